From an optimization exercise on the open Yosys and OpenROAD flow, aimed at small area and a short achievable clock period; shortcuts taken in it are not production practice.
At most, simulation tests tie the RTL to the original design; equivalence was not proved.
The runs stand in the order in which they began. Some may have run side by side, so a run need not build on the results above it, and the first need not be the original design.
Some runs may be left out. An edit can pass the tests and still lose a function that they never use.
The RTL of runs 2, 3, 5 to 8, 14, 20, 22, 28 and 29 was laid out without a check of its function.
No activity file was given, so power comes from the tool's default toggle rates.

`flow/design.v`:
```
module testSpeed
(
	input clk_50Mhz,
	input rst,
	input speedInfrac,
	output reg [13:0] outSpeed
);
reg [26:0] cnt;
reg [6:0] circleCnt;
reg last; 
always@(posedge clk_50Mhz) begin
	if(rst) begin
		last=1;
		outSpeed<=9999;
		cnt=0;
		circleCnt=0;
	end
	else begin
	if(speedInfrac!=last && speedInfrac) begin 
		circleCnt=circleCnt+1;
	end
	else if(circleCnt>30) begin
		circleCnt=0;
		if(cnt==0)
			outSpeed<=14'h3fff;
		else
			outSpeed<=172787/cnt; 
		cnt=0;
	end
	else if(cnt < 50000) begin 
		cnt=cnt+1;
	end
	else begin
		cnt=0;
		outSpeed<=0;
	end
	last=speedInfrac;
	end
end
endmodule
module Digital(clk_16k, rst, A, OL, DIG);
	input clk_16k;
	input rst;
	input [13:0] A;
	output reg [6:0] OL;
	output reg [3:0] DIG;
	reg [1:0] col;
	reg [3:0] out;
	always@ (posedge clk_16k) begin
		if(rst) begin
			col=0;
			OL<=0;
			DIG<=0;
		end
		else begin
		col=col+1;
		case(col)
			0: begin out=A/1000;DIG<=4'b1000; end
			1: begin out=(A/100)%10; DIG<=4'b0100; end
			2: begin out=(A/10)%10; DIG<=4'b0010; end
			3: begin out=A%10; DIG<=4'b0001; end
		endcase
		case(out)
			0: OL<=7'b1111110;
			1: OL<=7'b0110000;
			2: OL<=7'b1101101;
			3: OL<=7'b1111001;
			4: OL<=7'b0110011;
			5: OL<=7'b1011011;
			6: OL<=7'b1011111;
			7: OL<=7'b1110000;
			8: OL<=7'b1111111;
			9: OL<=7'b1111011;
			default: OL<=7'b0000000;
		endcase
		end
	end
endmodule
module speedometer
(
	input clk,
	input rst,
	input speedInfrac,
	output [13:0] outSpeed,
	output [6:0] OL,
	output [3:0] DIG
);
testSpeed u_speed
(
	.clk_50Mhz(clk),
	.rst(rst),
	.speedInfrac(speedInfrac),
	.outSpeed(outSpeed)
);
Digital u_disp
(
	.clk_16k(clk),
	.rst(rst),
	.A(outSpeed),
	.OL(OL),
	.DIG(DIG)
);
endmodule
```
`flow/config.mk`:
```
export PLATFORM = sky130hd
export DESIGN_NAME = speedometer
export DESIGN_NICKNAME = speedometer
export VERILOG_FILES = /design/flow/design.v
export SDC_FILE = /design/flow/constraint.sdc
export NUM_CORES = 4
export LEC_CHECK = 0
export ABC_AREA = 1
export CAP_MARGIN = 20
export CORE_MARGIN = 2
export CORE_UTILIZATION = 40
export SLEW_MARGIN = 20
```
`flow/constraint.sdc`:
```
create_clock -name core_clock -period 150.0 [get_ports {clk}]
set_input_delay 30.0000 -clock core_clock [delete_from_list [all_inputs] [get_ports {clk}]]
set_output_delay 30.0000 -clock core_clock [all_outputs]
set_load 0.01 [all_outputs]
```
`flow/run.sh`:
```
#!/bin/bash
# synth_recipe.tcl (not shown) runs the flow's synth.tcl, then flattens the netlist and writes it again
# the make line also repeats each setting of config.mk as NAME=value (left out here)
make -C /OpenROAD-flow-scripts/flow DESIGN_CONFIG=/design/flow/config.mk WORK_HOME=/design/flow/orfs CLKGATE_MAP_FILE= SYNTH_SCRIPT=/design/flow/synth_recipe.tcl finish
```
==> out/qor.csv, run 1 <==
stage,metric,value,unit
outcome,outcome,finished clean,
sta,rsz0062_at_grt,false,
critical_path,crit_path_end_kind,flop,
drt,firstDrtPassIters,6,
place,dpl_cell_area,35600,sq um
global_route,antenna_found_initial,0,
worst_hold_path,min-delay-start,u_disp.col[0],
cells_and_area,layout-drive-gt1-share,4.81,%
sta,fmax,0.0109,GHz
critical_path,r2r_setup_slack,58.64,ns
critical_path,crit_arrival,91.61,ns
critical_path,crit_type,reg2reg,
synth,ys_types,69,
cts,cts_tree,done,
cells_and_area,nets,6398,
sta,max_slew_margin,32.4,%
cells_and_area,fin_cells,6984,
cts,htreeDepth,3,
synth,synthSimpleGateAreaFrac,32.4,%
critical_path,r2r_cells,608,
drt,drt_iter0_markers,1950,
die,dieArea,87500,sq um
synth,synth_fa_ha_area_share,20.6,%
global_route,grt_pass1_vias,33290,
critical_path,crit_path_start,u_speed.cnt[19],
synth,ys_top_cells_by_area,"ha_1 21%, nand2_1 15%, inv_1 8.7%, a21oi_1 8.5%, xor2_1 7.4%",
synth,synth_seq_area_share,3.64,%
drt,wl_per_cell,14.8,um
synth,yosysTopAreaCell,ha_1,
die,fp.dieW,296,um
run,cap_violations,0,
global_route,grt_pass1_wl,168000,um
worst_hold_path,hold_depth,1,
die,fp-row-count,107,
sta,hold_viol,0,
critical_path,cp-start-kind,flop,
synth,synth_mux_area_share,0.0588,%
synth,yosys.cell_count.top_type,nand2_1,
global_route,grt.total_usage,23.3,%
cts,post-cts-setup-buffer-count,0,
drt,num_vias,36273,
die,core,84700,sq um
synth,synth_fp_nets,6427,
synth,synth_edf_count,0,
cts,cts-root-buf,clkbuf_16,
critical_path,endpoint,u_speed.outSpeed[0],
cts,insertion_delay,0.36,ns
sta,final.setup_skew,0.0130,ns
cts,cts.clk_slew.worst_paths,0.06,ns
cts,ctsResizeCount,0,
synth,yosysWarnings,2,
synth,async_reset_ff_share,0,%
synth,syn_area,34100,sq um
sta,tns,0,ns
global_route,grt_max_degree,49,
critical_path,r2r_start,u_speed.cnt[19],
synth,syn_area_per_cell,5.81,sq um
drt,drc,0,
critical_path,cpMostUsedCell,nand2_1,
synth,syn_inst,5864,
critical_path,required,150.25,ns
place,dp_cells,6968,
cells_and_area,diodes,0,
synth,synth_compound_area_share,21.0,%
place,io_buffers,27,
cts,cts_buffers,9,
cts,ctsHoldBuffers,0,
worst_hold_path,whs_endpoint,u_disp.col[0],
cells_and_area,finalInstanceArea,35900,sq um
global_route,overflow,0,
sta,worstMarginPinSlew,1.01,ns
critical_path,slowest_delay,0.77,ns
drt,avgViaCountPerCell,5.19,
synth,synthFlopType,dfxtp_1,
drt,routed_wl,104000,um
critical_path,cp_max_fo,48,
cells_and_area,area_growth,5.53,%
sta,layout_min_cycle_time,91.36,ns
drt,antenna_left,0,
synth,synth.ff_latch_count,62,
critical_path,r2r-end,u_speed.outSpeed[0],
cts,cts.sinks,62,
synth,synthTopCellsByCount,"1365 x nand2_1, 793 x inv_1, 577 x a21oi_1, 560 x ha_1, 472 x nor2_1",
place,globalplace.congestion,0.904,
sta,setup_viol,0,
critical_path,slowest_stage,nor2_2,
critical_path,critical_path_depth,608,
critical_path,crit_family,compound AO/OA/AOI/OAI gates,
worst_hold_path,worstHoldPathType,reg2reg,
die,ios,28,
critical_path,crit_buf_inv,70,
synth,synth_top_family_by_area,simple AND/OR/NAND/NOR gates,
cts,cts_buffer_depth,2,
sta,drv_slew,0,
die,die_h,296,um
synth,synth_xor_area_share,11.7,%
die,start_util,40.2,%
sta,fin_crit_sh,60.9,%
place,place_hpwl,82700,um
synth,synth_top_area_share,20.6,%
[through the flow]
step / hold WS [ns] / setup slack (ns) / util [%]
2_1_floorplan: 0.433 / 70.73 / -
3_3_place_gp: 0.453 / 61.57 / 42.1
3_5_place_dp: 0.463 / 59.50 / 42.1
4_1_cts: 0.475 / 59.13 / 42.4
5_1_grt: 0.521 / 46.21 / 42.4
6_report: 0.474 / 58.64 / 42.4
[layer usage]
layer	part of all wire (%)	up-vias	track usage [%]
met5	0	-	0
met4	2.5	0	5.86
met3	3.4	148	1.24
met2	48	612	42.5
met1	46	16163	29.8
li1	-	19350	-
[cell families after synthesis]
family	Yosys count
simple gates	2541
compound gates	1303
xor+xnor	455
flops	62
mux	2
fa+ha+maj	560
buf+inv	940
other cells	1
[area by class of cell]
type,count,area (sq um)
clock buffers,11,243
clock inverters,5,57.6
fillers,9273,48800
inverters,830,3120
multi-input cells,4862,29200
flip-flops and latches,62,1240
well taps,1144,1430
repair buffers,70,593
[registers in the layout, indices dropped and copies added (netlist names)]
signal / count
u_speed.circleCnt: 7
u_disp.OL: 7
u_speed.cnt: 27
u_disp.DIG: 4
u_speed.last: 1
u_speed.outSpeed: 14
u_disp.col: 2
[cells in the final DEF (no fill, tap or decap), types with 10 or more instances in the layout]
cell	instances
dfxtp_1	61
nand2_4	11
o21bai_1	113
o211ai_1	15
a21oi_1	575
a31oi_1	11
and2_1	11
nand2_2	58
buf_4	43
inv_2	24
nand2_1	1365
inv_1	791
nand3b_1	10
ha_1	559
nor2_4	14
xnor2_1	166
o21ai_1	43
xor2_1	287
nor3_1	60
clkinv_1	12
nand3_2	17
clkdlybuf4s50_1	27
nor2_1	468
o21ai_0	453
a21o_1	23
nand4_1	72
or2_2	46
o31ai_1	12
nor2_2	22
nand3_1	360
Power of run 1 is not shown: the default activity estimate is doubtful for this run.
==> run 2: changes to the inputs <==
==> flow/design.v (replaced) <==
module testSpeed
(
	input clk_50Mhz,
	input rst,
	input speedInfrac,
	output reg [13:0] outSpeed
);
reg [15:0] cnt;	 
reg [4:0] circleCnt;	 
reg last;
wire [15:0] ncnt = ~cnt;
wire [0:0] t17 = 1'd1;
wire [0:0] n17 = ncnt[0:0];
wire [1:0] c17;
wire [1:0] d17;
assign c17[0] = 1'b1;
genvar g17;
generate for (g17 = 0; g17 < 1; g17 = g17 + 1) begin : row17
	assign d17[g17] = t17[g17] ^ n17[g17] ^ c17[g17];
	assign c17[g17+1] = (t17[g17] & n17[g17]) | (t17[g17] & c17[g17]) | (n17[g17] & c17[g17]);
end endgenerate
assign d17[1] = ~c17[1];
wire q17 = ~|cnt[15:1] & ~d17[1];
wire [0:0] r17 = q17 ? d17[0:0] : t17[0:0];
wire [1:0] t16 = {r17, 1'b0};
wire [1:0] n16 = ncnt[1:0];
wire [2:0] c16;
wire [2:0] d16;
assign c16[0] = 1'b1;
genvar g16;
generate for (g16 = 0; g16 < 2; g16 = g16 + 1) begin : row16
	assign d16[g16] = t16[g16] ^ n16[g16] ^ c16[g16];
	assign c16[g16+1] = (t16[g16] & n16[g16]) | (t16[g16] & c16[g16]) | (n16[g16] & c16[g16]);
end endgenerate
assign d16[2] = ~c16[2];
wire q16 = ~|cnt[15:2] & ~d16[2];
wire [1:0] r16 = q16 ? d16[1:0] : t16[1:0];
wire [2:0] t15 = {r16, 1'b1};
wire [2:0] n15 = ncnt[2:0];
wire [3:0] c15;
wire [3:0] d15;
assign c15[0] = 1'b1;
genvar g15;
generate for (g15 = 0; g15 < 3; g15 = g15 + 1) begin : row15
	assign d15[g15] = t15[g15] ^ n15[g15] ^ c15[g15];
	assign c15[g15+1] = (t15[g15] & n15[g15]) | (t15[g15] & c15[g15]) | (n15[g15] & c15[g15]);
end endgenerate
assign d15[3] = ~c15[3];
wire q15 = ~|cnt[15:3] & ~d15[3];
wire [2:0] r15 = q15 ? d15[2:0] : t15[2:0];
wire [3:0] t14 = {r15, 1'b0};
wire [3:0] n14 = ncnt[3:0];
wire [4:0] c14;
wire [4:0] d14;
assign c14[0] = 1'b1;
genvar g14;
generate for (g14 = 0; g14 < 4; g14 = g14 + 1) begin : row14
	assign d14[g14] = t14[g14] ^ n14[g14] ^ c14[g14];
	assign c14[g14+1] = (t14[g14] & n14[g14]) | (t14[g14] & c14[g14]) | (n14[g14] & c14[g14]);
end endgenerate
assign d14[4] = ~c14[4];
wire q14 = ~|cnt[15:4] & ~d14[4];
wire [3:0] r14 = q14 ? d14[3:0] : t14[3:0];
wire [4:0] t13 = {r14, 1'b1};
wire [4:0] n13 = ncnt[4:0];
wire [5:0] c13;
wire [5:0] d13;
assign c13[0] = 1'b1;
genvar g13;
generate for (g13 = 0; g13 < 5; g13 = g13 + 1) begin : row13
	assign d13[g13] = t13[g13] ^ n13[g13] ^ c13[g13];
	assign c13[g13+1] = (t13[g13] & n13[g13]) | (t13[g13] & c13[g13]) | (n13[g13] & c13[g13]);
end endgenerate
assign d13[5] = ~c13[5];
wire q13 = ~|cnt[15:5] & ~d13[5];
wire [4:0] r13 = q13 ? d13[4:0] : t13[4:0];
wire [5:0] t12 = {r13, 1'b0};
wire [5:0] n12 = ncnt[5:0];
wire [6:0] c12;
wire [6:0] d12;
assign c12[0] = 1'b1;
genvar g12;
generate for (g12 = 0; g12 < 6; g12 = g12 + 1) begin : row12
	assign d12[g12] = t12[g12] ^ n12[g12] ^ c12[g12];
	assign c12[g12+1] = (t12[g12] & n12[g12]) | (t12[g12] & c12[g12]) | (n12[g12] & c12[g12]);
end endgenerate
assign d12[6] = ~c12[6];
wire q12 = ~|cnt[15:6] & ~d12[6];
wire [5:0] r12 = q12 ? d12[5:0] : t12[5:0];
wire [6:0] t11 = {r12, 1'b0};
wire [6:0] n11 = ncnt[6:0];
wire [7:0] c11;
wire [7:0] d11;
assign c11[0] = 1'b1;
genvar g11;
generate for (g11 = 0; g11 < 7; g11 = g11 + 1) begin : row11
	assign d11[g11] = t11[g11] ^ n11[g11] ^ c11[g11];
	assign c11[g11+1] = (t11[g11] & n11[g11]) | (t11[g11] & c11[g11]) | (n11[g11] & c11[g11]);
end endgenerate
assign d11[7] = ~c11[7];
wire q11 = ~|cnt[15:7] & ~d11[7];
wire [6:0] r11 = q11 ? d11[6:0] : t11[6:0];
wire [7:0] t10 = {r11, 1'b0};
wire [7:0] n10 = ncnt[7:0];
wire [8:0] c10;
wire [8:0] d10;
assign c10[0] = 1'b1;
genvar g10;
generate for (g10 = 0; g10 < 8; g10 = g10 + 1) begin : row10
	assign d10[g10] = t10[g10] ^ n10[g10] ^ c10[g10];
	assign c10[g10+1] = (t10[g10] & n10[g10]) | (t10[g10] & c10[g10]) | (n10[g10] & c10[g10]);
end endgenerate
assign d10[8] = ~c10[8];
wire q10 = ~|cnt[15:8] & ~d10[8];
wire [7:0] r10 = q10 ? d10[7:0] : t10[7:0];
wire [8:0] t9 = {r10, 1'b1};
wire [8:0] n9 = ncnt[8:0];
wire [9:0] c9;
wire [9:0] d9;
assign c9[0] = 1'b1;
genvar g9;
generate for (g9 = 0; g9 < 9; g9 = g9 + 1) begin : row9
	assign d9[g9] = t9[g9] ^ n9[g9] ^ c9[g9];
	assign c9[g9+1] = (t9[g9] & n9[g9]) | (t9[g9] & c9[g9]) | (n9[g9] & c9[g9]);
end endgenerate
assign d9[9] = ~c9[9];
wire q9 = ~|cnt[15:9] & ~d9[9];
wire [8:0] r9 = q9 ? d9[8:0] : t9[8:0];
wire [9:0] t8 = {r9, 1'b0};
wire [9:0] n8 = ncnt[9:0];
wire [10:0] c8;
wire [10:0] d8;
assign c8[0] = 1'b1;
genvar g8;
generate for (g8 = 0; g8 < 10; g8 = g8 + 1) begin : row8
	assign d8[g8] = t8[g8] ^ n8[g8] ^ c8[g8];
	assign c8[g8+1] = (t8[g8] & n8[g8]) | (t8[g8] & c8[g8]) | (n8[g8] & c8[g8]);
end endgenerate
assign d8[10] = ~c8[10];
wire q8 = ~|cnt[15:10] & ~d8[10];
wire [9:0] r8 = q8 ? d8[9:0] : t8[9:0];
wire [10:0] t7 = {r8, 1'b1};
wire [10:0] n7 = ncnt[10:0];
wire [11:0] c7;
wire [11:0] d7;
assign c7[0] = 1'b1;
genvar g7;
generate for (g7 = 0; g7 < 11; g7 = g7 + 1) begin : row7
	assign d7[g7] = t7[g7] ^ n7[g7] ^ c7[g7];
	assign c7[g7+1] = (t7[g7] & n7[g7]) | (t7[g7] & c7[g7]) | (n7[g7] & c7[g7]);
end endgenerate
assign d7[11] = ~c7[11];
wire q7 = ~|cnt[15:11] & ~d7[11];
wire [10:0] r7 = q7 ? d7[10:0] : t7[10:0];
wire [11:0] t6 = {r7, 1'b1};
wire [11:0] n6 = ncnt[11:0];
wire [12:0] c6;
wire [12:0] d6;
assign c6[0] = 1'b1;
genvar g6;
generate for (g6 = 0; g6 < 12; g6 = g6 + 1) begin : row6
	assign d6[g6] = t6[g6] ^ n6[g6] ^ c6[g6];
	assign c6[g6+1] = (t6[g6] & n6[g6]) | (t6[g6] & c6[g6]) | (n6[g6] & c6[g6]);
end endgenerate
assign d6[12] = ~c6[12];
wire q6 = ~|cnt[15:12] & ~d6[12];
wire [11:0] r6 = q6 ? d6[11:0] : t6[11:0];
wire [12:0] t5 = {r6, 1'b1};
wire [12:0] n5 = ncnt[12:0];
wire [13:0] c5;
wire [13:0] d5;
assign c5[0] = 1'b1;
genvar g5;
generate for (g5 = 0; g5 < 13; g5 = g5 + 1) begin : row5
	assign d5[g5] = t5[g5] ^ n5[g5] ^ c5[g5];
	assign c5[g5+1] = (t5[g5] & n5[g5]) | (t5[g5] & c5[g5]) | (n5[g5] & c5[g5]);
end endgenerate
assign d5[13] = ~c5[13];
wire q5 = ~|cnt[15:13] & ~d5[13];
wire [12:0] r5 = q5 ? d5[12:0] : t5[12:0];
wire [13:0] t4 = {r5, 1'b1};
wire [13:0] n4 = ncnt[13:0];
wire [14:0] c4;
wire [14:0] d4;
assign c4[0] = 1'b1;
genvar g4;
generate for (g4 = 0; g4 < 14; g4 = g4 + 1) begin : row4
	assign d4[g4] = t4[g4] ^ n4[g4] ^ c4[g4];
	assign c4[g4+1] = (t4[g4] & n4[g4]) | (t4[g4] & c4[g4]) | (n4[g4] & c4[g4]);
end endgenerate
assign d4[14] = ~c4[14];
wire q4 = ~|cnt[15:14] & ~d4[14];
wire [13:0] r4 = q4 ? d4[13:0] : t4[13:0];
wire [14:0] t3 = {r4, 1'b0};
wire [14:0] n3 = ncnt[14:0];
wire [15:0] c3;
wire [15:0] d3;
assign c3[0] = 1'b1;
genvar g3;
generate for (g3 = 0; g3 < 15; g3 = g3 + 1) begin : row3
	assign d3[g3] = t3[g3] ^ n3[g3] ^ c3[g3];
	assign c3[g3+1] = (t3[g3] & n3[g3]) | (t3[g3] & c3[g3]) | (n3[g3] & c3[g3]);
end endgenerate
assign d3[15] = ~c3[15];
wire q3 = ~|cnt[15:15] & ~d3[15];
wire [14:0] r3 = q3 ? d3[14:0] : t3[14:0];
wire [15:0] t2 = {r3, 1'b0};
wire [15:0] n2 = ncnt[15:0];
wire [16:0] c2;
wire [16:0] d2;
assign c2[0] = 1'b1;
genvar g2;
generate for (g2 = 0; g2 < 16; g2 = g2 + 1) begin : row2
	assign d2[g2] = t2[g2] ^ n2[g2] ^ c2[g2];
	assign c2[g2+1] = (t2[g2] & n2[g2]) | (t2[g2] & c2[g2]) | (n2[g2] & c2[g2]);
end endgenerate
assign d2[16] = ~c2[16];
wire q2 = 1'b1 & ~d2[16];
wire [15:0] r2 = q2 ? d2[15:0] : t2[15:0];
wire [16:0] t1 = {r2, 1'b1};
wire [16:0] n1 = {{1{1'b1}}, ncnt[15:0]};
wire [17:0] c1;
wire [17:0] d1;
assign c1[0] = 1'b1;
genvar g1;
generate for (g1 = 0; g1 < 17; g1 = g1 + 1) begin : row1
	assign d1[g1] = t1[g1] ^ n1[g1] ^ c1[g1];
	assign c1[g1+1] = (t1[g1] & n1[g1]) | (t1[g1] & c1[g1]) | (n1[g1] & c1[g1]);
end endgenerate
assign d1[17] = ~c1[17];
wire q1 = 1'b1 & ~d1[17];
wire [15:0] r1 = q1 ? d1[15:0] : t1[15:0];
wire [16:0] t0 = {r1, 1'b1};
wire [16:0] n0 = {{1{1'b1}}, ncnt[15:0]};
wire [17:0] c0;
wire [17:0] d0;
assign c0[0] = 1'b1;
genvar g0;
generate for (g0 = 0; g0 < 17; g0 = g0 + 1) begin : row0
	assign d0[g0] = t0[g0] ^ n0[g0] ^ c0[g0];
	assign c0[g0+1] = (t0[g0] & n0[g0]) | (t0[g0] & c0[g0]) | (n0[g0] & c0[g0]);
end endgenerate
assign d0[17] = ~c0[17];
wire q0 = 1'b1 & ~d0[17];
wire [13:0] quo = {q13, q12, q11, q10, q9, q8, q7, q6, q5, q4, q3, q2, q1, q0};
wire edge_ = speedInfrac & ~last;
wire meas = &circleCnt;
wire tmo = cnt[15] & cnt[14] & cnt[9] & cnt[8] & cnt[6] & cnt[4];
always @(posedge clk_50Mhz) begin
	if (rst) begin
		last <= 1'b1;
		outSpeed <= 14'd9999;
		cnt <= 16'd0;
		circleCnt <= 5'd0;
	end
	else begin
		if (edge_)
			circleCnt <= circleCnt + 5'd1;
		else if (meas) begin
			circleCnt <= 5'd0;
			outSpeed <= quo;	 
			cnt <= 16'd0;
		end
		else if (!tmo)
			cnt <= cnt + 16'd1;
		else begin
			cnt <= 16'd0;
			outSpeed <= 14'd0;
		end
		last <= speedInfrac;
	end
end
endmodule
module Digital(clk_16k, rst, A, OL, DIG);
	input clk_16k;
	input rst;
	input [13:0] A;
	output reg [6:0] OL;
	output reg [3:0] DIG;
	reg [3:0] dig;
	reg [19:0] bcd;
	integer i;
	always @* begin
		bcd = 20'd0;
		for (i = 13; i >= 0; i = i - 1) begin
			if (bcd[3:0] > 4) bcd[3:0] = bcd[3:0] + 4'd3;
			if (bcd[7:4] > 4) bcd[7:4] = bcd[7:4] + 4'd3;
			if (bcd[11:8] > 4) bcd[11:8] = bcd[11:8] + 4'd3;
			if (bcd[15:12] > 4) bcd[15:12] = bcd[15:12] + 4'd3;
			bcd = {bcd[18:0], A[i]};
		end
	end
	wire [3:0] thou = bcd[15:12] + (bcd[16] ? 4'd10 : 4'd0);
	always @(posedge clk_16k) begin
		if (rst) begin
			dig <= 4'hf;
			DIG <= 4'b0000;
		end
		else begin
			DIG <= {DIG[0], DIG[3] | ~|DIG, DIG[2], DIG[1]};
			if (DIG[0]) dig <= thou;
			else if (DIG[1]) dig <= bcd[3:0];
			else if (DIG[2]) dig <= bcd[7:4];
			else dig <= bcd[11:8];
		end
	end
	always @* begin
		case(dig)
			0: OL = 7'b1111110;
			1: OL = 7'b0110000;
			2: OL = 7'b1101101;
			3: OL = 7'b1111001;
			4: OL = 7'b0110011;
			5: OL = 7'b1011011;
			6: OL = 7'b1011111;
			7: OL = 7'b1110000;
			8: OL = 7'b1111111;
			9: OL = 7'b1111011;
			default: OL = 7'b0000000;
		endcase
	end
endmodule
module speedometer
(
	input clk,
	input rst,
	input speedInfrac,
	output [13:0] outSpeed,
	output [6:0] OL,
	output [3:0] DIG
);
testSpeed u_speed
(
	.clk_50Mhz(clk),
	.rst(rst),
	.speedInfrac(speedInfrac),
	.outSpeed(outSpeed)
);
Digital u_disp
(
	.clk_16k(clk),
	.rst(rst),
	.A(outSpeed),
	.OL(OL),
	.DIG(DIG)
);
endmodule
==> run 2 against run 1 <==
Still clean. Register-to-register slack improved by 22 ns. Synthesized cell count fell by 75%. Clock-buffer cell count fell by 5. Die area fell by 70%. Global-route usage fell by 4.3 points. Final cell count fell by 74%. Final area fell by 69%. Flip-flop and latch count fell by 15.
==> out/qor.csv, run 2 <==
stage,metric,value,unit
cts,ctsHoldBuffers,0,
worst_hold_path,whs_endpoint,u_speed.circleCnt[4],
critical_path,r2r_cells,211,
sta,final.setup_skew,0.0100,ns
drt,drt_iter0_markers,369,
sta,whs,0.471,ns
cts,cts_tree,done,
synth,yosysTopAreaCell,fa_1,
sta,hold_viol,0,
drt,firstDrtPassIters,5,
drt,antenna_left,0,
synth,synth_fp_nets,1686,
global_route,grt_pass1_wl,41600,um
worst_hold_path,hold_depth,2,
synth,yosysWarnings,2,
critical_path,slowest_delay,0.63,ns
synth,ys_top_cells_by_area,"fa_1 25%, nand2_1 19%, dfxtp_1 9.3%, ha_1 9.2%, inv_1 6.5%",
die,die_h,163,um
synth,synthFlopType,dfxtp_1,
cts,cts-root-buf,clkbuf_16,
cells_and_area,layout_common_cells,"504 x nand2_1, 176 x inv_1, 126 x nor2_1, 126 x fa_1, 102 x nand3_1",
synth,synth_edf_count,0,
sta,drv_slew,0,
power_and_ir_drop,p_leak,0.00574,uW
synth,syn_area,10100,sq um
critical_path,slowest_stage,clkinv_1,
drt,routed_wl,23300,um
cells_and_area,largest_reg_flops,16,
critical_path,required,150.20,ns
critical_path,crit_path_end_kind,flop,
cells_and_area,area_growth,8.63,%
cts,cts_buffer_depth,2,
global_route,grt_pass1_vias,8993,
die,ios,28,
worst_hold_path,worstHoldPathType,reg2reg,
sta,max_slew_margin,34.1,%
global_route,grt_max_degree,31,
die,core,25000,sq um
critical_path,crit_type,reg2reg,
drt,num_vias,9172,
sta,fmax,0.0145,GHz
die,start_util,40.4,%
die,fp-row-count,58,
global_route,grt.total_usage,19.0,%
cells_and_area,diodes,0,
cts,cts.sinks,47,
critical_path,r2r-end,u_speed.outSpeed[0],
synth,synth.ff_latch_count,47,
place,globalplace.congestion,0.837,
synth,synth_seq_area_share,9.32,%
synth,yosys.cell_count.top_type,nand2_1,
cells_and_area,fin_cells,1838,
sta,tns,0,ns
cts,htreeDepth,2,
worst_hold_path,min-delay-start,u_speed.circleCnt[4],
run,cap_violations,0,
global_route,antenna_found_initial,0,
cells_and_area,layout-drive-gt1-share,8.02,%
cts,insertion_delay,0.31,ns
die,fp.dieW,163,um
drt,wl_per_cell,12.7,um
power_and_ir_drop,power_density,10.1,nW/um^2
synth,syn_area_per_cell,6.80,sq um
place,io_buffers,27,
sta,fin_crit_sh,46.0,%
outcome,outcome,finished clean,
cts,cts_buffers,5,
synth,syn_inst,1483,
power_and_ir_drop,ir_drop,0.0000107,V
critical_path,cpMostUsedCell,fa_1,
cts,ctsResizeCount,0,
cells_and_area,layout_commonest_cell,nand2_1,
place,place_hpwl,19400,um
critical_path,r2r_start,u_speed.cnt[4],
synth,ys_types,49,
drt,drc,0,
synth,synthTopCellsByCount,"504 x nand2_1, 176 x inv_1, 126 x fa_1, 126 x nor2_1, 102 x nand3_1",
sta,setup_viol,0,
cts,cts.clk_slew.worst_paths,0.08,ns
die,dieArea,26500,sq um
critical_path,cp-start-kind,flop,
cells_and_area,nets,1710,
critical_path,cp_max_fo,22,
global_route,overflow,0,
drt,avgViaCountPerCell,4.99,
critical_path,r2r_setup_slack,80.93,ns
cts,post-cts-setup-buffer-count,0,
synth,async_reset_ff_share,0,%
place,dp_cells,1830,
critical_path,crit_arrival,69.28,ns
synth,synth_top_area_share,25.0,%
sta,rsz0062_at_grt,false,
sta,worstMarginPinSlew,0.988,ns
sta,layout_min_cycle_time,69.07,ns
run 2: worst max path at each step:
stage	from	end	slack, ns	depth (start not counted)
2_1_floorplan	u_speed.cnt[2]	u_speed.outSpeed[0]	87.12	209
3_3_place_gp	u_speed.cnt[4]	u_speed.outSpeed[0]	82.05	211
3_5_place_dp	u_speed.cnt[5]	u_speed.outSpeed[0]	80.70	211
4_1_cts	u_speed.cnt[4]	u_speed.outSpeed[0]	80.63	211
5_1_grt	u_speed.cnt[5]	u_speed.outSpeed[0]	75.93	211
6_report	u_speed.cnt[4]	u_speed.outSpeed[0]	80.93	211
run 2: cells by family after synthesis:
| group | share of synthesized area, % |
|---|---|
| adders and majority gates | 34.2 |
| AOI/OAI and AO/OA | 9.23 |
| muxes | 0.0992 |
| buffers and inverters | 8.41 |
| and+or+nand+nor | 36.4 |
| DFF | 9.32 |
| xor gates and xnor gates | 2.34 |
run 2: cell type report:
class	count	area [sq um]
Inverter	202	761
Sequential cell	47	941
Fill cell	2629	14000
Clock buffer	6	139
Timing Repair Buffer	40	368
Tap cell	330	413
Multi-Input combinational cell	1211	8300
Clock inverter	2	38.8
run 2: report_power, final:
| group | switching (uW) | internal, uW |
|---|---|---|
| registers | 0.216 | 12.9 |
| logic | 51.1 | 31.6 |
| clock network | 6.03 | 8.42 |
| total | 57.3 | 52.9 |
run 2: through the flow:
stage / setup WS, ns / area (sq um) / total power [uW] / util [%]
6_report: 80.93 / 11000 / 110 / 43.9
5_1_grt: 75.93 / 11000 / 129 / 43.9
3_3_place_gp: 82.05 / 10800 / 95.5 / 43.2
3_5_place_dp: 80.70 / 10800 / 96.8 / 43.2
2_1_floorplan: 87.12 / 10100 / 81.2 / -
4_1_cts: 80.63 / 11000 / 112 / 43.9
run 2: critical path, delay by kind of cell, from the launching register on:
family / cells / cell delay, ns
AO/OA/AOI/OAI: 9 / 1.15
adder cells (fa/ha/maj): 125 / 52.51
buffers and inverters: 19 / 5.33
flip-flops: 1 / 0.32
AND/OR/NAND/NOR: 58 / 9.57
run 2: routing by layer:
metal / vias to the layer above / track usage (%) / share of wire [%]
met1: 4296 / 24.0 / 45
li1: 4729 / - / -
met3: 25 / 1.91 / 2.7
met2: 122 / 35.0 / 50
met5: - / 0 / 0
met4: 0 / 3.78 / 1.5
==> run 3: changes to the inputs <==
==> flow/design.v (replaced) <==
module testSpeed
(
	input clk_50Mhz,
	input rst,
	input speedInfrac,
	output reg [13:0] outSpeed
);
reg [15:0] cnt;		 
reg [4:0] circleCnt;	 
reg last;
wire edge_ = speedInfrac & ~last;
wire meas = &circleCnt;
wire tmo = cnt[15] & cnt[14] & cnt[9] & cnt[8] & cnt[6] & cnt[4];
wire [15:0] ncnt = ~cnt;
wire [0:0] t17 = 1'd1;
wire [0:0] n17 = ncnt[0:0];
wire [1:0] c17;
wire [0:0] d17;
assign c17[0] = 1'b1;
genvar g17;
generate for (g17 = 0; g17 < 1; g17 = g17 + 1) begin : row17
	assign d17[g17] = t17[g17] ^ n17[g17] ^ c17[g17];
	assign c17[g17+1] = (t17[g17] & n17[g17]) | (t17[g17] & c17[g17]) | (n17[g17] & c17[g17]);
end endgenerate
wire q17 = ~|cnt[15:1] & c17[1];
wire [0:0] r17 = q17 ? d17[0:0] : t17[0:0];
wire [1:0] t16 = {r17, 1'b0};
wire [1:0] n16 = ncnt[1:0];
wire [2:0] c16;
wire [1:0] d16;
assign c16[0] = 1'b1;
genvar g16;
generate for (g16 = 0; g16 < 2; g16 = g16 + 1) begin : row16
	assign d16[g16] = t16[g16] ^ n16[g16] ^ c16[g16];
	assign c16[g16+1] = (t16[g16] & n16[g16]) | (t16[g16] & c16[g16]) | (n16[g16] & c16[g16]);
end endgenerate
wire q16 = ~|cnt[15:2] & c16[2];
wire [1:0] r16 = q16 ? d16[1:0] : t16[1:0];
wire [2:0] t15 = {r16, 1'b1};
wire [2:0] n15 = ncnt[2:0];
wire [3:0] c15;
wire [2:0] d15;
assign c15[0] = 1'b1;
genvar g15;
generate for (g15 = 0; g15 < 3; g15 = g15 + 1) begin : row15
	assign d15[g15] = t15[g15] ^ n15[g15] ^ c15[g15];
	assign c15[g15+1] = (t15[g15] & n15[g15]) | (t15[g15] & c15[g15]) | (n15[g15] & c15[g15]);
end endgenerate
wire q15 = ~|cnt[15:3] & c15[3];
wire [2:0] r15 = q15 ? d15[2:0] : t15[2:0];
wire [3:0] t14 = {r15, 1'b0};
wire [3:0] n14 = ncnt[3:0];
wire [4:0] c14;
wire [3:0] d14;
assign c14[0] = 1'b1;
genvar g14;
generate for (g14 = 0; g14 < 4; g14 = g14 + 1) begin : row14
	assign d14[g14] = t14[g14] ^ n14[g14] ^ c14[g14];
	assign c14[g14+1] = (t14[g14] & n14[g14]) | (t14[g14] & c14[g14]) | (n14[g14] & c14[g14]);
end endgenerate
wire q14 = ~|cnt[15:4] & c14[4];
wire [3:0] r14 = q14 ? d14[3:0] : t14[3:0];
wire [4:0] t13 = {r14, 1'b1};
wire [4:0] n13 = ncnt[4:0];
wire [5:0] c13;
wire [4:0] d13;
assign c13[0] = 1'b1;
genvar g13;
generate for (g13 = 0; g13 < 5; g13 = g13 + 1) begin : row13
	assign d13[g13] = t13[g13] ^ n13[g13] ^ c13[g13];
	assign c13[g13+1] = (t13[g13] & n13[g13]) | (t13[g13] & c13[g13]) | (n13[g13] & c13[g13]);
end endgenerate
wire q13 = ~|cnt[15:5] & c13[5];
wire [4:0] r13 = q13 ? d13[4:0] : t13[4:0];
wire [5:0] t12 = {r13, 1'b0};
wire [5:0] n12 = ncnt[5:0];
wire [6:0] c12;
wire [5:0] d12;
assign c12[0] = 1'b1;
genvar g12;
generate for (g12 = 0; g12 < 6; g12 = g12 + 1) begin : row12
	assign d12[g12] = t12[g12] ^ n12[g12] ^ c12[g12];
	assign c12[g12+1] = (t12[g12] & n12[g12]) | (t12[g12] & c12[g12]) | (n12[g12] & c12[g12]);
end endgenerate
wire q12 = ~|cnt[15:6] & c12[6];
wire [5:0] r12 = q12 ? d12[5:0] : t12[5:0];
wire [6:0] t11 = {r12, 1'b0};
wire [6:0] n11 = ncnt[6:0];
wire [7:0] c11;
wire [6:0] d11;
assign c11[0] = 1'b1;
genvar g11;
generate for (g11 = 0; g11 < 7; g11 = g11 + 1) begin : row11
	assign d11[g11] = t11[g11] ^ n11[g11] ^ c11[g11];
	assign c11[g11+1] = (t11[g11] & n11[g11]) | (t11[g11] & c11[g11]) | (n11[g11] & c11[g11]);
end endgenerate
wire q11 = ~|cnt[15:7] & c11[7];
wire [6:0] r11 = q11 ? d11[6:0] : t11[6:0];
wire [7:0] t10 = {r11, 1'b0};
wire [7:0] n10 = ncnt[7:0];
wire [8:0] c10;
wire [7:0] d10;
assign c10[0] = 1'b1;
genvar g10;
generate for (g10 = 0; g10 < 8; g10 = g10 + 1) begin : row10
	assign d10[g10] = t10[g10] ^ n10[g10] ^ c10[g10];
	assign c10[g10+1] = (t10[g10] & n10[g10]) | (t10[g10] & c10[g10]) | (n10[g10] & c10[g10]);
end endgenerate
wire q10 = ~|cnt[15:8] & c10[8];
wire [7:0] r10 = q10 ? d10[7:0] : t10[7:0];
wire [8:0] t9 = {r10, 1'b1};
wire [8:0] n9 = ncnt[8:0];
wire [9:0] c9;
wire [8:0] d9;
assign c9[0] = 1'b1;
genvar g9;
generate for (g9 = 0; g9 < 9; g9 = g9 + 1) begin : row9
	assign d9[g9] = t9[g9] ^ n9[g9] ^ c9[g9];
	assign c9[g9+1] = (t9[g9] & n9[g9]) | (t9[g9] & c9[g9]) | (n9[g9] & c9[g9]);
end endgenerate
wire q9 = ~|cnt[15:9] & c9[9];
wire [8:0] r9 = q9 ? d9[8:0] : t9[8:0];
wire [9:0] t8 = {r9, 1'b0};
wire [9:0] n8 = ncnt[9:0];
wire [10:0] c8;
wire [9:0] d8;
assign c8[0] = 1'b1;
genvar g8;
generate for (g8 = 0; g8 < 10; g8 = g8 + 1) begin : row8
	assign d8[g8] = t8[g8] ^ n8[g8] ^ c8[g8];
	assign c8[g8+1] = (t8[g8] & n8[g8]) | (t8[g8] & c8[g8]) | (n8[g8] & c8[g8]);
end endgenerate
wire q8 = ~|cnt[15:10] & c8[10];
wire [9:0] r8 = q8 ? d8[9:0] : t8[9:0];
wire [10:0] t7 = {r8, 1'b1};
wire [10:0] n7 = ncnt[10:0];
wire [11:0] c7;
wire [10:0] d7;
assign c7[0] = 1'b1;
genvar g7;
generate for (g7 = 0; g7 < 11; g7 = g7 + 1) begin : row7
	assign d7[g7] = t7[g7] ^ n7[g7] ^ c7[g7];
	assign c7[g7+1] = (t7[g7] & n7[g7]) | (t7[g7] & c7[g7]) | (n7[g7] & c7[g7]);
end endgenerate
wire q7 = ~|cnt[15:11] & c7[11];
wire [10:0] r7 = q7 ? d7[10:0] : t7[10:0];
wire [11:0] t6 = {r7, 1'b1};
wire [11:0] n6 = ncnt[11:0];
wire [12:0] c6;
wire [11:0] d6;
assign c6[0] = 1'b1;
genvar g6;
generate for (g6 = 0; g6 < 12; g6 = g6 + 1) begin : row6
	assign d6[g6] = t6[g6] ^ n6[g6] ^ c6[g6];
	assign c6[g6+1] = (t6[g6] & n6[g6]) | (t6[g6] & c6[g6]) | (n6[g6] & c6[g6]);
end endgenerate
wire q6 = ~|cnt[15:12] & c6[12];
wire [11:0] r6 = q6 ? d6[11:0] : t6[11:0];
reg [11:0] p6;
always @(posedge clk_50Mhz) p6 <= r6;
reg pq13_0;
always @(posedge clk_50Mhz) pq13_0 <= q13;
reg pq12_0;
always @(posedge clk_50Mhz) pq12_0 <= q12;
reg pq11_0;
always @(posedge clk_50Mhz) pq11_0 <= q11;
reg pq10_0;
always @(posedge clk_50Mhz) pq10_0 <= q10;
reg pq9_0;
always @(posedge clk_50Mhz) pq9_0 <= q9;
reg pq8_0;
always @(posedge clk_50Mhz) pq8_0 <= q8;
reg pq7_0;
always @(posedge clk_50Mhz) pq7_0 <= q7;
reg pq6_0;
always @(posedge clk_50Mhz) pq6_0 <= q6;
wire [12:0] t5 = {p6, 1'b1};
wire [12:0] n5 = ncnt[12:0];
wire [13:0] c5;
wire [12:0] d5;
assign c5[0] = 1'b1;
genvar g5;
generate for (g5 = 0; g5 < 13; g5 = g5 + 1) begin : row5
	assign d5[g5] = t5[g5] ^ n5[g5] ^ c5[g5];
	assign c5[g5+1] = (t5[g5] & n5[g5]) | (t5[g5] & c5[g5]) | (n5[g5] & c5[g5]);
end endgenerate
wire q5 = ~|cnt[15:13] & c5[13];
wire [12:0] r5 = q5 ? d5[12:0] : t5[12:0];
wire [13:0] t4 = {r5, 1'b1};
wire [13:0] n4 = ncnt[13:0];
wire [14:0] c4;
wire [13:0] d4;
assign c4[0] = 1'b1;
genvar g4;
generate for (g4 = 0; g4 < 14; g4 = g4 + 1) begin : row4
	assign d4[g4] = t4[g4] ^ n4[g4] ^ c4[g4];
	assign c4[g4+1] = (t4[g4] & n4[g4]) | (t4[g4] & c4[g4]) | (n4[g4] & c4[g4]);
end endgenerate
wire q4 = ~|cnt[15:14] & c4[14];
wire [13:0] r4 = q4 ? d4[13:0] : t4[13:0];
wire [14:0] t3 = {r4, 1'b0};
wire [14:0] n3 = ncnt[14:0];
wire [15:0] c3;
wire [14:0] d3;
assign c3[0] = 1'b1;
genvar g3;
generate for (g3 = 0; g3 < 15; g3 = g3 + 1) begin : row3
	assign d3[g3] = t3[g3] ^ n3[g3] ^ c3[g3];
	assign c3[g3+1] = (t3[g3] & n3[g3]) | (t3[g3] & c3[g3]) | (n3[g3] & c3[g3]);
end endgenerate
wire q3 = ~|cnt[15:15] & c3[15];
wire [14:0] r3 = q3 ? d3[14:0] : t3[14:0];
wire [15:0] t2 = {r3, 1'b0};
wire [15:0] n2 = ncnt[15:0];
wire [16:0] c2;
wire [15:0] d2;
assign c2[0] = 1'b1;
genvar g2;
generate for (g2 = 0; g2 < 16; g2 = g2 + 1) begin : row2
	assign d2[g2] = t2[g2] ^ n2[g2] ^ c2[g2];
	assign c2[g2+1] = (t2[g2] & n2[g2]) | (t2[g2] & c2[g2]) | (n2[g2] & c2[g2]);
end endgenerate
wire q2 = 1'b1 & c2[16];
wire [15:0] r2 = q2 ? d2[15:0] : t2[15:0];
wire [16:0] t1 = {r2, 1'b1};
wire [16:0] n1 = {{1{1'b1}}, ncnt[15:0]};
wire [17:0] c1;
wire [16:0] d1;
assign c1[0] = 1'b1;
genvar g1;
generate for (g1 = 0; g1 < 17; g1 = g1 + 1) begin : row1
	assign d1[g1] = t1[g1] ^ n1[g1] ^ c1[g1];
	assign c1[g1+1] = (t1[g1] & n1[g1]) | (t1[g1] & c1[g1]) | (n1[g1] & c1[g1]);
end endgenerate
wire q1 = 1'b1 & c1[17];
wire [15:0] r1 = q1 ? d1[15:0] : t1[15:0];
wire [16:0] t0 = {r1, 1'b1};
wire [16:0] n0 = {{1{1'b1}}, ncnt[15:0]};
wire [17:0] c0;
wire [16:0] d0;
assign c0[0] = 1'b1;
genvar g0;
generate for (g0 = 0; g0 < 17; g0 = g0 + 1) begin : row0
	assign d0[g0] = t0[g0] ^ n0[g0] ^ c0[g0];
	assign c0[g0+1] = (t0[g0] & n0[g0]) | (t0[g0] & c0[g0]) | (n0[g0] & c0[g0]);
end endgenerate
wire q0 = 1'b1 & c0[17];
wire [13:0] quo = {pq13_0, pq12_0, pq11_0, pq10_0, pq9_0, pq8_0, pq7_0, pq6_0, q5, q4, q3, q2, q1, q0};
always @(posedge clk_50Mhz) begin
	if (rst) begin
		last <= 1'b1;
		outSpeed <= 14'd9999;
		cnt <= 16'd0;
		circleCnt <= 5'd0;
	end
	else begin
		if (edge_)
			circleCnt <= circleCnt + 5'd1;
		else if (meas) begin
			circleCnt <= 5'd0;
			outSpeed <= quo;	 
			cnt <= 16'd0;
		end
		else if (!tmo)
			cnt <= cnt + 16'd1;
		else begin
			cnt <= 16'd0;
			outSpeed <= 14'd0;
		end
		last <= speedInfrac;
	end
end
endmodule
module Digital(clk_16k, rst, A, OL, DIG);
	input clk_16k;
	input rst;
	input [13:0] A;
	output reg [6:0] OL;
	output reg [3:0] DIG;
	reg [3:0] dig;
	reg [19:0] bcd;
	integer i;
	always @* begin
		bcd = 20'd0;
		for (i = 13; i >= 0; i = i - 1) begin
			if (bcd[3:0] > 4) bcd[3:0] = bcd[3:0] + 4'd3;
			if (bcd[7:4] > 4) bcd[7:4] = bcd[7:4] + 4'd3;
			if (bcd[11:8] > 4) bcd[11:8] = bcd[11:8] + 4'd3;
			if (bcd[15:12] > 4) bcd[15:12] = bcd[15:12] + 4'd3;
			bcd = {bcd[18:0], A[i]};
		end
	end
	wire [3:0] thou = bcd[15:12] + (bcd[16] ? 4'd10 : 4'd0);
	always @(posedge clk_16k) begin
		if (rst) begin
			dig <= 4'hf;
			DIG <= 4'b0000;
		end
		else begin
			DIG <= {DIG[0], DIG[3] | ~|DIG, DIG[2], DIG[1]};
			if (DIG[0]) dig <= thou;
			else if (DIG[1]) dig <= bcd[3:0];
			else if (DIG[2]) dig <= bcd[7:4];
			else dig <= bcd[11:8];
		end
	end
	always @* begin
		case(dig)
			0: OL = 7'b1111110;
			1: OL = 7'b0110000;
			2: OL = 7'b1101101;
			3: OL = 7'b1111001;
			4: OL = 7'b0110011;
			5: OL = 7'b1011011;
			6: OL = 7'b1011111;
			7: OL = 7'b1110000;
			8: OL = 7'b1111111;
			9: OL = 7'b1111011;
			default: OL = 7'b0000000;
		endcase
	end
endmodule
module speedometer
(
	input clk,
	input rst,
	input speedInfrac,
	output [13:0] outSpeed,
	output [6:0] OL,
	output [3:0] DIG
);
testSpeed u_speed
(
	.clk_50Mhz(clk),
	.rst(rst),
	.speedInfrac(speedInfrac),
	.outSpeed(outSpeed)
);
Digital u_disp
(
	.clk_16k(clk),
	.rst(rst),
	.A(outSpeed),
	.OL(OL),
	.DIG(DIG)
);
endmodule
==> run 3 against run 2 <==
Still clean. Worst hold slack worse by 0.010 ns. Clock power increased by 51%. Non-clock buffer count grew 3. Critical path depth shrank 106. Flip-flop and latch count increased by 20. Register-to-register slack better by 33 ns. Sequential share of layout area grew 2.6 points. Power is 2.8% higher. Maximum frequency is 92% higher. Largest power group unchanged.
==> out/qor.csv, run 3 <==
stage,metric,value,unit
place,io_buffers,27,
global_route,antenna_found_initial,0,
die,start_util,40.7,%
die,ios,28,
die,core,26900,sq um
worst_hold_path,whs_endpoint,u_speed.outSpeed[13],
power_and_ir_drop,p_leak,0.00601,uW
synth,yosysWarnings,2,
synth,synth_fp_nets,1739,
place,dp_cells,1897,
critical_path,required,150.29,ns
cts,cts.clk_slew.worst_paths,0.06,ns
cells_and_area,largest_reg_flops,16,
sta,fin_crit_sh,24.0,%
critical_path,cp_max_fo,29,
sta,drv_slew,0,
synth,syn_area_per_cell,7.11,sq um
drt,num_vias,9639,
power_and_ir_drop,ir_drop,0.00000659,V
sta,layout_setup_ws,114.05,ns
cells_and_area,fin_cells,1913,
critical_path,r2r_cells,105,
run,cap_violations,0,
synth,yosys.cell_count.top_type,nand2_1,
cells_and_area,area_growth,9.39,%
sta,tns,0,ns
cts,insertion_delay,0.35,ns
synth,synth_top_area_share,23.1,%
drt,routed_wl,25400,um
cells_and_area,fillers,2770,
global_route,grt_pass1_wl,45200,um
sta,fmax,0.0278,GHz
synth,synthTopCellsByCount,"482 x nand2_1, 190 x inv_1, 126 x fa_1, 123 x nand3_1, 115 x nor2_1",
place,dp_slack,113.93,ns
sta,hold_viol,0,
cts,cts_buffers,9,
power_and_ir_drop,power_density,9.48,nW/um^2
sta,whs,0.461,ns
sta,worstMarginPinSlew,0.929,ns
synth,async_reset_ff_share,0,%
die,fp-row-count,60,
cts,cts-root-buf,clkbuf_16,
cts,ctsResizeCount,0,
critical_path,r2r_start,u_speed.cnt[1],
outcome,outcome,finished clean,
synth,yosysTopAreaCell,fa_1,
die,dieArea,28700,sq um
die,die_h,169,um
sta,layout_min_cycle_time,35.95,ns
critical_path,r2r_setup_slack,114.05,ns
sta,max_slew_margin,37.9,%
cts,ctsHoldBuffers,0,
global_route,grt_pass1_vias,9553,
drt,avgViaCountPerCell,5.04,
worst_hold_path,worstHoldPathType,reg2reg,
sta,final.setup_skew,0.0140,ns
critical_path,cpMostUsedCell,fa_1,
sta,setup_viol,0,
drt,drc,0,
cells_and_area,diodes,0,
cells_and_area,layout_commonest_cell,nand2_1,
cts,cts_buffer_depth,2,
synth,synth_seq_area_share,12.3,%
drt,drt_iter0_markers,477,
critical_path,cp-start-kind,flop,
synth,synthFlopType,dfxtp_1,
cells_and_area,nets,1770,
place,place_hpwl,20800,um
synth,ys_top_cells_by_area,"fa_1 23%, nand2_1 17%, dfxtp_1 12%, ha_1 8.5%, inv_1 6.5%",
critical_path,r2r-end,u_speed.outSpeed[0],
critical_path,slowest_stage,clkinv_1,
critical_path,crit_arrival,36.24,ns
critical_path,slowest_delay,0.70,ns
cts,htreeDepth,3,
die,fp.dieW,169,um
synth,syn_inst,1536,
sta,rsz0062_at_grt,false,
synth,ys_types,51,
critical_path,crit_path_end_kind,flop,
cells_and_area,layout-drive-gt1-share,10.2,%
synth,synth_edf_count,0,
drt,wl_per_cell,13.3,um
critical_path,crit_type,reg2reg,
synth,syn_area,10900,sq um
cts,cts_tree,done,
worst_hold_path,min-delay-start,u_speed.pq13_0,
drt,firstDrtPassIters,7,
cells_and_area,layout_common_cells,"482 x nand2_1, 190 x inv_1, 126 x fa_1, 123 x nand3_1, 115 x nor2_1",
global_route,grt_max_degree,30,
synth,synth.ff_latch_count,67,
place,globalplace.congestion,0.814,
drt,antenna_left,0,
cts,cts.sinks,67,
cts,post-cts-setup-buffer-count,0,
global_route,grt.total_usage,19.1,%
global_route,overflow,0,
worst_hold_path,hold_depth,2,
==> run 3: worst max path at each step <==
stage	startpoint	slack (ns)	endpoint	cells past startpoint
floorplan	u_speed.cnt[12]	117.86	u_speed.p6[1]	118
global placement	u_speed.cnt[1]	114.19	u_speed.outSpeed[0]	105
detailed placement	u_speed.cnt[1]	113.93	u_speed.outSpeed[0]	105
CTS	u_speed.cnt[1]	113.84	u_speed.outSpeed[0]	104
global route	u_speed.cnt[1]	111.97	u_speed.outSpeed[0]	105
finish	u_speed.cnt[1]	114.05	u_speed.outSpeed[0]	105
==> run 3: per-layer routing <==
metal / routed length, um / track usage [%] / vias up
met5: 0 / 0 / -
met4: 380 / 4.53 / 0
met3: 541 / 1.94 / 21
met2: 12800 / 34.4 / 111
met1: 11700 / 24.5 / 4560
li1: - / - / 4947
==> run 3: layout make-up <==
class	instances	area (sq um)	share of cell area (%)
clock buffers	10	229	1.92
multi-input cells	1242	8730	73.1
repair buffers	43	390	3.27
clock inverters	6	66.3	0.555
inverters	204	766	6.41
well taps	341	427	3.57
flip-flops and latches	67	1340	11.2
==> run 3: critical path: cells and delay by family (launching register included) <==
kind                     cells  cell delay, ns
AND/OR/NAND/NOR             19            3.44
flip-flops                   1            0.34
adder cells (fa/ha/maj)     68           28.55
buffers and inverters        9            2.27
AO/OA/AOI/OAI                9            1.27
==> run 3: kinds of logic after synthesis <==
kind of cell / share of synthesized area [%]
AOI/OAI and AO/OA: 7.37
xor gates and xnor gates: 1.01
and+or+nand+nor: 38.3
buffers and inverters: 7.80
adders and majority gates: 31.7
muxes: 1.57
DFF: 12.3
==> run 3: through the flow <==
step / utilization (%) / total power, uW / cell area [sq um]
3_5_place_dp: 43.4 / 92.3 / 11700
6_report: 44.5 / 113 / 12000
2_1_floorplan: - / 76.9 / 10900
5_1_grt: 44.5 / 129 / 12000
4_1_cts: 44.5 / 115 / 12000
3_3_place_gp: 43.4 / 92.0 / 11700
==> run 3: power by group <==
part / switching, uW / internal [uW] / total, uW
combinational: 43.5 / 26.3 / 69.8
sequential: 1.48 / 20.1 / 21.6
clock: 9.01 / 12.9 / 21.9
total: 54.0 / 59.3 / 113
==> run 4: changes to the inputs <==
--- a/flow/design.v
+++ b/flow/design.v
@@ -16,7 +16,7 @@
 wire [0:0] n17 = ncnt[0:0];
 wire [1:0] c17;
 wire [0:0] d17;
-assign c17[0] = 1'b1;
+assign c17[0] = 1'b0;
 genvar g17;
 generate for (g17 = 0; g17 < 1; g17 = g17 + 1) begin : row17
 	assign d17[g17] = t17[g17] ^ n17[g17] ^ c17[g17];
@@ -28,7 +28,7 @@
 wire [1:0] n16 = ncnt[1:0];
 wire [2:0] c16;
 wire [1:0] d16;
-assign c16[0] = 1'b1;
+assign c16[0] = 1'b0;
 genvar g16;
 generate for (g16 = 0; g16 < 2; g16 = g16 + 1) begin : row16
 	assign d16[g16] = t16[g16] ^ n16[g16] ^ c16[g16];
@@ -40,7 +40,7 @@
 wire [2:0] n15 = ncnt[2:0];
 wire [3:0] c15;
 wire [2:0] d15;
-assign c15[0] = 1'b1;
+assign c15[0] = 1'b0;
 genvar g15;
 generate for (g15 = 0; g15 < 3; g15 = g15 + 1) begin : row15
 	assign d15[g15] = t15[g15] ^ n15[g15] ^ c15[g15];
@@ -52,7 +52,7 @@
 wire [3:0] n14 = ncnt[3:0];
 wire [4:0] c14;
 wire [3:0] d14;
-assign c14[0] = 1'b1;
+assign c14[0] = 1'b0;
 genvar g14;
 generate for (g14 = 0; g14 < 4; g14 = g14 + 1) begin : row14
 	assign d14[g14] = t14[g14] ^ n14[g14] ^ c14[g14];
@@ -64,7 +64,7 @@
 wire [4:0] n13 = ncnt[4:0];
 wire [5:0] c13;
 wire [4:0] d13;
-assign c13[0] = 1'b1;
+assign c13[0] = 1'b0;
 genvar g13;
 generate for (g13 = 0; g13 < 5; g13 = g13 + 1) begin : row13
 	assign d13[g13] = t13[g13] ^ n13[g13] ^ c13[g13];
@@ -76,7 +76,7 @@
 wire [5:0] n12 = ncnt[5:0];
 wire [6:0] c12;
 wire [5:0] d12;
-assign c12[0] = 1'b1;
+assign c12[0] = 1'b0;
 genvar g12;
 generate for (g12 = 0; g12 < 6; g12 = g12 + 1) begin : row12
 	assign d12[g12] = t12[g12] ^ n12[g12] ^ c12[g12];
@@ -88,7 +88,7 @@
 wire [6:0] n11 = ncnt[6:0];
 wire [7:0] c11;
 wire [6:0] d11;
-assign c11[0] = 1'b1;
+assign c11[0] = 1'b0;
 genvar g11;
 generate for (g11 = 0; g11 < 7; g11 = g11 + 1) begin : row11
 	assign d11[g11] = t11[g11] ^ n11[g11] ^ c11[g11];
@@ -100,7 +100,7 @@
 wire [7:0] n10 = ncnt[7:0];
 wire [8:0] c10;
 wire [7:0] d10;
-assign c10[0] = 1'b1;
+assign c10[0] = 1'b0;
 genvar g10;
 generate for (g10 = 0; g10 < 8; g10 = g10 + 1) begin : row10
 	assign d10[g10] = t10[g10] ^ n10[g10] ^ c10[g10];
@@ -112,7 +112,7 @@
 wire [8:0] n9 = ncnt[8:0];
 wire [9:0] c9;
 wire [8:0] d9;
-assign c9[0] = 1'b1;
+assign c9[0] = 1'b0;
 genvar g9;
 generate for (g9 = 0; g9 < 9; g9 = g9 + 1) begin : row9
 	assign d9[g9] = t9[g9] ^ n9[g9] ^ c9[g9];
@@ -120,7 +120,19 @@
 end endgenerate
 wire q9 = ~|cnt[15:9] & c9[9];
 wire [8:0] r9 = q9 ? d9[8:0] : t9[8:0];
-wire [9:0] t8 = {r9, 1'b0};
+reg [8:0] p9;
+always @(posedge clk_50Mhz) p9 <= r9;
+reg pq13_0;
+always @(posedge clk_50Mhz) pq13_0 <= q13 | tmo;
+reg pq12_0;
+always @(posedge clk_50Mhz) pq12_0 <= q12 | tmo;
+reg pq11_0;
+always @(posedge clk_50Mhz) pq11_0 <= q11 | tmo;
+reg pq10_0;
+always @(posedge clk_50Mhz) pq10_0 <= q10 | tmo;
+reg pq9_0;
+always @(posedge clk_50Mhz) pq9_0 <= q9 | tmo;
+wire [9:0] t8 = {p9, 1'b0};
 wire [9:0] n8 = ncnt[9:0];
 wire [10:0] c8;
 wire [9:0] d8;
@@ -156,25 +168,7 @@
 end endgenerate
 wire q6 = ~|cnt[15:12] & c6[12];
 wire [11:0] r6 = q6 ? d6[11:0] : t6[11:0];
-reg [11:0] p6;
-always @(posedge clk_50Mhz) p6 <= r6;
-reg pq13_0;
-always @(posedge clk_50Mhz) pq13_0 <= q13;
-reg pq12_0;
-always @(posedge clk_50Mhz) pq12_0 <= q12;
-reg pq11_0;
-always @(posedge clk_50Mhz) pq11_0 <= q11;
-reg pq10_0;
-always @(posedge clk_50Mhz) pq10_0 <= q10;
-reg pq9_0;
-always @(posedge clk_50Mhz) pq9_0 <= q9;
-reg pq8_0;
-always @(posedge clk_50Mhz) pq8_0 <= q8;
-reg pq7_0;
-always @(posedge clk_50Mhz) pq7_0 <= q7;
-reg pq6_0;
-always @(posedge clk_50Mhz) pq6_0 <= q6;
-wire [12:0] t5 = {p6, 1'b1};
+wire [12:0] t5 = {r6, 1'b1};
 wire [12:0] n5 = ncnt[12:0];
 wire [13:0] c5;
 wire [12:0] d5;
@@ -198,7 +192,29 @@
 end endgenerate
 wire q4 = ~|cnt[15:14] & c4[14];
 wire [13:0] r4 = q4 ? d4[13:0] : t4[13:0];
-wire [14:0] t3 = {r4, 1'b0};
+reg [13:0] p4;
+always @(posedge clk_50Mhz) p4 <= r4;
+reg pq13_1;
+always @(posedge clk_50Mhz) pq13_1 <= pq13_0;
+reg pq12_1;
+always @(posedge clk_50Mhz) pq12_1 <= pq12_0;
+reg pq11_1;
+always @(posedge clk_50Mhz) pq11_1 <= pq11_0;
+reg pq10_1;
+always @(posedge clk_50Mhz) pq10_1 <= pq10_0;
+reg pq9_1;
+always @(posedge clk_50Mhz) pq9_1 <= pq9_0;
+reg pq8_1;
+always @(posedge clk_50Mhz) pq8_1 <= q8;
+reg pq7_1;
+always @(posedge clk_50Mhz) pq7_1 <= q7;
+reg pq6_1;
+always @(posedge clk_50Mhz) pq6_1 <= q6;
+reg pq5_1;
+always @(posedge clk_50Mhz) pq5_1 <= q5;
+reg pq4_1;
+always @(posedge clk_50Mhz) pq4_1 <= q4;
+wire [14:0] t3 = {p4, 1'b0};
 wire [14:0] n3 = ncnt[14:0];
 wire [15:0] c3;
 wire [14:0] d3;
@@ -245,7 +261,7 @@
 	assign c0[g0+1] = (t0[g0] & n0[g0]) | (t0[g0] & c0[g0]) | (n0[g0] & c0[g0]);
 end endgenerate
 wire q0 = 1'b1 & c0[17];
-wire [13:0] quo = {pq13_0, pq12_0, pq11_0, pq10_0, pq9_0, pq8_0, pq7_0, pq6_0, q5, q4, q3, q2, q1, q0};
+wire [13:0] quo = {pq13_1, pq12_1, pq11_1, pq10_1, pq9_1, pq8_1, pq7_1, pq6_1, pq5_1, pq4_1, q3, q2, q1, q0};
 always @(posedge clk_50Mhz) begin
 	if (rst) begin
 		last <= 1'b1;
==> run 4 against run 3 <==
Still clean. Via count down 0.36%. Critical path depth fell by 97. Worst setup slack improved by 3.6 ns. Die area increased by 1.2%. Sequential power up 36%. First-iteration DRC count is 16% lower. Final cell count shrank 0.31%. Clock skew hardly changed. Core utilization grew 0.29 points. Maximum frequency rose by 11%. Synthesized cell count down 0.33%. Register-to-register slack gained 8.4 ns.
==> out/qor.csv, run 4 <==
stage,metric,value,unit
cells_and_area,layout-drive-gt1-share,7.02,%
synth,async_reset_ff_share,0,%
synth,ys_top_cells_by_area,"fa_1 22%, nand2_1 16%, dfxtp_1 15%, ha_1 8.9%, nand3_1 7.1%",
cells_and_area,largest_reg_flops,16,
critical_path,r2r_start,u_speed.cnt[0],
sta,fmax,0.0309,GHz
sta,drv_slew,0,
power_and_ir_drop,p_leak,0.00591,uW
synth,ys_types,39,
critical_path,crit_arrival,32.62,ns
drt,drt_iter0_markers,401,
cells_and_area,layout_commonest_cell,nand2_1,
power_and_ir_drop,sw_frac_of_total,45.7,%
sta,final.setup_skew,0.0138,ns
die,fp-row-count,60,
drt,routed_wl,25800,um
sta,hold_viol,0,
critical_path,r2r-end,u_speed.p4[13],
drt,drc,0,
global_route,use_met1,24.1,%
cts,cts-root-buf,clkbuf_16,
power_and_ir_drop,seq_power_share,25.4,%
run,cap_violations,0,
worst_hold_path,min-delay-start,u_speed.pq12_0,
critical_path,r2r_setup_slack,122.41,ns
synth,synth_seq_area_share,15.4,%
cells_and_area,area_growth,9.34,%
synth,yosysWarnings,2,
synth,synth_fp_nets,1734,
critical_path,cp_max_fo,14,
critical_path,crit_type,in2reg,
cts,post-cts-setup-buffer-count,0,
cells_and_area,diodes,0,
die,die_h,170,um
power_and_ir_drop,power_density,9.58,nW/um^2
power_and_ir_drop,internal_power,62.9,uW
global_route,grt_pass1_wl,44900,um
drt,wl_per_cell,13.5,um
global_route,antenna_found_initial,0,
drt,firstDrtPassIters,5,
worst_hold_path,worstHoldPathType,reg2reg,
critical_path,r2r_cells,72,
synth,synth.ff_latch_count,85,
cts,cts.sinks,85,
drt,avgViaCountPerCell,5.04,
synth,syn_area,11100,sq um
cts,cts_buffers,9,
worst_hold_path,whs_endpoint,u_speed.pq12_1,
sta,worstMarginPinSlew,0.822,ns
cts,ctsHoldBuffers,0,
global_route,met3_usage,2.05,%
cts,htreeDepth,3,
place,io_buffers,27,
cts,cts_buffer_depth,2,
global_route,grt.total_usage,19.0,%
global_route,grt_pass1_vias,9595,
synth,synthTopCellsByCount,"484 x nand2_1, 187 x inv_1, 157 x nand3_1, 121 x fa_1",
place,dp_slack,117.29,ns
synth,yosys.cell_count.top_type,nand2_1,
cts,ctsResizeCount,0,
critical_path,required,150.30,ns
cts,cts.clk_slew.worst_paths,0.07,ns
synth,synth_top_area_share,21.9,%
cts,cts_tree,done,
power_and_ir_drop,p_clk_share,19.4,%
global_route,grt_max_degree,24,
drt,antenna_left,0,
synth,synth_edf_count,0,
die,ios,28,
sta,tns,0,ns
die,fp.dieW,170,um
power_and_ir_drop,p_comb_share,55.2,%
synth,synthFlopType,dfxtp_1,
power_and_ir_drop,ir_drop,0.0000108,V
die,dieArea,29000,sq um
global_route,busiest_layer,met2,
synth,yosysTopAreaCell,fa_1,
sta,setup_viol,0,
synth,syn_area_per_cell,7.23,sq um
worst_hold_path,hold_depth,0,
critical_path,cp-start-kind,primary input,
global_route,overflow,0,
sta,rsz0062_at_grt,false,
die,core,27000,sq um
cells_and_area,fillers,2761,
power_and_ir_drop,power.switching,53.0,uW
place,globalplace.congestion,0.799,
sta,layout_setup_ws,117.68,ns
critical_path,crit_path_end_kind,flop,
synth,syn_inst,1531,
cells_and_area,layout_common_cells,"484 x nand2_1, 187 x inv_1, 157 x nand3_1, 121 x fa_1",
place,place_hpwl,20900,um
drt,num_vias,9604,
die,start_util,40.9,%
sta,fin_crit_sh,21.5,%
global_route,grt_use_met2,34.7,%
sta,max_slew_margin,45.0,%
cts,insertion_delay,0.36,ns
outcome,outcome,finished clean,
sta,layout_min_cycle_time,32.32,ns
cells_and_area,nets,1764,
## run 4: through the flow
step | util [%] | cells | area [sq um] | hold WS, ns | power, uW
global route | 44.8 | 1907 | 12100 | 0.335 | 131
detailed placement | 43.7 | 1891 | 11800 | 0.312 | 95.2
floorplan | - | 1531 | 11100 | 0.310 | 81.3
global placement | 43.7 | 1891 | 11800 | 0.312 | 92.8
finish | 44.8 | 1907 | 12100 | 0.328 | 116
CTS | 44.8 | 1907 | 12100 | 0.330 | 118
## run 4: cells by family (layout without fill, tap and decap cells)
family                     Yosys count  after routing  share of synthesized area, %
xor gates and xnor gates             5              5                         0.396
muxes                               39             39                          3.54
buffers and inverters              219            254                          7.43
AOI/OAI and AO/OA                  130            130                          6.67
adders and majority gates          200            200                          30.8
DFF                                 85             85                          15.4
and+or+nand+nor                    853            853                          35.7
## run 4: cell type report
type	instances	area [sq um]	area share, %
clock buffers	9	225	1.86
multi-input cells	1227	8540	70.6
repair buffers	44	398	3.29
clock inverters	7	73.8	0.610
flip-flops and latches	85	1700	14.1
inverters	194	728	6.02
well taps	341	427	3.53
## run 4: worst max-delay path by stage
stage / startpoint / to / slack [ns]
2_1_floorplan: speedInfrac / u_speed.outSpeed[4] / 118.74
5_1_grt: speedInfrac / u_speed.cnt[10] / 117.39
4_1_cts: speedInfrac / u_speed.cnt[10] / 117.66
3_5_place_dp: speedInfrac / u_speed.cnt[10] / 117.29
6_report: speedInfrac / u_speed.cnt[10] / 117.68
3_3_place_gp: speedInfrac / u_speed.cnt[10] / 117.36
## run 4: per-layer routing
layer / vias to the layer above / wire length [um]
li1: 4969 / -
met4: 0 / 286
met1: 4512 / 11700
met2: 101 / 13100
met3: 22 / 615
met5: - / 0
## run 4: power by group through the flow
stage               combinational, uW  sequential [uW]  clock (uW)
CTS                              65.3             29.5        23.1
detailed placement               65.2             30.0           0
global route                     77.3             30.0        23.8
global placement                 62.9             29.9           0
floorplan                        51.5             29.7           0
finish                           64.0             29.4        22.5
## run 4: worst max-delay path, stage by stage
cell,delay [ns]
clkdlybuf4s50_1,0.45
inv_1,0.06
nor2_1,0.63
a21oi_1,0.37
nor2_1,0.43
inv_1,0.34
a21oi_1,0.20
o21a_1,0.13
==> run 5: changes to the inputs <==
--- a/flow/design.v
+++ b/flow/design.v
@@ -294,15 +294,26 @@
 	output reg [6:0] OL;
 	output reg [3:0] DIG;
 	reg [3:0] dig;
+	function [3:0] add3;
+		input [3:0] x;
+		reg ge5;
+		begin
+			ge5 = x[3] | (x[2] & (x[1] | x[0]));
+			add3[3] = ge5;
+			add3[2] = (x[2] & ~x[1] & ~x[0]) | (x[3] & x[0]);
+			add3[1] = (x[1] & (~x[2] | x[0])) | (x[3] & ~x[0]);
+			add3[0] = x[0] ^ ge5;
+		end
+	endfunction
 	reg [19:0] bcd;
 	integer i;
 	always @* begin
 		bcd = 20'd0;
 		for (i = 13; i >= 0; i = i - 1) begin
-			if (bcd[3:0] > 4) bcd[3:0] = bcd[3:0] + 4'd3;
-			if (bcd[7:4] > 4) bcd[7:4] = bcd[7:4] + 4'd3;
-			if (bcd[11:8] > 4) bcd[11:8] = bcd[11:8] + 4'd3;
-			if (bcd[15:12] > 4) bcd[15:12] = bcd[15:12] + 4'd3;
+			bcd[3:0] = add3(bcd[3:0]);
+			bcd[7:4] = add3(bcd[7:4]);
+			bcd[11:8] = add3(bcd[11:8]);
+			bcd[15:12] = add3(bcd[15:12]);
 			bcd = {bcd[18:0], A[i]};
 		end
 	end
==> run 5 against run 4 <==
Still clean. Critical path depth down 1. Maximum frequency down 0.42%. Global-route usage up 0.15 points. Combinational power down 0.6%. Clock skew down 0.0033 ns. Sequential power about the same. Non-clock buffer count down 4. Core utilization up 0.33 points. Final cell count down 22%. Clock-buffer cell count unchanged.
==> out/qor.csv, run 5 <==
stage,metric,value,unit
synth,syn_area_per_cell,7.66,sq um
sta,tns,0,ns
synth,synthTopCellsByCount,"346 x nand2_1, 121 x fa_1, 116 x inv_1, 85 x dfxtp_1, 83 x nor2_1",
critical_path,worstPathCellList,clkdlybuf4s50_1 -> inv_1 -> nor2_1 -> a21oi_1 -> nor2_1 -> inv_1 -> a2111oi_0,
critical_path,crit_path_end_kind,flop,
critical_path,cp_max_fo,15,
synth,synth_top_area_share,27.1,%
cts,ctsResizeCount,0,
cells_and_area,diodes,0,
die,die_h,153,um
sta,layout_min_cycle_time,32.46,ns
sta,setup_viol,0,
cts,cts_buffers,9,
power_and_ir_drop,p_leak,0.00453,uW
place,globalplace.congestion,0.782,
critical_path,crit_arrival,32.69,ns
cells_and_area,layout_common_cells,"346 x nand2_1, 121 x fa_1, 116 x inv_1, 85 x dfxtp_1, 83 x nor2_1",
cts,ctsHoldBuffers,0,
sta,final.setup_skew,0.0105,ns
cts,insertion_delay,0.35,ns
synth,synth_fa_ha_area_share,30.5,%
synth,synth_compound_area_share,13.3,%
drt,drt_iter0_markers,391,
synth,synth_top_family_by_area,adder cells,
outcome,outcome,finished clean,
synth,synth.ff_latch_count,85,
global_route,grt_pass1_wl,36900,um
global_route,overflow,0,
critical_path,required,150.24,ns
cts,cts.clk_slew.worst_paths,0.07,ns
synth,syn_area,8930,sq um
sta,rsz0062_at_grt,false,
global_route,grt_max_degree,25,
global_route,antenna_found_initial,0,
drt,antenna_left,0,
sta,worstMarginPinSlew,0.976,ns
die,ios,28,
power_and_ir_drop,power_density,11.8,nW/um^2
sta,hold_viol,0,
drt,routed_wl,21100,um
power_and_ir_drop,ir_drop,0.00000807,V
synth,async_reset_ff_share,0,%
synth,syn_inst,1166,
sta,drv_slew,0,
cells_and_area,fillers,2201,
critical_path,cp-start-kind,primary input,
cts,htreeDepth,3,
cells_and_area,fin_util,45.1,%
critical_path,slowest_stage,nor2_1,
synth,yosysTopAreaCell,fa_1,
synth,synth_xor_area_share,0.588,%
place,dp_slack,117.16,ns
drt,avgViaCountPerCell,5.08,
die,start_util,40.8,%
cells_and_area,largest_reg_flops,16,
drt,wl_per_cell,14.3,um
cts,post-cts-setup-buffer-count,0,
sta,layout_setup_ws,117.54,ns
die,dieArea,23500,sq um
sta,max_slew_margin,34.7,%
sta,fin_crit_sh,21.6,%
global_route,grt_pass1_vias,7522,
synth,ys_top_cells_by_area,"fa_1 27%, dfxtp_1 19%, nand2_1 15%, inv_1 4.9%, mux2i_1 4.4%",
cts,cts_buffer_depth,2,
die,fp-row-count,54,
worst_hold_path,worstHoldPathType,reg2reg,
run,cap_violations,0,
cells_and_area,nets,1341,
cells_and_area,layout-drive-gt1-share,8.01,%
critical_path,crit_type,in2reg,
synth,synth_seq_area_share,19.0,%
synth,yosysWarnings,2,
synth,ys_types,46,
drt,num_vias,7503,
cells_and_area,area_growth,10.5,%
die,core,21900,sq um
place,io_buffers,27,
synth,synthSimpleGateAreaFrac,25.0,%
synth,yosys.cell_count.top_type,nand2_1,
critical_path,slowest_delay,0.73,ns
synth,synth_fp_nets,1314,
die,fp.dieW,153,um
drt,drc,0,
cts,cts_tree,done,
sta,whs,0.321,ns
cts,cts.sinks,85,
place,place_hpwl,16900,um
global_route,grt.total_usage,19.2,%
synth,synthFlopType,dfxtp_1,
drt,firstDrtPassIters,4,
sta,fmax,0.0308,GHz
synth,synth_edf_count,0,
synth,synth_mux_area_share,4.50,%
cells_and_area,layout_commonest_cell,nand2_1,
cts,cts-root-buf,clkbuf_16,
==> run 5: changes by cell type after synthesis, sizes merged, moves of 9 or more <==
cell    delta
nand3b    -14
nand3    -118
nand2    -174
nand4      -9
inv       -50
a31oi      +9
o21ai     +28
ha        -55
o22ai     +12
==> run 5: path summary, 6_finish.rpt <==
| kind | start | end | slack, ns | depth (start not counted) |
|---|---|---|---|---|
| max reg2reg | u_speed.cnt[1] | u_speed.p4[11] | 122.53 | 70 |
| max | speedInfrac | u_speed.cnt[4] | 117.54 | 7 |
| min | u_speed.pq13_0 | u_speed.pq13_1 | 0.32 | 0 |
| min reg2reg | u_speed.pq13_0 | u_speed.pq13_1 | 0.32 | 0 |
==> run 5: kinds of logic after synthesis <==
kind of cell               Yosys count
AOI/OAI and AO/OA                  189
xor gates and xnor gates             6
adders and majority gates          145
buffers and inverters              169
DFF                                 85
muxes                               40
and+or+nand+nor                    532
==> run 5: per-stage QoR <==
stage / area [sq um] / cells / power (uW)
2_1_floorplan: 8930 / 1166 / 81.1
3_3_place_gp: 9560 / 1462 / 92.4
3_5_place_dp: 9560 / 1462 / 94.0
4_1_cts: 9870 / 1478 / 118
5_1_grt: 9870 / 1478 / 132
6_report: 9870 / 1478 / 116
==> run 5: cell type report <==
| type | instances | area [sq um] | area share (%) |
|---|---|---|---|
| clock inverter | 7 | 81.3 | 0.824 |
| timing repair buffer | 40 | 368 | 3.73 |
| multi-input combinational | 912 | 6600 | 66.9 |
| tap | 280 | 350 | 3.55 |
| sequential | 85 | 1700 | 17.2 |
| inverter | 145 | 544 | 5.51 |
| clock buffer | 9 | 225 | 2.28 |
==> run 5: critical path: cells and delay by family <==
kind,cells,cell delay (ns)
AOI/OAI and AO/OA,2,0.72
buffers and inverters,3,0.86
and+or+nand+nor,2,1.12
==> run 5: power by group <==
part	leakage [uW]	switching, uW	internal (uW)
registers	0.000698	2.67	26.7
clock network	0.000146	10.2	13.2
logic	0.00369	39.1	24.4
total	0.00453	52.0	64.3
==> run 5: layer usage <==
metal / routed length, um / track usage [%]
met2: 10200 / 33.0
met3: 697 / 2.27
met4: 310 / 4.98
met5: 0 / 0
met1: 9920 / 25.7
==> run 6: changes to the inputs <==
--- a/flow/config.mk
+++ b/flow/config.mk
@@ -9,4 +9,5 @@
 export CAP_MARGIN = 20
 export CORE_MARGIN = 2
 export CORE_UTILIZATION = 40
+export CTS_BUF_LIST = sky130_fd_sc_hd__clkbuf_8
 export SLEW_MARGIN = 20
==> run 6 against run 5 <==
Still clean on timing, DRC and antenna. Maximum frequency rose by 0.18%. Non-clock buffer count did not move. Worst setup slack improved by 0.057 ns. Critical path type unchanged. Highest routed layer unchanged.
==> out/qor.csv, run 6 <==
stage,metric,value,unit
cts,insertion_delay,0.39,ns
global_route,antenna_found_initial,0,
drt,num_vias,7508,
synth,synth_top_family_by_area,adder cells,
synth,syn_area,8930,sq um
drt,wl_per_cell,14.3,um
place,globalplace.congestion,0.782,
cells_and_area,fin_cells,1478,
cts,cts.clk_slew.worst_paths,0.09,ns
die,fp.dieW,153,um
cells_and_area,layout_commonest_cell,nand2_1,
synth,synth_edf_count,0,
critical_path,crit_type,in2reg,
synth,synthSimpleGateAreaFrac,25.0,%
worst_hold_path,hold_depth,0,
synth,synth.ff_latch_count,85,
cells_and_area,fin_util,44.6,%
power_and_ir_drop,finalPower,110,uW
synth,yosysWarnings,2,
critical_path,r2r_setup_slack,122.55,ns
global_route,grt_pass1_wl,36800,um
drt,avgViaCountPerCell,5.08,
cts,cts_buffers,9,
place,dp_cells,1462,
drt,routed_wl,21100,um
sta,tns,0,ns
global_route,grt_max_degree,25,
cts,cts.sinks,85,
critical_path,crit_arrival,32.68,ns
cts,post-cts-setup-buffer-count,0,
critical_path,cp_max_fo,15,
cts,ctsHoldBuffers,0,
drt,drt_iter0_markers,312,
critical_path,r2r_cells,70,
synth,yosysTopAreaCell,fa_1,
sta,setup_viol,0,
synth,ys_top_cells_by_area,"fa_1 27%, dfxtp_1 19%, nand2_1 15%, inv_1 4.9%, mux2i_1 4.4%",
worst_hold_path,worstHoldPathType,reg2reg,
drt,antenna_left,0,
cells_and_area,area_growth,9.33,%
sta,hold_viol,0,
synth,synth_seq_area_share,19.0,%
synth,synthFlopType,dfxtp_1,
synth,syn_area_per_cell,7.66,sq um
cells_and_area,layout-drive-gt1-share,8.01,%
cts,htreeDepth,3,
power_and_ir_drop,p_leak,0.00448,uW
cts,cts_tree,done,
die,core,21900,sq um
cts,cts_buffer_depth,2,
synth,synth_fp_nets,1314,
synth,ys_types,46,
power_and_ir_drop,power_density,11.3,nW/um^2
worst_hold_path,min-delay-start,u_speed.pq13_0,
critical_path,r2r-end,u_speed.p4[4],
synth,synth_fa_ha_area_share,30.5,%
critical_path,r2r_start,u_speed.cnt[1],
cells_and_area,fillers,2225,
drt,drc,0,
cts,ctsResizeCount,0,
power_and_ir_drop,ir_drop,0.00000690,V
critical_path,crit_path_end_kind,flop,
synth,synth_compound_area_share,13.3,%
global_route,overflow,0,
cells_and_area,largest_reg_flops,16,
sta,fmax,0.0309,GHz
global_route,grt.total_usage,19.2,%
critical_path,required,150.27,ns
synth,synth_xor_area_share,0.588,%
cells_and_area,layout_common_cells,"346 x nand2_1, 121 x fa_1, 116 x inv_1, 85 x dfxtp_1, 83 x nor2_1",
die,die_h,153,um
place,io_buffers,27,
synth,yosys.cell_count.top_type,nand2_1,
cells_and_area,nets,1341,
cts,cts-root-buf,clkbuf_8,
sta,fin_crit_sh,21.6,%
cells_and_area,diodes,0,
sta,rsz0062_at_grt,false,
outcome,outcome,finished clean,
synth,synth_mux_area_share,4.50,%
synth,async_reset_ff_share,0,%
die,ios,28,
run,cap_violations,0,
die,fp-row-count,54,
sta,drv_slew,0,
worst_hold_path,whs_endpoint,u_speed.pq13_1,
synth,syn_inst,1166,
synth,synth_top_area_share,27.1,%
sta,worstMarginPinSlew,0.963,ns
sta,layout_min_cycle_time,32.40,ns
sta,final.setup_skew,0.0162,ns
sta,max_slew_margin,35.6,%
place,place_hpwl,16900,um
drt,firstDrtPassIters,5,
die,start_util,40.8,%
global_route,grt_pass1_vias,7512,
synth,synthTopCellsByCount,"346 x nand2_1, 121 x fa_1, 116 x inv_1, 85 x dfxtp_1, 83 x nor2_1",
critical_path,cp-start-kind,primary input,
die,dieArea,23500,sq um
run 6: layout make-up:
class,instances,area (sq um),area share [%]
clock buffer,9,124,1.27
clock inverter,7,81.3,0.833
inverter,145,544,5.57
multi-input combinational,912,6600,67.6
sequential,85,1700,17.4
tap,280,350,3.59
timing repair buffer,40,368,3.77
run 6: critical path, stage by stage:
cell	delay, ns
clkdlybuf4s50_1	0.49
inv_1	0.06
nor2_1	0.72
a21oi_1	0.39
nor2_1	0.39
inv_1	0.31
a2111oi_0	0.32
run 6: logic make-up after synthesis:
group	Yosys count
simple gates	532
compound gates	189
buf+inv	169
fa+ha+maj	145
flops	85
mux	40
xor+xnor	6
run 6: worst max path at each step:
stage | start | endpoint | slack (ns) | depth (start not counted)
after floorplan | speedInfrac | u_speed.cnt[14] | 118.31 | 15
after global placement | speedInfrac | u_speed.cnt[4] | 117.27 | 7
after detailed placement | speedInfrac | u_speed.cnt[4] | 117.16 | 7
after CTS | speedInfrac | u_speed.cnt[4] | 117.55 | 7
after global routing | speedInfrac | u_speed.cnt[4] | 117.31 | 7
final | speedInfrac | u_speed.cnt[4] | 117.60 | 7
run 6: metal layers:
metal | track usage, % | part of all wire, % | vias to the layer above
met5 | 0 | 0 | -
met4 | 4.76 | 1.5 | 0
met3 | 2.69 | 3.2 | 22
met2 | 32.8 | 48 | 105
met1 | 25.7 | 47 | 3538
li1 | - | - | 3843
run 6: power by group:
group | switching, uW | total, uW | internal (uW)
clock | 9.50 | 17.4 | 7.95
combinational | 39.1 | 63.5 | 24.4
sequential | 2.65 | 29.3 | 26.6
total | 51.3 | 110 | 59.0
run 6: metrics by stage:
stage                     hold WS [ns]  cell area, sq um  setup WS, ns
after detailed placement         0.314              9560        117.16
final                            0.326              9770        117.60
after global placement           0.311              9560        117.27
after CTS                        0.332              9770        117.55
after global routing             0.339              9770        117.31
after floorplan                  0.310              8930        118.31
==> run 7: changes to the inputs <==
==> flow/flow/run.sh (new file) <==
#!/bin/bash
set -euo pipefail
rm -rf scripts_area
cp -r "$FLOW_HOME/scripts" scripts_area
printf 'strash\ndch\nmap -a\n' > scripts_area/abc_area.script
bash standard.sh SCRIPTS_DIR="$PWD/scripts_area" \
  BUFFER_PORTS_ARGS="-buffer_cell sky130_fd_sc_hd__buf_1" finish > standard_flow.log 2>&1
==> flow/standard.sh (new file) <==
#!/bin/bash
# synth_recipe.tcl (not shown) runs the flow's synth.tcl, then flattens the netlist and writes it again
# the make line also repeats each setting of config.mk as NAME=value (left out here)
make -C /OpenROAD-flow-scripts/flow DESIGN_CONFIG=/design/flow/config.mk WORK_HOME=/design/flow/orfs CLKGATE_MAP_FILE= SYNTH_SCRIPT=/design/flow/synth_recipe.tcl "${@:-finish}"
removed: flow/run.sh
==> run 7 against run 6 <==
Still clean on timing, DRC and antenna. Global-route usage rose by 0.28 points. Flip-flop and latch count did not move. Clock skew rose by 0.0014 ns. Worst hold slack improved by 0.0016 ns. Clock power fell by 5%. Via count fell by 5.6%. Sequential power barely moved. Critical endpoint is now OL[3]. Largest cell class unchanged. Highest routed layer unchanged.
==> out/qor.csv, run 7 <==
stage,metric,value,unit
outcome,outcome,finished clean,
synth,syn_area,8390,sq um
synth,syn_area_per_cell,7.95,sq um
sta,hold_viol,0,
drt,antenna_left,0,
drt,routed_wl,19700,um
cts,insertion_delay,0.38,ns
cells_and_area,layout_commonest_cell,nand2_1,
sta,tns,0,ns
global_route,grt_pass1_vias,6933,
power_and_ir_drop,ir_drop,0.00000542,V
worst_hold_path,worstHoldPathType,reg2reg,
sta,fin_crit_sh,21.1,%
cells_and_area,layout-drive-gt1-share,3.15,%
cells_and_area,multiInputGateArea,6160,sq um
critical_path,required,150.32,ns
die,die_h,149,um
sta,rsz0062_at_grt,false,
global_route,use_met1,26.6,%
synth,synth_top_area_share,28.9,%
sta,worstMarginPinSlew,0.905,ns
synth,async_reset_ff_share,0,%
synth,ys_types,28,
critical_path,crit_path_start,rst,
cts,cts_buffers,9,
sta,drv_slew,0,
critical_path,r2r-end,u_speed.p4[13],
die,start_util,41.1,%
drt,firstDrtPassIters,7,
sta,final.setup_skew,0.0177,ns
sta,layout_min_cycle_time,31.69,ns
global_route,grt.total_usage,19.5,%
cts,cts_buffer_depth,2,
cells_and_area,layout_common_cells,"232 x nand2_1, 140 x clkinv_1, 132 x nor2_1, 121 x fa_1, 85 x dfxtp_1",
synth,syn_inst,1055,
global_route,grt_max_degree,23,
cells_and_area,nets,1255,
power_and_ir_drop,internal_power,58.4,uW
die,fp-row-count,52,
cts,cts_tree,done,
synth,yosysTopAreaCell,fa_1,
power_and_ir_drop,power_density,12.2,nW/um^2
drt,drc,0,
power_and_ir_drop,power.switching,52.8,uW
synth,synth.ff_latch_count,85,
critical_path,endpoint,OL[3],
drt,wl_per_cell,14.3,um
synth,yosys.cell_count.top_type,nand2_1,
synth,yosysWarnings,2,
global_route,met3_usage,3.00,%
place,io_buffers,27,
sta,max_slew_margin,39.0,%
global_route,antenna_found_initial,0,
critical_path,crit_path_end_kind,flop,
cts,cts-root-buf,clkbuf_8,
synth,ys_top_cells_by_area,"fa_1 29%, dfxtp_1 20%, nand2_1 10%, clkinv_1 6.3%, nor2_1 5.9%",
critical_path,r2r_setup_slack,121.40,ns
global_route,grt_use_met2,33.0,%
critical_path,r2r_cells,73,
cts,ctsResizeCount,0,
die,dieArea,22200,sq um
critical_path,cp_max_fo,18,
synth,synth_fp_nets,1203,
run,cap_violations,0,
die,core,20400,sq um
place,place_hpwl,16000,um
synth,synth_seq_area_share,20.3,%
critical_path,r2r_start,u_speed.cnt[0],
power_and_ir_drop,p_leak,0.00374,uW
drt,drt_iter0_markers,339,
cts,ctsHoldBuffers,0,
cells_and_area,layout.area.seq,1700,sq um
die,fp.dieW,149,um
drt,num_vias,7090,
cells_and_area,largest_reg_flops,16,
cells_and_area,fillers,2091,
global_route,overflow,0,
power_and_ir_drop,seq_power_share,26.3,%
cells_and_area,fin_util,44.7,%
sta,fmax,0.0316,GHz
drt,avgViaCountPerCell,5.13,
sta,setup_viol,0,
synth,synthTopCellsByCount,"232 x nand2_1, 140 x clkinv_1, 132 x nor2_1, 121 x fa_1, 85 x dfxtp_1",
cts,cts.clk_slew.worst_paths,0.11,ns
critical_path,crit_type,in2reg,
cts,htreeDepth,3,
power_and_ir_drop,p_comb_share,58.8,%
die,ios,28,
power_and_ir_drop,sw_frac_of_total,47.5,%
global_route,grt_pass1_wl,34500,um
place,globalplace.congestion,0.813,
cells_and_area,diodes,0,
cts,cts.sinks,85,
global_route,busiest_layer,met2,
synth,synthFlopType,dfxtp_1,
critical_path,cp-start-kind,primary input,
critical_path,crit_arrival,32.01,ns
cells_and_area,area_growth,8.90,%
cts,post-cts-setup-buffer-count,0,
power_and_ir_drop,p_clk_share,15.0,%
synth,synth_edf_count,0,
## run 7: cell types whose count changed in the layout (fill, tap and decap cells not counted), moves of 22 or more
cell             before  now
nand2_1             346  232
inv_2                25    0
buf_1                 0   27
nand3_1              50   20
clkdlybuf4s50_1      27    0
a21oi_1              30   58
nor2_1               83  132
clkinv_1              4  140
inv_1               116    0
o21ai_1              22    0
## run 7: worst max-delay path, stage by stage
cell	delay, ns
buf_1	0.07
buf_4	0.20
nor2_1	0.20
clkinv_1	0.10
o21ai_0	0.71
clkinv_1	0.33
nor2_1	0.20
a21oi_1	0.05
o21ai_0	0.13
## run 7: worst min path at each step
stage / from / endpoint / slack, ns / cells past startpoint
floorplan: u_speed.pq10_0 / u_speed.pq10_1 / 0.31 / 0
global placement: u_speed.pq13_0 / u_speed.pq13_1 / 0.31 / 0
detailed placement: u_speed.pq13_0 / u_speed.pq13_1 / 0.31 / 0
CTS: u_speed.pq13_0 / u_speed.pq13_1 / 0.33 / 0
global route: u_speed.pq13_0 / u_speed.pq13_1 / 0.33 / 0
finish: u_speed.pq13_0 / u_speed.pq13_1 / 0.33 / 0
## run 7: cell type report
| type | count | share of cell area [%] |
|---|---|---|
| clock buffer | 9 | 1.36 |
| clock inverter | 7 | 0.863 |
| inverter | 140 | 5.75 |
| multi-input combinational | 830 | 67.5 |
| sequential | 85 | 18.6 |
| tap | 270 | 3.70 |
| timing repair buffer | 41 | 2.26 |
## run 7: power by group through the flow
stage / clock [uW] / combinational, uW / sequential [uW]
finish: 16.6 / 65.3 / 29.2
global route: 18.0 / 79.3 / 29.9
CTS: 17.1 / 66.6 / 29.3
detailed placement: 0 / 66.3 / 29.8
global placement: 0 / 64.4 / 29.7
floorplan: 0 / 53.0 / 29.6
## run 7: per-layer routing
metal	vias up	wire, um
li1	3606	-
met1	3356	9350
met2	115	9280
met3	13	852
met4	0	265
met5	-	0
## run 7: cells by family (layout without fill, tap and decap cells)
family	after synthesis	count (layout)	share of synthesized area, %
AO/OA/AOI/OAI	213	213	14.9
XOR/XNOR	20	20	2.09
multiplexers	37	37	4.41
AND/OR/NAND/NOR	413	413	19.4
flip-flops	85	85	20.3
buffers and inverters	140	197	6.26
adder cells (fa/ha/maj)	147	147	32.7
## run 7: per-stage QoR
stage                     std cells  hold slack (ns)  power [uW]  cell area [sq um]  setup slack (ns)
final                          1382            0.328         111               9140            118.31
after global routing           1382            0.330         127               9140            118.01
after CTS                      1382            0.331         113               9140            118.34
after detailed placement       1366            0.314        96.2               8930            117.93
after global placement         1366            0.310        94.2               8930            117.99
after floorplan                1055            0.310        82.7               8390            118.34
==> run 8: changes to the inputs <==
--- a/flow/design.v
+++ b/flow/design.v
@@ -12,54 +12,29 @@
 wire meas = &circleCnt;
 wire tmo = cnt[15] & cnt[14] & cnt[9] & cnt[8] & cnt[6] & cnt[4];
 wire [15:0] ncnt = ~cnt;
-wire [0:0] t17 = 1'd1;
-wire [0:0] n17 = ncnt[0:0];
-wire [1:0] c17;
-wire [0:0] d17;
-assign c17[0] = 1'b0;
-genvar g17;
-generate for (g17 = 0; g17 < 1; g17 = g17 + 1) begin : row17
-	assign d17[g17] = t17[g17] ^ n17[g17] ^ c17[g17];
-	assign c17[g17+1] = (t17[g17] & n17[g17]) | (t17[g17] & c17[g17]) | (n17[g17] & c17[g17]);
-end endgenerate
-wire q17 = ~|cnt[15:1] & c17[1];
-wire [0:0] r17 = q17 ? d17[0:0] : t17[0:0];
-wire [1:0] t16 = {r17, 1'b0};
-wire [1:0] n16 = ncnt[1:0];
-wire [2:0] c16;
-wire [1:0] d16;
-assign c16[0] = 1'b0;
-genvar g16;
-generate for (g16 = 0; g16 < 2; g16 = g16 + 1) begin : row16
-	assign d16[g16] = t16[g16] ^ n16[g16] ^ c16[g16];
-	assign c16[g16+1] = (t16[g16] & n16[g16]) | (t16[g16] & c16[g16]) | (n16[g16] & c16[g16]);
-end endgenerate
-wire q16 = ~|cnt[15:2] & c16[2];
-wire [1:0] r16 = q16 ? d16[1:0] : t16[1:0];
-wire [2:0] t15 = {r16, 1'b1};
-wire [2:0] n15 = ncnt[2:0];
-wire [3:0] c15;
-wire [2:0] d15;
-assign c15[0] = 1'b0;
-genvar g15;
-generate for (g15 = 0; g15 < 3; g15 = g15 + 1) begin : row15
-	assign d15[g15] = t15[g15] ^ n15[g15] ^ c15[g15];
-	assign c15[g15+1] = (t15[g15] & n15[g15]) | (t15[g15] & c15[g15]) | (n15[g15] & c15[g15]);
-end endgenerate
-wire q15 = ~|cnt[15:3] & c15[3];
-wire [2:0] r15 = q15 ? d15[2:0] : t15[2:0];
-wire [3:0] t14 = {r15, 1'b0};
-wire [3:0] n14 = ncnt[3:0];
-wire [4:0] c14;
-wire [3:0] d14;
-assign c14[0] = 1'b0;
-genvar g14;
-generate for (g14 = 0; g14 < 4; g14 = g14 + 1) begin : row14
-	assign d14[g14] = t14[g14] ^ n14[g14] ^ c14[g14];
-	assign c14[g14+1] = (t14[g14] & n14[g14]) | (t14[g14] & c14[g14]) | (n14[g14] & c14[g14]);
-end endgenerate
-wire q14 = ~|cnt[15:4] & c14[4];
-wire [3:0] r14 = q14 ? d14[3:0] : t14[3:0];
+reg [3:0] tab14;
+always @* begin
+	case (cnt[3:0])
+		4'd0: tab14 = 4'd0;
+		4'd1: tab14 = 4'd0;
+		4'd2: tab14 = 4'd1;
+		4'd3: tab14 = 4'd2;
+		4'd4: tab14 = 4'd0;
+		4'd5: tab14 = 4'd4;
+		4'd6: tab14 = 4'd3;
+		4'd7: tab14 = 4'd2;
+		4'd8: tab14 = 4'd1;
+		4'd9: tab14 = 4'd0;
+		4'd10: tab14 = 4'd10;
+		4'd11: tab14 = 4'd10;
+		4'd12: tab14 = 4'd10;
+		4'd13: tab14 = 4'd10;
+		4'd14: tab14 = 4'd10;
+		4'd15: tab14 = 4'd10;
+	endcase
+end
+wire big14 = |cnt[15:4];	 
+wire [3:0] r14 = big14 ? 4'd10 : tab14[3:0];
 wire [4:0] t13 = {r14, 1'b1};
 wire [4:0] n13 = ncnt[4:0];
 wire [5:0] c13;
@@ -331,20 +306,19 @@
 			else dig <= bcd[11:8];
 		end
 	end
+	wire [15:0] dd;
+	genvar k;
+	generate for (k = 0; k < 16; k = k + 1) begin : dec
+		assign dd[k] = dig == k;
+	end endgenerate
 	always @* begin
-		case(dig)
-			0: OL = 7'b1111110;
-			1: OL = 7'b0110000;
-			2: OL = 7'b1101101;
-			3: OL = 7'b1111001;
-			4: OL = 7'b0110011;
-			5: OL = 7'b1011011;
-			6: OL = 7'b1011111;
-			7: OL = 7'b1110000;
-			8: OL = 7'b1111111;
-			9: OL = 7'b1111011;
-			default: OL = 7'b0000000;
-		endcase
+		OL[6] = dd[0] | dd[2] | dd[3] | dd[5] | dd[6] | dd[7] | dd[8] | dd[9];
+		OL[5] = dd[0] | dd[1] | dd[2] | dd[3] | dd[4] | dd[7] | dd[8] | dd[9];
+		OL[4] = dd[0] | dd[1] | dd[3] | dd[4] | dd[5] | dd[6] | dd[7] | dd[8] | dd[9];
+		OL[3] = dd[0] | dd[2] | dd[3] | dd[5] | dd[6] | dd[8] | dd[9];
+		OL[2] = dd[0] | dd[2] | dd[6] | dd[8];
+		OL[1] = dd[0] | dd[4] | dd[5] | dd[6] | dd[8] | dd[9];
+		OL[0] = dd[2] | dd[3] | dd[4] | dd[5] | dd[6] | dd[8] | dd[9];
 	end
 endmodule
 module speedometer
==> run 8 against run 7 <==
Combinational power down 21%. Clock skew is essentially flat. Maximum frequency down 0.58%. Clock power is essentially flat. Synthesized area is 1.8% lower. Flip-flop and latch count increased by 1. Clock-buffer cell count did not move. Final cell count fell by 0.58%. Critical path type unchanged.
==> out/qor.csv, run 8 <==
stage,metric,value,unit
global_route,grt.total_usage,21.0,%
worst_hold_path,worstHoldPathType,reg2reg,
drt,drc,0,
sta,final.setup_skew,0.0172,ns
drt,top_layer,met4,
drt,num_vias,7156,
drt,dr_wl_met3,717,um
critical_path,crit_buf_inv,5,
global_route,grt_max_degree,21,
cts,post-cts-setup-buffer-count,0,
place,globalplace.congestion,0.821,
die,ios,28,
power_and_ir_drop,power_density,10.9,nW/um^2
critical_path,cp_max_fo,17,
cells_and_area,largest_reg_flops,16,
synth,syn_area,8240,sq um
cts,cts.clk_slew.worst_paths,0.11,ns
place,io_buffers,27,
cells_and_area,area_growth,9.13,%
power_and_ir_drop,ir_drop,0.00000903,V
drt,wl_per_cell,15.6,um
power_and_ir_drop,p_leak,0.00362,uW
synth,synth_edf_count,0,
critical_path,crit_arrival,32.21,ns
place,place_hpwl,16800,um
die,fp-row-count,52,
cts,cts.sinks,86,
global_route,overflow,0,
cells_and_area,layout_common_cells,"235 x nand2_1, 152 x clkinv_1, 120 x nor2_1, 119 x fa_1, 86 x dfxtp_1",
cells_and_area,diodes,0,
drt,routed_wl,21400,um
cells_and_area,layout.area.seq,1720,sq um
synth,synth_top_area_share,28.9,%
place,dp_slack,117.73,ns
worst_hold_path,whs_endpoint,u_speed.pq11_1,
cells_and_area,nets,1236,
drt,firstDrtPassIters,5,
cts,insertion_delay,0.40,ns
die,core,20200,sq um
global_route,grt_pass1_wl,36000,um
cells_and_area,multiInputGateArea,5950,sq um
drt,antenna_left,0,
sta,layout_setup_ws,118.12,ns
cells_and_area,layout-drive-gt1-share,3.26,%
cts,ctsHoldBuffers,0,
critical_path,r2r_cells,70,
cells_and_area,fin_util,44.4,%
synth,synthFlopType,dfxtp_1,
worst_hold_path,min-delay-start,u_speed.pq11_0,
critical_path,r2r_setup_slack,122.09,ns
cts,cts_buffer_depth,2,
critical_path,slowest_stage,clkinv_1,
cts,cts-root-buf,clkbuf_8,
synth,ys_types,31,
worst_hold_path,hold_depth,0,
sta,drv_slew,0,
synth,yosysTopAreaCell,fa_1,
synth,syn_area_per_cell,7.88,sq um
critical_path,crit_family,buffers and inverters,
synth,ys_top_cells_by_area,"fa_1 29%, dfxtp_1 21%, nand2_1 11%, clkinv_1 6.9%, nor2_1 5.5%",
sta,rsz0062_at_grt,false,
drt,avgViaCountPerCell,5.21,
die,start_util,40.7,%
global_route,grt_pass1_vias,7007,
critical_path,crit_path_end_kind,flop,
critical_path,r2r_start,u_speed.cnt[0],
synth,synth_seq_area_share,20.9,%
sta,max_slew_margin,48.5,%
sta,fmax,0.0314,GHz
synth,synth.ff_latch_count,86,
synth,synth_fp_nets,1183,
sta,worstMarginPinSlew,0.770,ns
synth,syn_inst,1046,
cts,cts_buffers,9,
critical_path,crit_type,in2reg,
synth,yosysWarnings,2,
drt,drt_iter0_markers,334,
cts,htreeDepth,3,
critical_path,cp-start-kind,primary input,
cells_and_area,layout_commonest_cell,nand2_1,
outcome,outcome,finished clean,
global_route,antenna_found_initial,0,
critical_path,worstPathCellList,buf_1 -> clkinv_1 -> nor2_1 -> buf_4 -> a21oi_1 -> nor2_1 -> clkinv_1 -> nor3_1 -> clkinv_1 -> a21oi_1 -> or2_2,
sta,layout_min_cycle_time,31.88,ns
sta,setup_viol,0,
critical_path,slowest_delay,0.45,ns
cts,ctsResizeCount,0,
die,dieArea,21800,sq um
synth,async_reset_ff_share,0,%
sta,hold_viol,0,
drt,wl_met1,9890,um
critical_path,cpMostUsedCell,clkinv_1,
cts,cts_tree,done,
synth,yosys.cell_count.top_type,nand2_1,
sta,fin_crit_sh,21.3,%
die,die_h,148,um
critical_path,r2r-end,u_speed.p4[3],
die,fp.dieW,148,um
drt,wl_met2,10200,um
critical_path,required,150.33,ns
synth,synthTopCellsByCount,"235 x nand2_1, 152 x clkinv_1, 120 x nor2_1, 119 x fa_1, 86 x dfxtp_1",
cells_and_area,fillers,2054,
run,cap_violations,0,
sta,tns,0,ns
==> run 8: cell count changes after synthesis, sizes merged, moves of 3 or more <==
cell    before  now
clkinv     140  152
nor2       132  120
a31oi       27   18
ha          24   15
a21oi       58   66
o21ai       66   60
o22ai       19   25
nand4        3    7
a211oi       1    4
a22oi       16   13
mux2i       37   34
nand2      232  235
==> run 8: worst max path at each step <==
stage | from | to | slack [ns] | depth (start not counted)
2_1_floorplan | speedInfrac | u_speed.tab14[1] | 117.96 | 9
3_3_place_gp | speedInfrac | u_speed.tab14[1] | 117.75 | 11
3_5_place_dp | speedInfrac | u_speed.tab14[1] | 117.73 | 11
4_1_cts | speedInfrac | u_speed.tab14[1] | 118.15 | 11
5_1_grt | speedInfrac | u_speed.tab14[1] | 117.82 | 11
6_report | speedInfrac | u_speed.tab14[1] | 118.12 | 11
==> run 8: cell families after synthesis <==
kind of cell	count (synthesis)	share of synthesized area, %
muxes	34	4.13
DFF	86	20.9
and+or+nand+nor	408	19.7
xor gates and xnor gates	19	2.02
buffers and inverters	152	6.93
AOI/OAI and AO/OA	213	15.2
adders and majority gates	134	31.2
==> run 8: cell type report <==
cell class	count	share of cell area, %
flip-flops and latches	86	19.2
multi-input cells	808	66.1
repair buffers	42	2.38
clock buffers	9	1.38
well taps	270	3.76
clock inverters	7	0.849
inverters	152	6.35
==> run 8: where the power goes <==
part	internal, uW	switching (uW)	leakage [uW]
Sequential	26.7	3.02	0.000706
Clock	6.59	10.3	0.000102
Combinational	20.1	31.6	0.00281
==> run 8: layer usage <==
metal	track usage, %	vias up
li1	-	3572
met1	28.5	3445
met2	35.2	113
met3	2.10	26
met4	7.50	0
met5	0	-
==> run 8: metrics by stage <==
stage	hold WS (ns)	cell area (sq um)	std cells	power (uW)
after floorplan	0.310	8240	1046	71.9
final	0.317	8990	1374	98.3
after global placement	0.311	8790	1358	81.2
after CTS	0.315	8990	1374	99.7
after detailed placement	0.313	8790	1358	83.0
after global routing	0.323	8990	1374	111
==> run 9: changes to the inputs <==
--- a/flow/design.v
+++ b/flow/design.v
@@ -12,27 +12,16 @@
 wire meas = &circleCnt;
 wire tmo = cnt[15] & cnt[14] & cnt[9] & cnt[8] & cnt[6] & cnt[4];
 wire [15:0] ncnt = ~cnt;
-reg [3:0] tab14;
-always @* begin
-	case (cnt[3:0])
-		4'd0: tab14 = 4'd0;
-		4'd1: tab14 = 4'd0;
-		4'd2: tab14 = 4'd1;
-		4'd3: tab14 = 4'd2;
-		4'd4: tab14 = 4'd0;
-		4'd5: tab14 = 4'd4;
-		4'd6: tab14 = 4'd3;
-		4'd7: tab14 = 4'd2;
-		4'd8: tab14 = 4'd1;
-		4'd9: tab14 = 4'd0;
-		4'd10: tab14 = 4'd10;
-		4'd11: tab14 = 4'd10;
-		4'd12: tab14 = 4'd10;
-		4'd13: tab14 = 4'd10;
-		4'd14: tab14 = 4'd10;
-		4'd15: tab14 = 4'd10;
-	endcase
-end
+wire [15:0] dv14;
+genvar gv14;
+generate for (gv14 = 0; gv14 < 16; gv14 = gv14 + 1) begin : dec14
+	assign dv14[gv14] = cnt[3:0] == gv14;
+end endgenerate
+wire [3:0] tab14;
+assign tab14[0] = dv14[2] | dv14[6] | dv14[8];
+assign tab14[1] = dv14[3] | dv14[6] | dv14[7] | dv14[10] | dv14[11] | dv14[12] | dv14[13] | dv14[14] | dv14[15];
+assign tab14[2] = dv14[5];
+assign tab14[3] = dv14[10] | dv14[11] | dv14[12] | dv14[13] | dv14[14] | dv14[15];
 wire big14 = |cnt[15:4];	 
 wire [3:0] r14 = big14 ? 4'd10 : tab14[3:0];
 wire [4:0] t13 = {r14, 1'b1};
==> flow/flow/run.sh (replaced) <==
#!/bin/bash
set -euo pipefail
rm -rf scripts_area
cp -r "$FLOW_HOME/scripts" scripts_area
printf 'strash\ndch\nmap -a\n' > scripts_area/abc_area.script
bash standard.sh SCRIPTS_DIR="$PWD/scripts_area" \
  BUFFER_PORTS_ARGS="-buffer_cell sky130_fd_sc_hd__buf_1" SETUP_SLACK_MARGIN=119 finish > standard_flow.log 2>&1
--- a/flow/config.mk
+++ b/flow/config.mk
@@ -8,6 +8,6 @@
 export ABC_AREA = 1
 export CAP_MARGIN = 20
 export CORE_MARGIN = 2
-export CORE_UTILIZATION = 40
+export CORE_UTILIZATION = 60
 export CTS_BUF_LIST = sky130_fd_sc_hd__clkbuf_8
 export SLEW_MARGIN = 20
==> run 9 against run 8 <==
Sequential share of layout area decreased by 0.42 points. Worst hold slack improved by 0.019 ns. Clock skew down 0.0078 ns. Via count down 1.5%. Critical path depth decreased by 7. Core utilization grew 23 points. Worst setup slack gained 0.54 ns. Routed wire length down 10%. Flip-flop and latch count down 4. Non-clock buffer count rose by 2. Sequential power decreased by 3%. Critical endpoint is now OL[5]. Largest cell class unchanged. Highest routed layer unchanged.
==> out/qor.csv, run 9 <==
stage,metric,value,unit
cells_and_area,fin_util,67.3,%
synth,synth.ff_latch_count,82,
cells_and_area,layout-drive-gt1-share,7.89,%
sta,layout_min_cycle_time,31.34,ns
drt,drc,0,
place,globalplace.congestion,0.885,
die,die_h,120,um
die,dieArea,14500,sq um
drt,drt_iter0_markers,423,
critical_path,required,120.00,ns
drt,avgViaCountPerCell,5.62,
sta,whs,0.336,ns
die,fp-row-count,42,
critical_path,crit_arrival,1.34,ns
synth,ys_top_cells_by_area,"fa_1 29%, dfxtp_1 20%, nand2_1 10%, clkinv_1 6.2%, nor2_1 5.7%",
global_route,overflow,0,
global_route,antenna_found_initial,0,
synth,synth_top_area_share,29.3,%
critical_path,crit_type,reg2out,
die,core,13200,sq um
sta,layout_setup_ws,118.66,ns
synth,syn_inst,1017,
critical_path,crit_path_end_kind,primary output,
cts,cts_buffers,9,
drt,wl_per_cell,15.3,um
synth,synthTopCellsByCount,"226 x nand2_1, 134 x clkinv_1, 123 x nor2_1, 119 x fa_1, 82 x dfxtp_1",
cts,cts.sinks,82,
synth,async_reset_ff_share,0,%
synth,synthFlopType,dfxtp_1,
die,ios,28,
outcome,outcome,finished clean,
die,fp.dieW,120,um
cells_and_area,fillers,1178,
synth,syn_area,8120,sq um
synth,syn_area_per_cell,7.99,sq um
die,start_util,61.3,%
synth,synth_fp_nets,1156,
sta,fmax,0.0319,GHz
sta,setup_viol,0,
global_route,grt.total_usage,28.8,%
cts,cts.clk_slew.worst_paths,0.10,ns
sta,max_slew_margin,54.3,%
drt,num_vias,7046,
cts,cts_buffer_depth,2,
cts,htreeDepth,3,
run,cap_violations,0,
cells_and_area,largest_reg_flops,16,
drt,antenna_left,0,
synth,synth_seq_area_share,20.2,%
cts,insertion_delay,0.38,ns
synth,yosysTopAreaCell,fa_1,
synth,yosys.cell_count.top_type,nand2_1,
drt,routed_wl,19100,um
place,dp_slack,118.23,ns
cells_and_area,area_growth,9.80,%
global_route,grt_pass1_vias,6756,
global_route,grt_pass1_wl,32700,um
critical_path,cp-start-kind,flop,
cts,cts-root-buf,clkbuf_8,
global_route,grt_max_degree,23,
cells_and_area,layout_common_cells,"225 x nand2_1, 129 x clkinv_1, 119 x fa_1, 116 x nor2_1, 71 x dfxtp_1",
cells_and_area,diodes,0,
place,io_buffers,27,
power_and_ir_drop,ir_drop,0.00000960,V
cells_and_area,nets,1211,
synth,synth_edf_count,0,
sta,drv_slew,0,
power_and_ir_drop,p_leak,0.00368,uW
place,place_hpwl,15000,um
cells_and_area,layout_commonest_cell,nand2_1,
cts,cts_tree,done,
sta,worstMarginPinSlew,0.683,ns
critical_path,cp_max_fo,6,
sta,tns,0,ns
synth,yosysWarnings,2,
sta,fin_crit_sh,20.9,%
cts,ctsHoldBuffers,0,
power_and_ir_drop,power_density,10.9,nW/um^2
drt,firstDrtPassIters,5,
sta,hold_viol,0,
sta,rsz0062_at_grt,true,
synth,ys_types,35,
worst_hold_path,worstHoldPathType,reg2reg,
sta,final.setup_skew,0.00942,ns
[run 9: kinds of logic after synthesis]
kind of cell | after synthesis | share of synthesized area [%]
adder cells (fa/ha/maj) | 137 | 32.1
buffers and inverters | 134 | 6.19
flip-flops | 82 | 20.2
multiplexers | 35 | 4.31
XOR/XNOR | 24 | 2.59
AO/OA/AOI/OAI | 208 | 15.3
AND/OR/NAND/NOR | 397 | 19.3
[run 9: through the flow]
stage                     power, uW  cell area, sq um  std cells
after global placement         79.6              8570       1233
after global routing            110              8920       1253
final                          97.3              8920       1253
after floorplan                71.2              8150       1017
after CTS                      98.3              8840       1251
after detailed placement       81.8              8570       1233
[run 9: report_power, final]
group	internal (uW)	leakage [uW]	total (uW)	switching, uW
Sequential	25.6	0.000674	28.7	3.11
Combinational	20.9	0.00290	52.2	31.3
Clock	6.69	0.000104	16.3	9.63
[run 9: path summary, 6_finish.rpt]
| path | slack, ns | end | from | cells past startpoint |
|---|---|---|---|---|
| setup / recovery | 118.66 | OL[5] | u_disp.dig[3] | 4 |
| hold / removal | 0.34 | u_speed.pq9_1 | u_speed.pq9_0 | 0 |
| setup reg to reg | 121.26 | u_speed.p4[7] | u_speed.cnt[0] | 71 |
| hold reg to reg | 0.34 | u_speed.pq9_1 | u_speed.pq9_0 | 0 |
[run 9: cell type report]
class,count,area (sq um),area share (%)
clock buffer,9,124,1.39
clock inverter,7,78.8,0.884
inverter,134,514,5.77
multi-input combinational,801,6060,68.0
sequential,82,1670,18.7
tap,176,220,2.47
timing repair buffer,44,248,2.78
[run 9: timing repair]
action | 4_1_cts | 5_1_grt
setup endpoints to repair | 26 | 29
pin swaps | 5 | 7
buffers inserted | 2 | 2
endpoints found under the hold margin | 0 | 0
resized for setup | 28 | 23
[run 9: layer usage]
layer	up-vias	part of all wire (%)	routed length (um)	GRT usage (%)
met5	-	0	0	0
li1	3497	-	-	-
met2	167	49	9310	49.1
met4	0	2.1	405	8.36
met1	3355	45	8530	38.4
met3	27	4.7	900	4.39
[run 9: critical path: stages (launching register included)]
cell and delay [ns]:
dfxtp_4 0.42, nor2_2 0.08, o21ai_2 0.19, o2111ai_2 0.12, buf_2 0.16
==> run 10: changes to the inputs <==
==> flow/flow/run.sh (replaced) <==
#!/bin/bash
set -euo pipefail
rm -rf scripts_area
cp -r "$FLOW_HOME/scripts" scripts_area
printf 'strash\ndch\nmap -a\n' > scripts_area/abc_area.script
bash standard.sh SCRIPTS_DIR="$PWD/scripts_area" \
  BUFFER_PORTS_ARGS="-buffer_cell sky130_fd_sc_hd__buf_1" finish > standard_flow.log 2>&1
==> run 10 against run 9 <==
Critical path type is now in2reg. Synthesized cell count did not move. Flip-flop and latch count unchanged. Synthesized area stayed put.
==> out/qor.csv, run 10 <==
stage,metric,value,unit
drt,avgViaCountPerCell,5.61,
synth,synth_seq_area_share,20.2,%
power_and_ir_drop,p_leak,0.00358,uW
critical_path,crit_family,simple AND/OR/NAND/NOR gates,
cells_and_area,layout_common_cells,"226 x nand2_1, 134 x clkinv_1, 123 x nor2_1, 119 x fa_1, 82 x dfxtp_1",
drt,top_layer,met4,
drt,wl_met1,8660,um
synth,async_reset_ff_share,0,%
drt,drc,0,
drt,drt_iter0_markers,372,
global_route,overflow,0,
global_route,grt_pass1_wl,33400,um
synth,syn_area,8120,sq um
sta,fmax,0.0314,GHz
worst_hold_path,whs_endpoint,u_speed.pq9_1,
run,cap_violations,0,
critical_path,slowest_delay,0.55,ns
cts,insertion_delay,0.39,ns
die,fp-row-count,42,
drt,wl_per_cell,15.5,um
global_route,grt_pass1_vias,6799,
sta,hold_viol,0,
cts,cts.clk_slew.worst_paths,0.10,ns
cts,post-cts-setup-buffer-count,0,
critical_path,required,150.30,ns
cells_and_area,layout_commonest_cell,nand2_1,
die,dieArea,14500,sq um
power_and_ir_drop,power_density,11.1,nW/um^2
cts,cts_buffer_depth,2,
critical_path,crit_buf_inv,3,
drt,num_vias,7001,
worst_hold_path,hold_depth,0,
sta,layout_min_cycle_time,31.84,ns
drt,wl_met2,9450,um
cells_and_area,fin_util,65.9,%
global_route,grt_max_degree,23,
sta,tns,0,ns
synth,syn_area_per_cell,7.99,sq um
place,globalplace.congestion,0.856,
place,place_hpwl,15200,um
critical_path,crit_path_end_kind,flop,
cts,ctsResizeCount,0,
outcome,outcome,finished clean,
die,core,13200,sq um
synth,yosysWarnings,2,
cts,cts-root-buf,clkbuf_8,
cts,ctsHoldBuffers,0,
synth,ys_top_cells_by_area,"fa_1 29%, dfxtp_1 20%, nand2_1 10%, clkinv_1 6.2%, nor2_1 5.7%",
synth,yosysTopAreaCell,fa_1,
sta,final.setup_skew,0.0131,ns
drt,antenna_left,0,
worst_hold_path,worstHoldPathType,reg2reg,
sta,drv_slew,0,
drt,routed_wl,19300,um
synth,syn_inst,1017,
critical_path,r2r_start,u_speed.cnt[0],
place,io_buffers,27,
die,die_h,120,um
place,dp_slack,117.73,ns
synth,synth.ff_latch_count,82,
power_and_ir_drop,ir_drop,0.0000101,V
sta,setup_viol,0,
cells_and_area,layout-drive-gt1-share,3.45,%
cells_and_area,finalInstanceArea,8730,sq um
synth,synth_fp_nets,1156,
synth,yosys.cell_count.top_type,nand2_1,
cts,cts_tree,done,
global_route,grt.total_usage,29.3,%
sta,worstMarginPinSlew,0.911,ns
synth,synth_top_area_share,29.3,%
cts,htreeDepth,3,
sta,max_slew_margin,39.2,%
place,dpl_cell_area,8530,sq um
critical_path,crit_arrival,32.14,ns
die,fp.dieW,120,um
cells_and_area,largest_reg_flops,16,
cells_and_area,area_growth,7.53,%
synth,synthTopCellsByCount,"226 x nand2_1, 134 x clkinv_1, 123 x nor2_1, 119 x fa_1, 82 x dfxtp_1",
critical_path,cp_max_fo,17,
synth,synthFlopType,dfxtp_1,
critical_path,r2r-end,u_speed.p4[3],
worst_hold_path,min-delay-start,u_speed.pq9_0,
critical_path,slowest_stage,nor2_1,
sta,layout_setup_ws,118.16,ns
sta,whs,0.336,ns
drt,firstDrtPassIters,6,
cts,cts_buffers,9,
cells_and_area,nets,1205,
synth,synth_edf_count,0,
sta,fin_crit_sh,21.2,%
critical_path,cp-start-kind,primary input,
critical_path,r2r_cells,71,
sta,rsz0062_at_grt,false,
die,ios,28,
critical_path,crit_type,in2reg,
global_route,antenna_found_initial,2,
die,start_util,61.3,%
critical_path,worstPathCellList,buf_1 -> clkinv_1 -> nor2_1 -> a21oi_1 -> nor2_1 -> clkinv_1 -> a211oi_1,
drt,dr_wl_met3,809,um
critical_path,r2r_setup_slack,120.37,ns
synth,ys_types,35,
cts,cts.sinks,82,
run 10: final cells by class:
type                            count  area (sq um)
Multi-Input combinational cell    801          5980
Fill cell                        1194          4510
Sequential cell                    82          1640
Inverter                          134           503
Tap cell                          176           220
Timing Repair Buffer               38           184
Clock buffer                        9           124
Clock inverter                      7          78.8
Antenna cell                        2          5.00
run 10: logic make-up after synthesis:
family,share of synthesized area [%]
simple gates,19.3
compound gates,15.3
fa+ha+maj,32.1
buf+inv,6.19
flops,20.2
mux,4.31
xor+xnor,2.59
run 10: report_power, final:
group          switching, uW  leakage [uW]  internal [uW]
clock network           9.85      0.000104           6.70
registers               3.13      0.000674           25.6
logic                   31.3       0.00280           20.7
total                   44.2       0.00358           53.0
run 10: worst max-delay path by stage:
stage | startpoint | end | slack (ns) | cells past startpoint
2_1_floorplan | speedInfrac | u_speed.cnt[11] | 118.56 | 6
3_3_place_gp | speedInfrac | u_speed.cnt[14] | 117.83 | 7
3_5_place_dp | speedInfrac | u_speed.cnt[11] | 117.73 | 7
4_1_cts | speedInfrac | u_speed.cnt[11] | 118.15 | 7
5_1_grt | speedInfrac | u_speed.cnt[11] | 117.93 | 7
6_report | speedInfrac | u_speed.cnt[11] | 118.16 | 7
run 10: per-layer routing:
layer | GRT usage (%) | vias to the layer above
met4 | 8.07 | 0
met2 | 49.9 | 143
met3 | 5.71 | 29
met5 | 0 | -
li1 | - | 3471
met1 | 38.6 | 3358
run 10: metrics by stage:
stage	power, uW	std cells
after CTS	98.3	1247
after detailed placement	81.7	1231
after global routing	110	1248
after global placement	79.5	1231
final	97.3	1249
after floorplan	71.2	1017
==> run 11: changes to the inputs <==
--- a/flow/config.mk
+++ b/flow/config.mk
@@ -10,4 +10,4 @@
 export CORE_MARGIN = 2
 export CORE_UTILIZATION = 60
 export CTS_BUF_LIST = sky130_fd_sc_hd__clkbuf_8
-export SLEW_MARGIN = 20
+export SLEW_MARGIN = 80
==> run 11 against run 10 <==
Clock-buffer cell count is the same. Synthesized cell count unchanged. Final area is 9.2% higher. Critical endpoint is now OL[5]. Highest routed layer unchanged.
==> out/qor.csv, run 11 <==
stage,metric,value,unit
outcome,outcome,finished clean,
die,dieArea,14500,sq um
drt,antenna_left,0,
cts,cts_buffers,9,
synth,async_reset_ff_share,0,%
cells_and_area,layout_commonest_cell,nand2_1,
cells_and_area,layout_common_cells,"220 x nand2_1, 118 x fa_1, 113 x clkinv_1, 104 x nor2_1, 74 x dfxtp_1",
drt,avgViaCountPerCell,5.72,
drt,routed_wl,20300,um
sta,rsz0062_at_grt,false,
global_route,overflow,0,
power_and_ir_drop,power_density,11.4,nW/um^2
cts,htreeDepth,3,
critical_path,crit_path_end_kind,primary output,
sta,hold_viol,0,
global_route,grt_use_met2,51.2,%
cts,cts-root-buf,clkbuf_8,
cts,cts.sinks,82,
sta,max_slew_margin,80.4,%
drt,firstDrtPassIters,5,
global_route,met3_usage,4.95,%
synth,ys_top_cells_by_area,"fa_1 29%, dfxtp_1 20%, nand2_1 10%, clkinv_1 6.2%, nor2_1 5.7%",
cells_and_area,largest_reg_flops,16,
critical_path,crit_family,flip-flops,
critical_path,worstPathCellList,nor2_1 -> o21ai_0 -> o2111ai_1 -> buf_1,
die,fp.dieW,120,um
sta,worstMarginPinSlew,0.288,ns
cts,insertion_delay,0.37,ns
drt,drc,0,
die,die_h,120,um
synth,synth_top_family_by_area,adder cells,
sta,whs,0.336,ns
synth,synth_compound_area_share,15.3,%
sta,layout_min_cycle_time,31.45,ns
synth,synth_fp_nets,1156,
sta,tns,0,ns
critical_path,cp_max_fo,6,
sta,setup_viol,0,
die,ios,28,
sta,fin_crit_sh,21.0,%
cells_and_area,fin_cells,1261,
global_route,antenna_found_initial,1,
cts,ctsHoldBuffers,0,
synth,synth_top_area_share,29.3,%
global_route,grt.total_usage,29.7,%
synth,synthFlopType,dfxtp_1,
synth,synthTopCellsByCount,"226 x nand2_1, 134 x clkinv_1, 123 x nor2_1, 119 x fa_1, 82 x dfxtp_1",
cells_and_area,fillers,1056,
critical_path,required,120.00,ns
synth,synth_edf_count,0,
global_route,use_met1,38.7,%
global_route,grt_max_degree,23,
synth,syn_inst,1017,
synth,synth.ff_latch_count,82,
synth,yosys.cell_count.top_type,nand2_1,
cells_and_area,layout.area.seq,1660,sq um
sta,layout_setup_ws,118.55,ns
die,fp-row-count,42,
die,start_util,61.3,%
global_route,grt_pass1_vias,6963,
cells_and_area,fin_util,72.0,%
die,core,13200,sq um
critical_path,crit_arrival,1.45,ns
drt,num_vias,7219,
run,cap_violations,0,
synth,synth_seq_area_share,20.2,%
synth,syn_area_per_cell,7.99,sq um
critical_path,cp-start-kind,flop,
power_and_ir_drop,p_leak,0.00369,uW
synth,ys_types,35,
synth,syn_area,8120,sq um
cts,cts_tree,done,
cts,ctsResizeCount,0,
synth,yosysWarnings,2,
critical_path,crit_type,reg2out,
global_route,grt_pass1_wl,33700,um
drt,drt_iter0_markers,423,
cells_and_area,layout-drive-gt1-share,16.7,%
synth,yosysTopAreaCell,fa_1,
critical_path,slowest_delay,0.46,ns
cells_and_area,multiInputGateArea,6610,sq um
cells_and_area,area_growth,17.4,%
worst_hold_path,worstHoldPathType,reg2reg,
synth,synth_xor_area_share,2.59,%
power_and_ir_drop,ir_drop,0.0000126,V
synth,synth_mux_area_share,4.31,%
cts,cts.clk_slew.worst_paths,0.09,ns
cells_and_area,nets,1218,
place,io_buffers,27,
critical_path,crit_buf_inv,1,
sta,fmax,0.0318,GHz
critical_path,slowest_stage,dfxtp_1,
place,dp_cells,1239,
global_route,busiest_layer,met2,
place,place_hpwl,15500,um
place,dp_slack,118.41,ns
synth,synth_fa_ha_area_share,32.1,%
drt,wl_per_cell,16.1,um
synth,synthSimpleGateAreaFrac,19.3,%
cts,post-cts-setup-buffer-count,0,
sta,final.setup_skew,0.0103,ns
sta,drv_slew,0,
place,globalplace.congestion,0.856,
cts,cts_buffer_depth,2,
-- run 11: cell types whose count changed in the layout (fill, tap and decap cells not counted), moves of 9 or more --
| cell | before | now |
|---|---|---|
| mux2i_1 | 35 | 1 |
| mux2i_2 | 0 | 26 |
| o21ai_0 | 62 | 37 |
| clkinv_1 | 134 | 113 |
| nor2_1 | 123 | 104 |
| clkinv_2 | 0 | 15 |
| o21ai_1 | 0 | 14 |
| a31oi_1 | 21 | 8 |
| nor2_2 | 0 | 12 |
| o21ai_2 | 0 | 11 |
| a21oi_1 | 60 | 51 |
-- run 11: path summary, 6_finish.rpt --
| path | from | endpoint | slack, ns | depth (start not counted) |
|---|---|---|---|---|
| setup reg to reg | u_speed.cnt[0] | u_speed.p4[3] | 123.75 | 71 |
| hold / removal | u_speed.pq11_0 | u_speed.pq11_1 | 0.34 | 0 |
| setup / recovery | u_disp.dig[3] | OL[5] | 118.55 | 4 |
| hold reg to reg | u_speed.pq11_0 | u_speed.pq11_1 | 0.34 | 0 |
-- run 11: metal layers --
layer	vias up	wire length (um)
met5	-	0
met1	3480	8650
met3	32	1040
met2	198	10100
li1	3509	-
met4	0	429
-- run 11: cells by family (layout without fill, tap and decap cells) --
group	after synthesis	after routing
AOI/OAI and AO/OA	208	208
buffers and inverters	134	201
xor gates and xnor gates	24	24
adders and majority gates	137	137
DFF	82	82
other	0	1
and+or+nand+nor	397	397
muxes	35	35
-- run 11: where the power goes --
group	internal, uW	switching (uW)	leakage [uW]
registers	25.6	3.88	0.000678
logic	27.2	36.5	0.00292
clock network	6.48	9.31	0.0000965
total	59.3	49.7	0.00369
-- run 11: final cells by class --
cell class	count	area share (%)
inverter	134	5.79
clock buffer	9	1.30
clock inverter	7	0.682
tap	176	2.31
timing repair buffer	51	3.16
sequential	82	17.4
multi-input combinational	801	69.3
antenna	1	0.0262
-- run 11: through the flow --
step	power [uW]	area, sq um
after floorplan	71.2	8120
after global routing	121	9530
final	109	9530
after detailed placement	87.3	8980
after CTS	103	9170
after global placement	79.5	8530
-- run 11: worst register-to-register path, delay by kind of cell, from the launching register on --
family / cells / cell delay (ns)
fa+ha+maj: 52 / 22.38
flops: 1 / 0.51
buf+inv: 7 / 1.27
mux: 1 / 0.15
simple gates: 10 / 1.65
compound gates: 1 / 0.24
==> run 12: changes to the inputs <==
--- a/flow/config.mk
+++ b/flow/config.mk
@@ -8,6 +8,6 @@
 export ABC_AREA = 1
 export CAP_MARGIN = 20
 export CORE_MARGIN = 2
-export CORE_UTILIZATION = 60
+export CORE_UTILIZATION = 75
 export CTS_BUF_LIST = sky130_fd_sc_hd__clkbuf_8
-export SLEW_MARGIN = 80
+export SLEW_MARGIN = 20
==> run 12 against run 11 <==
Routed wire length down 5.3%. Critical path depth rose by 3. Largest cell class unchanged. Synthesized area is the same. Critical path type is now in2reg. Highest routed layer unchanged. Synthesized cell count is the same.
==> out/qor.csv, run 12 <==
stage,metric,value,unit
power_and_ir_drop,p_leak,0.00357,uW
place,dpl_cell_area,8470,sq um
sta,setup_viol,0,
critical_path,crit_type,in2reg,
critical_path,r2r_setup_slack,121.31,ns
synth,async_reset_ff_share,0,%
sta,max_slew_margin,40.5,%
global_route,overflow,0,
cells_and_area,area_growth,6.73,%
synth,yosys.cell_count.top_type,nand2_1,
sta,hold_viol,0,
die,dieArea,11700,sq um
sta,tns,0,ns
global_route,antenna_found_initial,0,
global_route,grt_pass1_vias,7135,
critical_path,cp_max_fo,17,
critical_path,cp-start-kind,primary input,
cts,htreeDepth,3,
cts,cts_buffers,9,
sta,fmax,0.0314,GHz
sta,layout_min_cycle_time,31.87,ns
cells_and_area,fin_util,83.2,%
global_route,grt_pass1_wl,32500,um
synth,synth_top_area_share,29.3,%
synth,syn_area_per_cell,7.99,sq um
place,io_buffers,27,
synth,synthTopCellsByCount,"226 x nand2_1, 134 x clkinv_1, 123 x nor2_1, 119 x fa_1, 82 x dfxtp_1",
cts,cts.sinks,82,
synth,synth.ff_latch_count,82,
critical_path,crit_path_end_kind,flop,
power_and_ir_drop,ir_drop,0.0000147,V
global_route,grt_max_degree,23,
critical_path,required,150.28,ns
drt,wl_per_cell,15.9,um
drt,routed_wl,19200,um
cts,cts_tree,done,
synth,synthFlopType,dfxtp_1,
die,fp-row-count,37,
outcome,outcome,finished clean,
die,fp.dieW,108,um
global_route,grt.total_usage,36.0,%
cts,ctsResizeCount,0,
sta,rsz0062_at_grt,false,
cts,insertion_delay,0.38,ns
cts,ctsHoldBuffers,0,
cts,cts_buffer_depth,2,
drt,avgViaCountPerCell,5.97,
cells_and_area,diodes,0,
synth,yosysTopAreaCell,fa_1,
drt,num_vias,7194,
cells_and_area,largest_reg_flops,16,
drt,drt_iter0_markers,629,
synth,synth_edf_count,0,
place,place_hpwl,14900,um
sta,worstMarginPinSlew,0.870,ns
sta,drv_slew,0,
drt,firstDrtPassIters,7,
synth,ys_types,35,
cells_and_area,layout_commonest_cell,nand2_1,
cts,cts-root-buf,clkbuf_8,
die,core,10400,sq um
cts,cts.clk_slew.worst_paths,0.10,ns
die,start_util,78.0,%
sta,final.setup_skew,0.0125,ns
worst_hold_path,worstHoldPathType,reg2reg,
synth,syn_inst,1017,
synth,syn_area,8120,sq um
cts,post-cts-setup-buffer-count,0,
place,globalplace.congestion,0.925,
power_and_ir_drop,power_density,11.3,nW/um^2
sta,layout_setup_ws,118.13,ns
critical_path,slowest_stage,nor2_1,
drt,drc,0,
critical_path,slowest_delay,0.56,ns
cells_and_area,finalInstanceArea,8670,sq um
cells_and_area,layout_common_cells,"226 x nand2_1, 134 x clkinv_1, 123 x nor2_1, 119 x fa_1, 82 x dfxtp_1",
synth,ys_top_cells_by_area,"fa_1 29%, dfxtp_1 20%, nand2_1 10%, clkinv_1 6.2%, nor2_1 5.7%",
cells_and_area,layout-drive-gt1-share,3.36,%
place,dp_slack,117.81,ns
run,cap_violations,0,
drt,antenna_left,0,
synth,yosysWarnings,2,
cells_and_area,nets,1204,
cells_and_area,fin_cells,1206,
cells_and_area,fillers,667,
sta,fin_crit_sh,21.2,%
critical_path,worstPathCellList,buf_1 -> clkinv_1 -> nor2_1 -> a21oi_1 -> nor2_1 -> clkinv_1 -> a211oi_1,
critical_path,crit_arrival,32.15,ns
synth,synth_seq_area_share,20.2,%
die,ios,28,
die,die_h,108,um
place,dp_cells,1190,
synth,synth_fp_nets,1156,
## run 12: area by class of cell
cell class	instances	area, sq um	share of cell area, %
repair buffers	37	176	2.04
flip-flops and latches	82	1640	18.9
clock inverters	7	76.3	0.880
clock buffers	9	124	1.43
inverters	134	503	5.80
multi-input cells	801	5980	69.0
well taps	136	170	1.96
## run 12: worst max-delay path, delay by kind of cell
kind | cells | cell delay [ns]
buf+inv | 3 | 0.63
simple gates | 2 | 0.87
compound gates | 2 | 0.64
## run 12: path summary, 6_finish.rpt
kind                  start              end  cells after the start
max reg2reg  u_speed.cnt[0]    u_speed.p4[2]                     70
min          u_speed.pq13_0   u_speed.pq13_1                      0
max             speedInfrac  u_speed.cnt[14]                      7
min reg2reg  u_speed.pq13_0   u_speed.pq13_1                      0
## run 12: per-stage QoR
step	total power [uW]	hold slack, ns
after floorplan	71.2	0.310
after global placement	78.7	0.312
after CTS	98.5	0.335
after detailed placement	82.4	0.312
after global routing	109	0.352
final	98.3	0.336
## run 12: where the power goes
group	switching [uW]	internal (uW)
combinational	32.3	20.9
sequential	3.09	25.6
clock	9.68	6.67
## run 12: cells by family after synthesis
group / after synthesis / synth area share (%)
and+or+nand+nor: 397 / 19.3
AOI/OAI and AO/OA: 208 / 15.3
adders and majority gates: 137 / 32.1
buffers and inverters: 134 / 6.19
DFF: 82 / 20.2
muxes: 35 / 4.31
xor gates and xnor gates: 24 / 2.59
## run 12: per-layer routing
| layer | vias to the layer above | part of all wire, % | GRT usage (%) |
|---|---|---|---|
| met4 | 0 | 4.6 | 16.8 |
| met3 | 70 | 6.7 | 7.84 |
| met2 | 255 | 49 | 60.7 |
| met1 | 3394 | 40 | 44.3 |
| met5 | - | 0 | 0 |
| li1 | 3475 | - | - |
==> run 13: changes to the inputs <==
--- a/flow/config.mk
+++ b/flow/config.mk
@@ -8,6 +8,7 @@
 export ABC_AREA = 1
 export CAP_MARGIN = 20
 export CORE_MARGIN = 2
-export CORE_UTILIZATION = 75
+export CORE_UTILIZATION = 60
 export CTS_BUF_LIST = sky130_fd_sc_hd__clkbuf_8
+export GPL_TIMING_DRIVEN = 0
 export SLEW_MARGIN = 20
==> run 13 against run 12 <==
Still clean on timing, DRC and antenna. Register-to-register slack got worse by 1.6 ns. Worst hold slack worse by 0.00099 ns. Critical path depth is the same. Die area rose by 24%. Flip-flop and latch count stayed put. Core utilization down 18 points. Critical path type unchanged. Largest power group unchanged. Highest routed layer unchanged.
==> out/qor.csv, run 13 <==
stage,metric,value,unit
outcome,outcome,finished clean,
die,fp.dieW,120,um
synth,async_reset_ff_share,0,%
sta,max_slew_margin,35.5,%
global_route,grt_pass1_vias,6714,
sta,final.setup_skew,0.0138,ns
cts,cts_buffers,9,
critical_path,r2r_start,u_speed.cnt[0],
place,globalplace.congestion,0.840,
synth,synth_top_area_share,29.3,%
synth,synthFlopType,dfxtp_1,
critical_path,r2r-end,u_speed.p4[4],
synth,ys_top_cells_by_area,"fa_1 29%, dfxtp_1 20%, nand2_1 10%, clkinv_1 6.2%, nor2_1 5.7%",
synth,syn_area,8120,sq um
cts,htreeDepth,3,
synth,synthTopCellsByCount,"226 x nand2_1, 134 x clkinv_1, 123 x nor2_1, 119 x fa_1, 82 x dfxtp_1",
sta,fmax,0.0312,GHz
synth,synth_edf_count,0,
synth,syn_area_per_cell,7.99,sq um
cells_and_area,layout_commonest_cell,nand2_1,
critical_path,crit_type,in2reg,
worst_hold_path,min-delay-start,u_speed.pq11_0,
global_route,busiest_layer,met2,
die,fp-row-count,42,
critical_path,required,150.28,ns
die,core,13200,sq um
synth,yosysWarnings,2,
sta,tns,0,ns
place,io_buffers,27,
global_route,use_met1,37.0,%
power_and_ir_drop,p_leak,0.00352,uW
synth,yosys.cell_count.top_type,nand2_1,
critical_path,crit_path_end_kind,flop,
die,ios,28,
place,place_hpwl,14400,um
critical_path,r2r_cells,71,
die,die_h,120,um
place,dp_slack,117.52,ns
global_route,antenna_found_initial,0,
cells_and_area,multiInputGateArea,5990,sq um
critical_path,cp_max_fo,17,
synth,yosysTopAreaCell,fa_1,
sta,setup_viol,0,
cts,post-cts-setup-buffer-count,0,
critical_path,crit_arrival,32.33,ns
drt,drt_iter0_markers,401,
cells_and_area,largest_reg_flops,16,
synth,syn_inst,1017,
power_and_ir_drop,power_density,11.2,nW/um^2
sta,fin_crit_sh,21.4,%
cts,insertion_delay,0.38,ns
worst_hold_path,whs_endpoint,u_speed.pq11_1,
sta,layout_min_cycle_time,32.05,ns
global_route,met3_usage,3.30,%
global_route,grt.total_usage,27.2,%
cts,cts_buffer_depth,2,
sta,worstMarginPinSlew,0.967,ns
drt,drc,0,
cts,cts.sinks,82,
cells_and_area,layout_common_cells,"226 x nand2_1, 134 x clkinv_1, 122 x nor2_1, 119 x fa_1, 82 x dfxtp_1",
cells_and_area,fillers,1232,
worst_hold_path,hold_depth,0,
drt,routed_wl,17700,um
cells_and_area,layout-drive-gt1-share,2.64,%
sta,drv_slew,0,
global_route,overflow,0,
cts,cts.clk_slew.worst_paths,0.09,ns
worst_hold_path,worstHoldPathType,reg2reg,
synth,synth_seq_area_share,20.2,%
critical_path,cp-start-kind,primary input,
drt,antenna_left,0,
synth,ys_types,35,
drt,num_vias,6884,
global_route,grt_pass1_wl,31700,um
cells_and_area,layout.area.seq,1640,sq um
sta,whs,0.335,ns
cts,cts-root-buf,clkbuf_8,
critical_path,r2r_setup_slack,119.68,ns
run,cap_violations,0,
global_route,grt_max_degree,23,
sta,hold_viol,0,
drt,avgViaCountPerCell,5.57,
synth,synth_fp_nets,1156,
synth,synth.ff_latch_count,82,
die,start_util,61.3,%
cells_and_area,diodes,0,
global_route,grt_use_met2,46.8,%
drt,wl_per_cell,14.3,um
sta,layout_setup_ws,117.95,ns
die,dieArea,14500,sq um
cells_and_area,area_growth,6.61,%
cts,ctsResizeCount,0,
power_and_ir_drop,ir_drop,0.0000100,V
cts,ctsHoldBuffers,0,
cells_and_area,nets,1194,
sta,rsz0062_at_grt,false,
drt,firstDrtPassIters,5,
cts,cts_tree,done,
==> run 13: cell types whose count changed in the layout (fill, tap and decap cells not counted), sizes merged <==
cell and delta:
clkinv +1, bufinv +1, inv -2, buf -10
==> run 13: cell type report <==
cell class                      count  share of cell area, %
Multi-Input combinational cell    801                   69.1
Clock inverter                      7                  0.954
Sequential cell                    82                   19.0
Tap cell                          176                   2.54
Inverter                          134                   5.81
Clock buffer                        9                   1.43
Timing Repair Buffer               27                   1.17
==> run 13: cells by family (layout without fill, tap and decap cells) <==
logic type / count (synthesis) / in the layout / synth area share [%]
and+or+nand+nor: 397 / 397 / 19.3
xor gates and xnor gates: 24 / 24 / 2.59
adders and majority gates: 137 / 137 / 32.1
DFF: 82 / 82 / 20.2
AOI/OAI and AO/OA: 208 / 208 / 15.3
buffers and inverters: 134 / 177 / 6.19
muxes: 35 / 35 / 4.31
==> run 13: how the worst max path moves through the flow <==
stage          slack [ns]  cells past startpoint   startpoint                   end
6_report           117.95                      7  speedInfrac   u_speed.outSpeed[7]
5_1_grt            117.65                      7  speedInfrac  u_speed.outSpeed[12]
4_1_cts            117.93                      7  speedInfrac       u_speed.cnt[14]
3_5_place_dp       117.52                      7  speedInfrac       u_speed.cnt[14]
3_3_place_gp       117.55                      7  speedInfrac       u_speed.cnt[14]
2_1_floorplan      118.56                      6  speedInfrac       u_speed.cnt[11]
==> run 13: through the flow <==
| step | power (uW) | cell area [sq um] | std cells | utilization (%) |
|---|---|---|---|---|
| floorplan | 71.2 | 8120 | 1017 | - |
| global placement | 78.7 | 8440 | 1220 | 63.8 |
| detailed placement | 81.0 | 8450 | 1220 | 63.8 |
| CTS | 98.1 | 8650 | 1236 | 65.3 |
| global route | 110 | 8660 | 1236 | 65.4 |
| finish | 96.9 | 8660 | 1236 | 65.4 |
==> run 13: report_power, final <==
| group | internal, uW | total [uW] | switching, uW |
|---|---|---|---|
| sequential | 25.6 | 28.6 | 3.03 |
| clock | 7.99 | 17.2 | 9.24 |
| combinational | 20.5 | 51.0 | 30.6 |
==> run 13: per-layer routing <==
metal,wire length (um),vias up,share of wire [%]
met1,8080,3324,46
met3,644,11,3.6
met5,0,-,0
li1,-,3455,-
met2,8790,94,50
met4,204,0,1.2
==> run 13: critical path: stages <==
cell	delay (ns)
buf_1	0.07
clkinv_1	0.07
nor2_1	0.60
a21oi_1	0.37
nor2_1	0.34
clkinv_1	0.55
o21ai_0	0.33
==> run 14: changes to the inputs <==
--- a/flow/design.v
+++ b/flow/design.v
@@ -3,10 +3,10 @@
 	input clk_50Mhz,
 	input rst,
 	input speedInfrac,
-	output reg [13:0] outSpeed
+	output [13:0] outSpeed
 );
-reg [15:0] cnt;		 
-reg [4:0] circleCnt;	 
+wire [15:0] cnt;	 
+wire [4:0] circleCnt;	 
 reg last;
 wire edge_ = speedInfrac & ~last;
 wire meas = &circleCnt;
@@ -226,28 +226,70 @@
 end endgenerate
 wire q0 = 1'b1 & c0[17];
 wire [13:0] quo = {pq13_1, pq12_1, pq11_1, pq10_1, pq9_1, pq8_1, pq7_1, pq6_1, pq5_1, pq4_1, q3, q2, q1, q0};
+wire [15:0] cnt_n = (meas | tmo) ? 16'd0 : cnt + 16'd1;
+ccReg u_cc (.clk(clk_50Mhz), .rst(rst), .s(speedInfrac), .last(last), .meas(meas), .q(circleCnt));
+cntReg u_cnt (.clk(clk_50Mhz), .rst(rst), .s(speedInfrac), .last(last), .n(cnt_n), .q(cnt));
+osReg u_os (.clk(clk_50Mhz), .rst(rst), .s(speedInfrac), .last(last), .meas(meas), .tmo(tmo), .quo(quo), .q(outSpeed));
 always @(posedge clk_50Mhz) begin
-	if (rst) begin
+	if (rst)
 		last <= 1'b1;
-		outSpeed <= 14'd9999;
-		cnt <= 16'd0;
-		circleCnt <= 5'd0;
-	end
-	else begin
-		if (edge_)
-			circleCnt <= circleCnt + 5'd1;
-		else if (meas) begin
-			circleCnt <= 5'd0;
-			outSpeed <= quo;	 
-			cnt <= 16'd0;
-		end
-		else if (!tmo)
-			cnt <= cnt + 16'd1;
-		else begin
-			cnt <= 16'd0;
-			outSpeed <= 14'd0;
-		end
+	else
 		last <= speedInfrac;
+end
+endmodule
+module ccReg
+(
+	input clk,
+	input rst,
+	input s,
+	input last,
+	input meas,
+	output reg [4:0] q
+);
+always @(posedge clk) begin
+	if (rst)
+		q <= 5'd0;
+	else if (s & ~last)
+		q <= q + 5'd1;
+	else if (meas)
+		q <= 5'd0;
+end
+endmodule
+module cntReg
+(
+	input clk,
+	input rst,
+	input s,
+	input last,
+	input [15:0] n,
+	output reg [15:0] q
+);
+always @(posedge clk) begin
+	if (rst)
+		q <= 16'd0;
+	else if (!(s & ~last))
+		q <= n;
+end
+endmodule
+module osReg
+(
+	input clk,
+	input rst,
+	input s,
+	input last,
+	input meas,
+	input tmo,
+	input [13:0] quo,
+	output reg [13:0] q
+);
+always @(posedge clk) begin
+	if (rst)
+		q <= 14'd9999;
+	else if (!(s & ~last)) begin
+		if (meas)
+			q <= quo;	 
+		else if (tmo)
+			q <= 14'd0;
 	end
 end
 endmodule
@@ -256,8 +298,8 @@
 	input rst;
 	input [13:0] A;
 	output reg [6:0] OL;
-	output reg [3:0] DIG;
-	reg [3:0] dig;
+	output [3:0] DIG;
+	wire [3:0] dig;
 	function [3:0] add3;
 		input [3:0] x;
 		reg ge5;
@@ -282,19 +324,9 @@
 		end
 	end
 	wire [3:0] thou = bcd[15:12] + (bcd[16] ? 4'd10 : 4'd0);
-	always @(posedge clk_16k) begin
-		if (rst) begin
-			dig <= 4'hf;
-			DIG <= 4'b0000;
-		end
-		else begin
-			DIG <= {DIG[0], DIG[3] | ~|DIG, DIG[2], DIG[1]};
-			if (DIG[0]) dig <= thou;
-			else if (DIG[1]) dig <= bcd[3:0];
-			else if (DIG[2]) dig <= bcd[7:4];
-			else dig <= bcd[11:8];
-		end
-	end
+	wire [3:0] DIG_n = {DIG[0], DIG[3] | ~|DIG, DIG[2], DIG[1]};
+	wire [3:0] dig_n = DIG[0] ? thou : DIG[1] ? bcd[3:0] : DIG[2] ? bcd[7:4] : bcd[11:8];
+	digReg u_reg (.clk(clk_16k), .rst(rst), .n({DIG_n, dig_n}), .q({DIG, dig}));
 	wire [15:0] dd;
 	genvar k;
 	generate for (k = 0; k < 16; k = k + 1) begin : dec
@@ -310,6 +342,20 @@
 		OL[0] = dd[2] | dd[3] | dd[4] | dd[5] | dd[6] | dd[8] | dd[9];
 	end
 endmodule
+module digReg
+(
+	input clk,
+	input rst,
+	input [7:0] n,
+	output reg [7:0] q
+);
+always @(posedge clk) begin
+	if (rst)
+		q <= 8'h0f;
+	else
+		q <= n;
+end
+endmodule
 module speedometer
 (
 	input clk,
==> flow/flow/run.sh (replaced) <==
#!/bin/bash
set -euo pipefail
rm -rf scripts_area
cp -r "$FLOW_HOME/scripts" scripts_area
printf 'strash\ndch\nmap -a\n' > scripts_area/abc_area.script
bash standard.sh SCRIPTS_DIR="$PWD/scripts_area" \
  SYNTH_KEEP_MODULES="ccReg cntReg osReg digReg" \
  BUFFER_PORTS_ARGS="-buffer_cell sky130_fd_sc_hd__buf_1" finish > standard_flow.log 2>&1
--- a/flow/config.mk
+++ b/flow/config.mk
@@ -10,5 +10,4 @@
 export CORE_MARGIN = 2
 export CORE_UTILIZATION = 60
 export CTS_BUF_LIST = sky130_fd_sc_hd__clkbuf_8
-export GPL_TIMING_DRIVEN = 0
 export SLEW_MARGIN = 20
==> run 14 against run 13 <==
Still clean. Non-clock buffer count increased by 17. Via count up 5.6%. Core utilization up 0.25 points. Maximum frequency is 1.6% higher. Sequential share of layout area is 0.73 points lower. Synthesized area up 3.0%.
==> out/qor.csv, run 14 <==
stage,metric,value,unit
power_and_ir_drop,p_comb_share,53.8,%
cts,insertion_delay,0.38,ns
critical_path,crit_arrival,1.54,ns
global_route,grt_pass1_wl,33000,um
die,fp.dieW,122,um
die,fp-row-count,43,
sta,tns,0,ns
synth,synth_fp_nets,1212,
drt,routed_wl,18900,um
drt,antenna_left,0,
cells_and_area,layout-drive-gt1-share,4.67,%
critical_path,cp-start-kind,flop,
cts,cts-root-buf,clkbuf_8,
power_and_ir_drop,seq_power_share,30.0,%
cells_and_area,nets,1267,
cells_and_area,largest_reg_flops,16,
cells_and_area,layout_commonest_cell,nand2_1,
cts,cts.sinks,82,
drt,avgViaCountPerCell,5.53,
power_and_ir_drop,power_density,10.4,nW/um^2
sta,final.setup_skew,0.0144,ns
synth,ys_top_cells_by_area,"fa_1 28%, dfxtp_1 20%, nand2_1 12%, clkinv_1 6.1%, nor2_1 5.6%",
cts,cts_buffer_depth,2,
synth,synth_compound_area_share,14.6,%
sta,fmax,0.0317,GHz
drt,drt_iter0_markers,402,
sta,drv_slew,0,
die,start_util,60.9,%
sta,worstMarginPinSlew,0.745,ns
cts,cts_buffers,9,
synth,synthFlopType,dfxtp_1,
synth,synth_fa_ha_area_share,31.6,%
sta,hold_viol,0,
synth,syn_area_per_cell,7.79,sq um
cts,cts.clk_slew.worst_paths,0.09,ns
synth,synthSimpleGateAreaFrac,21.4,%
cells_and_area,finalInstanceArea,9000,sq um
synth,synth_seq_area_share,19.6,%
run,cap_violations,0,
die,ios,28,
drt,firstDrtPassIters,5,
cts,cts_tree,done,
die,die_h,122,um
place,globalplace.congestion,0.821,
cts,htreeDepth,3,
synth,synth.ff_latch_count,82,
synth,yosysTopAreaCell,fa_1,
cells_and_area,fillers,1282,
global_route,grt_pass1_vias,7019,
sta,whs,0.333,ns
synth,synth_mux_area_share,4.46,%
cells_and_area,fin_cells,1314,
synth,yosysWarnings,6,
synth,synth_top_area_share,28.5,%
drt,num_vias,7269,
die,core,13700,sq um
sta,rsz0062_at_grt,false,
cts,ctsResizeCount,0,
synth,synth_xor_area_share,2.30,%
global_route,overflow,0,
synth,async_reset_ff_share,0,%
worst_hold_path,hold_depth,0,
global_route,antenna_found_initial,0,
synth,synth_top_family_by_area,adder cells,
cts,post-cts-setup-buffer-count,0,
place,dp_cells,1298,
power_and_ir_drop,internal_power,51.5,uW
global_route,grt_max_degree,38,
cells_and_area,area_growth,7.68,%
synth,synth_edf_count,0,
global_route,grt.total_usage,28.2,%
power_and_ir_drop,p_clk_share,16.2,%
die,dieArea,14900,sq um
worst_hold_path,worstHoldPathType,reg2reg,
power_and_ir_drop,power.switching,42.5,uW
synth,syn_area,8360,sq um
outcome,outcome,finished clean,
sta,setup_viol,0,
cells_and_area,layout_common_cells,"270 x nand2_1, 135 x clkinv_1, 122 x nor2_1, 119 x fa_1, 82 x dfxtp_1",
synth,synthTopCellsByCount,"270 x nand2_1, 135 x clkinv_1, 124 x nor2_1, 119 x fa_1, 82 x dfxtp_1",
synth,ys_types,33,
drt,wl_per_cell,14.4,um
critical_path,cp_max_fo,5,
place,io_buffers,27,
sta,fin_crit_sh,21.0,%
cts,ctsHoldBuffers,0,
place,place_hpwl,15300,um
synth,yosys.cell_count.top_type,nand2_1,
cells_and_area,diodes,0,
critical_path,crit_path_end_kind,primary output,
power_and_ir_drop,sw_frac_of_total,45.2,%
critical_path,crit_type,reg2out,
place,dpl_cell_area,8820,sq um
power_and_ir_drop,p_leak,0.00374,uW
synth,syn_inst,1074,
critical_path,required,120.00,ns
drt,drc,0,
sta,layout_min_cycle_time,31.54,ns
critical_path,r2r_cells,72,
sta,max_slew_margin,50.4,%
power_and_ir_drop,ir_drop,0.00000940,V
## run 14: cell count changes after synthesis, moves of 3 or more
cell      change
a21oi_1      +13
a22oi_1      +12
a31oi_1       -3
maj3_1        +5
nand2_1      +44
nand3_1       -6
nor3_1       +10
o21ai_0      -13
o221ai_1      -6
or2_2         +5
## run 14: area by class of cell
class	instances	area (sq um)	share of cell area, %
clock inverter	7	53.8	0.598
inverter	135	507	5.63
sequential	82	1640	18.2
clock buffer	9	124	1.38
multi-input combinational	857	6220	69.1
timing repair buffer	44	230	2.56
tap	180	225	2.50
## run 14: power groups by stage
stage / clock, uW / sequential, uW / combinational, uW
floorplan: 0 / 28.4 / 40.7
global placement: 0 / 28.6 / 48.8
detailed placement: 0 / 28.8 / 50.9
CTS: 15.6 / 28.2 / 51.2
global route: 16.4 / 28.7 / 61.7
finish: 15.2 / 28.2 / 50.6
## run 14: modules after synthesis, one instance, submodules excluded
module,cells,flops+latches,cell area [sq um],copies in the design
digReg,20,8,215,1
speedometer,909,39,6920,1
osReg,49,14,465,1
ccReg,29,5,228,1
cntReg,67,16,532,1
## run 14: per-layer routing
metal	global-route usage [%]	vias up	wire length, um
li1	-	3648	-
met4	8.41	0	367
met1	36.0	3489	8430
met2	49.4	106	9370
met3	4.68	26	713
met5	0	-	0
## run 14: per-stage QoR
stage          power (uW)  util, %  setup WS (ns)
2_1_floorplan        69.1        -         118.61
3_3_place_gp         77.4     64.3         117.83
3_5_place_dp         79.6     64.3         117.81
4_1_cts              95.0     65.6         118.23
5_1_grt               107     65.6         118.29
6_report             94.0     65.6         118.46
## run 14: cells by family (layout without fill, tap and decap cells)
logic type	after synthesis	after routing
buffers and inverters	135	195
AOI/OAI and AO/OA	206	206
and+or+nand+nor	451	451
muxes	37	37
DFF	82	82
adders and majority gates	141	141
xor gates and xnor gates	22	22
## run 14: path summary, 6_finish.rpt
kind / startpoint / end / slack, ns
worst max-delay path: u_disp.u_reg.q[2] / OL[5] / 118.46
worst min-delay path: u_speed.pq10_0 / u_speed.pq10_1 / 0.33
worst max register to register: u_speed.u_cnt.q[1] / u_speed.p4[4] / 121.92
worst min register to register: u_speed.pq10_0 / u_speed.pq10_1 / 0.33
## run 14: critical path, cell delays in order (launching register included)
cell and delay (ns):
dfxtp_1 0.40, clkinv_1 0.08, nor2_1 0.24, nand3_1 0.14, o2111ai_1 0.13, buf_1 0.17
==> run 15: changes to the inputs <==
==> flow/design.v: back to that of run 9 <==
==> flow/flow/run.sh (replaced) <==
#!/bin/bash
set -euo pipefail
rm -rf scripts_area
cp -r "$FLOW_HOME/scripts" scripts_area
printf 'strash\ndc2\ndch\namap\n' > scripts_area/abc_area.script
bash standard.sh SCRIPTS_DIR="$PWD/scripts_area" \
  BUFFER_PORTS_ARGS="-buffer_cell sky130_fd_sc_hd__buf_1" finish > standard_flow.log 2>&1
==> run 15 against run 14 <==
Critical endpoint is now u_speed.cnt[14]. Via count decreased by 9.7%. Die area decreased by 8.8%. Worst setup slack worse by 0.98 ns. Still clean. Clock skew shrank 0.0021 ns. Final cell count decreased by 20%. First-iteration DRC count decreased by 5.7%. Combinational power increased by 11%. Core utilization fell by 0.063 points. Flip-flop and latch count is the same. Worst hold slack improved by 0.00055 ns. Highest routed layer unchanged. Clock power is 5% higher. Maximum frequency fell by 3.0%.
==> out/qor.csv, run 15 <==
stage,metric,value,unit
sta,fmax,0.0307,GHz
cts,insertion_delay,0.37,ns
cells_and_area,layout_common_cells,"119 x fa_1, 107 x nor2_1, 99 x clkinv_1, 85 x o22ai_1, 82 x dfxtp_1",
synth,synth_top_area_share,31.3,%
drt,drt_iter0_markers,379,
cts,cts-root-buf,clkbuf_8,
worst_hold_path,worstHoldPathType,reg2reg,
cells_and_area,fin_util,65.6,%
cts,htreeDepth,3,
drt,drc,0,
synth,yosysWarnings,2,
die,dieArea,13600,sq um
drt,antenna_left,0,
global_route,antenna_found_initial,0,
synth,yosysTopAreaCell,fa_1,
synth,syn_area,7600,sq um
outcome,outcome,finished clean,
global_route,grt_max_degree,19,
sta,rsz0062_at_grt,false,
synth,syn_inst,825,
critical_path,required,150.28,ns
sta,worstMarginPinSlew,0.756,ns
sta,drv_slew,0,
synth,synth_seq_area_share,21.6,%
cts,ctsHoldBuffers,0,
die,die_h,117,um
critical_path,cp_max_fo,17,
synth,synthTopCellsByCount,"119 x fa_1, 107 x nor2_1, 99 x clkinv_1, 85 x o22ai_1, 82 x dfxtp_1",
drt,firstDrtPassIters,5,
cells_and_area,diodes,0,
power_and_ir_drop,p_leak,0.00298,uW
sta,fin_crit_sh,21.7,%
die,ios,28,
sta,final.setup_skew,0.0124,ns
die,core,12500,sq um
critical_path,crit_type,in2reg,
critical_path,crit_path_end_kind,flop,
cts,cts.clk_slew.worst_paths,0.10,ns
cts,cts_buffer_depth,2,
cells_and_area,nets,1014,
die,fp-row-count,41,
global_route,grt_pass1_vias,6482,
cells_and_area,fillers,1097,
cells_and_area,largest_reg_flops,16,
sta,layout_min_cycle_time,32.52,ns
cells_and_area,layout-drive-gt1-share,3.30,%
die,start_util,60.7,%
place,place_hpwl,14700,um
drt,routed_wl,18200,um
power_and_ir_drop,ir_drop,0.0000148,V
synth,syn_area_per_cell,9.21,sq um
synth,synth_fp_nets,964,
synth,ys_types,39,
critical_path,crit_arrival,32.81,ns
sta,tns,0,ns
run,cap_violations,0,
place,globalplace.congestion,0.882,
sta,hold_viol,0,
global_route,overflow,0,
global_route,grt.total_usage,29.4,%
cts,ctsResizeCount,0,
place,io_buffers,27,
synth,synthFlopType,dfxtp_1,
sta,setup_viol,0,
drt,wl_per_cell,17.3,um
synth,synth_edf_count,0,
drt,avgViaCountPerCell,6.24,
die,fp.dieW,117,um
cells_and_area,area_growth,7.97,%
cts,post-cts-setup-buffer-count,0,
cells_and_area,layout_commonest_cell,fa_1,
cts,cts_buffers,9,
critical_path,cp-start-kind,primary input,
synth,async_reset_ff_share,0,%
cts,cts_tree,done,
sta,max_slew_margin,49.4,%
power_and_ir_drop,power_density,12.3,nW/um^2
synth,synth.ff_latch_count,82,
synth,ys_top_cells_by_area,"fa_1 31%, dfxtp_1 22%, o22a_1 7.4%, o22ai_1 7.0%, nor2_1 5.3%",
global_route,grt_pass1_wl,31200,um
synth,yosys.cell_count.top_type,fa_1,
drt,num_vias,6563,
cts,cts.sinks,82,
-- run 15: worst paths after layout --
kind             startpoint         endpoint  slack (ns)  cells past startpoint
max reg2reg  u_speed.cnt[0]    u_speed.p4[5]      121.16                     71
max             speedInfrac  u_speed.cnt[14]      117.48                      8
min reg2reg  u_speed.pq10_0   u_speed.pq10_1        0.33                      0
min          u_speed.pq10_0   u_speed.pq10_1        0.33                      0
-- run 15: worst max-delay path, stage by stage --
cell and delay, ns:
buf_1 0.10, nor2b_1 0.49, clkinv_1 0.32, nand2_1 0.36
nand2_1 0.29, nor2_1 0.35, clkinv_1 0.50, a311oi_1 0.39
-- run 15: cell type report --
type                            instances  area, sq um  area share, %
Multi-Input combinational cell        644         5590           68.2
Sequential cell                        82         1640           20.0
Inverter                               99          372           4.53
Tap cell                              172          215           2.62
Timing Repair Buffer                   39          191           2.33
Clock buffer                            9          124           1.51
Clock inverter                          7         68.8          0.839
-- run 15: through the flow --
| step | hold WS [ns] | power [uW] | instances | instance area, sq um | setup WS, ns |
|---|---|---|---|---|---|
| 5_1_grt | 0.342 | 114 | 1052 | 8210 | 117.22 |
| 3_3_place_gp | 0.312 | 83.5 | 1036 | 8010 | 117.36 |
| 4_1_cts | 0.337 | 102 | 1052 | 8200 | 117.54 |
| 2_1_floorplan | 0.310 | 74.7 | 825 | 7600 | 118.02 |
| 3_5_place_dp | 0.314 | 86.1 | 1036 | 8010 | 117.17 |
| 6_report | 0.334 | 101 | 1052 | 8210 | 117.48 |
-- run 15: metal layers --
metal | wire length (um) | vias up | GRT usage, %
met3 | 751 | 30 | 4.36
met5 | 0 | - | 0
met2 | 9110 | 156 | 51.4
li1 | - | 3144 | -
met1 | 7960 | 3233 | 38.4
met4 | 380 | 0 | 8.55
-- run 15: report_power, final --
part           leakage (uW)  switching (uW)  total [uW]  internal [uW]
combinational       0.00221            31.3        56.4           25.1
sequential         0.000674            3.11        29.0           25.9
clock             0.0000915            9.43        15.9           6.44
-- run 15: logic make-up (layout without fill, tap and decap cells) --
kind of cell             after synthesis  after routing  synth area share, %
AO/OA/AOI/OAI                        307            307                 28.0
AND/OR/NAND/NOR                      201            201                 11.4
adder cells (fa/ha/maj)              136            136                 34.1
buffers and inverters                 99            154                 4.89
flip-flops                            82             82                 21.6
==> run 16: changes to the inputs <==
--- a/flow/design.v
+++ b/flow/design.v
@@ -144,20 +144,8 @@
 end endgenerate
 wire q5 = ~|cnt[15:13] & c5[13];
 wire [12:0] r5 = q5 ? d5[12:0] : t5[12:0];
-wire [13:0] t4 = {r5, 1'b1};
-wire [13:0] n4 = ncnt[13:0];
-wire [14:0] c4;
-wire [13:0] d4;
-assign c4[0] = 1'b1;
-genvar g4;
-generate for (g4 = 0; g4 < 14; g4 = g4 + 1) begin : row4
-	assign d4[g4] = t4[g4] ^ n4[g4] ^ c4[g4];
-	assign c4[g4+1] = (t4[g4] & n4[g4]) | (t4[g4] & c4[g4]) | (n4[g4] & c4[g4]);
-end endgenerate
-wire q4 = ~|cnt[15:14] & c4[14];
-wire [13:0] r4 = q4 ? d4[13:0] : t4[13:0];
-reg [13:0] p4;
-always @(posedge clk_50Mhz) p4 <= r4;
+reg [12:0] p5;
+always @(posedge clk_50Mhz) p5 <= r5;
 reg pq13_1;
 always @(posedge clk_50Mhz) pq13_1 <= pq13_0;
 reg pq12_1;
@@ -176,9 +164,19 @@
 always @(posedge clk_50Mhz) pq6_1 <= q6;
 reg pq5_1;
 always @(posedge clk_50Mhz) pq5_1 <= q5;
-reg pq4_1;
-always @(posedge clk_50Mhz) pq4_1 <= q4;
-wire [14:0] t3 = {p4, 1'b0};
+wire [13:0] t4 = {p5, 1'b1};
+wire [13:0] n4 = ncnt[13:0];
+wire [14:0] c4;
+wire [13:0] d4;
+assign c4[0] = 1'b1;
+genvar g4;
+generate for (g4 = 0; g4 < 14; g4 = g4 + 1) begin : row4
+	assign d4[g4] = t4[g4] ^ n4[g4] ^ c4[g4];
+	assign c4[g4+1] = (t4[g4] & n4[g4]) | (t4[g4] & c4[g4]) | (n4[g4] & c4[g4]);
+end endgenerate
+wire q4 = ~|cnt[15:14] & c4[14];
+wire [13:0] r4 = q4 ? d4[13:0] : t4[13:0];
+wire [14:0] t3 = {r4, 1'b0};
 wire [14:0] n3 = ncnt[14:0];
 wire [15:0] c3;
 wire [14:0] d3;
@@ -225,7 +223,7 @@
 	assign c0[g0+1] = (t0[g0] & n0[g0]) | (t0[g0] & c0[g0]) | (n0[g0] & c0[g0]);
 end endgenerate
 wire q0 = 1'b1 & c0[17];
-wire [13:0] quo = {pq13_1, pq12_1, pq11_1, pq10_1, pq9_1, pq8_1, pq7_1, pq6_1, pq5_1, pq4_1, q3, q2, q1, q0};
+wire [13:0] quo = {pq13_1, pq12_1, pq11_1, pq10_1, pq9_1, pq8_1, pq7_1, pq6_1, pq5_1, q4, q3, q2, q1, q0};
 always @(posedge clk_50Mhz) begin
 	if (rst) begin
 		last <= 1'b1;
==> run 16 against run 15 <==
Largest cell class unchanged. Flip-flop and latch count down 2. Die area down 0.39%. Maximum frequency up 0.21%. Sequential power down 3%. Core utilization up 0.23 points. Clock power up 8%. Largest power group unchanged. Sequential share of layout area down 0.48 points. Via count up 1.4%. Worst setup slack better by 0.069 ns. Synthesized area down 0.40%. Critical path depth unchanged.
==> out/qor.csv, run 16 <==
stage,metric,value,unit
outcome,outcome,finished clean,
drt,avgViaCountPerCell,6.29,
critical_path,crit_family,simple AND/OR/NAND/NOR gates,
synth,synth_top_family_by_area,adder cells,
sta,setup_viol,0,
sta,fin_crit_sh,21.6,%
sta,layout_min_cycle_time,32.45,ns
sta,final.setup_skew,0.00768,ns
critical_path,crit_path_end_kind,flop,
cells_and_area,nets,1020,
cts,cts-root-buf,clkbuf_8,
drt,drc,0,
die,ios,28,
critical_path,crit_arrival,32.73,ns
sta,rsz0062_at_grt,false,
drt,routed_wl,18400,um
synth,syn_area_per_cell,9.12,sq um
cts,cts.clk_slew.worst_paths,0.09,ns
synth,ys_types,37,
synth,synth_seq_area_share,21.2,%
synth,synth_edf_count,0,
cts,ctsResizeCount,0,
synth,synth_compound_area_share,27.6,%
cts,ctsHoldBuffers,0,
synth,yosysTopAreaCell,fa_1,
cts,cts_buffer_depth,2,
synth,synthTopCellsByCount,"119 x fa_1, 113 x nor2_1, 100 x clkinv_1, 83 x o22ai_1, 80 x dfxtp_1",
synth,synth_fa_ha_area_share,34.3,%
cells_and_area,area_growth,8.33,%
global_route,grt_max_degree,20,
synth,ys_top_cells_by_area,"fa_1 31%, dfxtp_1 21%, o22ai_1 6.9%, o22a_1 6.6%, nor2_1 5.6%",
power_and_ir_drop,p_leak,0.00299,uW
die,core,12500,sq um
critical_path,cp-start-kind,primary input,
die,start_util,60.7,%
cts,htreeDepth,3,
drt,top_layer,met4,
synth,synth_xor_area_share,0,%
drt,wl_met1,7870,um
critical_path,crit_buf_inv,3,
cells_and_area,fillers,1046,
sta,worstMarginPinSlew,0.958,ns
synth,synth_mux_area_share,0,%
cells_and_area,layout_common_cells,"119 x fa_1, 113 x nor2_1, 100 x clkinv_1, 83 x o22ai_1, 80 x dfxtp_1",
critical_path,slowest_stage,nor2b_1,
global_route,grt.total_usage,29.5,%
sta,hold_viol,0,
place,io_buffers,27,
place,place_hpwl,14600,um
die,fp-row-count,41,
power_and_ir_drop,power_density,12.1,nW/um^2
critical_path,slowest_delay,0.52,ns
run,cap_violations,0,
critical_path,cp_max_fo,19,
synth,yosys.cell_count.top_type,fa_1,
synth,synth_fp_nets,969,
cells_and_area,largest_reg_flops,16,
cells_and_area,fin_util,65.8,%
cells_and_area,diodes,0,
synth,syn_inst,830,
critical_path,required,150.28,ns
power_and_ir_drop,ir_drop,0.00000925,V
die,dieArea,13500,sq um
drt,wl_per_cell,17.4,um
sta,fmax,0.0308,GHz
global_route,antenna_found_initial,0,
cts,insertion_delay,0.38,ns
cells_and_area,layout-drive-gt1-share,3.39,%
cts,cts.sinks,80,
critical_path,r2r_setup_slack,121.38,ns
synth,syn_area,7570,sq um
synth,synthFlopType,dfxtp_1,
cells_and_area,layout_commonest_cell,fa_1,
synth,async_reset_ff_share,0,%
drt,wl_met2,9320,um
place,dp_cells,1041,
drt,antenna_left,0,
place,globalplace.congestion,0.915,
synth,yosysWarnings,2,
synth,synth.ff_latch_count,80,
cts,post-cts-setup-buffer-count,0,
die,fp.dieW,116,um
worst_hold_path,worstHoldPathType,reg2reg,
die,die_h,116,um
critical_path,crit_type,in2reg,
global_route,grt_pass1_wl,31000,um
sta,max_slew_margin,35.6,%
global_route,grt_pass1_vias,6564,
synth,synth_top_area_share,31.5,%
drt,firstDrtPassIters,5,
drt,drt_iter0_markers,405,
synth,synthSimpleGateAreaFrac,12.0,%
sta,tns,0,ns
cts,cts_tree,done,
cts,cts_buffers,9,
global_route,overflow,0,
drt,dr_wl_met3,781,um
sta,drv_slew,0,
cells_and_area,fin_cells,1058,
critical_path,worstPathCellList,buf_1 -> nor2b_1 -> clkinv_1 -> nand2_1 -> nand2_1 -> nor2_1 -> clkinv_1 -> a211oi_1,
drt,num_vias,6652,
-- run 16: cell types whose count changed after synthesis, sizes merged, moves of 3 or more --
cell	change
a221oi	+3
a22o	+7
o21ai	+4
a211oi	-5
a22oi	+3
a21oi	-4
nor2	+6
o221ai	+3
nor2b	+5
o32a	-3
nor4	-3
o22a	-7
-- run 16: kinds of logic after synthesis --
group           count (synthesis)
simple gates                  211
compound gates                303
fa+ha+maj                     136
buf+inv                       100
flops                          80
-- run 16: through the flow --
| stage | instance area [sq um] | power, uW | setup WS (ns) | hold slack, ns |
|---|---|---|---|---|
| floorplan | 7570 | 72.2 | 118.00 | 0.310 |
| global placement | 7980 | 80.8 | 117.41 | 0.315 |
| detailed placement | 7980 | 83.1 | 117.17 | 0.327 |
| global route | 8200 | 110 | 117.16 | 0.356 |
| CTS | 8190 | 101 | 117.56 | 0.348 |
| finish | 8200 | 99.4 | 117.55 | 0.347 |
-- run 16: power breakdown --
group	switching, uW	internal, uW	leakage [uW]
clock	8.72	8.40	0.000110
combinational	29.8	24.3	0.00222
sequential	2.97	25.2	0.000657
-- run 16: layout make-up --
type | count | area (sq um) | area share (%)
Multi-Input combinational cell | 650 | 5600 | 68.3
Tap cell | 172 | 215 | 2.62
Clock buffer | 10 | 138 | 1.68
Clock inverter | 6 | 72.6 | 0.885
Timing Repair Buffer | 40 | 199 | 2.43
Sequential cell | 80 | 1600 | 19.5
Inverter | 100 | 375 | 4.58
-- run 16: worst paths after layout --
path	end	from	cells past startpoint
worst min register to register	u_speed.pq12_1	u_speed.pq12_0	0
worst max register to register	u_speed.outSpeed[0]	u_speed.cnt[2]	95
worst max-delay path	u_speed.cnt[10]	speedInfrac	8
worst min-delay path	u_speed.pq12_1	u_speed.pq12_0	0
-- run 16: per-layer routing --
layer | vias up | GRT usage [%]
met5 | - | 0
met4 | 0 | 10.8
met3 | 36 | 3.84
met2 | 182 | 51.5
met1 | 3286 | 37.7
li1 | 3148 | -
==> run 17: changes to the inputs <==
==> flow/flow/run.sh (replaced) <==
#!/bin/bash
set -euo pipefail
rm -rf scripts_area
cp -r "$FLOW_HOME/scripts" scripts_area
printf 'strash\ndc2\ndch\namap\n' > scripts_area/abc_area.script
bash standard.sh SCRIPTS_DIR="$PWD/scripts_area" \
  CTS_ARGS="-sink_clustering_enable -repair_clock_nets -buf_list sky130_fd_sc_hd__clkbuf_8 -sink_clustering_size 30 -sink_clustering_max_diameter 100 -dont_use_dummy_load" \
  BUFFER_PORTS_ARGS="-buffer_cell sky130_fd_sc_hd__buf_1" finish > standard_flow.log 2>&1
--- a/flow/config.mk
+++ b/flow/config.mk
@@ -10,4 +10,5 @@
 export CORE_MARGIN = 2
 export CORE_UTILIZATION = 60
 export CTS_BUF_LIST = sky130_fd_sc_hd__clkbuf_8
+export GPL_TIMING_DRIVEN = 0
 export SLEW_MARGIN = 20
==> run 17 against run 16 <==
Still clean on timing, DRC and antenna. Clock power fell by 28%. Power fell by 3.9%. Combinational power rose by 1%. Synthesized cell count did not move. Via count fell by 1.7%.
==> out/qor.csv, run 17 <==
stage,metric,value,unit
sta,layout_min_cycle_time,32.89,ns
critical_path,slowest_stage,nor2b_1,
cells_and_area,diodes,0,
cells_and_area,fin_cells,1039,
global_route,antenna_found_initial,0,
synth,ys_top_cells_by_area,"fa_1 31%, dfxtp_1 21%, o22ai_1 6.9%, o22a_1 6.6%, nor2_1 5.6%",
place,globalplace.congestion,0.828,
cts,ctsHoldBuffers,0,
synth,yosysTopAreaCell,fa_1,
sta,final.setup_skew,0.0411,ns
cts,cts_buffer_depth,2,
power_and_ir_drop,power_density,11.9,nW/um^2
die,ios,28,
die,fp.dieW,116,um
synth,syn_inst,830,
cts,htreeDepth,3,
cells_and_area,largest_reg_flops,16,
synth,synth_seq_area_share,21.2,%
cts,insertion_delay,0.39,ns
cells_and_area,fillers,1073,
drt,num_vias,6540,
synth,synthTopCellsByCount,"119 x fa_1, 113 x nor2_1, 100 x clkinv_1, 83 x o22ai_1, 80 x dfxtp_1",
cts,cts.sinks,80,
sta,whs,0.329,ns
global_route,grt_pass1_wl,30900,um
cells_and_area,nets,1008,
drt,wl_per_cell,17.2,um
die,die_h,116,um
global_route,overflow,0,
cells_and_area,finalInstanceArea,8040,sq um
drt,routed_wl,17800,um
cells_and_area,layout_common_cells,"119 x fa_1, 112 x nor2_1, 100 x clkinv_1, 83 x o22ai_1, 80 x dfxtp_1",
critical_path,worstPathCellList,buf_1 -> nor2b_1 -> clkinv_1 -> nand2_1 -> nand2_1 -> nor2_1 -> clkinv_1 -> a311oi_1,
place,place_hpwl,14300,um
critical_path,crit_path_end_kind,flop,
sta,max_slew_margin,38.2,%
drt,drt_iter0_markers,395,
sta,fin_crit_sh,21.9,%
die,core,12500,sq um
cells_and_area,area_growth,6.25,%
drt,antenna_left,0,
synth,synth_edf_count,0,
die,dieArea,13500,sq um
sta,rsz0062_at_grt,false,
synth,syn_area_per_cell,9.12,sq um
drt,drc,0,
synth,synth_fp_nets,969,
synth,synthFlopType,dfxtp_1,
global_route,grt_max_degree,20,
critical_path,required,150.24,ns
cts,cts-root-buf,clkbuf_8,
drt,avgViaCountPerCell,6.29,
cts,cts_tree,done,
die,start_util,60.7,%
outcome,outcome,finished clean,
global_route,grt.total_usage,28.8,%
sta,setup_viol,0,
synth,synth_top_area_share,31.5,%
cells_and_area,layout_commonest_cell,fa_1,
power_and_ir_drop,p_leak,0.00289,uW
place,dp_cells,1030,
drt,firstDrtPassIters,5,
critical_path,crit_type,in2reg,
critical_path,cp_max_fo,19,
global_route,grt_pass1_vias,6453,
sta,hold_viol,0,
sta,drv_slew,0,
place,dpl_cell_area,7910,sq um
synth,yosysWarnings,2,
synth,async_reset_ff_share,0,%
cells_and_area,layout-drive-gt1-share,1.61,%
synth,ys_types,37,
worst_hold_path,worstHoldPathType,reg2reg,
critical_path,crit_arrival,33.13,ns
die,fp-row-count,41,
sta,fmax,0.0304,GHz
synth,syn_area,7570,sq um
critical_path,cp-start-kind,primary input,
cts,cts_buffers,9,
cells_and_area,fin_util,64.5,%
cts,cts.clk_slew.worst_paths,0.07,ns
sta,tns,0,ns
synth,yosys.cell_count.top_type,fa_1,
cts,post-cts-setup-buffer-count,0,
place,io_buffers,27,
power_and_ir_drop,ir_drop,0.0000128,V
critical_path,slowest_delay,0.59,ns
cts,ctsResizeCount,0,
run,cap_violations,0,
sta,worstMarginPinSlew,0.923,ns
synth,synth.ff_latch_count,80,
run 17: cell counts after synthesis:
Identical to the previous run, type by type.
run 17: cells by family after synthesis:
group | after synthesis | share of synthesized area (%)
flops | 80 | 21.2
compound gates | 303 | 27.6
simple gates | 211 | 12.0
fa+ha+maj | 136 | 34.3
buf+inv | 100 | 4.96
run 17: layout make-up:
cell class,instances,area [sq um],share of cell area (%)
Timing Repair Buffer,28,113,1.40
Sequential cell,80,1600,19.9
Clock buffer,9,124,1.54
Multi-Input combinational cell,650,5620,69.8
Tap cell,172,215,2.68
Inverter,100,375,4.67
run 17: worst paths after layout:
check	endpoint	cells past startpoint	slack, ns	startpoint
min reg2reg	u_speed.pq10_1	0	0.33	u_speed.pq10_0
max	u_speed.cnt[14]	8	117.11	speedInfrac
max reg2reg	u_speed.outSpeed[0]	93	120.26	u_speed.cnt[2]
min	u_speed.pq10_1	0	0.33	u_speed.pq10_0
run 17: power breakdown:
group          internal [uW]  total [uW]  leakage, uW  switching, uW
Clock                   5.35        12.3    0.0000647           6.99
Combinational           24.6        54.9      0.00217           30.3
Sequential              25.2        28.2     0.000657           3.01
Total                   55.2        95.5      0.00289           40.3
run 17: critical path: cells and delay by family:
| family | cells | cell delay (ns) |
|---|---|---|
| AND/OR/NAND/NOR | 4 | 1.71 |
| buffers and inverters | 3 | 1.00 |
| AO/OA/AOI/OAI | 1 | 0.41 |
run 17: per-stage QoR:
stage                     power, uW  setup slack (ns)
after floorplan                72.2            118.00
after global placement         80.4            116.89
after detailed placement       83.8            116.78
after CTS                      96.1            117.11
after global routing            106            116.80
final                          95.5            117.11
run 17: metal layers:
layer	global-route usage (%)	vias up	routed length (um)
met2	49.7	141	8980
met5	0	-	0
li1	-	3124	-
met4	8.49	0	375
met1	38.2	3245	7930
met3	4.00	30	546
==> run 18: changes to the inputs <==
--- a/flow/config.mk
+++ b/flow/config.mk
@@ -10,5 +10,4 @@
 export CORE_MARGIN = 2
 export CORE_UTILIZATION = 60
 export CTS_BUF_LIST = sky130_fd_sc_hd__clkbuf_8
-export GPL_TIMING_DRIVEN = 0
 export SLEW_MARGIN = 20
==> run 18 against run 17 <==
Largest power group unchanged. Routed wire length increased by 3.8%. Still clean. Final cell count increased by 1.2%. Worst setup slack improved by 0.40 ns. Clock power about the same. Sequential power about the same. Critical endpoint is now u_speed.cnt[10]. Flip-flop and latch count unchanged. Final area increased by 0.89%. Power decreased by 0.80%. Global-route usage increased by 0.60 points. Maximum frequency increased by 1.2%.
==> out/qor.csv, run 18 <==
stage,metric,value,unit
place,place_hpwl,14600,um
die,start_util,60.7,%
synth,synth_fp_nets,969,
synth,syn_area,7570,sq um
critical_path,crit_buf_inv,3,
critical_path,r2r_setup_slack,121.30,ns
run,cap_violations,0,
global_route,antenna_found_initial,0,
drt,avgViaCountPerCell,6.34,
critical_path,worstPathCellList,buf_1 -> nor2b_1 -> clkinv_1 -> nand2_1 -> nand2_1 -> nor2_1 -> clkinv_1 -> a211oi_1,
sta,rsz0062_at_grt,false,
worst_hold_path,worstHoldPathType,reg2reg,
synth,synth_top_family_by_area,adder cells,
critical_path,r2r_cells,95,
sta,worstMarginPinSlew,0.969,ns
global_route,overflow,0,
sta,setup_viol,0,
worst_hold_path,min-delay-start,u_speed.pq12_0,
cts,cts.clk_slew.worst_paths,0.09,ns
critical_path,crit_path_end_kind,flop,
synth,syn_area_per_cell,9.12,sq um
cts,cts_buffers,9,
drt,firstDrtPassIters,5,
sta,fin_crit_sh,21.7,%
sta,tns,0,ns
sta,max_slew_margin,34.8,%
outcome,outcome,finished clean,
critical_path,critical_path_depth,8,
critical_path,r2r-end,u_speed.outSpeed[0],
synth,syn_inst,830,
global_route,grt.total_usage,29.4,%
cells_and_area,multiInputGateArea,5600,sq um
critical_path,cp-start-kind,primary input,
power_and_ir_drop,ir_drop,0.00000975,V
critical_path,slowest_delay,0.51,ns
cts,insertion_delay,0.38,ns
critical_path,r2r_start,u_speed.cnt[2],
cells_and_area,largest_reg_flops,16,
place,io_buffers,27,
cells_and_area,fillers,1055,
critical_path,required,150.26,ns
power_and_ir_drop,power_density,11.7,nW/um^2
synth,yosysWarnings,2,
sta,final.setup_skew,0.0285,ns
critical_path,slowest_stage,nor2b_1,
cts,cts_buffer_depth,2,
critical_path,crit_family,simple AND/OR/NAND/NOR gates,
place,dpl_cell_area,7980,sq um
drt,drc,0,
die,dieArea,13500,sq um
cts,post-cts-setup-buffer-count,0,
place,globalplace.congestion,0.915,
cells_and_area,diodes,0,
synth,synth.ff_latch_count,80,
drt,num_vias,6661,
synth,yosysTopAreaCell,fa_1,
critical_path,crit_path_start,speedInfrac,
synth,synth_edf_count,0,
drt,routed_wl,18500,um
critical_path,crit_arrival,32.75,ns
sta,fmax,0.0308,GHz
cells_and_area,area_growth,7.19,%
synth,ys_types,37,
synth,synth_xor_area_share,0,%
cells_and_area,nets,1020,
cells_and_area,finalInstanceArea,8120,sq um
cells_and_area,layout-drive-gt1-share,2.62,%
synth,synthSimpleGateAreaFrac,12.0,%
critical_path,cp_max_fo,19,
cells_and_area,layout.area.seq,1600,sq um
synth,synth_top_area_share,31.5,%
synth,synth_mux_area_share,0,%
cells_and_area,layout_common_cells,"119 x fa_1, 113 x nor2_1, 100 x clkinv_1, 83 x o22ai_1, 80 x dfxtp_1",
die,die_h,116,um
die,ios,28,
drt,wl_per_cell,17.6,um
synth,synth_fa_ha_area_share,34.3,%
cts,cts-root-buf,clkbuf_8,
cts,ctsHoldBuffers,0,
global_route,grt_pass1_wl,31000,um
sta,layout_min_cycle_time,32.49,ns
cells_and_area,layout_commonest_cell,fa_1,
global_route,grt_max_degree,20,
power_and_ir_drop,p_leak,0.00295,uW
die,fp.dieW,116,um
synth,synthTopCellsByCount,"119 x fa_1, 113 x nor2_1, 100 x clkinv_1, 83 x o22ai_1, 80 x dfxtp_1",
synth,async_reset_ff_share,0,%
synth,yosys.cell_count.top_type,fa_1,
critical_path,crit_type,in2reg,
global_route,grt_pass1_vias,6533,
cts,htreeDepth,3,
drt,antenna_left,0,
sta,hold_viol,0,
die,fp-row-count,41,
sta,drv_slew,0,
critical_path,endpoint,u_speed.cnt[10],
cts,cts_tree,done,
cts,cts.sinks,80,
synth,synth_compound_area_share,27.6,%
die,core,12500,sq um
cts,ctsResizeCount,0,
synth,ys_top_cells_by_area,"fa_1 31%, dfxtp_1 21%, o22ai_1 6.9%, o22a_1 6.6%, nor2_1 5.6%",
drt,drt_iter0_markers,435,
synth,synth_seq_area_share,21.2,%
synth,synthFlopType,dfxtp_1,
-- run 18: worst min-delay path by stage --
stage | depth (start not counted) | to
final | 0 | u_speed.pq12_1
after global routing | 0 | u_speed.pq11_1
after CTS | 0 | u_speed.pq12_1
after detailed placement | 0 | u_speed.pq12_1
after global placement | 0 | u_speed.pq12_1
after floorplan | 0 | u_speed.pq10_1
-- run 18: metal layers --
layer  global-route usage (%)  vias up  share of wire, %  routed length [um]
li1                         -     3138                 -                   -
met2                     51.4      180                51                9380
met3                     3.84       39               4.3                 802
met1                     37.7     3304                42                7860
met4                     10.8        0               2.5                 470
met5                        0        -                 0                   0
-- run 18: final cells by class --
cell class	count	share of cell area (%)
Multi-Input combinational cell	650	69.0
Sequential cell	80	19.7
Inverter	100	4.63
Tap cell	172	2.65
Timing Repair Buffer	40	2.45
Clock buffer	9	1.53
-- run 18: cell families (layout without fill, tap and decap cells) --
group | Yosys count | in the layout
flip-flops | 80 | 80
AO/OA/AOI/OAI | 303 | 303
AND/OR/NAND/NOR | 211 | 211
adder cells (fa/ha/maj) | 136 | 136
buffers and inverters | 100 | 149
-- run 18: where the power goes --
part | leakage (uW) | internal [uW] | switching (uW)
Combinational | 0.00222 | 24.3 | 29.9
Clock | 0.0000647 | 5.36 | 7.04
Sequential | 0.000657 | 25.2 | 2.98
Total | 0.00295 | 54.9 | 39.9
-- run 18: stage by stage --
stage	setup slack (ns)	std cells	hold slack, ns	util [%]	power [uW]
2_1_floorplan	118.00	830	0.310	-	72.2
3_3_place_gp	117.41	1041	0.315	64.0	80.8
3_5_place_dp	117.17	1041	0.327	64.0	83.1
4_1_cts	117.53	1050	0.348	65.0	95.8
5_1_grt	117.14	1051	0.355	65.1	105
6_report	117.51	1051	0.347	65.1	94.8
==> run 19: changes to the inputs <==
--- a/flow/design.v
+++ b/flow/design.v
@@ -72,11 +72,21 @@
 end endgenerate
 wire q10 = ~|cnt[15:8] & c10[8];
 wire [7:0] r10 = q10 ? d10[7:0] : t10[7:0];
-wire [8:0] t9 = {r10, 1'b1};
+reg [7:0] p10;
+always @(posedge clk_50Mhz) p10 <= r10;
+reg pq13_0;
+always @(posedge clk_50Mhz) pq13_0 <= q13 | tmo;
+reg pq12_0;
+always @(posedge clk_50Mhz) pq12_0 <= q12 | tmo;
+reg pq11_0;
+always @(posedge clk_50Mhz) pq11_0 <= q11 | tmo;
+reg pq10_0;
+always @(posedge clk_50Mhz) pq10_0 <= q10 | tmo;
+wire [8:0] t9 = {p10, 1'b1};
 wire [8:0] n9 = ncnt[8:0];
 wire [9:0] c9;
 wire [8:0] d9;
-assign c9[0] = 1'b0;
+assign c9[0] = 1'b1;
 genvar g9;
 generate for (g9 = 0; g9 < 9; g9 = g9 + 1) begin : row9
 	assign d9[g9] = t9[g9] ^ n9[g9] ^ c9[g9];
@@ -84,19 +94,7 @@
 end endgenerate
 wire q9 = ~|cnt[15:9] & c9[9];
 wire [8:0] r9 = q9 ? d9[8:0] : t9[8:0];
-reg [8:0] p9;
-always @(posedge clk_50Mhz) p9 <= r9;
-reg pq13_0;
-always @(posedge clk_50Mhz) pq13_0 <= q13 | tmo;
-reg pq12_0;
-always @(posedge clk_50Mhz) pq12_0 <= q12 | tmo;
-reg pq11_0;
-always @(posedge clk_50Mhz) pq11_0 <= q11 | tmo;
-reg pq10_0;
-always @(posedge clk_50Mhz) pq10_0 <= q10 | tmo;
-reg pq9_0;
-always @(posedge clk_50Mhz) pq9_0 <= q9 | tmo;
-wire [9:0] t8 = {p9, 1'b0};
+wire [9:0] t8 = {r9, 1'b0};
 wire [9:0] n8 = ncnt[9:0];
 wire [10:0] c8;
 wire [9:0] d8;
@@ -155,7 +153,7 @@
 reg pq10_1;
 always @(posedge clk_50Mhz) pq10_1 <= pq10_0;
 reg pq9_1;
-always @(posedge clk_50Mhz) pq9_1 <= pq9_0;
+always @(posedge clk_50Mhz) pq9_1 <= q9;
 reg pq8_1;
 always @(posedge clk_50Mhz) pq8_1 <= q8;
 reg pq7_1;
==> flow/flow/run.sh (replaced) <==
#!/bin/bash
set -euo pipefail
rm -rf scripts_area
cp -r "$FLOW_HOME/scripts" scripts_area
printf 'strash\ndc2\ndch\namap\n' > scripts_area/abc_area.script
bash standard.sh SCRIPTS_DIR="$PWD/scripts_area" \
  CTS_ARGS="-sink_clustering_enable -repair_clock_nets -buf_list sky130_fd_sc_hd__clkbuf_8 -sink_clustering_size 30 -sink_clustering_max_diameter 100 -dont_use_dummy_load" \
  BUFFER_PORTS_ARGS="-buffer_cell sky130_fd_sc_hd__buf_1" \
  POST_GLOBAL_PLACE_TCL="$PWD/flow/inbuf.tcl" finish > standard_flow.log 2>&1
==> flow/flow/inbuf.tcl (new file) <==
# After port buffering: the input ports' buffers (not the clock's) become
# buf_4, so that rst and speedInfrac reach their many loads sooner.
set block [ord::get_db_block]
foreach bterm [$block getBTerms] {
  if {[$bterm getIoType] != "INPUT" || [$bterm getName] == "clk"} { continue }
  set net [$bterm getNet]
  if {$net == "NULL"} { continue }
  foreach iterm [$net getITerms] {
    set inst [$iterm getInst]
    set master [[$inst getMaster] getName]
    if {[string match "sky130_fd_sc_hd__buf_1" $master]} {
      puts "inbuf: [$inst getName] ($master) on [$bterm getName] -> sky130_fd_sc_hd__buf_4"
      replace_cell [$inst getName] sky130_fd_sc_hd__buf_4
    }
  }
}
==> run 19 against run 18 <==
Still clean on timing, DRC and antenna. Die area down 0.16%. First-iteration DRC count down 3.9%. Synthesized area down 0.17%. Critical path depth up 6. Via count down 0.48%. Largest cell class unchanged. Highest routed layer unchanged.
==> out/qor.csv, run 19 <==
stage,metric,value,unit
power_and_ir_drop,power.switching,38.5,uW
global_route,grt_max_degree,19,
power_and_ir_drop,p_clk_share,13.9,%
cts,ctsResizeCount,0,
worst_hold_path,worstHoldPathType,reg2reg,
synth,syn_inst,834,
cells_and_area,fillers,1068,
drt,avgViaCountPerCell,6.25,
synth,synthFlopType,dfxtp_1,
cts,htreeDepth,3,
critical_path,r2r_setup_slack,121.49,ns
cells_and_area,multiInputGateArea,5580,sq um
critical_path,r2r_start,u_speed.cnt[2],
cts,ctsHoldBuffers,0,
power_and_ir_drop,internal_power,52.9,uW
critical_path,crit_path_end_kind,flop,
drt,antenna_left,0,
cts,cts.sinks,78,
die,start_util,60.6,%
synth,yosysTopAreaCell,fa_1,
global_route,grt_pass1_wl,32000,um
critical_path,crit_arrival,32.15,ns
cells_and_area,diodes,0,
place,dp_cells,1051,
power_and_ir_drop,sw_frac_of_total,42.1,%
cts,cts_buffer_depth,2,
synth,syn_area_per_cell,9.06,sq um
global_route,overflow,0,
synth,ys_types,38,
cells_and_area,nets,1029,
sta,layout_min_cycle_time,31.86,ns
run,cap_violations,0,
place,io_buffers,27,
power_and_ir_drop,power_density,11.2,nW/um^2
sta,fmax,0.0314,GHz
synth,synth_fp_nets,973,
drt,wl_per_cell,17.9,um
global_route,grt_pass1_vias,6643,
cts,cts-root-buf,clkbuf_8,
synth,yosys.cell_count.top_type,fa_1,
synth,synth_seq_area_share,20.7,%
critical_path,cp-start-kind,primary input,
drt,drc,0,
critical_path,crit_type,in2reg,
die,dieArea,13500,sq um
worst_hold_path,min-delay-start,u_speed.pq13_0,
synth,syn_area,7560,sq um
sta,drv_slew,0,
sta,setup_viol,0,
sta,tns,0,ns
drt,firstDrtPassIters,5,
critical_path,required,150.28,ns
sta,rsz0062_at_grt,false,
die,ios,28,
die,fp-row-count,41,
synth,synth_edf_count,0,
synth,synth_top_area_share,31.5,%
sta,max_slew_margin,37.2,%
critical_path,crit_path_start,speedInfrac,
synth,synthTopCellsByCount,"119 x fa_1, 113 x clkinv_1, 109 x nor2_1, 85 x o22ai_1, 78 x dfxtp_1",
cts,cts_buffers,9,
power_and_ir_drop,p_leak,0.00300,uW
cts,insertion_delay,0.39,ns
synth,async_reset_ff_share,0,%
sta,worstMarginPinSlew,0.918,ns
die,fp.dieW,116,um
cells_and_area,layout_commonest_cell,fa_1,
critical_path,r2r_cells,95,
die,core,12500,sq um
sta,final.setup_skew,0.0355,ns
cts,post-cts-setup-buffer-count,0,
outcome,outcome,finished clean,
cells_and_area,area_growth,7.80,%
sta,fin_crit_sh,21.2,%
place,place_hpwl,15200,um
synth,yosysWarnings,2,
synth,ys_top_cells_by_area,"fa_1 32%, dfxtp_1 21%, o22a_1 7.9%, o22ai_1 7.0%, clkinv_1 5.6%",
global_route,grt.total_usage,30.6,%
critical_path,cp_max_fo,9,
cells_and_area,layout_common_cells,"119 x fa_1, 113 x clkinv_1, 109 x nor2_1, 85 x o22ai_1, 78 x dfxtp_1",
critical_path,r2r-end,u_speed.outSpeed[0],
power_and_ir_drop,ir_drop,0.00000805,V
cells_and_area,fin_cells,1060,
cts,cts_tree,done,
drt,num_vias,6629,
die,die_h,116,um
synth,synth.ff_latch_count,78,
cells_and_area,largest_reg_flops,16,
sta,hold_viol,0,
power_and_ir_drop,seq_power_share,30.0,%
critical_path,endpoint,u_speed.cnt[14],
global_route,antenna_found_initial,0,
drt,drt_iter0_markers,418,
power_and_ir_drop,p_comb_share,56.1,%
drt,routed_wl,19000,um
cts,cts.clk_slew.worst_paths,0.10,ns
cells_and_area,layout-drive-gt1-share,3.38,%
cells_and_area,layout.area.seq,1560,sq um
==> run 19: cell types whose count changed after synthesis, moves of 3 or more <==
cell / before / now
nor2_1: 113 / 109
o21ai_0: 43 / 40
clkinv_1: 100 / 113
a31oi_1: 3 / 6
nand2_1: 41 / 35
a22oi_1: 17 / 12
o22a_1: 57 / 68
a211oi_1: 4 / 7
nor2b_1: 12 / 9
a21oi_1: 39 / 43
a22o_1: 12 / 7
==> run 19: cells by family (layout without fill, tap and decap cells) <==
kind of cell / after synthesis / after routing / synth area share (%)
compound gates: 304 / 304 / 27.6
fa+ha+maj: 136 / 136 / 34.3
buf+inv: 113 / 167 / 5.61
flops: 78 / 78 / 20.7
simple gates: 203 / 203 / 11.8
==> run 19: area by class of cell <==
type                       instances  share of cell area [%]
clock buffer                       9                    1.52
inverter                         113                    5.21
multi-input combinational        643                    68.5
sequential                        78                    19.2
tap                              172                    2.64
timing repair buffer              45                    2.99
==> run 19: power by group through the flow <==
| stage | logic (uW) | clock network, uW | registers [uW] |
|---|---|---|---|
| 4_1_cts | 51.9 | 12.8 | 27.4 |
| 6_report | 51.2 | 12.7 | 27.4 |
| 3_5_place_dp | 51.5 | 0 | 27.8 |
| 3_3_place_gp | 48.9 | 0 | 27.6 |
| 2_1_floorplan | 40.7 | 0 | 27.3 |
| 5_1_grt | 59.5 | 13.6 | 27.9 |
==> run 19: critical path, stage by stage <==
cell and delay [ns]:
buf_4 0.11, nor2b_1 0.21, nor2_1 0.17, clkinv_1 0.10, nor3_1 0.23, nand2_1 0.10, nor2_1 0.12, nand2_1 0.09
nor2_1 0.15, clkinv_1 0.12, nor4_1 0.36, nand2_1 0.12, o21ai_0 0.19, a21oi_1 0.06
==> run 19: per-stage QoR <==
step | instance area, sq um | utilization [%] | total power (uW) | hold WS [ns] | setup WS (ns)
3_3_place_gp | 8020 | 64.3 | 76.6 | 0.312 | 117.87
3_5_place_dp | 8020 | 64.4 | 79.3 | 0.316 | 117.73
4_1_cts | 8150 | 65.4 | 92.0 | 0.333 | 118.12
6_report | 8150 | 65.4 | 91.3 | 0.329 | 118.14
2_1_floorplan | 7560 | - | 68.0 | 0.310 | 118.13
5_1_grt | 8150 | 65.4 | 101 | 0.339 | 117.87
==> run 19: worst min-delay path by stage <==
stage	to	slack (ns)	cells past startpoint
CTS	u_speed.pq11_1	0.33	0
finish	u_speed.pq13_1	0.33	0
floorplan	u_speed.pq10_1	0.31	0
global placement	u_speed.pq13_1	0.31	0
global route	u_speed.pq13_1	0.34	0
detailed placement	u_speed.pq11_1	0.32	0
==> run 19: routing by layer <==
layer  vias up  part of all wire, %  track usage [%]
met5         -                    0                0
met4         0                  2.4             9.92
met3        33                  4.2             5.14
met2       161                   52             54.8
met1      3282                   42             37.8
li1       3153                    -                -
==> run 20: changes to the inputs <==
--- a/flow/design.v
+++ b/flow/design.v
@@ -5,142 +5,148 @@
 	input speedInfrac,
 	output reg [13:0] outSpeed
 );
-reg [15:0] cnt;		 
+reg [15:0] x;		 
 reg [4:0] circleCnt;	 
+reg pend;		 
+reg hold;		 
 reg last;
 wire edge_ = speedInfrac & ~last;
-wire meas = &circleCnt;
-wire tmo = cnt[15] & cnt[14] & cnt[9] & cnt[8] & cnt[6] & cnt[4];
-wire [15:0] ncnt = ~cnt;
-wire [15:0] dv14;
+wire [15:0] m = x + 16'd1;	 
+wire full = hold | (m[15] & m[14] & m[9] & m[8] & m[6] & m[4] & ~(m[0] ^ pend));
+wire meas = pend ? (circleCnt == 5'd30) : (circleCnt == 5'd31);
+wire xones = &x;		 
+wire [15:0] nm = ~m;
+wire [15:0] nx = ~x;
+wire [4:0] ti14 = {m[3:0], pend};
+wire [31:0] dv14;
 genvar gv14;
-generate for (gv14 = 0; gv14 < 16; gv14 = gv14 + 1) begin : dec14
-	assign dv14[gv14] = cnt[3:0] == gv14;
+generate for (gv14 = 0; gv14 < 32; gv14 = gv14 + 1) begin : dec14
+	assign dv14[gv14] = ti14 == gv14;
 end endgenerate
 wire [3:0] tab14;
-assign tab14[0] = dv14[2] | dv14[6] | dv14[8];
-assign tab14[1] = dv14[3] | dv14[6] | dv14[7] | dv14[10] | dv14[11] | dv14[12] | dv14[13] | dv14[14] | dv14[15];
-assign tab14[2] = dv14[5];
-assign tab14[3] = dv14[10] | dv14[11] | dv14[12] | dv14[13] | dv14[14] | dv14[15];
-wire big14 = |cnt[15:4];	 
+assign tab14[0] = dv14[4] | dv14[7] | dv14[12] | dv14[15] | dv14[16] | dv14[19];
+assign tab14[1] = dv14[1] | dv14[6] | dv14[9] | dv14[12] | dv14[14] | dv14[15] | dv14[17] | dv14[20] | dv14[22] | dv14[23] | dv14[24] | dv14[25] | dv14[26] | dv14[27] | dv14[28] | dv14[29] | dv14[30] | dv14[31];
+assign tab14[2] = dv14[10] | dv14[13];
+assign tab14[3] = dv14[1] | dv14[20] | dv14[22] | dv14[23] | dv14[24] | dv14[25] | dv14[26] | dv14[27] | dv14[28] | dv14[29] | dv14[30] | dv14[31];
+wire big14 = |m[15:4];	 
 wire [3:0] r14 = big14 ? 4'd10 : tab14[3:0];
 wire [4:0] t13 = {r14, 1'b1};
-wire [4:0] n13 = ncnt[4:0];
+wire [4:0] n13 = nm[4:0];
 wire [5:0] c13;
 wire [4:0] d13;
-assign c13[0] = 1'b0;
+assign c13[0] = pend;
 genvar g13;
 generate for (g13 = 0; g13 < 5; g13 = g13 + 1) begin : row13
 	assign d13[g13] = t13[g13] ^ n13[g13] ^ c13[g13];
 	assign c13[g13+1] = (t13[g13] & n13[g13]) | (t13[g13] & c13[g13]) | (n13[g13] & c13[g13]);
 end endgenerate
-wire q13 = ~|cnt[15:5] & c13[5];
+wire q13 = ~|m[15:5] & c13[5];
 wire [4:0] r13 = q13 ? d13[4:0] : t13[4:0];
 wire [5:0] t12 = {r13, 1'b0};
-wire [5:0] n12 = ncnt[5:0];
+wire [5:0] n12 = nm[5:0];
 wire [6:0] c12;
 wire [5:0] d12;
-assign c12[0] = 1'b0;
+assign c12[0] = pend;
 genvar g12;
 generate for (g12 = 0; g12 < 6; g12 = g12 + 1) begin : row12
 	assign d12[g12] = t12[g12] ^ n12[g12] ^ c12[g12];
 	assign c12[g12+1] = (t12[g12] & n12[g12]) | (t12[g12] & c12[g12]) | (n12[g12] & c12[g12]);
 end endgenerate
-wire q12 = ~|cnt[15:6] & c12[6];
+wire q12 = ~|m[15:6] & c12[6];
 wire [5:0] r12 = q12 ? d12[5:0] : t12[5:0];
 wire [6:0] t11 = {r12, 1'b0};
-wire [6:0] n11 = ncnt[6:0];
+wire [6:0] n11 = nm[6:0];
 wire [7:0] c11;
 wire [6:0] d11;
-assign c11[0] = 1'b0;
+assign c11[0] = pend;
 genvar g11;
 generate for (g11 = 0; g11 < 7; g11 = g11 + 1) begin : row11
 	assign d11[g11] = t11[g11] ^ n11[g11] ^ c11[g11];
 	assign c11[g11+1] = (t11[g11] & n11[g11]) | (t11[g11] & c11[g11]) | (n11[g11] & c11[g11]);
 end endgenerate
-wire q11 = ~|cnt[15:7] & c11[7];
+wire q11 = ~|m[15:7] & c11[7];
 wire [6:0] r11 = q11 ? d11[6:0] : t11[6:0];
 wire [7:0] t10 = {r11, 1'b0};
-wire [7:0] n10 = ncnt[7:0];
+wire [7:0] n10 = nm[7:0];
 wire [8:0] c10;
 wire [7:0] d10;
-assign c10[0] = 1'b0;
+assign c10[0] = pend;
 genvar g10;
 generate for (g10 = 0; g10 < 8; g10 = g10 + 1) begin : row10
 	assign d10[g10] = t10[g10] ^ n10[g10] ^ c10[g10];
 	assign c10[g10+1] = (t10[g10] & n10[g10]) | (t10[g10] & c10[g10]) | (n10[g10] & c10[g10]);
 end endgenerate
-wire q10 = ~|cnt[15:8] & c10[8];
+wire q10 = ~|m[15:8] & c10[8];
 wire [7:0] r10 = q10 ? d10[7:0] : t10[7:0];
 reg [7:0] p10;
 always @(posedge clk_50Mhz) p10 <= r10;
 reg pq13_0;
-always @(posedge clk_50Mhz) pq13_0 <= q13 | tmo;
+always @(posedge clk_50Mhz) pq13_0 <= q13 | full;
 reg pq12_0;
-always @(posedge clk_50Mhz) pq12_0 <= q12 | tmo;
+always @(posedge clk_50Mhz) pq12_0 <= q12 | full;
 reg pq11_0;
-always @(posedge clk_50Mhz) pq11_0 <= q11 | tmo;
+always @(posedge clk_50Mhz) pq11_0 <= q11 | full;
 reg pq10_0;
-always @(posedge clk_50Mhz) pq10_0 <= q10 | tmo;
+always @(posedge clk_50Mhz) pq10_0 <= q10 | full;
 wire [8:0] t9 = {p10, 1'b1};
-wire [8:0] n9 = ncnt[8:0];
+wire [8:0] n9 = nx[8:0];
 wire [9:0] c9;
 wire [8:0] d9;
-assign c9[0] = 1'b1;
+assign c9[0] = 1'b0;
 genvar g9;
 generate for (g9 = 0; g9 < 9; g9 = g9 + 1) begin : row9
 	assign d9[g9] = t9[g9] ^ n9[g9] ^ c9[g9];
 	assign c9[g9+1] = (t9[g9] & n9[g9]) | (t9[g9] & c9[g9]) | (n9[g9] & c9[g9]);
 end endgenerate
-wire q9 = ~|cnt[15:9] & c9[9];
+wire q9 = ~|x[15:9] & c9[9];
 wire [8:0] r9 = q9 ? d9[8:0] : t9[8:0];
 wire [9:0] t8 = {r9, 1'b0};
-wire [9:0] n8 = ncnt[9:0];
+wire [9:0] n8 = nx[9:0];
 wire [10:0] c8;
 wire [9:0] d8;
-assign c8[0] = 1'b1;
+assign c8[0] = 1'b0;
 genvar g8;
 generate for (g8 = 0; g8 < 10; g8 = g8 + 1) begin : row8
 	assign d8[g8] = t8[g8] ^ n8[g8] ^ c8[g8];
 	assign c8[g8+1] = (t8[g8] & n8[g8]) | (t8[g8] & c8[g8]) | (n8[g8] & c8[g8]);
 end endgenerate
-wire q8 = ~|cnt[15:10] & c8[10];
+wire q8 = ~|x[15:10] & c8[10];
 wire [9:0] r8 = q8 ? d8[9:0] : t8[9:0];
 wire [10:0] t7 = {r8, 1'b1};
-wire [10:0] n7 = ncnt[10:0];
+wire [10:0] n7 = nx[10:0];
 wire [11:0] c7;
 wire [10:0] d7;
-assign c7[0] = 1'b1;
+assign c7[0] = 1'b0;
 genvar g7;
 generate for (g7 = 0; g7 < 11; g7 = g7 + 1) begin : row7
 	assign d7[g7] = t7[g7] ^ n7[g7] ^ c7[g7];
 	assign c7[g7+1] = (t7[g7] & n7[g7]) | (t7[g7] & c7[g7]) | (n7[g7] & c7[g7]);
 end endgenerate
-wire q7 = ~|cnt[15:11] & c7[11];
+wire q7 = ~|x[15:11] & c7[11];
 wire [10:0] r7 = q7 ? d7[10:0] : t7[10:0];
 wire [11:0] t6 = {r7, 1'b1};
-wire [11:0] n6 = ncnt[11:0];
+wire [11:0] n6 = nx[11:0];
 wire [12:0] c6;
 wire [11:0] d6;
-assign c6[0] = 1'b1;
+assign c6[0] = 1'b0;
 genvar g6;
 generate for (g6 = 0; g6 < 12; g6 = g6 + 1) begin : row6
 	assign d6[g6] = t6[g6] ^ n6[g6] ^ c6[g6];
 	assign c6[g6+1] = (t6[g6] & n6[g6]) | (t6[g6] & c6[g6]) | (n6[g6] & c6[g6]);
 end endgenerate
-wire q6 = ~|cnt[15:12] & c6[12];
+wire q6 = ~|x[15:12] & c6[12];
 wire [11:0] r6 = q6 ? d6[11:0] : t6[11:0];
 wire [12:0] t5 = {r6, 1'b1};
-wire [12:0] n5 = ncnt[12:0];
+wire [12:0] n5 = nx[12:0];
 wire [13:0] c5;
 wire [12:0] d5;
-assign c5[0] = 1'b1;
+assign c5[0] = 1'b0;
 genvar g5;
 generate for (g5 = 0; g5 < 13; g5 = g5 + 1) begin : row5
 	assign d5[g5] = t5[g5] ^ n5[g5] ^ c5[g5];
 	assign c5[g5+1] = (t5[g5] & n5[g5]) | (t5[g5] & c5[g5]) | (n5[g5] & c5[g5]);
 end endgenerate
-wire q5 = ~|cnt[15:13] & c5[13];
+wire q5 = ~|x[15:13] & c5[13];
 wire [12:0] r5 = q5 ? d5[12:0] : t5[12:0];
 reg [12:0] p5;
 always @(posedge clk_50Mhz) p5 <= r5;
@@ -153,17 +159,17 @@
 reg pq10_1;
 always @(posedge clk_50Mhz) pq10_1 <= pq10_0;
 reg pq9_1;
-always @(posedge clk_50Mhz) pq9_1 <= q9;
+always @(posedge clk_50Mhz) pq9_1 <= q9 | xones;
 reg pq8_1;
-always @(posedge clk_50Mhz) pq8_1 <= q8;
+always @(posedge clk_50Mhz) pq8_1 <= q8 | xones;
 reg pq7_1;
-always @(posedge clk_50Mhz) pq7_1 <= q7;
+always @(posedge clk_50Mhz) pq7_1 <= q7 | xones;
 reg pq6_1;
-always @(posedge clk_50Mhz) pq6_1 <= q6;
+always @(posedge clk_50Mhz) pq6_1 <= q6 | xones;
 reg pq5_1;
-always @(posedge clk_50Mhz) pq5_1 <= q5;
+always @(posedge clk_50Mhz) pq5_1 <= q5 | xones;
 wire [13:0] t4 = {p5, 1'b1};
-wire [13:0] n4 = ncnt[13:0];
+wire [13:0] n4 = nx[13:0];
 wire [14:0] c4;
 wire [13:0] d4;
 assign c4[0] = 1'b1;
@@ -172,10 +178,10 @@
 	assign d4[g4] = t4[g4] ^ n4[g4] ^ c4[g4];
 	assign c4[g4+1] = (t4[g4] & n4[g4]) | (t4[g4] & c4[g4]) | (n4[g4] & c4[g4]);
 end endgenerate
-wire q4 = ~|cnt[15:14] & c4[14];
+wire q4 = ~|x[15:14] & c4[14];
 wire [13:0] r4 = q4 ? d4[13:0] : t4[13:0];
 wire [14:0] t3 = {r4, 1'b0};
-wire [14:0] n3 = ncnt[14:0];
+wire [14:0] n3 = nx[14:0];
 wire [15:0] c3;
 wire [14:0] d3;
 assign c3[0] = 1'b1;
@@ -184,10 +190,10 @@
 	assign d3[g3] = t3[g3] ^ n3[g3] ^ c3[g3];
 	assign c3[g3+1] = (t3[g3] & n3[g3]) | (t3[g3] & c3[g3]) | (n3[g3] & c3[g3]);
 end endgenerate
-wire q3 = ~|cnt[15:15] & c3[15];
+wire q3 = ~|x[15:15] & c3[15];
 wire [14:0] r3 = q3 ? d3[14:0] : t3[14:0];
 wire [15:0] t2 = {r3, 1'b0};
-wire [15:0] n2 = ncnt[15:0];
+wire [15:0] n2 = nx[15:0];
 wire [16:0] c2;
 wire [15:0] d2;
 assign c2[0] = 1'b1;
@@ -199,7 +205,7 @@
 wire q2 = 1'b1 & c2[16];
 wire [15:0] r2 = q2 ? d2[15:0] : t2[15:0];
 wire [16:0] t1 = {r2, 1'b1};
-wire [16:0] n1 = {{1{1'b1}}, ncnt[15:0]};
+wire [16:0] n1 = {{1{1'b1}}, nx[15:0]};
 wire [17:0] c1;
 wire [16:0] d1;
 assign c1[0] = 1'b1;
@@ -211,7 +217,7 @@
 wire q1 = 1'b1 & c1[17];
 wire [15:0] r1 = q1 ? d1[15:0] : t1[15:0];
 wire [16:0] t0 = {r1, 1'b1};
-wire [16:0] n0 = {{1{1'b1}}, ncnt[15:0]};
+wire [16:0] n0 = {{1{1'b1}}, nx[15:0]};
 wire [17:0] c0;
 wire [16:0] d0;
 assign c0[0] = 1'b1;
@@ -225,25 +231,30 @@
 always @(posedge clk_50Mhz) begin
 	if (rst) begin
 		last <= 1'b1;
+		pend <= 1'b0;
+		hold <= 1'b0;
 		outSpeed <= 14'd9999;
-		cnt <= 16'd0;
+		x <= 16'hffff;
 		circleCnt <= 5'd0;
 	end
 	else begin
-		if (edge_)
-			circleCnt <= circleCnt + 5'd1;
-		else if (meas) begin
+		last <= speedInfrac;
+		pend <= edge_;
+		hold <= full & edge_;
+		if (meas | full)
+			x <= 16'hffff;
+		else if (!pend)
+			x <= m;
+		if (meas)
 			circleCnt <= 5'd0;
-			outSpeed <= quo;	 
-			cnt <= 16'd0;
-		end
-		else if (!tmo)
-			cnt <= cnt + 16'd1;
-		else begin
-			cnt <= 16'd0;
-			outSpeed <= 14'd0;
+		else
+			circleCnt <= circleCnt + {4'd0, pend};
+		if (!edge_) begin
+			if (meas)
+				outSpeed <= hold ? 14'd3 : quo;	 
+			else if (full)
+				outSpeed <= 14'd0;
 		end
-		last <= speedInfrac;
 	end
 end
 endmodule
==> flow/flow/run.sh (replaced) <==
#!/bin/bash
set -euo pipefail
rm -rf scripts_area
cp -r "$FLOW_HOME/scripts" scripts_area
printf 'strash\ndc2\ndch\namap\n' > scripts_area/abc_area.script
bash standard.sh SCRIPTS_DIR="$PWD/scripts_area" \
  CTS_ARGS="-sink_clustering_enable -repair_clock_nets -buf_list sky130_fd_sc_hd__clkbuf_8 -sink_clustering_size 30 -sink_clustering_max_diameter 100 -dont_use_dummy_load" \
  BUFFER_PORTS_ARGS="-buffer_cell sky130_fd_sc_hd__buf_1" finish > standard_flow.log 2>&1
removed: flow/flow/inbuf.tcl
==> run 20 against run 19 <==
Clock-buffer cell count stayed put. Final cell count is 2.3% higher. Non-clock buffer count is 9 lower. Via count is 5.4% higher. Synthesized cell count is 4.0% higher. Global-route usage is 2.0 points lower. Flip-flop and latch count is 2 higher. Still clean. Maximum frequency is 0.87% higher. Critical endpoint is now u_speed.x[13]. Clock skew is 0.010 ns lower. Routed wire length is 0.84% lower.
==> out/qor.csv, run 20 <==
stage,metric,value,unit
synth,yosysWarnings,2,
global_route,grt.total_usage,28.6,%
critical_path,crit_arrival,31.75,ns
cts,cts_tree,done,
cells_and_area,area_growth,6.48,%
cells_and_area,layout-drive-gt1-share,1.97,%
sta,final.setup_skew,0.0250,ns
cts,cts.clk_slew.worst_paths,0.09,ns
drt,routed_wl,18800,um
place,io_buffers,27,
drt,antenna_left,0,
worst_hold_path,hold_depth,0,
synth,ys_top_cells_by_area,"fa_1 31%, dfxtp_1 20%, o22a_1 6.8%, o22ai_1 6.5%, nor2_1 5.4%",
sta,worstMarginPinSlew,1.02,ns
critical_path,cp_max_fo,20,
drt,num_vias,6988,
sta,setup_viol,0,
cts,htreeDepth,3,
global_route,grt_pass1_wl,33000,um
global_route,grt_pass1_vias,6717,
die,start_util,61.9,%
critical_path,r2r_setup_slack,120.97,ns
critical_path,crit_buf_inv,2,
die,fp-row-count,41,
synth,synth_edf_count,0,
sta,fmax,0.0317,GHz
outcome,outcome,finished clean,
critical_path,worstPathCellList,buf_1 -> buf_4 -> or2_0 -> nor2b_1 -> o221ai_1,
synth,synthFlopType,dfxtp_1,
global_route,antenna_found_initial,0,
drt,drc,0,
drt,firstDrtPassIters,9,
sta,drv_slew,0,
synth,synth_top_area_share,31.1,%
worst_hold_path,worstHoldPathType,reg2reg,
cells_and_area,fillers,1107,
synth,yosys.cell_count.top_type,fa_1,
cells_and_area,layout_commonest_cell,fa_1,
critical_path,cp-start-kind,primary input,
cts,ctsResizeCount,0,
global_route,grt_max_degree,21,
cells_and_area,layout_common_cells,"122 x fa_1, 113 x nor2_1, 112 x clkinv_1, 81 x o22ai_1, 80 x dfxtp_1",
worst_hold_path,min-delay-start,u_speed.pq13_0,
drt,wl_per_cell,17.3,um
synth,yosysTopAreaCell,fa_1,
global_route,overflow,0,
synth,syn_area,7840,sq um
critical_path,slowest_stage,nor2b_1,
drt,drt_iter0_markers,504,
die,core,12700,sq um
worst_hold_path,whs_endpoint,u_speed.pq13_1,
sta,layout_min_cycle_time,31.59,ns
cts,post-cts-setup-buffer-count,0,
synth,synth_seq_area_share,20.4,%
synth,async_reset_ff_share,0,%
cts,ctsHoldBuffers,0,
sta,max_slew_margin,31.2,%
synth,syn_inst,867,
cells_and_area,largest_reg_flops,16,
critical_path,crit_family,simple AND/OR/NAND/NOR gates,
critical_path,crit_path_start,rst,
die,dieArea,14000,sq um
cts,cts_buffer_depth,2,
sta,rsz0062_at_grt,false,
critical_path,crit_path_end_kind,flop,
critical_path,crit_type,in2reg,
synth,synth.ff_latch_count,80,
die,ios,28,
place,place_hpwl,15600,um
cts,insertion_delay,0.36,ns
place,globalplace.congestion,0.887,
critical_path,slowest_delay,0.82,ns
die,fp.dieW,118,um
cells_and_area,nets,1054,
synth,ys_types,38,
cts,cts-root-buf,clkbuf_8,
cells_and_area,diodes,0,
drt,avgViaCountPerCell,6.45,
sta,fin_crit_sh,21.1,%
critical_path,required,150.16,ns
sta,hold_viol,0,
critical_path,r2r_cells,95,
synth,synth_fp_nets,1007,
sta,tns,0,ns
cts,cts_buffers,9,
die,die_h,118,um
run,cap_violations,0,
synth,synthTopCellsByCount,"122 x fa_1, 113 x nor2_1, 112 x clkinv_1, 81 x o22ai_1, 80 x dfxtp_1",
synth,syn_area_per_cell,9.05,sq um
critical_path,r2r-end,u_speed.outSpeed[0],
critical_path,r2r_start,u_speed.x[2],
cts,cts.sinks,80,
critical_path,critical_path_depth,5,
==> run 20: cell types whose count changed after synthesis, sizes merged, moves of 5 or more <==
cell / delta
o21ai: +6
a21oi: -6
o32ai: +5
o221ai: +12
nor3: +8
o22a: -7
nor2b: +5
a22oi: +15
==> run 20: final cells by class <==
| type | instances | area [sq um] | share of cell area, % |
|---|---|---|---|
| Inverter | 112 | 420 | 5.03 |
| Clock buffer | 9 | 124 | 1.48 |
| Tap cell | 172 | 215 | 2.58 |
| Sequential cell | 80 | 1600 | 19.2 |
| Timing Repair Buffer | 36 | 169 | 2.02 |
| Multi-Input combinational cell | 675 | 5820 | 69.7 |
==> run 20: through the flow <==
stage,setup slack (ns),hold WS [ns],utilization [%],std cells,cell area (sq um)
final,118.41,0.327,65.9,1084,8350
after global routing,118.24,0.334,65.9,1084,8350
after CTS,118.40,0.327,65.9,1084,8350
after detailed placement,118.04,0.315,64.9,1075,8230
after global placement,118.16,0.313,64.9,1075,8230
after floorplan,118.73,0.310,-,867,7840
==> run 20: cells by family after synthesis <==
family	share of synthesized area, %
buffers and inverters	5.36
AND/OR/NAND/NOR	11.7
adder cells (fa/ha/maj)	33.5
flip-flops	20.4
AO/OA/AOI/OAI	29.0
==> run 20: worst max-delay path by stage <==
stage,to,slack [ns]
floorplan,u_speed.outSpeed[4],118.73
global placement,u_speed.x[15],118.16
detailed placement,u_speed.x[13],118.04
CTS,u_speed.x[13],118.40
global route,u_speed.outSpeed[12],118.24
finish,u_speed.x[13],118.41
==> run 20: layer usage <==
| metal | global-route usage (%) | routed length, um | vias up |
|---|---|---|---|
| met1 | 43.1 | 8930 | 3449 |
| met4 | 7.53 | 281 | 0 |
| met3 | 2.51 | 1090 | 25 |
| met5 | 0 | 0 | - |
| li1 | - | - | 3276 |
| met2 | 44.6 | 8500 | 238 |
Power of run 20 is not shown: the default activity estimate is doubtful for this run.
==> run 21: changes to the inputs <==
==> flow/design.v: back to that of run 19 <==
==> run 21 against run 20 <==
Sequential share of layout area hardly changed. Final area is 2.5% lower. Critical endpoint is now u_speed.cnt[8]. Register-to-register slack better by 0.40 ns.
==> out/qor.csv, run 21 <==
stage,metric,value,unit
outcome,outcome,finished clean,
critical_path,slowest_stage,nor2b_1,
sta,final.setup_skew,0.0344,ns
die,fp.dieW,116,um
critical_path,cpMostUsedCell,nor2_1,
place,io_buffers,27,
synth,ys_types,38,
global_route,grt_max_degree,19,
cells_and_area,layout_commonest_cell,fa_1,
drt,firstDrtPassIters,5,
sta,fmax,0.0314,GHz
global_route,grt_pass1_wl,32100,um
cts,cts-root-buf,clkbuf_8,
die,dieArea,13500,sq um
cts,insertion_delay,0.39,ns
cts,cts_buffers,9,
die,ios,28,
sta,layout_setup_ws,118.15,ns
power_and_ir_drop,ir_drop,0.00000738,V
drt,drt_iter0_markers,429,
synth,ys_top_cells_by_area,"fa_1 32%, dfxtp_1 21%, o22a_1 7.9%, o22ai_1 7.0%, clkinv_1 5.6%",
critical_path,r2r_start,u_speed.cnt[2],
cts,ctsHoldBuffers,0,
synth,synth_mux_area_share,0,%
critical_path,slowest_delay,0.49,ns
synth,synth.ff_latch_count,78,
drt,routed_wl,19000,um
cells_and_area,fillers,1080,
synth,async_reset_ff_share,0,%
place,globalplace.congestion,0.862,
critical_path,crit_buf_inv,2,
sta,setup_viol,0,
sta,drv_slew,0,
drt,drc,0,
synth,synth_edf_count,0,
cells_and_area,layout_common_cells,"119 x fa_1, 113 x clkinv_1, 109 x nor2_1, 85 x o22ai_1, 78 x dfxtp_1",
cells_and_area,nets,1029,
sta,max_slew_margin,47.4,%
cts,cts_tree,done,
critical_path,cp-start-kind,primary input,
synth,synthTopCellsByCount,"119 x fa_1, 113 x clkinv_1, 109 x nor2_1, 85 x o22ai_1, 78 x dfxtp_1",
synth,yosys.cell_count.top_type,fa_1,
drt,num_vias,6621,
critical_path,required,150.27,ns
global_route,grt_pass1_vias,6624,
worst_hold_path,worstHoldPathType,reg2reg,
synth,syn_area_per_cell,9.06,sq um
synth,yosysWarnings,2,
critical_path,cp_max_fo,17,
power_and_ir_drop,finalPower,91.4,uW
place,dpl_cell_area,8020,sq um
drt,wl_per_cell,17.9,um
cts,post-cts-setup-buffer-count,0,
sta,layout_min_cycle_time,31.85,ns
critical_path,crit_family,simple AND/OR/NAND/NOR gates,
run,cap_violations,0,
cells_and_area,finalInstanceArea,8140,sq um
cts,cts.clk_slew.worst_paths,0.07,ns
cells_and_area,largest_reg_flops,16,
cells_and_area,layout-drive-gt1-share,3.15,%
critical_path,crit_type,in2reg,
die,start_util,60.6,%
cts,ctsResizeCount,0,
power_and_ir_drop,power_density,11.2,nW/um^2
place,place_hpwl,15100,um
drt,antenna_left,0,
synth,synthFlopType,dfxtp_1,
cells_and_area,diodes,0,
cts,cts.sinks,78,
critical_path,crit_arrival,32.12,ns
die,die_h,116,um
synth,synth_fa_ha_area_share,34.3,%
cells_and_area,area_growth,7.71,%
critical_path,crit_path_start,speedInfrac,
synth,synth_xor_area_share,0,%
critical_path,r2r_setup_slack,121.37,ns
sta,hold_viol,0,
global_route,antenna_found_initial,0,
sta,rsz0062_at_grt,false,
critical_path,worstPathCellList,buf_1 -> nor2b_1 -> nor2_1 -> nor2_1 -> clkinv_1 -> a221oi_1,
worst_hold_path,min-delay-start,u_speed.pq11_0,
die,core,12500,sq um
cts,cts_buffer_depth,2,
synth,yosysTopAreaCell,fa_1,
critical_path,crit_path_end_kind,flop,
place,dp_slack,117.78,ns
global_route,overflow,0,
sta,tns,0,ns
sta,fin_crit_sh,21.2,%
synth,synth_compound_area_share,27.6,%
global_route,grt.total_usage,30.8,%
synth,syn_inst,834,
synth,synth_seq_area_share,20.7,%
synth,synth_top_area_share,31.5,%
synth,synth_top_family_by_area,adder cells,
synth,synth_fp_nets,973,
sta,worstMarginPinSlew,0.783,ns
drt,avgViaCountPerCell,6.25,
die,fp-row-count,41,
cts,htreeDepth,3,
synth,syn_area,7560,sq um
synth,synthSimpleGateAreaFrac,11.8,%
power_and_ir_drop,p_leak,0.00299,uW
==> run 21: area by class of cell <==
type / count / area [sq um] / share of cell area, %
repair buffers: 45 / 236 / 2.90
inverters: 113 / 424 / 5.21
clock buffers: 9 / 124 / 1.52
well taps: 172 / 215 / 2.64
multi-input cells: 643 / 5580 / 68.5
flip-flops and latches: 78 / 1560 / 19.2
==> run 21: worst register-to-register path: cells and delay by family (launching register included) <==
family                   cells  cell delay, ns
adder cells (fa/ha/maj)     53           20.86
AO/OA/AOI/OAI               20            3.13
buffers and inverters       11            3.01
flip-flops                   1            0.31
AND/OR/NAND/NOR             11            1.16
==> run 21: worst paths after layout <==
check | depth (start not counted) | to
worst max-delay path | 6 | u_speed.cnt[8]
worst min-delay path | 0 | u_speed.pq11_1
worst max register to register | 95 | u_speed.outSpeed[0]
worst min register to register | 0 | u_speed.pq11_1
==> run 21: per-stage QoR <==
stage	hold slack [ns]	util (%)	std cells
6_report	0.328	65.3	1060
2_1_floorplan	0.310	-	834
5_1_grt	0.337	65.3	1060
3_3_place_gp	0.312	64.3	1051
3_5_place_dp	0.312	64.3	1051
4_1_cts	0.328	65.3	1060
==> run 21: per-layer routing <==
| metal | wire (um) | up-vias | GRT usage (%) | share of wire (%) |
|---|---|---|---|---|
| met3 | 883 | 35 | 5.60 | 4.6 |
| met4 | 421 | 0 | 10.2 | 2.2 |
| li1 | - | 3142 | - | - |
| met5 | 0 | - | 0 | 0 |
| met2 | 9830 | 178 | 54.1 | 52 |
| met1 | 7890 | 3266 | 38.4 | 41 |
==> run 21: power by group <==
part / switching, uW / internal [uW] / leakage [uW] / total (uW)
clock network: 7.24 / 5.36 / 0.0000647 / 12.6
logic: 28.4 / 23.0 / 0.00229 / 51.4
registers: 2.93 / 24.5 / 0.000641 / 27.4
total: 38.5 / 52.9 / 0.00299 / 91.4
==> run 21: kinds of logic (layout without fill, tap and decap cells) <==
logic type / Yosys count / in the layout
AO/OA/AOI/OAI: 304 / 304
adder cells (fa/ha/maj): 136 / 136
buffers and inverters: 113 / 167
flip-flops: 78 / 78
AND/OR/NAND/NOR: 203 / 203
==> run 22: changes to the inputs <==
==> flow/design.v: back to that of run 20 <==
--- a/flow/config.mk
+++ b/flow/config.mk
@@ -10,4 +10,4 @@
 export CORE_MARGIN = 2
 export CORE_UTILIZATION = 60
 export CTS_BUF_LIST = sky130_fd_sc_hd__clkbuf_8
-export SLEW_MARGIN = 20
+export SLEW_MARGIN = 50
==> run 22 against run 21 <==
Via count grew 5.0%. First-iteration DRC count grew 8.2%. Highest routed layer unchanged. Worst setup slack gained 0.28 ns. Synthesized area grew 3.8%. Still clean on timing, DRC and antenna.
==> out/qor.csv, run 22 <==
stage,metric,value,unit
place,io_buffers,27,
cells_and_area,largest_reg_flops,16,
cts,cts_buffers,9,
place,place_hpwl,15500,um
synth,yosysTopAreaCell,fa_1,
critical_path,required,120.00,ns
drt,drc,0,
synth,synthFlopType,dfxtp_1,
synth,async_reset_ff_share,0,%
cells_and_area,diodes,0,
cts,post-cts-setup-buffer-count,0,
cts,ctsResizeCount,0,
synth,synth_seq_area_share,20.4,%
die,fp.dieW,118,um
drt,avgViaCountPerCell,6.41,
synth,syn_area_per_cell,9.05,sq um
synth,yosysWarnings,2,
global_route,overflow,0,
sta,fmax,0.0317,GHz
synth,synth_top_area_share,31.1,%
worst_hold_path,worstHoldPathType,reg2reg,
drt,num_vias,6953,
cts,ctsHoldBuffers,0,
global_route,grt_pass1_vias,6561,
cts,cts-root-buf,clkbuf_8,
sta,rsz0062_at_grt,false,
cts,cts.sinks,80,
cells_and_area,layout_commonest_cell,fa_1,
synth,synth_mux_area_share,0,%
run,cap_violations,0,
synth,synth_xor_area_share,0,%
die,core,12700,sq um
cts,htreeDepth,3,
synth,syn_inst,867,
synth,synthTopCellsByCount,"122 x fa_1, 113 x nor2_1, 112 x clkinv_1, 81 x o22ai_1, 80 x dfxtp_1",
synth,synth_fp_nets,1007,
cts,cts.clk_slew.worst_paths,0.09,ns
synth,ys_types,38,
cells_and_area,layout_common_cells,"121 x fa_1, 112 x clkinv_1, 111 x nor2_1, 79 x o22ai_1, 79 x dfxtp_1",
synth,synthSimpleGateAreaFrac,11.7,%
synth,synth_fa_ha_area_share,33.5,%
sta,final.setup_skew,0.0320,ns
sta,hold_viol,0,
die,die_h,118,um
global_route,grt.total_usage,28.0,%
synth,syn_area,7840,sq um
synth,synth.ff_latch_count,80,
critical_path,cp_max_fo,4,
die,start_util,61.9,%
critical_path,crit_arrival,1.57,ns
sta,max_slew_margin,54.0,%
critical_path,cp-start-kind,flop,
critical_path,crit_path_end_kind,primary output,
global_route,grt_max_degree,21,
sta,layout_min_cycle_time,31.57,ns
die,dieArea,14000,sq um
place,globalplace.congestion,0.887,
cells_and_area,fillers,1090,
drt,antenna_left,0,
global_route,antenna_found_initial,0,
synth,synth_edf_count,0,
sta,drv_slew,0,
cts,cts_buffer_depth,2,
drt,firstDrtPassIters,9,
synth,yosys.cell_count.top_type,fa_1,
die,ios,28,
outcome,outcome,finished clean,
cells_and_area,layout-drive-gt1-share,2.96,%
synth,synth_compound_area_share,29.0,%
cells_and_area,nets,1055,
drt,routed_wl,18700,um
sta,worstMarginPinSlew,0.688,ns
sta,fin_crit_sh,21.0,%
sta,tns,0,ns
drt,drt_iter0_markers,464,
cts,insertion_delay,0.36,ns
die,fp-row-count,41,
synth,synth_top_family_by_area,adder cells,
drt,wl_per_cell,17.2,um
cells_and_area,area_growth,6.91,%
sta,setup_viol,0,
global_route,grt_pass1_wl,32300,um
critical_path,crit_type,reg2out,
synth,ys_top_cells_by_area,"fa_1 31%, dfxtp_1 20%, o22a_1 6.8%, o22ai_1 6.5%, nor2_1 5.4%",
cts,cts_tree,done,
[run 22: metrics by stage]
step | instance area [sq um] | util, % | hold WS (ns) | instances | setup WS, ns
after global routing | 8380 | 66.2 | 0.340 | 1085 | 118.35
after CTS | 8370 | 66.1 | 0.329 | 1085 | 118.46
after floorplan | 7840 | - | 0.310 | 867 | 118.73
after global placement | 8230 | 64.9 | 0.313 | 1075 | 118.16
after detailed placement | 8250 | 65.1 | 0.323 | 1076 | 118.39
final | 8380 | 66.2 | 0.332 | 1085 | 118.43
[run 22: worst max-delay path, cell delays in order, from the launching register on]
cell,delay (ns)
dfxtp_1,0.39
clkinv_1,0.10
nor2_1,0.14
o21ai_0,0.12
and2_0,0.19
o21ai_0,0.09
buf_1,0.17
[run 22: final timing paths]
path | from | end | slack (ns) | depth (start not counted)
max reg2reg | u_speed.x[2] | u_speed.outSpeed[0] | 121.32 | 95
min reg2reg | u_speed.pq10_0 | u_speed.pq10_1 | 0.33 | 0
max | u_disp.dig[2] | OL[1] | 118.43 | 6
min | u_speed.pq10_0 | u_speed.pq10_1 | 0.33 | 0
[run 22: kinds of logic after synthesis]
family / count (synthesis)
compound gates: 325
fa+ha+maj: 137
buf+inv: 112
flops: 80
simple gates: 213
[run 22: layer usage]
layer	global-route usage (%)	vias up	share of wire (%)
li1	-	3277	-
met1	42.2	3439	47
met2	43.6	217	45
met3	2.90	20	5.8
met4	6.70	0	1.3
met5	0	-	0
[run 22: cell type report]
cell class	count	area [sq um]	share of cell area (%)
inverters	112	420	5.01
well taps	172	215	2.57
repair buffers	37	174	2.07
clock buffers	9	124	1.48
multi-input cells	675	5850	69.8
flip-flops and latches	80	1600	19.1
Power of run 22 is not shown: the default activity estimate is doubtful for this run.
==> run 23: changes to the inputs <==
==> flow/design.v: back to that of run 19 <==
==> flow/flow/run.sh (replaced) <==
#!/bin/bash
set -euo pipefail
rm -rf scripts_area
cp -r "$FLOW_HOME/scripts" scripts_area
printf 'strash\ndc2\ndch\namap\n' > scripts_area/abc_area.script
bash standard.sh SCRIPTS_DIR="$PWD/scripts_area" \
  CTS_ARGS="-sink_clustering_enable -repair_clock_nets -buf_list sky130_fd_sc_hd__clkbuf_8 -sink_clustering_size 30 -sink_clustering_max_diameter 100 -dont_use_dummy_load" \
  BUFFER_PORTS_ARGS="-buffer_cell sky130_fd_sc_hd__buf_1" \
  POST_GLOBAL_PLACE_TCL="$PWD/flow/insize.tcl" finish > standard_flow.log 2>&1
==> flow/flow/insize.tcl (new file) <==
# After global placement: in the logic fed by the data inputs (rst and
# speedInfrac, which arrive late in the cycle), size each gate that drives
# four or more pins up to its 2x drive version, so that these signals reach
# the registers sooner.  Flip-flops and the clock are not touched.
set block [ord::get_db_block]
proc insize_out_net {inst} {
  foreach it [$inst getITerms] {
    if {[$it isOutputSignal]} { return [$it getNet] }
  }
  return "NULL"
}
set frontier {}
foreach bterm [$block getBTerms] {
  if {[$bterm getIoType] != "INPUT" || [$bterm getName] == "clk"} { continue }
  set net [$bterm getNet]
  if {$net != "NULL"} { lappend frontier $net }
}
set seen [dict create]
set sized 0
for {set depth 0} {$depth < 12 && [llength $frontier] > 0} {incr depth} {
  set next {}
  foreach net $frontier {
    foreach it [$net getITerms] {
      if {![$it isInputSignal]} { continue }
      set inst [$it getInst]
      set name [$inst getName]
      if {[dict exists $seen $name]} { continue }
      dict set seen $name 1
      set master [[$inst getMaster] getName]
      if {[string match "*__df*" $master] || [string match "*__edf*" $master]} { continue }
      set on [insize_out_net $inst]
      if {$on == "NULL"} { continue }
      set fanout 0
      foreach lit [$on getITerms] { if {[$lit isInputSignal]} { incr fanout } }
      if {$fanout >= 4 && [regexp {^(sky130_fd_sc_hd__[a-z0-9]+)_(0|1)$} $master -> base drive]} {
        set new "${base}_2"
        if {[llength [get_lib_cells -quiet $new]] > 0} {
          puts "insize: $name $master -> $new (fanout $fanout)"
          replace_cell $name $new
          incr sized
        }
      }
      lappend next $on
    }
  }
  set frontier $next
}
puts "insize: $sized cells sized up"
--- a/flow/config.mk
+++ b/flow/config.mk
@@ -10,4 +10,4 @@
 export CORE_MARGIN = 2
 export CORE_UTILIZATION = 60
 export CTS_BUF_LIST = sky130_fd_sc_hd__clkbuf_8
-export SLEW_MARGIN = 50
+export SLEW_MARGIN = 20
==> run 23 against run 22 <==
First-iteration DRC count is 6.9% lower. Clock skew grew 0.00081 ns. Worst setup slack lost 0.24 ns. Critical path depth up 8. Sequential share of layout area barely moved. Critical path type is now in2reg. Highest routed layer unchanged.
==> out/qor.csv, run 23 <==
stage,metric,value,unit
cells_and_area,layout_common_cells,"119 x fa_1, 110 x clkinv_1, 106 x nor2_1, 85 x o22ai_1, 78 x dfxtp_1",
outcome,outcome,finished clean,
critical_path,crit_path_start,speedInfrac,
synth,ys_top_cells_by_area,"fa_1 32%, dfxtp_1 21%, o22a_1 7.9%, o22ai_1 7.0%, clkinv_1 5.6%",
die,start_util,60.6,%
cts,cts.clk_slew.worst_paths,0.10,ns
sta,hold_viol,0,
critical_path,r2r-end,u_speed.outSpeed[0],
cells_and_area,area_growth,8.01,%
sta,drv_slew,0,
cells_and_area,layout.area.seq,1560,sq um
synth,synth_compound_area_share,27.6,%
global_route,antenna_found_initial,0,
synth,synth_mux_area_share,0,%
critical_path,endpoint,u_speed.cnt[14],
power_and_ir_drop,power_density,11.2,nW/um^2
cts,cts-root-buf,clkbuf_8,
sta,whs,0.325,ns
synth,yosysWarnings,2,
critical_path,cp-start-kind,primary input,
die,die_h,116,um
power_and_ir_drop,ir_drop,0.00000771,V
sta,fmax,0.0314,GHz
synth,synth_fa_ha_area_share,34.3,%
synth,ys_types,38,
cells_and_area,diodes,0,
synth,synth_fp_nets,973,
synth,synth_edf_count,0,
synth,synth_xor_area_share,0,%
global_route,grt_max_degree,19,
drt,drc,0,
critical_path,crit_arrival,32.10,ns
sta,tns,0,ns
cells_and_area,nets,1029,
synth,yosys.cell_count.top_type,fa_1,
die,fp.dieW,116,um
cts,cts.sinks,78,
synth,synthFlopType,dfxtp_1,
place,dp_slack,117.82,ns
cells_and_area,fin_util,65.5,%
global_route,grt.total_usage,31.0,%
cts,cts_tree,done,
critical_path,cp_max_fo,9,
synth,synth.ff_latch_count,78,
critical_path,r2r_cells,95,
critical_path,crit_type,in2reg,
synth,synthTopCellsByCount,"119 x fa_1, 113 x clkinv_1, 109 x nor2_1, 85 x o22ai_1, 78 x dfxtp_1",
place,dpl_cell_area,8040,sq um
critical_path,required,150.29,ns
cells_and_area,multiInputGateArea,5600,sq um
synth,async_reset_ff_share,0,%
drt,antenna_left,0,
worst_hold_path,worstHoldPathType,reg2reg,
cts,cts_buffer_depth,2,
synth,yosysTopAreaCell,fa_1,
global_route,grt_pass1_vias,6688,
drt,wl_per_cell,18.1,um
sta,final.setup_skew,0.0328,ns
sta,setup_viol,0,
drt,routed_wl,19100,um
synth,synth_top_area_share,31.5,%
cells_and_area,largest_reg_flops,16,
cells_and_area,layout_commonest_cell,fa_1,
cells_and_area,layout-drive-gt1-share,4.28,%
sta,rsz0062_at_grt,false,
synth,synthSimpleGateAreaFrac,11.8,%
drt,firstDrtPassIters,5,
synth,syn_area_per_cell,9.06,sq um
sta,worstMarginPinSlew,0.800,ns
global_route,grt_pass1_wl,32400,um
sta,layout_setup_ws,118.19,ns
cells_and_area,finalInstanceArea,8160,sq um
cts,ctsResizeCount,0,
place,io_buffers,27,
drt,avgViaCountPerCell,6.30,
synth,synth_top_family_by_area,adder cells,
die,core,12500,sq um
critical_path,r2r_start,u_speed.cnt[2],
critical_path,r2r_setup_slack,121.36,ns
drt,drt_iter0_markers,432,
die,dieArea,13500,sq um
critical_path,crit_path_end_kind,flop,
run,cap_violations,0,
cts,cts_buffers,9,
cts,insertion_delay,0.40,ns
cts,post-cts-setup-buffer-count,0,
place,place_hpwl,15200,um
synth,synth_seq_area_share,20.7,%
die,fp-row-count,41,
cts,ctsHoldBuffers,0,
sta,layout_min_cycle_time,31.81,ns
drt,num_vias,6682,
cells_and_area,fillers,1101,
global_route,overflow,0,
synth,syn_inst,834,
cts,htreeDepth,3,
die,ios,28,
synth,syn_area,7560,sq um
power_and_ir_drop,p_leak,0.00300,uW
sta,fin_crit_sh,21.2,%
sta,max_slew_margin,46.3,%
-- run 23: cell type report --
class | count | area share, %
Inverter | 113 | 5.24
Sequential cell | 78 | 19.1
Clock buffer | 9 | 1.52
Multi-Input combinational cell | 643 | 68.6
Timing Repair Buffer | 45 | 2.91
Tap cell | 172 | 2.64
-- run 23: worst min path at each step --
stage	start	to	cells past startpoint
6_report	u_speed.pq13_0	u_speed.pq13_1	0
5_1_grt	u_speed.pq13_0	u_speed.pq13_1	0
4_1_cts	u_speed.pq13_0	u_speed.pq13_1	0
3_5_place_dp	u_speed.pq10_0	u_speed.pq10_1	0
3_3_place_gp	u_speed.pq13_0	u_speed.pq13_1	0
2_1_floorplan	u_speed.pq10_0	u_speed.pq10_1	0
-- run 23: stage by stage --
stage / instances / power [uW]
final: 1060 / 91.6
after detailed placement: 1051 / 79.4
after CTS: 1060 / 92.3
after floorplan: 834 / 68.0
after global routing: 1060 / 101
after global placement: 1051 / 76.6
-- run 23: cells by family (layout without fill, tap and decap cells) --
| kind of cell | count (synthesis) | in the layout |
|---|---|---|
| AO/OA/AOI/OAI | 304 | 304 |
| AND/OR/NAND/NOR | 203 | 203 |
| adder cells (fa/ha/maj) | 136 | 136 |
| buffers and inverters | 113 | 167 |
| flip-flops | 78 | 78 |
-- run 23: per-layer routing --
layer	track usage [%]	wire length (um)	up-vias
li1	-	-	3147
met1	38.5	7860	3320
met2	55.9	9960	184
met3	4.62	956	31
met4	9.37	362	0
met5	0	0	-
-- run 23: where the power goes --
| group | leakage [uW] | switching (uW) | total, uW | internal, uW |
|---|---|---|---|---|
| clock network | 0.0000647 | 7.36 | 12.7 | 5.36 |
| registers | 0.000641 | 2.89 | 27.4 | 24.5 |
| logic | 0.00230 | 28.4 | 51.5 | 23.1 |
-- run 23: worst max-delay path: stages --
cell and delay [ns]:
buf_1 0.08, nor2b_2 0.21, nor2_1 0.15, clkinv_1 0.10, nor3_1 0.22, nand2_1 0.10, nor2_1 0.12, nand2_1 0.09
nor2_1 0.15, clkinv_1 0.13, nor4_1 0.38, nand2_1 0.12, o21ai_0 0.19, a21oi_1 0.07
==> run 24: changes to the inputs <==
==> flow/flow/run.sh (replaced) <==
#!/bin/bash
set -euo pipefail
rm -rf scripts_area
cp -r "$FLOW_HOME/scripts" scripts_area
printf 'strash\ndc2\ndch\namap\n' > scripts_area/abc_area.script
bash standard.sh SCRIPTS_DIR="$PWD/scripts_area" \
  CTS_ARGS="-sink_clustering_enable -repair_clock_nets -buf_list sky130_fd_sc_hd__clkbuf_8 -sink_clustering_size 30 -sink_clustering_max_diameter 100 -dont_use_dummy_load" \
  BUFFER_PORTS_ARGS="-buffer_cell sky130_fd_sc_hd__buf_1" finish > standard_flow.log 2>&1
--- a/flow/config.mk
+++ b/flow/config.mk
@@ -10,4 +10,5 @@
 export CORE_MARGIN = 2
 export CORE_UTILIZATION = 60
 export CTS_BUF_LIST = sky130_fd_sc_hd__clkbuf_8
+export GPL_TIMING_DRIVEN = 0
 export SLEW_MARGIN = 20
removed: flow/flow/insize.tcl
==> run 24 against run 23 <==
Worst setup slack worse by 0.64 ns. Final area is 1.7% lower. First-iteration DRC count is 14% lower. Non-clock buffer count is 17 lower. Core utilization is 1.1 points lower. Register-to-register slack worse by 1.5 ns. Critical endpoint is now u_speed.cnt[2]. Synthesized cell count stayed put. Global-route usage is 2.6 points lower. Clock skew is 0.019 ns lower. Clock-buffer cell count stayed put. Sequential power hardly changed. Still clean on timing, DRC and antenna. Flip-flop and latch count stayed put.
==> out/qor.csv, run 24 <==
stage,metric,value,unit
outcome,outcome,finished clean,
die,fp.dieW,116,um
cells_and_area,diodes,0,
drt,avgViaCountPerCell,6.16,
cts,ctsHoldBuffers,0,
global_route,grt_pass1_vias,6240,
critical_path,r2r_start,u_speed.cnt[2],
cells_and_area,layout_commonest_cell,fa_1,
critical_path,crit_path_start,speedInfrac,
sta,setup_viol,0,
cells_and_area,fin_cells,1043,
cells_and_area,fin_util,64.4,%
die,fp-row-count,41,
drt,wl_per_cell,16.7,um
cts,insertion_delay,0.37,ns
synth,synth.ff_latch_count,78,
synth,synth_edf_count,0,
critical_path,crit_type,in2reg,
cts,post-cts-setup-buffer-count,0,
synth,yosysWarnings,2,
cells_and_area,finalInstanceArea,8030,sq um
cells_and_area,largest_reg_flops,16,
synth,synth_fp_nets,973,
cells_and_area,layout_common_cells,"119 x fa_1, 113 x clkinv_1, 109 x nor2_1, 85 x o22ai_1, 78 x dfxtp_1",
cells_and_area,area_growth,6.22,%
place,globalplace.congestion,0.874,
drt,drc,0,
cts,cts-root-buf,clkbuf_8,
sta,fin_crit_sh,21.6,%
worst_hold_path,min-delay-start,u_speed.pq11_0,
critical_path,crit_arrival,32.70,ns
synth,yosysTopAreaCell,fa_1,
drt,firstDrtPassIters,6,
sta,rsz0062_at_grt,false,
critical_path,required,150.25,ns
synth,synthFlopType,dfxtp_1,
power_and_ir_drop,p_leak,0.00291,uW
cts,ctsResizeCount,0,
power_and_ir_drop,power_density,11.2,nW/um^2
cells_and_area,layout-drive-gt1-share,1.61,%
cts,htreeDepth,3,
synth,yosys.cell_count.top_type,fa_1,
cts,cts_buffers,9,
place,io_buffers,27,
cts,cts_tree,done,
global_route,overflow,0,
sta,worstMarginPinSlew,1.01,ns
global_route,grt.total_usage,28.4,%
global_route,grt_pass1_wl,30200,um
worst_hold_path,worstHoldPathType,reg2reg,
cts,cts.clk_slew.worst_paths,0.08,ns
synth,syn_area,7560,sq um
place,place_hpwl,14500,um
critical_path,crit_path_end_kind,flop,
drt,drt_iter0_markers,371,
sta,final.setup_skew,0.0141,ns
die,die_h,116,um
cells_and_area,fillers,1101,
cells_and_area,layout.area.seq,1560,sq um
synth,synth_top_area_share,31.5,%
sta,drv_slew,0,
synth,ys_top_cells_by_area,"fa_1 32%, dfxtp_1 21%, o22a_1 7.9%, o22ai_1 7.0%, clkinv_1 5.6%",
sta,max_slew_margin,32.1,%
synth,async_reset_ff_share,0,%
power_and_ir_drop,ir_drop,0.0000120,V
synth,syn_area_per_cell,9.06,sq um
drt,antenna_left,0,
synth,ys_types,38,
synth,synthTopCellsByCount,"119 x fa_1, 113 x clkinv_1, 109 x nor2_1, 85 x o22ai_1, 78 x dfxtp_1",
synth,synth_seq_area_share,20.7,%
cts,cts_buffer_depth,2,
place,dpl_cell_area,7910,sq um
sta,tns,0,ns
drt,routed_wl,17400,um
die,ios,28,
cells_and_area,nets,1012,
critical_path,cp-start-kind,primary input,
drt,num_vias,6428,
global_route,antenna_found_initial,0,
place,dp_cells,1034,
cells_and_area,multiInputGateArea,5600,sq um
critical_path,cp_max_fo,17,
sta,layout_min_cycle_time,32.45,ns
cts,cts.sinks,78,
die,dieArea,13500,sq um
global_route,grt_max_degree,19,
run,cap_violations,0,
die,core,12500,sq um
die,start_util,60.6,%
sta,hold_viol,0,
sta,fmax,0.0308,GHz
synth,syn_inst,834,
[run 24: cell count changes in the layout (fill, tap and decap cells not counted), sizes merged]
cell  delta
buf     -17
[run 24: final timing paths]
kind / slack, ns / depth (start not counted) / end
min reg2reg: 0.33 / 0 / u_speed.pq11_1
min: 0.33 / 0 / u_speed.pq11_1
max: 117.55 / 6 / u_speed.cnt[2]
max reg2reg: 119.90 / 92 / u_speed.outSpeed[0]
[run 24: cells by family after synthesis]
group	Yosys count	synth area share, %
AO/OA/AOI/OAI	304	27.6
adder cells (fa/ha/maj)	136	34.3
buffers and inverters	113	5.61
flip-flops	78	20.7
AND/OR/NAND/NOR	203	11.8
[run 24: cell type report]
type	count	share of cell area, %
Multi-Input combinational cell	643	69.7
Inverter	113	5.28
Clock buffer	9	1.54
Tap cell	172	2.68
Timing Repair Buffer	28	1.36
Sequential cell	78	19.4
[run 24: layer usage]
metal	vias up	wire, um	track usage (%)
li1	3122	-	-
met1	3151	7570	37.3
met2	132	8960	49.5
met3	23	561	3.27
met4	0	328	9.21
met5	-	0	0
[run 24: power by group]
group	internal, uW	leakage, uW	total [uW]	switching (uW)
combinational	22.9	0.00221	50.1	27.3
clock	5.36	0.0000647	12.4	7.02
sequential	24.5	0.000641	27.5	3.04
[run 24: critical path: stages]
cell and delay (ns):
buf_1 0.07, nor2b_1 0.59, nor2_1 0.38, nor2_1 0.56, clkinv_1 0.68, a221oi_1 0.41
[run 24: stage by stage]
step | worst slack (ns) | hold WS (ns) | total power (uW)
CTS | 117.55 | 0.332 | 90.8
global route | 117.32 | 0.340 | 99.8
detailed placement | 117.16 | 0.313 | 78.3
floorplan | 118.13 | 0.310 | 68.0
finish | 117.55 | 0.329 | 90.0
global placement | 117.29 | 0.310 | 75.6
==> run 25: changes to the inputs <==
--- a/flow/config.mk
+++ b/flow/config.mk
@@ -8,7 +8,6 @@
 export ABC_AREA = 1
 export CAP_MARGIN = 20
 export CORE_MARGIN = 2
-export CORE_UTILIZATION = 60
+export CORE_UTILIZATION = 50
 export CTS_BUF_LIST = sky130_fd_sc_hd__clkbuf_8
-export GPL_TIMING_DRIVEN = 0
 export SLEW_MARGIN = 20
==> run 25 against run 24 <==
Still clean on timing, DRC and antenna. Synthesized cell count is the same. Routed wire length grew 15%. Worst setup slack better by 0.53 ns. Core utilization fell by 8.7 points. Clock power hardly changed. Sequential power fell by 1%. Non-clock buffer count is 17 higher. First-iteration DRC count up 25%. Die area grew 19%. Maximum frequency is 1.7% higher. Critical path type unchanged. Critical endpoint is now u_speed.cnt[8]. Largest cell class unchanged.
==> out/qor.csv, run 25 <==
stage,metric,value,unit
die,fp-row-count,44,
die,core,14600,sq um
power_and_ir_drop,internal_power,52.8,uW
sta,hold_viol,0,
cts,insertion_delay,0.38,ns
die,dieArea,16100,sq um
drt,drt_iter0_markers,465,
global_route,antenna_found_initial,0,
cells_and_area,layout_common_cells,"119 x fa_1, 113 x clkinv_1, 109 x nor2_1, 85 x o22ai_1, 78 x dfxtp_1",
critical_path,crit_arrival,32.18,ns
sta,worstMarginPinSlew,0.894,ns
global_route,grt_max_degree,18,
run,cap_violations,0,
cts,ctsHoldBuffers,0,
synth,synth_fp_nets,973,
sta,drv_slew,0,
place,globalplace.congestion,0.826,
synth,synth.ff_latch_count,78,
synth,syn_inst,834,
die,die_h,127,um
sta,rsz0062_at_grt,false,
synth,syn_area,7560,sq um
synth,async_reset_ff_share,0,%
cells_and_area,layout_commonest_cell,fa_1,
cts,cts-root-buf,clkbuf_8,
drt,num_vias,6594,
place,place_hpwl,15700,um
synth,synthFlopType,dfxtp_1,
cts,cts.sinks,78,
power_and_ir_drop,p_clk_share,13.7,%
critical_path,cp_max_fo,17,
global_route,grt_pass1_wl,34200,um
global_route,grt_pass1_vias,6724,
place,io_buffers,27,
critical_path,cp-start-kind,primary input,
die,start_util,51.6,%
power_and_ir_drop,ir_drop,0.00000692,V
sta,fin_crit_sh,21.3,%
cts,cts_buffers,9,
critical_path,crit_path_end_kind,flop,
sta,final.setup_skew,0.0243,ns
power_and_ir_drop,sw_frac_of_total,42.4,%
power_and_ir_drop,finalPower,91.7,uW
sta,tns,0,ns
synth,synthTopCellsByCount,"119 x fa_1, 113 x clkinv_1, 109 x nor2_1, 85 x o22ai_1, 78 x dfxtp_1",
worst_hold_path,worstHoldPathType,reg2reg,
power_and_ir_drop,p_leak,0.00299,uW
synth,yosysWarnings,2,
drt,antenna_left,0,
outcome,outcome,finished clean,
global_route,met3_usage,3.75,%
synth,yosys.cell_count.top_type,fa_1,
sta,max_slew_margin,38.9,%
drt,routed_wl,20000,um
global_route,use_met1,35.7,%
cts,cts_buffer_depth,2,
critical_path,required,150.26,ns
global_route,grt.total_usage,26.8,%
drt,drc,0,
cts,htreeDepth,3,
cts,ctsResizeCount,0,
synth,synth_edf_count,0,
cells_and_area,nets,1029,
drt,avgViaCountPerCell,6.15,
die,fp.dieW,127,um
critical_path,r2r_cells,93,
synth,ys_types,38,
cells_and_area,area_growth,7.90,%
power_and_ir_drop,power_density,11.2,nW/um^2
drt,firstDrtPassIters,5,
global_route,busiest_layer,met2,
cts,cts.clk_slew.worst_paths,0.06,ns
synth,synth_top_area_share,31.5,%
power_and_ir_drop,seq_power_share,29.6,%
sta,fmax,0.0313,GHz
global_route,grt_use_met2,45.7,%
synth,yosysTopAreaCell,fa_1,
synth,synth_seq_area_share,20.7,%
cells_and_area,diodes,0,
worst_hold_path,hold_depth,0,
power_and_ir_drop,p_comb_share,56.8,%
cells_and_area,largest_reg_flops,16,
power_and_ir_drop,power.switching,38.8,uW
die,ios,28,
drt,wl_per_cell,18.6,um
global_route,overflow,0,
cells_and_area,layout-drive-gt1-share,3.15,%
critical_path,crit_type,in2reg,
synth,syn_area_per_cell,9.06,sq um
cts,cts_tree,done,
sta,setup_viol,0,
sta,layout_min_cycle_time,31.92,ns
cts,post-cts-setup-buffer-count,0,
synth,ys_top_cells_by_area,"fa_1 32%, dfxtp_1 21%, o22a_1 7.9%, o22ai_1 7.0%, clkinv_1 5.6%",
-- run 25: cell count changes in the layout (fill, tap and decap cells not counted), sizes merged --
cell / change
buf: +17
-- run 25: logic make-up after synthesis --
logic type                 share of synthesized area, %
buffers and inverters                              5.61
DFF                                                20.7
adders and majority gates                          34.3
AOI/OAI and AO/OA                                  27.6
and+or+nand+nor                                    11.8
-- run 25: layout make-up --
| cell class | instances | area (sq um) |
|---|---|---|
| fillers | 1362 | 6490 |
| multi-input cells | 643 | 5580 |
| inverters | 113 | 424 |
| well taps | 184 | 230 |
| flip-flops and latches | 78 | 1560 |
| repair buffers | 45 | 236 |
| clock buffers | 9 | 124 |
-- run 25: layer usage --
metal  up-vias  routed length, um  share of wire, %
li1       3154                  -                 -
met1      3247               8850                44
met2       156               9860                49
met3        37                779               3.9
met4         0                494               2.5
met5         -                  0                 0
-- run 25: power by group through the flow --
stage	clock network, uW	registers, uW	logic [uW]
after global routing	13.6	27.7	60.5
after detailed placement	0	27.6	52.0
final	12.6	27.1	52.0
after CTS	12.9	27.2	52.5
after global placement	0	27.5	49.4
after floorplan	0	27.3	40.7
-- run 25: final timing paths --
kind | from | end | slack [ns]
max | speedInfrac | u_speed.cnt[8] | 118.08
max reg2reg | u_speed.cnt[2] | u_speed.outSpeed[0] | 121.30
min reg2reg | u_speed.pq10_0 | u_speed.pq10_1 | 0.33
min | u_speed.pq10_0 | u_speed.pq10_1 | 0.33
-- run 25: stage by stage --
| step | cells | hold slack (ns) | cell area, sq um | worst slack [ns] | util (%) |
|---|---|---|---|---|---|
| floorplan | 834 | 0.310 | 7560 | 118.13 | - |
| global route | 1072 | 0.333 | 8160 | 117.80 | 55.7 |
| finish | 1072 | 0.328 | 8160 | 118.08 | 55.7 |
| detailed placement | 1063 | 0.315 | 8030 | 117.71 | 54.8 |
| global placement | 1063 | 0.310 | 8030 | 117.85 | 54.8 |
| CTS | 1072 | 0.330 | 8160 | 118.10 | 55.7 |
-- run 25: worst max-delay path, cell delays in order --
cell and delay (ns):
buf_1 0.09, nor2b_1 0.54, nor2_1 0.34, nor2_1 0.33
clkinv_1 0.50, a221oi_1 0.37
==> run 26: changes to the inputs <==
--- a/flow/design.v
+++ b/flow/design.v
@@ -253,7 +253,6 @@
 	input [13:0] A;
 	output reg [6:0] OL;
 	output reg [3:0] DIG;
-	reg [3:0] dig;
 	function [3:0] add3;
 		input [3:0] x;
 		reg ge5;
@@ -278,33 +277,30 @@
 		end
 	end
 	wire [3:0] thou = bcd[15:12] + (bcd[16] ? 4'd10 : 4'd0);
+	wire [3:0] dig = DIG[0] ? thou : DIG[1] ? bcd[3:0] : DIG[2] ? bcd[7:4] : bcd[11:8];
+	wire [15:0] dd;
+	genvar k;
+	generate for (k = 0; k < 16; k = k + 1) begin : dec
+		assign dd[k] = dig == k;
+	end endgenerate
+	wire [6:0] seg;
+	assign seg[6] = dd[0] | dd[2] | dd[3] | dd[5] | dd[6] | dd[7] | dd[8] | dd[9];
+	assign seg[5] = dd[0] | dd[1] | dd[2] | dd[3] | dd[4] | dd[7] | dd[8] | dd[9];
+	assign seg[4] = dd[0] | dd[1] | dd[3] | dd[4] | dd[5] | dd[6] | dd[7] | dd[8] | dd[9];
+	assign seg[3] = dd[0] | dd[2] | dd[3] | dd[5] | dd[6] | dd[8] | dd[9];
+	assign seg[2] = dd[0] | dd[2] | dd[6] | dd[8];
+	assign seg[1] = dd[0] | dd[4] | dd[5] | dd[6] | dd[8] | dd[9];
+	assign seg[0] = dd[2] | dd[3] | dd[4] | dd[5] | dd[6] | dd[8] | dd[9];
 	always @(posedge clk_16k) begin
 		if (rst) begin
-			dig <= 4'hf;
+			OL <= 7'd0;
 			DIG <= 4'b0000;
 		end
 		else begin
 			DIG <= {DIG[0], DIG[3] | ~|DIG, DIG[2], DIG[1]};
-			if (DIG[0]) dig <= thou;
-			else if (DIG[1]) dig <= bcd[3:0];
-			else if (DIG[2]) dig <= bcd[7:4];
-			else dig <= bcd[11:8];
+			OL <= seg;
 		end
 	end
-	wire [15:0] dd;
-	genvar k;
-	generate for (k = 0; k < 16; k = k + 1) begin : dec
-		assign dd[k] = dig == k;
-	end endgenerate
-	always @* begin
-		OL[6] = dd[0] | dd[2] | dd[3] | dd[5] | dd[6] | dd[7] | dd[8] | dd[9];
-		OL[5] = dd[0] | dd[1] | dd[2] | dd[3] | dd[4] | dd[7] | dd[8] | dd[9];
-		OL[4] = dd[0] | dd[1] | dd[3] | dd[4] | dd[5] | dd[6] | dd[7] | dd[8] | dd[9];
-		OL[3] = dd[0] | dd[2] | dd[3] | dd[5] | dd[6] | dd[8] | dd[9];
-		OL[2] = dd[0] | dd[2] | dd[6] | dd[8];
-		OL[1] = dd[0] | dd[4] | dd[5] | dd[6] | dd[8] | dd[9];
-		OL[0] = dd[2] | dd[3] | dd[4] | dd[5] | dd[6] | dd[8] | dd[9];
-	end
 endmodule
 module speedometer
 (
--- a/flow/config.mk
+++ b/flow/config.mk
@@ -8,6 +8,6 @@
 export ABC_AREA = 1
 export CAP_MARGIN = 20
 export CORE_MARGIN = 2
-export CORE_UTILIZATION = 50
+export CORE_UTILIZATION = 60
 export CTS_BUF_LIST = sky130_fd_sc_hd__clkbuf_8
 export SLEW_MARGIN = 20
==> run 26 against run 25 <==
Still clean. Final cell count shrank 0.84%. Critical path depth up 9. Register-to-register slack worse by 2.0 ns. Sequential share of layout area up 0.63 points. Clock power hardly changed. Combinational power increased by 1%. Via count is 1.8% higher. Clock skew increased by 0.0047 ns. Clock-buffer cell count stayed put. Routed wire length shrank 7.4%. Global-route usage grew 2.8 points. Worst hold slack got worse by 0.010 ns. Largest cell class unchanged.
==> out/qor.csv, run 26 <==
stage,metric,value,unit
outcome,outcome,finished clean,
die,fp-row-count,41,
die,start_util,60.9,%
drt,routed_wl,18500,um
global_route,grt.total_usage,29.7,%
place,io_buffers,27,
synth,async_reset_ff_share,0,%
die,core,12500,sq um
cts,ctsResizeCount,0,
synth,synth_edf_count,0,
cts,insertion_delay,0.38,ns
synth,synth_seq_area_share,21.3,%
synth,syn_inst,838,
cts,cts.clk_slew.worst_paths,0.09,ns
cells_and_area,nets,1032,
cells_and_area,finalInstanceArea,8200,sq um
place,place_hpwl,14700,um
run,cap_violations,0,
cts,cts-root-buf,clkbuf_8,
cts,post-cts-setup-buffer-count,0,
synth,yosys.cell_count.top_type,fa_1,
cts,htreeDepth,3,
sta,setup_viol,0,
global_route,grt_max_degree,20,
worst_hold_path,worstHoldPathType,reg2reg,
synth,synth_top_area_share,31.3,%
synth,yosysTopAreaCell,fa_1,
drt,drc,0,
critical_path,worstPathCellList,buf_1 -> nor2b_1 -> clkinv_1 -> nand2_1 -> nor2_1 -> nand2_1 -> nor2_1 -> nand2_1 -> nor2_1 -> nand2_1 -> clkinv_1 -> nand2_1 -> nor2_1 -> a31oi_1 -> nor3_1,
cts,cts_tree,done,
critical_path,required,150.26,ns
critical_path,crit_family,simple AND/OR/NAND/NOR gates,
sta,max_slew_margin,34.2,%
critical_path,cp_max_fo,9,
power_and_ir_drop,power_density,11.4,nW/um^2
sta,tns,0,ns
cells_and_area,area_growth,7.62,%
power_and_ir_drop,ir_drop,0.00000923,V
critical_path,crit_arrival,32.07,ns
critical_path,crit_type,in2reg,
cells_and_area,layout.area.seq,1620,sq um
sta,drv_slew,0,
synth,synth.ff_latch_count,81,
drt,antenna_left,0,
synth,syn_area_per_cell,9.09,sq um
sta,fmax,0.0314,GHz
cells_and_area,layout_common_cells,"119 x fa_1, 114 x nor2_1, 106 x clkinv_1, 81 x dfxtp_1, 80 x o22ai_1",
synth,ys_top_cells_by_area,"fa_1 31%, dfxtp_1 21%, o22a_1 7.7%, o22ai_1 6.6%, nor2_1 5.6%",
sta,final.setup_skew,0.0290,ns
cts,cts.sinks,81,
die,dieArea,13600,sq um
drt,avgViaCountPerCell,6.31,
cells_and_area,layout-drive-gt1-share,3.14,%
cells_and_area,largest_reg_flops,16,
die,fp.dieW,117,um
cells_and_area,fillers,1094,
synth,ys_types,37,
synth,synthFlopType,dfxtp_1,
global_route,overflow,0,
synth,syn_area,7620,sq um
critical_path,slowest_delay,0.49,ns
global_route,grt_pass1_wl,31300,um
drt,num_vias,6712,
drt,drt_iter0_markers,465,
sta,worstMarginPinSlew,0.980,ns
sta,hold_viol,0,
synth,yosysWarnings,2,
cells_and_area,layout_commonest_cell,fa_1,
place,dp_slack,117.79,ns
cells_and_area,multiInputGateArea,5610,sq um
sta,rsz0062_at_grt,false,
synth,synth_fp_nets,977,
place,globalplace.congestion,0.850,
drt,firstDrtPassIters,5,
synth,synthTopCellsByCount,"119 x fa_1, 114 x nor2_1, 106 x clkinv_1, 81 x dfxtp_1, 80 x o22ai_1",
place,dpl_cell_area,8070,sq um
die,ios,28,
critical_path,cpMostUsedCell,nand2_1,
die,die_h,117,um
cts,cts_buffers,9,
cts,cts_buffer_depth,2,
cells_and_area,diodes,0,
critical_path,cp-start-kind,primary input,
sta,layout_setup_ws,118.19,ns
global_route,grt_pass1_vias,6515,
cts,ctsHoldBuffers,0,
sta,layout_min_cycle_time,31.81,ns
critical_path,crit_buf_inv,3,
drt,wl_per_cell,17.4,um
global_route,antenna_found_initial,0,
power_and_ir_drop,p_leak,0.00302,uW
sta,fin_crit_sh,21.2,%
critical_path,slowest_stage,nor2b_1,
critical_path,crit_path_end_kind,flop,
[run 26: cell count changes after synthesis, moves of 4 or more]
cell	change
a211oi_1	+4
nor3_1	+7
clkinv_1	-7
nand2_1	+5
o22ai_1	-5
a21oi_1	+4
nor2_1	+5
o21ai_0	-5
[run 26: stage by stage]
step | instances | util [%] | power [uW] | hold WS (ns)
global route | 1063 | 65.5 | 104 | 0.322
finish | 1063 | 65.5 | 93.6 | 0.318
CTS | 1063 | 65.5 | 94.5 | 0.317
detailed placement | 1054 | 64.5 | 81.3 | 0.312
floorplan | 838 | - | 70.2 | 0.310
global placement | 1054 | 64.5 | 78.6 | 0.311
[run 26: per-layer routing]
layer	global-route usage, %	routed length (um)	up-vias
met5	0	0	-
met4	10.5	482	0
met3	4.51	684	36
met2	50.4	9210	172
met1	39.1	8150	3338
li1	-	-	3166
[run 26: kinds of logic after synthesis]
kind of cell | Yosys count | share of synthesized area (%)
AO/OA/AOI/OAI | 304 | 27.6
adder cells (fa/ha/maj) | 136 | 34.1
buffers and inverters | 106 | 5.22
flip-flops | 81 | 21.3
AND/OR/NAND/NOR | 211 | 11.8
[run 26: path summary, 6_finish.rpt]
kind / from / slack (ns) / cells past startpoint / endpoint
worst min register to register: u_speed.pq11_0 / 0.32 / 0 / u_speed.pq11_1
worst min-delay path: u_speed.pq11_0 / 0.32 / 0 / u_speed.pq11_1
worst max-delay path: speedInfrac / 118.19 / 15 / u_speed.cnt[12]
worst max register to register: u_speed.cnt[2] / 119.30 / 97 / u_speed.outSpeed[0]
[run 26: worst reg2reg max path: cells and delay by family, from the launching register on]
kind            cells  cell delay (ns)
compound gates     24             3.56
fa+ha+maj          53            22.34
buf+inv            10             2.87
flops               1             0.74
simple gates       10             1.09
[run 26: area by class of cell]
| type | instances | area share, % |
|---|---|---|
| clock buffer | 9 | 1.51 |
| tap | 172 | 2.63 |
| sequential | 81 | 19.8 |
| inverter | 106 | 4.85 |
| timing repair buffer | 44 | 2.79 |
| multi-input combinational | 651 | 68.4 |
[run 26: report_power, final]
group | switching [uW] | internal (uW) | total (uW) | leakage (uW)
clock | 7.36 | 5.37 | 12.7 | 0.0000647
combinational | 29.2 | 23.4 | 52.6 | 0.00229
sequential | 2.80 | 25.5 | 28.3 | 0.000666
==> run 27: changes to the inputs <==
==> flow/flow/run.sh (replaced) <==
#!/bin/bash
set -euo pipefail
rm -rf scripts_area
cp -r "$FLOW_HOME/scripts" scripts_area
printf 'strash\ndc2\ndch\namap\n' > scripts_area/abc_area.script
bash standard.sh SCRIPTS_DIR="$PWD/scripts_area" \
  CTS_ARGS="-sink_clustering_enable -repair_clock_nets -buf_list sky130_fd_sc_hd__clkbuf_4 -root_buf sky130_fd_sc_hd__clkbuf_8 -sink_clustering_size 30 -sink_clustering_max_diameter 100 -dont_use_dummy_load" \
  BUFFER_PORTS_ARGS="-buffer_cell sky130_fd_sc_hd__buf_1" finish > standard_flow.log 2>&1
==> run 27 against run 26 <==
Still clean. Synthesized cell count unchanged. Power unchanged. First-iteration DRC count unchanged. Routed wire length unchanged. Clock-buffer cell count unchanged. Via count unchanged. Largest cell class unchanged.
==> out/qor.csv, run 27 <==
stage,metric,value,unit
cells_and_area,layout_commonest_cell,fa_1,
die,ios,28,
drt,routed_wl,18500,um
die,dieArea,13600,sq um
synth,synth_xor_area_share,0,%
cts,cts-root-buf,clkbuf_8,
global_route,grt_max_degree,20,
power_and_ir_drop,power_density,11.4,nW/um^2
synth,synth_seq_area_share,21.3,%
synth,yosys.cell_count.top_type,fa_1,
drt,firstDrtPassIters,5,
cells_and_area,fillers,1094,
cells_and_area,layout_common_cells,"119 x fa_1, 114 x nor2_1, 106 x clkinv_1, 81 x dfxtp_1, 80 x o22ai_1",
synth,ys_top_cells_by_area,"fa_1 31%, dfxtp_1 21%, o22a_1 7.7%, o22ai_1 6.6%, nor2_1 5.6%",
cts,insertion_delay,0.38,ns
power_and_ir_drop,power.switching,39.3,uW
cells_and_area,fin_cells,1063,
drt,drc,0,
global_route,grt_pass1_wl,31300,um
synth,syn_inst,838,
sta,fmax,0.0314,GHz
die,core,12500,sq um
drt,wl_per_cell,17.4,um
global_route,grt.total_usage,29.7,%
place,place_hpwl,14700,um
global_route,grt_pass1_vias,6515,
synth,synth_mux_area_share,0,%
global_route,grt_use_met2,50.4,%
power_and_ir_drop,sw_frac_of_total,42.0,%
sta,tns,0,ns
critical_path,cp_max_fo,9,
critical_path,r2r-end,u_speed.outSpeed[0],
power_and_ir_drop,ir_drop,0.00000923,V
critical_path,r2r_start,u_speed.cnt[2],
die,start_util,60.9,%
cts,ctsResizeCount,0,
synth,yosysTopAreaCell,fa_1,
synth,ys_types,37,
global_route,use_met1,39.1,%
global_route,met3_usage,4.51,%
synth,async_reset_ff_share,0,%
sta,hold_viol,0,
synth,synth_fa_ha_area_share,34.1,%
drt,drt_iter0_markers,465,
place,dp_cells,1054,
synth,yosysWarnings,2,
synth,syn_area,7620,sq um
critical_path,slowest_stage,nor2b_1,
synth,synth.ff_latch_count,81,
critical_path,cp-start-kind,primary input,
synth,synth_top_area_share,31.3,%
critical_path,endpoint,u_speed.cnt[12],
global_route,busiest_layer,met2,
cts,ctsHoldBuffers,0,
critical_path,cpMostUsedCell,nand2_1,
synth,syn_area_per_cell,9.09,sq um
synth,synth_top_family_by_area,adder cells,
cts,cts.clk_slew.worst_paths,0.09,ns
critical_path,worstPathCellList,buf_1 -> nor2b_1 -> clkinv_1 -> nand2_1 -> nor2_1 -> nand2_1 -> nor2_1 -> nand2_1 -> nor2_1 -> nand2_1 -> clkinv_1 -> nand2_1 -> nor2_1 -> a31oi_1 -> nor3_1,
power_and_ir_drop,seq_power_share,30.3,%
drt,avgViaCountPerCell,6.31,
cts,post-cts-setup-buffer-count,0,
drt,num_vias,6712,
die,fp-row-count,41,
critical_path,crit_family,simple AND/OR/NAND/NOR gates,
outcome,outcome,finished clean,
cts,cts_tree,done,
synth,synthTopCellsByCount,"119 x fa_1, 114 x nor2_1, 106 x clkinv_1, 81 x dfxtp_1, 80 x o22ai_1",
power_and_ir_drop,p_leak,0.00302,uW
drt,antenna_left,0,
place,globalplace.congestion,0.850,
cells_and_area,area_growth,7.62,%
critical_path,crit_arrival,32.07,ns
cells_and_area,layout-drive-gt1-share,3.14,%
sta,max_slew_margin,34.2,%
cells_and_area,diodes,0,
power_and_ir_drop,p_comb_share,56.1,%
die,die_h,117,um
place,io_buffers,27,
synth,synth_compound_area_share,27.6,%
cells_and_area,multiInputGateArea,5610,sq um
cts,htreeDepth,3,
critical_path,critical_path_depth,15,
cts,cts.sinks,81,
cells_and_area,layout.area.seq,1620,sq um
sta,worstMarginPinSlew,0.980,ns
cells_and_area,nets,1032,
cells_and_area,largest_reg_flops,16,
power_and_ir_drop,finalPower,93.6,uW
sta,drv_slew,0,
critical_path,crit_path_start,speedInfrac,
power_and_ir_drop,p_clk_share,13.6,%
critical_path,crit_type,in2reg,
sta,whs,0.318,ns
sta,final.setup_skew,0.0290,ns
synth,synth_fp_nets,977,
critical_path,crit_path_end_kind,flop,
cts,cts_buffers,9,
critical_path,r2r_setup_slack,119.30,ns
cts,cts_buffer_depth,2,
synth,synthFlopType,dfxtp_1,
sta,fin_crit_sh,21.2,%
synth,synthSimpleGateAreaFrac,11.8,%
global_route,overflow,0,
die,fp.dieW,117,um
power_and_ir_drop,internal_power,54.3,uW
run,cap_violations,0,
synth,synth_edf_count,0,
critical_path,slowest_delay,0.49,ns
worst_hold_path,worstHoldPathType,reg2reg,
sta,rsz0062_at_grt,false,
global_route,antenna_found_initial,0,
sta,layout_min_cycle_time,31.81,ns
critical_path,crit_buf_inv,3,
critical_path,required,150.26,ns
sta,setup_viol,0,
critical_path,r2r_cells,97,
[run 27: cell counts after synthesis]
Identical to the previous run, type by type.
[run 27: cells by family after synthesis]
logic type,count (synthesis)
AOI/OAI and AO/OA,304
adders and majority gates,136
buffers and inverters,106
DFF,81
and+or+nand+nor,211
[run 27: routing by layer]
layer	wire length, um	vias to the layer above
met3	684	36
met5	0	-
met4	482	0
met2	9210	172
met1	8150	3338
li1	-	3166
[run 27: worst min-delay path by stage]
stage | startpoint | to | slack (ns) | cells past startpoint
final | u_speed.pq11_0 | u_speed.pq11_1 | 0.32 | 0
after global routing | u_speed.pq11_0 | u_speed.pq11_1 | 0.32 | 0
after CTS | u_speed.pq11_0 | u_speed.pq11_1 | 0.32 | 0
after detailed placement | u_speed.pq11_0 | u_speed.pq11_1 | 0.31 | 0
after global placement | u_speed.pq10_0 | u_speed.pq10_1 | 0.31 | 0
after floorplan | u_speed.pq10_0 | u_speed.pq10_1 | 0.31 | 0
[run 27: power groups by stage]
stage                     clock (uW)  combinational, uW  sequential [uW]
after global placement             0               49.9             28.6
after global routing            13.9               61.2             28.9
final                           12.7               52.6             28.3
after detailed placement           0               52.4             28.9
after floorplan                    0               41.8             28.4
after CTS                       13.0               53.0             28.4
[run 27: layout make-up]
class / count / area share [%]
flip-flops and latches: 81 / 19.8
repair buffers: 44 / 2.79
multi-input cells: 651 / 68.4
clock buffers: 9 / 1.51
inverters: 106 / 4.85
well taps: 172 / 2.63
[run 27: worst register-to-register path, delay by kind of cell, from the launching register on]
family          cells  cell delay [ns]
compound gates     24             3.56
fa+ha+maj          53            22.34
buf+inv            10             2.87
flops               1             0.74
simple gates       10             1.09
[run 27: metrics by stage]
step	utilization [%]	setup WS, ns	cell area, sq um
global route	65.5	117.75	8200
finish	65.5	118.19	8200
CTS	65.5	118.20	8200
detailed placement	64.5	117.79	8070
floorplan	-	118.26	7620
global placement	64.5	117.85	8070
==> run 28: changes to the inputs <==
--- a/flow/design.v
+++ b/flow/design.v
@@ -8,9 +8,11 @@
 reg [15:0] cnt;		 
 reg [4:0] circleCnt;	 
 reg last;
+reg hold;		 
 wire edge_ = speedInfrac & ~last;
 wire meas = &circleCnt;
 wire tmo = cnt[15] & cnt[14] & cnt[9] & cnt[8] & cnt[6] & cnt[4];
+wire tmox = tmo | hold;
 wire [15:0] ncnt = ~cnt;
 wire [15:0] dv14;
 genvar gv14;
@@ -75,13 +77,13 @@
 reg [7:0] p10;
 always @(posedge clk_50Mhz) p10 <= r10;
 reg pq13_0;
-always @(posedge clk_50Mhz) pq13_0 <= q13 | tmo;
+always @(posedge clk_50Mhz) pq13_0 <= q13 | tmox;
 reg pq12_0;
-always @(posedge clk_50Mhz) pq12_0 <= q12 | tmo;
+always @(posedge clk_50Mhz) pq12_0 <= q12 | tmox;
 reg pq11_0;
-always @(posedge clk_50Mhz) pq11_0 <= q11 | tmo;
+always @(posedge clk_50Mhz) pq11_0 <= q11 | tmox;
 reg pq10_0;
-always @(posedge clk_50Mhz) pq10_0 <= q10 | tmo;
+always @(posedge clk_50Mhz) pq10_0 <= q10 | tmox;
 wire [8:0] t9 = {p10, 1'b1};
 wire [8:0] n9 = ncnt[8:0];
 wire [9:0] c9;
@@ -225,25 +227,28 @@
 always @(posedge clk_50Mhz) begin
 	if (rst) begin
 		last <= 1'b1;
+		hold <= 1'b0;
 		outSpeed <= 14'd9999;
 		cnt <= 16'd0;
 		circleCnt <= 5'd0;
 	end
 	else begin
+		last <= speedInfrac;
+		hold <= tmo & edge_;
 		if (edge_)
 			circleCnt <= circleCnt + 5'd1;
-		else if (meas) begin
+		else if (meas)
 			circleCnt <= 5'd0;
-			outSpeed <= quo;	 
+		if (meas | tmox)
 			cnt <= 16'd0;
-		end
-		else if (!tmo)
+		else if (!edge_)
 			cnt <= cnt + 16'd1;
-		else begin
-			cnt <= 16'd0;
-			outSpeed <= 14'd0;
+		if (!edge_) begin
+			if (meas)
+				outSpeed <= hold ? 14'd3 : quo;	 
+			else if (tmox)
+				outSpeed <= 14'd0;
 		end
-		last <= speedInfrac;
 	end
 end
 endmodule
==> flow/flow/run.sh (replaced) <==
#!/bin/bash
set -euo pipefail
rm -rf scripts_area
cp -r "$FLOW_HOME/scripts" scripts_area
printf 'strash\ndc2\ndch\namap\n' > scripts_area/abc_area.script
bash standard.sh SCRIPTS_DIR="$PWD/scripts_area" \
  CTS_ARGS="-sink_clustering_enable -repair_clock_nets -buf_list sky130_fd_sc_hd__clkbuf_8 -sink_clustering_size 30 -sink_clustering_max_diameter 100 -dont_use_dummy_load" \
  BUFFER_PORTS_ARGS="-buffer_cell sky130_fd_sc_hd__buf_1" finish > standard_flow.log 2>&1
==> run 28 against run 27 <==
Synthesized area is essentially flat. Register-to-register slack lost 0.41 ns. Critical path depth is the same. Maximum frequency shrank 0.22%. Critical endpoint is now u_speed.cnt[14]. Final cell count shrank 0.66%. First-iteration DRC count shrank 15%. Critical path type unchanged.
==> out/qor.csv, run 28 <==
stage,metric,value,unit
die,fp.dieW,117,um
die,core,12500,sq um
critical_path,cp-start-kind,primary input,
cts,htreeDepth,3,
cts,ctsResizeCount,0,
critical_path,worstPathCellList,buf_1 -> nor2b_1 -> clkinv_1 -> nand2_1 -> nor3_1 -> nand2_1 -> nor2_1 -> nand2_1 -> nor2_1 -> clkinv_1 -> nor2_1 -> nand3_1 -> nor2_1 -> nand2_1 -> a211oi_1,
sta,tns,0,ns
sta,final.setup_skew,0.0183,ns
global_route,grt.total_usage,29.7,%
cts,cts.sinks,82,
global_route,antenna_found_initial,0,
die,fp-row-count,41,
synth,synth.ff_latch_count,82,
sta,fin_crit_sh,21.3,%
synth,synth_seq_area_share,21.5,%
cts,cts.clk_slew.worst_paths,0.08,ns
critical_path,slowest_stage,a211oi_1,
critical_path,r2r_setup_slack,118.89,ns
outcome,outcome,finished clean,
drt,drc,0,
cts,cts_buffers,9,
critical_path,r2r_cells,93,
place,place_hpwl,14900,um
drt,firstDrtPassIters,5,
sta,rsz0062_at_grt,false,
die,die_h,117,um
drt,num_vias,6598,
synth,yosys.cell_count.top_type,fa_1,
global_route,overflow,0,
sta,hold_viol,0,
drt,drt_iter0_markers,396,
synth,yosysWarnings,2,
place,io_buffers,27,
critical_path,crit_arrival,32.15,ns
global_route,grt_pass1_wl,31300,um
critical_path,slowest_delay,0.24,ns
synth,syn_inst,831,
global_route,grt_pass1_vias,6498,
cells_and_area,fin_cells,1056,
critical_path,cp_max_fo,8,
cells_and_area,area_growth,7.45,%
synth,synthFlopType,dfxtp_1,
sta,fmax,0.0314,GHz
sta,setup_viol,0,
synth,syn_area,7620,sq um
sta,layout_min_cycle_time,31.88,ns
synth,ys_types,39,
worst_hold_path,worstHoldPathType,reg2reg,
critical_path,crit_path_end_kind,flop,
drt,avgViaCountPerCell,6.25,
synth,synth_edf_count,0,
die,ios,28,
global_route,grt_max_degree,27,
drt,wl_per_cell,17.8,um
place,dp_cells,1047,
synth,synth_fp_nets,970,
drt,routed_wl,18800,um
cells_and_area,layout-drive-gt1-share,2.94,%
cts,insertion_delay,0.37,ns
critical_path,crit_type,in2reg,
cts,cts_buffer_depth,2,
sta,worstMarginPinSlew,1.08,ns
cts,post-cts-setup-buffer-count,0,
synth,async_reset_ff_share,0,%
cts,cts-root-buf,clkbuf_8,
synth,ys_top_cells_by_area,"fa_1 31%, dfxtp_1 22%, o22a_1 7.8%, o22ai_1 6.2%, nor2_1 5.5%",
drt,antenna_left,0,
cells_and_area,layout_commonest_cell,fa_1,
cells_and_area,nets,1025,
cts,ctsHoldBuffers,0,
sta,drv_slew,0,
cells_and_area,diodes,0,
die,dieArea,13600,sq um
critical_path,required,150.27,ns
synth,synth_top_area_share,31.2,%
synth,synthTopCellsByCount,"119 x fa_1, 112 x nor2_1, 93 x clkinv_1, 82 x dfxtp_1, 75 x o22ai_1",
power_and_ir_drop,power_density,11.2,nW/um^2
power_and_ir_drop,ir_drop,0.00000972,V
die,start_util,60.9,%
cells_and_area,largest_reg_flops,16,
place,globalplace.congestion,0.851,
cells_and_area,layout_common_cells,"119 x fa_1, 112 x nor2_1, 93 x clkinv_1, 82 x dfxtp_1, 75 x o22ai_1",
sta,max_slew_margin,27.7,%
worst_hold_path,hold_depth,0,
run,cap_violations,0,
cts,cts_tree,done,
power_and_ir_drop,p_leak,0.00297,uW
synth,yosysTopAreaCell,fa_1,
synth,syn_area_per_cell,9.17,sq um
## run 28: cell type report
type	instances	area [sq um]
Clock buffer	9	124
Fill cell	1119	4330
Inverter	93	349
Multi-Input combinational cell	656	5630
Sequential cell	82	1640
Tap cell	172	215
Timing Repair Buffer	44	229
## run 28: power by group
| group | switching [uW] | total [uW] | internal, uW |
|---|---|---|---|
| clock | 7.14 | 12.5 | 5.37 |
| sequential | 2.57 | 28.3 | 25.7 |
| combinational | 28.9 | 51.0 | 22.0 |
## run 28: metal layers
metal	global-route usage, %	wire, um
met4	9.73	340
met5	0	0
met2	52.3	9730
met1	37.6	7860
met3	4.88	911
## run 28: cells by family after synthesis
| family | Yosys count | share of synthesized area, % |
|---|---|---|
| buffers and inverters | 93 | 4.58 |
| adder cells (fa/ha/maj) | 136 | 34.0 |
| AO/OA/AOI/OAI | 304 | 27.6 |
| flip-flops | 82 | 21.5 |
| AND/OR/NAND/NOR | 216 | 12.3 |
## run 28: path summary, 6_finish.rpt
| check | start | endpoint |
|---|---|---|
| worst max-delay path | speedInfrac | u_speed.cnt[14] |
| worst max register to register | u_speed.cnt[2] | u_speed.outSpeed[0] |
| worst min register to register | u_speed.pq10_0 | u_speed.pq10_1 |
| worst min-delay path | u_speed.pq10_0 | u_speed.pq10_1 |
## run 28: through the flow
stage / worst slack [ns] / utilization (%) / power, uW / cell area (sq um) / hold WS (ns)
floorplan: 118.18 / - / 68.1 / 7620 / 0.310
detailed placement: 117.78 / 64.5 / 79.5 / 8070 / 0.314
CTS: 118.14 / 65.4 / 92.3 / 8190 / 0.334
finish: 118.12 / 65.4 / 91.8 / 8190 / 0.332
global placement: 117.88 / 64.5 / 76.6 / 8070 / 0.310
global route: 117.54 / 65.4 / 101 / 8190 / 0.349
## run 28: worst max-delay path: cells and delay by family
family                 cells  cell delay, ns
AND/OR/NAND/NOR           11            1.54
buffers and inverters      3            0.37
AO/OA/AOI/OAI              1            0.24
==> run 29: changes to the inputs <==
--- a/flow/design.v
+++ b/flow/design.v
@@ -8,11 +8,9 @@
 reg [15:0] cnt;		 
 reg [4:0] circleCnt;	 
 reg last;
-reg hold;		 
 wire edge_ = speedInfrac & ~last;
 wire meas = &circleCnt;
 wire tmo = cnt[15] & cnt[14] & cnt[9] & cnt[8] & cnt[6] & cnt[4];
-wire tmox = tmo | hold;
 wire [15:0] ncnt = ~cnt;
 wire [15:0] dv14;
 genvar gv14;
@@ -77,13 +75,13 @@
 reg [7:0] p10;
 always @(posedge clk_50Mhz) p10 <= r10;
 reg pq13_0;
-always @(posedge clk_50Mhz) pq13_0 <= q13 | tmox;
+always @(posedge clk_50Mhz) pq13_0 <= q13 | tmo;
 reg pq12_0;
-always @(posedge clk_50Mhz) pq12_0 <= q12 | tmox;
+always @(posedge clk_50Mhz) pq12_0 <= q12 | tmo;
 reg pq11_0;
-always @(posedge clk_50Mhz) pq11_0 <= q11 | tmox;
+always @(posedge clk_50Mhz) pq11_0 <= q11 | tmo;
 reg pq10_0;
-always @(posedge clk_50Mhz) pq10_0 <= q10 | tmox;
+always @(posedge clk_50Mhz) pq10_0 <= q10 | tmo;
 wire [8:0] t9 = {p10, 1'b1};
 wire [8:0] n9 = ncnt[8:0];
 wire [9:0] c9;
@@ -224,32 +222,20 @@
 end endgenerate
 wire q0 = 1'b1 & c0[17];
 wire [13:0] quo = {pq13_1, pq12_1, pq11_1, pq10_1, pq9_1, pq8_1, pq7_1, pq6_1, pq5_1, q4, q3, q2, q1, q0};
+wire cnt_ld = rst | ~edge_;
+wire [15:0] cnt_d = (cnt + 16'd1) & {16{~(rst | meas | tmo)}};
+wire cc_ld = rst | edge_ | meas;
+wire [4:0] cc_d = (circleCnt + 5'd1) & {5{~(rst | meas)}};
+wire os_ld = rst | (~edge_ & (meas | tmo));
+wire [13:0] os_d = ({14{rst}} & 14'd9999) | ({14{~rst & meas}} & quo);	 
 always @(posedge clk_50Mhz) begin
-	if (rst) begin
-		last <= 1'b1;
-		hold <= 1'b0;
-		outSpeed <= 14'd9999;
-		cnt <= 16'd0;
-		circleCnt <= 5'd0;
-	end
-	else begin
-		last <= speedInfrac;
-		hold <= tmo & edge_;
-		if (edge_)
-			circleCnt <= circleCnt + 5'd1;
-		else if (meas)
-			circleCnt <= 5'd0;
-		if (meas | tmox)
-			cnt <= 16'd0;
-		else if (!edge_)
-			cnt <= cnt + 16'd1;
-		if (!edge_) begin
-			if (meas)
-				outSpeed <= hold ? 14'd3 : quo;	 
-			else if (tmox)
-				outSpeed <= 14'd0;
-		end
-	end
+	last <= rst | speedInfrac;
+	if (cnt_ld)
+		cnt <= cnt_d;
+	if (cc_ld)
+		circleCnt <= cc_d;
+	if (os_ld)
+		outSpeed <= os_d;
 end
 endmodule
 module Digital(clk_16k, rst, A, OL, DIG);
==> run 29 against run 28 <==
Still clean. Clock skew grew 0.018 ns. First-iteration DRC count increased by 6.1%. Register-to-register slack improved by 1.2 ns. Flip-flop and latch count decreased by 1. Final area rose by 2.4%. Via count about the same. Worst setup slack improved by 0.14 ns. Critical path type unchanged. Critical endpoint is now u_speed.cnt[14].
==> out/qor.csv, run 29 <==
stage,metric,value,unit
outcome,outcome,finished clean,
synth,synthFlopType,dfxtp_1,
cts,cts_buffer_depth,2,
die,die_h,118,um
critical_path,r2r_start,u_speed.cnt[2],
place,dp_cells,1025,
die,ios,28,
critical_path,cp-start-kind,primary input,
synth,yosysTopAreaCell,fa_1,
critical_path,crit_arrival,31.92,ns
sta,fmax,0.0315,GHz
place,io_buffers,27,
critical_path,r2r_cells,94,
drt,drc,0,
synth,ys_types,37,
synth,ys_top_cells_by_area,"fa_1 30%, edfxtp_1 13%, dfxtp_1 12%, o22a_1 8.0%, o22ai_1 6.1%",
sta,tns,0,ns
drt,avgViaCountPerCell,6.39,
critical_path,crit_path_start,rst,
cells_and_area,fin_cells,1034,
cts,ctsHoldBuffers,0,
cts,ctsResizeCount,0,
critical_path,crit_path_end_kind,flop,
critical_path,endpoint,u_speed.cnt[14],
synth,async_reset_ff_share,0,%
die,fp-row-count,41,
synth,syn_inst,813,
global_route,grt_pass1_wl,31600,um
cells_and_area,layout-drive-gt1-share,2.90,%
cts,cts.clk_slew.worst_paths,0.07,ns
critical_path,required,150.18,ns
place,place_hpwl,14500,um
global_route,overflow,0,
sta,max_slew_margin,41.3,%
synth,syn_area_per_cell,9.64,sq um
synth,syn_area,7830,sq um
critical_path,r2r_setup_slack,120.04,ns
sta,layout_min_cycle_time,31.74,ns
cells_and_area,nets,1003,
sta,hold_viol,0,
drt,dr_wl_met3,908,um
drt,num_vias,6604,
run,cap_violations,0,
cts,cts_buffers,9,
drt,drt_iter0_markers,420,
cts,cts.sinks,81,
drt,wl_per_cell,17.6,um
sta,setup_viol,0,
sta,fin_crit_sh,21.2,%
cells_and_area,layout_common_cells,"119 x fa_1, 106 x nor2_1, 94 x clkinv_1, 76 x o22ai_1, 72 x o22a_1",
synth,yosysWarnings,2,
drt,wl_met1,7730,um
worst_hold_path,hold_depth,0,
cells_and_area,area_growth,7.06,%
synth,synthTopCellsByCount,"119 x fa_1, 107 x nor2_1, 94 x clkinv_1, 76 x o22ai_1, 72 x o22a_1",
cells_and_area,layout_commonest_cell,fa_1,
sta,layout_setup_ws,118.26,ns
drt,routed_wl,18200,um
place,dp_slack,117.83,ns
die,fp.dieW,118,um
sta,drv_slew,0,
global_route,antenna_found_initial,1,
cts,cts-root-buf,clkbuf_8,
global_route,grt.total_usage,28.2,%
synth,synth_top_area_share,30.4,%
global_route,grt_max_degree,19,
synth,yosys.cell_count.top_type,fa_1,
synth,synth_fp_nets,952,
sta,worstMarginPinSlew,0.873,ns
sta,rsz0062_at_grt,false,
worst_hold_path,worstHoldPathType,reg2reg,
cells_and_area,largest_reg_flops,16,
synth,synth_edf_count,35,
place,globalplace.congestion,0.867,
synth,synth.ff_latch_count,81,
sta,final.setup_skew,0.0362,ns
synth,synth_seq_area_share,25.2,%
drt,firstDrtPassIters,6,
cells_and_area,fillers,1074,
cts,post-cts-setup-buffer-count,0,
worst_hold_path,min-delay-start,u_speed.pq12_0,
cells_and_area,diodes,0,
cts,htreeDepth,3,
critical_path,cp_max_fo,13,
cts,insertion_delay,0.39,ns
die,dieArea,14000,sq um
sta,whs,0.330,ns
drt,wl_met2,9020,um
cts,cts_tree,done,
drt,top_layer,met5,
die,core,12700,sq um
critical_path,r2r-end,u_speed.outSpeed[0],
drt,antenna_left,0,
global_route,grt_pass1_vias,6616,
die,start_util,61.8,%
critical_path,crit_type,in2reg,
[run 29: per-stage QoR]
step | utilization, % | instance area [sq um]
finish | 66.2 | 8390
global route | 66.2 | 8390
CTS | 66.1 | 8380
detailed placement | 65.1 | 8250
global placement | 65.1 | 8250
floorplan | - | 7830
[run 29: final cells by class]
cell class	instances	area, sq um	area share, %
Clock buffer	9	124	1.48
Sequential cell	81	1970	23.5
Timing Repair Buffer	40	199	2.37
Tap cell	172	215	2.57
Inverter	94	353	4.21
Multi-Input combinational cell	638	5520	65.9
[run 29: worst min path at each step]
| stage | to | slack (ns) |
|---|---|---|
| 2_1_floorplan | u_speed.pq10_1 | 0.31 |
| 6_report | u_speed.pq12_1 | 0.33 |
| 5_1_grt | u_speed.pq12_1 | 0.34 |
| 4_1_cts | u_speed.pq12_1 | 0.33 |
| 3_3_place_gp | u_speed.pq12_1 | 0.31 |
| 3_5_place_dp | u_speed.pq12_1 | 0.31 |
[run 29: cells by family after synthesis]
group	count (synthesis)	synth area share [%]
AO/OA/AOI/OAI	289	25.2
adder cells (fa/ha/maj)	136	33.1
flip-flops	81	25.2
buffers and inverters	94	4.50
AND/OR/NAND/NOR	213	12.0
[run 29: critical path, cell delays in order]
cell and delay (ns):
buf_1 0.27, nor2_1 0.34, clkinv_1 0.18, nor2_1 0.34, clkinv_1 0.41, a311oi_1 0.39
[run 29: per-layer routing]
metal / vias up / global-route usage (%)
met3: 50 / 5.07
met5: - / 0
met2: 209 / 48.3
met1: 3256 / 35.9
li1: 3087 / -
met4: 2 / 10.4
Power of run 29 is not shown: the default activity estimate is doubtful for this run.

port drivers added, routing unchanged:
In the flow no input, the clock included, has a driving cell. The finished layouts below were timed again as built, in two steps. Step 1: set_driving_cell puts a clkbuf_16 on clk and a buf_2 on each other input, an assumption about the parent block. Step 2 adds t to the input delays and takes it off the output delays; t is the mean of the earliest and latest rising clock arrival at the registers after step 1. Input paths then give back, and output paths get back, about the clock's delay inside the block. Three values: ideal ports, drivers, drivers and shift; two values: the first two.
run | t, ns | slack for setup (ns) | hold slack, ns | cell pins on the clock port's net
run 1 | 0.411 | 58.643 / 58.643 / 58.643 | 0.474 / 0.474 / 0.474 | 1
run 2 | 0.352 | 80.927 / 80.927 / 80.927 | 0.471 / 0.471 / 0.471 | 1
run 3 | 0.391 | 114.049 / 114.049 / 114.049 | 0.461 / 0.461 / 0.461 | 1
run 4 | 0.400 | 117.678 / 117.702 / 117.302 | 0.328 / 0.328 / 0.328 | 1
run 5 | 0.390 | 117.541 / 117.558 / 117.168 | 0.321 / 0.321 / 0.321 | 1
run 6 | 0.420 | 117.598 / 117.612 / 117.191 | 0.326 / 0.326 / 0.326 | 1
run 7 | 0.414 | 118.307 / 118.321 / 117.907 | 0.328 / 0.328 / 0.328 | 1
run 8 | 0.428 | 118.123 / 118.143 / 117.714 | 0.317 / 0.317 / 0.317 | 1
run 9 | 0.415 | 118.663 / 118.626 / 118.693 | 0.336 / 0.336 / 0.336 | 1
run 10 | 0.413 | 118.162 / 118.174 / 117.761 | 0.336 / 0.336 / 0.336 | 1
run 11 | 0.405 | 118.553 / 118.516 / 118.523 | 0.336 / 0.336 / 0.336 | 1
run 12 | 0.413 | 118.133 / 118.148 / 117.735 | 0.336 / 0.336 / 0.336 | 1
run 13 | 0.412 | 117.952 / 117.970 / 117.558 | 0.335 / 0.335 / 0.335 | 1
run 14 | 0.414 | 118.457 / 118.419 / 118.199 | 0.333 / 0.333 / 0.333 | 1
run 15 | 0.402 | 117.477 / 117.491 / 117.089 | 0.334 / 0.334 / 0.334 | 1
run 16 | 0.412 | 117.546 / 117.558 / 117.146 | 0.347 / 0.347 / 0.347 | 1
run 17 | 0.401 | 117.109 / 117.121 / 116.720 | 0.329 / 0.329 / 0.329 | 1
run 18 | 0.399 | 117.506 / 117.518 / 117.118 | 0.347 / 0.347 / 0.347 | 1
run 19 | 0.407 | 118.137 / 118.150 / 117.743 | 0.329 / 0.329 / 0.329 | 1
run 20 | 0.383 | 118.411 / 118.425 / 118.042 | 0.327 / 0.327 / 0.327 | 1
run 21 | 0.412 | 118.147 / 118.161 / 117.748 | 0.328 / 0.328 / 0.328 | 1
run 22 | 0.384 | 118.431 / 118.397 / 118.370 | 0.332 / 0.332 / 0.332 | 1
run 23 | 0.416 | 118.188 / 118.205 / 117.789 | 0.325 / 0.325 / 0.325 | 1
run 24 | 0.399 | 117.551 / 117.565 / 117.166 | 0.329 / 0.329 / 0.329 | 1
run 25 | 0.405 | 118.078 / 118.092 / 117.687 | 0.328 / 0.328 / 0.328 | 1
run 26 | 0.403 | 118.190 / 118.205 / 117.802 | 0.318 / 0.318 / 0.318 | 1
run 27 | 0.403 | 118.190 / 118.205 / 117.802 | 0.318 / 0.318 / 0.318 | 1
run 28 | 0.396 | 118.121 / 118.126 / 117.730 | 0.332 / 0.332 / 0.332 | 1
run 29 | 0.410 | 118.260 / 118.276 / 117.866 | 0.330 / 0.330 / 0.330 | 1
After both steps setup and hold are still met in every run listed. The setup slack of run 8, which loses most, moves by +0.020 ns with the drivers and by -0.409 ns with both steps.
